What follows belongs to an exercise in optimizing a design on an open flow for small area, a short achievable clock period and few clock cycles per item; a production flow would make more cautious choices.
Where RTL was checked, it was by simulation tests only, not by an equivalence proof against the original.
Order is by start time. A run may have started before the one above it ended, and the first run may already hold edits.
Not every run is shown, and edits may drop behaviour that the tests do not exercise.
For runs 2 to 5 and 8, only the layout was checked, not whether the RTL still works.
Power figures rest on the tool's default switching activity, not on a simulated workload.

<file path="flow/config.mk">
export PLATFORM = sky130hd
export DESIGN_NAME = DatapathPipelined
export DESIGN_NICKNAME = DatapathPipelined
export VERILOG_FILES = /design/flow/design.v
export SDC_FILE = /design/flow/constraint.sdc
export NUM_CORES = 4
export LEC_CHECK = 0
export CAP_MARGIN = 20
export CELL_PAD_IN_SITES_DETAIL_PLACEMENT = 1
export CELL_PAD_IN_SITES_GLOBAL_PLACEMENT = 2
export CORE_MARGIN = 2
export CORE_UTILIZATION = 30
export PLACE_DENSITY = 0.5
export SLEW_MARGIN = 20
</file>
<file path="flow/constraint.sdc">
create_clock -name core_clock -period 20.0 [get_ports {clk}]
set_input_delay 4.0000 -clock core_clock [delete_from_list [all_inputs] [get_ports {clk}]]
set_output_delay 4.0000 -clock core_clock [all_outputs]
set_load 0.01 [all_outputs]
</file>
<file path="flow/design.v">
`timescale 1ns / 1ps
module gp1(input wire a, b,
           output wire g, p);
   assign g = a & b;
   assign p = a | b;
endmodule
module gp4(input wire [3:0] gin, pin,
           input wire cin,
           output wire gout, pout,
           output wire [2:0] cout);
   wire [3:0] c;
   assign c[0] = cin;
   assign c[1] = gin[0] | (pin[0] & c[0]);
   assign c[2] = gin[1] | (pin[1] & gin[0]) | (pin[1] & pin[0] & c[0]);
   assign c[3] = gin[2] | (pin[2] & gin[1]) | (pin[2] & pin[1] & gin[0]) | (pin[2] & pin[1] & pin[0] & c[0]);
   assign gout = gin[3] | (pin[3] & gin[2]) | (pin[3] & pin[2] & gin[1]) | (pin[3] & pin[2] & pin[1] & gin[0]);
   assign pout = &pin;
   assign cout = c[3:1];
endmodule
module gp8(input wire [7:0] gin, pin,
           input wire cin,
           output wire gout, pout,
           output wire [6:0] cout);
   wire gout_lo, pout_lo;
   wire gout_hi, pout_hi;
   wire c4;
   wire [2:0] cout_lo, cout_hi;
   gp4 gpa_lo (
      .gin(gin[3:0]),
      .pin(pin[3:0]),
      .cin(cin),
      .gout(gout_lo),
      .pout(pout_lo),
      .cout(cout_lo)
   );
   assign c4 = gout_lo | (pout_lo & cin);
   gp4 gpa_hi (
      .gin(gin[7:4]),
      .pin(pin[7:4]),
      .cin(c4),
      .gout(gout_hi),
      .pout(pout_hi),
      .cout(cout_hi)
   );
   assign gout = gout_hi | (pout_hi & gout_lo);
   assign pout = pout_hi & pout_lo;
   assign cout = {cout_hi, c4, cout_lo};
endmodule
module cla
  (input wire [31:0]  a, b,
   input wire         cin,
   output wire [31:0] sum);
   wire [31:0] g, p;
   genvar i;
   generate
      for(i = 0; i < 32; i = i + 1) begin : gp1_loop
         gp1 u_gp1 (
            .a(a[i]),
            .b(b[i]),
            .g(g[i]),
            .p(p[i])
         );
      end
   endgenerate
   wire [7:0] gout, pout;
   wire [7:0] c_in;
   wire [23:0] c_out;
   wire unused_gout, unused_pout;
   assign c_in[0] = cin;
   gp8 u_gp8 (
      .gin(gout),
      .pin(pout),
      .cin(cin),
      .gout(unused_gout),
      .pout(unused_pout),
      .cout(c_in[7:1])
   );
   generate
      for(i = 0; i < 8; i = i + 1) begin : gp4_loop
         gp4 u_gp4 (
            .gin(g[4*i + 3 : 4*i]),
            .pin(p[4*i + 3 : 4*i]),
            .cin(c_in[i]),
            .gout(gout[i]),
            .pout(pout[i]),
            .cout(c_out[3*i + 2 : 3*i])
         );
      end
   endgenerate
   wire [31:0] full_cout;
   generate
      for(i = 0; i < 8; i = i + 1) begin : cout_loop
         assign full_cout[4*i] = c_in[i];
         assign full_cout[4*i + 3 : 4*i + 1] = c_out[3*i + 2 : 3*i];
      end
   endgenerate
   assign sum = a ^ b ^ full_cout;
endmodule
`timescale 1ns / 1ns
module DividerUnsignedPipelined (
    input             clk, rst, stall,
    input      [31:0] i_dividend,
    input      [31:0] i_divisor,
    output reg [31:0] o_remainder,
    output reg [31:0] o_quotient
);
reg [31:0] r_dividend [0:6];
reg [31:0] r_divisor [0:6];
reg [31:0] r_quotient [0:6];
reg [31:0] r_remainder [0:6];
wire [31:0] s0_dividend [0:4];
wire [31:0] s0_quotient [0:4];
wire [31:0] s0_remainder [0:4];
assign s0_dividend[0] = i_dividend;
assign s0_quotient[0] = 32'b0;
assign s0_remainder[0] = 32'b0;
genvar i, j;
generate 
    for (j = 0; j < 4; j = j + 1) begin : stage0_loop
        divu_1iter u_div0 (
            .i_dividend  (s0_dividend[j]),
            .i_divisor   (i_divisor),
            .i_remainder (s0_remainder[j]),
            .i_quotient  (s0_quotient[j]),
            .o_dividend  (s0_dividend[j + 1]),
            .o_remainder (s0_remainder[j + 1]),
            .o_quotient  (s0_quotient[j + 1])
        );
    end
endgenerate
always @(posedge clk) begin
    if (rst) begin
        r_dividend[0] <= 32'b0;
        r_divisor[0] <= 32'b0;
        r_quotient[0] <= 32'b0;
        r_remainder[0] <= 32'b0;
    end else if (!stall) begin
        r_dividend[0] <= s0_dividend[4];
        r_divisor[0] <= i_divisor;
        r_quotient[0] <= s0_quotient[4];
        r_remainder[0] <= s0_remainder[4];
    end
end
generate
    for (i = 1; i < 7; i = i + 1) begin : pipe_loop
        wire [31:0] chain_dividend [0:4];
        wire [31:0] chain_quotient [0:4];
        wire [31:0] chain_remainder [0:4];
        wire [31:0] stage_divisor;
        assign chain_dividend[0] = r_dividend[i - 1];
        assign chain_quotient[0] = r_quotient[i - 1];
        assign chain_remainder[0] = r_remainder[i - 1];
        assign stage_divisor = r_divisor[i - 1];
        for (j = 0; j < 4; j = j + 1) begin : iter_loop
            divu_1iter u_div (
                .i_dividend  (chain_dividend[j]),
                .i_divisor   (stage_divisor),
                .i_remainder (chain_remainder[j]),
                .i_quotient  (chain_quotient[j]),
                .o_dividend  (chain_dividend[j + 1]),
                .o_remainder (chain_remainder[j + 1]),
                .o_quotient  (chain_quotient[j + 1])
            );
        end
        always @(posedge clk) begin
            if (rst) begin
                r_dividend[i] <= 32'b0;
                r_divisor[i] <= 32'b0;
                r_quotient[i] <= 32'b0;
                r_remainder[i] <= 32'b0;
            end else if (!stall) begin
                r_dividend[i] <= chain_dividend[4];
                r_divisor[i] <= stage_divisor;
                r_quotient[i] <= chain_quotient[4];
                r_remainder[i] <= chain_remainder[4];
            end
        end
    end
endgenerate
wire [31:0] s7_dividend [0:4];
wire [31:0] s7_quotient [0:4];
wire [31:0] s7_remainder [0:4];
assign s7_dividend[0] = r_dividend[6];
assign s7_quotient[0] = r_quotient[6];
assign s7_remainder[0] = r_remainder[6];
generate
    for (j = 0; j < 4; j = j + 1) begin : stage7_loop
        divu_1iter u_div7 (
            .i_dividend  (s7_dividend[j]),
            .i_divisor   (r_divisor[6]),
            .i_remainder (s7_remainder[j]),
            .i_quotient  (s7_quotient[j]),
            .o_dividend  (s7_dividend[j + 1]),
            .o_remainder (s7_remainder[j + 1]),
            .o_quotient  (s7_quotient[j + 1])
        );
    end
endgenerate
always @(posedge clk) begin
    if (rst) begin
        o_quotient <= 32'b0;
        o_remainder <= 32'b0;
    end else if (!stall) begin
        o_quotient <= s7_quotient[4];
        o_remainder <= s7_remainder[4];
    end
end
endmodule
module divu_1iter (
    input      [31:0] i_dividend,
    input      [31:0] i_divisor,
    input      [31:0] i_remainder,
    input      [31:0] i_quotient,
    output reg [31:0] o_dividend,
    output reg [31:0] o_remainder,
    output reg [31:0] o_quotient
);
wire [31:0] new_remainder, subtract;
assign new_remainder = {i_remainder[30:0], i_dividend[31]};
assign subtract = new_remainder - i_divisor;
always @(*) begin
  o_dividend = i_dividend << 1;
  if (new_remainder >= i_divisor) begin
    o_remainder = subtract;
    o_quotient = {i_quotient[30:0], 1'b1};
  end else begin
    o_remainder = new_remainder;
    o_quotient = {i_quotient[30:0], 1'b0};
  end
end
endmodule
`timescale 1ns / 1ns
module RegFile (
  input      [        4:0] rd,
  input      [31:0] rd_data,
  input      [        4:0] rs1,
  output reg [31:0] rs1_data,
  input      [        4:0] rs2,
  output reg [31:0] rs2_data,
  input                    clk,
  input                    we,
  input                    rst
);
  localparam NumRegs = 32;
  reg [31:0] regs[0:NumRegs-1];
  integer i;
  always @(negedge clk) begin
    if (rst) 
        for (i = 0; i < NumRegs; i = i + 1) regs[i] <= 0;
    else if (we && (rd != 0)) 
        regs[rd] <= rd_data;
  end
  always @(*) begin
    rs1_data = (rs1 == 0) ? 32'd0 : regs[rs1];
    rs2_data = (rs2 == 0) ? 32'd0 : regs[rs2];
  end
endmodule
module DatapathPipelined (
  input                     clk,
  input                     rst,
  output     [ 31:0] pc_to_imem,
  input      [31:0] inst_from_imem,
  output reg [ 31:0] addr_to_dmem,
  input      [ 31:0] load_data_from_dmem,
  output reg [ 31:0] store_data_to_dmem,
  output reg [         3:0] store_we_to_dmem,
  output reg                halt,
  output reg [ 31:0] trace_writeback_pc,
  output reg [31:0] trace_writeback_inst
);
  localparam [6:0] OpcodeLoad    = 7'b00_000_11;
  localparam [6:0] OpcodeStore   = 7'b01_000_11;
  localparam [6:0] OpcodeBranch  = 7'b11_000_11;
  localparam [6:0] OpcodeJalr    = 7'b11_001_11;
  localparam [6:0] OpcodeMiscMem = 7'b00_011_11;
  localparam [6:0] OpcodeJal     = 7'b11_011_11;
  localparam [6:0] OpcodeRegImm  = 7'b00_100_11;
  localparam [6:0] OpcodeRegReg  = 7'b01_100_11;
  localparam [6:0] OpcodeEnviron = 7'b11_100_11;
  localparam [6:0] OpcodeAuipc   = 7'b00_101_11;
  localparam [6:0] OpcodeLui     = 7'b01_101_11;
  localparam [31:0] NOP = 32'h00000013;
  reg [31:0] cycles_current;
  always @(posedge clk) begin
    if (rst) begin
      cycles_current <= 0;
    end else begin
      cycles_current <= cycles_current + 1;
    end
  end
  reg  [31:0] f_pc;
  wire [31:0] f_pc_next;
  wire stall; 
  wire pc_src; 
  wire [31:0] x_target_pc;
  reg [31:0] d_pc;
  reg [31:0] d_inst;
  reg [31:0] x_pc, x_rs1_data, x_rs2_data, x_imm;
  reg [31:0] x_inst;
  reg [4:0] x_rd, x_rs1, x_rs2;
  reg [6:0] x_opcode, x_funct7;
  reg [2:0] x_funct3;
  reg x_reg_write, x_mem_read, x_mem_write, x_branch, x_jal, x_jalr, x_halt;
  reg [31:0] m_pc, m_alu_res, m_rs2_data;
  reg [31:0] m_inst;
  reg [4:0] m_rd;
  reg [2:0] m_funct3;
  reg m_reg_write, m_mem_read, m_mem_write, m_halt;
  reg [31:0] w_pc, w_alu_res, w_mem_read_data;
  reg [31:0] w_inst;
  reg [4:0] w_rd;
  reg [2:0] w_funct3;
  reg w_reg_write, w_mem_read, w_halt;
  wire [31:0] w_final_data;
  assign f_pc_next = pc_src ? x_target_pc : (f_pc + 4);
  assign pc_to_imem = f_pc;
  always @(posedge clk) begin
    if (rst) 
      f_pc <= 0;
    else if (pc_src || !stall) 
      f_pc <= f_pc_next;
  end
  always @(posedge clk) begin
    if (rst) begin 
        d_pc <= 0; 
        d_inst <= NOP; 
    end else if (pc_src) begin 
        d_pc <= 0; 
        d_inst <= NOP; 
    end else if (!stall) begin 
        d_pc <= f_pc; 
        d_inst <= inst_from_imem;
    end
  end
  wire [6:0] d_funct7, d_opcode;
  wire [2:0] d_funct3;
  wire [4:0] d_rs1, d_rs2, d_rd;
  wire [31:0] rf_rs1_data, rf_rs2_data;
  assign {d_funct7, d_rs2, d_rs1, d_funct3, d_rd, d_opcode} = d_inst;
  RegFile rf (
    .rd(w_rd), 
    .rd_data(w_final_data), 
    .we(w_reg_write),       
    .rs1(d_rs1), 
    .rs1_data(rf_rs1_data),
    .rs2(d_rs2), 
    .rs2_data(rf_rs2_data),
    .clk(clk), 
    .rst(rst)
  );
  wire [31:0] d_rs1_val = (w_reg_write && w_rd != 0 && w_rd == d_rs1) ? w_final_data : rf_rs1_data;
  wire [31:0] d_rs2_val = (w_reg_write && w_rd != 0 && w_rd == d_rs2) ? w_final_data : rf_rs2_data;
  reg [31:0] d_imm;
  always @(*) begin
    case (d_opcode)
      OpcodeStore:  d_imm = { {20{d_inst[31]}}, d_inst[31:25], d_inst[11:7] };
      OpcodeBranch: d_imm = { {20{d_inst[31]}}, d_inst[7], d_inst[30:25], d_inst[11:8], 1'b0 };
      OpcodeJal:    d_imm = { {12{d_inst[31]}}, d_inst[19:12], d_inst[20], d_inst[30:21], 1'b0 };
      OpcodeLui, OpcodeAuipc: d_imm = { d_inst[31:12], 12'b0 };
      default:      d_imm = { {20{d_inst[31]}}, d_inst[31:20] };
    endcase
  end
  wire d_use_rs1 = (d_opcode != OpcodeLui && d_opcode != OpcodeAuipc && d_opcode != OpcodeJal);
  wire d_use_rs2 = (d_opcode == OpcodeRegReg || d_opcode == OpcodeStore || d_opcode == OpcodeBranch);
  wire load_use_hazard = (x_mem_read && x_rd != 0 && ((d_use_rs1 && d_rs1 == x_rd) || (d_use_rs2 && d_rs2 == x_rd)));
  reg [4:0] fifo_div_rd [0:8-1];
  reg fifo_div_valid [0:8-1];
  reg fifo_div_rem [0:8-1];
  reg [31:0] fifo_div_pc [0:8-1];
  reg [31:0] fifo_div_inst [0:8-1];
  reg fifo_div_a_neg [0:8-1];
  reg fifo_div_b_neg [0:8-1];
  reg fifo_div_by_zero [0:8-1];
  reg [31:0] fifo_div_dividend [0:8-1];
  wire x_is_div = (x_opcode == OpcodeRegReg) && (x_funct7 == 7'b0000001) && x_funct3[2];
  wire div_in_ex = x_is_div && x_reg_write && (x_rd != 0);
  wire [4:0] div_rd_in_fifo [0:7];
  assign div_rd_in_fifo[0] = fifo_div_valid[0] ? fifo_div_rd[0] : 5'b0;
  assign div_rd_in_fifo[1] = fifo_div_valid[1] ? fifo_div_rd[1] : 5'b0;
  assign div_rd_in_fifo[2] = fifo_div_valid[2] ? fifo_div_rd[2] : 5'b0;
  assign div_rd_in_fifo[3] = fifo_div_valid[3] ? fifo_div_rd[3] : 5'b0;
  assign div_rd_in_fifo[4] = fifo_div_valid[4] ? fifo_div_rd[4] : 5'b0;
  assign div_rd_in_fifo[5] = fifo_div_valid[5] ? fifo_div_rd[5] : 5'b0;
  assign div_rd_in_fifo[6] = fifo_div_valid[6] ? fifo_div_rd[6] : 5'b0;
  assign div_rd_in_fifo[7] = fifo_div_valid[7] ? fifo_div_rd[7] : 5'b0;
  wire div_raw_hazard = 
                    (d_use_rs1 && (d_rs1 != 0) && 
                      ( (div_in_ex && (d_rs1 == x_rd)) || 
                        (d_rs1 == div_rd_in_fifo[0]) ||
                        (d_rs1 == div_rd_in_fifo[1]) ||
                        (d_rs1 == div_rd_in_fifo[2]) ||
                        (d_rs1 == div_rd_in_fifo[3]) ||
                        (d_rs1 == div_rd_in_fifo[4]) ||
                        (d_rs1 == div_rd_in_fifo[5]) ||
                        (d_rs1 == div_rd_in_fifo[6]) 
                      )
                    ) ||
                    (d_use_rs2 && (d_rs2 != 0) && 
                      ( (div_in_ex && (d_rs2 == x_rd)) || 
                        (d_rs2 == div_rd_in_fifo[0]) ||
                        (d_rs2 == div_rd_in_fifo[1]) ||
                        (d_rs2 == div_rd_in_fifo[2]) ||
                        (d_rs2 == div_rd_in_fifo[3]) ||
                        (d_rs2 == div_rd_in_fifo[4]) ||
                        (d_rs2 == div_rd_in_fifo[5]) ||
                        (d_rs2 == div_rd_in_fifo[6]) 
                      )
                    );
  wire d_writes_reg = (d_opcode != OpcodeStore && d_opcode != OpcodeBranch) && (d_rd != 0);
  wire d_is_div = (d_opcode == OpcodeRegReg) && (d_funct7 == 7'b0000001) && d_funct3[2];
  wire div_busy = div_in_ex || fifo_div_valid[0] || fifo_div_valid[1] || fifo_div_valid[2] || fifo_div_valid[3] || fifo_div_valid[4] || fifo_div_valid[5] || fifo_div_valid[6];
  wire div_struct_hazard = div_busy && (d_writes_reg || d_opcode == OpcodeLoad || d_opcode == OpcodeStore) && !d_is_div;
  assign stall = load_use_hazard || div_raw_hazard || div_struct_hazard;
  always @(posedge clk) begin
    if (rst || stall || pc_src) begin 
      x_pc <= 0; 
      x_inst <= NOP; 
      x_rd <= 0; 
      x_rs1 <= 0; 
      x_rs2 <= 0;
      x_rs1_data <= 0; 
      x_rs2_data <= 0; 
      x_imm <= 0; 
      x_opcode <= 0; 
      x_funct3 <= 0; 
      x_funct7 <= 0;
      x_reg_write <= 0; 
      x_mem_read <= 0; 
      x_mem_write <= 0;
      x_branch <= 0; 
      x_jal <= 0; 
      x_jalr <= 0; 
      x_halt <= 0;
    end else begin 
      x_pc <= d_pc; 
      x_inst <= d_inst; 
      x_rd <= d_rd; 
      x_rs1 <= d_rs1; 
      x_rs2 <= d_rs2;
      x_rs1_data <= d_rs1_val; 
      x_rs2_data <= d_rs2_val;
      x_imm <= d_imm;
      x_opcode <= d_opcode; 
      x_funct3 <= d_funct3; 
      x_funct7 <= d_funct7;
      x_reg_write <= (d_opcode != OpcodeStore && d_opcode != OpcodeBranch);
      x_mem_read <= (d_opcode == OpcodeLoad); 
      x_mem_write <= (d_opcode == OpcodeStore);
      x_branch <= (d_opcode == OpcodeBranch); 
      x_jal <= (d_opcode == OpcodeJal); 
      x_jalr <= (d_opcode == OpcodeJalr);
      x_halt <= (d_inst == 32'h00000073) || (d_inst == 32'h00100073);
    end
  end
  wire match_mem_rs1 = (m_reg_write && m_rd != 0 && m_rd == x_rs1);
  wire match_wb_rs1  = (w_reg_write && w_rd != 0 && w_rd == x_rs1);
  wire match_mem_rs2 = (m_reg_write && m_rd != 0 && m_rd == x_rs2);
  wire match_wb_rs2  = (w_reg_write && w_rd != 0 && w_rd == x_rs2);
  wire [31:0] fwd_a_val = match_mem_rs1 ? m_alu_res :
                                (match_wb_rs1 ? w_final_data : x_rs1_data);
  wire [31:0] fwd_b_val = match_mem_rs2 ? m_alu_res :
                                (match_wb_rs2 ? w_final_data : x_rs2_data);
  wire x_is_imm = (x_opcode == OpcodeRegImm) || (x_opcode == OpcodeLoad) || (x_opcode == OpcodeJalr) || (x_opcode == OpcodeAuipc) || (x_opcode == OpcodeLui) || (x_opcode == OpcodeStore);
  wire [31:0] x_alu_op1 = fwd_a_val;
  wire [31:0] x_alu_op2 = x_is_imm ? x_imm : fwd_b_val;
  wire x_is_sub = (x_opcode == OpcodeRegReg) && (x_funct7[5] && x_funct3 == 3'b000);
  wire div_start = x_is_div && !pc_src; 
  wire div_signed = !x_funct3[0];
  wire current_div_a_neg = div_signed && fwd_a_val[31];
  wire current_div_b_neg = div_signed && fwd_b_val[31];
  wire current_div_by_zero = (fwd_b_val == 0);
  wire [31:0] current_div_a = current_div_a_neg ? (~fwd_a_val + 1) : fwd_a_val;
  wire [31:0] current_div_b = current_div_b_neg ? (~fwd_b_val + 1) : fwd_b_val;
  integer k;
  always @(posedge clk) begin
    if (rst) begin
      for (k = 0; k < 8; k = k + 1) begin
        fifo_div_valid[k] <= 0;
        fifo_div_rd[k] <= 0;
        fifo_div_rem[k] <= 0;
        fifo_div_pc[k] <= 0;
        fifo_div_inst[k] <= 0;
        fifo_div_a_neg[k] <= 0;
        fifo_div_b_neg[k] <= 0;
        fifo_div_by_zero[k] <= 0;
        fifo_div_dividend[k] <= 0;
      end
    end else begin
      for (k = 8-1; k > 0; k = k - 1) begin
        fifo_div_valid[k] <= fifo_div_valid[k - 1];
        fifo_div_rd[k] <= fifo_div_rd[k - 1];
        fifo_div_rem[k] <= fifo_div_rem[k - 1];
        fifo_div_pc[k] <= fifo_div_pc[k - 1];
        fifo_div_inst[k] <= fifo_div_inst[k - 1];
        fifo_div_a_neg[k] <= fifo_div_a_neg[k - 1];
        fifo_div_b_neg[k] <= fifo_div_b_neg[k - 1];
        fifo_div_by_zero[k] <= fifo_div_by_zero[k - 1];
        fifo_div_dividend[k] <= fifo_div_dividend[k - 1];
      end
      fifo_div_valid[0] <= div_start;
      fifo_div_rd[0] <= x_rd;
      fifo_div_rem[0] <= x_funct3[1];
      fifo_div_pc[0] <= x_pc;
      fifo_div_inst[0] <= x_inst;
      fifo_div_a_neg[0] <= current_div_a_neg;
      fifo_div_b_neg[0] <= current_div_b_neg;
      fifo_div_by_zero[0] <= current_div_by_zero;
      fifo_div_dividend[0] <= fwd_a_val;
    end
  end
  wire [31:0] div_quot_raw, div_rem_raw;
  DividerUnsignedPipelined u_div (
    .clk(clk),
    .rst(rst),
    .stall(1'b0),
    .i_dividend(current_div_a),
    .i_divisor(current_div_b),
    .o_quotient(div_quot_raw),
    .o_remainder(div_rem_raw)
  );
  wire [31:0] div_quot_mid = (fifo_div_a_neg[8-1] ^ fifo_div_b_neg[8-1]) ? (~div_quot_raw + 1) : div_quot_raw;
  wire [31:0] div_rem_mid = fifo_div_a_neg[8-1] ? (~div_rem_raw + 1) : div_rem_raw;
  wire [31:0] div_quot_final = fifo_div_by_zero[8-1] ? 32'hFFFFFFFF : div_quot_mid;
  wire [31:0] div_rem_final = fifo_div_by_zero[8-1] ? fifo_div_dividend[8-1] : div_rem_mid;
  wire [31:0] div_res = fifo_div_rem[8-1] ? div_rem_final : div_quot_final;
  wire div_done = fifo_div_valid[8-1];
  wire [31:0] cla_res;
  wire [31:0] cla_op_b = x_is_sub ? ~x_alu_op2 : x_alu_op2;
  wire cla_cin = x_is_sub ? 1'b1 : 1'b0;
  cla u_cla (
    .a(x_alu_op1),
    .b(cla_op_b),
    .cin(cla_cin),
    .sum(cla_res)
  );
  wire mul_a_sgn = (x_funct3[1:0] == 2'b01) || (x_funct3[1:0] == 2'b10);
  wire mul_b_sgn = (x_funct3[1:0] == 2'b01);
  wire signed [32:0] mul_a = {mul_a_sgn & x_alu_op1[31], x_alu_op1};
  wire signed [32:0] mul_b = {mul_b_sgn & x_alu_op2[31], x_alu_op2};
  wire signed [65:0] mul_p = mul_a * mul_b;
  reg [31:0] alu_res;
  always @(*) begin
    case (x_opcode)
      OpcodeLui: alu_res = x_alu_op2;
      OpcodeAuipc: alu_res = x_pc + x_alu_op2;
      OpcodeJal, OpcodeJalr: alu_res = x_pc + 4;
      OpcodeLoad, OpcodeStore: alu_res = cla_res;
      OpcodeRegImm, OpcodeRegReg:
        if ((x_opcode == OpcodeRegReg) && (x_funct7 == 7'b0000001)) begin
          case (x_funct3)
            3'b000: alu_res = mul_p[31:0];
            3'b001, 3'b010, 3'b011: alu_res = mul_p[63:32];
            default: alu_res = div_res;
          endcase
        end else begin
          case (x_funct3)
            3'b000: alu_res = cla_res; 
            3'b001: alu_res = x_alu_op1 << x_alu_op2[4:0];
            3'b010: alu_res = ($signed(x_alu_op1) < $signed(x_alu_op2)) ? 32'd1 : 32'd0;
            3'b011: alu_res = (x_alu_op1 < x_alu_op2) ? 32'd1 : 32'd0;
            3'b100: alu_res = x_alu_op1 ^ x_alu_op2;
            3'b101: begin
              if (x_funct7[5]) begin
                alu_res = $signed(x_alu_op1) >>> x_alu_op2[4:0];
              end else begin
                alu_res = x_alu_op1 >> x_alu_op2[4:0];
              end
            end
            3'b110: alu_res = x_alu_op1 | x_alu_op2;
            3'b111: alu_res = x_alu_op1 & x_alu_op2;
            default: alu_res = 32'd0;
          endcase
        end
        default: alu_res = 32'd0;
    endcase
  end
  reg taken;
  always @(*) begin
    case (x_funct3)
      3'b000: taken = (fwd_a_val == fwd_b_val);
      3'b001: taken = (fwd_a_val != fwd_b_val);
      3'b100: taken = ($signed(fwd_a_val) < $signed(fwd_b_val));
      3'b101: taken = ($signed(fwd_a_val) >= $signed(fwd_b_val));
      3'b110: taken = (fwd_a_val < fwd_b_val);
      3'b111: taken = (fwd_a_val >= fwd_b_val);
      default: taken = 0;
    endcase
  end
  assign pc_src = (x_branch && taken) || x_jal || x_jalr;
  assign x_target_pc = (x_opcode == OpcodeJalr) ? ((fwd_a_val + x_imm) & ~32'd1) : (x_pc + x_imm);
  always @(posedge clk) begin
    if (rst) begin
      m_pc <= 0;
      m_inst <= NOP;
      m_alu_res <= 0;
      m_rs2_data <= 0;
      m_rd <= 0;
      m_funct3 <= 0;
      m_reg_write <= 0;
      m_mem_read <= 0;
      m_mem_write <= 0;
      m_halt <= 0;
    end else begin
      m_pc <= x_pc;
      m_inst <= x_inst;
      m_rs2_data <= fwd_b_val;
      m_funct3 <= x_funct3;
      m_mem_read <= x_mem_read;
      m_mem_write <= x_mem_write;
      m_halt <= x_halt;
      if (div_done) begin
        m_alu_res <= div_res;
        m_rd <= fifo_div_rd[8-1];
        m_reg_write <= 1'b1;
      end else begin
        m_alu_res <= alu_res;
        m_rd <= x_rd;
        m_reg_write <= x_reg_write && !x_is_div;
      end
    end
  end
  always @(*) begin
    addr_to_dmem = m_alu_res;
    store_data_to_dmem = m_rs2_data;
    store_we_to_dmem = 4'b0000;
    if (m_mem_write) begin
      case (m_funct3)
        2'b00: begin  
            case (m_alu_res[1:0])
                2'b00: begin store_data_to_dmem = {24'b0, m_rs2_data[7:0]};       store_we_to_dmem = 4'b0001; end
                2'b01: begin store_data_to_dmem = {16'b0, m_rs2_data[7:0], 8'b0}; store_we_to_dmem = 4'b0010; end
                2'b10: begin store_data_to_dmem = {8'b0, m_rs2_data[7:0], 16'b0}; store_we_to_dmem = 4'b0100; end
                2'b11: begin store_data_to_dmem = {m_rs2_data[7:0], 24'b0};       store_we_to_dmem = 4'b1000; end
            endcase
        end
        2'b01: begin  
            case (m_alu_res[1])
                1'b0: begin store_data_to_dmem = {16'b0, m_rs2_data[15:0]}; store_we_to_dmem = 4'b0011; end
                1'b1: begin store_data_to_dmem = {m_rs2_data[15:0], 16'b0}; store_we_to_dmem = 4'b1100; end
            endcase
        end
        default: begin  
            store_data_to_dmem = m_rs2_data;
            store_we_to_dmem = 4'b1111;
        end
      endcase
    end
  end
  always @(posedge clk) begin
    if (rst) begin
      w_reg_write <= 0;
      w_rd <= 0;
      w_pc <= 0;
      w_inst <= NOP;
      w_halt <= 0;
      w_alu_res <= 0;
      w_mem_read_data <= 0;
      w_funct3 <= 0;
      w_mem_read <= 0;
    end else begin
      w_reg_write <= m_reg_write;
      w_rd <= m_rd;
      w_alu_res <= m_alu_res;
      w_mem_read_data <= load_data_from_dmem; 
      w_mem_read <= m_mem_read;
      w_funct3 <= m_funct3;
      w_pc <= m_pc; 
      w_inst <= m_inst;
      w_halt <= m_halt;
    end
  end
  wire [31:0] w_load_process;
  reg [31:0] w_load_shift;
  wire [1:0] w_byte_offset = w_alu_res[1:0];
  wire [7:0] byte0, byte1, byte2, byte3;
  assign {byte3, byte2, byte1, byte0} = w_mem_read_data;
  wire [15:0] half0, half1;
  assign {half1, half0} = w_mem_read_data;
  wire [31:0] lb0 = {{24{byte0[7]}}, byte0};
  wire [31:0] lb1 = {{24{byte1[7]}}, byte1};  
  wire [31:0] lb2 = {{24{byte2[7]}}, byte2};
  wire [31:0] lb3 = {{24{byte3[7]}}, byte3};
  wire [31:0] lh0 = {{16{half0[15]}}, half0};
  wire [31:0] lh1 = {{16{half1[15]}}, half1};
  assign w_load_process = (w_funct3 == 3'b000) ?  
                            ( w_byte_offset == 2'b00 ? lb0 :
                              w_byte_offset == 2'b01 ? lb1 :
                              w_byte_offset == 2'b10 ? lb2 : lb3) :
                          (w_funct3 == 3'b001) ?  
                            ( w_byte_offset == 2'b00 ? lh0 : lh1) :
                          (w_funct3 == 3'b100) ?  
                            (w_byte_offset == 2'b00 ? {24'd0, byte0} :
                            w_byte_offset == 2'b01 ? {24'd0, byte1} :
                            w_byte_offset == 2'b10 ? {24'd0, byte2} : {24'd0, byte3}) :
                          (w_funct3 == 3'b101) ?  
                            (w_byte_offset == 2'b00 ? {16'd0, half0} : {16'd0, half1}) :
                          w_mem_read_data;  
assign w_final_data = w_mem_read ? w_load_process : w_alu_res;
  always @(posedge clk) begin
    if (rst) begin
      halt <= 0;
      trace_writeback_pc <= 0;
      trace_writeback_inst <= NOP;
    end else begin
      halt <= w_halt;
      trace_writeback_pc <= w_pc;
      trace_writeback_inst <= w_inst;
    end
  end
endmodule
</file>
<file path="flow/run.sh">
#!/bin/bash
# synth_recipe.tcl (not shown) runs the flow's synth.tcl, then flattens the netlist and writes it again
# the make line also repeats each setting of config.mk as NAME=value (left out here)
make -C /OpenROAD-flow-scripts/flow DESIGN_CONFIG=/design/flow/config.mk WORK_HOME=/design/flow/orfs CLKGATE_MAP_FILE= SYNTH_SCRIPT=/design/flow/synth_recipe.tcl finish
</file>
==> impl_metrics.csv, run 1 <==
group,metric,value,unit
cts,cts_root_buf,"clkbuf_16",
yosys,syn_inst,22700,
die,boundaryPins,231,
hold_path,holdPathStages,1,
timing,fin_setup_tns,0,ps
critical_path,r2r_cells,65,
layout,top_register,"rf.regs",
detailed_routing,wl_met3,53100,um
global_routing,grt_use_total,28.8,%
timing,skew,139,ps
placement,hpwl,833000,um
layout,mostFrequentLayoutCells,"inv_1, nor2_1, nand2_1, dfxtp_1, ha_1",
timing,post-route-period-util,95.4,%
die,fp-row-count,309,
yosys,synth_edf_count,1024,
detailed_routing,route.met2.wl,490000,um
critical_path,start_kind,"register",
cts,clockBufferDepth,4,
detailed_routing,first_pass_iters,9,
cts,cts_tree,"built",
cts,cts_setup_buffers,0,
placement,io_buffers,230,
cts,path_clk_slew,60,ps
yosys,synthFlopType,"dfxtp_1",
detailed_routing,drc,0,
die,initial_core_util,30.1,%
yosys,syn_area,0.214,sq mm
yosys,ys_seq_area_share,29.8,%
layout,drive_gt1_share,11.3,%
die,die_width,848,um
layout,top_regs,"rf.regs: 1024 flops, fifo_div_dividend: 256 flops, u_div.r_divisor: 223 flops",
timing,fmax,52.4,MHz
timing,hold_viol,0,
critical_path,crit_start,"w_alu_res[1]$_SDFF_PP0_",
timing,worst_pin_slew,1340,ps
hold_path,min_path_type,"register to register",
timing,max_slew_margin,10.3,%
die,coreArea,0.709,sq mm
layout,layout_commonest_cell,"inv_1",
timing,final_max_slew_viol_count,0,
global_routing,antenna_found_initial,133,
critical_path,cp-end-kind,"register",
critical_path,worstSetupPathType,"register to register",
cts,cts_hold_buf,0,
critical_path,slowest_stage,"dfxtp_2",
global_routing,grt_first_pass_wirelength,1480000,um
layout,largest_reg_flops,1024,
detailed_routing,drt_wl_total,1060000,um
detailed_routing,drt-met1-wl,480000,um
yosys,async_reset_ff_share,0,%
detailed_routing,top_layer,"met5",
global_routing,grt_max_degree,167,
yosys,yosys_warnings,21,
detailed_routing,wl_per_cell,31.8,um
yosys,synth_top_area_share,15.4,%
yosys,syn_avg_cell_area,9.40,sq um
timing,fin_crit,19080,ps
yosys,yosys-top-cells-area,"dfxtp_1, edfxtp_1, fa_1, ha_1, mux4_2",
die,dieHeight,848,um
critical_path,critical_path_required,20900,ps
hold_path,hp-start,"x_inst[1]$_SDFF_PP1_",
detailed_routing,drt-vias-per-instance,5.36,
cts,clkLatencyLatePin,1080,ps
detailed_routing,drt-initial-drc-count,14200,
timing,setup_viol,0,
yosys,yosysUniqueCellTypes,114,
cts,htree_levels,5,
cts,clock-sinks,2666,
critical_path,timing.rr.start,"w_alu_res[1]$_SDFF_PP0_",
global_routing,grt_pass1_vias,186000,
detailed_routing,ant_nets,0,
yosys,yosysTopAreaCell,"dfxtp_1",
die,dieArea,0.719,sq mm
flow_run,drv_cap,0,
status,status,"timing/DRC/antenna clean",
placement,globalplace.congestion,0.929,
detailed_routing,vias,179000,
global_routing,grt-ovfl-total,0,
cts,cts_made_buffers,337,
timing,grt_setup_unrepaired,"false",
layout,nets,26400,
critical_path,worstPathArrival,19970,ps
critical_path,critPathMostFrequentCell,"o21ai_0",
layout,syn_to_final_growth,14.3,%
yosys,ys_seq_elements,2666,
critical_path,max_stage_delay,640,ps
critical_path,crit_path_max_fanout,42,
==> cell families after synthesis <==
kind of cell               after synthesis  share of synthesized area (%)
adders and majority gates             2664                           19.7
buffers and inverters                 3064                           5.44
DFF                                   2666                           29.8
xor gates and xnor gates              1244                           5.10
muxes                                 1476                           11.0
and+or+nand+nor                       7301                           15.7
AOI/OAI and AO/OA                     4291                           13.2
other                                    1                        0.00176
==> worst max-delay path: cells and delay by family, from the launching register on <==
family	cells	cell delay [ps]
simple gates	12	3740
compound gates	39	10530
mux	3	1110
fa+ha+maj	5	1740
flops	1	640
buf+inv	6	1100
==> layer usage <==
metal  GRT usage (%)  vias to the layer above
li1                -                    80800
met1            39.1                    92500
met2            47.0                     4664
met3            4.28                     1158
met4            9.48                       34
met5               0                        -
==> stage by stage <==
stage / instance area, sq um / setup slack, ps / instances / hold WS (ps) / util (%)
3_5_place_dp: 228000 / -410 / 31700 / 397 / 32.2
5_1_grt: 244000 / 93.4 / 33400 / 423 / 34.4
2_1_floorplan: 214000 / 3730 / 22700 / 389 / -
6_report: 244000 / 925 / 33400 / 409 / 34.4
3_3_place_gp: 228000 / -1070 / 31700 / 395 / 32.2
4_1_cts: 244000 / 147 / 33400 / 410 / 34.4
==> final cells by class <==
class	instances	area (sq um)
sequential	2666	63700
timing repair buffer	748	6390
clock inverter	1190	5800
inverter	1836	6900
tap	9485	11900
antenna	56	140
clock buffer	444	9410
fill	80600	465000
multi-input combinational	17000	140000
==> path summary, 6_finish.rpt <==
check	end	slack, ps
min	m_inst[1]$_SDFF_PP1_	410
min reg2reg	m_inst[1]$_SDFF_PP1_	410
max reg2reg	u_div.r_remainder[0][23]$_SDFF_PP0_	920
max	u_div.r_remainder[0][23]$_SDFF_PP0_	920
==> what timing repair did <==
action | CTS | global route
setup endpoints to repair | 18 | 32
gates cloned | 0 | 0
gates resized for setup | 2 | 15
pin swaps | 0 | 1
==> cell usage after synthesis, drive strengths merged (36+ instances only) <==
| cell type | n |
|---|---|
| a211o | 45 |
| a211oi | 170 |
| a21boi | 65 |
| a21o | 514 |
| a21oi | 1185 |
| a221oi | 85 |
| a22o | 60 |
| a22oi | 107 |
| a31oi | 164 |
| and2 | 108 |
| and3 | 195 |
| and4 | 36 |
| buf | 216 |
| clkbuf | 1011 |
| dfxtp | 1642 |
| edfxtp | 1024 |
| fa | 1166 |
| ha | 1498 |
| inv | 1831 |
| mux2 | 575 |
| mux2i | 258 |
| mux4 | 643 |
| nand2 | 1938 |
| nand2b | 205 |
| nand3 | 297 |
| nand4 | 152 |
| nor2 | 2716 |
| nor2b | 940 |
| nor3 | 315 |
| nor4 | 106 |
| o2111ai | 38 |
| o211ai | 94 |
| o21a | 194 |
| o21ai | 822 |
| o21bai | 125 |
| o221ai | 38 |
| o22ai | 58 |
| o31ai | 129 |
| or2 | 85 |
| or3 | 99 |
| xnor2 | 847 |
| xor2 | 397 |
Testbench counts, summed over its fixed seeds: cycles 255,390, instrs 148,298.
Power of run 1 is not shown: default switching activity piles up to over one toggle a cycle in this logic, so the estimate is an artifact.
==> run 2: changes to the inputs <==
==> flow/design.v (replaced) <==
`timescale 1ns / 1ns
module RegFile (
  input             clk,
  input             we,
  input      [ 4:0] wa,
  input      [31:0] wd,
  input      [ 4:0] ra1,
  input      [ 4:0] ra2,
  output reg [31:0] rd1,
  output reg [31:0] rd2
);
  reg [31:0] regs [1:31];
  integer i;
  always @(posedge clk) begin
    for (i = 1; i < 32; i = i + 1)
      if (we && wa == i) regs[i] <= wd;
  end
  always @(*) begin
    rd1 = 32'd0;
    rd2 = 32'd0;
    for (i = 1; i < 32; i = i + 1) begin
      rd1 = rd1 | (regs[i] & {32{ra1 == i}});
      rd2 = rd2 | (regs[i] & {32{ra2 == i}});
    end
  end
endmodule
`timescale 1ns / 1ns
module MulDiv (
  input         clk,
  input         rst,
  input         go,      
  input  [ 2:0] f3,
  input  [31:0] a,
  input  [31:0] b,
  output        done,    
  output [31:0] res
);
  reg  [ 1:0] ph;    
  reg  [ 4:0] cnt;
  reg  [33:0] acc;   
  reg  [31:0] lo;    
  reg  [31:0] dv;    
  reg         an, qn, triv, dz;
  wire is_div = f3[2];
  wire a_sg = ~(f3[1] & f3[0]);    
  wire b_sg = ~f3[1];              
  wire [32:0] ma = {a_sg & a[31], a};
  wire [32:0] mb = {b_sg & b[31], b};
  wire fit1 = (&mb[32:8])  | ~(|mb[32:8]);
  wire fit2 = (&mb[32:16]) | ~(|mb[32:16]);
  wire fit3 = (&mb[32:24]) | ~(|mb[32:24]);
  wire [1:0] klast = fit1 ? 2'd0 : fit2 ? 2'd1 : fit3 ? 2'd2 : 2'd3;
  wire mlast = (cnt[1:0] == klast);
  reg  [8:0] dig;
  always @(*) begin
    case (cnt[1:0])
      2'd0: dig = {mb[8],  mb[7:0]};
      2'd1: dig = {mb[16], mb[15:8]};
      2'd2: dig = {mb[24], mb[23:16]};
      default: dig = {mb[32], mb[31:24]};
    endcase
    if (!mlast) dig[8] = 1'b0;
  end
  wire signed [41:0] pp = $signed(ma) * $signed(dig);
  wire signed [41:0] t  = $signed({{8{acc[33]}}, acc}) + pp;
  reg [31:0] mlo, mhi;
  always @(*) begin
    case (cnt[1:0])
      2'd0: begin mlo = {acc[23:0], lo[31:24]}; mhi = {{22{acc[33]}}, acc[33:24]}; end
      2'd1: begin mlo = {acc[15:0], lo[31:16]}; mhi = {{14{acc[33]}}, acc[33:16]}; end
      2'd2: begin mlo = {acc[7:0],  lo[31:8]};  mhi = {{6{acc[33]}},  acc[33:8]};  end
      default: begin mlo = lo; mhi = acc[31:0]; end
    endcase
  end
  wire sg = ~f3[0];
  wire a_neg = sg & a[31];
  wire b_neg = sg & b[31];
  wire [31:0] aa = a_neg ? (~a + 32'd1) : a;
  wire [31:0] ba = b_neg ? (~b + 32'd1) : b;
  wire bz = ~(|b);
  function [4:0] msb;
    input [31:0] v;
    integer j;
    begin
      msb = 5'd0;
      for (j = 0; j < 32; j = j + 1)
        if (v[j]) msb = j;
    end
  endfunction
  wire [4:0] sh = msb(acc[31:0]) - msb(dv);
  wire [32:0] diff = {1'b0, acc[31:0]} - {1'b0, dv};
  wire ge = ~diff[32];
  wire [31:0] rneg = an ? (~acc[31:0] + 32'd1) : acc[31:0];
  wire [31:0] qneg = qn ? (~lo + 32'd1) : lo;
  assign done = (ph == 2'd3) | ((ph == 2'd1) & triv);
  reg [31:0] r;
  always @(*) begin
    if (!is_div)
      r = (f3[1:0] == 2'b00) ? mlo : mhi;
    else if (ph == 2'd1)    
      r = f3[1] ? a : {32{dz}};
    else
      r = f3[1] ? rneg : qneg;
  end
  assign res = r;
  always @(posedge clk) begin
    if (rst) begin
      ph  <= 2'd0;
      cnt <= 5'd0;
      acc <= 34'd0;
    end else if (go) begin
      case (ph)
        2'd0: begin
          if (!is_div) begin
            acc <= t[41:8];
            lo  <= {t[7:0], lo[31:8]};
            if (mlast) ph <= 2'd3;
            else begin ph <= 2'd2; cnt <= cnt + 5'd1; end
          end else begin
            acc  <= {2'b00, aa};
            dv   <= ba;
            an   <= a_neg;
            qn   <= a_neg ^ b_neg;
            dz   <= bz;
            triv <= bz | (aa < ba);
            ph   <= 2'd1;
          end
        end
        2'd1: begin
          if (triv) begin
            ph  <= 2'd0;
            acc <= 34'd0;
          end else begin
            dv  <= dv << sh;
            cnt <= sh;
            lo  <= 32'd0;
            ph  <= 2'd2;
          end
        end
        2'd2: begin
          if (!is_div) begin
            acc <= t[41:8];
            lo  <= {t[7:0], lo[31:8]};
            if (mlast) ph <= 2'd3;
            else cnt <= cnt + 5'd1;
          end else begin
            if (ge) acc[31:0] <= diff[31:0];
            lo <= {lo[30:0], ge};
            dv <= dv >> 1;
            if (cnt == 5'd0) ph <= 2'd3;
            else cnt <= cnt - 5'd1;
          end
        end
        default: begin
          ph  <= 2'd0;
          cnt <= 5'd0;
          acc <= 34'd0;
        end
      endcase
    end
  end
endmodule
`timescale 1ns / 1ns
module DatapathPipelined (
  input         clk,
  input         rst,
  output [31:0] pc_to_imem,
  input  [31:0] inst_from_imem,
  output [31:0] addr_to_dmem,
  input  [31:0] load_data_from_dmem,
  output [31:0] store_data_to_dmem,
  output [ 3:0] store_we_to_dmem,
  output        halt,
  output [31:0] trace_writeback_pc,
  output [31:0] trace_writeback_inst
);
  reg  [31:2] f_pc;
  reg         d_valid;
  reg  [31:2] d_pc;
  reg  [31:0] d_inst;
  reg         x_valid;
  reg  [31:2] x_pc;
  reg  [31:0] x_inst;
  reg  [31:0] x_a, x_b, x_sd;
  reg         x_cin;
  reg  [31:2] x_tgt;
  reg  [ 4:0] x_rd;
  reg  [ 2:0] x_f3;
  reg         x_wr, x_load, x_store, x_br, x_jalr, x_halt, x_md;
  reg         x_sel_add, x_sel_slt, x_sel_xor, x_sel_or, x_sel_and;
  reg         x_sel_sll, x_sel_sr, x_sel_link, x_sra;
  reg         m_wr, m_load;
  reg  [ 4:0] m_rd;
  reg  [ 2:0] m_f3;
  reg  [31:0] m_res, m_sd;
  reg  [ 3:0] m_we;
  reg         w_wr, w_load;
  reg  [ 4:0] w_rd;
  reg  [ 2:0] w_f3;
  reg  [ 1:0] w_off;
  reg  [31:0] w_reg;
  reg [31:0] w_ld;
  always @(*) begin
    case (w_f3[1:0])
      2'b00: begin
        case (w_off)
          2'd0: w_ld[7:0] = w_reg[7:0];
          2'd1: w_ld[7:0] = w_reg[15:8];
          2'd2: w_ld[7:0] = w_reg[23:16];
          default: w_ld[7:0] = w_reg[31:24];
        endcase
        w_ld[31:8] = {24{~w_f3[2] & w_ld[7]}};
      end
      2'b01: begin
        w_ld[15:0] = w_off[1] ? w_reg[31:16] : w_reg[15:0];
        w_ld[31:16] = {16{~w_f3[2] & w_ld[15]}};
      end
      default: w_ld = w_reg;
    endcase
  end
  wire [31:0] w_data = w_load ? w_ld : w_reg;
  wire [4:0] d_op  = d_inst[6:2];
  wire [2:0] d_f3  = d_inst[14:12];
  wire [4:0] d_rd  = d_inst[11:7];
  wire [4:0] d_rs1 = d_inst[19:15];
  wire [4:0] d_rs2 = d_inst[24:20];
  wire d_lui   = (d_op == 5'b01101);
  wire d_auipc = (d_op == 5'b00101);
  wire d_jal   = (d_op == 5'b11011);
  wire d_jalr  = (d_op == 5'b11001);
  wire d_br    = (d_op == 5'b11000);
  wire d_load  = (d_op == 5'b00000);
  wire d_store = (d_op == 5'b01000);
  wire d_opimm = (d_op == 5'b00100);
  wire d_oprr  = (d_op == 5'b01100);
  wire d_sys   = (d_op == 5'b11100);
  wire d_md    = d_oprr & d_inst[25];
  wire d_alu   = d_opimm | (d_oprr & ~d_inst[25]);
  wire d_wr   = ~(d_br | d_store | d_sys) & (d_rd != 5'd0);
  wire d_use1 = ~(d_lui | d_auipc | d_jal);
  wire d_use2 = d_oprr | d_store | d_br;
  wire [31:0] imm_i = {{20{d_inst[31]}}, d_inst[31:20]};
  wire [31:0] imm_s = {{20{d_inst[31]}}, d_inst[31:25], d_inst[11:7]};
  wire [31:0] imm_u = {d_inst[31:12], 12'b0};
  wire [31:2] imm_b = {{19{d_inst[31]}}, d_inst[31], d_inst[7], d_inst[30:25], d_inst[11:9]};
  wire [31:2] imm_j = {{11{d_inst[31]}}, d_inst[31], d_inst[19:12], d_inst[20], d_inst[30:22]};
  wire [31:0] d_imm = d_store ? imm_s : (d_lui | d_auipc) ? imm_u : imm_i;
  wire [31:2] d_tgt = d_pc + (d_jal ? imm_j : imm_b);
  wire d_slt = d_alu & (d_f3 == 3'b010 || d_f3 == 3'b011);
  wire d_sub = d_br | d_slt | (d_oprr & ~d_inst[25] & d_inst[30] & d_f3 == 3'b000);
  wire [31:0] rf1, rf2;
  RegFile rf (
    .clk(clk), .we(w_wr), .wa(w_rd), .wd(w_data),
    .ra1(d_rs1), .ra2(d_rs2), .rd1(rf1), .rd2(rf2)
  );
  wire [31:0] x_res;
  wire        x_busy;
  wire x_hit1 = x_valid & x_wr & (x_rd == d_rs1);
  wire m_hit1 = m_wr & (m_rd == d_rs1);
  wire w_hit1 = w_wr & (w_rd == d_rs1);
  wire x_hit2 = x_valid & x_wr & (x_rd == d_rs2);
  wire m_hit2 = m_wr & (m_rd == d_rs2);
  wire w_hit2 = w_wr & (w_rd == d_rs2);
  wire [31:0] rs1v = x_hit1 ? x_res : m_hit1 ? m_res : w_hit1 ? w_data : rf1;
  wire [31:0] rs2v = x_hit2 ? x_res : m_hit2 ? m_res : w_hit2 ? w_data : rf2;
  wire hazard = d_valid & (
                (d_use1 & ((x_hit1 & x_load) | (m_hit1 & m_load))) |
                (d_use2 & ((x_hit2 & x_load) | (m_hit2 & m_load))));
  wire x_fire = x_valid & ~x_busy;
  wire x_taken;
  wire redirect_x = x_fire & ((x_br & x_taken) | x_jalr);
  wire d_hold = x_busy | hazard;
  wire redirect_d = d_valid & d_jal & ~d_hold & ~redirect_x;
  wire [31:0] x_sum;
  assign pc_to_imem = {f_pc, 2'b00};
  always @(posedge clk) begin
    if (rst)
      f_pc <= 30'd0;
    else if (redirect_x)
      f_pc <= x_jalr ? x_sum[31:2] : x_tgt;
    else if (redirect_d)
      f_pc <= d_tgt;
    else if (!d_hold)
      f_pc <= f_pc + 30'd1;
  end
  always @(posedge clk) begin
    if (rst)
      d_valid <= 1'b0;
    else if (redirect_x || redirect_d)
      d_valid <= 1'b0;
    else if (!d_hold)
      d_valid <= 1'b1;
  end
  always @(posedge clk) begin
    if (!d_hold) begin
      d_pc   <= f_pc;
      d_inst <= inst_from_imem;
    end
  end
  always @(posedge clk) begin
    if (rst)
      x_valid <= 1'b0;
    else if (!x_busy)
      x_valid <= d_valid & ~hazard & ~redirect_x;
  end
  always @(posedge clk) begin
    if (!x_busy) begin
      x_pc    <= d_pc;
      x_inst  <= d_inst;
      x_a     <= d_lui ? 32'd0 : d_auipc ? {d_pc, 2'b00} : rs1v;
      x_b     <= (d_oprr | d_br ? rs2v : d_imm) ^ {32{d_sub}};
      x_sd    <= d_store ? rs2v : {f_pc, 2'b00};    
      x_cin   <= d_sub;
      x_tgt   <= d_tgt;
      x_rd    <= d_rd;
      x_f3    <= d_f3;
      x_wr    <= d_wr;
      x_load  <= d_load;
      x_store <= d_store;
      x_br    <= d_br;
      x_jalr  <= d_jalr;
      x_halt  <= d_sys;
      x_md    <= d_md;
      x_sel_add  <= d_lui | d_auipc | d_load | d_store | (d_alu & d_f3 == 3'b000);
      x_sel_slt  <= d_slt;
      x_sel_xor  <= d_alu & d_f3 == 3'b100;
      x_sel_or   <= d_alu & d_f3 == 3'b110;
      x_sel_and  <= d_alu & d_f3 == 3'b111;
      x_sel_sll  <= d_alu & d_f3 == 3'b001;
      x_sel_sr   <= d_alu & d_f3 == 3'b101;
      x_sel_link <= d_jal | d_jalr;
      x_sra      <= d_inst[30];
    end
  end
  wire [32:0] sum33 = {1'b0, x_a} + {1'b0, x_b} + {32'd0, x_cin};
  assign x_sum = sum33[31:0];
  wire lt_u = ~sum33[32];
  wire lt_s = (x_a[31] == x_b[31]) ? x_a[31] : x_sum[31];    
  wire eq   = &(x_a ^ x_b);
  assign x_taken = x_f3[2] ? ((x_f3[1] ? lt_u : lt_s) ^ x_f3[0]) : (eq ^ x_f3[0]);
  wire [31:0] sll = x_a << x_b[4:0];
  wire signed [32:0] sra_in = {x_sra & x_a[31], x_a};
  wire [32:0] srx = sra_in >>> x_b[4:0];
  wire        md_done;
  wire [31:0] md_res;
  MulDiv md (
    .clk(clk), .rst(rst), .go(x_valid & x_md), .f3(x_f3),
    .a(x_a), .b(x_b), .done(md_done), .res(md_res)
  );
  assign x_busy = x_valid & x_md & ~md_done;
  assign x_res = ({32{x_sel_add}}  & x_sum)
               | ({32{x_sel_slt}}  & {31'd0, x_f3[0] ? lt_u : lt_s})
               | ({32{x_sel_xor}}  & (x_a ^ x_b))
               | ({32{x_sel_or}}   & (x_a | x_b))
               | ({32{x_sel_and}}  & (x_a & x_b))
               | ({32{x_sel_sll}}  & sll)
               | ({32{x_sel_sr}}   & srx[31:0])
               | ({32{x_sel_link}} & x_sd)
               | ({32{x_md}}       & md_res);
  reg [3:0] x_we;
  always @(*) begin
    case (x_f3[1:0])
      2'b00:   x_we = 4'b0001 << x_sum[1:0];
      2'b01:   x_we = x_sum[1] ? 4'b1100 : 4'b0011;
      default: x_we = 4'b1111;
    endcase
  end
  assign trace_writeback_pc   = {x_pc, 2'b00};
  assign trace_writeback_inst = x_fire ? x_inst : 32'd0;
  assign halt                 = x_fire & x_halt;
  always @(posedge clk) begin
    if (rst) begin
      m_wr <= 1'b0;
      m_we <= 4'd0;
    end else begin
      m_wr <= x_fire & x_wr;
      m_we <= (x_fire & x_store) ? x_we : 4'd0;
    end
    m_load <= x_load;
    m_rd   <= x_rd;
    m_f3   <= x_f3;
    m_res  <= x_res;
    m_sd   <= (x_f3[1:0] == 2'b00) ? {4{x_sd[7:0]}} :
              (x_f3[1:0] == 2'b01) ? {2{x_sd[15:0]}} : x_sd;
  end
  assign addr_to_dmem       = m_res;
  assign store_data_to_dmem = m_sd;
  assign store_we_to_dmem   = m_we;
  always @(posedge clk) begin
    if (rst)
      w_wr <= 1'b0;
    else
      w_wr <= m_wr;
    w_load <= m_load;
    w_rd   <= m_rd;
    w_f3   <= m_f3;
    w_off  <= m_res[1:0];
    w_reg  <= m_load ? load_data_from_dmem : m_res;
  end
endmodule
==> impl_metrics.csv, run 2 <==
group,metric,value,unit
timing,fin_setup_tns,0,ps
yosys,syn_area,0.0957,sq mm
global_routing,antenna_found_initial,76,
hold_path,min_path_type,"register to register",
layout,drive_gt1_share,11.3,%
placement,placed_cells,13300,
detailed_routing,drc,0,
critical_path,timing.critical_path.to,"md.acc[32]$_SDFFE_PP0P_",
die,die_width,569,um
timing,whs,338,ps
critical_path,max_stage_delay,740,ps
status,status,"timing/DRC/antenna clean",
critical_path,rrSetupSlack,11130,ps
cts,cts_resized,0,
detailed_routing,vias,88500,
layout,final_util,34.9,%
detailed_routing,first_pass_iters,9,
cts,cts_hold_buf,0,
critical_path,timing.rr.start,"x_inst[13]$_DFFE_PN_",
power,p_int,7.22,mW
placement,io_buffers,226,
timing,grt_setup_unrepaired,"false",
layout,fin_area,0.111,sq mm
placement,globalplace.congestion,0.959,
die,coreArea,0.318,sq mm
global_routing,grt_max_degree,85,
layout,top_register,"rf.regs",
flow_run,drv_cap,0,
layout,syn_to_final_growth,15.8,%
cts,clockBufferDepth,4,
die,initial_core_util,30.1,%
die,dieHeight,569,um
cts,cts_root_buf,"clkbuf_16",
detailed_routing,drt_wl_total,636000,um
critical_path,start_kind,"register",
layout,final-instance-count-excl-fill,13700,
timing,post-route-period-util,44.3,%
cts,clock-sinks,1521,
yosys,yosysUniqueCellTypes,88,
cts,htree_levels,4,
power,power.density,108,mW/mm^2
cts,cts_made_buffers,193,
yosys,yosysTopAreaCell,"edfxtp_1",
critical_path,critPathMostFrequentCell,"fa_1",
timing,fmax,113,MHz
cts,clkLatencyLatePin,930,ps
yosys,ys_seq_elements,1521,
power,clockPowerShare,30.5,%
critical_path,slowest_stage,"edfxtp_1",
power,power,11.9,mW
timing,max_slew_margin,13.4,%
power,p_leak,40.8,nW
power,p_seq_share,31.2,%
global_routing,grt_pass1_vias,87000,
detailed_routing,drt-initial-drc-count,13000,
cts,cts_tree,"built",
global_routing,grt_use_total,38.1,%
placement,hpwl,435000,um
timing,setup_viol,0,
critical_path,crit_start,"x_inst[13]$_DFFE_PN_",
layout,mostFrequentLayoutCells,"edfxtp_1, nand2_1, a22oi_1, inv_1, nor2_1",
yosys,synth_top_area_share,41.6,%
yosys,syn_avg_cell_area,10.4,sq um
cts,cts_setup_buffers,0,
layout,multiInputGateArea,0.0481,sq mm
layout,layout_commonest_cell,"edfxtp_1",
layout,nets,9919,
yosys,yosys_warnings,4,
hold_path,holdPathStages,0,
detailed_routing,ant_nets,0,
die,fp-row-count,207,
global_routing,grt_first_pass_wirelength,835000,um
timing,skew,110,ps
yosys,yosys-top-cells-area,"edfxtp_1, a22oi_1, fa_1, dfxtp_1, nand2_1",
critical_path,cp-end-kind,"register",
detailed_routing,wl_per_cell,46.5,um
critical_path,worstSetupPathType,"register to register",
die,boundaryPins,231,
layout,top_regs,"rf.regs: 992 flops, md.acc: 34 flops",
critical_path,r2r_cells,29,
timing,fin_crit,8870,ps
yosys,async_reset_ff_share,0,%
detailed_routing,drt-vias-per-instance,6.47,
timing,final_max_slew_viol_count,0,
timing,fin_ws,11130,ps
yosys,syn_inst,9203,
yosys,synthFlopType,"edfxtp_1",
power,power.switching,4.72,mW
global_routing,grt-ovfl-total,0,
power,vdd_ir_drop_max,0.0788,mV
critical_path,worstPathArrival,9660,ps
die,dieArea,0.323,sq mm
timing,worst_pin_slew,1290,ps
yosys,synth.most_common_cell,"edfxtp_1",
placement,placed_cell_area,0.104,sq mm
layout,regArea,0.0437,sq mm
cts,path_clk_slew,70,ps
critical_path,critical_path_required,20800,ps
yosys,ys_seq_area_share,45.7,%
layout,largest_reg_flops,992,
yosys,synth_common_cells,"edfxtp_1, nand2_1, a22oi_1",
power,p_comb_share,38.3,%
layout,fillers,34800,
yosys,synth_edf_count,1326,
power,power.switching_fraction,39.5,%
critical_path,r2r_end,"md.acc[32]$_SDFFE_PP0P_",
critical_path,crit_path_max_fanout,30,
timing,hold_viol,0,
placement,pre_cts_slack,11130,ps
==> run 2: cells by family (layout without fill, tap and decap cells) <==
| group | count (synthesis) | in the layout | share of synthesized area, % |
|---|---|---|---|
| flip-flops | 1521 | 1521 | 45.7 |
| AO/OA/AOI/OAI | 2678 | 2678 | 19.9 |
| other | 1 | 39 | 0.00392 |
| buffers and inverters | 1257 | 1510 | 4.99 |
| XOR/XNOR | 301 | 301 | 2.76 |
| AND/OR/NAND/NOR | 2603 | 2603 | 12.9 |
| adder cells (fa/ha/maj) | 553 | 553 | 9.44 |
| multiplexers | 289 | 289 | 4.33 |
==> run 2: how the worst min path moves through the flow <==
stage,start,endpoint,slack [ps]
floorplan,m_f3[0]$_DFF_P_,w_f3[0]$_DFF_P_,310
global placement,m_f3[0]$_DFF_P_,w_f3[0]$_DFF_P_,390
detailed placement,m_f3[0]$_DFF_P_,w_f3[0]$_DFF_P_,370
CTS,m_rd[0]$_DFF_P_,w_rd[0]$_DFF_P_,340
global route,m_rd[0]$_DFF_P_,w_rd[0]$_DFF_P_,350
finish,m_rd[0]$_DFF_P_,w_rd[0]$_DFF_P_,340
==> run 2: power groups by stage <==
stage / Combinational (mW) / Sequential (mW) / Clock [mW]
detailed placement: 4.51 / 3.79 / 0
global placement: 4.50 / 3.79 / 0
floorplan: 2.66 / 3.72 / 0
CTS: 4.53 / 3.72 / 3.68
global route: 4.92 / 3.73 / 3.79
finish: 4.57 / 3.73 / 3.65
==> run 2: critical path: cells and delay by family, from the launching register on <==
family	cells	cell delay [ps]
adder cells (fa/ha/maj)	6	2820
flip-flops	1	740
buffers and inverters	4	800
AO/OA/AOI/OAI	9	2350
XOR/XNOR	1	200
AND/OR/NAND/NOR	8	1510
multiplexers	1	350
==> run 2: area by class of cell <==
type / instances / area share (%)
Sequential cell: 1521 / 39.5
Tap cell: 4180 / 4.72
Inverter: 529 / 1.80
Multi-Input combinational cell: 6428 / 43.4
Clock inverter: 101 / 0.924
Clock buffer: 253 / 4.81
Antenna cell: 35 / 0.0791
Timing Repair Buffer: 627 / 4.80
==> run 2: routing by layer <==
layer | vias to the layer above | track usage (%) | routed length, um
met3 | 1292 | 7.09 | 52600
met2 | 5319 | 57.9 | 277000
met5 | - | 0 | 115
li1 | 35000 | - | -
met4 | 16 | 22.4 | 44000
met1 | 46900 | 50.6 | 262000
==> run 3: changes to the inputs <==
==> flow/design.v (replaced) <==
`timescale 1ns / 1ns
module RegFile (
  input             clk,
  input             we,
  input      [ 4:0] wa,
  input      [31:0] wd,
  input      [ 4:0] ra1,
  input      [ 4:0] ra2,
  output reg [31:0] rd1,
  output reg [31:0] rd2
);
  reg [31:0] regs [1:31];
  integer i;
  always @(posedge clk) begin
    for (i = 1; i < 32; i = i + 1)
      if (we && wa == i) regs[i] <= wd;
  end
  always @(*) begin
    rd1 = 32'd0;
    rd2 = 32'd0;
    for (i = 1; i < 32; i = i + 1) begin
      rd1 = rd1 | (regs[i] & {32{ra1 == i}});
      rd2 = rd2 | (regs[i] & {32{ra2 == i}});
    end
  end
endmodule
`timescale 1ns / 1ns
module MulDiv (
  input         clk,
  input         rst,
  input         go,      
  input  [ 2:0] f3,
  input  [31:0] a,
  input  [31:0] b,
  output        done,
  input  [ 2:0] m_f3,
  output [31:0] res
);
  reg  [ 1:0] ph;    
  reg  [ 4:0] cnt;
  reg  [ 1:0] mk;    
  reg  [33:0] acc;   
  reg  [31:0] lo;    
  reg  [31:0] dv;    
  reg         an, qn;
  wire is_div = f3[2];
  wire a_sg = ~(f3[1] & f3[0]);    
  wire b_sg = ~f3[1];              
  wire [32:0] ma = {a_sg & a[31], a};
  wire [32:0] mb = {b_sg & b[31], b};
  wire last0 = (&mb[32:7])  | ~(|mb[32:7]);
  wire last1 = (&mb[32:15]) | ~(|mb[32:15]);
  wire last2 = (&mb[32:23]) | ~(|mb[32:23]);
  wire mlast = (cnt[1:0] == 2'd0) ? last0 :
               (cnt[1:0] == 2'd1) ? last1 :
               (cnt[1:0] == 2'd2) ? last2 : 1'b1;
  reg [7:0] by;
  reg       sb, pv;
  always @(*) begin
    case (cnt[1:0])
      2'd0: begin by = mb[7:0];   sb = mb[7];  pv = 1'b0;   end
      2'd1: begin by = mb[15:8];  sb = mb[15]; pv = mb[7];  end
      2'd2: begin by = mb[23:16]; sb = mb[23]; pv = mb[15]; end
      default: begin by = mb[31:24]; sb = mb[32]; pv = mb[23]; end
    endcase
  end
  wire [8:0] bb = {by, pv};
  wire [41:0] row [0:4];
  wire [3:0]  neg;
  wire [41:0] ma42 = {{9{ma[32]}}, ma};
  genvar k;
  generate
    for (k = 0; k < 4; k = k + 1) begin : booth
      wire b0 = bb[2*k], b1 = bb[2*k+1], b2 = bb[2*k+2];
      wire one = b0 ^ b1;
      wire two = (b2 & ~b1 & ~b0) | (~b2 & b1 & b0);
      assign neg[k] = b2 & ~(b1 & b0);
      wire [41:0] mag = ({42{one}} & ma42) | ({42{two}} & {ma42[40:0], 1'b0});
      wire [41:0] sgn = mag ^ {42{neg[k]}};
      assign row[k] = sgn << (2 * k);
    end
  endgenerate
  wire r4 = by[7] & ~sb;
  assign row[4] = {({42{r4}} & ma42)} << 8;
  wire [41:0] c1 = row[1] | {41'd0, neg[0]};
  wire [41:0] c2 = row[2] | {39'd0, neg[1], 2'd0};
  wire [41:0] c3 = row[3] | {37'd0, neg[2], 4'd0};
  wire [41:0] c4 = row[4] | {35'd0, neg[3], 6'd0};
  wire [41:0] c0 = row[0];
  wire [41:0] ca = (ph == 2'd0) ? 42'd0 : {{8{acc[33]}}, acc};
  wire [41:0] s1a = c0 ^ c1 ^ c2;
  wire [41:0] k1a = ((c0 & c1) | (c0 & c2) | (c1 & c2)) << 1;
  wire [41:0] s1b = c3 ^ c4 ^ ca;
  wire [41:0] k1b = ((c3 & c4) | (c3 & ca) | (c4 & ca)) << 1;
  wire [41:0] s2  = s1a ^ k1a ^ s1b;
  wire [41:0] k2  = ((s1a & k1a) | (s1a & s1b) | (k1a & s1b)) << 1;
  wire [41:0] s3  = s2 ^ k2 ^ k1b;
  wire [41:0] k3  = ((s2 & k2) | (s2 & k1b) | (k2 & k1b)) << 1;
  wire [41:0] t   = s3 + k3;
  wire sg    = ~f3[0];
  wire a_neg = sg & a[31];
  wire b_neg = sg & b[31];
  wire [31:0] aa = a_neg ? (~a + 32'd1) : a;
  wire [31:0] ba = b_neg ? (~b + 32'd1) : b;
  wire bz   = ~(|b);
  wire triv = bz | (aa < ba);
  function [4:0] msb;
    input [31:0] v;
    integer j;
    begin
      msb = 5'd0;
      for (j = 0; j < 32; j = j + 1)
        if (v[j]) msb = j;
    end
  endfunction
  wire [4:0] sh = msb(acc[31:0]) - msb(dv);
  wire [32:0] diff = {1'b0, acc[31:0]} - {1'b0, dv};
  wire ge = ~diff[32];
  assign done = is_div ? ((ph == 2'd0) ? triv : (ph == 2'd2) & (cnt == 5'd0)) : mlast;
  always @(posedge clk) begin
    if (rst) begin
      ph  <= 2'd0;
      cnt <= 5'd0;
    end else if (go) begin
      if (!is_div) begin
        acc <= t[41:8];
        lo  <= {t[7:0], lo[31:8]};
        if (mlast) begin
          ph  <= 2'd0;
          cnt <= 5'd0;
          mk  <= cnt[1:0];
        end else begin
          ph  <= 2'd2;
          cnt <= cnt + 5'd1;
        end
      end else begin
        case (ph)
          2'd0: begin
            acc <= {2'b00, aa};
            dv  <= ba;
            lo  <= {32{bz}};
            an  <= a_neg;
            qn  <= (a_neg ^ b_neg) & ~bz;
            if (!triv) ph <= 2'd1;
          end
          2'd1: begin
            dv  <= dv << sh;
            cnt <= sh;
            ph  <= 2'd2;
          end
          default: begin
            if (ge) acc[31:0] <= diff[31:0];
            lo <= {lo[30:0], ge};
            dv <= dv >> 1;
            if (cnt == 5'd0) ph <= 2'd0;
            else cnt <= cnt - 5'd1;
          end
        endcase
      end
    end
  end
  reg [31:0] mlo, mhi;
  always @(*) begin
    case (mk)
      2'd0: begin mlo = {acc[23:0], lo[31:24]}; mhi = {{22{acc[33]}}, acc[33:24]}; end
      2'd1: begin mlo = {acc[15:0], lo[31:16]}; mhi = {{14{acc[33]}}, acc[33:16]}; end
      2'd2: begin mlo = {acc[7:0],  lo[31:8]};  mhi = {{6{acc[33]}},  acc[33:8]};  end
      default: begin mlo = lo; mhi = acc[31:0]; end
    endcase
  end
  wire        nsel = m_f3[1] ? an : qn;
  wire [31:0] nin  = m_f3[1] ? acc[31:0] : lo;
  wire [31:0] dres = (nin ^ {32{nsel}}) + {31'd0, nsel};
  assign res = m_f3[2] ? dres : (m_f3[1:0] == 2'b00) ? mlo : mhi;
endmodule
`timescale 1ns / 1ns
module DatapathPipelined (
  input         clk,
  input         rst,
  output [31:0] pc_to_imem,
  input  [31:0] inst_from_imem,
  output [31:0] addr_to_dmem,
  input  [31:0] load_data_from_dmem,
  output [31:0] store_data_to_dmem,
  output [ 3:0] store_we_to_dmem,
  output        halt,
  output [31:0] trace_writeback_pc,
  output [31:0] trace_writeback_inst
);
  reg  [31:2] f_pc;
  reg         d_valid;
  reg  [31:2] d_pc;
  reg  [31:0] d_inst;
  reg         x_valid;
  reg  [31:2] x_pc;
  reg  [31:0] x_inst;
  reg  [31:0] x_a, x_b, x_sd;
  reg         x_cin;
  reg  [ 4:0] x_rd;
  reg  [ 2:0] x_f3;
  reg         x_wr, x_load, x_store, x_br, x_pred, x_jalr, x_halt, x_md;
  reg         x_sel_add, x_sel_slt, x_sel_xor, x_sel_or, x_sel_and;
  reg         x_sel_sll, x_sel_sr, x_sel_link, x_sra;
  reg         m_wr, m_load, m_md;
  reg  [ 4:0] m_rd;
  reg  [ 2:0] m_f3;
  reg  [31:0] m_res, m_sd;
  reg  [ 3:0] m_we;
  reg  [31:2] t_pc;
  reg  [31:0] t_inst;
  reg         t_halt;
  wire [31:0] md_res;
  reg  [31:0] m_ld;
  always @(*) begin
    case (m_f3[1:0])
      2'b00: begin
        case (m_res[1:0])
          2'd0: m_ld[7:0] = load_data_from_dmem[7:0];
          2'd1: m_ld[7:0] = load_data_from_dmem[15:8];
          2'd2: m_ld[7:0] = load_data_from_dmem[23:16];
          default: m_ld[7:0] = load_data_from_dmem[31:24];
        endcase
        m_ld[31:8] = {24{~m_f3[2] & m_ld[7]}};
      end
      2'b01: begin
        m_ld[15:0] = m_res[1] ? load_data_from_dmem[31:16] : load_data_from_dmem[15:0];
        m_ld[31:16] = {16{~m_f3[2] & m_ld[15]}};
      end
      default: m_ld = load_data_from_dmem;
    endcase
  end
  wire [31:0] m_wd = m_load ? m_ld : m_md ? md_res : m_res;
  wire [4:0] d_op  = d_inst[6:2];
  wire [2:0] d_f3  = d_inst[14:12];
  wire [4:0] d_rd  = d_inst[11:7];
  wire [4:0] d_rs1 = d_inst[19:15];
  wire [4:0] d_rs2 = d_inst[24:20];
  wire d_lui   = (d_op == 5'b01101);
  wire d_auipc = (d_op == 5'b00101);
  wire d_jal   = (d_op == 5'b11011);
  wire d_jalr  = (d_op == 5'b11001);
  wire d_br    = (d_op == 5'b11000);
  wire d_load  = (d_op == 5'b00000);
  wire d_store = (d_op == 5'b01000);
  wire d_opimm = (d_op == 5'b00100);
  wire d_oprr  = (d_op == 5'b01100);
  wire d_sys   = (d_op == 5'b11100);
  wire d_md    = d_oprr & d_inst[25];
  wire d_alu   = d_opimm | (d_oprr & ~d_inst[25]);
  wire d_pred  = d_br & d_inst[31];      
  wire d_wr   = ~(d_br | d_store | d_sys) & (d_rd != 5'd0);
  wire d_use1 = ~(d_lui | d_auipc | d_jal);
  wire d_use2 = d_oprr | d_store | d_br;
  wire [31:0] imm_i = {{20{d_inst[31]}}, d_inst[31:20]};
  wire [31:0] imm_s = {{20{d_inst[31]}}, d_inst[31:25], d_inst[11:7]};
  wire [31:0] imm_u = {d_inst[31:12], 12'b0};
  wire [31:2] imm_b = {{19{d_inst[31]}}, d_inst[31], d_inst[7], d_inst[30:25], d_inst[11:9]};
  wire [31:2] imm_j = {{11{d_inst[31]}}, d_inst[31], d_inst[19:12], d_inst[20], d_inst[30:22]};
  wire [31:0] d_imm = d_store ? imm_s : (d_lui | d_auipc) ? imm_u : imm_i;
  wire [31:2] d_tgt = d_pc + (d_jal ? imm_j : imm_b);
  wire d_slt = d_alu & (d_f3 == 3'b010 || d_f3 == 3'b011);
  wire d_sub = d_br | d_slt | (d_oprr & ~d_inst[25] & d_inst[30] & d_f3 == 3'b000);
  wire [31:0] rf1, rf2;
  RegFile rf (
    .clk(clk), .we(m_wr), .wa(m_rd), .wd(m_wd),
    .ra1(d_rs1), .ra2(d_rs2), .rd1(rf1), .rd2(rf2)
  );
  wire [31:0] x_res;
  wire        x_busy;
  wire x_hit1 = x_valid & x_wr & (x_rd == d_rs1);
  wire m_hit1 = m_wr & (m_rd == d_rs1);
  wire x_hit2 = x_valid & x_wr & (x_rd == d_rs2);
  wire m_hit2 = m_wr & (m_rd == d_rs2);
  wire [31:0] rs1v = x_hit1 ? x_res : m_hit1 ? m_wd : rf1;
  wire [31:0] rs2v = x_hit2 ? x_res : m_hit2 ? m_wd : rf2;
  wire x_late = x_load | x_md;    
  wire hazard = d_valid & x_late & ((d_use1 & x_hit1) | (d_use2 & x_hit2));
  wire x_fire = x_valid & ~x_busy;
  wire x_taken;
  wire redirect_x = x_fire & (x_jalr | (x_br & (x_taken ^ x_pred)));
  wire d_hold = x_busy | hazard;
  wire redirect_d = d_valid & (d_jal | d_pred) & ~d_hold & ~redirect_x;
  wire [31:0] x_sum;
  assign pc_to_imem = {f_pc, 2'b00};
  always @(posedge clk) begin
    if (rst)
      f_pc <= 30'd0;
    else if (redirect_x)
      f_pc <= x_jalr ? x_sum[31:2] : x_sd[31:2];
    else if (redirect_d)
      f_pc <= d_tgt;
    else if (!d_hold)
      f_pc <= f_pc + 30'd1;
  end
  always @(posedge clk) begin
    if (rst)
      d_valid <= 1'b0;
    else if (redirect_x || redirect_d)
      d_valid <= 1'b0;
    else if (!d_hold)
      d_valid <= 1'b1;
  end
  always @(posedge clk) begin
    if (!d_hold) begin
      d_pc   <= f_pc;
      d_inst <= inst_from_imem;
    end
  end
  always @(posedge clk) begin
    if (rst)
      x_valid <= 1'b0;
    else if (!x_busy)
      x_valid <= d_valid & ~hazard & ~redirect_x;
  end
  always @(posedge clk) begin
    if (!x_busy) begin
      x_pc    <= d_pc;
      x_inst  <= d_inst;
      x_a     <= d_lui ? 32'd0 : d_auipc ? {d_pc, 2'b00} : rs1v;
      x_b     <= (d_oprr | d_br ? rs2v : d_imm) ^ {32{d_sub}};
      x_sd    <= d_store ? rs2v : (d_br & ~d_pred) ? {d_tgt, 2'b00} : {f_pc, 2'b00};
      x_cin   <= d_sub;
      x_rd    <= d_rd;
      x_f3    <= d_f3;
      x_wr    <= d_wr;
      x_load  <= d_load;
      x_store <= d_store;
      x_br    <= d_br;
      x_pred  <= d_pred;
      x_jalr  <= d_jalr;
      x_halt  <= d_sys;
      x_md    <= d_md;
      x_sel_add  <= d_lui | d_auipc | d_load | d_store | (d_alu & d_f3 == 3'b000);
      x_sel_slt  <= d_slt;
      x_sel_xor  <= d_alu & d_f3 == 3'b100;
      x_sel_or   <= d_alu & d_f3 == 3'b110;
      x_sel_and  <= d_alu & d_f3 == 3'b111;
      x_sel_sll  <= d_alu & d_f3 == 3'b001;
      x_sel_sr   <= d_alu & d_f3 == 3'b101;
      x_sel_link <= d_jal | d_jalr;
      x_sra      <= d_inst[30];
    end
  end
  wire [32:0] sum33 = {1'b0, x_a} + {1'b0, x_b} + {32'd0, x_cin};
  assign x_sum = sum33[31:0];
  wire lt_u = ~sum33[32];
  wire lt_s = (x_a[31] == x_b[31]) ? x_a[31] : x_sum[31];    
  wire eq   = &(x_a ^ x_b);
  assign x_taken = x_f3[2] ? ((x_f3[1] ? lt_u : lt_s) ^ x_f3[0]) : (eq ^ x_f3[0]);
  wire [31:0] sll = x_a << x_b[4:0];
  wire signed [32:0] sra_in = {x_sra & x_a[31], x_a};
  wire [32:0] srx = sra_in >>> x_b[4:0];
  wire md_done;
  MulDiv md (
    .clk(clk), .rst(rst), .go(x_valid & x_md), .f3(x_f3),
    .a(x_a), .b(x_b), .done(md_done), .m_f3(m_f3), .res(md_res)
  );
  assign x_busy = x_valid & x_md & ~md_done;
  assign x_res = ({32{x_sel_add}}  & x_sum)
               | ({32{x_sel_slt}}  & {31'd0, x_f3[0] ? lt_u : lt_s})
               | ({32{x_sel_xor}}  & (x_a ^ x_b))
               | ({32{x_sel_or}}   & (x_a | x_b))
               | ({32{x_sel_and}}  & (x_a & x_b))
               | ({32{x_sel_sll}}  & sll)
               | ({32{x_sel_sr}}   & srx[31:0])
               | ({32{x_sel_link}} & x_sd);
  reg [3:0] x_we;
  always @(*) begin
    case (x_f3[1:0])
      2'b00:   x_we = 4'b0001 << x_sum[1:0];
      2'b01:   x_we = x_sum[1] ? 4'b1100 : 4'b0011;
      default: x_we = 4'b1111;
    endcase
  end
  always @(posedge clk) begin
    if (rst) begin
      m_wr <= 1'b0;
      m_we <= 4'd0;
    end else begin
      m_wr <= x_fire & x_wr;
      m_we <= (x_fire & x_store) ? x_we : 4'd0;
    end
    m_load <= x_load;
    m_md   <= x_md;
    m_rd   <= x_rd;
    m_f3   <= x_f3;
    m_res  <= x_res;
    m_sd   <= (x_f3[1:0] == 2'b00) ? {4{x_sd[7:0]}} :
              (x_f3[1:0] == 2'b01) ? {2{x_sd[15:0]}} : x_sd;
  end
  assign addr_to_dmem       = m_res;
  assign store_data_to_dmem = m_sd;
  assign store_we_to_dmem   = m_we;
  always @(posedge clk) begin
    if (rst) begin
      t_inst <= 32'd0;
      t_halt <= 1'b0;
    end else begin
      t_inst <= x_fire ? x_inst : 32'd0;
      t_halt <= x_fire & x_halt;
    end
    t_pc <= x_pc;
  end
  assign trace_writeback_pc   = {t_pc, 2'b00};
  assign trace_writeback_inst = t_inst;
  assign halt                 = t_halt;
endmodule
==> impl_metrics.csv, run 3 <==
group,metric,value,unit
status,status,"timing/DRC/antenna clean",
detailed_routing,vias,84700,
timing,worst_pin_slew,1400,ps
global_routing,use_met2,61.3,%
detailed_routing,ant_nets,0,
layout,mostFrequentLayoutCells,"edfxtp_1, a22oi_1, nand2_1, nor2_1, buf_4",
cts,clkLatencyLatePin,960,ps
cts,cts_resized,0,
placement,pre_cts_slack,11370,ps
layout,regArea,0.0436,sq mm
hold_path,min_path_type,"register to register",
layout,top_regs,"rf.regs: 992 flops, md.acc: 34 flops",
cts,cts_root_buf,"clkbuf_16",
detailed_routing,drt_wl_total,620000,um
timing,fin_crit,8270,ps
yosys,ys_seq_elements,1512,
yosys,async_reset_ff_share,0,%
detailed_routing,drt-initial-drc-count,12200,
placement,io_buffers,226,
layout,multiInputGateArea,0.0449,sq mm
layout,layout_commonest_cell,"edfxtp_1",
critical_path,crit_start,"md.cnt[0]$_SDFFE_PP0P_",
cts,cts_hold_buf,0,
timing,fin_ws,11730,ps
layout,drive_gt1_share,12.5,%
detailed_routing,drt-vias-per-instance,6.50,
yosys,syn_avg_cell_area,10.6,sq um
yosys,yosysUniqueCellTypes,105,
global_routing,grt_max_degree,112,
global_routing,antenna_found_initial,48,
die,coreArea,0.305,sq mm
yosys,synth.most_common_cell,"edfxtp_1",
critical_path,worstPathArrival,8850,ps
critical_path,worstSetupPathType,"register to register",
yosys,synth_edf_count,1331,
layout,syn_to_final_growth,16.3,%
power,power.density,121,mW/mm^2
global_routing,grt_use_met1,48.0,%
yosys,synth_top_area_share,43.6,%
global_routing,grt_pass1_vias,84200,
cts,clock-sinks,1512,
yosys,synthFlopType,"edfxtp_1",
yosys,ys_seq_area_share,47.5,%
timing,skew,113,ps
yosys,yosysTopAreaCell,"edfxtp_1",
timing,fin_setup_tns,0,ps
yosys,syn_area,0.0918,sq mm
global_routing,met3_usage,6.30,%
detailed_routing,wl_per_cell,47.6,um
yosys,synth_common_cells,"edfxtp_1, a22oi_1, nand2_1",
layout,fin_area,0.107,sq mm
critical_path,crit_path_max_fanout,34,
global_routing,grt_first_pass_wirelength,811000,um
power,vdd_ir_drop_max,0.114,mV
layout,fillers,33100,
timing,post-route-period-util,41.3,%
yosys,yosys-top-cells-area,"edfxtp_1, a22oi_1, dfxtp_1, fa_1, nand2_1",
die,dieHeight,557,um
critical_path,worstPathCellList,"inv_1, ha_1, a222oi_1, mux2i_1, ha_1, buf_4, a22oi_1, xnor2_1, fa_1, inv_1, fa_1, inv_1, fa_1, ha_1, a21o_1, a21o_1, a2111oi_0, o21bai_1, a221oi_1, o21ai_0, a221o_1, a21oi_1, xor2_1, a221oi_1",
global_routing,grt-ovfl-total,0,
critical_path,crit_buf_inv,4,
die,fp-row-count,203,
yosys,yosys_warnings,4,
yosys,syn_inst,8620,
timing,setup_viol,0,
die,die_width,557,um
cts,cts_tree,"built",
cts,cts_made_buffers,186,
timing,fmax,121,MHz
power,power,12.9,mW
die,initial_core_util,30.1,%
power,p_leak,38.8,nW
placement,placed_cell_area,0.101,sq mm
placement,hpwl,425000,um
die,dieArea,0.310,sq mm
die,boundaryPins,231,
cts,htree_levels,4,
critical_path,max_stage_delay,710,ps
detailed_routing,drc,0,
cts,path_clk_slew,60,ps
hold_path,hp-start,"x_pc[15]$_DFFE_PN_",
detailed_routing,first_pass_iters,10,
flow_run,drv_cap,0,
timing,final_max_slew_viol_count,0,
timing,hold_viol,0,
timing,max_slew_margin,6.33,%
critical_path,critPathTopFamily,"compound AO/OA/AOI/OAI gates",
layout,largest_reg_flops,992,
critical_path,slowest_stage,"a221oi_1",
placement,globalplace.congestion,1.00,
critical_path,start_kind,"register",
global_routing,busiest_layer,"met2",
critical_path,critical_path_required,20580,ps
global_routing,grt_use_total,38.8,%
cts,clockBufferDepth,4,
critical_path,timing.rr.start,"md.cnt[0]$_SDFFE_PP0P_",
critical_path,rrSetupSlack,11730,ps
cts,cts_setup_buffers,0,
critical_path,cp-end-kind,"register",
timing,grt_setup_unrepaired,"false",
layout,nets,9197,
layout,top_register,"rf.regs",
run 3: changes by cell type in the layout (fill, tap and decap cells not counted), moves of 27 or more:
cell	change
nand3_1	-31
a22o_1	-41
nor3_1	+55
fa_1	-134
a21oi_1	-39
xnor2_1	+102
nand2_1	-195
and2_1	-200
inv_1	-154
mux2i_1	+46
a22oi_1	+148
ha_1	-43
xor2_1	+27
run 3: final cells by class:
class / count / share of cell area, %
sequential: 1512 / 40.8
multi-input combinational: 6047 / 42.0
antenna: 19 / 0.0445
tap: 4100 / 4.81
clock buffer: 240 / 4.75
timing repair buffer: 635 / 5.19
inverter: 377 / 1.33
clock inverter: 95 / 1.01
run 3: path summary, 6_finish.rpt:
kind / end / depth (start not counted)
worst max-delay path: md.acc[23]$_DFFE_PP_ / 24
worst min-delay path: t_pc[15]$_DFF_P_ / 0
worst max register to register: md.acc[23]$_DFFE_PP_ / 24
worst min register to register: t_pc[15]$_DFF_P_ / 0
run 3: worst reg2reg max path, cell delays in order, from the launching register on:
cell and delay (ps):
dfxtp_1 460, inv_1 120, ha_1 400, a222oi_1 550
mux2i_1 370, ha_1 390, buf_4 420, a22oi_1 200
xnor2_1 180, fa_1 550, inv_1 70, fa_1 480
inv_1 50, fa_1 450, ha_1 390, a21o_1 210
a21o_1 190, a2111oi_0 450, o21bai_1 140, a221oi_1 710
o21ai_0 310, a221o_1 400, a21oi_1 210, xor2_1 180
a221oi_1 90
run 3: stage by stage:
| step | hold WS, ps | cells | utilization (%) |
|---|---|---|---|
| finish | 341 | 13000 | 35.0 |
| global route | 347 | 13000 | 35.0 |
| CTS | 343 | 13000 | 35.0 |
| detailed placement | 328 | 12700 | 33.0 |
| global placement | 329 | 12700 | 32.9 |
| floorplan | 323 | 8623 | - |
run 3: power breakdown:
group | internal (mW) | total (mW) | switching, mW
combinational | 1.96 | 5.55 | 3.59
sequential | 3.65 | 3.79 | 0.144
clock | 2.02 | 3.55 | 1.53
run 3: cells by family (layout without fill, tap and decap cells):
kind of cell,after synthesis,after routing,share of synthesized area (%)
buffers and inverters,1064,1347,4.58
AOI/OAI and AO/OA,2594,2594,20.1
adders and majority gates,372,372,6.28
xor gates and xnor gates,428,428,4.08
muxes,366,366,5.68
DFF,1512,1512,47.5
other,1,23,0.00409
and+or+nand+nor,2283,2283,11.8
run 3: routing by layer:
metal,up-vias,wire length (um)
li1,33400,-
met1,44800,240000
met2,5040,280000
met3,1484,47000
met4,10,53400
met5,-,87
==> run 4: changes to the inputs <==
--- a/flow/design.v
+++ b/flow/design.v
@@ -33,4 +33,6 @@
   input  [31:0] a,
   input  [31:0] b,
+  input         load,    
+  input  [12:0] d_bsel,  
   output        done,
   input  [ 2:0] m_f3,
@@ -55,15 +57,22 @@
                (cnt[1:0] == 2'd1) ? last1 :
                (cnt[1:0] == 2'd2) ? last2 : 1'b1;
+  reg [12:0] bsel;
   reg [7:0] by;
   reg       sb, pv;
   always @(*) begin
     case (cnt[1:0])
-      2'd0: begin by = mb[7:0];   sb = mb[7];  pv = 1'b0;   end
-      2'd1: begin by = mb[15:8];  sb = mb[15]; pv = mb[7];  end
-      2'd2: begin by = mb[23:16]; sb = mb[23]; pv = mb[15]; end
+      2'd0: begin by = mb[15:8];  sb = mb[15]; pv = mb[7];  end
+      2'd1: begin by = mb[23:16]; sb = mb[23]; pv = mb[15]; end
       default: begin by = mb[31:24]; sb = mb[32]; pv = mb[23]; end
     endcase
   end
-  wire [8:0] bb = {by, pv};
+  wire [12:0] n_bsel;
+  BoothSel nb (.by(by), .sb(sb), .pv(pv), .sel(n_bsel));
+  always @(posedge clk) begin
+    if (load)
+      bsel <= d_bsel;
+    else if (go && !is_div)
+      bsel <= n_bsel;
+  end
   wire [41:0] row [0:4];
   wire [3:0]  neg;
@@ -72,8 +81,6 @@
   generate
     for (k = 0; k < 4; k = k + 1) begin : booth
-      wire b0 = bb[2*k], b1 = bb[2*k+1], b2 = bb[2*k+2];
-      wire one = b0 ^ b1;
-      wire two = (b2 & ~b1 & ~b0) | (~b2 & b1 & b0);
-      assign neg[k] = b2 & ~(b1 & b0);
+      wire one = bsel[3*k], two = bsel[3*k+1];
+      assign neg[k] = bsel[3*k+2];
       wire [41:0] mag = ({42{one}} & ma42) | ({42{two}} & {ma42[40:0], 1'b0});
       wire [41:0] sgn = mag ^ {42{neg[k]}};
@@ -81,6 +88,5 @@
     end
   endgenerate
-  wire r4 = by[7] & ~sb;
-  assign row[4] = {({42{r4}} & ma42)} << 8;
+  assign row[4] = {({42{bsel[12]}} & ma42)} << 8;
   wire [41:0] c1 = row[1] | {41'd0, neg[0]};
   wire [41:0] c2 = row[2] | {39'd0, neg[1], 2'd0};
@@ -174,4 +180,22 @@
   assign res = m_f3[2] ? dres : (m_f3[1:0] == 2'b00) ? mlo : mhi;
 endmodule
+module BoothSel (
+  input  [ 7:0] by,
+  input         sb,
+  input         pv,
+  output [12:0] sel
+);
+  wire [8:0] bb = {by, pv};
+  genvar k;
+  generate
+    for (k = 0; k < 4; k = k + 1) begin : enc
+      wire b0 = bb[2*k], b1 = bb[2*k+1], b2 = bb[2*k+2];
+      assign sel[3*k]   = b0 ^ b1;
+      assign sel[3*k+1] = (b2 & ~b1 & ~b0) | (~b2 & b1 & b0);
+      assign sel[3*k+2] = b2 & ~(b1 & b0);
+    end
+  endgenerate
+  assign sel[12] = by[7] & ~sb;
+endmodule
 `timescale 1ns / 1ns
 module DatapathPipelined (
@@ -207,28 +231,34 @@
   reg  [31:0] m_res, m_sd;
   reg  [ 3:0] m_we;
+  reg         w_wr, w_load;
+  reg  [ 4:0] w_rd;
+  reg  [ 2:0] w_f3;
+  reg  [ 1:0] w_off;
+  reg  [31:0] w_reg;
   reg  [31:2] t_pc;
   reg  [31:0] t_inst;
   reg         t_halt;
   wire [31:0] md_res;
-  reg  [31:0] m_ld;
+  wire [31:0] m_fwd = m_md ? md_res : m_res;
+  reg  [31:0] w_ld;
   always @(*) begin
-    case (m_f3[1:0])
+    case (w_f3[1:0])
       2'b00: begin
-        case (m_res[1:0])
-          2'd0: m_ld[7:0] = load_data_from_dmem[7:0];
-          2'd1: m_ld[7:0] = load_data_from_dmem[15:8];
-          2'd2: m_ld[7:0] = load_data_from_dmem[23:16];
-          default: m_ld[7:0] = load_data_from_dmem[31:24];
+        case (w_off)
+          2'd0: w_ld[7:0] = w_reg[7:0];
+          2'd1: w_ld[7:0] = w_reg[15:8];
+          2'd2: w_ld[7:0] = w_reg[23:16];
+          default: w_ld[7:0] = w_reg[31:24];
         endcase
-        m_ld[31:8] = {24{~m_f3[2] & m_ld[7]}};
+        w_ld[31:8] = {24{~w_f3[2] & w_ld[7]}};
       end
       2'b01: begin
-        m_ld[15:0] = m_res[1] ? load_data_from_dmem[31:16] : load_data_from_dmem[15:0];
-        m_ld[31:16] = {16{~m_f3[2] & m_ld[15]}};
+        w_ld[15:0] = w_off[1] ? w_reg[31:16] : w_reg[15:0];
+        w_ld[31:16] = {16{~w_f3[2] & w_ld[15]}};
       end
-      default: m_ld = load_data_from_dmem;
+      default: w_ld = w_reg;
     endcase
   end
-  wire [31:0] m_wd = m_load ? m_ld : m_md ? md_res : m_res;
+  wire [31:0] w_data = w_load ? w_ld : w_reg;
   wire [4:0] d_op  = d_inst[6:2];
   wire [2:0] d_f3  = d_inst[14:12];
@@ -263,5 +293,5 @@
   wire [31:0] rf1, rf2;
   RegFile rf (
-    .clk(clk), .we(m_wr), .wa(m_rd), .wd(m_wd),
+    .clk(clk), .we(w_wr), .wa(w_rd), .wd(w_data),
     .ra1(d_rs1), .ra2(d_rs2), .rd1(rf1), .rd2(rf2)
   );
@@ -270,10 +300,16 @@
   wire x_hit1 = x_valid & x_wr & (x_rd == d_rs1);
   wire m_hit1 = m_wr & (m_rd == d_rs1);
+  wire w_hit1 = w_wr & (w_rd == d_rs1);
   wire x_hit2 = x_valid & x_wr & (x_rd == d_rs2);
   wire m_hit2 = m_wr & (m_rd == d_rs2);
-  wire [31:0] rs1v = x_hit1 ? x_res : m_hit1 ? m_wd : rf1;
-  wire [31:0] rs2v = x_hit2 ? x_res : m_hit2 ? m_wd : rf2;
-  wire x_late = x_load | x_md;    
-  wire hazard = d_valid & x_late & ((d_use1 & x_hit1) | (d_use2 & x_hit2));
+  wire w_hit2 = w_wr & (w_rd == d_rs2);
+  wire [31:0] rs1v = x_hit1 ? x_res : m_hit1 ? m_fwd : w_hit1 ? w_data : rf1;
+  wire [31:0] rs2v = x_hit2 ? x_res : m_hit2 ? m_fwd : w_hit2 ? w_data : rf2;
+  wire x_late = x_load | x_md;
+  wire hazard = d_valid & (
+                (d_use1 & ((x_hit1 & x_late) | (m_hit1 & m_load))) |
+                (d_use2 & ((x_hit2 & x_late) | (m_hit2 & m_load))));
+  wire [12:0] d_bsel;
+  BoothSel db (.by(rs2v[7:0]), .sb(rs2v[7]), .pv(1'b0), .sel(d_bsel));
   wire x_fire = x_valid & ~x_busy;
   wire x_taken;
@@ -354,5 +390,6 @@
   MulDiv md (
     .clk(clk), .rst(rst), .go(x_valid & x_md), .f3(x_f3),
-    .a(x_a), .b(x_b), .done(md_done), .m_f3(m_f3), .res(md_res)
+    .a(x_a), .b(x_b), .load(~x_busy), .d_bsel(d_bsel),
+    .done(md_done), .m_f3(m_f3), .res(md_res)
   );
   assign x_busy = x_valid & x_md & ~md_done;
@@ -393,4 +430,15 @@
   assign store_we_to_dmem   = m_we;
   always @(posedge clk) begin
+    if (rst)
+      w_wr <= 1'b0;
+    else
+      w_wr <= m_wr;
+    w_load <= m_load;
+    w_rd   <= m_rd;
+    w_f3   <= m_f3;
+    w_off  <= m_res[1:0];
+    w_reg  <= m_load ? load_data_from_dmem : m_fwd;
+  end
+  always @(posedge clk) begin
     if (rst) begin
       t_inst <= 32'd0;
==> impl_metrics.csv, run 4 <==
group,metric,value,unit
yosys,ys_seq_area_share,47.9,%
die,initial_core_util,30.1,%
layout,nets,9428,
yosys,synth_top_family_by_area,"compound AO/OA/AOI/OAI gates",
critical_path,start_kind,"register",
layout,layout_commonest_cell,"edfxtp_1",
timing,max_slew_margin,19.0,%
global_routing,grt_max_degree,76,
layout,syn_to_final_growth,16.2,%
global_routing,grt_first_pass_wirelength,791000,um
die,fp-row-count,205,
layout,mostFrequentLayoutCells,"edfxtp_1, a22oi_1, nand2_1, nor2_1, buf_4",
critical_path,worstSetupPathType,"register to register",
yosys,synth_edf_count,1343,
yosys,yosysUniqueCellTypes,114,
detailed_routing,wl_per_cell,45.2,um
yosys,syn_inst,8840,
die,dieArea,0.317,sq mm
critical_path,worstPathArrival,8490,ps
layout,top_register,"rf.regs",
detailed_routing,drc,0,
global_routing,antenna_found_initial,47,
placement,hpwl,419000,um
timing,setup_viol,0,
global_routing,grt_use_total,36.9,%
timing,fin_setup_tns,0,ps
power,power,14.1,mW
power,power.density,130,mW/mm^2
cts,clockBufferDepth,4,
timing,hold_viol,0,
layout,top_regs,"rf.regs: 992 flops, md.acc: 34 flops",
yosys,synth_mux_area_share,5.29,%
cts,clkLatencyLatePin,950,ps
timing,fin_crit,8020,ps
cts,cts_made_buffers,195,
critical_path,critical_path_required,20470,ps
cts,clock-sinks,1569,
yosys,yosys.area_share.simple,12.2,%
cts,cts_setup_buffers,0,
detailed_routing,drt_wl_total,602000,um
layout,largest_reg_flops,992,
yosys,yosys_warnings,4,
layout,fillers,33800,
critical_path,cp-end-kind,"register",
cts,htree_levels,4,
yosys,synthFlopType,"edfxtp_1",
yosys,synth_common_cells,"edfxtp_1, a22oi_1, nand2_1",
timing,final_max_slew_viol_count,0,
global_routing,grt-ovfl-total,0,
yosys,async_reset_ff_share,0,%
detailed_routing,vias,84300,
yosys,yosys-top-cells-area,"edfxtp_1, a22oi_1, dfxtp_1, nand2_1, fa_1",
yosys,synth-compound-area-share,19.6,%
flow_run,drv_cap,0,
cts,cts_hold_buf,0,
yosys,synth_top_area_share,43.1,%
placement,globalplace.congestion,0.933,
detailed_routing,ant_nets,0,
die,die_width,563,um
detailed_routing,drt-initial-drc-count,10800,
die,coreArea,0.311,sq mm
layout,drive_gt1_share,12.1,%
layout,regArea,0.0449,sq mm
die,boundaryPins,231,
critical_path,crit_path_max_fanout,57,
cts,cts_root_buf,"clkbuf_16",
cts,path_clk_slew,60,ps
timing,skew,110,ps
yosys,yosysTopAreaCell,"edfxtp_1",
detailed_routing,first_pass_iters,8,
timing,grt_setup_unrepaired,"false",
timing,fmax,125,MHz
layout,multiInputGateArea,0.0454,sq mm
hold_path,min_path_type,"register to register",
placement,placed_cells,12900,
power,p_leak,39.6,nW
layout,final-instance-count-excl-fill,13300,
timing,worst_pin_slew,1200,ps
yosys,synthXorXnorAreaFrac,4.41,%
cts,cts_resized,0,
detailed_routing,drt-vias-per-instance,6.33,
die,dieHeight,563,um
global_routing,grt_pass1_vias,83600,
yosys,synth.most_common_cell,"edfxtp_1",
cts,cts_tree,"built",
placement,io_buffers,226,
yosys,syn_avg_cell_area,10.6,sq um
yosys,ys_seq_elements,1569,
yosys,synth_fa_ha_area_share,6.16,%
status,status,"timing/DRC/antenna clean",
yosys,syn_area,0.0936,sq mm
timing,post-route-period-util,40.1,%
power,vdd_ir_drop_max,0.167,mV
-- run 4: through the flow --
stage | hold slack, ps | area, sq um | setup WS, ps | util (%)
floorplan | 323 | 93700 | 10120 | -
global placement | 327 | 102000 | 12120 | 32.8
detailed placement | 328 | 102000 | 12110 | 32.8
CTS | 341 | 109000 | 12050 | 34.9
global route | 349 | 109000 | 11590 | 35.0
finish | 341 | 109000 | 11980 | 35.0
-- run 4: power breakdown --
part           switching [mW]  total (mW)  internal, mW  leakage (nW)
logic                    4.16        6.41          2.25          21.7
registers               0.149        3.98          3.83          14.7
clock network            1.59        3.71          2.12          3.15
total                    5.90        14.1          8.20          39.6
-- run 4: cell families after synthesis --
| group | Yosys count |
|---|---|
| adder cells (fa/ha/maj) | 372 |
| AND/OR/NAND/NOR | 2419 |
| AO/OA/AOI/OAI | 2605 |
| other | 1 |
| flip-flops | 1569 |
| buffers and inverters | 1061 |
| multiplexers | 343 |
| XOR/XNOR | 470 |
-- run 4: path summary, 6_finish.rpt --
path                        start                 end  slack, ps  cells after the start
max          x_a[4]$_SDFFCE_PN0N_  x_pc[18]$_DFFE_PN_      11980                     20
min             x_pc[7]$_DFFE_PN_     t_pc[7]$_DFF_P_        340                      0
max reg2reg  x_a[4]$_SDFFCE_PN0N_  x_pc[18]$_DFFE_PN_      11980                     20
min reg2reg     x_pc[7]$_DFFE_PN_     t_pc[7]$_DFF_P_        340                      0
-- run 4: critical path, stage by stage (launching register included) --
cell	delay [ps]
edfxtp_1	380
buf_4	230
or3_1	400
nor3_2	240
nand2_1	110
nor3_1	350
nand2_1	210
nor3_1	520
a21oi_1	170
xnor2_1	270
ha_1	300
a21oi_1	210
nand2_1	100
nor4_1	420
nand3_1	170
o21ai_2	320
or3_4	260
buf_4	670
buf_4	540
buf_4	770
buf_4	810
-- run 4: area by class of cell --
class	instances	share of cell area, %
Multi-Input combinational cell	6213	41.7
Sequential cell	1569	41.2
Timing Repair Buffer	638	4.97
Clock buffer	241	4.77
Tap cell	4140	4.76
Inverter	373	1.29
Clock inverter	119	1.19
Antenna cell	26	0.0598
-- run 4: metal layers --
layer  vias up  global-route usage (%)  share of wire [%]
met5         -                       0              0.013
met4        12                    21.7                6.8
met3      1177                    5.39                6.6
met2      4514                    60.4                 47
met1     44700                    46.2                 40
li1      33900                       -                  -
==> run 5: changes to the inputs <==
==> flow/flow/run.sh (new file) <==
#!/bin/bash
# Standard ORFS layout (standard.sh, standard synthesis), with the
# timing repair steps asked for extra setup slack so that they also shorten
# the achieved clock period. Constraints and clock period are unchanged.
set -euo pipefail
MARGIN=13.5
bash standard.sh SETUP_SLACK_MARGIN=$MARGIN finish > flow_make.log 2>&1
==> flow/standard.sh (new file) <==
#!/bin/bash
# synth_recipe.tcl (not shown) runs the flow's synth.tcl, then flattens the netlist and writes it again
# the make line also repeats each setting of config.mk as NAME=value (left out here)
make -C /OpenROAD-flow-scripts/flow DESIGN_CONFIG=/design/flow/config.mk WORK_HOME=/design/flow/orfs CLKGATE_MAP_FILE= SYNTH_SCRIPT=/design/flow/synth_recipe.tcl "${@:-finish}"
removed: flow/run.sh
==> impl_metrics.csv, run 5 <==
group,metric,value,unit
status,failed_checks,"max-capacitance violations, max-slew violations",
yosys,synth_common_cells,"edfxtp_1, a22oi_1, nand2_1",
layout,final_util,35.0,%
hold_path,holdPathEnd,"t_pc[22]$_DFF_P_",
yosys,yosysTopAreaCell,"edfxtp_1",
timing,worst_pin_slew,1750,ps
layout,largest_reg_flops,992,
yosys,async_reset_ff_share,0,%
timing,skew,89.6,ps
layout,mostFrequentLayoutCells,"edfxtp_1, a22oi_1, nand2_1, nor2_1, buf_4",
cts,clkLatencyLatePin,930,ps
cts,htree_levels,4,
cts,clock-sinks,1569,
critical_path,r2r_end,"x_a[2]$_SDFFCE_PN0N_",
timing,grt_setup_unrepaired,"true",
critical_path,crit_path_max_fanout,13,
timing,hold_viol,0,
timing,final_max_slew_viol_count,3,
layout,syn_to_final_growth,16.3,%
cts,clockBufferDepth,4,
placement,io_buffers,226,
placement,placed_cell_area,0.102,sq mm
critical_path,r2r_cells,11,
critical_path,start_kind,"register",
critical_path,max_stage_delay,950,ps
global_routing,grt_first_pass_wirelength,798000,um
layout,nets,9447,
power,p_leak,39.6,nW
critical_path,timing.rr.start,"d_inst[16]$_DFFE_PN_",
layout,layout_commonest_cell,"edfxtp_1",
timing,fin_setup_tns,0,ps
die,dieArea,0.317,sq mm
yosys,synth_top_area_share,43.1,%
detailed_routing,vias,84700,
critical_path,slowest_stage,"edfxtp_1",
critical_path,critPathMostFrequentCell,"o21ai_0",
yosys,synth_mux_area_share,5.29,%
critical_path,worstPathCellList,"nand2_1, nor2_4, buf_4, buf_4, a221oi_1, and3_1, a31oi_1, o21ai_0, nand2_1, o21ai_0, o21ai_0",
hold_path,min_path_type,"register to register",
critical_path,critical_path_required,20580,ps
global_routing,grt_use_total,37.2,%
yosys,synthXorXnorAreaFrac,4.41,%
critical_path,cp-end-kind,"register",
power,power,14.0,mW
yosys,synth-compound-area-share,19.6,%
yosys,ys_seq_elements,1569,
yosys,synthFlopType,"edfxtp_1",
cts,cts_hold_buf,0,
die,boundaryPins,231,
layout,top_register,"rf.regs",
cts,cts_root_buf,"clkbuf_16",
layout,fin_area,0.109,sq mm
global_routing,grt_max_degree,88,
cts,cts_made_buffers,196,
flow_run,drv_cap,1,
power,vdd_ir_drop_max,0.133,mV
detailed_routing,drt-vias-per-instance,6.36,
die,fp-row-count,205,
placement,hpwl,416000,um
critical_path,worstPathArrival,7240,ps
yosys,syn_avg_cell_area,10.6,sq um
yosys,yosys_warnings,4,
layout,drive_gt1_share,12.3,%
timing,fmax,150,MHz
power,power.density,129,mW/mm^2
yosys,synth_fa_ha_area_share,6.16,%
timing,whs,341,ps
global_routing,antenna_found_initial,53,
die,coreArea,0.311,sq mm
detailed_routing,wl_per_cell,45.6,um
yosys,yosysUniqueCellTypes,114,
detailed_routing,first_pass_iters,7,
global_routing,grt-ovfl-total,0,
timing,fin_ws,13340,ps
critical_path,worstSetupPathType,"register to register",
yosys,yosys-top-cells-area,"edfxtp_1, a22oi_1, dfxtp_1, nand2_1, fa_1",
placement,placed_cells,12900,
cts,cts_tree,"built",
layout,top_regs,"rf.regs: 992 flops, md.acc: 34 flops",
hold_path,holdPathStages,0,
yosys,syn_inst,8840,
detailed_routing,drt_wl_total,607000,um
status,status,"failed layout checks",
die,die_width,563,um
yosys,synth_top_family_by_area,"compound AO/OA/AOI/OAI gates",
hold_path,hp-start,"x_pc[22]$_DFFE_PN_",
critical_path,rrSetupSlack,13340,ps
yosys,yosys.area_share.simple,12.2,%
layout,final-instance-count-excl-fill,13300,
timing,setup_viol,0,
yosys,ys_seq_area_share,47.9,%
timing,post-route-period-util,33.3,%
yosys,synth.most_common_cell,"edfxtp_1",
yosys,syn_area,0.0936,sq mm
global_routing,grt_pass1_vias,83900,
layout,fillers,33900,
timing,max_slew_margin,-17.6,%
detailed_routing,ant_nets,0,
die,dieHeight,563,um
detailed_routing,drc,0,
yosys,synth_edf_count,1343,
placement,globalplace.congestion,0.945,
die,initial_core_util,30.1,%
detailed_routing,drt-initial-drc-count,11500,
cts,path_clk_slew,60,ps
timing,fin_crit,6660,ps
placement,pre_cts_slack,12940,ps
-- run 5: cell counts after synthesis --
Identical to the previous run, type by type.
-- run 5: how the worst max path moves through the flow --
stage                          from                     to  slack (ps)  cells past startpoint
2_1_floorplan                   rst    md.acc[0]$_DFFE_PP_       13700                      3
3_3_place_gp   x_a[2]$_SDFFCE_PN0N_  f_pc[22]$_SDFFE_PP0P_       12730                     21
3_5_place_dp   x_a[4]$_SDFFCE_PN0N_  f_pc[15]$_SDFFE_PP0P_       12940                     21
4_1_cts        x_a[2]$_SDFFCE_PN0N_  f_pc[22]$_SDFFE_PP0P_       13500                     23
5_1_grt            x_b[0]$_DFFE_PN_  f_pc[29]$_SDFFE_PP0P_       13480                     21
6_report       d_inst[16]$_DFFE_PN_   x_a[2]$_SDFFCE_PN0N_       13340                     11
-- run 5: metal layers --
metal	part of all wire [%]	global-route usage, %	vias up
li1	-	-	33900
met1	39	47.0	44700
met2	47	60.6	4702
met3	7.4	5.83	1304
met4	6.7	20.7	14
met5	0.015	0	-
-- run 5: power breakdown --
group          internal (mW)  total [mW]  switching, mW
combinational           2.26        6.43           4.17
sequential              3.83        3.99          0.162
clock                   2.03        3.61           1.57
-- run 5: final cells by class --
| cell class | count | area (sq um) | share of cell area (%) |
|---|---|---|---|
| multi-input cells | 6215 | 45500 | 41.8 |
| flip-flops and latches | 1569 | 44900 | 41.2 |
| repair buffers | 654 | 5590 | 5.14 |
| clock buffers | 259 | 5410 | 4.97 |
| well taps | 4140 | 5180 | 4.76 |
| inverters | 373 | 1410 | 1.29 |
| clock inverters | 93 | 862 | 0.792 |
| diodes | 17 | 42.5 | 0.0391 |
-- run 5: repair_timing --
item,in CTS,in global routing
resized for setup,11,16
buffers inserted,6,12
gates cloned,1,1
setup endpoints to repair,52,213
pin swaps,0,3
-- run 5: critical path, delay by kind of cell, from the launching register on --
family	cells	cell delay [ps]
flops	1	950
buf+inv	2	970
simple gates	4	1990
compound gates	5	2300
-- run 5: kinds of logic after synthesis --
group           Yosys count
simple gates           2419
xor+xnor                470
buf+inv                1061
mux                     343
fa+ha+maj               372
other cells               1
compound gates         2605
flops                  1569
==> run 6: changes to the inputs <==
--- a/flow/design.v
+++ b/flow/design.v
@@ -44,5 +44,5 @@
   reg  [33:0] acc;   
   reg  [31:0] lo;    
-  reg  [31:0] dv;    
+  reg  [32:0] dv;    
   reg         an, qn;
   wire is_div = f3[2];
@@ -120,7 +120,11 @@
     end
   endfunction
-  wire [4:0] sh = msb(acc[31:0]) - msb(dv);
-  wire [32:0] diff = {1'b0, acc[31:0]} - {1'b0, dv};
-  wire ge = ~diff[32];
+  wire [4:0] sh = msb(acc[31:0]) - msb(dv[31:0]);
+  wire [33:0] d1  = {2'b00, acc[31:0]} - {1'b0, dv};
+  wire        ge1 = ~d1[33];
+  wire [31:0] r1  = ge1 ? d1[31:0] : acc[31:0];
+  wire [33:0] d2  = {2'b00, r1} - {2'b00, dv[32:1]};
+  wire        ge2 = ~d2[33];
+  wire [31:0] r2  = ge2 ? d2[31:0] : r1;
   assign done = is_div ? ((ph == 2'd0) ? triv : (ph == 2'd2) & (cnt == 5'd0)) : mlast;
   always @(posedge clk) begin
@@ -144,5 +148,5 @@
           2'd0: begin
             acc <= {2'b00, aa};
-            dv  <= ba;
+            dv  <= {1'b0, ba};
             lo  <= {32{bz}};
             an  <= a_neg;
@@ -151,12 +155,12 @@
           end
           2'd1: begin
-            dv  <= dv << sh;
-            cnt <= sh;
+            dv  <= dv << {sh[4:1], 1'b1};
+            cnt <= {1'b0, sh[4:1]};
             ph  <= 2'd2;
           end
           default: begin
-            if (ge) acc[31:0] <= diff[31:0];
-            lo <= {lo[30:0], ge};
-            dv <= dv >> 1;
+            acc[31:0] <= r2;
+            lo <= {lo[29:0], ge1, ge2};
+            dv <= dv >> 2;
             if (cnt == 5'd0) ph <= 2'd0;
             else cnt <= cnt - 5'd1;
@@ -236,7 +240,4 @@
   reg  [ 1:0] w_off;
   reg  [31:0] w_reg;
-  reg  [31:2] t_pc;
-  reg  [31:0] t_inst;
-  reg         t_halt;
   wire [31:0] md_res;
   wire [31:0] m_fwd = m_md ? md_res : m_res;
@@ -343,14 +344,23 @@
     end
   end
+  wire x_new = ~x_busy & d_valid & ~hazard & ~redirect_x;
   always @(posedge clk) begin
     if (rst)
       x_valid <= 1'b0;
     else if (!x_busy)
-      x_valid <= d_valid & ~hazard & ~redirect_x;
+      x_valid <= x_new;
+  end
+  always @(posedge clk) begin
+    if (rst) begin
+      x_inst <= 32'd0;
+      x_halt <= 1'b0;
+    end else begin
+      x_inst <= x_new ? d_inst : 32'd0;
+      x_halt <= x_new & d_sys;
+    end
+    x_pc <= d_pc;
   end
   always @(posedge clk) begin
     if (!x_busy) begin
-      x_pc    <= d_pc;
-      x_inst  <= d_inst;
       x_a     <= d_lui ? 32'd0 : d_auipc ? {d_pc, 2'b00} : rs1v;
       x_b     <= (d_oprr | d_br ? rs2v : d_imm) ^ {32{d_sub}};
@@ -365,5 +375,4 @@
       x_pred  <= d_pred;
       x_jalr  <= d_jalr;
-      x_halt  <= d_sys;
       x_md    <= d_md;
       x_sel_add  <= d_lui | d_auipc | d_load | d_store | (d_alu & d_f3 == 3'b000);
@@ -440,16 +449,6 @@
     w_reg  <= m_load ? load_data_from_dmem : m_fwd;
   end
-  always @(posedge clk) begin
-    if (rst) begin
-      t_inst <= 32'd0;
-      t_halt <= 1'b0;
-    end else begin
-      t_inst <= x_fire ? x_inst : 32'd0;
-      t_halt <= x_fire & x_halt;
-    end
-    t_pc <= x_pc;
-  end
-  assign trace_writeback_pc   = {t_pc, 2'b00};
-  assign trace_writeback_inst = t_inst;
-  assign halt                 = t_halt;
+  assign trace_writeback_pc   = {x_pc, 2'b00};
+  assign trace_writeback_inst = x_inst;
+  assign halt                 = x_halt;
 endmodule
==> flow/flow/run.sh (replaced) <==
#!/bin/bash
# Standard ORFS layout (standard.sh, standard synthesis), with the
# timing repair steps asked for extra setup slack so that they also shorten
# the achieved clock period. Constraints and clock period are unchanged.
# Gate cloning is skipped: a cloned driver was left over its slew limit.
set -euo pipefail
MARGIN=15
bash standard.sh SETUP_SLACK_MARGIN=$MARGIN SKIP_GATE_CLONING=1 finish > flow_make.log 2>&1
==> impl_metrics.csv, run 6 <==
group,metric,value,unit
status,status,"timing/DRC/antenna clean",
die,dieArea,0.315,sq mm
timing,max_slew_margin,15.4,%
timing,skew,76.2,ps
yosys,synth_top_area_share,41.6,%
critical_path,critical_path_required,20590,ps
timing,fin_crit,5860,ps
power,power.density,129,mW/mm^2
layout,final-instance-count-excl-fill,13900,
global_routing,grt_first_pass_wirelength,827000,um
detailed_routing,drt-vias-per-instance,6.38,
placement,hpwl,419000,um
yosys,synth_edf_count,1290,
timing,post-route-period-util,29.3,%
detailed_routing,drt-initial-drc-count,11600,
critical_path,slowest_stage,"edfxtp_1",
yosys,syn_area,0.0932,sq mm
die,dieHeight,561,um
die,initial_core_util,30.2,%
placement,io_buffers,226,
timing,fmax,171,MHz
yosys,synth.most_common_cell,"edfxtp_1",
detailed_routing,ant_nets,0,
power,vdd_ir_drop_max,0.197,mV
detailed_routing,drt_wl_total,634000,um
yosys,yosysTopAreaCell,"edfxtp_1",
power,p_leak,43.6,nW
layout,fillers,33200,
cts,clockBufferDepth,4,
flow_run,drv_cap,0,
detailed_routing,vias,88500,
hold_path,min_path_type,"register to register",
detailed_routing,top_layer,"met5",
detailed_routing,wl_met3,46300,um
critical_path,r2r_end,"md.acc[17]$_DFFE_PP_",
detailed_routing,route.met2.wl,295000,um
critical_path,start_kind,"register",
cts,cts_hold_buf,0,
die,fp-row-count,204,
cts,clkLatencyLatePin,910,ps
yosys,ys_seq_elements,1516,
timing,fin_setup_tns,0,ps
cts,clock-sinks,1516,
hold_path,holdPathStages,0,
critical_path,r2r_cells,26,
power,power,15.3,mW
detailed_routing,first_pass_iters,8,
global_routing,grt_use_total,38.6,%
die,coreArea,0.309,sq mm
timing,final_max_slew_viol_count,0,
cts,htree_levels,4,
critical_path,rrSetupSlack,14140,ps
cts,cts_made_buffers,188,
yosys,yosysUniqueCellTypes,115,
placement,globalplace.congestion,0.927,
die,die_width,561,um
layout,top_regs,"rf.regs: 992 flops, md.acc: 34 flops, md.dv: 33 flops",
layout,final_util,38.4,%
global_routing,grt_max_degree,77,
layout,nets,10000,
layout,syn_to_final_growth,27.2,%
critical_path,cp-end-kind,"register",
timing,setup_viol,0,
critical_path,max_stage_delay,450,ps
critical_path,crit_buf_inv,8,
cts,cts_root_buf,"clkbuf_16",
cts,path_clk_slew,60,ps
critical_path,worstSetupPathType,"register to register",
global_routing,grt-ovfl-total,0,
layout,layout_commonest_cell,"edfxtp_1",
yosys,syn_inst,8942,
yosys,synth_common_cells,"edfxtp_1, a22oi_1, nand2_1",
yosys,syn_avg_cell_area,10.4,sq um
detailed_routing,drc,0,
layout,drive_gt1_share,25.2,%
yosys,yosys-top-cells-area,"edfxtp_1, a22oi_1, dfxtp_1, ha_1, fa_1",
yosys,synthFlopType,"edfxtp_1",
critical_path,critPathTopFamily,"compound AO/OA/AOI/OAI gates",
timing,hold_viol,0,
global_routing,antenna_found_initial,59,
placement,placed_cells,13000,
timing,grt_setup_unrepaired,"true",
yosys,async_reset_ff_share,0,%
placement,pre_cts_slack,11930,ps
critical_path,crit_path_max_fanout,6,
global_routing,grt_pass1_vias,87600,
timing,fin_ws,14140,ps
critical_path,worstPathArrival,6450,ps
hold_path,hp-start,"x_md$_DFFE_PN_",
layout,largest_reg_flops,992,
hold_path,holdPathEnd,"m_md$_DFF_P_",
cts,cts_tree,"built",
layout,top_register,"rf.regs",
detailed_routing,wl_per_cell,45.7,um
yosys,yosys_warnings,4,
die,boundaryPins,231,
critical_path,timing.rr.start,"md.dv[16]$_DFFE_PP_",
detailed_routing,drt-met1-wl,247000,um
yosys,ys_seq_area_share,46.4,%
timing,worst_pin_slew,1260,ps
layout,mostFrequentLayoutCells,"edfxtp_1, a22oi_1, nand2_1, buf_4, nor2_1",
[run 6: layout make-up]
type,instances,area (sq um),area share (%)
repair buffers,1131,11800,9.96
diodes,29,72.6,0.0612
clock inverters,99,1050,0.885
inverters,361,1420,1.19
flip-flops and latches,1516,43500,36.7
well taps,4120,5150,4.35
clock buffers,244,5120,4.32
multi-input cells,6371,50400,42.5
[run 6: repair_timing]
action                     4_1_cts  5_1_grt
setup endpoints to repair      668      528
setup buffers                  392      132
pin swaps                      160      211
gates cloned                     0        0
gates resized for setup       1556      519
[run 6: cells by family (layout without fill, tap and decap cells)]
kind of cell    after synthesis  in the layout  synth area share, %
compound gates             2780           2780                 21.0
simple gates               2358           2358                 11.9
flops                      1516           1516                 46.4
buf+inv                    1058           1835                 4.50
xor+xnor                    486            486                 4.57
fa+ha+maj                   404            404                 6.63
mux                         339            339                 4.96
other cells                   1             33              0.00403
[run 6: routing by layer]
layer  track usage (%)  vias up
met3              5.89     1433
met2              63.6     4821
met5                 0        -
met1              47.9    46800
met4              22.5       10
li1                  -    35400
[run 6: how the worst max path moves through the flow]
stage,from,endpoint,slack (ps),cells past startpoint
2_1_floorplan,rst,md.acc[0]$_DFFE_PP_,14090,4
3_3_place_gp,md.acc[10]$_DFFE_PP_,md.acc[13]$_DFFE_PP_,11940,21
3_5_place_dp,md.acc[10]$_DFFE_PP_,md.acc[29]$_DFFE_PP_,11930,20
4_1_cts,md.dv[7]$_DFFE_PP_,md.acc[29]$_DFFE_PP_,14120,25
5_1_grt,md.dv[27]$_DFFE_PP_,md.acc[29]$_DFFE_PP_,13880,25
6_report,md.dv[16]$_DFFE_PP_,md.acc[17]$_DFFE_PP_,14140,26
[run 6: stage by stage]
stage	hold WS [ps]	instance area, sq um
floorplan	332	94100
CTS	433	115000
global placement	403	102000
detailed placement	402	102000
global route	446	118000
finish	431	118000
[run 6: power breakdown]
part | switching, mW | leakage [nW] | internal (mW)
clock network | 1.54 | 3.00 | 2.03
logic | 4.94 | 26.5 | 3.01
registers | 0.127 | 14.2 | 3.67
Testbench counts for the RTL of run 6, summed over its fixed seeds: cycles 218,843, instrs 148,298.
==> run 7: changes to the inputs <==
--- a/flow/flow/run.sh
+++ b/flow/flow/run.sh
@@ -5,4 +5,4 @@
 # Gate cloning is skipped: a cloned driver was left over its slew limit.
 set -euo pipefail
-MARGIN=15
+MARGIN=14
 bash standard.sh SETUP_SLACK_MARGIN=$MARGIN SKIP_GATE_CLONING=1 finish > flow_make.log 2>&1
==> impl_metrics.csv, run 7 <==
group,metric,value,unit
yosys,synth_edf_count,1290,
yosys,syn_avg_cell_area,10.4,sq um
timing,worst_pin_slew,1330,ps
critical_path,worstSetupPathType,"register to register",
timing,final_max_slew_viol_count,0,
global_routing,grt_max_degree,76,
yosys,yosysTopAreaCell,"edfxtp_1",
yosys,synthFlopType,"edfxtp_1",
detailed_routing,wl_per_cell,45.1,um
timing,fin_setup_tns,0,ps
power,power.density,127,mW/mm^2
flow_run,drv_cap,0,
power,power,14.1,mW
timing,grt_setup_unrepaired,"true",
power,vdd_ir_drop_max,0.145,mV
global_routing,grt_use_total,37.4,%
global_routing,antenna_found_initial,62,
cts,clockBufferDepth,4,
hold_path,hp-start,"d_inst[0]$_DFFE_PN_",
placement,globalplace.congestion,0.936,
die,dieHeight,561,um
timing,hold_viol,0,
cts,cts_tree,"built",
critical_path,worstPathArrival,6620,ps
detailed_routing,first_pass_iters,8,
timing,max_slew_margin,10.6,%
critical_path,r2r_end,"md.acc[31]$_DFFE_PP_",
critical_path,worstPathCellList,"buf_8, a22oi_1, xnor2_1, fa_1, inv_1, fa_1, fa_1, inv_1, ha_1, inv_1, or3_1, o31ai_4, o31ai_4, o31ai_2, buf_4, a2111oi_2, buf_4, a21oi_4, a21oi_1, o211a_1, o31ai_4, nand3_1",
status,status,"timing/DRC/antenna clean",
critical_path,cp-end-kind,"register",
timing,whs,459,ps
detailed_routing,vias,85400,
critical_path,max_stage_delay,490,ps
yosys,ys_seq_elements,1516,
yosys,yosys-top-cells-area,"edfxtp_1, a22oi_1, dfxtp_1, ha_1, fa_1",
layout,fin_area,0.110,sq mm
cts,cts_made_buffers,187,
detailed_routing,ant_nets,0,
layout,mostFrequentLayoutCells,"edfxtp_1, a22oi_1, nand2_1, nor2_1, buf_4",
timing,post-route-period-util,30.1,%
cts,clkLatencyLatePin,950,ps
critical_path,start_kind,"register",
yosys,synth_top_area_share,41.6,%
detailed_routing,drc,0,
layout,top_regs,"rf.regs: 992 flops, md.acc: 34 flops, md.dv: 33 flops",
yosys,yosys_warnings,4,
yosys,ys_seq_area_share,46.4,%
placement,placed_cell_area,0.102,sq mm
global_routing,grt_pass1_vias,85700,
detailed_routing,drt-initial-drc-count,11200,
timing,fin_crit,6020,ps
layout,syn_to_final_growth,18.6,%
cts,htree_levels,4,
global_routing,grt_first_pass_wirelength,803000,um
detailed_routing,drt-vias-per-instance,6.33,
global_routing,grt-ovfl-total,0,
placement,io_buffers,226,
yosys,yosysUniqueCellTypes,115,
layout,drive_gt1_share,15.0,%
die,coreArea,0.309,sq mm
yosys,syn_inst,8942,
critical_path,timing.rr.start,"x_a[8]$_SDFFCE_PN0N_",
layout,fillers,33700,
critical_path,rrSetupSlack,13980,ps
layout,layout_commonest_cell,"edfxtp_1",
yosys,synth_common_cells,"edfxtp_1, a22oi_1, nand2_1",
die,dieArea,0.315,sq mm
die,boundaryPins,231,
detailed_routing,drt_wl_total,609000,um
cts,cts_root_buf,"clkbuf_16",
hold_path,min_path_type,"register to register",
placement,hpwl,423000,um
layout,nets,9672,
critical_path,critical_path_required,20600,ps
timing,fmax,166,MHz
yosys,async_reset_ff_share,0,%
cts,clock-sinks,1516,
die,initial_core_util,30.2,%
critical_path,crit_path_max_fanout,21,
hold_path,holdPathStages,1,
yosys,synth.most_common_cell,"edfxtp_1",
die,fp-row-count,204,
hold_path,holdPathEnd,"x_inst[0]$_SDFF_PP0_",
die,die_width,561,um
layout,largest_reg_flops,992,
cts,path_clk_slew,60,ps
power,p_leak,40.1,nW
yosys,syn_area,0.0932,sq mm
timing,setup_viol,0,
critical_path,r2r_cells,22,
timing,skew,115,ps
critical_path,slowest_stage,"fa_1",
layout,top_register,"rf.regs",
==> run 7: logic make-up (layout without fill, tap and decap cells) <==
logic type	count (synthesis)	in the layout	synth area share, %
xor gates and xnor gates	486	486	4.57
and+or+nand+nor	2358	2358	11.9
other	1	23	0.00403
buffers and inverters	1058	1466	4.50
DFF	1516	1516	46.4
AOI/OAI and AO/OA	2780	2780	21.0
adders and majority gates	404	404	6.63
muxes	339	339	4.96
==> run 7: worst max path at each step <==
stage	start	end	slack (ps)	depth (start not counted)
4_1_cts	x_a[31]$_SDFFCE_PN0N_	md.acc[28]$_DFFE_PP_	13900	18
2_1_floorplan	rst	md.acc[0]$_DFFE_PP_	14020	4
5_1_grt	md.dv[10]$_DFFE_PP_	md.acc[29]$_DFFE_PP_	13760	26
3_3_place_gp	md.acc[7]$_DFFE_PP_	md.acc[31]$_DFFE_PP_	11560	23
6_report	x_a[8]$_SDFFCE_PN0N_	md.acc[31]$_DFFE_PP_	13980	22
3_5_place_dp	md.acc[7]$_DFFE_PP_	md.acc[31]$_DFFE_PP_	11470	23
==> run 7: worst max-delay path: cells and delay by family (launching register included) <==
kind	cells	cell delay (ps)
flops	1	420
xor+xnor	1	170
fa+ha+maj	4	1690
compound gates	9	1990
simple gates	2	560
buf+inv	6	780
==> run 7: repair_timing <==
| action | CTS | global route |
|---|---|---|
| buffers inserted | 84 | 51 |
| setup endpoints to repair | 381 | 267 |
| pin swaps | 32 | 59 |
| hold endpoints to repair | 0 | 0 |
| hold buffers | 0 | 0 |
| resized for setup | 241 | 170 |
==> run 7: cell type report <==
class / instances / area [sq um] / share of cell area [%]
antenna: 19 / 47.5 / 0.0430
clock buffer: 235 / 5010 / 4.54
clock inverter: 105 / 1190 / 1.08
inverter: 361 / 1380 / 1.25
multi-input combinational: 6371 / 47500 / 43.0
sequential: 1516 / 43300 / 39.2
tap: 4120 / 5150 / 4.67
timing repair buffer: 765 / 6870 / 6.22
==> run 7: metrics by stage <==
step                utilization [%]  cells  setup WS [ps]
floorplan                         -   8945          14020
global placement               32.9  13000          11560
detailed placement             32.9  13000          11470
CTS                            35.4  13400          13900
global route                   35.8  13500          13760
finish                         35.8  13500          13980
==> run 7: per-layer routing <==
metal	part of all wire [%]	GRT usage (%)	up-vias
met5	0.016	0	-
met4	7.3	22.7	14
met3	6.5	4.57	1355
met2	47	61.8	4548
met1	39	46.6	44800
li1	-	-	34600
==> run 7: where the power goes <==
part	leakage [nW]	internal [mW]	switching, mW	total [mW]
logic	23.0	2.45	4.24	6.69
clock network	2.99	2.03	1.54	3.57
registers	14.1	3.67	0.132	3.80
total	40.1	8.15	5.92	14.1
==> run 8: changes to the inputs <==
--- a/flow/design.v
+++ b/flow/design.v
@@ -44,5 +44,5 @@
   reg  [33:0] acc;   
   reg  [31:0] lo;    
-  reg  [32:0] dv;    
+  reg  [31:0] dv;    
   reg         an, qn;
   wire is_div = f3[2];
@@ -110,5 +110,9 @@
   wire [31:0] ba = b_neg ? (~b + 32'd1) : b;
   wire bz   = ~(|b);
-  wire triv = bz | (aa < ba);
+  wire [31:0] ax = a ^ {32{a_neg}};
+  wire [31:0] bx = b ^ {32{b_neg}};
+  wire [1:0]  cc = {a_neg & ~b_neg, ~(a_neg ^ b_neg)};
+  wire [33:0] cmp = {2'b00, ax} + {2'b00, ~bx} + {32'd0, cc};
+  wire triv = bz | ~(cmp[33] | cmp[32]);
   function [4:0] msb;
     input [31:0] v;
@@ -120,11 +124,7 @@
     end
   endfunction
-  wire [4:0] sh = msb(acc[31:0]) - msb(dv[31:0]);
-  wire [33:0] d1  = {2'b00, acc[31:0]} - {1'b0, dv};
-  wire        ge1 = ~d1[33];
-  wire [31:0] r1  = ge1 ? d1[31:0] : acc[31:0];
-  wire [33:0] d2  = {2'b00, r1} - {2'b00, dv[32:1]};
-  wire        ge2 = ~d2[33];
-  wire [31:0] r2  = ge2 ? d2[31:0] : r1;
+  wire [4:0] sh = msb(acc[31:0]) - msb(dv);
+  wire [32:0] d1  = {1'b0, acc[31:0]} - {1'b0, dv};
+  wire        ge1 = ~d1[32];
   assign done = is_div ? ((ph == 2'd0) ? triv : (ph == 2'd2) & (cnt == 5'd0)) : mlast;
   always @(posedge clk) begin
@@ -148,5 +148,5 @@
           2'd0: begin
             acc <= {2'b00, aa};
-            dv  <= {1'b0, ba};
+            dv  <= ba;
             lo  <= {32{bz}};
             an  <= a_neg;
@@ -155,12 +155,12 @@
           end
           2'd1: begin
-            dv  <= dv << {sh[4:1], 1'b1};
-            cnt <= {1'b0, sh[4:1]};
+            dv  <= dv << sh;
+            cnt <= sh;
             ph  <= 2'd2;
           end
           default: begin
-            acc[31:0] <= r2;
-            lo <= {lo[29:0], ge1, ge2};
-            dv <= dv >> 2;
+            if (ge1) acc[31:0] <= d1[31:0];
+            lo <= {lo[30:0], ge1};
+            dv <= dv >> 1;
             if (cnt == 5'd0) ph <= 2'd0;
             else cnt <= cnt - 5'd1;
@@ -216,4 +216,6 @@
   output [31:0] trace_writeback_inst
 );
+  reg         rst_r;
+  always @(posedge clk) rst_r <= rst;
   reg  [31:2] f_pc;
   reg         d_valid;
@@ -321,5 +323,5 @@
   assign pc_to_imem = {f_pc, 2'b00};
   always @(posedge clk) begin
-    if (rst)
+    if (rst_r)
       f_pc <= 30'd0;
     else if (redirect_x)
@@ -331,5 +333,5 @@
   end
   always @(posedge clk) begin
-    if (rst)
+    if (rst_r)
       d_valid <= 1'b0;
     else if (redirect_x || redirect_d)
@@ -346,5 +348,5 @@
   wire x_new = ~x_busy & d_valid & ~hazard & ~redirect_x;
   always @(posedge clk) begin
-    if (rst)
+    if (rst_r)
       x_valid <= 1'b0;
     else if (!x_busy)
@@ -352,5 +354,5 @@
   end
   always @(posedge clk) begin
-    if (rst) begin
+    if (rst_r) begin
       x_inst <= 32'd0;
       x_halt <= 1'b0;
@@ -398,5 +400,5 @@
   wire md_done;
   MulDiv md (
-    .clk(clk), .rst(rst), .go(x_valid & x_md), .f3(x_f3),
+    .clk(clk), .rst(rst_r), .go(x_valid & x_md), .f3(x_f3),
     .a(x_a), .b(x_b), .load(~x_busy), .d_bsel(d_bsel),
     .done(md_done), .m_f3(m_f3), .res(md_res)
@@ -420,5 +422,5 @@
   end
   always @(posedge clk) begin
-    if (rst) begin
+    if (rst_r) begin
       m_wr <= 1'b0;
       m_we <= 4'd0;
@@ -439,5 +441,5 @@
   assign store_we_to_dmem   = m_we;
   always @(posedge clk) begin
-    if (rst)
+    if (rst_r)
       w_wr <= 1'b0;
     else
--- a/flow/flow/run.sh
+++ b/flow/flow/run.sh
@@ -5,4 +5,4 @@
 # Gate cloning is skipped: a cloned driver was left over its slew limit.
 set -euo pipefail
-MARGIN=14
+MARGIN=14.5
 bash standard.sh SETUP_SLACK_MARGIN=$MARGIN SKIP_GATE_CLONING=1 finish > flow_make.log 2>&1
==> impl_metrics.csv, run 8 <==
group,metric,value,unit
yosys,ys_seq_elements,1516,
timing,post-route-period-util,28.4,%
layout,drive_gt1_share,18.2,%
die,fp-row-count,205,
detailed_routing,drt-met1-wl,239000,um
detailed_routing,drt-initial-drc-count,10800,
power,p_leak,41.2,nW
die,die_width,562,um
layout,largest_reg_flops,992,
timing,grt_setup_unrepaired,"true",
yosys,synth_common_cells,"edfxtp_1, a22oi_1, nand2_1",
layout,final_util,36.4,%
critical_path,timing.rr.start,"x_a[5]$_SDFFCE_PN0N_",
power,p_seq_share,25.7,%
cts,clkLatencyLatePin,940,ps
hold_path,min_path_type,"register to register",
power,vdd_ir_drop_max,0.176,mV
hold_path,holdPathStages,0,
yosys,yosysUniqueCellTypes,109,
detailed_routing,first_pass_iters,7,
cts,cts_tree,"built",
yosys,yosys_warnings,4,
critical_path,r2r_cells,24,
power,power,14.7,mW
die,dieHeight,562,um
yosys,synth_edf_count,1289,
yosys,yosysTopAreaCell,"edfxtp_1",
detailed_routing,wl_met3,42800,um
cts,cts_root_buf,"clkbuf_16",
timing,whs,356,ps
timing,fin_crit,5680,ps
layout,final-instance-count-excl-fill,13700,
yosys,yosys-top-cells-area,"edfxtp_1, a22oi_1, dfxtp_1, xnor2_1, fa_1",
global_routing,grt_max_degree,134,
die,dieArea,0.316,sq mm
power,p_comb_share,50.6,%
critical_path,max_stage_delay,560,ps
die,boundaryPins,231,
placement,io_buffers,226,
cts,cts_made_buffers,188,
critical_path,critical_path_required,20540,ps
yosys,synth.most_common_cell,"edfxtp_1",
placement,globalplace.congestion,0.953,
yosys,syn_area,0.0936,sq mm
hold_path,hp-start,"x_load$_DFFE_PN_",
detailed_routing,drc,0,
detailed_routing,wl_per_cell,45.2,um
power,power.switching,6.18,mW
power,p_int,8.49,mW
yosys,syn_avg_cell_area,10.4,sq um
global_routing,grt_pass1_vias,86600,
detailed_routing,top_layer,"met5",
timing,skew,131,ps
die,coreArea,0.311,sq mm
detailed_routing,ant_nets,0,
yosys,synthFlopType,"edfxtp_1",
hold_path,holdPathEnd,"m_load$_DFF_P_",
timing,final_max_slew_viol_count,0,
detailed_routing,drt-vias-per-instance,6.39,
timing,max_slew_margin,10.2,%
status,status,"timing/DRC/antenna clean",
layout,top_register,"rf.regs",
critical_path,start_kind,"register",
detailed_routing,route.met2.wl,292000,um
critical_path,rrSetupSlack,14320,ps
yosys,async_reset_ff_share,0,%
critical_path,r2r_end,"md.acc[32]$_SDFFCE_PP0P_",
detailed_routing,vias,87500,
timing,setup_viol,0,
timing,worst_pin_slew,1350,ps
layout,top_regs,"rf.regs: 992 flops, md.acc: 34 flops",
yosys,syn_inst,9021,
cts,htree_levels,4,
cts,path_clk_slew,60,ps
global_routing,grt_first_pass_wirelength,810000,um
power,power.switching_fraction,42.1,%
global_routing,grt-ovfl-total,0,
yosys,ys_seq_area_share,46.2,%
global_routing,grt_use_total,37.5,%
critical_path,worstSetupPathType,"register to register",
global_routing,antenna_found_initial,49,
timing,hold_viol,0,
timing,fin_setup_tns,0,ps
power,clockPowerShare,23.7,%
placement,hpwl,411000,um
critical_path,slowest_stage,"fa_1",
critical_path,worstPathArrival,6220,ps
detailed_routing,drt_wl_total,619000,um
layout,layout_commonest_cell,"edfxtp_1",
yosys,synth_top_area_share,41.4,%
cts,clock-sinks,1516,
cts,clockBufferDepth,4,
flow_run,drv_cap,0,
layout,nets,9832,
critical_path,cp-end-kind,"register",
layout,mostFrequentLayoutCells,"edfxtp_1, a22oi_1, nand2_1, buf_4, nor2_1",
placement,placed_cells,13000,
critical_path,crit_path_max_fanout,8,
power,power.density,129,mW/mm^2
critical_path,worstPathCellList,"buf_6, buf_12, a22oi_2, xnor2_2, fa_1, inv_2, fa_1, fa_1, inv_2, ha_4, or3_4, buf_6, a21oi_4, o31ai_4, nand3_2, a211oi_4, buf_6, o41ai_4, o21ai_2, o41ai_4, buf_4, o21ai_2, xnor2_1, nor2_1",
timing,fmax,176,MHz
layout,syn_to_final_growth,21.1,%
die,initial_core_util,30.1,%
## run 8: power groups by stage
stage                     Clock (mW)  Sequential [mW]  Combinational (mW)
after global routing            3.61             3.77                7.99
final                           3.47             3.78                7.42
after detailed placement           0             3.85                6.21
after floorplan                    0             3.78                4.06
after CTS                       3.51             3.77                6.84
after global placement             0             3.85                6.24
## run 8: repair_timing
item | 4_1_cts | 5_1_grt
buffers inserted | 151 | 146
hold buffers | 0 | 0
endpoints found under the setup margin | 536 | 262
resized for setup | 804 | 264
endpoints found under the hold margin | 0 | 0
pin swaps | 52 | 122
## run 8: logic make-up after synthesis
family / after synthesis / share of synthesized area (%)
other cells: 1 / 0.00401
simple gates: 2367 / 11.9
xor+xnor: 507 / 4.75
compound gates: 2784 / 20.8
fa+ha+maj: 375 / 6.21
mux: 368 / 5.53
buf+inv: 1103 / 4.57
flops: 1516 / 46.2
## run 8: worst max path at each step
| stage | slack (ps) | start | depth (start not counted) | end |
|---|---|---|---|---|
| floorplan | 14510 | x_b[31]$_DFFE_PN_ | 22 | d_inst[0]$_DFFE_PN_ |
| detailed placement | 12810 | x_b[31]$_DFFE_PN_ | 18 | md.bsel[5]$_DFFE_PP_ |
| global placement | 12930 | x_b[31]$_DFFE_PN_ | 23 | md.bsel[7]$_DFFE_PP_ |
| CTS | 14230 | md.bsel[8]$_DFFE_PP_ | 20 | md.acc[33]$_SDFFCE_PP0P_ |
| global route | 14160 | x_a[5]$_SDFFCE_PN0N_ | 24 | md.acc[32]$_SDFFCE_PP0P_ |
| finish | 14320 | x_a[5]$_SDFFCE_PN0N_ | 24 | md.acc[32]$_SDFFCE_PP0P_ |
## run 8: routing by layer
metal / vias up / GRT usage [%]
li1: 35100 / -
met1: 46200 / 46.1
met2: 4750 / 62.2
met3: 1404 / 5.38
met4: 20 / 22.9
met5: - / 0
## run 8: critical path, delay by kind of cell (launching register included)
kind | cells | cell delay, ps
AOI/OAI and AO/OA | 8 | 1520
xor gates and xnor gates | 2 | 280
adders and majority gates | 4 | 1720
and+or+nand+nor | 3 | 590
DFF | 1 | 390
buffers and inverters | 7 | 840
## run 8: through the flow
stage / area [sq um] / worst slack [ps]
floorplan: 93700 / 14510
global placement: 102000 / 12930
detailed placement: 102000 / 12810
CTS: 111000 / 14230
global route: 113000 / 14160
finish: 113000 / 14320
## run 8: layout make-up
class,count,area (sq um)
Antenna cell,22,55.1
Clock buffer,237,5030
Clock inverter,101,995
Fill cell,33800,198000
Inverter,381,1540
Multi-Input combinational cell,6405,48500
Sequential cell,1516,43500
Tap cell,4140,5180
Timing Repair Buffer,899,8610
==> run 9: changes to the inputs <==
--- a/flow/design.v
+++ b/flow/design.v
@@ -44,5 +44,5 @@
   reg  [33:0] acc;   
   reg  [31:0] lo;    
-  reg  [31:0] dv;    
+  reg  [32:0] dv;    
   reg         an, qn;
   wire is_div = f3[2];
@@ -124,7 +124,13 @@
     end
   endfunction
-  wire [4:0] sh = msb(acc[31:0]) - msb(dv);
-  wire [32:0] d1  = {1'b0, acc[31:0]} - {1'b0, dv};
-  wire        ge1 = ~d1[32];
+  wire [4:0] sh = msb(acc[31:0]) - msb(dv[31:0]);
+  wire [33:0] d1  = {2'b00, acc[31:0]} - {1'b0, dv};
+  wire        ge1 = ~d1[33];
+  wire [31:0] r1  = ge1 ? d1[31:0] : acc[31:0];
+  wire [33:0] d2  = {2'b00, r1} - {2'b00, dv[32:1]};
+  wire        ge2 = ~d2[33];
+  wire [31:0] r2  = ge2 ? d2[31:0] : r1;
+  wire [1:0]  qd  = {ge1, ge2};
+  wire [32:0] dvs = dv << {sh[4:1], 1'b1};
   assign done = is_div ? ((ph == 2'd0) ? triv : (ph == 2'd2) & (cnt == 5'd0)) : mlast;
   always @(posedge clk) begin
@@ -148,5 +154,5 @@
           2'd0: begin
             acc <= {2'b00, aa};
-            dv  <= ba;
+            dv  <= {1'b0, ba};
             lo  <= {32{bz}};
             an  <= a_neg;
@@ -155,12 +161,12 @@
           end
           2'd1: begin
-            dv  <= dv << sh;
-            cnt <= sh;
+            dv  <= dvs;
+            cnt <= {1'b0, sh[4:1]};
             ph  <= 2'd2;
           end
           default: begin
-            if (ge1) acc[31:0] <= d1[31:0];
-            lo <= {lo[30:0], ge1};
-            dv <= dv >> 1;
+            acc[31:0] <= r2;
+            lo <= {lo[29:0], qd};
+            dv <= dv >> 2;
             if (cnt == 5'd0) ph <= 2'd0;
             else cnt <= cnt - 5'd1;
@@ -237,31 +243,29 @@
   reg  [31:0] m_res, m_sd;
   reg  [ 3:0] m_we;
-  reg         w_wr, w_load;
+  reg         w_wr;
   reg  [ 4:0] w_rd;
-  reg  [ 2:0] w_f3;
-  reg  [ 1:0] w_off;
   reg  [31:0] w_reg;
   wire [31:0] md_res;
-  wire [31:0] m_fwd = m_md ? md_res : m_res;
-  reg  [31:0] w_ld;
+  reg  [31:0] m_ld;
   always @(*) begin
-    case (w_f3[1:0])
+    case (m_f3[1:0])
       2'b00: begin
-        case (w_off)
-          2'd0: w_ld[7:0] = w_reg[7:0];
-          2'd1: w_ld[7:0] = w_reg[15:8];
-          2'd2: w_ld[7:0] = w_reg[23:16];
-          default: w_ld[7:0] = w_reg[31:24];
+        case (m_res[1:0])
+          2'd0: m_ld[7:0] = load_data_from_dmem[7:0];
+          2'd1: m_ld[7:0] = load_data_from_dmem[15:8];
+          2'd2: m_ld[7:0] = load_data_from_dmem[23:16];
+          default: m_ld[7:0] = load_data_from_dmem[31:24];
         endcase
-        w_ld[31:8] = {24{~w_f3[2] & w_ld[7]}};
+        m_ld[31:8] = {24{~m_f3[2] & m_ld[7]}};
       end
       2'b01: begin
-        w_ld[15:0] = w_off[1] ? w_reg[31:16] : w_reg[15:0];
-        w_ld[31:16] = {16{~w_f3[2] & w_ld[15]}};
+        m_ld[15:0] = m_res[1] ? load_data_from_dmem[31:16] : load_data_from_dmem[15:0];
+        m_ld[31:16] = {16{~m_f3[2] & m_ld[15]}};
       end
-      default: w_ld = w_reg;
+      default: m_ld = load_data_from_dmem;
     endcase
   end
-  wire [31:0] w_data = w_load ? w_ld : w_reg;
+  wire [31:0] m_fwd = m_load ? m_ld : m_md ? md_res : m_res;
+  wire [31:0] w_data = w_reg;
   wire [4:0] d_op  = d_inst[6:2];
   wire [2:0] d_f3  = d_inst[14:12];
@@ -310,7 +314,5 @@
   wire [31:0] rs2v = x_hit2 ? x_res : m_hit2 ? m_fwd : w_hit2 ? w_data : rf2;
   wire x_late = x_load | x_md;
-  wire hazard = d_valid & (
-                (d_use1 & ((x_hit1 & x_late) | (m_hit1 & m_load))) |
-                (d_use2 & ((x_hit2 & x_late) | (m_hit2 & m_load))));
+  wire hazard = d_valid & x_late & ((d_use1 & x_hit1) | (d_use2 & x_hit2));
   wire [12:0] d_bsel;
   BoothSel db (.by(rs2v[7:0]), .sb(rs2v[7]), .pv(1'b0), .sel(d_bsel));
@@ -445,9 +447,6 @@
     else
       w_wr <= m_wr;
-    w_load <= m_load;
     w_rd   <= m_rd;
-    w_f3   <= m_f3;
-    w_off  <= m_res[1:0];
-    w_reg  <= m_load ? load_data_from_dmem : m_fwd;
+    w_reg  <= m_fwd;
   end
   assign trace_writeback_pc   = {x_pc, 2'b00};
==> flow/flow/run.sh (replaced) <==
#!/bin/bash
# Standard ORFS layout (standard.sh, standard synthesis), with the
# timing repair steps asked for extra setup slack so that they also shorten
# the achieved clock period. Constraints and clock period are unchanged.
# Gate cloning is skipped: a cloned driver was left over its slew limit.
# Ports are buffered with buf_2 cells; the clock tree uses small clock buffers.
set -euo pipefail
bash standard.sh SETUP_SLACK_MARGIN=14 SKIP_GATE_CLONING=1 TNS_END_PERCENT=100 \
  "BUFFER_PORTS_ARGS=-buffer_cell sky130_fd_sc_hd__buf_2" \
  "CTS_BUF_LIST=sky130_fd_sc_hd__clkbuf_4 sky130_fd_sc_hd__clkbuf_8" finish > flow_make.log 2>&1
==> impl_metrics.csv, run 9 <==
group,metric,value,unit
status,status,"timing/DRC/antenna clean",
global_routing,use_met2,57.9,%
critical_path,slowest_stage,"or4b_4",
cts,cts_made_buffers,301,
yosys,synth_top_family_by_area,"compound AO/OA/AOI/OAI gates",
placement,hpwl,440000,um
die,initial_core_util,30.1,%
layout,largest_reg_flops,992,
layout,top_register,"rf.regs",
detailed_routing,wl_per_cell,45.9,um
power,power.density,128,mW/mm^2
power,p_leak,42.6,nW
critical_path,start_kind,"register",
cts,cts_tree,"built",
critical_path,max_stage_delay,580,ps
yosys,synth_common_cells,"edfxtp_1, a22oi_1, nand2_1",
layout,regArea,0.0432,sq mm
timing,post-route-period-util,31.2,%
global_routing,grt_first_pass_wirelength,855000,um
power,power.switching,6.55,mW
yosys,synth_fa_ha_area_share,6.57,%
critical_path,worstPathArrival,6990,ps
timing,whs,388,ps
die,fp-row-count,206,
placement,io_buffers,226,
yosys,syn_area,0.0947,sq mm
detailed_routing,drc,0,
yosys,yosys.area_share.simple,12.1,%
timing,worst_pin_slew,1420,ps
layout,syn_to_final_growth,20.8,%
detailed_routing,first_pass_iters,8,
power,vdd_ir_drop_max,0.143,mV
power,clockPowerShare,23.1,%
timing,final_max_slew_viol_count,0,
timing,fin_setup_tns,0,ps
yosys,synth_edf_count,1290,
yosys,ys_seq_elements,1511,
die,dieHeight,566,um
layout,multiInputGateArea,0.0505,sq mm
layout,mostFrequentLayoutCells,"edfxtp_1, a22oi_1, nand2_1, buf_4, nor2_1",
yosys,synth_top_area_share,40.9,%
critical_path,critPathMostFrequentCell,"buf_12",
cts,clock-sinks,1511,
cts,path_clk_slew,60,ps
timing,fmax,160,MHz
detailed_routing,vias,91800,
detailed_routing,ant_nets,0,
power,p_int,8.13,mW
global_routing,grt_max_degree,80,
yosys,yosys_warnings,4,
yosys,ys_seq_area_share,45.6,%
global_routing,grt_use_total,39.6,%
timing,max_slew_margin,4.78,%
yosys,synthXorXnorAreaFrac,5.15,%
cts,clockBufferDepth,4,
yosys,syn_inst,9306,
global_routing,antenna_found_initial,76,
yosys,synth.most_common_cell,"edfxtp_1",
global_routing,met3_usage,7.97,%
die,die_width,566,um
detailed_routing,drt-initial-drc-count,14900,
hold_path,min_path_type,"register to register",
layout,top_regs,"rf.regs: 992 flops, md.acc: 34 flops, md.dv: 33 flops",
yosys,async_reset_ff_share,0,%
critical_path,critical_path_required,20760,ps
yosys,synth_mux_area_share,4.66,%
detailed_routing,drt-vias-per-instance,6.42,
yosys,syn_avg_cell_area,10.2,sq um
critical_path,worstSetupPathType,"register to register",
placement,globalplace.congestion,0.976,
yosys,synthFlopType,"edfxtp_1",
layout,nets,10300,
timing,hold_viol,0,
yosys,yosys-top-cells-area,"edfxtp_1, a22oi_1, dfxtp_1, xnor2_1, nand2_1",
power,power.switching_fraction,44.6,%
critical_path,cp-end-kind,"register",
yosys,synth-compound-area-share,21.4,%
timing,fin_crit,6230,ps
die,boundaryPins,231,
global_routing,grt-ovfl-total,0,
yosys,yosysTopAreaCell,"edfxtp_1",
power,p_comb_share,51.0,%
layout,layout_commonest_cell,"edfxtp_1",
timing,grt_setup_unrepaired,"true",
die,coreArea,0.314,sq mm
timing,skew,80.7,ps
flow_run,drv_cap,0,
cts,clkLatencyLatePin,1100,ps
cts,cts_root_buf,"clkbuf_8",
global_routing,grt_use_met1,54.7,%
die,dieArea,0.320,sq mm
global_routing,grt_pass1_vias,90000,
power,p_seq_share,25.9,%
layout,fillers,34800,
yosys,yosysUniqueCellTypes,115,
timing,setup_viol,0,
layout,final_util,36.4,%
cts,htree_levels,5,
global_routing,busiest_layer,"met2",
critical_path,crit_path_max_fanout,9,
layout,drive_gt1_share,21.3,%
detailed_routing,drt_wl_total,656000,um
==> run 9: cell families after synthesis <==
kind of cell,Yosys count
AO/OA/AOI/OAI,2930
XOR/XNOR,557
adder cells (fa/ha/maj),407
buffers and inverters,1103
flip-flops,1511
multiplexers,325
other,1
AND/OR/NAND/NOR,2472
==> run 9: what timing repair did <==
action / in CTS / in global routing
setup buffers: 170 / 93
gates resized for setup: 453 / 232
setup endpoints to repair: 360 / 164
pin swaps: 91 / 80
gates cloned: 0 / 0
hold buffers: 0 / 0
==> run 9: worst max-delay path, delay by kind of cell (launching register included) <==
| family | cells | cell delay [ps] |
|---|---|---|
| compound gates | 15 | 2320 |
| buf+inv | 8 | 1360 |
| simple gates | 5 | 1130 |
| fa+ha+maj | 2 | 530 |
| flops | 1 | 520 |
==> run 9: layout make-up <==
class / count / area share, %
tap: 4160 / 4.55
clock inverter: 114 / 0.702
clock buffer: 428 / 4.60
multi-input combinational: 6695 / 44.1
timing repair buffer: 911 / 6.63
inverter: 398 / 1.44
antenna: 74 / 0.162
sequential: 1511 / 37.8
==> run 9: layer usage <==
metal / up-vias / share of wire [%] / routed length (um)
li1: 36400 / - / -
met1: 48300 / 42 / 276000
met2: 5690 / 42 / 275000
met3: 1339 / 9.4 / 61700
met4: 34 / 6.4 / 41900
met5: - / 0.035 / 232
==> run 9: metrics by stage <==
stage | cells | power [mW] | instance area (sq um) | setup slack [ps]
floorplan | 9309 | 7.74 | 94800 | 13710
global placement | 13400 | 10.6 | 103000 | 11040
detailed placement | 13400 | 10.5 | 103000 | 10980
CTS | 14100 | 14.4 | 112000 | 13830
global route | 14300 | 15.2 | 114000 | 13650
finish | 14300 | 14.7 | 114000 | 13770
==> run 9: power by group through the flow <==
stage | Combinational (mW) | Clock [mW] | Sequential (mW)
2_1_floorplan | 3.94 | 0 | 3.80
3_3_place_gp | 6.71 | 0 | 3.87
3_5_place_dp | 6.63 | 0 | 3.87
4_1_cts | 7.15 | 3.44 | 3.80
5_1_grt | 7.89 | 3.54 | 3.80
6_report | 7.48 | 3.39 | 3.80
==> run 9: path summary, 6_finish.rpt <==
path / end / slack, ps / startpoint / cells past startpoint
setup / recovery: md.acc[29]$_DFFE_PP_ / 13770 / md.dv[4]$_DFFE_PP_ / 30
hold / removal: m_load$_DFF_P_ / 390 / x_load$_DFFE_PN_ / 0
hold reg to reg: m_load$_DFF_P_ / 390 / x_load$_DFFE_PN_ / 0
setup reg to reg: md.acc[29]$_DFFE_PP_ / 13770 / md.dv[4]$_DFFE_PP_ / 30
Testbench counts for the RTL of run 9, summed over its fixed seeds: cycles 215,663, instrs 148,298.
==> run 10: changes to the inputs <==
--- a/flow/config.mk
+++ b/flow/config.mk
@@ -10,5 +10,5 @@
 export CELL_PAD_IN_SITES_GLOBAL_PLACEMENT = 2
 export CORE_MARGIN = 2
-export CORE_UTILIZATION = 30
-export PLACE_DENSITY = 0.5
+export CORE_UTILIZATION = 40
+export PLACE_DENSITY = 0.55
 export SLEW_MARGIN = 20
==> impl_metrics.csv, run 10 <==
group,metric,value,unit
yosys,synth-compound-area-share,21.4,%
die,die_width,490,um
yosys,syn_avg_cell_area,10.2,sq um
timing,hold_viol,0,
cts,clock-sinks,1511,
global_routing,grt_pass1_vias,89900,
placement,io_buffers,226,
yosys,synth_common_cells,"edfxtp_1, a22oi_1, nand2_1",
hold_path,hp-start,"m_rd[4]$_DFF_P_",
critical_path,rrSetupSlack,13810,ps
timing,post-route-period-util,31.0,%
layout,top_regs,"rf.regs: 992 flops, md.acc: 34 flops, md.dv: 33 flops",
detailed_routing,route.met2.wl,234000,um
yosys,synth_mux_area_share,4.66,%
critical_path,critPathMostFrequentCell,"a21oi_1",
timing,fin_crit,6200,ps
hold_path,holdPathEnd,"w_rd[4]$_DFF_P_",
die,fp-row-count,178,
yosys,ys_seq_area_share,45.6,%
layout,top_register,"rf.regs",
yosys,yosys-top-cells-area,"edfxtp_1, a22oi_1, dfxtp_1, xnor2_1, nand2_1",
timing,skew,176,ps
global_routing,antenna_found_initial,50,
critical_path,worstPathArrival,7010,ps
critical_path,worstSetupPathType,"input port to register",
detailed_routing,vias,93500,
yosys,synth_top_area_share,40.9,%
global_routing,grt_use_total,45.8,%
placement,globalplace.congestion,1.05,
critical_path,r2r_cells,23,
critical_path,start_kind,"input port",
detailed_routing,drt_wl_total,577000,um
cts,clockBufferDepth,4,
detailed_routing,drc,0,
cts,htree_levels,5,
yosys,syn_area,0.0947,sq mm
critical_path,cp-end-kind,"register",
cts,path_clk_slew,60,ps
die,initial_core_util,40.3,%
yosys,ys_seq_elements,1511,
hold_path,min_path_type,"register to register",
yosys,yosysUniqueCellTypes,115,
flow_run,drv_cap,0,
yosys,synth_fa_ha_area_share,6.57,%
die,boundaryPins,231,
cts,cts_hold_buf,0,
timing,max_slew_margin,10.4,%
critical_path,crit_path_max_fanout,6,
detailed_routing,drt-vias-per-instance,7.13,
layout,layout_commonest_cell,"edfxtp_1",
yosys,yosys.area_share.simple,12.1,%
detailed_routing,top_layer,"met5",
die,dieArea,0.241,sq mm
yosys,yosysTopAreaCell,"edfxtp_1",
global_routing,grt_max_degree,89,
critical_path,max_stage_delay,1040,ps
detailed_routing,ant_nets,0,
layout,nets,10200,
global_routing,grt-ovfl-total,0,
yosys,async_reset_ff_share,0,%
critical_path,r2r_end,"md.acc[30]$_DFFE_PP_",
cts,cts_tree,"built",
global_routing,grt_first_pass_wirelength,769000,um
yosys,syn_inst,9306,
layout,mostFrequentLayoutCells,"edfxtp_1, a22oi_1, nand2_1, nor2_1, buf_4",
yosys,yosys_warnings,4,
timing,worst_pin_slew,1340,ps
yosys,synthXorXnorAreaFrac,5.15,%
timing,final_max_slew_viol_count,0,
detailed_routing,wl_per_cell,44.0,um
critical_path,worstPathCellList,"buf_2, mux2_2, o22a_1, o22ai_1, a21oi_1, mux2i_1, a21oi_1, buf_4, and2_1",
die,dieHeight,490,um
timing,setup_viol,0,
timing,grt_setup_unrepaired,"true",
layout,final-instance-count-excl-fill,13100,
timing,whs,376,ps
cts,cts_root_buf,"clkbuf_8",
cts,clkLatencyLatePin,1120,ps
timing,fin_setup_tns,0,ps
detailed_routing,drt-initial-drc-count,16500,
critical_path,slowest_stage,"a21oi_1",
hold_path,holdPathStages,0,
status,status,"timing/DRC/antenna clean",
die,coreArea,0.235,sq mm
power,power.density,129,mW/mm^2
placement,placed_cells,12400,
yosys,synth.most_common_cell,"edfxtp_1",
timing,fmax,161,MHz
layout,largest_reg_flops,992,
critical_path,timing.rr.start,"x_a[7]$_SDFFCE_PN0N_",
critical_path,critical_path_required,20810,ps
placement,hpwl,386000,um
detailed_routing,wl_met3,78100,um
cts,cts_made_buffers,293,
power,p_leak,41.7,nW
yosys,synth_edf_count,1290,
power,vdd_ir_drop_max,0.310,mV
yosys,synthFlopType,"edfxtp_1",
layout,drive_gt1_share,19.3,%
yosys,synth_top_family_by_area,"compound AO/OA/AOI/OAI gates",
layout,syn_to_final_growth,17.0,%
detailed_routing,drt-met1-wl,219000,um
detailed_routing,first_pass_iters,7,
-- run 10: cell counts after synthesis --
No cell type changed its count.
-- run 10: final cells by class --
cell class	instances	area, sq um
diodes	47	118
clock buffers	413	5060
clock inverters	88	636
fillers	25700	124000
inverters	398	1560
multi-input cells	6695	49800
flip-flops and latches	1511	43200
well taps	3150	3940
repair buffers	811	6460
-- run 10: worst max-delay path by stage --
stage / start / end / slack (ps) / depth (start not counted)
global route: x_a[7]$_SDFFCE_PN0N_ / md.acc[30]$_DFFE_PP_ / 13720 / 23
finish: load_data_from_dmem[25] / x_sd[1]$_SDFFCE_PN0N_ / 13800 / 9
global placement: md.dv[2]$_DFFE_PP_ / md.acc[17]$_DFFE_PP_ / 12030 / 28
CTS: x_a[7]$_SDFFCE_PN0N_ / md.acc[30]$_DFFE_PP_ / 13880 / 24
detailed placement: md.acc[1]$_DFFE_PP_ / md.acc[17]$_DFFE_PP_ / 12000 / 27
floorplan: load_data_from_dmem[31] / x_b[20]$_DFFE_PN_ / 13710 / 12
-- run 10: report_power, final --
part	total [mW]	switching (mW)	internal, mW
registers	3.80	0.153	3.65
clock network	3.20	1.47	1.73
logic	7.32	4.66	2.66
-- run 10: cells by family after synthesis --
kind of cell    count (synthesis)
compound gates               2930
simple gates                 2472
flops                        1511
buf+inv                      1103
xor+xnor                      557
fa+ha+maj                     407
mux                           325
other cells                     1
-- run 10: critical path: cells and delay by family --
kind	cells	cell delay, ps
buffers and inverters	2	400
AO/OA/AOI/OAI	4	1870
multiplexers	2	420
AND/OR/NAND/NOR	1	310
-- run 10: metrics by stage --
| step | util, % | setup WS [ps] | area (sq um) | power [mW] |
|---|---|---|---|---|
| after floorplan | - | 13710 | 94800 | 7.74 |
| after global placement | 42.8 | 12030 | 101000 | 10.2 |
| after detailed placement | 42.9 | 12000 | 101000 | 10.3 |
| after CTS | 46.2 | 13880 | 109000 | 13.8 |
| after global routing | 47.1 | 13720 | 111000 | 14.8 |
| final | 47.1 | 13800 | 111000 | 14.3 |
-- run 10: metal layers --
metal	vias up	global-route usage, %
met1	47400	60.9
met5	-	0
met4	36	30.2
met3	1856	14.0
li1	36200	-
met2	8000	64.1
-- run 10: timing repair --
action / in CTS / in global routing
setup endpoints to repair: 354 / 191
resized for setup: 288 / 212
buffers inserted: 99 / 111
pin swaps: 63 / 90
==> run 11: changes to the inputs <==
--- a/flow/design.v
+++ b/flow/design.v
@@ -243,7 +243,4 @@
   reg  [31:0] m_res, m_sd;
   reg  [ 3:0] m_we;
-  reg         w_wr;
-  reg  [ 4:0] w_rd;
-  reg  [31:0] w_reg;
   wire [31:0] md_res;
   reg  [31:0] m_ld;
@@ -267,5 +264,4 @@
   end
   wire [31:0] m_fwd = m_load ? m_ld : m_md ? md_res : m_res;
-  wire [31:0] w_data = w_reg;
   wire [4:0] d_op  = d_inst[6:2];
   wire [2:0] d_f3  = d_inst[14:12];
@@ -300,5 +296,5 @@
   wire [31:0] rf1, rf2;
   RegFile rf (
-    .clk(clk), .we(w_wr), .wa(w_rd), .wd(w_data),
+    .clk(clk), .we(m_wr), .wa(m_rd), .wd(m_fwd),
     .ra1(d_rs1), .ra2(d_rs2), .rd1(rf1), .rd2(rf2)
   );
@@ -307,10 +303,8 @@
   wire x_hit1 = x_valid & x_wr & (x_rd == d_rs1);
   wire m_hit1 = m_wr & (m_rd == d_rs1);
-  wire w_hit1 = w_wr & (w_rd == d_rs1);
   wire x_hit2 = x_valid & x_wr & (x_rd == d_rs2);
   wire m_hit2 = m_wr & (m_rd == d_rs2);
-  wire w_hit2 = w_wr & (w_rd == d_rs2);
-  wire [31:0] rs1v = x_hit1 ? x_res : m_hit1 ? m_fwd : w_hit1 ? w_data : rf1;
-  wire [31:0] rs2v = x_hit2 ? x_res : m_hit2 ? m_fwd : w_hit2 ? w_data : rf2;
+  wire [31:0] rs1v = x_hit1 ? x_res : m_hit1 ? m_fwd : rf1;
+  wire [31:0] rs2v = x_hit2 ? x_res : m_hit2 ? m_fwd : rf2;
   wire x_late = x_load | x_md;
   wire hazard = d_valid & x_late & ((d_use1 & x_hit1) | (d_use2 & x_hit2));
@@ -442,12 +436,4 @@
   assign store_data_to_dmem = m_sd;
   assign store_we_to_dmem   = m_we;
-  always @(posedge clk) begin
-    if (rst_r)
-      w_wr <= 1'b0;
-    else
-      w_wr <= m_wr;
-    w_rd   <= m_rd;
-    w_reg  <= m_fwd;
-  end
   assign trace_writeback_pc   = {x_pc, 2'b00};
   assign trace_writeback_inst = x_inst;
--- a/flow/config.mk
+++ b/flow/config.mk
@@ -10,5 +10,5 @@
 export CELL_PAD_IN_SITES_GLOBAL_PLACEMENT = 2
 export CORE_MARGIN = 2
-export CORE_UTILIZATION = 40
-export PLACE_DENSITY = 0.55
+export CORE_UTILIZATION = 30
+export PLACE_DENSITY = 0.5
 export SLEW_MARGIN = 20
==> impl_metrics.csv, run 11 <==
group,metric,value,unit
status,status,"timing/DRC/antenna clean",
yosys,synth_edf_count,1290,
yosys,synth-compound-area-share,21.6,%
yosys,synth_mux_area_share,4.94,%
critical_path,crit_path_max_fanout,4,
timing,fmax,161,MHz
cts,cts_made_buffers,292,
detailed_routing,ant_nets,0,
timing,setup_viol,0,
layout,drive_gt1_share,20.5,%
critical_path,r2r_cells,30,
layout,final-instance-count-excl-fill,13900,
layout,fin_area,0.112,sq mm
yosys,synth_fa_ha_area_share,6.69,%
yosys,ys_seq_elements,1473,
layout,top_register,"rf.regs",
critical_path,start_kind,"input port",
yosys,syn_avg_cell_area,10.3,sq um
global_routing,grt_pass1_vias,88200,
critical_path,critical_path_required,20750,ps
yosys,async_reset_ff_share,0,%
timing,fin_crit,6210,ps
yosys,yosysUniqueCellTypes,104,
layout,largest_reg_flops,992,
layout,mostFrequentLayoutCells,"edfxtp_1, a22oi_1, nand2_1, nor2_1, buf_4",
detailed_routing,drt-initial-drc-count,12500,
die,boundaryPins,231,
timing,skew,155,ps
critical_path,worstPathArrival,6950,ps
yosys,yosys_warnings,4,
die,fp-row-count,204,
detailed_routing,drt_wl_total,621000,um
power,power.density,121,mW/mm^2
layout,fillers,34000,
timing,grt_setup_unrepaired,"true",
hold_path,holdPathStages,1,
yosys,synthFlopType,"edfxtp_1",
critical_path,cp-end-kind,"register",
yosys,synth_top_area_share,41.7,%
layout,nets,9978,
yosys,syn_inst,9025,
die,coreArea,0.309,sq mm
layout,multiInputGateArea,0.0493,sq mm
cts,clkLatencyLatePin,1080,ps
yosys,yosys-top-cells-area,"edfxtp_1, a22oi_1, dfxtp_1, xnor2_1, ha_1",
yosys,synth_common_cells,"edfxtp_1, a22oi_1, nand2_1",
cts,path_clk_slew,60,ps
detailed_routing,drc,0,
hold_path,min_path_type,"register to register",
power,p_leak,41.3,nW
yosys,yosys.area_share.simple,11.5,%
placement,io_buffers,226,
die,dieArea,0.314,sq mm
global_routing,grt_use_total,37.8,%
critical_path,worstSetupPathType,"input port to register",
placement,placed_cells,13100,
timing,max_slew_margin,9.41,%
power,vdd_ir_drop_max,0.122,mV
die,dieHeight,561,um
cts,clockBufferDepth,4,
yosys,synth_top_family_by_area,"compound AO/OA/AOI/OAI gates",
yosys,synth.most_common_cell,"edfxtp_1",
timing,final_max_slew_viol_count,0,
timing,post-route-period-util,31.0,%
cts,cts_tree,"built",
global_routing,grt-ovfl-total,0,
global_routing,grt_first_pass_wirelength,817000,um
yosys,synthXorXnorAreaFrac,5.06,%
detailed_routing,first_pass_iters,7,
detailed_routing,vias,89200,
timing,fin_setup_tns,0,ps
layout,syn_to_final_growth,20.6,%
detailed_routing,wl_per_cell,44.8,um
layout,top_regs,"rf.regs: 992 flops, md.acc: 34 flops, md.dv: 33 flops",
cts,cts_root_buf,"clkbuf_8",
placement,placed_cell_area,0.101,sq mm
layout,layout_commonest_cell,"edfxtp_1",
die,die_width,561,um
timing,worst_pin_slew,1360,ps
global_routing,grt_max_degree,87,
yosys,ys_seq_area_share,45.6,%
flow_run,drv_cap,0,
cts,htree_levels,5,
die,initial_core_util,30.1,%
placement,hpwl,409000,um
yosys,yosysTopAreaCell,"edfxtp_1",
layout,regArea,0.0424,sq mm
detailed_routing,drt-vias-per-instance,6.43,
global_routing,antenna_found_initial,45,
timing,hold_viol,0,
placement,globalplace.congestion,0.938,
cts,clock-sinks,1473,
yosys,syn_area,0.0930,sq mm
[run 11: cell types whose count changed after synthesis, moves of 34 or more]
cell,change
a31oi_1,-48
o211ai_1,-42
a22oi_1,-222
clkbuf_1,+34
dfxtp_1,-38
a221oi_1,+115
nand2_1,-201
mux2i_1,+35
o21ai_0,-47
a21oi_1,+86
nand4_1,+52
a22o_1,+115
[run 11: final cells by class]
class / instances / share of cell area, %
multi-input combinational: 6461 / 44.0
sequential: 1473 / 37.8
timing repair buffer: 888 / 6.87
tap: 4120 / 4.60
clock buffer: 416 / 4.58
inverter: 389 / 1.37
clock inverter: 108 / 0.732
antenna: 20 / 0.0447
[run 11: cell families after synthesis]
logic type	after synthesis
simple gates	2292
mux	349
buf+inv	1094
compound gates	2872
fa+ha+maj	407
flops	1473
xor+xnor	537
other cells	1
[run 11: final timing paths]
path	from	endpoint	slack (ps)
max	load_data_from_dmem[7]	x_b[24]$_DFFE_PN_	13790
min	d_inst[0]$_DFFE_PN_	x_inst[0]$_SDFF_PP0_	440
max reg2reg	md.dv[1]$_DFFE_PP_	md.lo[0]$_DFFE_PP_	13900
min reg2reg	d_inst[0]$_DFFE_PN_	x_inst[0]$_SDFF_PP0_	440
[run 11: stage by stage]
| step | hold slack [ps] | util [%] | setup WS [ps] | power, mW |
|---|---|---|---|---|
| after floorplan | 343 | - | 13310 | 7.67 |
| after global placement | 426 | 32.7 | 12050 | 9.61 |
| after detailed placement | 438 | 32.8 | 12110 | 9.61 |
| after CTS | 444 | 35.5 | 13750 | 13.1 |
| after global routing | 456 | 36.3 | 13640 | 14.3 |
| final | 442 | 36.3 | 13790 | 13.5 |
[run 11: worst max-delay path, stage by stage]
cell and delay (ps):
buf_4 130, mux4_2 480, a21o_4 240, a21o_1 160
a21boi_4 160, nand2_4 130, buf_12 110, buf_6 80
a21oi_2 30, a221oi_2 260, o21ai_4 140, buf_12 170
o211ai_1 280, o21ai_4 170, a221oi_2 310, xnor2_1 90
[run 11: what timing repair did]
action | in CTS | in global routing
setup endpoints to repair | 413 | 268
setup buffers | 120 | 119
hold buffers | 0 | 0
resized for setup | 295 | 246
pin swaps | 60 | 109
[run 11: where the power goes]
part / internal [mW] / switching, mW / total, mW
clock network: 1.76 / 1.53 / 3.29
registers: 3.56 / 0.118 / 3.68
logic: 2.55 / 4.02 / 6.57
total: 7.87 / 5.66 / 13.5
[run 11: metal layers]
layer  share of wire [%]  wire length, um  global-route usage, %  vias to the layer above
met4                 6.7            41500                   20.9                        8
met2                  43           269000                   57.4                     5501
met5              0.0084               52                      0                        -
met1                  41           257000                   51.1                    46900
li1                    -                -                      -                    35500
met3                 8.6            53600                   6.40                     1273
Testbench counts for the RTL of run 11, summed over its fixed seeds: cycles 215,663, instrs 148,298.
==> run 12: changes to the inputs <==
==> flow/design.v: back to that of run 6 <==
==> impl_metrics.csv, run 12 <==
group,metric,value,unit
yosys,synth_top_area_share,41.6,%
status,status,"timing/DRC/antenna clean",
power,vdd_ir_drop_max,0.149,mV
yosys,synth_top_family_by_area,"compound AO/OA/AOI/OAI gates",
power,p_leak,40.5,nW
yosys,ys_seq_elements,1516,
layout,layout_commonest_cell,"edfxtp_1",
layout,syn_to_final_growth,17.0,%
layout,largest_reg_flops,992,
layout,top_regs,"rf.regs: 992 flops, md.acc: 34 flops, md.dv: 33 flops",
timing,fin_ws,14060,ps
yosys,synth_edf_count,1290,
timing,whs,403,ps
layout,drive_gt1_share,18.9,%
die,dieArea,0.315,sq mm
yosys,synth.most_common_cell,"edfxtp_1",
detailed_routing,drt-vias-per-instance,6.32,
global_routing,grt_first_pass_wirelength,801000,um
yosys,syn_inst,8942,
layout,fin_area,0.109,sq mm
yosys,synthXorXnorAreaFrac,4.57,%
global_routing,antenna_found_initial,76,
yosys,syn_avg_cell_area,10.4,sq um
global_routing,grt_use_total,37.3,%
critical_path,max_stage_delay,450,ps
timing,fin_crit,5940,ps
critical_path,worstPathCellList,"ha_4, a21oi_2, o211ai_1, a2111oi_4, a21oi_4, o21ai_4, o211ai_1, buf_4, o21ai_4, buf_12, and2_4, mux2_4, fa_2, a211oi_2, o211ai_1, a21oi_2, o31ai_2, buf_4, o221ai_4, o31ai_4, o22a_2, buf_4, mux2_2, a221o_1",
layout,top_register,"rf.regs",
global_routing,grt-ovfl-total,0,
timing,grt_setup_unrepaired,"true",
die,coreArea,0.309,sq mm
placement,placed_cell_area,0.101,sq mm
yosys,yosysUniqueCellTypes,115,
detailed_routing,drt_wl_total,608000,um
cts,cts_root_buf,"clkbuf_8",
placement,hpwl,419000,um
hold_path,min_path_type,"register to register",
timing,skew,85.6,ps
detailed_routing,first_pass_iters,9,
global_routing,grt_max_degree,77,
detailed_routing,drc,0,
critical_path,worstSetupPathType,"register to register",
layout,nets,9776,
layout,fillers,34000,
cts,htree_levels,5,
cts,cts_tree,"built",
die,boundaryPins,231,
yosys,ys_seq_area_share,46.4,%
yosys,yosys-top-cells-area,"edfxtp_1, a22oi_1, dfxtp_1, ha_1, fa_1",
timing,hold_viol,0,
yosys,synth_mux_area_share,4.96,%
timing,worst_pin_slew,1340,ps
critical_path,crit_path_max_fanout,4,
yosys,yosys.area_share.simple,11.9,%
placement,globalplace.congestion,0.942,
cts,clock-sinks,1516,
timing,setup_viol,0,
detailed_routing,ant_nets,0,
die,die_width,561,um
yosys,synth_common_cells,"edfxtp_1, a22oi_1, nand2_1",
critical_path,cp-end-kind,"register",
yosys,syn_area,0.0932,sq mm
critical_path,start_kind,"register",
critical_path,rrSetupSlack,14060,ps
placement,io_buffers,226,
cts,cts_made_buffers,297,
timing,final_max_slew_viol_count,0,
timing,fin_setup_tns,0,ps
die,initial_core_util,30.2,%
layout,mostFrequentLayoutCells,"edfxtp_1, a22oi_1, nand2_1, nor2_1, buf_4",
detailed_routing,drt-initial-drc-count,11400,
cts,clockBufferDepth,4,
detailed_routing,vias,86400,
detailed_routing,wl_per_cell,44.4,um
critical_path,worstPathArrival,6710,ps
global_routing,grt_pass1_vias,86200,
critical_path,slowest_stage,"edfxtp_1",
cts,clkLatencyLatePin,1050,ps
power,power.density,125,mW/mm^2
die,dieHeight,561,um
timing,fmax,168,MHz
yosys,yosys_warnings,4,
critical_path,critical_path_required,20770,ps
yosys,synth-compound-area-share,21.0,%
yosys,synthFlopType,"edfxtp_1",
power,power,13.6,mW
die,fp-row-count,204,
placement,pre_cts_slack,11580,ps
yosys,yosysTopAreaCell,"edfxtp_1",
cts,path_clk_slew,60,ps
timing,post-route-period-util,29.7,%
yosys,synth_fa_ha_area_share,6.63,%
critical_path,crit_buf_inv,4,
flow_run,drv_cap,0,
critical_path,critPathTopFamily,"compound AO/OA/AOI/OAI gates",
yosys,async_reset_ff_share,0,%
timing,max_slew_margin,10.3,%
## run 12: logic make-up (layout without fill, tap and decap cells)
family | after synthesis | in the layout
compound gates | 2780 | 2780
mux | 339 | 339
other cells | 1 | 28
simple gates | 2358 | 2358
flops | 1516 | 1516
buf+inv | 1058 | 1653
xor+xnor | 486 | 486
fa+ha+maj | 404 | 404
## run 12: per-stage QoR
stage	std cells	utilization [%]
3_5_place_dp	13000	32.6
6_report	13700	35.3
3_3_place_gp	13000	32.5
4_1_cts	13600	35.0
5_1_grt	13700	35.3
2_1_floorplan	8945	-
## run 12: cell type report
class / instances / area (sq um) / area share (%)
clock buffer: 405 / 4980 / 4.57
multi-input combinational: 6371 / 47500 / 43.5
tap: 4120 / 5150 / 4.73
clock inverter: 128 / 958 / 0.879
inverter: 361 / 1390 / 1.27
timing repair buffer: 759 / 5750 / 5.27
sequential: 1516 / 43300 / 39.7
antenna: 24 / 60.1 / 0.0551
## run 12: path summary, 6_finish.rpt
check / start / end / cells after the start
worst max-delay path: md.acc[7]$_DFFE_PP_ / md.acc[29]$_DFFE_PP_ / 24
worst min-delay path: m_res[1]$_DFF_P_ / w_off[1]$_DFF_P_ / 0
worst max register to register: md.acc[7]$_DFFE_PP_ / md.acc[29]$_DFFE_PP_ / 24
worst min register to register: m_res[1]$_DFF_P_ / w_off[1]$_DFF_P_ / 0
## run 12: per-layer routing
| layer | track usage, % | vias to the layer above | part of all wire [%] |
|---|---|---|---|
| li1 | - | 34900 | - |
| met1 | 46.0 | 45400 | 39 |
| met2 | 62.2 | 4739 | 47 |
| met3 | 5.33 | 1404 | 6.9 |
| met4 | 21.4 | 26 | 6.8 |
| met5 | 0 | - | 0.030 |
## run 12: power by group
part / total (mW) / internal [mW] / switching, mW
Sequential: 3.80 / 3.67 / 0.129
Clock: 3.30 / 1.73 / 1.56
Combinational: 6.52 / 2.40 / 4.12
## run 12: what timing repair did
action,CTS,global route
resized for setup,172,139
setup endpoints to repair,329,219
pin swaps,32,51
hold buffers,0,0
buffers inserted,93,37
endpoints found under the hold margin,0,0
Testbench counts for the RTL of run 12, summed over its fixed seeds: cycles 218,843, instrs 148,298.
==> run 13: changes to the inputs <==
--- a/flow/flow/run.sh
+++ b/flow/flow/run.sh
@@ -8,3 +8,3 @@
 bash standard.sh SETUP_SLACK_MARGIN=14 SKIP_GATE_CLONING=1 TNS_END_PERCENT=100 \
   "BUFFER_PORTS_ARGS=-buffer_cell sky130_fd_sc_hd__buf_2" \
-  "CTS_BUF_LIST=sky130_fd_sc_hd__clkbuf_4 sky130_fd_sc_hd__clkbuf_8" finish > flow_make.log 2>&1
+  "CTS_BUF_LIST=sky130_fd_sc_hd__clkbuf_8 sky130_fd_sc_hd__clkbuf_16" finish > flow_make.log 2>&1
--- a/flow/config.mk
+++ b/flow/config.mk
@@ -6,9 +6,11 @@
 export NUM_CORES = 4
 export LEC_CHECK = 0
-export CAP_MARGIN = 20
+export CAP_MARGIN = 30
 export CELL_PAD_IN_SITES_DETAIL_PLACEMENT = 1
 export CELL_PAD_IN_SITES_GLOBAL_PLACEMENT = 2
 export CORE_MARGIN = 2
-export CORE_UTILIZATION = 30
-export PLACE_DENSITY = 0.5
-export SLEW_MARGIN = 20
+export CORE_UTILIZATION = 40
+export CTS_CLUSTER_DIAMETER = 80
+export CTS_CLUSTER_SIZE = 24
+export PLACE_DENSITY = 0.55
+export SLEW_MARGIN = 30
==> impl_metrics.csv, run 13 <==
group,metric,value,unit
detailed_routing,ant_nets,0,
flow_run,drv_cap,0,
yosys,yosysUniqueCellTypes,115,
critical_path,slowest_stage,"a2111oi_4",
layout,syn_to_final_growth,13.2,%
placement,globalplace.congestion,1.00,
yosys,async_reset_ff_share,0,%
detailed_routing,wl_per_cell,45.4,um
yosys,synthFlopType,"edfxtp_1",
power,power.density,127,mW/mm^2
yosys,syn_area,0.0932,sq mm
cts,path_clk_slew,90,ps
yosys,synth_edf_count,1290,
cts,clock-sinks,1516,
placement,io_buffers,226,
die,boundaryPins,231,
critical_path,r2r_cells,31,
global_routing,met3_usage,11.9,%
yosys,yosys_warnings,4,
timing,max_slew_margin,17.0,%
timing,hold_viol,0,
layout,nets,9569,
global_routing,grt_pass1_vias,85300,
die,initial_core_util,40.1,%
detailed_routing,drt-initial-drc-count,15200,
global_routing,grt_use_total,45.5,%
power,vdd_ir_drop_max,0.280,mV
layout,layout_commonest_cell,"edfxtp_1",
yosys,synth_common_cells,"edfxtp_1, a22oi_1, nand2_1",
yosys,ys_seq_elements,1516,
global_routing,grt_max_degree,77,
critical_path,worstSetupPathType,"register to register",
power,p_leak,39.1,nW
cts,clkLatencyLatePin,830,ps
hold_path,holdPathStages,0,
critical_path,critPathTopFamily,"compound AO/OA/AOI/OAI gates",
timing,final_max_slew_viol_count,0,
timing,post-route-period-util,30.2,%
yosys,syn_inst,8942,
yosys,syn_avg_cell_area,10.4,sq um
detailed_routing,vias,88200,
die,die_width,487,um
global_routing,busiest_layer,"met2",
timing,fin_ws,13950,ps
timing,fin_crit,6050,ps
timing,fmax,165,MHz
layout,top_register,"rf.regs",
placement,pre_cts_slack,11100,ps
critical_path,start_kind,"register",
critical_path,critical_path_depth,31,
global_routing,grt_first_pass_wirelength,741000,um
detailed_routing,first_pass_iters,10,
hold_path,min_path_type,"register to register",
cts,cts_made_buffers,100,
critical_path,critical_path_required,20540,ps
yosys,yosysTopAreaCell,"edfxtp_1",
timing,setup_viol,0,
die,fp-row-count,177,
cts,cts_hold_buf,0,
cts,htree_levels,3,
detailed_routing,drt-vias-per-instance,7.20,
critical_path,critPathMostFrequentCell,"buf_12",
yosys,synth.most_common_cell,"edfxtp_1",
critical_path,cp-end-kind,"register",
critical_path,max_stage_delay,420,ps
cts,cts_tree,"built",
detailed_routing,drc,0,
critical_path,crit_buf_inv,9,
global_routing,use_met2,67.0,%
detailed_routing,drt_wl_total,556000,um
timing,fin_setup_tns,0,ps
yosys,ys_seq_area_share,46.4,%
global_routing,grt-ovfl-total,0,
status,status,"timing/DRC/antenna clean",
layout,largest_reg_flops,992,
timing,worst_pin_slew,1230,ps
yosys,yosys-top-cells-area,"edfxtp_1, a22oi_1, dfxtp_1, ha_1, fa_1",
cts,cts_root_buf,"clkbuf_16",
timing,skew,75.1,ps
critical_path,worstPathArrival,6590,ps
layout,mostFrequentLayoutCells,"edfxtp_1, a22oi_1, nand2_1, nor2_1, buf_4",
global_routing,grt_use_met1,56.9,%
layout,top_regs,"rf.regs: 992 flops, md.acc: 34 flops, md.dv: 33 flops",
layout,drive_gt1_share,16.5,%
global_routing,antenna_found_initial,55,
critical_path,crit_path_max_fanout,7,
die,coreArea,0.232,sq mm
die,dieArea,0.237,sq mm
timing,grt_setup_unrepaired,"true",
yosys,synth_top_area_share,41.6,%
die,dieHeight,487,um
cts,clockBufferDepth,3,
placement,hpwl,376000,um
## run 13: cell counts after synthesis
Identical to the previous run, type by type.
## run 13: path summary, 6_finish.rpt
kind,from,endpoint,slack (ps)
worst max-delay path,md.acc[7]$_DFFE_PP_,md.acc[24]$_DFFE_PP_,13950
worst min-delay path,x_load$_DFFE_PN_,m_load$_DFF_P_,380
worst max register to register,md.acc[7]$_DFFE_PP_,md.acc[24]$_DFFE_PP_,13950
worst min register to register,x_load$_DFFE_PN_,m_load$_DFF_P_,380
## run 13: what timing repair did
action | in CTS | in global routing
setup buffers | 100 | 60
endpoints found under the setup margin | 331 | 275
gates resized for setup | 162 | 169
pin swaps | 41 | 64
## run 13: per-stage QoR
step / util, % / power (mW) / instances / hold slack, ps / instance area, sq um
after floorplan: - / 7.79 / 8945 / 332 / 93200
after detailed placement: 42.6 / 10.3 / 11900 / 366 / 99000
after CTS: 44.8 / 13.0 / 12200 / 380 / 104000
after global routing: 45.4 / 13.9 / 12200 / 403 / 105000
final: 45.4 / 13.4 / 12300 / 383 / 105000
after global placement: 42.5 / 10.2 / 11900 / 360 / 98700
## run 13: area by class of cell
| class | instances | area [sq um] |
|---|---|---|
| Timing Repair Buffer | 749 | 5720 |
| Clock buffer | 102 | 2540 |
| Clock inverter | 77 | 956 |
| Sequential cell | 1516 | 43300 |
| Fill cell | 25000 | 127000 |
| Inverter | 361 | 1370 |
| Multi-Input combinational cell | 6371 | 47700 |
| Tap cell | 3043 | 3810 |
| Antenna cell | 31 | 77.6 |
## run 13: cell families (layout without fill, tap and decap cells)
family          after synthesis  after routing  synth area share (%)
xor+xnor                    486            486                  4.57
compound gates             2780           2780                  21.0
flops                      1516           1516                  46.4
simple gates               2358           2358                  11.9
other cells                   1             35               0.00403
mux                         339            339                  4.96
buf+inv                    1058           1289                  4.50
fa+ha+maj                   404            404                  6.63
## run 13: power by group
group	leakage [nW]	internal, mW	switching [mW]
registers	14.1	3.66	0.138
clock network	1.75	1.03	1.35
logic	23.2	2.55	4.65
total	39.1	7.24	6.14
## run 13: metal layers
| metal | vias to the layer above | routed length, um |
|---|---|---|
| li1 | 34400 | - |
| met1 | 45000 | 203000 |
| met2 | 6932 | 236000 |
| met3 | 1887 | 65500 |
| met4 | 26 | 51900 |
| met5 | - | 261 |
==> run 14: changes to the inputs <==
--- a/flow/design.v
+++ b/flow/design.v
@@ -110,5 +110,9 @@
   wire [31:0] ba = b_neg ? (~b + 32'd1) : b;
   wire bz   = ~(|b);
-  wire triv = bz | (aa < ba);
+  wire [31:0] ax = a ^ {32{a_neg}};
+  wire [31:0] bx = b ^ {32{b_neg}};
+  wire [1:0]  cc = {a_neg & ~b_neg, ~(a_neg ^ b_neg)};
+  wire [33:0] cmp = {2'b00, ax} + {2'b00, ~bx} + {32'd0, cc};
+  wire triv = bz | ~(cmp[33] | cmp[32]);
   function [4:0] msb;
     input [31:0] v;
@@ -127,4 +131,6 @@
   wire        ge2 = ~d2[33];
   wire [31:0] r2  = ge2 ? d2[31:0] : r1;
+  wire [1:0]  qd  = {ge1, ge2};
+  wire [32:0] dvs = dv << {sh[4:1], 1'b1};
   assign done = is_div ? ((ph == 2'd0) ? triv : (ph == 2'd2) & (cnt == 5'd0)) : mlast;
   always @(posedge clk) begin
@@ -155,5 +161,5 @@
           end
           2'd1: begin
-            dv  <= dv << {sh[4:1], 1'b1};
+            dv  <= dvs;
             cnt <= {1'b0, sh[4:1]};
             ph  <= 2'd2;
@@ -161,5 +167,5 @@
           default: begin
             acc[31:0] <= r2;
-            lo <= {lo[29:0], ge1, ge2};
+            lo <= {lo[29:0], qd};
             dv <= dv >> 2;
             if (cnt == 5'd0) ph <= 2'd0;
@@ -216,4 +222,6 @@
   output [31:0] trace_writeback_inst
 );
+  reg         rst_r;
+  always @(posedge clk) rst_r <= rst;
   reg  [31:2] f_pc;
   reg         d_valid;
@@ -321,5 +329,5 @@
   assign pc_to_imem = {f_pc, 2'b00};
   always @(posedge clk) begin
-    if (rst)
+    if (rst_r)
       f_pc <= 30'd0;
     else if (redirect_x)
@@ -331,5 +339,5 @@
   end
   always @(posedge clk) begin
-    if (rst)
+    if (rst_r)
       d_valid <= 1'b0;
     else if (redirect_x || redirect_d)
@@ -346,5 +354,5 @@
   wire x_new = ~x_busy & d_valid & ~hazard & ~redirect_x;
   always @(posedge clk) begin
-    if (rst)
+    if (rst_r)
       x_valid <= 1'b0;
     else if (!x_busy)
@@ -352,5 +360,5 @@
   end
   always @(posedge clk) begin
-    if (rst) begin
+    if (rst_r) begin
       x_inst <= 32'd0;
       x_halt <= 1'b0;
@@ -398,5 +406,5 @@
   wire md_done;
   MulDiv md (
-    .clk(clk), .rst(rst), .go(x_valid & x_md), .f3(x_f3),
+    .clk(clk), .rst(rst_r), .go(x_valid & x_md), .f3(x_f3),
     .a(x_a), .b(x_b), .load(~x_busy), .d_bsel(d_bsel),
     .done(md_done), .m_f3(m_f3), .res(md_res)
@@ -420,5 +428,5 @@
   end
   always @(posedge clk) begin
-    if (rst) begin
+    if (rst_r) begin
       m_wr <= 1'b0;
       m_we <= 4'd0;
@@ -439,5 +447,5 @@
   assign store_we_to_dmem   = m_we;
   always @(posedge clk) begin
-    if (rst)
+    if (rst_r)
       w_wr <= 1'b0;
     else
==> impl_metrics.csv, run 14 <==
group,metric,value,unit
yosys,ys_seq_area_share,45.8,%
timing,worst_pin_slew,1200,ps
critical_path,critical_path_required,20510,ps
yosys,async_reset_ff_share,0,%
yosys,yosysUniqueCellTypes,103,
layout,nets,9896,
detailed_routing,drc,0,
cts,cts_made_buffers,99,
cts,clock-sinks,1517,
critical_path,critPathTopFamily,"compound AO/OA/AOI/OAI gates",
detailed_routing,drt_wl_total,566000,um
yosys,synth_top_area_share,41.0,%
status,status,"timing/DRC/antenna clean",
die,dieHeight,490,um
timing,fin_setup_tns,0,ps
timing,max_slew_margin,19.4,%
detailed_routing,drt-initial-drc-count,14500,
flow_run,drv_cap,0,
yosys,synth_common_cells,"edfxtp_1, a22oi_1, nand2_1",
timing,final_max_slew_viol_count,0,
layout,fillers,25600,
die,dieArea,0.240,sq mm
critical_path,worstSetupPathType,"register to register",
yosys,syn_inst,9269,
layout,drive_gt1_share,15.2,%
die,die_width,490,um
power,p_comb_share,53.5,%
global_routing,antenna_found_initial,42,
layout,mostFrequentLayoutCells,"edfxtp_1, a22oi_1, nand2_1, nor2_1, o21ai_0",
cts,clkLatencyLatePin,880,ps
timing,fmax,165,MHz
die,coreArea,0.235,sq mm
global_routing,grt_use_total,45.1,%
power,p_int,7.24,mW
timing,fin_ws,13950,ps
yosys,ys_seq_elements,1517,
critical_path,crit_path_max_fanout,7,
cts,cts_root_buf,"clkbuf_16",
detailed_routing,wl_per_cell,44.7,um
cts,cts_hold_buf,0,
layout,layout_commonest_cell,"edfxtp_1",
layout,top_regs,"rf.regs: 992 flops, md.acc: 34 flops, md.dv: 33 flops",
timing,hold_viol,0,
power,p_leak,39.5,nW
yosys,syn_avg_cell_area,10.2,sq um
yosys,syn_area,0.0946,sq mm
global_routing,grt_first_pass_wirelength,754000,um
yosys,yosys_warnings,4,
layout,largest_reg_flops,992,
layout,multiInputGateArea,0.0489,sq mm
detailed_routing,first_pass_iters,9,
die,fp-row-count,178,
detailed_routing,ant_nets,0,
placement,hpwl,375000,um
power,clockPowerShare,18.0,%
cts,clockBufferDepth,3,
detailed_routing,drt-vias-per-instance,7.10,
die,initial_core_util,40.2,%
layout,syn_to_final_growth,13.6,%
cts,htree_levels,3,
power,vdd_ir_drop_max,0.213,mV
critical_path,max_stage_delay,450,ps
timing,fin_crit,6050,ps
power,power.switching_fraction,45.5,%
power,power.switching,6.04,mW
die,boundaryPins,231,
timing,setup_viol,0,
global_routing,grt_max_degree,86,
critical_path,start_kind,"register",
cts,path_clk_slew,90,ps
global_routing,grt_pass1_vias,87300,
power,p_seq_share,28.5,%
power,power.density,124,mW/mm^2
timing,skew,87.8,ps
placement,globalplace.congestion,1.05,
placement,io_buffers,226,
detailed_routing,vias,89900,
timing,grt_setup_unrepaired,"true",
yosys,yosys-top-cells-area,"edfxtp_1, a22oi_1, dfxtp_1, xnor2_1, ha_1",
critical_path,critPathMostFrequentCell,"buf_4",
critical_path,slowest_stage,"edfxtp_1",
critical_path,cp-end-kind,"register",
critical_path,crit_buf_inv,9,
timing,post-route-period-util,30.2,%
cts,cts_tree,"built",
hold_path,min_path_type,"register to register",
yosys,yosysTopAreaCell,"edfxtp_1",
placement,pre_cts_slack,12150,ps
yosys,synthFlopType,"edfxtp_1",
global_routing,grt-ovfl-total,0,
yosys,synth_edf_count,1290,
layout,top_register,"rf.regs",
critical_path,worstPathArrival,6550,ps
yosys,synth.most_common_cell,"edfxtp_1",
layout,regArea,0.0433,sq mm
==> run 14: changes by cell type after synthesis, moves of 27 or more <==
cell | previous run | this run
o21ai_0 | 365 | 484
xnor2_1 | 297 | 399
nand2_1 | 729 | 779
inv_1 | 355 | 399
a31oi_1 | 64 | 100
nand3_1 | 235 | 199
clkbuf_1 | 518 | 553
mux2i_1 | 168 | 201
xor2_1 | 189 | 158
nand3b_1 | 14 | 43
a221oi_1 | 48 | 75
==> run 14: what timing repair did <==
item                       4_1_cts  5_1_grt
hold endpoints to repair         0        0
pin swaps                       30       60
gates resized for setup        200      164
setup buffers                   81      111
setup endpoints to repair      325      183
==> run 14: final timing paths <==
check                                        start             endpoint  slack, ps  depth (start not counted)
worst max-delay path            md.dv[4]$_DFFE_PP_  md.acc[1]$_DFFE_PP_      13950                         30
worst min-delay path              x_load$_DFFE_PN_       m_load$_DFF_P_        390                          0
worst max register to register  md.dv[4]$_DFFE_PP_  md.acc[1]$_DFFE_PP_      13950                         30
worst min register to register    x_load$_DFFE_PN_       m_load$_DFF_P_        390                          0
==> run 14: metrics by stage <==
step,cells,hold slack [ps],total power [mW],cell area (sq um),utilization (%)
floorplan,9272,329,7.84,94600,-
global placement,12300,355,10.3,100000,42.6
detailed placement,12300,367,10.3,100000,42.7
CTS,12500,385,12.9,106000,44.9
global route,12700,390,13.8,107000,45.7
finish,12700,388,13.3,107000,45.7
==> run 14: kinds of logic (layout without fill, tap and decap cells) <==
logic type | count (synthesis) | count (layout) | share of synthesized area, %
AO/OA/AOI/OAI | 2929 | 2929 | 21.4
AND/OR/NAND/NOR | 2395 | 2395 | 11.9
flip-flops | 1517 | 1517 | 45.8
buffers and inverters | 1123 | 1347 | 4.61
XOR/XNOR | 557 | 557 | 5.16
adder cells (fa/ha/maj) | 407 | 407 | 6.58
multiplexers | 340 | 340 | 4.61
other | 1 | 21 | 0.00397
==> run 14: layout make-up <==
type,count,share of cell area [%]
Clock inverter,73,0.905
Inverter,405,1.47
Timing Repair Buffer,768,5.80
Antenna cell,17,0.0396
Sequential cell,1517,40.3
Multi-Input combinational cell,6632,45.5
Clock buffer,101,2.33
Tap cell,3150,3.67
==> run 14: power by group through the flow <==
stage / Combinational, mW / Sequential (mW) / Clock, mW
after floorplan: 4.05 / 3.79 / 0
after global placement: 6.42 / 3.85 / 0
after detailed placement: 6.45 / 3.85 / 0
after CTS: 6.75 / 3.78 / 2.38
after global routing: 7.53 / 3.79 / 2.48
final: 7.10 / 3.79 / 2.39
==> run 14: per-layer routing <==
layer,up-vias,track usage (%),routed length [um]
li1,35400,-,-
met1,45900,55.5,204000
met2,6815,68.1,245000
met3,1786,11.7,65100
met4,24,33.2,52500
met5,-,0.179,217
Testbench counts for the RTL of run 14, summed over its fixed seeds: cycles 218,939, instrs 148,298.
==> run 15: changes to the inputs <==
==> flow/design.v: back to that of run 6 <==
--- a/flow/config.mk
+++ b/flow/config.mk
@@ -6,4 +6,5 @@
 export NUM_CORES = 4
 export LEC_CHECK = 0
+export ABC_AREA = 1
 export CAP_MARGIN = 30
 export CELL_PAD_IN_SITES_DETAIL_PLACEMENT = 1
==> impl_metrics.csv, run 15 <==
group,metric,value,unit
yosys,yosysUniqueCellTypes,86,
layout,final-instance-count-excl-fill,14000,
layout,regArea,0.0433,sq mm
yosys,synth_top_area_share,41.8,%
timing,fin_ws,13920,ps
die,dieHeight,485,um
layout,top_regs,"rf.regs: 992 flops, md.acc: 34 flops, md.dv: 33 flops",
power,vdd_ir_drop_max,0.256,mV
yosys,syn_inst,10400,
yosys,ys_seq_area_share,46.7,%
global_routing,grt_first_pass_wirelength,742000,um
layout,mostFrequentLayoutCells,"nand2_1, edfxtp_1, inv_1, o21ai_0, a21oi_1",
yosys,synth.most_common_cell,"nand2_1",
placement,globalplace.congestion,1.03,
layout,nets,11300,
yosys,yosys-top-cells-area,"edfxtp_1, nand2_1, inv_1, dfxtp_1, o21ai_0",
power,p_seq_share,29.2,%
timing,max_slew_margin,20.6,%
yosys,syn_avg_cell_area,8.88,sq um
die,die_width,485,um
layout,layout_commonest_cell,"nand2_1",
cts,path_clk_slew,100,ps
yosys,synth_fa_ha_area_share,6.67,%
timing,final_max_slew_viol_count,0,
power,power.switching_fraction,45.3,%
cts,cts_made_buffers,105,
yosys,synthXorXnorAreaFrac,4.03,%
timing,whs,409,ps
die,boundaryPins,231,
global_routing,antenna_found_initial,46,
placement,placed_cells,13500,
timing,fin_setup_tns,0,ps
placement,pre_cts_slack,11900,ps
timing,grt_setup_unrepaired,"true",
power,clockPowerShare,18.8,%
yosys,synth_edf_count,1290,
critical_path,worstPathCellList,"inv_1, nor2_1, inv_1, nor2_1, nand2_2, clkinv_2, buf_4, nand2_1, nand2_1, a221oi_1, nand4_1, o21ai_1, a31oi_1, o21ai_0, o21ai_1, nand2_1, o21ai_0",
die,initial_core_util,40.2,%
power,p_comb_share,52.0,%
power,power.switching,5.91,mW
detailed_routing,drt-initial-drc-count,13500,
critical_path,worstPathArrival,6630,ps
global_routing,grt_max_degree,69,
timing,worst_pin_slew,1160,ps
power,power,13.0,mW
die,fp-row-count,176,
global_routing,grt_use_total,45.1,%
yosys,yosysTopAreaCell,"edfxtp_1",
layout,top_register,"rf.regs",
critical_path,critPathMostFrequentCell,"nand2_1",
yosys,ys_seq_elements,1516,
timing,fmax,165,MHz
power,p_int,7.13,mW
cts,cts_root_buf,"clkbuf_16",
hold_path,min_path_type,"register to register",
cts,clockBufferDepth,3,
layout,largest_reg_flops,992,
timing,skew,126,ps
critical_path,critical_path_required,20550,ps
global_routing,grt_pass1_vias,89400,
detailed_routing,first_pass_iters,8,
detailed_routing,vias,91900,
cts,htree_levels,3,
timing,setup_viol,0,
die,coreArea,0.230,sq mm
yosys,yosys_warnings,4,
cts,cts_tree,"built",
timing,post-route-period-util,30.4,%
yosys,synth_common_cells,"nand2_1, inv_1, edfxtp_1",
timing,fin_crit,6080,ps
power,power.density,122,mW/mm^2
yosys,syn_area,0.0926,sq mm
layout,multiInputGateArea,0.0441,sq mm
critical_path,max_stage_delay,620,ps
yosys,synth_top_family_by_area,"compound AO/OA/AOI/OAI gates",
power,p_leak,42.6,nW
layout,syn_to_final_growth,15.1,%
detailed_routing,drt-vias-per-instance,6.58,
layout,fillers,26400,
die,dieArea,0.235,sq mm
cts,clock-sinks,1516,
detailed_routing,ant_nets,0,
status,status,"timing/DRC/antenna clean",
yosys,synthFlopType,"edfxtp_1",
timing,hold_viol,0,
detailed_routing,drc,0,
placement,hpwl,403000,um
yosys,synth-compound-area-share,19.6,%
critical_path,slowest_stage,"o21ai_1",
yosys,yosys.area_share.simple,14.9,%
cts,clkLatencyLatePin,850,ps
detailed_routing,drt_wl_total,548000,um
yosys,async_reset_ff_share,0,%
critical_path,cp-end-kind,"register",
placement,io_buffers,226,
detailed_routing,wl_per_cell,39.3,um
global_routing,grt-ovfl-total,0,
layout,drive_gt1_share,14.1,%
critical_path,crit_path_max_fanout,19,
critical_path,start_kind,"register",
flow_run,drv_cap,0,
yosys,synth_mux_area_share,0.151,%
critical_path,worstSetupPathType,"register to register",
-- run 15: cell count changes after synthesis, moves of 109 or more --
cell	delta
a21oi_1	+224
a221oi_1	+176
a22oi_1	-972
clkbuf_1	-135
inv_1	+915
mux2i_1	-187
nand2_1	+1224
nand3_1	+109
o21ai_0	+296
o221ai_1	+113
o22ai_1	+319
xnor2_1	-337
xor2_1	+201
-- run 15: kinds of logic (layout without fill, tap and decap cells) --
| logic type | count (synthesis) | after routing |
|---|---|---|
| AO/OA/AOI/OAI | 2858 | 2858 |
| XOR/XNOR | 424 | 424 |
| adder cells (fa/ha/maj) | 404 | 404 |
| buffers and inverters | 1916 | 2381 |
| flip-flops | 1516 | 1516 |
| multiplexers | 14 | 14 |
| other | 1 | 36 |
| AND/OR/NAND/NOR | 3295 | 3295 |
-- run 15: path summary, 6_finish.rpt --
check             cells after the start                 end                 start  slack [ps]
setup reg to reg                     17  x_sd[25]$_DFFE_PN_  d_inst[20]$_DFFE_PN_       13920
hold / removal                        0      m_load$_DFF_P_      x_load$_DFFE_PN_         410
hold reg to reg                       0      m_load$_DFF_P_      x_load$_DFFE_PN_         410
setup / recovery                     17  x_sd[25]$_DFFE_PN_  d_inst[20]$_DFFE_PN_       13920
-- run 15: layer usage --
metal / global-route usage (%) / wire length, um
met5: 0 / 169
met1: 54.3 / 197000
met2: 69.5 / 242000
met4: 37.2 / 55300
met3: 9.33 / 53800
-- run 15: final cells by class --
cell class | instances | share of cell area, %
timing repair buffer | 823 | 6.03
antenna | 32 | 0.0751
sequential | 1516 | 40.6
tap | 3026 | 3.55
multi-input combinational | 6999 | 41.3
clock buffer | 106 | 2.49
inverter | 1371 | 4.95
clock inverter | 81 | 0.958
-- run 15: critical path, delay by kind of cell (launching register included) --
| kind | cells | cell delay (ps) |
|---|---|---|
| compound gates | 6 | 2340 |
| buf+inv | 4 | 1530 |
| flops | 1 | 530 |
| simple gates | 7 | 1330 |
-- run 15: through the flow --
stage / utilization (%) / area [sq um]
after detailed placement: 42.8 / 98600
after global placement: 42.8 / 98500
after CTS: 45.4 / 105000
after floorplan: - / 92600
final: 46.3 / 107000
after global routing: 46.3 / 107000
-- run 15: power by group through the flow --
| stage | Clock [mW] | Sequential (mW) | Combinational [mW] |
|---|---|---|---|
| global placement | 0 | 3.89 | 5.75 |
| finish | 2.45 | 3.81 | 6.78 |
| CTS | 2.45 | 3.80 | 6.26 |
| floorplan | 0 | 3.79 | 3.58 |
| detailed placement | 0 | 3.89 | 5.84 |
| global route | 2.55 | 3.80 | 7.29 |
-- run 15: what timing repair did --
item,CTS,global route
pin swaps,37,98
hold buffers,0,0
gates resized for setup,249,232
buffers inserted,136,105
cloned,0,0
endpoints found under the setup margin,346,290
Testbench counts for the RTL of run 15, summed over its fixed seeds: cycles 218,843, instrs 148,298.
==> run 16: changes to the inputs <==
--- a/flow/flow/run.sh
+++ b/flow/flow/run.sh
@@ -6,5 +6,5 @@
 # Ports are buffered with buf_2 cells; the clock tree uses small clock buffers.
 set -euo pipefail
-bash standard.sh SETUP_SLACK_MARGIN=14 SKIP_GATE_CLONING=1 TNS_END_PERCENT=100 \
+bash standard.sh SETUP_SLACK_MARGIN=14.5 SKIP_GATE_CLONING=1 TNS_END_PERCENT=100 \
   "BUFFER_PORTS_ARGS=-buffer_cell sky130_fd_sc_hd__buf_2" \
   "CTS_BUF_LIST=sky130_fd_sc_hd__clkbuf_8 sky130_fd_sc_hd__clkbuf_16" finish > flow_make.log 2>&1
==> impl_metrics.csv, run 16 <==
group,metric,value,unit
yosys,yosys_warnings,4,
timing,fin_crit,5930,ps
critical_path,r2r_end,"md.acc[31]$_DFFE_PP_",
yosys,synthXorXnorAreaFrac,4.03,%
cts,cts_made_buffers,108,
yosys,yosys.area_share.simple,14.9,%
cts,cts_hold_buf,0,
die,die_width,485,um
placement,hpwl,402000,um
critical_path,critical_path_depth,32,
critical_path,worstPathArrival,6460,ps
critical_path,worstSetupPathType,"register to register",
layout,fillers,26000,
yosys,async_reset_ff_share,0,%
timing,fin_ws,14070,ps
yosys,ys_seq_elements,1516,
global_routing,grt-ovfl-total,0,
cts,cts_tree,"built",
power,p_seq_share,27.2,%
yosys,synth.most_common_cell,"nand2_1",
die,coreArea,0.230,sq mm
critical_path,timing.critical_path.to,"md.acc[31]$_DFFE_PP_",
power,p_comb_share,55.0,%
critical_path,crit_path_max_fanout,16,
layout,drive_gt1_share,19.1,%
critical_path,timing.rr.start,"md.ph[1]$_SDFFE_PP0P_",
layout,nets,11600,
critical_path,start_kind,"register",
placement,globalplace.congestion,1.04,
power,clockPowerShare,17.8,%
detailed_routing,drc,0,
layout,largest_reg_flops,992,
power,p_leak,44.8,nW
yosys,syn_inst,10400,
hold_path,min_path_type,"register to register",
yosys,synth_top_family_by_area,"compound AO/OA/AOI/OAI gates",
critical_path,critical_path_required,20530,ps
cts,cts_root_buf,"clkbuf_16",
yosys,synth_edf_count,1290,
yosys,synth-compound-area-share,19.6,%
power,power.density,125,mW/mm^2
detailed_routing,wl_per_cell,39.4,um
critical_path,cp-end-kind,"register",
die,dieArea,0.235,sq mm
timing,grt_setup_unrepaired,"true",
detailed_routing,drt-vias-per-instance,6.58,
critical_path,max_stage_delay,620,ps
power,power.switching_fraction,44.5,%
yosys,yosysUniqueCellTypes,86,
yosys,syn_area,0.0926,sq mm
cts,clkLatencyLatePin,870,ps
yosys,synthFlopType,"edfxtp_1",
detailed_routing,vias,93800,
critical_path,crit_buf_inv,6,
die,boundaryPins,231,
layout,syn_to_final_growth,20.5,%
yosys,synth_common_cells,"nand2_1, inv_1, edfxtp_1",
timing,worst_pin_slew,1250,ps
timing,skew,114,ps
global_routing,grt_first_pass_wirelength,745000,um
yosys,ys_seq_area_share,46.7,%
timing,final_max_slew_viol_count,0,
critical_path,r2r_cells,32,
cts,clockBufferDepth,3,
detailed_routing,ant_nets,0,
timing,fin_setup_tns,0,ps
detailed_routing,first_pass_iters,6,
yosys,synth_mux_area_share,0.151,%
placement,io_buffers,226,
power,vdd_ir_drop_max,0.282,mV
placement,pre_cts_slack,12160,ps
timing,max_slew_margin,15.7,%
yosys,syn_avg_cell_area,8.88,sq um
global_routing,grt_pass1_vias,90500,
layout,mostFrequentLayoutCells,"nand2_1, edfxtp_1, inv_1, buf_4, o21ai_0",
yosys,synth_fa_ha_area_share,6.67,%
critical_path,slowest_stage,"fa_2",
yosys,yosys-top-cells-area,"edfxtp_1, nand2_1, inv_1, dfxtp_1, o21ai_0",
die,initial_core_util,40.2,%
critical_path,rrSetupSlack,14070,ps
global_routing,grt_max_degree,69,
timing,hold_viol,0,
layout,top_register,"rf.regs",
layout,layout_commonest_cell,"nand2_1",
timing,setup_viol,0,
flow_run,drv_cap,0,
cts,htree_levels,3,
timing,fmax,168,MHz
critical_path,critPathTopFamily,"simple AND/OR/NAND/NOR gates",
critical_path,critPathMostFrequentCell,"nand2_2",
power,p_int,7.76,mW
power,power.switching,6.22,mW
cts,clock-sinks,1516,
layout,final_util,48.5,%
timing,post-route-period-util,29.7,%
yosys,synth_top_area_share,41.8,%
global_routing,grt_use_total,45.2,%
die,fp-row-count,176,
detailed_routing,drt-initial-drc-count,13200,
yosys,yosysTopAreaCell,"edfxtp_1",
global_routing,antenna_found_initial,53,
die,dieHeight,485,um
detailed_routing,drt_wl_total,561000,um
status,status,"timing/DRC/antenna clean",
critical_path,crit_start,"md.ph[1]$_SDFFE_PP0P_",
layout,top_regs,"rf.regs: 992 flops, md.acc: 34 flops, md.dv: 33 flops",
cts,path_clk_slew,90,ps
[run 16: cell counts after synthesis]
Identical to the previous run, type by type.
[run 16: metrics by stage]
stage               cell area [sq um]  total power, mW  std cells  hold slack, ps
floorplan                       92700             7.37      10400             329
detailed placement              98600             9.67      13500             375
global route                   112000             14.6      14200             393
finish                         112000             14.0      14300             401
global placement                98400             9.61      13500             363
CTS                            107000             13.2      13900             396
[run 16: worst min-delay path by stage]
stage                           from          endpoint  slack (ps)  cells after the start
floorplan            m_f3[2]$_DFF_P_   w_f3[2]$_DFF_P_         330                      0
global placement    x_load$_DFFE_PN_    m_load$_DFF_P_         360                      0
detailed placement  x_load$_DFFE_PN_    m_load$_DFF_P_         370                      0
CTS                 x_load$_DFFE_PN_    m_load$_DFF_P_         400                      0
global route        m_res[1]$_DFF_P_  w_off[1]$_DFF_P_         390                      0
finish              x_load$_DFFE_PN_    m_load$_DFF_P_         400                      0
[run 16: worst reg2reg max path: cells and delay by family (launching register included)]
family          cells  cell delay [ps]
buf+inv             6              600
fa+ha+maj           4             1470
compound gates     10             1540
flops               1              520
simple gates       12             1570
[run 16: metal layers]
metal | vias to the layer above | GRT usage [%] | wire, um
li1 | 38300 | - | -
met1 | 46900 | 54.3 | 198000
met2 | 6477 | 69.1 | 245000
met3 | 2028 | 10.3 | 59600
met4 | 34 | 37.8 | 58400
met5 | - | 0 | 236
[run 16: power by group through the flow]
stage / registers [mW] / clock network [mW] / logic, mW
finish: 3.80 / 2.50 / 7.69
global route: 3.80 / 2.58 / 8.21
CTS: 3.79 / 2.48 / 6.90
detailed placement: 3.88 / 0 / 5.80
global placement: 3.88 / 0 / 5.73
floorplan: 3.79 / 0 / 3.58
[run 16: layout make-up]
| cell class | count | area (sq um) | area share (%) |
|---|---|---|---|
| diodes | 28 | 70.1 | 0.0628 |
| clock buffers | 110 | 2750 | 2.47 |
| clock inverters | 76 | 971 | 0.870 |
| inverters | 1371 | 5470 | 4.90 |
| multi-input cells | 6999 | 45500 | 40.8 |
| flip-flops and latches | 1516 | 43400 | 38.9 |
| well taps | 3026 | 3790 | 3.39 |
| repair buffers | 1127 | 9640 | 8.64 |
[run 16: what timing repair did]
item	CTS	global route
endpoints found under the setup margin	434	402
resized for setup	543	563
pin swaps	104	186
gates cloned	0	0
setup buffers	275	279
[run 16: cells by family (layout without fill, tap and decap cells)]
| kind of cell | Yosys count | in the layout |
|---|---|---|
| AND/OR/NAND/NOR | 3295 | 3295 |
| AO/OA/AOI/OAI | 2858 | 2858 |
| buffers and inverters | 1916 | 2684 |
| flip-flops | 1516 | 1516 |
| XOR/XNOR | 424 | 424 |
| adder cells (fa/ha/maj) | 404 | 404 |
| multiplexers | 14 | 14 |
| other | 1 | 32 |
==> run 17: changes to the inputs <==
--- a/flow/flow/run.sh
+++ b/flow/flow/run.sh
@@ -6,5 +6,5 @@
 # Ports are buffered with buf_2 cells; the clock tree uses small clock buffers.
 set -euo pipefail
-bash standard.sh SETUP_SLACK_MARGIN=14.5 SKIP_GATE_CLONING=1 TNS_END_PERCENT=100 \
+bash standard.sh SETUP_SLACK_MARGIN=14 SKIP_GATE_CLONING=1 TNS_END_PERCENT=100 \
   "BUFFER_PORTS_ARGS=-buffer_cell sky130_fd_sc_hd__buf_2" \
   "CTS_BUF_LIST=sky130_fd_sc_hd__clkbuf_8 sky130_fd_sc_hd__clkbuf_16" finish > flow_make.log 2>&1
--- a/flow/config.mk
+++ b/flow/config.mk
@@ -6,12 +6,11 @@
 export NUM_CORES = 4
 export LEC_CHECK = 0
-export ABC_AREA = 1
 export CAP_MARGIN = 30
 export CELL_PAD_IN_SITES_DETAIL_PLACEMENT = 1
 export CELL_PAD_IN_SITES_GLOBAL_PLACEMENT = 2
 export CORE_MARGIN = 2
-export CORE_UTILIZATION = 40
+export CORE_UTILIZATION = 45
 export CTS_CLUSTER_DIAMETER = 80
 export CTS_CLUSTER_SIZE = 24
-export PLACE_DENSITY = 0.55
+export PLACE_DENSITY = 0.6
 export SLEW_MARGIN = 30
==> impl_metrics.csv, run 17 <==
group,metric,value,unit
critical_path,crit_path_max_fanout,25,
yosys,synth_top_area_share,41.6,%
timing,max_slew_margin,17.6,%
yosys,synthFlopType,"edfxtp_1",
detailed_routing,first_pass_iters,9,
layout,drive_gt1_share,16.1,%
critical_path,critical_path_required,20430,ps
placement,io_buffers,226,
critical_path,slowest_stage,"a31oi_2",
global_routing,antenna_found_initial,47,
die,fp-row-count,167,
yosys,async_reset_ff_share,0,%
placement,pre_cts_slack,11410,ps
timing,grt_setup_unrepaired,"true",
yosys,ys_seq_area_share,46.4,%
timing,fmax,165,MHz
yosys,synth.most_common_cell,"edfxtp_1",
die,die_width,459,um
cts,cts_tree,"built",
critical_path,worstPathArrival,6480,ps
yosys,yosysTopAreaCell,"edfxtp_1",
layout,mostFrequentLayoutCells,"edfxtp_1, a22oi_1, nand2_1, nor2_1, buf_4",
yosys,synth_common_cells,"edfxtp_1, a22oi_1, nand2_1",
die,coreArea,0.206,sq mm
global_routing,grt_use_total,49.5,%
cts,clock-sinks,1516,
timing,fin_setup_tns,0,ps
detailed_routing,drt_wl_total,540000,um
cts,clockBufferDepth,3,
detailed_routing,vias,89600,
critical_path,critPathMostFrequentCell,"buf_4",
timing,whs,409,ps
timing,worst_pin_slew,1230,ps
die,dieArea,0.211,sq mm
hold_path,min_path_type,"register to register",
timing,hold_viol,0,
placement,hpwl,357000,um
timing,setup_viol,0,
die,initial_core_util,45.1,%
cts,clkLatencyLatePin,870,ps
global_routing,grt-ovfl-total,0,
cts,htree_levels,3,
status,status,"timing/DRC/antenna clean",
flow_run,drv_cap,0,
critical_path,cp-end-kind,"register",
global_routing,grt_first_pass_wirelength,723000,um
detailed_routing,ant_nets,0,
die,dieHeight,459,um
yosys,syn_avg_cell_area,10.4,sq um
power,power.density,125,mW/mm^2
detailed_routing,drt-vias-per-instance,7.54,
placement,globalplace.congestion,1.04,
global_routing,grt_max_degree,77,
yosys,yosys-top-cells-area,"edfxtp_1, a22oi_1, dfxtp_1, ha_1, fa_1",
layout,layout_commonest_cell,"edfxtp_1",
cts,cts_root_buf,"clkbuf_16",
yosys,syn_area,0.0932,sq mm
cts,cts_made_buffers,98,
yosys,yosys_warnings,4,
layout,top_register,"rf.regs",
critical_path,worstPathCellList,"buf_4, nor3b_1, and2_2, buf_4, a22oi_1, nand4_1, nor3_1, nand3_1, o211ai_1, a31oi_2, a21oi_1, xnor2_1",
detailed_routing,drc,0,
yosys,synth_edf_count,1290,
yosys,ys_seq_elements,1516,
power,vdd_ir_drop_max,0.271,mV
layout,final_util,50.6,%
timing,fin_crit,6050,ps
yosys,syn_inst,8942,
timing,fin_ws,13950,ps
critical_path,start_kind,"register",
timing,post-route-period-util,30.3,%
global_routing,grt_pass1_vias,85900,
layout,largest_reg_flops,992,
die,boundaryPins,231,
layout,top_regs,"rf.regs: 992 flops, md.acc: 34 flops, md.dv: 33 flops",
yosys,yosysUniqueCellTypes,115,
detailed_routing,wl_per_cell,45.5,um
layout,nets,9526,
cts,path_clk_slew,100,ps
timing,skew,124,ps
layout,syn_to_final_growth,12.2,%
critical_path,max_stage_delay,930,ps
critical_path,worstSetupPathType,"register to register",
timing,final_max_slew_viol_count,0,
detailed_routing,drt-initial-drc-count,16800,
power,p_leak,38.7,nW
==> run 17: changes by cell type after synthesis, sizes merged, moves of 170 or more <==
cell and change:
xnor2 +232, nand2 -1280, a221oi -191, o22ai -330, inv -981, a22oi +982, xor2 -170, o21ai -459
a21oi -208
==> run 17: worst paths after layout <==
path	start	endpoint	slack, ps	cells past startpoint
min	x_load$_DFFE_PN_	m_load$_DFF_P_	410	0
max reg2reg	d_inst[22]$_DFFE_PN_	x_b[3]$_DFFE_PN_	13950	12
max	d_inst[22]$_DFFE_PN_	x_b[3]$_DFFE_PN_	13950	12
min reg2reg	x_load$_DFFE_PN_	m_load$_DFF_P_	410	0
==> run 17: kinds of logic (layout without fill, tap and decap cells) <==
family,Yosys count,after routing,share of synthesized area (%)
flip-flops,1516,1516,46.4
adder cells (fa/ha/maj),404,404,6.63
XOR/XNOR,486,486,4.57
other,1,45,0.00403
AO/OA/AOI/OAI,2780,2780,21.0
AND/OR/NAND/NOR,2358,2358,11.9
multiplexers,339,339,4.96
buffers and inverters,1058,1245,4.50
==> run 17: critical path, delay by kind of cell (launching register included) <==
family          cells  cell delay [ps]
flops               1              360
buf+inv             2             1080
compound gates      4             1590
xor+xnor            1              760
simple gates        5             1770
==> run 17: cell type report <==
class	count	area (sq um)
Inverter	361	1360
Clock buffer	100	2490
Sequential cell	1516	43300
Fill cell	22100	102000
Tap cell	2704	3380
Antenna cell	41	103
Clock inverter	76	857
Timing Repair Buffer	708	5350
Multi-Input combinational cell	6371	47700
==> run 17: through the flow <==
step | area (sq um) | instances | total power, mW
floorplan | 93200 | 8945 | 7.79
global placement | 98100 | 11500 | 10.0
detailed placement | 98200 | 11500 | 10.1
CTS | 103000 | 11800 | 12.6
global route | 104000 | 11800 | 13.6
finish | 105000 | 11900 | 13.1
==> run 17: layer usage <==
layer / global-route usage, % / vias to the layer above / share of wire, %
met5: 0.459 / - / 0.058
met4: 40.1 / 26 / 10
met3: 16.8 / 2327 / 14
met2: 70.9 / 7862 / 41
met1: 60.5 / 45100 / 35
li1: - / 34300 / -
==> run 17: power breakdown <==
group / internal, mW / switching (mW)
Combinational: 2.52 / 4.50
Sequential: 3.66 / 0.126
Clock: 0.995 / 1.30
Total: 7.18 / 5.93
==> run 17: what timing repair did <==
item / 4_1_cts / 5_1_grt
pin swaps: 32 / 62
hold buffers: 0 / 0
setup buffers: 75 / 70
gates resized for setup: 142 / 195
endpoints found under the setup margin: 323 / 247
gates cloned: 0 / 0
==> run 18: changes to the inputs <==
--- a/flow/flow/run.sh
+++ b/flow/flow/run.sh
@@ -6,5 +6,5 @@
 # Ports are buffered with buf_2 cells; the clock tree uses small clock buffers.
 set -euo pipefail
-bash standard.sh SETUP_SLACK_MARGIN=14 SKIP_GATE_CLONING=1 TNS_END_PERCENT=100 \
+bash standard.sh SETUP_SLACK_MARGIN=14.25 SKIP_GATE_CLONING=1 TNS_END_PERCENT=100 \
   "BUFFER_PORTS_ARGS=-buffer_cell sky130_fd_sc_hd__buf_2" \
   "CTS_BUF_LIST=sky130_fd_sc_hd__clkbuf_8 sky130_fd_sc_hd__clkbuf_16" finish > flow_make.log 2>&1
--- a/flow/config.mk
+++ b/flow/config.mk
@@ -10,7 +10,7 @@
 export CELL_PAD_IN_SITES_GLOBAL_PLACEMENT = 2
 export CORE_MARGIN = 2
-export CORE_UTILIZATION = 45
+export CORE_UTILIZATION = 40
 export CTS_CLUSTER_DIAMETER = 80
 export CTS_CLUSTER_SIZE = 24
-export PLACE_DENSITY = 0.6
+export PLACE_DENSITY = 0.55
 export SLEW_MARGIN = 30
==> impl_metrics.csv, run 18 <==
group,metric,value,unit
timing,fmax,168,MHz
power,power.density,130,mW/mm^2
layout,regArea,0.0433,sq mm
detailed_routing,ant_nets,0,
timing,post-route-period-util,29.7,%
cts,clkLatencyLatePin,860,ps
global_routing,antenna_found_initial,57,
global_routing,grt-ovfl-total,0,
global_routing,grt_use_total,45.8,%
timing,grt_setup_unrepaired,"true",
yosys,synth_top_area_share,41.6,%
yosys,synth_common_cells,"edfxtp_1, a22oi_1, nand2_1",
die,initial_core_util,40.1,%
layout,fillers,25000,
status,status,"timing/DRC/antenna clean",
placement,hpwl,375000,um
timing,hold_viol,0,
power,vdd_ir_drop_max,0.267,mV
critical_path,worstSetupPathType,"register to register",
power,power,13.9,mW
placement,globalplace.congestion,1.01,
placement,pre_cts_slack,11960,ps
yosys,synth.most_common_cell,"edfxtp_1",
cts,cts_root_buf,"clkbuf_16",
detailed_routing,wl_per_cell,45.7,um
critical_path,critPathMostFrequentCell,"nand3_1",
detailed_routing,drt-initial-drc-count,15200,
cts,cts_made_buffers,102,
cts,path_clk_slew,90,ps
yosys,synth_edf_count,1290,
timing,fin_crit,5940,ps
layout,drive_gt1_share,18.2,%
layout,nets,9617,
critical_path,max_stage_delay,930,ps
die,die_width,487,um
critical_path,worstPathArrival,6440,ps
yosys,async_reset_ff_share,0,%
timing,whs,392,ps
timing,max_slew_margin,15.5,%
layout,mostFrequentLayoutCells,"edfxtp_1, a22oi_1, nand2_1, nor2_1, buf_4",
yosys,ys_seq_elements,1516,
timing,fin_setup_tns,0,ps
die,dieHeight,487,um
cts,htree_levels,3,
cts,clock-sinks,1516,
hold_path,min_path_type,"register to register",
detailed_routing,drc,0,
layout,top_register,"rf.regs",
layout,largest_reg_flops,992,
flow_run,drv_cap,0,
critical_path,critical_path_required,20500,ps
cts,clockBufferDepth,3,
timing,fin_ws,14060,ps
detailed_routing,vias,88500,
yosys,yosys-top-cells-area,"edfxtp_1, a22oi_1, dfxtp_1, ha_1, fa_1",
layout,top_regs,"rf.regs: 992 flops, md.acc: 34 flops, md.dv: 33 flops",
yosys,yosysTopAreaCell,"edfxtp_1",
yosys,syn_inst,8942,
die,coreArea,0.232,sq mm
critical_path,start_kind,"register",
yosys,yosys_warnings,4,
timing,skew,61.3,ps
layout,layout_commonest_cell,"edfxtp_1",
yosys,synthFlopType,"edfxtp_1",
critical_path,rrSetupSlack,14060,ps
timing,worst_pin_slew,1260,ps
yosys,ys_seq_area_share,46.4,%
critical_path,cp-end-kind,"register",
critical_path,crit_path_max_fanout,17,
critical_path,slowest_stage,"and2_2",
cts,cts_tree,"built",
die,fp-row-count,177,
global_routing,grt_first_pass_wirelength,747000,um
placement,io_buffers,226,
cts,cts_hold_buf,0,
hold_path,holdPathStages,0,
global_routing,grt_max_degree,77,
yosys,yosysUniqueCellTypes,115,
detailed_routing,drt_wl_total,563000,um
yosys,syn_avg_cell_area,10.4,sq um
global_routing,grt_pass1_vias,85000,
timing,final_max_slew_viol_count,0,
die,dieArea,0.237,sq mm
die,boundaryPins,231,
power,p_leak,39.5,nW
layout,syn_to_final_growth,14.9,%
layout,multiInputGateArea,0.0486,sq mm
critical_path,worstPathCellList,"nor3b_1, and2_2, buf_4, a222oi_1, nand3_1, nor2_1, nand3_1, o211ai_1, a31oi_2, a21oi_1, xnor2_1",
timing,setup_viol,0,
detailed_routing,first_pass_iters,10,
detailed_routing,drt-vias-per-instance,7.20,
critical_path,r2r_cells,11,
yosys,syn_area,0.0932,sq mm
-- run 18: worst max-delay path, delay by kind of cell (launching register included) --
family / cells / cell delay, ps
flops: 1 / 740
buf+inv: 1 / 650
simple gates: 5 / 1900
xor+xnor: 1 / 740
compound gates: 4 / 1550
-- run 18: kinds of logic after synthesis --
kind of cell,count (synthesis),share of synthesized area (%)
compound gates,2780,21.0
xor+xnor,486,4.57
fa+ha+maj,404,6.63
buf+inv,1058,4.50
flops,1516,46.4
mux,339,4.96
other cells,1,0.00403
simple gates,2358,11.9
-- run 18: path summary, 6_finish.rpt --
path                                           start          endpoint
worst min-delay path                x_load$_DFFE_PN_    m_load$_DFF_P_
worst max register to register  d_inst[23]$_DFFE_PN_  x_b[3]$_DFFE_PN_
worst min register to register      x_load$_DFFE_PN_    m_load$_DFF_P_
worst max-delay path            d_inst[23]$_DFFE_PN_  x_b[3]$_DFFE_PN_
-- run 18: metrics by stage --
step / utilization [%] / std cells / instance area (sq um)
global route: 46.1 / 12300 / 107000
detailed placement: 42.6 / 11900 / 98800
CTS: 45.1 / 12200 / 105000
finish: 46.1 / 12300 / 107000
floorplan: - / 8945 / 93200
global placement: 42.5 / 11800 / 98500
-- run 18: area by class of cell --
class                   instances  share of cell area (%)
inverters                     361                    1.30
multi-input cells            6371                    45.4
well taps                    3043                    3.56
flip-flops and latches       1516                    40.4
repair buffers                795                    5.90
clock inverters                80                   0.977
diodes                         36                  0.0842
clock buffers                 102                    2.38
-- run 18: where the power goes --
part           internal, mW  switching (mW)
Clock                  1.05            1.38
Combinational          2.90            4.75
Sequential             3.66           0.132
Total                  7.61            6.27
-- run 18: metal layers --
metal	part of all wire (%)	vias to the layer above	GRT usage (%)
li1	-	34400	-
met1	36	45100	56.5
met2	43	7029	67.7
met3	12	1920	13.5
met4	9.2	28	34.5
met5	0.046	-	0.327
-- run 18: timing repair --
| action | in CTS | in global routing |
|---|---|---|
| setup buffers | 128 | 100 |
| endpoints found under the setup margin | 340 | 327 |
| pin swaps | 53 | 113 |
| gates resized for setup | 259 | 278 |
| cloned | 0 | 0 |
==> run 19: changes to the inputs <==
--- a/flow/flow/run.sh
+++ b/flow/flow/run.sh
@@ -6,5 +6,5 @@
 # Ports are buffered with buf_2 cells; the clock tree uses small clock buffers.
 set -euo pipefail
-bash standard.sh SETUP_SLACK_MARGIN=14.25 SKIP_GATE_CLONING=1 TNS_END_PERCENT=100 \
+bash standard.sh SETUP_SLACK_MARGIN=14 SKIP_GATE_CLONING=1 TNS_END_PERCENT=100 \
   "BUFFER_PORTS_ARGS=-buffer_cell sky130_fd_sc_hd__buf_2" \
   "CTS_BUF_LIST=sky130_fd_sc_hd__clkbuf_8 sky130_fd_sc_hd__clkbuf_16" finish > flow_make.log 2>&1
--- a/flow/config.mk
+++ b/flow/config.mk
@@ -11,6 +11,4 @@
 export CORE_MARGIN = 2
 export CORE_UTILIZATION = 40
-export CTS_CLUSTER_DIAMETER = 80
-export CTS_CLUSTER_SIZE = 24
 export PLACE_DENSITY = 0.55
 export SLEW_MARGIN = 30
==> impl_metrics.csv, run 19 <==
group,metric,value,unit
yosys,ys_seq_elements,1516,
die,fp-row-count,177,
hold_path,min_path_type,"register to register",
yosys,syn_inst,8942,
placement,io_buffers,226,
timing,worst_pin_slew,1170,ps
placement,hpwl,376000,um
timing,max_slew_margin,22.3,%
layout,layout_commonest_cell,"edfxtp_1",
yosys,synth_common_cells,"edfxtp_1, a22oi_1, nand2_1",
yosys,syn_avg_cell_area,10.4,sq um
timing,post-route-period-util,30.2,%
critical_path,critical_path_required,20560,ps
timing,hold_viol,0,
die,boundaryPins,231,
layout,largest_reg_flops,992,
cts,cts_made_buffers,171,
layout,regArea,0.0433,sq mm
yosys,synth_fa_ha_area_share,6.63,%
cts,clkLatencyLatePin,910,ps
timing,setup_viol,0,
critical_path,slowest_stage,"a2111oi_4",
layout,top_regs,"rf.regs: 992 flops, md.acc: 34 flops, md.dv: 33 flops",
detailed_routing,top_layer,"met5",
cts,clock-sinks,1516,
die,dieArea,0.237,sq mm
layout,fillers,24900,
layout,nets,9633,
detailed_routing,drc,0,
critical_path,start_kind,"register",
detailed_routing,first_pass_iters,10,
cts,cts_root_buf,"clkbuf_16",
yosys,yosysUniqueCellTypes,115,
yosys,syn_area,0.0932,sq mm
layout,fin_area,0.108,sq mm
yosys,ys_seq_area_share,46.4,%
cts,cts_hold_buf,0,
die,die_width,487,um
critical_path,timing.rr.start,"md.acc[7]$_DFFE_PP_",
global_routing,grt-ovfl-total,0,
global_routing,grt_first_pass_wirelength,745000,um
global_routing,grt_use_total,45.7,%
layout,top_register,"rf.regs",
global_routing,grt_pass1_vias,86100,
yosys,synthXorXnorAreaFrac,4.57,%
yosys,yosys_warnings,4,
placement,placed_cell_area,0.0990,sq mm
die,initial_core_util,40.1,%
timing,skew,98.0,ps
layout,final-instance-count-excl-fill,12400,
placement,globalplace.congestion,1.00,
global_routing,grt_max_degree,77,
critical_path,crit_path_max_fanout,6,
critical_path,worstSetupPathType,"register to register",
yosys,synth_mux_area_share,4.96,%
critical_path,worstPathArrival,6600,ps
flow_run,drv_cap,0,
yosys,synth_edf_count,1290,
die,coreArea,0.232,sq mm
detailed_routing,vias,88900,
timing,fin_setup_tns,0,ps
layout,drive_gt1_share,17.4,%
yosys,synth.most_common_cell,"edfxtp_1",
power,vdd_ir_drop_max,0.324,mV
hold_path,hp-start,"x_load$_DFFE_PN_",
detailed_routing,wl_met3,67900,um
critical_path,cp-end-kind,"register",
yosys,synth_top_family_by_area,"compound AO/OA/AOI/OAI gates",
critical_path,max_stage_delay,420,ps
timing,final_max_slew_viol_count,0,
status,status,"timing/DRC/antenna clean",
yosys,async_reset_ff_share,0,%
layout,syn_to_final_growth,15.8,%
detailed_routing,drt_wl_total,558000,um
power,power.density,134,mW/mm^2
critical_path,crit_start,"md.acc[7]$_DFFE_PP_",
cts,htree_levels,4,
detailed_routing,drt-met1-wl,203000,um
cts,path_clk_slew,70,ps
yosys,synthFlopType,"edfxtp_1",
layout,multiInputGateArea,0.0478,sq mm
power,p_leak,40.3,nW
cts,clockBufferDepth,3,
detailed_routing,route.met2.wl,237000,um
timing,grt_setup_unrepaired,"true",
detailed_routing,drt-vias-per-instance,7.18,
critical_path,rrSetupSlack,13960,ps
layout,mostFrequentLayoutCells,"edfxtp_1, a22oi_1, nand2_1, nor2_1, buf_4",
yosys,yosysTopAreaCell,"edfxtp_1",
global_routing,antenna_found_initial,63,
yosys,yosys.area_share.simple,11.9,%
timing,fmax,166,MHz
yosys,yosys-top-cells-area,"edfxtp_1, a22oi_1, dfxtp_1, ha_1, fa_1",
placement,placed_cells,11900,
cts,cts_tree,"built",
yosys,synth_top_area_share,41.6,%
yosys,synth-compound-area-share,21.0,%
detailed_routing,wl_per_cell,45.1,um
detailed_routing,drt-initial-drc-count,15000,
die,dieHeight,487,um
critical_path,critPathMostFrequentCell,"o211ai_1",
detailed_routing,ant_nets,0,
timing,fin_crit,6040,ps
-- run 19: cell types whose count changed in the layout (fill, tap and decap cells not counted), sizes merged --
| cell | previous run | this run |
|---|---|---|
| clkinvlp | 13 | 15 |
| inv | 388 | 395 |
| bufinv | 3 | 19 |
| clkbuf | 110 | 181 |
| buf | 787 | 739 |
| diode | 36 | 39 |
| clkinv | 37 | 69 |
-- run 19: power by group --
| group | leakage [nW] | internal, mW | switching (mW) | total, mW |
|---|---|---|---|---|
| sequential | 14.1 | 3.67 | 0.136 | 3.80 |
| clock | 2.94 | 1.86 | 1.48 | 3.34 |
| combinational | 23.2 | 2.59 | 4.68 | 7.27 |
-- run 19: area by class of cell --
class | instances | share of cell area [%]
diodes | 39 | 0.0905
well taps | 3043 | 3.53
repair buffers | 742 | 5.25
inverters | 361 | 1.27
clock buffers | 178 | 4.07
multi-input cells | 6371 | 44.3
flip-flops and latches | 1516 | 40.1
clock inverters | 137 | 1.38
-- run 19: per-stage QoR --
| step | setup slack [ps] | hold WS, ps | util (%) | total power [mW] |
|---|---|---|---|---|
| floorplan | 14020 | 332 | - | 7.79 |
| global placement | 11160 | 360 | 42.5 | 10.2 |
| detailed placement | 11100 | 366 | 42.6 | 10.3 |
| CTS | 14000 | 377 | 45.9 | 14.0 |
| global route | 13700 | 400 | 46.4 | 15.0 |
| finish | 13960 | 391 | 46.5 | 14.4 |
-- run 19: final timing paths --
path | to | cells past startpoint
setup / recovery | md.acc[24]$_DFFE_PP_ | 30
hold / removal | m_load$_DFF_P_ | 0
setup reg to reg | md.acc[24]$_DFFE_PP_ | 30
hold reg to reg | m_load$_DFF_P_ | 0
-- run 19: per-layer routing --
metal / global-route usage [%] / up-vias
li1: - / 34600
met1: 57.1 / 45300
met5: 0.245 / -
met2: 67.2 / 7132
met3: 12.6 / 1841
met4: 34.5 / 6
-- run 19: cell families after synthesis --
kind of cell               after synthesis
AOI/OAI and AO/OA                     2780
xor gates and xnor gates               486
adders and majority gates              404
buffers and inverters                 1058
DFF                                   1516
muxes                                  339
other                                    1
and+or+nand+nor                       2358
-- run 19: repair_timing --
item	CTS	global route
pin swaps	40	72
endpoints found under the setup margin	331	207
gates resized for setup	179	172
setup buffers	100	53
-- run 19: critical path, delay by kind of cell, from the launching register on --
| kind | cells | cell delay, ps |
|---|---|---|
| buffers and inverters | 8 | 1110 |
| AO/OA/AOI/OAI | 17 | 3220 |
| multiplexers | 1 | 320 |
| adder cells (fa/ha/maj) | 3 | 610 |
| AND/OR/NAND/NOR | 1 | 50 |
| flip-flops | 1 | 400 |
==> run 20: changes to the inputs <==
--- a/flow/design.v
+++ b/flow/design.v
@@ -120,5 +120,6 @@
     end
   endfunction
-  wire [4:0] sh = msb(acc[31:0]) - msb(dv[31:0]);
+  wire [4:0]  sh  = msb(aa) - msb(ba);
+  wire [32:0] dvs = {1'b0, ba} << {sh[4:1], 1'b1};
   wire [33:0] d1  = {2'b00, acc[31:0]} - {1'b0, dv};
   wire        ge1 = ~d1[33];
@@ -148,14 +149,10 @@
           2'd0: begin
             acc <= {2'b00, aa};
-            dv  <= {1'b0, ba};
+            dv  <= dvs;
+            cnt <= triv ? 5'd0 : {1'b0, sh[4:1]};
             lo  <= {32{bz}};
             an  <= a_neg;
             qn  <= (a_neg ^ b_neg) & ~bz;
-            if (!triv) ph <= 2'd1;
-          end
-          2'd1: begin
-            dv  <= dv << {sh[4:1], 1'b1};
-            cnt <= {1'b0, sh[4:1]};
-            ph  <= 2'd2;
+            if (!triv) ph <= 2'd2;
           end
           default: begin
--- a/flow/config.mk
+++ b/flow/config.mk
@@ -11,4 +11,6 @@
 export CORE_MARGIN = 2
 export CORE_UTILIZATION = 40
+export CTS_CLUSTER_DIAMETER = 80
+export CTS_CLUSTER_SIZE = 24
 export PLACE_DENSITY = 0.55
 export SLEW_MARGIN = 30
==> impl_metrics.csv, run 20 <==
group,metric,value,unit
placement,placed_cells,12000,
timing,hold_viol,0,
cts,cts_root_buf,"clkbuf_16",
detailed_routing,first_pass_iters,9,
timing,setup_viol,0,
detailed_routing,drt-vias-per-instance,7.17,
critical_path,critical_path_depth,1,
layout,final_util,46.2,%
layout,top_register,"rf.regs",
layout,nets,9678,
critical_path,crit_start,"m_res[15]$_DFF_P_",
critical_path,critPathTopFamily,"flip-flops",
critical_path,timing.critical_path.to,"addr_to_dmem[15]",
critical_path,r2r_cells,20,
yosys,synth_mux_area_share,4.94,%
timing,final_max_slew_viol_count,0,
layout,syn_to_final_growth,14.7,%
yosys,ys_seq_elements,1515,
yosys,synth_common_cells,"edfxtp_1, a22oi_1, nand2_1",
timing,worst_pin_slew,1160,ps
die,die_width,488,um
hold_path,min_path_type,"register to register",
placement,hpwl,374000,um
yosys,synth_top_family_by_area,"compound AO/OA/AOI/OAI gates",
cts,cts_tree,"built",
yosys,yosys.area_share.simple,12.0,%
global_routing,grt_max_degree,80,
critical_path,worstSetupPathType,"register to output pin",
critical_path,cp-end-kind,"output pin",
status,status,"timing/DRC/antenna clean",
yosys,yosysUniqueCellTypes,108,
timing,fmax,167,MHz
cts,clock-sinks,1515,
detailed_routing,vias,89200,
yosys,yosys-top-cells-area,"edfxtp_1, a22oi_1, dfxtp_1, ha_1, fa_1",
timing,skew,77.3,ps
yosys,synth.most_common_cell,"edfxtp_1",
global_routing,grt_use_total,45.5,%
critical_path,critical_path_required,16000,ps
critical_path,worstPathCellList,"buf_2",
yosys,synth_fa_ha_area_share,6.59,%
yosys,syn_inst,9003,
layout,layout_commonest_cell,"edfxtp_1",
die,dieArea,0.238,sq mm
power,power,15.6,mW
die,boundaryPins,231,
yosys,synth_top_area_share,41.3,%
layout,largest_reg_flops,992,
critical_path,crit_buf_inv,1,
placement,io_buffers,226,
timing,fin_crit,6000,ps
timing,fin_setup_tns,0,ps
yosys,yosys_warnings,4,
power,p_leak,39.5,nW
cts,cts_hold_buf,0,
critical_path,max_stage_delay,910,ps
power,vdd_ir_drop_max,0.471,mV
critical_path,crit_path_max_fanout,2,
cts,cts_made_buffers,99,
hold_path,holdPathStages,0,
layout,drive_gt1_share,17.7,%
global_routing,antenna_found_initial,41,
yosys,synth-compound-area-share,21.5,%
die,initial_core_util,40.3,%
detailed_routing,drc,0,
critical_path,r2r_end,"x_b[0]$_DFFE_PN_",
critical_path,start_kind,"register",
layout,final-instance-count-excl-fill,12400,
critical_path,slowest_stage,"dfxtp_1",
detailed_routing,wl_per_cell,45.0,um
critical_path,timing.rr.start,"x_a[8]$_SDFFCE_PN0N_",
yosys,syn_avg_cell_area,10.4,sq um
yosys,yosysTopAreaCell,"edfxtp_1",
die,coreArea,0.233,sq mm
yosys,async_reset_ff_share,0,%
yosys,syn_area,0.0938,sq mm
cts,path_clk_slew,90,ps
global_routing,grt_pass1_vias,86900,
detailed_routing,ant_nets,0,
timing,grt_setup_unrepaired,"true",
cts,clkLatencyLatePin,840,ps
yosys,ys_seq_area_share,46.1,%
detailed_routing,drt-initial-drc-count,14400,
flow_run,drv_cap,0,
critical_path,worstPathArrival,2000,ps
power,power.density,145,mW/mm^2
layout,top_regs,"rf.regs: 992 flops, md.acc: 34 flops, md.dv: 33 flops",
yosys,synthFlopType,"edfxtp_1",
timing,post-route-period-util,30.0,%
critical_path,rrSetupSlack,14020,ps
yosys,synthXorXnorAreaFrac,4.31,%
yosys,synth_edf_count,1290,
die,dieHeight,488,um
die,fp-row-count,177,
layout,mostFrequentLayoutCells,"edfxtp_1, a22oi_1, nand2_1, nor2_1, buf_4",
timing,max_slew_margin,22.6,%
placement,globalplace.congestion,0.986,
global_routing,grt_first_pass_wirelength,748000,um
cts,clockBufferDepth,3,
cts,htree_levels,3,
global_routing,grt-ovfl-total,0,
detailed_routing,drt_wl_total,560000,um
==> run 20: logic make-up (layout without fill, tap and decap cells) <==
family / count (synthesis) / in the layout
compound gates: 2861 / 2861
simple gates: 2329 / 2329
flops: 1515 / 1515
buf+inv: 1101 / 1378
xor+xnor: 458 / 458
fa+ha+maj: 405 / 405
mux: 333 / 333
other cells: 1 / 27
==> run 20: where the power goes <==
group / switching [mW] / total, mW / internal [mW] / leakage [nW]
logic: 6.24 / 9.35 / 3.11 / 23.6
clock network: 1.34 / 2.38 / 1.05 / 1.71
registers: 0.129 / 3.83 / 3.70 / 14.1
==> run 20: timing repair <==
item                                    in CTS  in global routing
resized for setup                          231                226
setup buffers                               99                 95
endpoints found under the setup margin     332                170
pin swaps                                   36                 48
endpoints found under the hold margin        0                  0
cloned                                       0                  0
==> run 20: layer usage <==
layer	part of all wire, %	vias up	track usage [%]
met5	0.055	-	0
met1	35	45300	54.9
li1	-	34900	-
met3	11	1997	11.1
met4	9.9	26	36.0
met2	44	6946	69.6
==> run 20: cell type report <==
| type | instances | area [sq um] |
|---|---|---|
| Clock buffer | 102 | 2530 |
| Fill cell | 25000 | 125000 |
| Timing Repair Buffer | 809 | 6410 |
| Tap cell | 3132 | 3920 |
| Sequential cell | 1515 | 43200 |
| Clock inverter | 73 | 986 |
| Multi-Input combinational cell | 6390 | 49000 |
| Inverter | 394 | 1540 |
| Antenna cell | 23 | 57.6 |
==> run 20: worst min-delay path by stage <==
| stage | startpoint | to |
|---|---|---|
| 2_1_floorplan | m_f3[1]$_DFF_P_ | w_f3[1]$_DFF_P_ |
| 4_1_cts | m_rd[0]$_DFF_P_ | w_rd[0]$_DFF_P_ |
| 3_3_place_gp | m_rd[0]$_DFF_P_ | w_rd[0]$_DFF_P_ |
| 3_5_place_dp | m_rd[0]$_DFF_P_ | w_rd[0]$_DFF_P_ |
| 6_report | m_rd[0]$_DFF_P_ | w_rd[0]$_DFF_P_ |
| 5_1_grt | m_rd[0]$_DFF_P_ | w_rd[0]$_DFF_P_ |
==> run 20: metrics by stage <==
step	setup WS, ps	hold slack (ps)	area [sq um]
global route	13850	410	108000
global placement	12050	386	99900
detailed placement	12020	390	100000
finish	14000	399	108000
CTS	13990	404	106000
floorplan	14020	326	93900
Testbench counts for the RTL of run 20, summed over its fixed seeds: cycles 216,606, instrs 148,298.
==> run 21: changes to the inputs <==
--- a/flow/config.mk
+++ b/flow/config.mk
@@ -10,7 +10,7 @@
 export CELL_PAD_IN_SITES_GLOBAL_PLACEMENT = 2
 export CORE_MARGIN = 2
-export CORE_UTILIZATION = 40
+export CORE_UTILIZATION = 45
 export CTS_CLUSTER_DIAMETER = 80
 export CTS_CLUSTER_SIZE = 24
-export PLACE_DENSITY = 0.55
+export PLACE_DENSITY = 0.6
 export SLEW_MARGIN = 30
==> impl_metrics.csv, run 21 <==
group,metric,value,unit
timing,grt_setup_unrepaired,"true",
critical_path,critical_path_required,20600,ps
status,status,"timing/DRC/antenna clean",
placement,hpwl,360000,um
critical_path,worstPathCellList,"buf_12, clkinv_1, buf_4, ha_2, a21o_1, a21oi_1, a21oi_1, o21ai_1, o21ai_1, a31oi_1, mux2i_1, nand3_1, o21ai_1, o21ai_0",
yosys,synth.most_common_cell,"edfxtp_1",
power,p_leak,39.3,nW
yosys,yosys-top-cells-area,"edfxtp_1, a22oi_1, dfxtp_1, ha_1, fa_1",
timing,max_slew_margin,19.7,%
critical_path,worstSetupPathType,"register to register",
timing,worst_pin_slew,1200,ps
critical_path,crit_path_max_fanout,52,
cts,cts_made_buffers,105,
yosys,synthFlopType,"edfxtp_1",
global_routing,grt-ovfl-total,0,
die,dieArea,0.212,sq mm
global_routing,grt_pass1_vias,87200,
cts,clockBufferDepth,3,
detailed_routing,wl_per_cell,45.2,um
cts,clock-sinks,1515,
yosys,ys_seq_elements,1515,
global_routing,grt_max_degree,78,
timing,skew,101,ps
power,vdd_ir_drop_max,0.755,mV
timing,fin_crit,6130,ps
cts,cts_root_buf,"clkbuf_16",
yosys,synth_edf_count,1290,
flow_run,drv_cap,0,
yosys,async_reset_ff_share,0,%
layout,top_regs,"rf.regs: 992 flops, md.acc: 34 flops, md.dv: 33 flops",
timing,fmax,163,MHz
cts,path_clk_slew,100,ps
die,die_width,461,um
yosys,yosys_warnings,4,
critical_path,worstPathArrival,6730,ps
critical_path,rrSetupSlack,13870,ps
die,initial_core_util,45.3,%
timing,final_max_slew_viol_count,0,
yosys,synth_top_area_share,41.3,%
yosys,syn_inst,9003,
critical_path,critPathMostFrequentCell,"o21ai_1",
detailed_routing,vias,90600,
die,dieHeight,461,um
yosys,syn_area,0.0938,sq mm
layout,final_util,51.5,%
yosys,syn_avg_cell_area,10.4,sq um
timing,hold_viol,0,
yosys,yosysTopAreaCell,"edfxtp_1",
layout,top_register,"rf.regs",
placement,io_buffers,226,
cts,clkLatencyLatePin,880,ps
layout,mostFrequentLayoutCells,"edfxtp_1, a22oi_1, nand2_1, nor2_1, buf_4",
hold_path,min_path_type,"register to register",
layout,syn_to_final_growth,13.8,%
timing,setup_viol,0,
detailed_routing,first_pass_iters,9,
detailed_routing,drt_wl_total,546000,um
critical_path,max_stage_delay,960,ps
global_routing,grt_use_total,49.8,%
critical_path,start_kind,"register",
critical_path,slowest_stage,"o21ai_1",
detailed_routing,drc,0,
global_routing,grt_first_pass_wirelength,730000,um
cts,htree_levels,3,
layout,largest_reg_flops,992,
timing,fin_setup_tns,0,ps
detailed_routing,ant_nets,0,
cts,cts_tree,"built",
global_routing,antenna_found_initial,41,
die,fp-row-count,167,
yosys,yosysUniqueCellTypes,108,
die,boundaryPins,231,
die,coreArea,0.207,sq mm
timing,post-route-period-util,30.7,%
placement,globalplace.congestion,1.03,
detailed_routing,drt-vias-per-instance,7.50,
yosys,ys_seq_area_share,46.1,%
power,power,15.9,mW
layout,layout_commonest_cell,"edfxtp_1",
detailed_routing,drt-initial-drc-count,16400,
critical_path,cp-end-kind,"register",
yosys,synth_common_cells,"edfxtp_1, a22oi_1, nand2_1",
power,power.density,149,mW/mm^2
layout,nets,9646,
layout,drive_gt1_share,17.3,%
-- run 21: critical path, delay by kind of cell, from the launching register on --
kind	cells	cell delay, ps
flip-flops	1	420
multiplexers	1	270
adder cells (fa/ha/maj)	1	420
AND/OR/NAND/NOR	1	850
buffers and inverters	3	730
AO/OA/AOI/OAI	8	3110
-- run 21: timing repair --
action	4_1_cts	5_1_grt
hold buffers	0	0
setup endpoints to repair	357	282
resized for setup	184	242
gates cloned	0	0
pin swaps	37	83
buffers inserted	76	92
-- run 21: per-stage QoR --
stage	instance area, sq um	std cells	setup WS, ps	hold slack [ps]
detailed placement	99400	11700	12260	392
CTS	105000	11900	13890	409
floorplan	93900	9006	14020	326
global placement	99300	11700	12130	386
global route	107000	12100	13870	418
finish	107000	12100	13870	402
-- run 21: where the power goes --
group          leakage, nW  total, mW  internal [mW]  switching (mW)
sequential            14.1       3.84           3.70           0.137
combinational         23.3       9.60           3.20            6.40
clock                 1.86       2.49           1.11            1.38
-- run 21: metal layers --
| metal | part of all wire, % | GRT usage (%) | vias up |
|---|---|---|---|
| met4 | 11 | 44.8 | 40 |
| met5 | 0.092 | 0.413 | - |
| li1 | - | - | 34800 |
| met2 | 42 | 72.7 | 7970 |
| met1 | 33 | 57.6 | 45200 |
| met3 | 13 | 17.5 | 2520 |
-- run 21: cell type report --
| class | instances | area, sq um |
|---|---|---|
| diodes | 33 | 82.6 |
| clock buffers | 108 | 2700 |
| clock inverters | 84 | 1040 |
| fillers | 22100 | 100000 |
| inverters | 394 | 1500 |
| multi-input cells | 6390 | 48900 |
| flip-flops and latches | 1515 | 43200 |
| well taps | 2788 | 3490 |
| repair buffers | 771 | 5870 |
-- run 21: logic make-up after synthesis --
logic type      synth area share [%]
compound gates                  21.5
simple gates                    12.0
flops                           46.1
buf+inv                         4.59
xor+xnor                        4.31
fa+ha+maj                       6.59
mux                             4.94
other cells                  0.00400
-- run 21: worst paths after layout --
check	start	endpoint	cells past startpoint
max	x_b[4]$_DFFE_PN_	x_a[30]$_SDFFCE_PN0N_	14
min	d_pc[31]$_DFFE_PN_	x_pc[31]$_DFF_P_	0
max reg2reg	x_b[4]$_DFFE_PN_	x_a[30]$_SDFFCE_PN0N_	14
min reg2reg	d_pc[31]$_DFFE_PN_	x_pc[31]$_DFF_P_	0
==> run 22: changes to the inputs <==
--- a/flow/design.v
+++ b/flow/design.v
@@ -120,6 +120,5 @@
     end
   endfunction
-  wire [4:0]  sh  = msb(aa) - msb(ba);
-  wire [32:0] dvs = {1'b0, ba} << {sh[4:1], 1'b1};
+  wire [4:0] sh = msb(acc[31:0]) - msb(dv[31:0]);
   wire [33:0] d1  = {2'b00, acc[31:0]} - {1'b0, dv};
   wire        ge1 = ~d1[33];
@@ -149,10 +148,14 @@
           2'd0: begin
             acc <= {2'b00, aa};
-            dv  <= dvs;
-            cnt <= triv ? 5'd0 : {1'b0, sh[4:1]};
+            dv  <= {1'b0, ba};
             lo  <= {32{bz}};
             an  <= a_neg;
             qn  <= (a_neg ^ b_neg) & ~bz;
-            if (!triv) ph <= 2'd2;
+            if (!triv) ph <= 2'd1;
+          end
+          2'd1: begin
+            dv  <= dv << {sh[4:1], 1'b1};
+            cnt <= {1'b0, sh[4:1]};
+            ph  <= 2'd2;
           end
           default: begin
--- a/flow/flow/run.sh
+++ b/flow/flow/run.sh
@@ -6,5 +6,5 @@
 # Ports are buffered with buf_2 cells; the clock tree uses small clock buffers.
 set -euo pipefail
-bash standard.sh SETUP_SLACK_MARGIN=14 SKIP_GATE_CLONING=1 TNS_END_PERCENT=100 \
+bash standard.sh SETUP_SLACK_MARGIN=13.75 SKIP_GATE_CLONING=1 TNS_END_PERCENT=100 \
   "BUFFER_PORTS_ARGS=-buffer_cell sky130_fd_sc_hd__buf_2" \
   "CTS_BUF_LIST=sky130_fd_sc_hd__clkbuf_8 sky130_fd_sc_hd__clkbuf_16" finish > flow_make.log 2>&1
==> impl_metrics.csv, run 22 <==
group,metric,value,unit
critical_path,r2r_cells,18,
global_routing,grt-ovfl-total,0,
yosys,synth_top_area_share,41.6,%
cts,path_clk_slew,100,ps
cts,clock-sinks,1516,
critical_path,timing.rr.start,"x_b[8]$_DFFE_PN_",
timing,max_slew_margin,17.1,%
global_routing,antenna_found_initial,50,
layout,syn_to_final_growth,11.3,%
yosys,yosysUniqueCellTypes,115,
global_routing,grt_use_met1,60.4,%
global_routing,use_met2,70.1,%
critical_path,timing.critical_path.to,"x_b[31]$_DFFE_PN_",
power,p_leak,38.4,nW
placement,io_buffers,226,
critical_path,crit_path_max_fanout,8,
cts,cts_root_buf,"clkbuf_16",
detailed_routing,drt-initial-drc-count,17400,
global_routing,busiest_layer,"met2",
placement,hpwl,352000,um
yosys,yosys_warnings,4,
cts,clockBufferDepth,3,
layout,drive_gt1_share,15.0,%
flow_run,drv_cap,0,
die,initial_core_util,45.1,%
yosys,synthFlopType,"edfxtp_1",
critical_path,start_kind,"register",
yosys,yosys-top-cells-area,"edfxtp_1, a22oi_1, dfxtp_1, ha_1, fa_1",
detailed_routing,drc,0,
timing,skew,49.1,ps
hold_path,min_path_type,"register to register",
critical_path,rrSetupSlack,13700,ps
detailed_routing,ant_nets,0,
die,boundaryPins,231,
layout,top_regs,"rf.regs: 992 flops, md.acc: 34 flops, md.dv: 33 flops",
hold_path,hp-start,"x_load$_DFFE_PN_",
yosys,syn_inst,8942,
timing,worst_pin_slew,1230,ps
detailed_routing,first_pass_iters,10,
critical_path,cp-end-kind,"register",
yosys,synth_edf_count,1290,
cts,cts_made_buffers,98,
power,p_int,7.04,mW
timing,whs,382,ps
layout,top_register,"rf.regs",
critical_path,crit_start,"x_b[8]$_DFFE_PN_",
timing,fin_crit,6300,ps
global_routing,grt_first_pass_wirelength,717000,um
layout,largest_reg_flops,992,
cts,htree_levels,3,
global_routing,grt_max_degree,77,
timing,fin_ws,13700,ps
power,clockPowerShare,18.4,%
yosys,syn_area,0.0932,sq mm
global_routing,met3_usage,16.8,%
layout,multiInputGateArea,0.0473,sq mm
cts,cts_hold_buf,0,
layout,fin_area,0.104,sq mm
critical_path,r2r_end,"x_b[31]$_DFFE_PN_",
power,power.switching_fraction,45.0,%
yosys,synth.most_common_cell,"edfxtp_1",
layout,regArea,0.0433,sq mm
layout,layout_commonest_cell,"edfxtp_1",
timing,final_max_slew_viol_count,0,
layout,fillers,22100,
placement,placed_cell_area,0.0980,sq mm
critical_path,critical_path_required,20550,ps
timing,setup_viol,0,
die,fp-row-count,167,
timing,post-route-period-util,31.5,%
power,power.switching,5.77,mW
power,power,12.8,mW
status,status,"timing/DRC/antenna clean",
detailed_routing,vias,89100,
die,dieHeight,459,um
global_routing,grt_pass1_vias,86000,
critical_path,worstSetupPathType,"register to register",
yosys,async_reset_ff_share,0,%
layout,mostFrequentLayoutCells,"edfxtp_1, a22oi_1, nand2_1, nor2_1, a21oi_1",
power,p_comb_share,52.0,%
power,power.density,124,mW/mm^2
power,vdd_ir_drop_max,0.274,mV
die,die_width,459,um
timing,fin_setup_tns,0,ps
cts,cts_tree,"built",
timing,fmax,159,MHz
yosys,syn_avg_cell_area,10.4,sq um
critical_path,worstPathArrival,6840,ps
power,p_seq_share,29.6,%
yosys,ys_seq_area_share,46.4,%
global_routing,grt_use_total,49.1,%
yosys,synth_common_cells,"edfxtp_1, a22oi_1, nand2_1",
timing,grt_setup_unrepaired,"true",
placement,globalplace.congestion,1.04,
layout,nets,9471,
die,coreArea,0.206,sq mm
cts,clkLatencyLatePin,840,ps
detailed_routing,wl_per_cell,45.3,um
yosys,ys_seq_elements,1516,
detailed_routing,drt-vias-per-instance,7.54,
die,dieArea,0.211,sq mm
yosys,yosysTopAreaCell,"edfxtp_1",
placement,pre_cts_slack,10850,ps
timing,hold_viol,0,
detailed_routing,drt_wl_total,536000,um
-- run 22: cell count changes after synthesis, moves of 27 or more --
cell      change
inv_1        -27
nor2_1       +64
nand3_1      +42
nand3b_1     -40
xor2_1       +48
nand2_1      +38
-- run 22: final cells by class --
cell class | count | area share, %
Tap cell | 2704 | 3.26
Inverter | 361 | 1.32
Multi-Input combinational cell | 6371 | 45.6
Timing Repair Buffer | 653 | 4.65
Clock inverter | 74 | 0.916
Antenna cell | 32 | 0.0772
Clock buffer | 101 | 2.42
Sequential cell | 1516 | 41.7
-- run 22: power groups by stage --
stage                     Clock (mW)  Sequential (mW)  Combinational, mW
after floorplan                    0             3.79               4.00
after global placement             0             3.85               6.15
after detailed placement           0             3.85               6.25
after CTS                       2.33             3.78               6.42
after global routing            2.44             3.79               7.08
final                           2.36             3.79               6.66
-- run 22: what timing repair did --
| item | CTS | global route |
|---|---|---|
| setup endpoints to repair | 229 | 185 |
| setup buffers | 49 | 69 |
| pin swaps | 23 | 46 |
| resized for setup | 103 | 124 |
-- run 22: how the worst min path moves through the flow --
stage / cells past startpoint / endpoint
after global placement: 0 / m_load$_DFF_P_
after floorplan: 0 / w_f3[1]$_DFF_P_
final: 0 / m_load$_DFF_P_
after detailed placement: 0 / m_load$_DFF_P_
after CTS: 0 / m_load$_DFF_P_
after global routing: 0 / m_load$_DFF_P_
-- run 22: through the flow --
step,utilization (%),std cells
2_1_floorplan,-,8945
3_3_place_gp,47.4,11500
3_5_place_dp,47.5,11500
4_1_cts,49.6,11700
5_1_grt,50.2,11800
6_report,50.2,11800
-- run 22: worst max-delay path, cell delays in order (launching register included) --
cell and delay, ps:
edfxtp_1 840, inv_1 230, ha_1 560, a21oi_1 150, o21ai_0 460, a31o_2 300
o2111ai_2 180, o21ai_2 330, a21bo_2 210, a21oi_1 100, nor2b_1 120, o21ai_0 80
nand2b_1 150, fa_1 540, a222oi_1 380, nand4_1 460, o21ai_0 570, o21ai_0 180
xor2_1 170
-- run 22: logic make-up after synthesis --
logic type      count (synthesis)  synth area share (%)
compound gates               2780                  21.0
simple gates                 2358                  11.9
flops                        1516                  46.4
buf+inv                      1058                  4.50
xor+xnor                      486                  4.57
fa+ha+maj                     404                  6.63
mux                           339                  4.96
other cells                     1               0.00403
-- run 22: routing by layer --
| metal | vias up | part of all wire (%) |
|---|---|---|
| met5 | - | 0.025 |
| met3 | 2295 | 14 |
| li1 | 34200 | - |
| met4 | 20 | 9.8 |
| met1 | 44500 | 35 |
| met2 | 8073 | 41 |
Testbench counts for the RTL of run 22, summed over its fixed seeds: cycles 218,843, instrs 148,298.
==> run 23: changes to the inputs <==
--- a/flow/flow/run.sh
+++ b/flow/flow/run.sh
@@ -6,5 +6,5 @@
 # Ports are buffered with buf_2 cells; the clock tree uses small clock buffers.
 set -euo pipefail
-bash standard.sh SETUP_SLACK_MARGIN=13.75 SKIP_GATE_CLONING=1 TNS_END_PERCENT=100 \
+bash standard.sh SETUP_SLACK_MARGIN=14 SKIP_GATE_CLONING=1 TNS_END_PERCENT=100 \
   "BUFFER_PORTS_ARGS=-buffer_cell sky130_fd_sc_hd__buf_2" \
   "CTS_BUF_LIST=sky130_fd_sc_hd__clkbuf_8 sky130_fd_sc_hd__clkbuf_16" finish > flow_make.log 2>&1
--- a/flow/config.mk
+++ b/flow/config.mk
@@ -7,6 +7,6 @@
 export LEC_CHECK = 0
 export CAP_MARGIN = 30
-export CELL_PAD_IN_SITES_DETAIL_PLACEMENT = 1
-export CELL_PAD_IN_SITES_GLOBAL_PLACEMENT = 2
+export CELL_PAD_IN_SITES_DETAIL_PLACEMENT = 0
+export CELL_PAD_IN_SITES_GLOBAL_PLACEMENT = 1
 export CORE_MARGIN = 2
 export CORE_UTILIZATION = 45
==> impl_metrics.csv, run 23 <==
group,metric,value,unit
global_routing,antenna_found_initial,42,
layout,drive_gt1_share,15.2,%
placement,hpwl,332000,um
yosys,synth.most_common_cell,"edfxtp_1",
critical_path,rrSetupSlack,13980,ps
detailed_routing,drt_wl_total,502000,um
global_routing,grt-ovfl-total,0,
yosys,yosys-top-cells-area,"edfxtp_1, a22oi_1, dfxtp_1, ha_1, fa_1",
timing,skew,86.9,ps
critical_path,r2r_cells,11,
power,p_leak,38.5,nW
status,status,"timing/DRC/antenna clean",
flow_run,drv_cap,0,
detailed_routing,drc,0,
yosys,ys_seq_area_share,46.4,%
cts,cts_hold_buf,0,
detailed_routing,ant_nets,0,
timing,setup_viol,0,
layout,top_regs,"rf.regs: 992 flops, md.acc: 34 flops, md.dv: 33 flops",
yosys,ys_seq_elements,1516,
timing,whs,398,ps
power,power,12.6,mW
yosys,synth_common_cells,"edfxtp_1, a22oi_1, nand2_1",
timing,fmax,166,MHz
placement,placed_cells,11500,
critical_path,worstPathCellList,"buf_2",
timing,post-route-period-util,30.2,%
die,fp-row-count,167,
critical_path,crit_path_max_fanout,2,
critical_path,crit_start,"m_res[19]$_DFF_P_",
layout,fillers,18900,
critical_path,crit_buf_inv,1,
placement,globalplace.congestion,1.05,
yosys,yosysTopAreaCell,"edfxtp_1",
critical_path,cp-end-kind,"output pin",
timing,fin_setup_tns,0,ps
cts,cts_made_buffers,98,
timing,max_slew_margin,22.5,%
detailed_routing,drt-vias-per-instance,7.29,
die,boundaryPins,231,
global_routing,grt_pass1_vias,80300,
die,dieHeight,459,um
yosys,syn_area,0.0932,sq mm
critical_path,start_kind,"register",
cts,clock-sinks,1516,
critical_path,critical_path_required,16000,ps
layout,largest_reg_flops,992,
yosys,yosys_warnings,4,
yosys,yosysUniqueCellTypes,115,
layout,mostFrequentLayoutCells,"edfxtp_1, a22oi_1, nand2_1, nor2_1, a21oi_1",
detailed_routing,first_pass_iters,9,
layout,final-instance-count-excl-fill,11800,
layout,layout_commonest_cell,"edfxtp_1",
power,vdd_ir_drop_max,0.226,mV
yosys,synth_edf_count,1290,
layout,nets,9489,
critical_path,worstPathArrival,2040,ps
yosys,synthFlopType,"edfxtp_1",
layout,final_util,50.3,%
yosys,syn_inst,8942,
yosys,synth_top_area_share,41.6,%
cts,htree_levels,3,
layout,top_register,"rf.regs",
cts,clkLatencyLatePin,890,ps
yosys,async_reset_ff_share,0,%
timing,grt_setup_unrepaired,"true",
placement,io_buffers,226,
yosys,syn_avg_cell_area,10.4,sq um
critical_path,critical_path_depth,1,
power,power.density,121,mW/mm^2
timing,hold_viol,0,
cts,clockBufferDepth,3,
die,initial_core_util,45.1,%
layout,syn_to_final_growth,11.5,%
die,coreArea,0.206,sq mm
detailed_routing,vias,86200,
critical_path,r2r_end,"x_sd[1]$_SDFFCE_PN0N_",
timing,fin_crit,6040,ps
timing,worst_pin_slew,1160,ps
detailed_routing,wl_per_cell,42.5,um
die,die_width,459,um
global_routing,grt_use_total,46.1,%
critical_path,max_stage_delay,950,ps
detailed_routing,drt-initial-drc-count,16600,
critical_path,timing.critical_path.to,"addr_to_dmem[19]",
global_routing,grt_first_pass_wirelength,675000,um
hold_path,min_path_type,"register to register",
critical_path,worstSetupPathType,"register to output pin",
critical_path,critPathTopFamily,"flip-flops",
global_routing,grt_max_degree,68,
cts,path_clk_slew,100,ps
critical_path,timing.rr.start,"d_inst[21]$_DFFE_PN_",
die,dieArea,0.211,sq mm
cts,cts_root_buf,"clkbuf_16",
critical_path,slowest_stage,"dfxtp_1",
hold_path,holdPathStages,0,
timing,final_max_slew_viol_count,0,
cts,cts_tree,"built",
-- run 23: what timing repair did --
item,CTS,global route
buffers inserted,70,66
setup endpoints to repair,324,249
gates resized for setup,111,147
pin swaps,28,59
hold endpoints to repair,0,0
-- run 23: kinds of logic after synthesis --
group | share of synthesized area [%]
DFF | 46.4
adders and majority gates | 6.63
buffers and inverters | 4.50
muxes | 4.96
and+or+nand+nor | 11.9
xor gates and xnor gates | 4.57
AOI/OAI and AO/OA | 21.0
other | 0.00403
-- run 23: worst min-delay path by stage --
stage / start / endpoint / slack [ps]
6_report: m_res[1]$_DFF_P_ / w_off[1]$_DFF_P_ / 400
3_5_place_dp: x_md$_DFFE_PN_ / m_md$_DFF_P_ / 390
4_1_cts: m_res[1]$_DFF_P_ / w_off[1]$_DFF_P_ / 410
3_3_place_gp: x_md$_DFFE_PN_ / m_md$_DFF_P_ / 390
5_1_grt: m_res[1]$_DFF_P_ / w_off[1]$_DFF_P_ / 410
2_1_floorplan: m_f3[1]$_DFF_P_ / w_f3[1]$_DFF_P_ / 330
-- run 23: power breakdown --
group	leakage [nW]	internal (mW)	switching, mW
Combinational	22.6	2.39	4.14
Clock	1.69	0.994	1.30
Sequential	14.1	3.66	0.134
-- run 23: metrics by stage --
| step | worst slack [ps] | area (sq um) |
|---|---|---|
| CTS | 14000 | 103000 |
| global placement | 10760 | 97900 |
| finish | 13960 | 104000 |
| floorplan | 14020 | 93200 |
| global route | 13890 | 104000 |
| detailed placement | 11260 | 98000 |
-- run 23: layout make-up --
cell class	count	area (sq um)	area share [%]
Clock inverter	78	900	0.866
Antenna cell	20	50.0	0.0482
Inverter	361	1370	1.32
Clock buffer	100	2480	2.39
Sequential cell	1516	43300	41.6
Multi-Input combinational cell	6371	47400	45.6
Timing Repair Buffer	671	5030	4.84
Tap cell	2704	3380	3.26
-- run 23: routing by layer --
metal / global-route usage, % / part of all wire, %
met5: 0 / 0.036
met4: 34.5 / 9.5
met3: 13.1 / 13
met2: 68.8 / 43
met1: 56.6 / 35
-- run 23: worst reg2reg max path, delay by kind of cell (launching register included) --
| kind | cells | cell delay [ps] |
|---|---|---|
| multiplexers | 1 | 810 |
| AND/OR/NAND/NOR | 5 | 2170 |
| AO/OA/AOI/OAI | 3 | 740 |
| flip-flops | 1 | 1020 |
| buffers and inverters | 2 | 990 |
==> run 24: changes to the inputs <==
--- a/flow/config.mk
+++ b/flow/config.mk
@@ -7,10 +7,10 @@
 export LEC_CHECK = 0
 export CAP_MARGIN = 30
-export CELL_PAD_IN_SITES_DETAIL_PLACEMENT = 0
-export CELL_PAD_IN_SITES_GLOBAL_PLACEMENT = 1
+export CELL_PAD_IN_SITES_DETAIL_PLACEMENT = 1
+export CELL_PAD_IN_SITES_GLOBAL_PLACEMENT = 2
 export CORE_MARGIN = 2
 export CORE_UTILIZATION = 45
 export CTS_CLUSTER_DIAMETER = 80
 export CTS_CLUSTER_SIZE = 24
-export PLACE_DENSITY = 0.6
+export PLACE_DENSITY = 0.7
 export SLEW_MARGIN = 30
==> impl_metrics.csv, run 24 <==
group,metric,value,unit
status,status,"timing/DRC/antenna clean",
cts,clkLatencyLatePin,870,ps
yosys,yosysUniqueCellTypes,115,
layout,layout_commonest_cell,"edfxtp_1",
cts,cts_tree,"built",
global_routing,grt-ovfl-total,0,
detailed_routing,drt_wl_total,540000,um
hold_path,min_path_type,"register to register",
layout,regArea,0.0433,sq mm
critical_path,start_kind,"register",
yosys,synth_edf_count,1290,
yosys,ys_seq_area_share,46.4,%
yosys,synth_top_area_share,41.6,%
yosys,syn_avg_cell_area,10.4,sq um
power,p_leak,38.7,nW
layout,final_util,50.6,%
die,initial_core_util,45.1,%
global_routing,grt_max_degree,77,
timing,setup_viol,0,
layout,fillers,22100,
detailed_routing,drc,0,
timing,fin_setup_tns,0,ps
placement,hpwl,357000,um
yosys,syn_area,0.0932,sq mm
yosys,yosys_warnings,4,
placement,io_buffers,226,
die,coreArea,0.206,sq mm
critical_path,crit_path_max_fanout,25,
yosys,synth_common_cells,"edfxtp_1, a22oi_1, nand2_1",
flow_run,drv_cap,0,
cts,cts_root_buf,"clkbuf_16",
power,vdd_ir_drop_max,0.271,mV
yosys,async_reset_ff_share,0,%
layout,top_regs,"rf.regs: 992 flops, md.acc: 34 flops, md.dv: 33 flops",
critical_path,cp-end-kind,"register",
timing,worst_pin_slew,1230,ps
yosys,ys_seq_elements,1516,
layout,fin_area,0.105,sq mm
critical_path,worstPathCellList,"buf_4, nor3b_1, and2_2, buf_4, a22oi_1, nand4_1, nor3_1, nand3_1, o211ai_1, a31oi_2, a21oi_1, xnor2_1",
power,power,13.1,mW
detailed_routing,first_pass_iters,9,
timing,fin_crit,6050,ps
timing,final_max_slew_viol_count,0,
die,fp-row-count,167,
yosys,synth.most_common_cell,"edfxtp_1",
critical_path,critPathMostFrequentCell,"buf_4",
cts,cts_made_buffers,98,
yosys,syn_inst,8942,
placement,placed_cell_area,0.0982,sq mm
layout,syn_to_final_growth,12.2,%
layout,largest_reg_flops,992,
timing,fmax,165,MHz
cts,path_clk_slew,100,ps
layout,nets,9526,
timing,post-route-period-util,30.3,%
cts,htree_levels,3,
die,die_width,459,um
global_routing,antenna_found_initial,47,
yosys,synthFlopType,"edfxtp_1",
global_routing,grt_first_pass_wirelength,723000,um
layout,top_register,"rf.regs",
critical_path,worstSetupPathType,"register to register",
detailed_routing,wl_per_cell,45.5,um
critical_path,slowest_stage,"a31oi_2",
power,power.density,125,mW/mm^2
critical_path,critical_path_required,20430,ps
critical_path,max_stage_delay,930,ps
layout,drive_gt1_share,16.1,%
yosys,yosysTopAreaCell,"edfxtp_1",
layout,mostFrequentLayoutCells,"edfxtp_1, a22oi_1, nand2_1, nor2_1, buf_4",
timing,skew,124,ps
critical_path,worstPathArrival,6480,ps
layout,multiInputGateArea,0.0477,sq mm
global_routing,grt_use_total,49.5,%
timing,max_slew_margin,17.6,%
placement,globalplace.congestion,1.04,
detailed_routing,drt-vias-per-instance,7.54,
cts,clockBufferDepth,3,
yosys,yosys-top-cells-area,"edfxtp_1, a22oi_1, dfxtp_1, ha_1, fa_1",
detailed_routing,vias,89600,
timing,hold_viol,0,
critical_path,critPathTopFamily,"simple AND/OR/NAND/NOR gates",
die,boundaryPins,231,
cts,clock-sinks,1516,
global_routing,grt_pass1_vias,85900,
critical_path,crit_buf_inv,2,
detailed_routing,ant_nets,0,
timing,grt_setup_unrepaired,"true",
die,dieArea,0.211,sq mm
detailed_routing,drt-initial-drc-count,16800,
die,dieHeight,459,um
[run 24: cell counts after synthesis]
No cell type changed its count.
[run 24: path summary, 6_finish.rpt]
| check | start | to | slack (ps) | cells past startpoint |
|---|---|---|---|---|
| worst min-delay path | x_load$_DFFE_PN_ | m_load$_DFF_P_ | 410 | 0 |
| worst max register to register | d_inst[22]$_DFFE_PN_ | x_b[3]$_DFFE_PN_ | 13950 | 12 |
| worst max-delay path | d_inst[22]$_DFFE_PN_ | x_b[3]$_DFFE_PN_ | 13950 | 12 |
| worst min register to register | x_load$_DFFE_PN_ | m_load$_DFF_P_ | 410 | 0 |
[run 24: metrics by stage]
stage | worst slack (ps) | cells | hold slack, ps
floorplan | 14020 | 8945 | 332
global placement | 11530 | 11500 | 364
detailed placement | 11410 | 11500 | 382
CTS | 14000 | 11800 | 403
global route | 13820 | 11800 | 409
finish | 13950 | 11900 | 409
[run 24: power breakdown]
| part | switching, mW | leakage [nW] | internal (mW) |
|---|---|---|---|
| logic | 4.50 | 22.9 | 2.52 |
| clock network | 1.30 | 1.68 | 0.995 |
| registers | 0.126 | 14.1 | 3.66 |
[run 24: per-layer routing]
metal	vias to the layer above	part of all wire (%)	global-route usage, %
met5	-	0.058	0.459
met1	45100	35	60.5
met4	26	10	40.1
met2	7862	41	70.9
li1	34300	-	-
met3	2327	14	16.8
[run 24: layout make-up]
type	instances	share of cell area [%]
Sequential cell	1516	41.4
Clock inverter	76	0.820
Tap cell	2704	3.24
Multi-Input combinational cell	6371	45.6
Antenna cell	41	0.0982
Timing Repair Buffer	708	5.12
Inverter	361	1.30
Clock buffer	100	2.38
[run 24: cell families (layout without fill, tap and decap cells)]
kind of cell             Yosys count  after routing  share of synthesized area, %
buffers and inverters           1058           1245                          4.50
AO/OA/AOI/OAI                   2780           2780                          21.0
AND/OR/NAND/NOR                 2358           2358                          11.9
flip-flops                      1516           1516                          46.4
XOR/XNOR                         486            486                          4.57
multiplexers                     339            339                          4.96
adder cells (fa/ha/maj)          404            404                          6.63
other                              1             45                       0.00403
[run 24: what timing repair did]
item | 4_1_cts | 5_1_grt
setup buffers | 75 | 70
hold buffers | 0 | 0
setup endpoints to repair | 323 | 247
gates cloned | 0 | 0
gates resized for setup | 142 | 195
endpoints found under the hold margin | 0 | 0
pin swaps | 32 | 62
==> run 25: changes to the inputs <==
--- a/flow/flow/run.sh
+++ b/flow/flow/run.sh
@@ -6,5 +6,5 @@
 # Ports are buffered with buf_2 cells; the clock tree uses small clock buffers.
 set -euo pipefail
-bash standard.sh SETUP_SLACK_MARGIN=14 SKIP_GATE_CLONING=1 TNS_END_PERCENT=100 \
+bash standard.sh SETUP_SLACK_MARGIN=14.1 SKIP_GATE_CLONING=1 TNS_END_PERCENT=100 \
   "BUFFER_PORTS_ARGS=-buffer_cell sky130_fd_sc_hd__buf_2" \
   "CTS_BUF_LIST=sky130_fd_sc_hd__clkbuf_8 sky130_fd_sc_hd__clkbuf_16" finish > flow_make.log 2>&1
--- a/flow/config.mk
+++ b/flow/config.mk
@@ -7,10 +7,10 @@
 export LEC_CHECK = 0
 export CAP_MARGIN = 30
-export CELL_PAD_IN_SITES_DETAIL_PLACEMENT = 1
-export CELL_PAD_IN_SITES_GLOBAL_PLACEMENT = 2
+export CELL_PAD_IN_SITES_DETAIL_PLACEMENT = 0
+export CELL_PAD_IN_SITES_GLOBAL_PLACEMENT = 1
 export CORE_MARGIN = 2
 export CORE_UTILIZATION = 45
 export CTS_CLUSTER_DIAMETER = 80
 export CTS_CLUSTER_SIZE = 24
-export PLACE_DENSITY = 0.7
+export PLACE_DENSITY = 0.6
 export SLEW_MARGIN = 30
==> impl_metrics.csv, run 25 <==
group,metric,value,unit
yosys,synth_common_cells,"edfxtp_1, a22oi_1, nand2_1",
layout,mostFrequentLayoutCells,"edfxtp_1, a22oi_1, nand2_1, nor2_1, a21oi_1",
die,initial_core_util,45.1,%
timing,fmax,167,MHz
die,coreArea,0.206,sq mm
timing,fin_setup_tns,0,ps
yosys,yosys-top-cells-area,"edfxtp_1, a22oi_1, dfxtp_1, ha_1, fa_1",
layout,drive_gt1_share,15.4,%
timing,worst_pin_slew,1240,ps
yosys,synth_edf_count,1290,
timing,fin_crit,6000,ps
detailed_routing,drt_wl_total,505000,um
detailed_routing,vias,86600,
yosys,yosys_warnings,4,
die,dieArea,0.211,sq mm
layout,fin_area,0.104,sq mm
die,fp-row-count,167,
layout,top_regs,"rf.regs: 992 flops, md.acc: 34 flops, md.dv: 33 flops",
critical_path,crit_path_max_fanout,21,
critical_path,critical_path_required,20670,ps
layout,layout_commonest_cell,"edfxtp_1",
yosys,syn_avg_cell_area,10.4,sq um
yosys,syn_area,0.0932,sq mm
yosys,synthFlopType,"edfxtp_1",
power,power.density,124,mW/mm^2
detailed_routing,first_pass_iters,11,
yosys,syn_inst,8942,
detailed_routing,ant_nets,0,
global_routing,grt_first_pass_wirelength,676000,um
critical_path,start_kind,"register",
critical_path,crit_start,"x_a[8]$_SDFFCE_PN0N_",
cts,clockBufferDepth,3,
placement,io_buffers,226,
critical_path,worstPathArrival,6680,ps
detailed_routing,wl_per_cell,42.7,um
yosys,yosysUniqueCellTypes,115,
cts,cts_made_buffers,100,
layout,largest_reg_flops,992,
placement,placed_cells,11500,
flow_run,drv_cap,0,
die,die_width,459,um
global_routing,grt-ovfl-total,0,
hold_path,hp-start,"m_res[1]$_DFF_P_",
timing,hold_viol,0,
layout,fillers,18800,
detailed_routing,drc,0,
critical_path,worstSetupPathType,"register to register",
yosys,ys_seq_elements,1516,
critical_path,slowest_stage,"fa_1",
critical_path,timing.rr.start,"x_a[8]$_SDFFCE_PN0N_",
yosys,ys_seq_area_share,46.4,%
detailed_routing,drt-initial-drc-count,16000,
cts,clkLatencyLatePin,840,ps
hold_path,min_path_type,"register to register",
cts,cts_tree,"built",
global_routing,grt_max_degree,77,
critical_path,critPathMostFrequentCell,"fa_1",
timing,post-route-period-util,30.0,%
detailed_routing,drt-vias-per-instance,7.33,
power,power,12.9,mW
global_routing,antenna_found_initial,36,
timing,max_slew_margin,17.3,%
layout,nets,9494,
cts,htree_levels,3,
critical_path,crit_buf_inv,3,
power,vdd_ir_drop_max,0.271,mV
die,dieHeight,459,um
global_routing,grt_use_total,46.2,%
layout,final-instance-count-excl-fill,11800,
timing,final_max_slew_viol_count,0,
power,p_leak,38.6,nW
placement,placed_cell_area,0.0980,sq mm
yosys,synth_top_area_share,41.6,%
timing,grt_setup_unrepaired,"true",
critical_path,cp-end-kind,"register",
layout,syn_to_final_growth,12.0,%
timing,skew,109,ps
status,status,"timing/DRC/antenna clean",
layout,final_util,50.5,%
placement,hpwl,334000,um
placement,globalplace.congestion,1.05,
cts,path_clk_slew,100,ps
yosys,yosysTopAreaCell,"edfxtp_1",
cts,clock-sinks,1516,
critical_path,worstPathCellList,"buf_4, a22oi_1, xor2_1, fa_1, fa_1, inv_1, fa_1, ha_1, a21oi_1, o21ai_1, a221o_1, a22oi_2, buf_6, or4_4, o21ai_4, o41ai_4, o21ai_1, xor2_1, a221o_1",
critical_path,critPathTopFamily,"adder cells",
global_routing,grt_pass1_vias,80700,
die,boundaryPins,231,
timing,setup_viol,0,
yosys,synth.most_common_cell,"edfxtp_1",
yosys,async_reset_ff_share,0,%
layout,top_register,"rf.regs",
cts,cts_root_buf,"clkbuf_16",
critical_path,max_stage_delay,560,ps
[run 25: cell counts after synthesis]
Identical to the previous run, type by type.
[run 25: logic make-up after synthesis]
group           count (synthesis)  share of synthesized area [%]
compound gates               2780                           21.0
simple gates                 2358                           11.9
flops                        1516                           46.4
buf+inv                      1058                           4.50
xor+xnor                      486                           4.57
fa+ha+maj                     404                           6.63
mux                           339                           4.96
other cells                     1                        0.00403
[run 25: worst paths after layout]
check	to	slack, ps	depth (start not counted)
setup / recovery	md.acc[30]$_DFFE_PP_	14000	19
setup reg to reg	md.acc[30]$_DFFE_PP_	14000	19
hold reg to reg	w_off[1]$_DFF_P_	390	0
hold / removal	w_off[1]$_DFF_P_	390	0
[run 25: timing repair]
action | CTS | global route
hold buffers | 0 | 0
resized for setup | 149 | 136
setup buffers | 99 | 50
endpoints found under the setup margin | 321 | 202
pin swaps | 32 | 58
[run 25: routing by layer]
metal / vias up / wire length (um) / GRT usage [%]
li1: 34200 / - / -
met1: 42600 / 174000 / 56.0
met2: 7563 / 217000 / 68.8
met3: 2215 / 63900 / 13.1
met4: 28 / 50300 / 37.0
met5: - / 181 / 0.0689
[run 25: final cells by class]
| class | count | area, sq um | area share (%) |
|---|---|---|---|
| clock buffers | 107 | 2660 | 2.55 |
| repair buffers | 674 | 5250 | 5.03 |
| well taps | 2704 | 3380 | 3.24 |
| clock inverters | 70 | 837 | 0.803 |
| inverters | 361 | 1380 | 1.32 |
| diodes | 21 | 52.6 | 0.0504 |
| flip-flops and latches | 1516 | 43300 | 41.5 |
| multi-input cells | 6371 | 47500 | 45.5 |
[run 25: power breakdown]
part,switching [mW],internal (mW)
sequential,0.132,3.66
clock,1.29,1.07
combinational,4.33,2.47
total,5.75,7.20
[run 25: per-stage QoR]
| stage | setup WS (ps) | hold slack, ps |
|---|---|---|
| 2_1_floorplan | 14090 | 332 |
| 3_3_place_gp | 11330 | 372 |
| 3_5_place_dp | 11190 | 371 |
| 4_1_cts | 14090 | 389 |
| 5_1_grt | 13790 | 399 |
| 6_report | 14000 | 392 |
==> run 26: changes to the inputs <==
--- a/flow/flow/run.sh
+++ b/flow/flow/run.sh
@@ -6,5 +6,5 @@
 # Ports are buffered with buf_2 cells; the clock tree uses small clock buffers.
 set -euo pipefail
-bash standard.sh SETUP_SLACK_MARGIN=14.1 SKIP_GATE_CLONING=1 TNS_END_PERCENT=100 \
+bash standard.sh SETUP_SLACK_MARGIN=14.2 SKIP_GATE_CLONING=1 TNS_END_PERCENT=100 \
   "BUFFER_PORTS_ARGS=-buffer_cell sky130_fd_sc_hd__buf_2" \
   "CTS_BUF_LIST=sky130_fd_sc_hd__clkbuf_8 sky130_fd_sc_hd__clkbuf_16" finish > flow_make.log 2>&1
==> impl_metrics.csv, run 26 <==
group,metric,value,unit
timing,whs,399,ps
timing,max_slew_margin,24.0,%
layout,largest_reg_flops,992,
global_routing,grt_use_total,45.9,%
layout,fillers,18800,
detailed_routing,drt-vias-per-instance,7.29,
detailed_routing,wl_per_cell,42.4,um
status,status,"timing/DRC/antenna clean",
cts,clockBufferDepth,3,
layout,layout_commonest_cell,"edfxtp_1",
critical_path,crit_path_max_fanout,10,
layout,final-instance-count-excl-fill,11800,
timing,hold_viol,0,
power,vdd_ir_drop_max,0.309,mV
cts,cts_tree,"built",
critical_path,r2r_end,"md.acc[28]$_DFFE_PP_",
cts,cts_made_buffers,98,
detailed_routing,drt-initial-drc-count,15800,
critical_path,crit_start,"md.acc[23]$_DFFE_PP_",
hold_path,hp-start,"m_rd[2]$_DFF_P_",
layout,nets,9522,
yosys,yosysTopAreaCell,"edfxtp_1",
cts,clock-sinks,1516,
timing,worst_pin_slew,1140,ps
timing,post-route-period-util,29.3,%
power,p_int,7.13,mW
power,p_leak,38.7,nW
critical_path,worstPathArrival,6410,ps
timing,fin_crit,5850,ps
yosys,synth_edf_count,1290,
placement,hpwl,332000,um
global_routing,grt-ovfl-total,0,
hold_path,holdPathEnd,"w_rd[2]$_DFF_P_",
detailed_routing,vias,86400,
yosys,syn_inst,8942,
yosys,synth_top_area_share,41.6,%
timing,grt_setup_unrepaired,"true",
detailed_routing,drt_wl_total,502000,um
die,die_width,459,um
power,power.switching,5.57,mW
cts,path_clk_slew,90,ps
die,dieHeight,459,um
layout,syn_to_final_growth,12.0,%
layout,top_register,"rf.regs",
flow_run,drv_cap,0,
die,fp-row-count,167,
layout,mostFrequentLayoutCells,"edfxtp_1, a22oi_1, nand2_1, nor2_1, a21oi_1",
global_routing,grt_pass1_vias,80400,
placement,globalplace.congestion,1.01,
power,power.density,122,mW/mm^2
critical_path,r2r_cells,21,
critical_path,critical_path_required,20560,ps
hold_path,holdPathStages,0,
timing,fin_setup_tns,0,ps
die,boundaryPins,231,
detailed_routing,first_pass_iters,9,
layout,drive_gt1_share,15.9,%
global_routing,grt_max_degree,140,
die,coreArea,0.206,sq mm
power,power.switching_fraction,43.9,%
power,p_seq_share,29.9,%
yosys,yosys-top-cells-area,"edfxtp_1, a22oi_1, dfxtp_1, ha_1, fa_1",
detailed_routing,ant_nets,0,
layout,top_regs,"rf.regs: 992 flops, md.acc: 34 flops, md.dv: 33 flops",
cts,clkLatencyLatePin,840,ps
critical_path,rrSetupSlack,14150,ps
power,clockPowerShare,17.8,%
cts,htree_levels,3,
hold_path,min_path_type,"register to register",
yosys,yosys_warnings,4,
placement,placed_cells,11500,
timing,final_max_slew_viol_count,0,
die,initial_core_util,45.1,%
yosys,yosysUniqueCellTypes,115,
yosys,synth.most_common_cell,"edfxtp_1",
yosys,async_reset_ff_share,0,%
critical_path,cp-end-kind,"register",
layout,fin_area,0.104,sq mm
detailed_routing,drc,0,
timing,fmax,171,MHz
global_routing,antenna_found_initial,47,
placement,placed_cell_area,0.0982,sq mm
yosys,ys_seq_elements,1516,
global_routing,grt_first_pass_wirelength,672000,um
yosys,syn_area,0.0932,sq mm
placement,io_buffers,226,
timing,skew,125,ps
power,p_comb_share,52.3,%
power,power,12.7,mW
critical_path,timing.rr.start,"md.acc[23]$_DFFE_PP_",
yosys,synthFlopType,"edfxtp_1",
critical_path,worstSetupPathType,"register to register",
die,dieArea,0.211,sq mm
cts,cts_hold_buf,0,
yosys,syn_avg_cell_area,10.4,sq um
timing,setup_viol,0,
critical_path,start_kind,"register",
yosys,synth_common_cells,"edfxtp_1, a22oi_1, nand2_1",
yosys,ys_seq_area_share,46.4,%
cts,cts_root_buf,"clkbuf_16",
==> run 26: kinds of logic after synthesis <==
| logic type | count (synthesis) | share of synthesized area, % |
|---|---|---|
| xor gates and xnor gates | 486 | 4.57 |
| AOI/OAI and AO/OA | 2780 | 21.0 |
| and+or+nand+nor | 2358 | 11.9 |
| other | 1 | 0.00403 |
| adders and majority gates | 404 | 6.63 |
| DFF | 1516 | 46.4 |
| muxes | 339 | 4.96 |
| buffers and inverters | 1058 | 4.50 |
==> run 26: metrics by stage <==
stage                     setup WS, ps  util (%)
after detailed placement         11660      47.6
final                            14150      50.5
after CTS                        14200      49.8
after global routing             13970      50.5
after global placement           11690      47.5
after floorplan                  14090         -
==> run 26: power by group through the flow <==
stage,clock [mW],combinational [mW],sequential (mW)
2_1_floorplan,0,4.00,3.79
3_3_place_gp,0,6.03,3.86
3_5_place_dp,0,6.05,3.86
4_1_cts,2.25,6.27,3.78
5_1_grt,2.35,7.11,3.79
6_report,2.26,6.65,3.79
==> run 26: per-layer routing <==
| metal | global-route usage [%] | vias to the layer above | routed length [um] |
|---|---|---|---|
| li1 | - | 34300 | - |
| met1 | 56.5 | 42600 | 176000 |
| met2 | 67.6 | 7409 | 214000 |
| met3 | 13.1 | 2105 | 62200 |
| met4 | 36.4 | 31 | 49800 |
| met5 | 0.321 | - | 282 |
==> run 26: critical path: stages (launching register included) <==
cell	delay, ps
edfxtp_1	900
ha_1	410
and3_1	190
and3_1	200
nand2_1	80
o211ai_1	100
buf_4	160
o21ai_4	270
and2_4	280
mux2_4	350
fa_2	400
a211oi_2	250
o211ai_1	210
a21oi_2	270
o31ai_4	140
o221ai_4	240
o31ai_4	130
o22ai_2	230
buf_12	160
nor2_4	50
a222oi_1	320
a21bo_2	260
==> run 26: what timing repair did <==
action                                  CTS  global route
pin swaps                                40            68
endpoints found under the setup margin  311           201
resized for setup                       153           202
setup buffers                            75            67
==> run 26: final cells by class <==
cell class | count | area [sq um] | share of cell area (%)
Antenna cell | 24 | 60.1 | 0.0576
Clock buffer | 98 | 2450 | 2.35
Clock inverter | 70 | 769 | 0.737
Inverter | 361 | 1390 | 1.33
Multi-Input combinational cell | 6371 | 47600 | 45.6
Sequential cell | 1516 | 43300 | 41.5
Tap cell | 2704 | 3380 | 3.24
Timing Repair Buffer | 704 | 5410 | 5.19
==> run 26: worst max path at each step <==
stage                           endpoint  cells after the start
floorplan            md.acc[0]$_DFFE_PP_                      4
global placement    md.acc[13]$_DFFE_PP_                     21
detailed placement  md.acc[13]$_DFFE_PP_                     21
CTS                 md.acc[30]$_DFFE_PP_                     18
global route        md.acc[24]$_DFFE_PP_                     25
finish              md.acc[28]$_DFFE_PP_                     21

-- afterwards: timing with drivers on the ports --
In the flow no input, the clock included, has a driving cell. The finished layouts below were timed again as built, in two steps. Step 1: set_driving_cell puts a clkbuf_16 on clk and a buf_2 on each other input, an assumption about the parent block. Step 2 moves the port delays by t, midway between the first and last clock arrival at a register: inputs arrive t later, outputs are due t later. That takes back most of the time a late clock gives input paths. Three values: ideal ports, drivers, drivers and shift; two values: the first two.
run | t, ns | slack for setup (ns) | clock arrival spread, ns | worst register clock-pin slew, ns
run 2 | 0.990 | 11.131 / 11.131 / 11.131 | 0.113 / 0.113 | 0.07 / 0.07
run 3 | 1.016 | 11.731 / 11.731 / 11.314 | 0.113 / 0.113 | 0.07 / 0.07
run 4 | 0.999 | 11.975 / 11.975 / 11.975 | 0.118 / 0.119 | 0.08 / 0.08
run 5 | 0.978 | 13.340 / 13.340 / 13.340 | 0.104 / 0.105 | 0.07 / 0.07
run 6 | 0.981 | 14.138 / 14.138 / 13.747 | 0.078 / 0.078 | 0.07 / 0.07
run 7 | 0.994 | 13.983 / 13.898 / 13.863 | 0.128 / 0.129 | 0.07 / 0.07
run 8 | 0.972 | 14.319 / 14.319 / 14.319 | 0.134 / 0.134 | 0.07 / 0.07
run 9 | 1.167 | 13.765 / 13.765 / 12.882 | 0.087 / 0.087 | 0.07 / 0.07
run 10 | 1.155 | 13.803 / 13.815 / 12.737 | 0.198 / 0.197 | 0.08 / 0.08
run 11 | 1.107 | 13.792 / 13.799 / 12.693 | 0.157 / 0.157 | 0.09 / 0.09
run 12 | 1.118 | 14.058 / 13.952 / 13.825 | 0.087 / 0.087 | 0.07 / 0.07
run 13 | 0.893 | 13.951 / 13.951 / 13.951 | 0.085 / 0.085 | 0.11 / 0.11
run 14 | 0.930 | 13.953 / 13.953 / 13.953 | 0.108 / 0.108 | 0.11 / 0.11
run 15 | 0.912 | 13.922 / 13.922 / 13.889 | 0.146 / 0.146 | 0.11 / 0.11
run 16 | 0.919 | 14.065 / 14.065 / 13.626 | 0.119 / 0.119 | 0.11 / 0.11
run 17 | 0.912 | 13.949 / 13.949 / 13.949 | 0.133 / 0.133 | 0.11 / 0.11
run 18 | 0.921 | 14.061 / 14.061 / 13.902 | 0.078 / 0.078 | 0.11 / 0.11
run 19 | 0.967 | 13.959 / 13.959 / 13.959 | 0.098 / 0.099 | 0.07 / 0.07
run 20 | 0.909 | 13.996 / 13.889 / 14.019 | 0.079 / 0.080 | 0.11 / 0.11
run 21 | 0.933 | 13.867 / 13.825 / 13.867 | 0.101 / 0.101 | 0.11 / 0.11
run 22 | 0.915 | 13.703 / 13.703 / 13.703 | 0.059 / 0.060 | 0.11 / 0.11
run 23 | 0.920 | 13.962 / 13.881 / 13.978 | 0.102 / 0.102 | 0.11 / 0.11
run 24 | 0.912 | 13.949 / 13.949 / 13.949 | 0.133 / 0.133 | 0.11 / 0.11
run 25 | 0.879 | 13.996 / 13.983 / 13.764 | 0.110 / 0.109 | 0.10 / 0.10
run 26 | 0.874 | 14.148 / 14.072 / 14.063 | 0.130 / 0.130 | 0.10 / 0.10
For run 11, which loses most, drivers alone change the setup slack by +0.007 ns; drivers and shift together by -1.099 ns.
